What follows belongs to an exercise in optimizing a design on an open flow for small area; a production flow would make more cautious choices.
Where RTL was checked, it was by simulation tests only, not by an equivalence proof against the original.
Order is by start time. A run may have started before the one above it ended, and the first run may already hold edits.
The series may have gaps, and a smaller design here may also do less where the tests do not look.
For runs 3 to 6 and 11, only the layout was checked, not whether the RTL still works.
No driver is modelled on the clock port, so clocking that relies on it looks cheaper here than on a real chip.
Power and IR drop assume default switching activity.

==> design.v <==
`timescale 1ns / 1ps 
module   STS_generator(  
    input                   clk         ,   
    input                   rst_n       ,   
    input                   Tx_Clr      ,   
    input                   Start_En    ,
    output reg [7:0]        STS_Im      ,
    output reg [7:0]        STS_Re      ,
    output reg              STS_Vld     ,
    output reg [7:0]        STS_Index   ,
    output reg              STS_Done             
);                 
    reg  [15:0] Short_Mem [15:0];
    reg  [3:0]  i,j;
    wire        STS_Req;
    assign STS_Req = Start_En || (STS_Index>0);
    always @(posedge clk or negedge rst_n) begin
        if(~rst_n) begin   
            Short_Mem[0]  <= {8'b00001100,8'b00001100};
            Short_Mem[1]  <= {8'b11011110,8'b00000001};
            Short_Mem[2]  <= {8'b11111101,8'b11101100};
            Short_Mem[3]  <= {8'b00100100,8'b11111101};
            Short_Mem[4]  <= {8'b00011000,8'b00000000};
            Short_Mem[5]  <= {8'b00100100,8'b11111101};
            Short_Mem[6]  <= {8'b11111101,8'b11101100};
            Short_Mem[7]  <= {8'b11011110,8'b00000001};
            Short_Mem[8]  <= {8'b00001100,8'b00001100};
            Short_Mem[9]  <= {8'b00000001,8'b11011110};
            Short_Mem[10] <= {8'b11101100,8'b11111101};
            Short_Mem[11] <= {8'b11111101,8'b00100100};
            Short_Mem[12] <= {8'b00000000,8'b00011000};
            Short_Mem[13] <= {8'b11111101,8'b00100100};
            Short_Mem[14] <= {8'b11101100,8'b11111101};
            Short_Mem[15] <= {8'b00000001,8'b11011110};
            STS_Vld <= 0;
            STS_Index <=  0;
            STS_Done <= 0;
            STS_Re <= 0;
            STS_Im <= 0;
            i <= 0;
            j <= 0;
           end  
        else if( Tx_Clr  ) begin 
            i <= 0;
            j <= 0;
            STS_Vld <= 0;
            STS_Index <= 0;
            STS_Done <= 0;
        end
        else if( STS_Req && (STS_Index<161) ) begin
            STS_Index <= STS_Index + 1;
            STS_Vld <=  1'b1; 
            if(i<10)    begin
                if(j==15) begin 
                    j <= 0;
                    i <= i+ 1; 
                    STS_Re <= Short_Mem[j][15:8];  
                    STS_Im <= Short_Mem[j][7:0];
                end
                else  begin
                    if(i==0 && j==0) begin
                        STS_Re <= Short_Mem[j][15:8]>>1;  
                        STS_Im <= Short_Mem[j][7:0]>>1; 
                    end
                    else begin
                        STS_Re <= Short_Mem[j][15:8];  
                        STS_Im <= Short_Mem[j][7:0];
                    end
                    j <= j + 1;
                end
            end
            else begin   
                STS_Re <= Short_Mem[0][15:8]>>1;  
                STS_Im <= Short_Mem[0][7:0]>>1; 
                STS_Done <= 1'b1;
            end
        end 
        else begin 
            STS_Vld <= 1'b0;
        end
    end
endmodule          
`timescale 1ns / 1ps 
module   LTS_generator(  
    input                   clk         ,   
    input                   rst_n       ,   
    input                   Tx_Clr      ,   
    input                   Start_En    ,
    output reg [7:0]        LTS_Im      ,
    output reg [7:0]        LTS_Re      ,
    output reg              LTS_Vld     ,
    output reg [7:0]        LTS_Index   ,
    output reg              LTS_Done             
);                 
    reg  [15:0] Long_Mem [63:0];
    reg  [6:0]  i,j;
    wire        LTS_Req;
    assign LTS_Req = Start_En || (LTS_Index>0);
    always @(posedge clk or negedge rst_n) begin
        if(~rst_n) begin   
            Long_Mem[0]  <= {8'b00101000 , 8'b00000000};
	        Long_Mem[1]  <= {8'b11111111 , 8'b11100001};
	        Long_Mem[2]  <= {8'b00001010 , 8'b11100100};
	        Long_Mem[3]  <= {8'b00011001 , 8'b00010101};
	        Long_Mem[4]  <= {8'b00000101 , 8'b00000111};
	        Long_Mem[5]  <= {8'b00001111 , 8'b11101010};
	        Long_Mem[6]  <= {8'b11100011 , 8'b11110010};
	        Long_Mem[7]  <= {8'b11110110 , 8'b11100101};
	        Long_Mem[8]  <= {8'b00011001 , 8'b11111001};
	        Long_Mem[9]  <= {8'b00001110 , 8'b00000001};
	        Long_Mem[10] <= {8'b00000000 , 8'b11100011};
	        Long_Mem[11] <= {8'b11011101 , 8'b11110100};
	        Long_Mem[12] <= {8'b00000110 , 8'b11110001};
	        Long_Mem[13] <= {8'b00001111 , 8'b11111100};
	        Long_Mem[14] <= {8'b11111010 , 8'b00101001};
	        Long_Mem[15] <= {8'b00011111 , 8'b11111111};
	        Long_Mem[16] <= {8'b00010000 , 8'b11110000};
	        Long_Mem[17] <= {8'b00001001 , 8'b00011001};
	        Long_Mem[18] <= {8'b11110001 , 8'b00001010};
	        Long_Mem[19] <= {8'b11011110 , 8'b00010001};
	        Long_Mem[20] <= {8'b00010101 , 8'b00011000};
	        Long_Mem[21] <= {8'b00010010 , 8'b00000100};
	        Long_Mem[22] <= {8'b11110001 , 8'b00010101};
	        Long_Mem[23] <= {8'b11110010 , 8'b11111010};
	        Long_Mem[24] <= {8'b11110111 , 8'b11011001};
	        Long_Mem[25] <= {8'b11100001 , 8'b11111100};
	        Long_Mem[26] <= {8'b11011111 , 8'b11111011};
	        Long_Mem[27] <= {8'b00010011 , 8'b11101101};
	        Long_Mem[28] <= {8'b11111111 , 8'b00001110};
	        Long_Mem[29] <= {8'b11101000 , 8'b00011101};
	        Long_Mem[30] <= {8'b00010111 , 8'b00011011};
	        Long_Mem[31] <= {8'b00000011 , 8'b00011001};
	        Long_Mem[32] <= {8'b11011000 , 8'b00000000};
	        Long_Mem[33] <= {8'b00000011 , 8'b11100111};
	        Long_Mem[34] <= {8'b00010111 , 8'b11100101};
	        Long_Mem[35] <= {8'b11101000 , 8'b11100011};
	        Long_Mem[36] <= {8'b11111111 , 8'b11110010};
	        Long_Mem[37] <= {8'b00010011 , 8'b00010011};
	        Long_Mem[38] <= {8'b11011111 , 8'b00000101};
	        Long_Mem[39] <= {8'b11100001 , 8'b00000100};
	        Long_Mem[40] <= {8'b11110111 , 8'b00100111};
	        Long_Mem[41] <= {8'b11110010 , 8'b00000110};
	        Long_Mem[42] <= {8'b11110001 , 8'b11101011};
	        Long_Mem[43] <= {8'b00010010 , 8'b11111100};
	        Long_Mem[44] <= {8'b00010101 , 8'b11101000};
	        Long_Mem[45] <= {8'b11011110 , 8'b11101111};
	        Long_Mem[46] <= {8'b11110001 , 8'b11110110};
	        Long_Mem[47] <= {8'b00001001 , 8'b11100111};
	        Long_Mem[48] <= {8'b00010000 , 8'b00010000};
	        Long_Mem[49] <= {8'b00011111 , 8'b00000001};
	        Long_Mem[50] <= {8'b11111010 , 8'b11010111};
	        Long_Mem[51] <= {8'b00001111 , 8'b00000100};
	        Long_Mem[52] <= {8'b00000110 , 8'b00001111};
	        Long_Mem[53] <= {8'b11011101 , 8'b00001100};
	        Long_Mem[54] <= {8'b00000000 , 8'b00011101};
	        Long_Mem[55] <= {8'b00001110 , 8'b11111111};
	        Long_Mem[56] <= {8'b00011001 , 8'b00000111};
	        Long_Mem[57] <= {8'b11110110 , 8'b00011011};
	        Long_Mem[58] <= {8'b11100011 , 8'b00001110};
	        Long_Mem[59] <= {8'b00001111 , 8'b00010110};
	        Long_Mem[60] <= {8'b00000101 , 8'b11111001};
	        Long_Mem[61] <= {8'b00011001 , 8'b11101011};
	        Long_Mem[62] <= {8'b00001010 , 8'b00011100};
	        Long_Mem[63] <= {8'b11111111 , 8'b00011111};
            LTS_Vld <= 0;
            LTS_Index <=  0;
            LTS_Done <= 0;
            LTS_Re <= 0;
            LTS_Im <= 0;
            i <= 0;
            j <= 0;
           end  
        else if( Tx_Clr  ) begin 
            i <= 0;
            j <= 0;
            LTS_Vld <= 0;
            LTS_Index <= 0;
            LTS_Done <= 0;
        end
        else if( LTS_Req && (LTS_Index<161) ) begin
            LTS_Index <= LTS_Index + 1;
            LTS_Vld <=  1'b1; 
            if(i==0)    begin
                if(j==31) begin 
                    j <= 0;
                    i <= i+ 1; 
                    LTS_Re <= Long_Mem[j+32][15:8];  
                    LTS_Im <= Long_Mem[j+32][7:0];
                end
                else  begin
                    if(i==0 && j==0) begin
                        LTS_Re <= 8'b11101100;  
                        LTS_Im <= Long_Mem[j+32][7:0];
                    end
                    else begin
                        LTS_Re <= Long_Mem[j+32][15:8];  
                        LTS_Im <= Long_Mem[j+32][7:0];
                    end
                    j <= j + 1;
                end
            end
            else if( i==1 || i==2 )    begin
                if(j==63) begin 
                    j <= 0;
                    i <= i+ 1; 
                    LTS_Re <= Long_Mem[j][15:8];  
                    LTS_Im <= Long_Mem[j][7:0];
                end
                else  begin 
                    LTS_Re <= Long_Mem[j][15:8];  
                    LTS_Im <= Long_Mem[j][7:0]; 
                    j <= j + 1;
                end
            end
            else begin   
                LTS_Re <= Long_Mem[0][15:8]>>1;  
                LTS_Im <= Long_Mem[0][7:0]>>1; 
                LTS_Done <= 1'b1;
            end
        end 
        else begin 
            LTS_Vld <= 1'b0;
        end
    end
endmodule          
`timescale 1ns / 1ps 
module   symbol_train(  
    input               clk         ,   
    input               rst_n       ,   
    input               Tx_Clr      ,   
    input               Start_En    ,
    output  [7:0]       Train_Im    ,
    output  [7:0]       Train_Re    ,
    output              Train_Vld   ,
    output  [8:0]       Train_Index ,
    output              Train_Done           
);              
    wire                STS_Start_En;
                             wire    [7:0]       STS_Im      ;
                             wire    [7:0]       STS_Re      ;
                             wire                STS_Vld     ;
    wire    [7:0]       STS_Index   ;
    wire                STS_Done    ;
    wire                LTS_Start_En;
                             wire    [7:0]       LTS_Im      ;
                             wire    [7:0]       LTS_Re      ;
                             wire                LTS_Vld     ;      
    wire    [7:0]       LTS_Index   ;
    wire                LTS_Done    ;
    STS_generator  u_STS
    (
        .clk                (clk            ),
        .rst_n              (rst_n          ),
        .Tx_Clr             (Tx_Clr         ),
        .Start_En           (STS_Start_En   ),
        .STS_Im             (STS_Im         ),
        .STS_Re             (STS_Re         ),
        .STS_Vld            (STS_Vld        ),
        .STS_Index          (STS_Index      ),
        .STS_Done           (STS_Done       )
    );
    LTS_generator  u_LTS
    (
        .clk                (clk            ),
        .rst_n              (rst_n          ),
        .Tx_Clr             (Tx_Clr         ),
        .Start_En           (LTS_Start_En   ),
        .LTS_Im             (LTS_Im         ),
        .LTS_Re             (LTS_Re         ),
        .LTS_Vld            (LTS_Vld        ),
        .LTS_Index          (LTS_Index      ),
        .LTS_Done           (LTS_Done       )
    );
    assign Train_Im = STS_Vld ? STS_Im : LTS_Vld ? LTS_Im : 8'b0 ; 
    assign Train_Re = STS_Vld ? STS_Re : LTS_Vld ? LTS_Re : 8'b0 ; 
    assign Train_Vld = STS_Vld ? 1'b1 : LTS_Vld ? 1'b1 : 1'b0;
    assign Train_Index = STS_Index + LTS_Index;
    assign Train_Done = LTS_Done;
    assign STS_Start_En = Start_En;
    assign LTS_Start_En = STS_Done;
endmodule          
`timescale 1ns / 1ps 
module spram_64
(
    input           rst_n,
	input			clka,  
	input			wea,
	input [5:0]		addra,
	input [7:0] 	dina,
	output[7:0] 	douta,
	input			clkb,
	input			web,
	input [5:0]		addrb,
	input [7:0]  	dinb,
	output[7:0] 	doutb
);
    integer i;
	reg [7:0]	int_mem [63:0]; 
	reg  [7:0]	out_mema;
	reg  [7:0]	out_memb;
	always @ (posedge clka  )
		begin
            if (wea)
				begin
					int_mem[addra] <= dina;
				end
			else
				begin
					out_mema <= int_mem[addra];
				end
		end
	always @ (posedge clkb)
		begin
			if (web)
				begin
					int_mem[addrb] <= dinb;
				end
			else
				begin
					out_memb <= int_mem[addrb];
				end
		end
	assign douta = (wea)? 8'b0 : out_mema;
	assign doutb = (web)? 8'b0 : out_memb;
endmodule
module cp_add(
        input                   clk         ,
        input                   rst_n       ,
        input       [7:0]       Din_Re      ,
        input       [7:0]       Din_Im      ,
        input                   Din_En      ,
        input       [5:0]       Din_Index   ,
        output reg  [7:0]       Dout_Re     ,
        output reg  [7:0]       Dout_Im     ,
        output reg              Dout_Vld        	
    );		 
    wire        wen1;                 
	wire        wen2;                 
    reg         Flag_Spam;
    reg         rd_ram_en;
    reg  [5:0]  rd_ram_addr;
    reg  [5:0]  rd_data_cnt;
    reg  [7:0]  First_Re1; 
    reg  [7:0]  First_Im1; 
    reg  [7:0]  First_Re2; 
    reg  [7:0]  First_Im2; 
    wire [7:0]  dout_Re1;        
	wire [7:0]  dout_Im1;
	wire [7:0]  dout_Re2;
	wire [7:0]  dout_Im2;
	assign wen1 = Din_En&&(~Flag_Spam);
	assign wen2 = Din_En&&Flag_Spam; 
    spram_64  spram_Re1(
        .rst_n          (rst_n          )  ,
	    .clka           (clk            )  , 
	    .wea            (wen1           )  ,
	    .addra          (Din_Index      )  ,
	    .dina           (Din_Re         )  ,
	    .douta          (               )  , 
	    .clkb           (clk            )  ,
	    .web            (1'b0       )  ,
	    .addrb          (rd_ram_addr    )  ,
	    .dinb           (               )  ,
	    .doutb          (dout_Re1       )  
    );
    spram_64  spram_Im1(
        .rst_n          (rst_n          )  ,
	    .clka           (clk            )  , 
	    .wea            (wen1           )  ,
	    .addra          (Din_Index      )  ,
	    .dina           (Din_Im         )  ,
	    .douta          (               )  , 
	    .clkb           (clk            )  ,
	    .web            (1'b0       )  ,
	    .addrb          (rd_ram_addr    )  ,
	    .dinb           (               )  ,
	    .doutb          (dout_Im1       )  
    );
    spram_64  spram_Re2(
        .rst_n          (rst_n          )  ,
	    .clka           (clk            )  , 
	    .wea            (wen2           )  ,
	    .addra          (Din_Index      )  ,
	    .dina           (Din_Re         )  ,
	    .douta          (               )  , 
	    .clkb           (clk            )  ,
	    .web            (1'b0       )  ,
	    .addrb          (rd_ram_addr    )  ,
	    .dinb           (               )  ,
	    .doutb          (dout_Re2       )  
    );
    spram_64  spram_Im2(
        .rst_n          (rst_n          )  ,
	    .clka           (clk            )  , 
	    .wea            (wen2           )  ,
	    .addra          (Din_Index      )  ,
	    .dina           (Din_Im         )  ,
	    .douta          (               )  , 
	    .clkb           (clk            )  ,
	    .web            (1'b0     )  ,
	    .addrb          (rd_ram_addr    )  ,
	    .dinb           (               )  ,
	    .doutb          (dout_Im2       )  
    );
    always@(posedge clk or negedge rst_n ) begin
        if(!rst_n) begin
            Flag_Spam  <= 0;  
        end    
        else  if( Din_Index ==63 ) begin    
            Flag_Spam  <= ~Flag_Spam;  
        end 
    end
    always@(posedge clk or negedge rst_n ) begin
        if(!rst_n) begin
            rd_ram_en  <= 0;  
        end    
        else  if( Din_Index==62 ) begin    
            rd_ram_en  <= 1'b1;  
        end   
        else  if( rd_data_cnt>=63  ) begin    
            rd_ram_en  <= 1'b0;  
        end 
    end
    always@(posedge clk or negedge rst_n ) begin
        if(!rst_n) begin
            rd_ram_addr  <= 0;  
        end     
        else  if( rd_ram_en || (Din_Index==63)  ) begin    
            rd_ram_addr  <= rd_ram_addr + 1'b1;  
        end 
        else begin 
            rd_ram_addr <= 0;
        end
    end
    always@(posedge clk or negedge rst_n ) begin
        if(!rst_n) begin
            rd_data_cnt  <= 0;  
        end      
        else  if( rd_ram_en  ) begin    
            rd_data_cnt  <= rd_ram_addr;  
        end 
        else begin 
            rd_data_cnt  <= 0;
        end
    end
    always@(posedge clk or negedge rst_n ) begin
        if(!rst_n) begin
            First_Re1 <= 0;
            First_Im1 <= 0;
            First_Re2 <= 0;
            First_Im2 <= 0;
        end      
        else  if( Din_Index==0  ) begin    
            case(Flag_Spam)
            0:begin 
                First_Re1 <= Din_Re;
                First_Im1 <= Din_Im;
            end
            1:begin 
                First_Re2 <= Din_Re;
                First_Im2 <= Din_Im;
            end
            endcase
        end
    end
    always@(posedge clk or negedge rst_n ) begin
        if(!rst_n) begin
            Dout_Re  <= 0;
            Dout_Im  <= 0;
            Dout_Vld <= 0; 
        end      
        else  if( Din_Index == 48 ) begin    
            Dout_Vld <= 1;
            case(Flag_Spam) 
            0:begin 
                Dout_Re <= (First_Re2 + Din_Re)>>1; 
                Dout_Im <= (First_Im2 + Din_Im)>>1; 
            end
            1:begin 
                Dout_Re <= (First_Re1 + Din_Re)>>1;
                Dout_Im <= (First_Im1 + Din_Im)>>1;
            end
            endcase
        end
        else  if( Din_Index>48  ) begin    
            Dout_Re  <= Din_Re;
            Dout_Im  <= Din_Im;
            Dout_Vld <= 1; 
        end 
        else  if( rd_ram_en ) begin    
            Dout_Vld <= 1; 
            case(Flag_Spam) 
            0:begin 
                Dout_Re <= dout_Re2;  
                Dout_Im <= dout_Im2;  
            end
            1:begin 
                Dout_Re <= dout_Re1;
                Dout_Im <= dout_Im1;
            end
            endcase  
        end 
        else begin 
            Dout_Vld <= 1'b0;
        end
    end
endmodule
`timescale 1ns / 1ps
module ofdm_tx_backend(
    input               clk             ,
    input               rst_n           ,
    input               Tx_Clr          ,
    input               Train_Start_En  ,
    input       [7:0]   Din_Re          ,
    input       [7:0]   Din_Im          ,
    input               Din_En          ,
    input       [5:0]   Din_Index       ,
    output      [7:0]   Dout_Re         ,
    output      [7:0]   Dout_Im         ,
    output              Dout_Vld
);
    wire [7:0]       Train_Im   ;
    wire [7:0]       Train_Re   ;
    wire             Train_Vld  ;
    wire [8:0]       Train_Index;
    wire             Train_Done ;
    wire [7:0]       Cp_Out_Re  ;
    wire [7:0]       Cp_Out_Im  ;
    wire             Cp_Out_Vld ;
    symbol_train  u_train (
        .clk                (clk            ),
        .rst_n              (rst_n          ),
        .Tx_Clr             (Tx_Clr         ),
        .Start_En           (Train_Start_En ),
        .Train_Im           (Train_Im       ),
        .Train_Re           (Train_Re       ),
        .Train_Vld          (Train_Vld      ),
        .Train_Index        (Train_Index    ),
        .Train_Done         (Train_Done     )
    );
    cp_add  u_cp_add(
        .clk                (clk            ),
        .rst_n              (rst_n          ),
        .Din_Re             (Din_Re         ),
        .Din_Im             (Din_Im         ),
        .Din_En             (Din_En         ),
        .Din_Index          (Din_Index      ),
        .Dout_Re            (Cp_Out_Re      ),
        .Dout_Im            (Cp_Out_Im      ),
        .Dout_Vld           (Cp_Out_Vld     )
    );
    assign Dout_Im  =  Train_Vld ? Train_Re  : Cp_Out_Re  ;
    assign Dout_Re  =  Train_Vld ? Train_Im  : Cp_Out_Im  ;
    assign Dout_Vld =  Train_Vld ? Train_Vld : Cp_Out_Vld ;
endmodule
==> run.sh <==
#!/bin/bash
# synth_recipe.tcl (not shown) runs the flow's synth.tcl, then flattens the netlist and writes it again
# the make line also repeats each setting of config.mk as NAME=value (left out here)
make -C /OpenROAD-flow-scripts/flow DESIGN_CONFIG=/design/flow/config.mk WORK_HOME=/design/flow/orfs CLKGATE_MAP_FILE= SYNTH_SCRIPT=/design/flow/synth_recipe.tcl finish
==> config.mk <==
export PLATFORM = sky130hd
export DESIGN_NAME = ofdm_tx_backend
export DESIGN_NICKNAME = ofdm_tx_backend
export VERILOG_FILES = /design/flow/design.v
export SDC_FILE = /design/flow/constraint.sdc
export NUM_CORES = 4
export LEC_CHECK = 0
export CAP_MARGIN = 20
export CORE_MARGIN = 2
export CORE_UTILIZATION = 40
export SLEW_MARGIN = 20
==> constraint.sdc <==
create_clock -name core_clock -period 5.0 [get_ports {clk}]
set_input_delay 1.0000 -clock core_clock [delete_from_list [all_inputs] [get_ports {clk}]]
set_output_delay 1.0000 -clock core_clock [all_outputs]
set_load 0.01 [all_outputs]
==> impl_metrics.xml, run 1 <==
<?xml version="1.0" encoding="UTF-8"?>
<metrics>
  <group name="cells_and_area">
    <metric name="post-route-cell-area" unit="sq mm">0.103</metric>
    <metric name="leading_cell_types_in_the_layout_fill_and_taps_excluded" unit="">edfxtp_1 (2048), mux2i_1 (410), a21oi_1 (312), mux4_2 (297), buf_4 (274)</metric>
    <metric name="fin_util" unit="%">45.8</metric>
    <metric name="syn2layout_area_growth" unit="%">14.0</metric>
    <metric name="most_common_cell_after_layout_fill_and_taps_aside" unit="">edfxtp_1</metric>
    <metric name="nNetsFinal" unit="">5568</metric>
    <metric name="post_route_cells_drive_above_1_share" unit="%">20.4</metric>
  </group>
  <group name="clocking">
    <metric name="clock_h_tree_levels" unit="">4</metric>
    <metric name="cts.reportedPaths.clkPinSlew" unit="ns">0.06</metric>
    <metric name="cts-resized-gates" unit="">0</metric>
    <metric name="tritoncts" unit="">done</metric>
    <metric name="cts_hold_repair.buffers" unit="">0</metric>
    <metric name="post-cts-setup-buffers" unit="">0</metric>
    <metric name="cts.root.buffer_cell" unit="">clkbuf_16</metric>
    <metric name="clk-insertion-delay-late" unit="ns">0.88</metric>
    <metric name="cts.sink_count" unit="">2214</metric>
    <metric name="clock_tree.buffer_depth" unit="">3</metric>
    <metric name="numCtsBuffers" unit="">221</metric>
  </group>
  <group name="grt">
    <metric name="pin_count_of_the_biggest_net_entering_global_routing" unit="">132</metric>
    <metric name="global_route.overflow_total" unit="">0</metric>
    <metric name="grt_antenna_before_repair" unit="">13</metric>
    <metric name="gr-usage-all-layers" unit="%">21.8</metric>
    <metric name="first_pass_grt_wire_length" unit="um">363000</metric>
    <metric name="grt_pass1_vias" unit="">48700</metric>
  </group>
  <group name="worst_setup_path">
    <metric name="worst_r2r_startpoint" unit="">u_train.u_LTS.j[3]</metric>
    <metric name="timing.critical_path.required" unit="ns">4.00</metric>
    <metric name="path_class" unit="">reg -&gt; out</metric>
    <metric name="rrSetupSlack" unit="ns">1.40</metric>
    <metric name="critical_path.startpoint" unit="">u_train.u_LTS.LTS_Vld</metric>
    <metric name="timing.critical_path.to" unit="">Dout_Im[0]</metric>
    <metric name="cp_cell_sequence" unit="">mux2i_1, o21ai_0, clkdlybuf4s50_1</metric>
    <metric name="reg2reg_depth" unit="">8</metric>
    <metric name="worst_path_largest_cell_delay" unit="ns">0.88</metric>
    <metric name="worst_path_max_delay_cell" unit="">dfrtp_1</metric>
    <metric name="worst_path_arrival" unit="ns">2.96</metric>
    <metric name="worst_r2r_endpoint" unit="">u_train.u_LTS.LTS_Re[6]</metric>
    <metric name="setup.worst_path.start_class" unit="">flip-flop</metric>
    <metric name="crit_fanout" unit="">17</metric>
    <metric name="critical_path.endpoint_type" unit="">output pin</metric>
  </group>
  <group name="routing">
    <metric name="via_count" unit="">50900</metric>
    <metric name="drt-vias-per-instance" unit="">5.86</metric>
    <metric name="antenna_violating_nets_post_route" unit="">0</metric>
    <metric name="drtPass1Iterations" unit="">8</metric>
    <metric name="routed_wire_per_std_cell" unit="um">29.3</metric>
    <metric name="drc" unit="">0</metric>
    <metric name="initialDrtViolationCount" unit="">6520</metric>
    <metric name="route.final.wire_length" unit="um">255000</metric>
  </group>
  <group name="place">
    <metric name="globalplace.congestion" unit="">0.939</metric>
    <metric name="dp_hpwl" unit="um">160000</metric>
    <metric name="dp_worst_setup_slack" unit="ns">0.683</metric>
    <metric name="place_area" unit="sq mm">0.0955</metric>
    <metric name="port_buffers" unit="">43</metric>
  </group>
  <group name="run">
    <metric name="maxCapViolations" unit="">0</metric>
  </group>
  <group name="floorplanning">
    <metric name="placeableCoreArea" unit="sq mm">0.224</metric>
    <metric name="initial_util" unit="%">40.2</metric>
    <metric name="rows" unit="">174</metric>
    <metric name="boundaryPins" unit="">44</metric>
    <metric name="die_height" unit="um">479</metric>
    <metric name="floorplan.die_area" unit="sq mm">0.229</metric>
    <metric name="dieWidth" unit="um">479</metric>
  </group>
  <group name="logic_synthesis">
    <metric name="syn_nets" unit="">5342</metric>
    <metric name="yosysUniqueCellTypes" unit="">87</metric>
    <metric name="yosys_most_used_dff" unit="">edfxtp_1</metric>
    <metric name="average_cell_area_after_synthesis" unit="sq um">17.1</metric>
    <metric name="synthesis.area" unit="sq mm">0.0902</metric>
    <metric name="yosysWarningCount" unit="">6</metric>
    <metric name="synth_sequential_area_ratio" unit="%">72.6</metric>
    <metric name="netlist_instances" unit="">5281</metric>
    <metric name="count_of_flip_flops_with_a_built_in_enable_after_synthesis" unit="">2048</metric>
    <metric name="synth.ff_latch_count" unit="">2214</metric>
    <metric name="async_flop_share" unit="%">6.05</metric>
  </group>
  <group name="sta">
    <metric name="fin_crit" unit="ns">3.96</metric>
    <metric name="fin_tns_setup" unit="ns">0</metric>
    <metric name="whs" unit="ns">0.248</metric>
    <metric name="timing.final.setup_violations" unit="">0</metric>
    <metric name="report.final.hold_viol_count" unit="">0</metric>
    <metric name="finalWorstSetupSlack" unit="ns">1.04</metric>
    <metric name="worst-slew-pin-transition" unit="ns">1.13</metric>
    <metric name="setup_repair_after_global_routing_missed_its_margin" unit="">false</metric>
    <metric name="achievable_freq" unit="MHz">253</metric>
    <metric name="clock_skew" unit="ns">0.0683</metric>
    <metric name="fin_crit_sh" unit="%">79.1</metric>
    <metric name="max_slew_violation_total_from_the_final_report" unit="">0</metric>
    <metric name="max-slew-margin-rel" unit="%">24.8</metric>
  </group>
  <group name="power">
    <metric name="power_density" unit="mW/mm^2">534</metric>
    <metric name="power.sequential.fraction" unit="%">39.5</metric>
    <metric name="power.switching" unit="W">0.0184</metric>
    <metric name="clock_power_share" unit="%">30.1</metric>
    <metric name="cellLeakagePower" unit="nW">34.6</metric>
    <metric name="comb_power_share" unit="%">30.4</metric>
    <metric name="power_switching_share" unit="%">33.5</metric>
    <metric name="internal_power" unit="W">0.0365</metric>
    <metric name="vdd_ir_drop_max" unit="mV">0.379</metric>
  </group>
  <group name="worst_hold_path">
    <metric name="hold_crit_path_type" unit="">in -&gt; async</metric>
  </group>
  <group name="status">
    <metric name="status" unit="">complete, no violations</metric>
  </group>
</metrics>
metal layers:
layer | global-route usage, % | wire, um
met1 | 32.1 | 110000
met3 | 3.30 | 18500
met4 | 5.96 | 7280
met2 | 33.9 | 119000
met5 | 0 | 26
power groups by stage:
stage          logic [W]  clock network [W]  registers (W)
6_report          0.0167             0.0165         0.0217
3_5_place_dp      0.0166                  0         0.0221
4_1_cts           0.0167             0.0168         0.0217
3_3_place_gp      0.0166                  0         0.0220
5_1_grt           0.0176             0.0175         0.0217
2_1_floorplan     0.0104                  0         0.0213
synth_stat cells (all sizes together) (12+ instances only):
master  count  area share (%)
nor3       23            0.13
xnor2      16            0.16
clkbuf    169            0.70
mux4      297             7.4
nor2      276             1.1
o31ai      18            0.15
edfxtp   2048              68
o221ai    125             1.2
o21ai     218             1.2
nand2b     27            0.20
or2        14           0.097
dfrtp     134             3.7
ha         32            0.44
nand3      42            0.23
mux2      172             2.1
a22oi      13            0.11
and3       13           0.090
nand2     268             1.1
a31oi      12           0.083
dfxtp      32            0.71
buf       158            0.85
nor2b      25            0.17
and2       19            0.13
a21oi     315             1.8
o22ai     141            0.98
or3        12           0.083
xor2       21            0.20
mux2i     410             4.6
nand4      16            0.11
inv        36            0.15
a211oi     21            0.18
sequential cells by signal (all words and copies together), names as in the netlist, 512 cells and up:
| name | flops |
|---|---|
| u_cp_add.spram_Im1.int_mem | 512 |
| u_cp_add.spram_Im2.int_mem | 512 |
| u_cp_add.spram_Re1.int_mem | 512 |
| u_cp_add.spram_Re2.int_mem | 512 |
cells by family (layout without fill, tap and decap cells):
logic type | after synthesis | in the layout | synth area share, %
compound gates | 981 | 981 | 6.83
simple gates | 773 | 773 | 3.87
xor+xnor | 37 | 37 | 0.368
flops | 2214 | 2214 | 72.6
mux | 879 | 879 | 14.1
other cells | 0 | 5 | 0
buf+inv | 363 | 774 | 1.71
fa+ha+maj | 34 | 34 | 0.488
worst max-delay path: cells and delay by family, from the launching register on:
family                 cells  cell delay, ns
AOI/OAI and AO/OA          1            0.38
DFF                        1            0.88
buffers and inverters      1            0.61
muxes                      1            0.27
how the worst min path moves through the flow:
stage	to	slack, ns	cells after the start
3_3_place_gp	u_train.u_STS.STS_Re[1]	0.46	2
2_1_floorplan	u_train.u_STS.STS_Re[1]	0.44	2
6_report	u_train.u_STS.STS_Re[4]	0.25	1
4_1_cts	u_train.u_STS.STS_Re[4]	0.25	1
3_5_place_dp	u_train.u_STS.STS_Re[1]	0.46	2
5_1_grt	u_train.u_STS.STS_Re[4]	0.29	1
final cells by class:
type                    instances  area (sq um)
fillers                     19000        122000
flip-flops and latches       2214         65500
multi-input cells            2704         23200
clock buffers                 275          5830
well taps                    2992          3740
repair buffers                330          2910
clock inverters               133          1410
inverters                      36           135
diodes                          5          12.5
stage by stage:
step | instances | total power (W)
final | 8689 | 0.0549
after global routing | 8685 | 0.0568
after CTS | 8684 | 0.0551
after detailed placement | 8276 | 0.0387
after global placement | 8276 | 0.0386
after floorplan | 5281 | 0.0317
==> inputs of run 2 (changes only) <==
==> design.v (replaced) <==
module STS_generator(
    input       [3:0]   addr,
    output reg  [15:0]  rom
);
    always @(*) begin
        case (addr)
            4'd0: rom = {8'h0c, 8'h0c};
            4'd1: rom = {8'hde, 8'h01};
            4'd2: rom = {8'hfd, 8'hec};
            4'd3: rom = {8'h24, 8'hfd};
            4'd4: rom = {8'h18, 8'h00};
            4'd5: rom = {8'h24, 8'hfd};
            4'd6: rom = {8'hfd, 8'hec};
            4'd7: rom = {8'hde, 8'h01};
            4'd8: rom = {8'h0c, 8'h0c};
            4'd9: rom = {8'h01, 8'hde};
            4'd10: rom = {8'hec, 8'hfd};
            4'd11: rom = {8'hfd, 8'h24};
            4'd12: rom = {8'h00, 8'h18};
            4'd13: rom = {8'hfd, 8'h24};
            4'd14: rom = {8'hec, 8'hfd};
            4'd15: rom = {8'h01, 8'hde};
        endcase
    end
endmodule
module LTS_generator(
    input       [5:0]   addr,
    output reg  [15:0]  rom
);
    always @(*) begin
        case (addr)
            6'd0: rom = {8'h28, 8'h00};
            6'd1: rom = {8'hff, 8'he1};
            6'd2: rom = {8'h0a, 8'he4};
            6'd3: rom = {8'h19, 8'h15};
            6'd4: rom = {8'h05, 8'h07};
            6'd5: rom = {8'h0f, 8'hea};
            6'd6: rom = {8'he3, 8'hf2};
            6'd7: rom = {8'hf6, 8'he5};
            6'd8: rom = {8'h19, 8'hf9};
            6'd9: rom = {8'h0e, 8'h01};
            6'd10: rom = {8'h00, 8'he3};
            6'd11: rom = {8'hdd, 8'hf4};
            6'd12: rom = {8'h06, 8'hf1};
            6'd13: rom = {8'h0f, 8'hfc};
            6'd14: rom = {8'hfa, 8'h29};
            6'd15: rom = {8'h1f, 8'hff};
            6'd16: rom = {8'h10, 8'hf0};
            6'd17: rom = {8'h09, 8'h19};
            6'd18: rom = {8'hf1, 8'h0a};
            6'd19: rom = {8'hde, 8'h11};
            6'd20: rom = {8'h15, 8'h18};
            6'd21: rom = {8'h12, 8'h04};
            6'd22: rom = {8'hf1, 8'h15};
            6'd23: rom = {8'hf2, 8'hfa};
            6'd24: rom = {8'hf7, 8'hd9};
            6'd25: rom = {8'he1, 8'hfc};
            6'd26: rom = {8'hdf, 8'hfb};
            6'd27: rom = {8'h13, 8'hed};
            6'd28: rom = {8'hff, 8'h0e};
            6'd29: rom = {8'he8, 8'h1d};
            6'd30: rom = {8'h17, 8'h1b};
            6'd31: rom = {8'h03, 8'h19};
            6'd32: rom = {8'hd8, 8'h00};
            6'd33: rom = {8'h03, 8'he7};
            6'd34: rom = {8'h17, 8'he5};
            6'd35: rom = {8'he8, 8'he3};
            6'd36: rom = {8'hff, 8'hf2};
            6'd37: rom = {8'h13, 8'h13};
            6'd38: rom = {8'hdf, 8'h05};
            6'd39: rom = {8'he1, 8'h04};
            6'd40: rom = {8'hf7, 8'h27};
            6'd41: rom = {8'hf2, 8'h06};
            6'd42: rom = {8'hf1, 8'heb};
            6'd43: rom = {8'h12, 8'hfc};
            6'd44: rom = {8'h15, 8'he8};
            6'd45: rom = {8'hde, 8'hef};
            6'd46: rom = {8'hf1, 8'hf6};
            6'd47: rom = {8'h09, 8'he7};
            6'd48: rom = {8'h10, 8'h10};
            6'd49: rom = {8'h1f, 8'h01};
            6'd50: rom = {8'hfa, 8'hd7};
            6'd51: rom = {8'h0f, 8'h04};
            6'd52: rom = {8'h06, 8'h0f};
            6'd53: rom = {8'hdd, 8'h0c};
            6'd54: rom = {8'h00, 8'h1d};
            6'd55: rom = {8'h0e, 8'hff};
            6'd56: rom = {8'h19, 8'h07};
            6'd57: rom = {8'hf6, 8'h1b};
            6'd58: rom = {8'he3, 8'h0e};
            6'd59: rom = {8'h0f, 8'h16};
            6'd60: rom = {8'h05, 8'hf9};
            6'd61: rom = {8'h19, 8'heb};
            6'd62: rom = {8'h0a, 8'h1c};
            6'd63: rom = {8'hff, 8'h1f};
        endcase
    end
endmodule
module symbol_train(
    input               clk         ,
    input               rst_n       ,
    input               Tx_Clr      ,
    input               Start_En    ,
    output      [7:0]   Train_Im    ,
    output      [7:0]   Train_Re    ,
    output              Train_Vld
);
    reg  [8:0]  T;
    wire        done = (T == 9'd323);
    always @(posedge clk or negedge rst_n) begin
        if (!rst_n)
            T <= 9'd0;
        else if (Tx_Clr)
            T <= 9'd0;
        else if ((Start_En || T != 9'd0) && !done)
            T <= T + 9'd1;
    end
    assign Train_Vld = (T != 9'd0) && !done;
    wire [8:0]  k      = T - 9'd1;
    wire        is_sts = (T <= 9'd161);
    wire [15:0] sts_w;
    STS_generator u_STS (.addr(k[3:0]), .rom(sts_w));
    wire [15:0] sts = (k == 9'd0 || k == 9'd160) ? 16'h0606 : sts_w;
    wire [8:0]  la = T + 9'd62;
    wire [15:0] lts_w;
    LTS_generator u_LTS (.addr(la[5:0]), .rom(lts_w));
    wire [15:0] lts = (T == 9'd162) ? {8'hEC, lts_w[7:0]} :
                      (T == 9'd322) ? 16'h1400 : lts_w;
    wire [15:0] s = is_sts ? sts : lts;
    assign Train_Re = s[15:8];
    assign Train_Im = s[7:0];
endmodule
module spram_64(
    input               clk ,
    input       [15:0]  din ,
    output      [15:0]  dout,
    output      [15:0]  tap
);
    reg [15:0] r [0:63];
    integer i;
    always @(posedge clk) begin
        r[0] <= din;
        for (i = 1; i < 64; i = i + 1)
            r[i] <= r[i-1];
    end
    assign dout = r[63];
    assign tap  = r[62];
endmodule
module cp_add(
    input               clk         ,
    input               rst_n       ,
    input       [7:0]   Din_Re      ,
    input       [7:0]   Din_Im      ,
    input               Din_En      ,
    input       [5:0]   Din_Index   ,
    output reg  [7:0]   Dout_Re     ,
    output reg  [7:0]   Dout_Im     ,
    output reg          Dout_Vld
);
    wire [15:0] dly, first;
    spram_64 u_buf (.clk(clk), .din({Din_Re, Din_Im}), .dout(dly), .tap(first));
    reg  [7:0]  Prev_Re, Prev_Im;
    always @(posedge clk or negedge rst_n) begin
        if (!rst_n) begin
            Prev_Re <= 8'd0;
            Prev_Im <= 8'd0;
        end else if (Din_Index == 6'd63) begin
            Prev_Re <= first[15:8];
            Prev_Im <= first[7:0];
        end
    end
    reg  [6:0]  rd_cnt;
    wire        rd_en = (rd_cnt != 7'd0);
    always @(posedge clk or negedge rst_n) begin
        if (!rst_n)
            rd_cnt <= 7'd0;
        else if (Din_Index == 6'd62)
            rd_cnt <= 7'd65;
        else if (rd_en)
            rd_cnt <= rd_cnt - 7'd1;
    end
    wire [7:0]  win_re = Prev_Re + Din_Re;
    wire [7:0]  win_im = Prev_Im + Din_Im;
    wire        cp     = (Din_Index[5:4] == 2'b11);
    wire        w48    = cp && (Din_Index[3:0] == 4'd0);
    always @(posedge clk or negedge rst_n) begin
        if (!rst_n)
            Dout_Vld <= 1'b0;
        else
            Dout_Vld <= cp || rd_en;
    end
    always @(posedge clk) begin
        if (w48) begin
            Dout_Re <= {1'b0, win_re[7:1]};
            Dout_Im <= {1'b0, win_im[7:1]};
        end else if (cp) begin
            Dout_Re <= Din_Re;
            Dout_Im <= Din_Im;
        end else begin
            Dout_Re <= dly[15:8];
            Dout_Im <= dly[7:0];
        end
    end
endmodule
`timescale 1ns / 1ps
module ofdm_tx_backend(
    input               clk             ,
    input               rst_n           ,
    input               Tx_Clr          ,
    input               Train_Start_En  ,
    input       [7:0]   Din_Re          ,
    input       [7:0]   Din_Im          ,
    input               Din_En          ,
    input       [5:0]   Din_Index       ,
    output      [7:0]   Dout_Re         ,
    output      [7:0]   Dout_Im         ,
    output              Dout_Vld
);
    wire [7:0]       Train_Im   ;
    wire [7:0]       Train_Re   ;
    wire             Train_Vld  ;
    wire [7:0]       Cp_Out_Re  ;
    wire [7:0]       Cp_Out_Im  ;
    wire             Cp_Out_Vld ;
    symbol_train  u_train (
        .clk                (clk            ),
        .rst_n              (rst_n          ),
        .Tx_Clr             (Tx_Clr         ),
        .Start_En           (Train_Start_En ),
        .Train_Im           (Train_Im       ),
        .Train_Re           (Train_Re       ),
        .Train_Vld          (Train_Vld      )
    );
    cp_add  u_cp_add(
        .clk                (clk            ),
        .rst_n              (rst_n          ),
        .Din_Re             (Din_Re         ),
        .Din_Im             (Din_Im         ),
        .Din_En             (Din_En         ),
        .Din_Index          (Din_Index      ),
        .Dout_Re            (Cp_Out_Re      ),
        .Dout_Im            (Cp_Out_Im      ),
        .Dout_Vld           (Cp_Out_Vld     )
    );
    assign Dout_Im  =  Train_Vld ? Train_Re  : Cp_Out_Re  ;
    assign Dout_Re  =  Train_Vld ? Train_Im  : Cp_Out_Im  ;
    assign Dout_Vld =  Train_Vld | Cp_Out_Vld ;
endmodule
==> run 2 against run 1 <==
Compared with the run above:
- wire length fell by 83%
- register-to-register slack improved by 1.2 ns
- sequential share of layout area rose by 7.3 points
- non-clock buffer count fell by 237
- area after synthesis fell by 72%
- critical path depth rose by 6
- flip-flop and latch count fell by 1141
- global-route usage fell by 8.7 points
- critical endpoint unchanged
- highest routed layer is now met4
- die area fell by 71%
- clock skew fell by 0.046 ns
- setup slack got worse by 0.91 ns
- critical path type unchanged
- synthesized cell count fell by 68%
==> impl_metrics.xml, run 2 <==
<?xml version="1.0" encoding="UTF-8"?>
<metrics>
  <group name="status">
    <metric name="status" unit="">complete, no violations</metric>
  </group>
  <group name="sta">
    <metric name="finalWorstSetupSlack" unit="ns">0.129</metric>
    <metric name="max-slew-margin-rel" unit="%">37.1</metric>
    <metric name="fin_crit" unit="ns">4.87</metric>
    <metric name="timing.final.setup_violations" unit="">0</metric>
    <metric name="clock_skew" unit="ns">0.0222</metric>
    <metric name="whs" unit="ns">0.308</metric>
    <metric name="max_slew_violation_total_from_the_final_report" unit="">0</metric>
    <metric name="report.final.hold_viol_count" unit="">0</metric>
    <metric name="fin_crit_sh" unit="%">97.4</metric>
    <metric name="worst-slew-pin-transition" unit="ns">0.942</metric>
    <metric name="achievable_freq" unit="MHz">205</metric>
    <metric name="setup_repair_after_global_routing_missed_its_margin" unit="">true</metric>
  </group>
  <group name="routing">
    <metric name="via_count" unit="">11900</metric>
    <metric name="drt-vias-per-instance" unit="">4.33</metric>
    <metric name="drc" unit="">0</metric>
    <metric name="initialDrtViolationCount" unit="">685</metric>
    <metric name="antenna_violating_nets_post_route" unit="">0</metric>
    <metric name="drtPass1Iterations" unit="">5</metric>
    <metric name="routed_wire_per_std_cell" unit="um">15.4</metric>
    <metric name="route.final.wire_length" unit="um">42400</metric>
  </group>
  <group name="worst_setup_path">
    <metric name="rrSetupSlack" unit="ns">2.58</metric>
    <metric name="worst_path_arrival" unit="ns">3.87</metric>
    <metric name="critical_path.top_delay_family" unit="">compound AO/OA/AOI/OAI gates</metric>
    <metric name="worst_r2r_endpoint" unit="">u_train.T[3]</metric>
    <metric name="worst_r2r_startpoint" unit="">u_train.T[1]</metric>
    <metric name="setup.worst_path.start_class" unit="">flip-flop</metric>
    <metric name="cp_cell_sequence" unit="">buf_4, ha_1, clkinv_1, nor2_1, o21ai_0, a31oi_1, o21ai_0, a221o_1, clkdlybuf4s50_1</metric>
    <metric name="critical_path.endpoint_type" unit="">output pin</metric>
    <metric name="crit_buf_inv" unit="">3</metric>
    <metric name="worst_path_largest_cell_delay" unit="ns">0.48</metric>
    <metric name="crit_fanout" unit="">24</metric>
    <metric name="worst_path_max_delay_cell" unit="">clkdlybuf4s50_1</metric>
    <metric name="cell_occurring_most_often_along_the_worst_timing_path" unit="">o21ai_0</metric>
    <metric name="timing.critical_path.required" unit="ns">4.00</metric>
    <metric name="path_class" unit="">reg -&gt; out</metric>
    <metric name="reg2reg_depth" unit="">9</metric>
  </group>
  <group name="clocking">
    <metric name="cts.reportedPaths.clkPinSlew" unit="ns">0.06</metric>
    <metric name="cts.root.buffer_cell" unit="">clkbuf_16</metric>
    <metric name="clock_h_tree_levels" unit="">3</metric>
    <metric name="tritoncts" unit="">done</metric>
    <metric name="cts.sink_count" unit="">1073</metric>
    <metric name="numCtsBuffers" unit="">93</metric>
    <metric name="clk-insertion-delay-late" unit="ns">0.63</metric>
    <metric name="clock_tree.buffer_depth" unit="">3</metric>
  </group>
  <group name="logic_synthesis">
    <metric name="synth.ff_latch_count" unit="">1073</metric>
    <metric name="syn_nets" unit="">1745</metric>
    <metric name="area_contributors_post_synth" unit="">dfxtp_1 (82%), dfrtp_1 (3.2%), ha_1 (1.3%)</metric>
    <metric name="async_flop_share" unit="%">3.08</metric>
    <metric name="netlist_instances" unit="">1690</metric>
    <metric name="count_of_flip_flops_with_a_built_in_enable_after_synthesis" unit="">0</metric>
    <metric name="yosysUniqueCellTypes" unit="">70</metric>
    <metric name="yosysWarningCount" unit="">6</metric>
    <metric name="synthesis.area" unit="sq mm">0.0255</metric>
    <metric name="average_cell_area_after_synthesis" unit="sq um">15.1</metric>
    <metric name="netlist_top_cells_count" unit="">dfxtp_1 (1040), nand2_1 (71), nor2_1 (70)</metric>
    <metric name="synth_top_area_cell" unit="">dfxtp_1</metric>
    <metric name="yosys_most_used_dff" unit="">dfxtp_1</metric>
    <metric name="synthDominantCellAreaShare" unit="%">81.7</metric>
    <metric name="yosysMostFrequentCell" unit="">dfxtp_1</metric>
    <metric name="synth_sequential_area_ratio" unit="%">84.9</metric>
  </group>
  <group name="power">
    <metric name="power_density" unit="mW/mm^2">656</metric>
    <metric name="cellLeakagePower" unit="nW">12.6</metric>
    <metric name="vdd_ir_drop_max" unit="mV">0.434</metric>
    <metric name="power" unit="W">0.0200</metric>
  </group>
  <group name="place">
    <metric name="dp_hpwl" unit="um">25900</metric>
    <metric name="place_area" unit="sq mm">0.0271</metric>
    <metric name="port_buffers" unit="">42</metric>
    <metric name="globalplace.congestion" unit="">0.828</metric>
    <metric name="dp_worst_setup_slack" unit="ns">0.395</metric>
  </group>
  <group name="cells_and_area">
    <metric name="syn2layout_area_growth" unit="%">19.6</metric>
    <metric name="largest_register_ffs" unit="">1024</metric>
    <metric name="most_common_cell_after_layout_fill_and_taps_aside" unit="">dfxtp_1</metric>
    <metric name="post-route-cell-area" unit="sq mm">0.0305</metric>
    <metric name="leading_cell_types_in_the_layout_fill_and_taps_excluded" unit="">dfxtp_1 (1040), clkbuf_16 (96), nand2_1 (71), nor2_1 (67), o21ai_0 (58)</metric>
    <metric name="nNetsFinal" unit="">1881</metric>
    <metric name="fin_util" unit="%">48.3</metric>
    <metric name="post_route_cells_drive_above_1_share" unit="%">13.7</metric>
    <metric name="max_flop_register" unit="">u_cp_add.u_buf.r</metric>
    <metric name="largest_registers" unit="">u_cp_add.u_buf.r: 1024 flops, u_train.T: 9 flops</metric>
  </group>
  <group name="run">
    <metric name="maxCapViolations" unit="">0</metric>
  </group>
  <group name="grt">
    <metric name="pin_count_of_the_biggest_net_entering_global_routing" unit="">34</metric>
    <metric name="global_route.overflow_total" unit="">0</metric>
    <metric name="first_pass_grt_wire_length" unit="um">67800</metric>
    <metric name="grt_antenna_before_repair" unit="">0</metric>
    <metric name="gr-usage-all-layers" unit="%">13.1</metric>
    <metric name="grt_pass1_vias" unit="">12300</metric>
  </group>
  <group name="floorplanning">
    <metric name="initial_util" unit="%">40.4</metric>
    <metric name="rows" unit="">92</metric>
    <metric name="dieWidth" unit="um">256</metric>
    <metric name="floorplan.die_area" unit="sq mm">0.0657</metric>
    <metric name="boundaryPins" unit="">44</metric>
    <metric name="die_height" unit="um">256</metric>
    <metric name="placeableCoreArea" unit="sq mm">0.0631</metric>
  </group>
  <group name="worst_hold_path">
    <metric name="hold_crit_path_type" unit="">reg -&gt; reg</metric>
    <metric name="holdPathStages" unit="">0</metric>
    <metric name="timing.hold.worst.start" unit="">u_cp_add.u_buf.r[18][8]</metric>
    <metric name="timing.hold.worst_endpoint" unit="">u_cp_add.u_buf.r[19][8]</metric>
  </group>
</metrics>
[run 2: cell count changes after synthesis, sizes merged, moves of 197 or more]
cell / before / now
edfxtp: 2048 / 0
nand2: 268 / 71
dfxtp: 32 / 1040
nor2: 276 / 70
mux2i: 410 / 14
a21oi: 315 / 49
mux4: 297 / 1
[run 2: worst reg2reg max path: cells and delay by family, from the launching register on]
kind / cells / cell delay (ns)
and+or+nand+nor: 4 / 0.93
DFF: 1 / 0.38
buffers and inverters: 2 / 0.35
adders and majority gates: 1 / 0.30
AOI/OAI and AO/OA: 1 / 0.18
xor gates and xnor gates: 1 / 0.16
[run 2: report_power, final]
| group | switching [W] | internal (W) |
|---|---|---|
| Sequential | 0.000111 | 0.00894 |
| Combinational | 0.00227 | 0.00145 |
| Clock | 0.00301 | 0.00420 |
[run 2: what timing repair did]
item | 4_1_cts | 5_1_grt
hold buffers | 0 | 0
hold endpoints to repair | 0 | 0
buffers inserted | 3 | 0
endpoints found under the setup margin | 15 | 16
resized for setup | 6 | 14
[run 2: cell type report]
cell class | count | area, sq um
Antenna cell | 1 | 2.50
Clock buffer | 135 | 2770
Tap cell | 846 | 1060
Clock inverter | 38 | 448
Sequential cell | 1073 | 21600
Fill cell | 5424 | 32600
Multi-Input combinational cell | 543 | 3670
Timing Repair Buffer | 93 | 798
Inverter | 22 | 86.3
[run 2: metal layers]
layer,track usage [%],wire [um],vias up
li1,-,-,5873
met1,18.1,21000,5706
met2,19.8,18200,246
met3,2.87,1910,89
met4,6.15,1260,0
met5,0,0,-
[run 2: per-stage QoR]
step | setup TNS [ns] | std cells
after floorplan | 0 | 1690
after global placement | 0 | 2574
after detailed placement | 0 | 2574
after CTS | 0 | 2750
after global routing | -0.00475 | 2750
final | 0 | 2751
[run 2: kinds of logic (layout without fill, tap and decap cells)]
group	after synthesis	count (layout)	synth area share [%]
adders and majority gates	28	28	1.43
muxes	38	38	1.65
other	0	1	0
buffers and inverters	74	288	1.12
AOI/OAI and AO/OA	222	222	5.67
DFF	1073	1073	84.9
and+or+nand+nor	225	225	4.11
xor gates and xnor gates	30	30	1.06
[run 2: how the worst max path moves through the flow]
| stage | start | end | cells after the start |
|---|---|---|---|
| after global placement | u_train.T[1] | Dout_Im[0] | 11 |
| final | u_train.T[0] | Dout_Im[0] | 9 |
| after global routing | u_train.T[1] | Dout_Im[6] | 12 |
| after detailed placement | u_train.T[1] | Dout_Re[1] | 11 |
| after floorplan | u_train.T[1] | Dout_Im[2] | 11 |
| after CTS | u_train.T[3] | Dout_Re[0] | 9 |
==> inputs of run 3 (changes only) <==
==> design.v (replaced) <==
module STS_generator(
    input       [3:0]   addr,
    output reg  [15:0]  rom
);
    always @(*) begin
        case (addr)
            4'd0: rom = {8'h0c, 8'h0c};
            4'd1: rom = {8'hde, 8'h01};
            4'd2: rom = {8'hfd, 8'hec};
            4'd3: rom = {8'h24, 8'hfd};
            4'd4: rom = {8'h18, 8'h00};
            4'd5: rom = {8'h24, 8'hfd};
            4'd6: rom = {8'hfd, 8'hec};
            4'd7: rom = {8'hde, 8'h01};
            4'd8: rom = {8'h0c, 8'h0c};
            4'd9: rom = {8'h01, 8'hde};
            4'd10: rom = {8'hec, 8'hfd};
            4'd11: rom = {8'hfd, 8'h24};
            4'd12: rom = {8'h00, 8'h18};
            4'd13: rom = {8'hfd, 8'h24};
            4'd14: rom = {8'hec, 8'hfd};
            4'd15: rom = {8'h01, 8'hde};
        endcase
    end
endmodule
module LTS_generator(
    input       [5:0]   addr,
    output reg  [15:0]  rom
);
    always @(*) begin
        case (addr)
            6'd0: rom = {8'hff, 8'h1f};
            6'd1: rom = {8'h28, 8'h00};
            6'd2: rom = {8'hff, 8'he1};
            6'd3: rom = {8'h0a, 8'he4};
            6'd4: rom = {8'h19, 8'h15};
            6'd5: rom = {8'h05, 8'h07};
            6'd6: rom = {8'h0f, 8'hea};
            6'd7: rom = {8'he3, 8'hf2};
            6'd8: rom = {8'hf6, 8'he5};
            6'd9: rom = {8'h19, 8'hf9};
            6'd10: rom = {8'h0e, 8'h01};
            6'd11: rom = {8'h00, 8'he3};
            6'd12: rom = {8'hdd, 8'hf4};
            6'd13: rom = {8'h06, 8'hf1};
            6'd14: rom = {8'h0f, 8'hfc};
            6'd15: rom = {8'hfa, 8'h29};
            6'd16: rom = {8'h1f, 8'hff};
            6'd17: rom = {8'h10, 8'hf0};
            6'd18: rom = {8'h09, 8'h19};
            6'd19: rom = {8'hf1, 8'h0a};
            6'd20: rom = {8'hde, 8'h11};
            6'd21: rom = {8'h15, 8'h18};
            6'd22: rom = {8'h12, 8'h04};
            6'd23: rom = {8'hf1, 8'h15};
            6'd24: rom = {8'hf2, 8'hfa};
            6'd25: rom = {8'hf7, 8'hd9};
            6'd26: rom = {8'he1, 8'hfc};
            6'd27: rom = {8'hdf, 8'hfb};
            6'd28: rom = {8'h13, 8'hed};
            6'd29: rom = {8'hff, 8'h0e};
            6'd30: rom = {8'he8, 8'h1d};
            6'd31: rom = {8'h17, 8'h1b};
            6'd32: rom = {8'h03, 8'h19};
            6'd33: rom = {8'hd8, 8'h00};
            6'd34: rom = {8'h03, 8'he7};
            6'd35: rom = {8'h17, 8'he5};
            6'd36: rom = {8'he8, 8'he3};
            6'd37: rom = {8'hff, 8'hf2};
            6'd38: rom = {8'h13, 8'h13};
            6'd39: rom = {8'hdf, 8'h05};
            6'd40: rom = {8'he1, 8'h04};
            6'd41: rom = {8'hf7, 8'h27};
            6'd42: rom = {8'hf2, 8'h06};
            6'd43: rom = {8'hf1, 8'heb};
            6'd44: rom = {8'h12, 8'hfc};
            6'd45: rom = {8'h15, 8'he8};
            6'd46: rom = {8'hde, 8'hef};
            6'd47: rom = {8'hf1, 8'hf6};
            6'd48: rom = {8'h09, 8'he7};
            6'd49: rom = {8'h10, 8'h10};
            6'd50: rom = {8'h1f, 8'h01};
            6'd51: rom = {8'hfa, 8'hd7};
            6'd52: rom = {8'h0f, 8'h04};
            6'd53: rom = {8'h06, 8'h0f};
            6'd54: rom = {8'hdd, 8'h0c};
            6'd55: rom = {8'h00, 8'h1d};
            6'd56: rom = {8'h0e, 8'hff};
            6'd57: rom = {8'h19, 8'h07};
            6'd58: rom = {8'hf6, 8'h1b};
            6'd59: rom = {8'he3, 8'h0e};
            6'd60: rom = {8'h0f, 8'h16};
            6'd61: rom = {8'h05, 8'hf9};
            6'd62: rom = {8'h19, 8'heb};
            6'd63: rom = {8'h0a, 8'h1c};
        endcase
    end
endmodule
module symbol_train(
    input               clk         ,
    input               rst_n       ,
    input               Tx_Clr      ,
    input               Start_En    ,
    output      [7:0]   Train_Im    ,
    output      [7:0]   Train_Re    ,
    output              Train_Adv
);
    reg  [8:0]  T;
    assign Train_Adv = !Tx_Clr && (Start_En || T != 9'd0) && T != 9'd322;
    always @(posedge clk or negedge rst_n) begin
        if (!rst_n)
            T <= 9'd0;
        else if (Tx_Clr)
            T <= 9'd0;
        else if (Train_Adv)
            T <= T + 9'd1;
    end
    wire [15:0] sts_w;
    STS_generator u_STS (.addr(T[3:0]), .rom(sts_w));
    wire [15:0] sts = (T == 9'd0 || T == 9'd160) ? 16'h0606 : sts_w;
    wire [15:0] lts_w;
    LTS_generator u_LTS (.addr(T[5:0]), .rom(lts_w));
    wire [15:0] lts = (T == 9'd161) ? {8'hEC, lts_w[7:0]} :
                      (T == 9'd321) ? 16'h1400 : lts_w;
    wire [15:0] s = (T <= 9'd160) ? sts : lts;
    assign Train_Re = s[15:8];
    assign Train_Im = s[7:0];
endmodule
module spram_64(
    input               clk ,
    input       [15:0]  din ,
    output      [15:0]  dout,
    output      [15:0]  tap
);
    reg [15:0] r [0:63];
    integer i;
    always @(posedge clk) begin
        r[0] <= din;
        for (i = 1; i < 64; i = i + 1)
            r[i] <= r[i-1];
    end
    assign dout = r[63];
    assign tap  = r[62];
endmodule
module cp_add(
    input               clk         ,
    input               rst_n       ,
    input       [7:0]   Din_Re      ,
    input       [7:0]   Din_Im      ,
    input               Din_En      ,
    input       [5:0]   Din_Index   ,
    output      [7:0]   Cp_Re       ,
    output      [7:0]   Cp_Im       ,
    output              Cp_Vld
);
    wire [15:0] dly, first;
    spram_64 u_buf (.clk(clk), .din({Din_Re, Din_Im}), .dout(dly), .tap(first));
    reg  [7:0]  Prev_Re, Prev_Im;
    always @(posedge clk or negedge rst_n) begin
        if (!rst_n) begin
            Prev_Re <= 8'd0;
            Prev_Im <= 8'd0;
        end else if (Din_Index == 6'd63) begin
            Prev_Re <= first[15:8];
            Prev_Im <= first[7:0];
        end
    end
    reg  [6:0]  rd_cnt;
    wire        rd_en = (rd_cnt != 7'd0);
    always @(posedge clk or negedge rst_n) begin
        if (!rst_n)
            rd_cnt <= 7'd0;
        else if (Din_Index == 6'd62)
            rd_cnt <= 7'd65;
        else if (rd_en)
            rd_cnt <= rd_cnt - 7'd1;
    end
    wire [7:0]  win_re = Prev_Re + Din_Re;
    wire [7:0]  win_im = Prev_Im + Din_Im;
    wire        cp     = (Din_Index[5:4] == 2'b11);
    wire        w48    = cp && (Din_Index[3:0] == 4'd0);
    assign Cp_Vld = cp || rd_en;
    assign Cp_Re  = w48 ? {1'b0, win_re[7:1]} : cp ? Din_Re : dly[15:8];
    assign Cp_Im  = w48 ? {1'b0, win_im[7:1]} : cp ? Din_Im : dly[7:0];
endmodule
`timescale 1ns / 1ps
module ofdm_tx_backend(
    input               clk             ,
    input               rst_n           ,
    input               Tx_Clr          ,
    input               Train_Start_En  ,
    input       [7:0]   Din_Re          ,
    input       [7:0]   Din_Im          ,
    input               Din_En          ,
    input       [5:0]   Din_Index       ,
    output reg  [7:0]   Dout_Re         ,
    output reg  [7:0]   Dout_Im         ,
    output reg          Dout_Vld
);
    wire [7:0]       Train_Im   ;
    wire [7:0]       Train_Re   ;
    wire             Train_Adv  ;
    wire [7:0]       Cp_Re      ;
    wire [7:0]       Cp_Im      ;
    wire             Cp_Vld     ;
    symbol_train  u_train (
        .clk                (clk            ),
        .rst_n              (rst_n          ),
        .Tx_Clr             (Tx_Clr         ),
        .Start_En           (Train_Start_En ),
        .Train_Im           (Train_Im       ),
        .Train_Re           (Train_Re       ),
        .Train_Adv          (Train_Adv      )
    );
    cp_add  u_cp_add(
        .clk                (clk            ),
        .rst_n              (rst_n          ),
        .Din_Re             (Din_Re         ),
        .Din_Im             (Din_Im         ),
        .Din_En             (Din_En         ),
        .Din_Index          (Din_Index      ),
        .Cp_Re              (Cp_Re          ),
        .Cp_Im              (Cp_Im          ),
        .Cp_Vld             (Cp_Vld         )
    );
    always @(posedge clk or negedge rst_n) begin
        if (!rst_n)
            Dout_Vld <= 1'b0;
        else
            Dout_Vld <= Train_Adv | Cp_Vld;
    end
    always @(posedge clk) begin
        Dout_Im <= Train_Adv ? Train_Re : Cp_Re;
        Dout_Re <= Train_Adv ? Train_Im : Cp_Im;
    end
endmodule
--- a/config.mk
+++ b/config.mk
@@ -10,2 +10,4 @@
 export CORE_UTILIZATION = 40
+export CTS_BUF_LIST = sky130_fd_sc_hd__clkbuf_4
+export CTS_CLUSTER_SIZE = 30
 export SLEW_MARGIN = 20
==> run 3 against run 2 <==
Compared with the run above:
- first-iteration DRC count down 30%
- critical path depth down 2
- register-to-register slack worse by 1.0 ns
- non-clock buffer count down 41
- clock skew up 0.029 ns
- sequential power up 0.7%
- wire length down 5.1%
- total power down 16%
- utilization down 0.89 points
- cell count up 4.1%
- hold slack worse by 0.065 ns
- global-route usage down 0.25 points
==> impl_metrics.xml, run 3 <==
<?xml version="1.0" encoding="UTF-8"?>
<metrics>
  <group name="logic_synthesis">
    <metric name="synth_sequential_area_ratio" unit="%">86.0</metric>
    <metric name="netlist_top_cells_count" unit="">dfxtp_1 (1040), nand2_1 (66), a21oi_1 (58)</metric>
    <metric name="async_flop_share" unit="%">3.08</metric>
    <metric name="yosysUniqueCellTypes" unit="">67</metric>
    <metric name="synthDominantCellAreaShare" unit="%">82.7</metric>
    <metric name="count_of_flip_flops_with_a_built_in_enable_after_synthesis" unit="">0</metric>
    <metric name="yosysMostFrequentCell" unit="">dfxtp_1</metric>
    <metric name="syn_nets" unit="">1691</metric>
    <metric name="synth_top_area_cell" unit="">dfxtp_1</metric>
    <metric name="synthesis.area" unit="sq mm">0.0252</metric>
    <metric name="yosys_most_used_dff" unit="">dfxtp_1</metric>
    <metric name="netlist_instances" unit="">1631</metric>
    <metric name="average_cell_area_after_synthesis" unit="sq um">15.4</metric>
    <metric name="yosysWarningCount" unit="">7</metric>
    <metric name="area_contributors_post_synth" unit="">dfxtp_1 (83%), dfrtp_1 (3.3%), ha_1 (1.5%)</metric>
    <metric name="synth.ff_latch_count" unit="">1073</metric>
  </group>
  <group name="routing">
    <metric name="antenna_violating_nets_post_route" unit="">0</metric>
    <metric name="via_count" unit="">12100</metric>
    <metric name="drt-vias-per-instance" unit="">4.23</metric>
    <metric name="drtPass1Iterations" unit="">4</metric>
    <metric name="routed_wire_per_std_cell" unit="um">14.1</metric>
    <metric name="drc" unit="">0</metric>
    <metric name="route.final.wire_length" unit="um">40200</metric>
    <metric name="initialDrtViolationCount" unit="">481</metric>
  </group>
  <group name="floorplanning">
    <metric name="placeableCoreArea" unit="sq mm">0.0619</metric>
    <metric name="dieWidth" unit="um">255</metric>
    <metric name="initial_util" unit="%">40.6</metric>
    <metric name="die_height" unit="um">255</metric>
    <metric name="rows" unit="">91</metric>
    <metric name="floorplan.die_area" unit="sq mm">0.0650</metric>
    <metric name="boundaryPins" unit="">44</metric>
  </group>
  <group name="clocking">
    <metric name="numCtsBuffers" unit="">219</metric>
    <metric name="cts.root.buffer_cell" unit="">clkbuf_4</metric>
    <metric name="clk-insertion-delay-late" unit="ns">0.89</metric>
    <metric name="clock_tree.buffer_depth" unit="">3</metric>
    <metric name="cts.sink_count" unit="">1073</metric>
    <metric name="clock_h_tree_levels" unit="">4</metric>
    <metric name="cts.reportedPaths.clkPinSlew" unit="ns">0.08</metric>
    <metric name="cts-resized-gates" unit="">0</metric>
    <metric name="post-cts-setup-buffers" unit="">0</metric>
    <metric name="tritoncts" unit="">done</metric>
    <metric name="cts_hold_repair.buffers" unit="">0</metric>
  </group>
  <group name="cells_and_area">
    <metric name="post_route_cells_drive_above_1_share" unit="%">19.2</metric>
    <metric name="nNetsFinal" unit="">1922</metric>
    <metric name="largest_register_ffs" unit="">1024</metric>
    <metric name="most_common_cell_after_layout_fill_and_taps_aside" unit="">dfxtp_1</metric>
    <metric name="largest_registers" unit="">u_cp_add.u_buf.r: 1024 flops, u_train.T: 9 flops</metric>
    <metric name="syn2layout_area_growth" unit="%">16.7</metric>
    <metric name="max_flop_register" unit="">u_cp_add.u_buf.r</metric>
    <metric name="fin_util" unit="%">47.4</metric>
    <metric name="leading_cell_types_in_the_layout_fill_and_taps_excluded" unit="">dfxtp_1 (1040), clkbuf_4 (324), nand2_1 (66), a21oi_1 (58), o21ai_0 (54)</metric>
  </group>
  <group name="power">
    <metric name="vdd_ir_drop_max" unit="mV">0.338</metric>
    <metric name="power_density" unit="mW/mm^2">568</metric>
    <metric name="cellLeakagePower" unit="nW">12.3</metric>
  </group>
  <group name="worst_setup_path">
    <metric name="path_class" unit="">reg -&gt; reg</metric>
    <metric name="worst_path_largest_cell_delay" unit="ns">0.91</metric>
    <metric name="cell_occurring_most_often_along_the_worst_timing_path" unit="">o21ai_0</metric>
    <metric name="timing.critical_path.required" unit="ns">5.75</metric>
    <metric name="worst_path_arrival" unit="ns">4.17</metric>
    <metric name="crit_fanout" unit="">40</metric>
    <metric name="rrSetupSlack" unit="ns">1.58</metric>
    <metric name="critical_path.endpoint_type" unit="">flip-flop</metric>
    <metric name="cp_cell_sequence" unit="">buf_4, nor2_1, and2_1, a41oi_1, o31a_1, o21ai_0, o21ai_0</metric>
    <metric name="setup.worst_path.start_class" unit="">flip-flop</metric>
    <metric name="worst_path_max_delay_cell" unit="">dfrtp_1</metric>
  </group>
  <group name="sta">
    <metric name="worst-slew-pin-transition" unit="ns">0.985</metric>
    <metric name="fin_crit_sh" unit="%">68.3</metric>
    <metric name="report.final.hold_viol_count" unit="">0</metric>
    <metric name="fin_tns_setup" unit="ns">0</metric>
    <metric name="max_slew_violation_total_from_the_final_report" unit="">0</metric>
    <metric name="timing.final.setup_violations" unit="">0</metric>
    <metric name="achievable_freq" unit="MHz">293</metric>
    <metric name="fin_crit" unit="ns">3.42</metric>
    <metric name="max-slew-margin-rel" unit="%">33.5</metric>
    <metric name="clock_skew" unit="ns">0.0512</metric>
    <metric name="setup_repair_after_global_routing_missed_its_margin" unit="">false</metric>
  </group>
  <group name="grt">
    <metric name="pin_count_of_the_biggest_net_entering_global_routing" unit="">52</metric>
    <metric name="grt_antenna_before_repair" unit="">1</metric>
    <metric name="gr-usage-all-layers" unit="%">12.9</metric>
    <metric name="grt_pass1_vias" unit="">12500</metric>
    <metric name="first_pass_grt_wire_length" unit="um">65100</metric>
    <metric name="global_route.overflow_total" unit="">0</metric>
  </group>
  <group name="worst_hold_path">
    <metric name="hold_crit_path_type" unit="">in -&gt; async</metric>
  </group>
  <group name="place">
    <metric name="port_buffers" unit="">42</metric>
    <metric name="globalplace.congestion" unit="">0.784</metric>
    <metric name="dp_hpwl" unit="um">23300</metric>
  </group>
  <group name="run">
    <metric name="maxCapViolations" unit="">0</metric>
  </group>
  <group name="status">
    <metric name="status" unit="">complete, no violations</metric>
  </group>
</metrics>
==> run 3: layer usage <==
metal | track usage (%) | vias to the layer above | part of all wire [%]
li1 | - | 5998 | -
met1 | 17.6 | 5765 | 50
met2 | 18.4 | 277 | 43
met3 | 4.58 | 79 | 5.4
met4 | 5.75 | 0 | 2.2
met5 | 0 | - | 0
==> run 3: path summary, 6_finish.rpt <==
| path | from | to | cells after the start |
|---|---|---|---|
| min in group core_clock | u_cp_add.u_buf.r[37][15] | u_cp_add.u_buf.r[38][15] | 0 |
| max in group asynchronous | rst_n | u_train.T[3] | 1 |
| worst min-delay path | rst_n | u_train.T[2] | 1 |
| worst max-delay path | u_train.T[2] | Dout_Re[7] | 7 |
| worst max register to register | u_train.T[2] | Dout_Re[7] | 7 |
| worst min register to register | u_cp_add.u_buf.r[37][15] | u_cp_add.u_buf.r[38][15] | 0 |
==> run 3: worst max-delay path, delay by kind of cell, from the launching register on <==
| kind | cells | cell delay [ns] |
|---|---|---|
| buf+inv | 1 | 0.52 |
| simple gates | 2 | 0.36 |
| flops | 1 | 0.91 |
| compound gates | 4 | 1.47 |
==> run 3: where the power goes <==
| group | internal, W | total [W] | switching, W |
|---|---|---|---|
| registers | 0.00898 | 0.00911 | 0.000139 |
| logic | 0.000519 | 0.00139 | 0.000868 |
| clock network | 0.00324 | 0.00619 | 0.00296 |
| total | 0.0127 | 0.0167 | 0.00396 |
==> run 3: layout make-up <==
type | instances | area (sq um)
Clock inverter | 59 | 412
Antenna cell | 2 | 5.00
Sequential cell | 1073 | 21600
Tap cell | 837 | 1050
Multi-Input combinational cell | 496 | 3270
Fill cell | 5464 | 32600
Inverter | 20 | 75.1
Timing Repair Buffer | 52 | 490
Clock buffer | 324 | 2430
==> run 3: logic make-up after synthesis <==
kind of cell | synth area share, %
AO/OA/AOI/OAI | 5.23
XOR/XNOR | 0.591
adder cells (fa/ha/maj) | 1.70
buffers and inverters | 1.04
flip-flops | 86.0
multiplexers | 1.35
AND/OR/NAND/NOR | 4.10
==> run 3: stage by stage <==
stage / power, W / worst slack [ns] / std cells / cell area (sq um) / hold slack, ns
after detailed placement: 0.0107 / 1.44 / 2478 / 26500 / 0.312
final: 0.0167 / 1.58 / 2863 / 29400 / 0.243
after global placement: 0.0107 / 1.46 / 2478 / 26500 / 0.310
after CTS: 0.0170 / 1.53 / 2861 / 29400 / 0.172
after global routing: 0.0176 / 1.33 / 2862 / 29400 / 0.206
after floorplan: 0.0101 / 2.23 / 1631 / 25200 / 0.310
==> inputs of run 4 (changes only) <==
--- a/config.mk
+++ b/config.mk
@@ -10,4 +10,2 @@
 export CORE_UTILIZATION = 40
-export CTS_BUF_LIST = sky130_fd_sc_hd__clkbuf_4
-export CTS_CLUSTER_SIZE = 30
 export SLEW_MARGIN = 20
==> run 4 against run 3 <==
Compared with the run above:
- still clean on timing, DRC and antenna
- flip-flop and latch count unchanged
- maximum frequency grew 0.93%
- cell count down 7.6%
- critical path depth is the same
- non-clock buffer count stayed put
- die area stayed put
- hold slack better by 0.073 ns
- clock-buffer cell count shrank 198
- area after synthesis is the same
- utilization rose by 0.44 points
- clock skew down 0.040 ns
- critical path type unchanged
- critical endpoint unchanged
- largest power group unchanged
- highest routed layer unchanged
==> impl_metrics.xml, run 4 <==
<?xml version="1.0" encoding="UTF-8"?>
<metrics>
  <group name="status">
    <metric name="status" unit="">complete, no violations</metric>
  </group>
  <group name="place">
    <metric name="globalplace.congestion" unit="">0.784</metric>
    <metric name="dp_hpwl" unit="um">23300</metric>
    <metric name="port_buffers" unit="">42</metric>
    <metric name="dpl.cell_count" unit="">2478</metric>
  </group>
  <group name="grt">
    <metric name="grt_util_met2" unit="%">18.0</metric>
    <metric name="global_route.overflow_total" unit="">0</metric>
    <metric name="grt_antenna_before_repair" unit="">0</metric>
    <metric name="grt_pass1_vias" unit="">11200</metric>
    <metric name="gr-usage-all-layers" unit="%">12.3</metric>
    <metric name="first_pass_grt_wire_length" unit="um">62000</metric>
    <metric name="grt.met1_usage" unit="%">17.6</metric>
    <metric name="grt_busiest_layer" unit="">met2</metric>
    <metric name="pin_count_of_the_biggest_net_entering_global_routing" unit="">52</metric>
    <metric name="use_met3" unit="%">3.19</metric>
  </group>
  <group name="logic_synthesis">
    <metric name="async_flop_share" unit="%">3.08</metric>
    <metric name="yosysUniqueCellTypes" unit="">67</metric>
    <metric name="yosysMostFrequentCell" unit="">dfxtp_1</metric>
    <metric name="count_of_flip_flops_with_a_built_in_enable_after_synthesis" unit="">0</metric>
    <metric name="yosys_most_used_dff" unit="">dfxtp_1</metric>
    <metric name="netlist_instances" unit="">1631</metric>
    <metric name="average_cell_area_after_synthesis" unit="sq um">15.4</metric>
    <metric name="area_contributors_post_synth" unit="">dfxtp_1 (83%), dfrtp_1 (3.3%), ha_1 (1.5%)</metric>
    <metric name="synth_sequential_area_ratio" unit="%">86.0</metric>
    <metric name="synthesis.area" unit="sq mm">0.0252</metric>
    <metric name="yosysWarningCount" unit="">7</metric>
    <metric name="synthDominantCellAreaShare" unit="%">82.7</metric>
    <metric name="synth.ff_latch_count" unit="">1073</metric>
    <metric name="syn_nets" unit="">1691</metric>
    <metric name="synth_top_area_cell" unit="">dfxtp_1</metric>
    <metric name="netlist_top_cells_count" unit="">dfxtp_1 (1040), nand2_1 (66), a21oi_1 (58)</metric>
  </group>
  <group name="sta">
    <metric name="achievable_freq" unit="MHz">296</metric>
    <metric name="max_slew_violation_total_from_the_final_report" unit="">0</metric>
    <metric name="fin_crit_sh" unit="%">67.7</metric>
    <metric name="report.final.hold_viol_count" unit="">0</metric>
    <metric name="fin_crit" unit="ns">3.38</metric>
    <metric name="clock_skew" unit="ns">0.0108</metric>
    <metric name="max-slew-margin-rel" unit="%">32.6</metric>
    <metric name="setup_repair_after_global_routing_missed_its_margin" unit="">false</metric>
    <metric name="whs" unit="ns">0.316</metric>
    <metric name="fin_tns_setup" unit="ns">0</metric>
    <metric name="timing.final.setup_violations" unit="">0</metric>
    <metric name="worst-slew-pin-transition" unit="ns">1.01</metric>
  </group>
  <group name="floorplanning">
    <metric name="dieWidth" unit="um">255</metric>
    <metric name="floorplan.die_area" unit="sq mm">0.0650</metric>
    <metric name="die_height" unit="um">255</metric>
    <metric name="rows" unit="">91</metric>
    <metric name="initial_util" unit="%">40.6</metric>
    <metric name="placeableCoreArea" unit="sq mm">0.0619</metric>
    <metric name="boundaryPins" unit="">44</metric>
  </group>
  <group name="clocking">
    <metric name="clk-insertion-delay-late" unit="ns">0.61</metric>
    <metric name="cts-resized-gates" unit="">0</metric>
    <metric name="cts.root.buffer_cell" unit="">clkbuf_16</metric>
    <metric name="cts_hold_repair.buffers" unit="">0</metric>
    <metric name="numCtsBuffers" unit="">89</metric>
    <metric name="post-cts-setup-buffers" unit="">0</metric>
    <metric name="clock_tree.buffer_depth" unit="">3</metric>
    <metric name="clock_h_tree_levels" unit="">3</metric>
    <metric name="tritoncts" unit="">done</metric>
    <metric name="cts.sink_count" unit="">1073</metric>
    <metric name="cts.reportedPaths.clkPinSlew" unit="ns">0.06</metric>
  </group>
  <group name="routing">
    <metric name="drc" unit="">0</metric>
    <metric name="antenna_violating_nets_post_route" unit="">0</metric>
    <metric name="routed_wire_per_std_cell" unit="um">14.7</metric>
    <metric name="initialDrtViolationCount" unit="">572</metric>
    <metric name="via_count" unit="">11300</metric>
    <metric name="route.final.wire_length" unit="um">38900</metric>
    <metric name="drt-vias-per-instance" unit="">4.27</metric>
    <metric name="drtPass1Iterations" unit="">4</metric>
  </group>
  <group name="run">
    <metric name="maxCapViolations" unit="">0</metric>
  </group>
  <group name="cells_and_area">
    <metric name="layoutNonFillerInstCount" unit="">2645</metric>
    <metric name="largest_register_ffs" unit="">1024</metric>
    <metric name="antennaDiodeCount" unit="">0</metric>
    <metric name="count_of_filler_cells_inserted_in_the_layout" unit="">5276</metric>
    <metric name="syn2layout_area_growth" unit="%">17.8</metric>
    <metric name="post_route_cells_drive_above_1_share" unit="%">11.1</metric>
    <metric name="nNetsFinal" unit="">1792</metric>
    <metric name="leading_cell_types_in_the_layout_fill_and_taps_excluded" unit="">dfxtp_1 (1040), clkbuf_16 (92), nand2_1 (66), a21oi_1 (58), o21ai_0 (54)</metric>
    <metric name="most_common_cell_after_layout_fill_and_taps_aside" unit="">dfxtp_1</metric>
    <metric name="max_flop_register" unit="">u_cp_add.u_buf.r</metric>
    <metric name="largest_registers" unit="">u_cp_add.u_buf.r: 1024 flops, u_train.T: 9 flops</metric>
  </group>
  <group name="worst_setup_path">
    <metric name="crit_buf_inv" unit="">1</metric>
    <metric name="timing.critical_path.required" unit="ns">5.51</metric>
    <metric name="crit_fanout" unit="">40</metric>
    <metric name="worstSetupPathDepth" unit="">7</metric>
    <metric name="worst_path_largest_cell_delay" unit="ns">0.91</metric>
    <metric name="worst_r2r_startpoint" unit="">u_train.T[2]</metric>
    <metric name="worst_path_arrival" unit="ns">3.89</metric>
    <metric name="worst_path_max_delay_cell" unit="">dfrtp_1</metric>
    <metric name="cell_occurring_most_often_along_the_worst_timing_path" unit="">o21ai_0</metric>
    <metric name="critical_path.endpoint_type" unit="">flip-flop</metric>
    <metric name="reg2reg_depth" unit="">7</metric>
    <metric name="setup.worst_path.start_class" unit="">flip-flop</metric>
    <metric name="cp_cell_sequence" unit="">buf_4, nor2_1, and2_1, a41oi_1, o31a_1, o21ai_0, o21ai_0</metric>
    <metric name="path_class" unit="">reg -&gt; reg</metric>
    <metric name="critical_path.top_delay_family" unit="">compound AO/OA/AOI/OAI gates</metric>
    <metric name="critical_path.startpoint" unit="">u_train.T[2]</metric>
  </group>
  <group name="power">
    <metric name="power_density" unit="mW/mm^2">592</metric>
    <metric name="cellLeakagePower" unit="nW">12.2</metric>
    <metric name="vdd_ir_drop_max" unit="mV">0.382</metric>
    <metric name="power" unit="W">0.0176</metric>
  </group>
  <group name="worst_hold_path">
    <metric name="hold_crit_path_type" unit="">reg -&gt; reg</metric>
    <metric name="holdPathStages" unit="">0</metric>
    <metric name="timing.hold.worst.start" unit="">u_cp_add.u_buf.r[47][7]</metric>
  </group>
</metrics>
run 4: path summary, 6_finish.rpt:
check / to / slack, ns
min: u_cp_add.u_buf.r[48][7] / 0.32
min in group asynchronous: u_train.T[2] / 0.53
min reg2reg: u_cp_add.u_buf.r[48][7] / 0.32
max: Dout_Re[7] / 1.62
max reg2reg: Dout_Re[7] / 1.62
max in group asynchronous: u_train.T[3] / 3.80
run 4: final cells by class:
| cell class | instances | area, sq um | share of cell area, % |
|---|---|---|---|
| sequential | 1073 | 21600 | 73.0 |
| multi-input combinational | 496 | 3270 | 11.0 |
| clock buffer | 126 | 2640 | 8.90 |
| tap | 837 | 1050 | 3.53 |
| timing repair buffer | 52 | 490 | 1.65 |
| clock inverter | 41 | 484 | 1.63 |
| inverter | 20 | 75.1 | 0.253 |
run 4: kinds of logic after synthesis:
family,Yosys count,share of synthesized area (%)
xor+xnor,17,0.591
mux,28,1.35
buf+inv,62,1.04
flops,1073,86.0
simple gates,210,4.10
fa+ha+maj,33,1.70
compound gates,208,5.23
run 4: through the flow:
stage          setup slack (ns)  cell area, sq um  util, %
2_1_floorplan              2.23             25200        -
3_3_place_gp               1.46             26500     42.8
3_5_place_dp               1.44             26500     42.8
4_1_cts                    1.58             29700     47.9
5_1_grt                    1.37             29700     47.9
6_report                   1.62             29700     47.9
run 4: metal layers:
layer | wire length [um] | vias up | share of wire [%]
li1 | - | 5614 | -
met1 | 19700 | 5400 | 51
met2 | 16500 | 216 | 42
met3 | 1850 | 73 | 4.7
met4 | 929 | 0 | 2.4
met5 | 0 | - | 0
run 4: worst reg2reg max path: stages (launching register included):
cell and delay (ns):
dfrtp_1 0.91, buf_4 0.53, nor2_1 0.15, and2_1 0.22
a41oi_1 0.79, o31a_1 0.29, o21ai_0 0.22, o21ai_0 0.18
run 4: where the power goes:
| part | internal (W) | switching (W) | total [W] |
|---|---|---|---|
| combinational | 0.000520 | 0.000873 | 0.00139 |
| clock | 0.00414 | 0.00291 | 0.00705 |
| sequential | 0.00898 | 0.000138 | 0.00912 |
==> inputs of run 5 (changes only) <==
--- a/config.mk
+++ b/config.mk
@@ -10,2 +10,4 @@
 export CORE_UTILIZATION = 40
+export CTS_CLUSTER_DIAMETER = 60
+export CTS_CLUSTER_SIZE = 30
 export SLEW_MARGIN = 20
==> run 5 against run 4 <==
Compared with the run above:
- combinational power hardly changed
- clock power is 41% lower
- setup slack better by 0.026 ns
- sequential power hardly changed
==> impl_metrics.xml, run 5 <==
<?xml version="1.0" encoding="UTF-8"?>
<metrics>
  <group name="floorplanning">
    <metric name="initial_util" unit="%">40.6</metric>
    <metric name="dieWidth" unit="um">255</metric>
    <metric name="die_height" unit="um">255</metric>
    <metric name="placeableCoreArea" unit="sq mm">0.0619</metric>
    <metric name="floorplan.die_area" unit="sq mm">0.0650</metric>
    <metric name="rows" unit="">91</metric>
    <metric name="boundaryPins" unit="">44</metric>
  </group>
  <group name="worst_setup_path">
    <metric name="crit_fanout" unit="">40</metric>
    <metric name="timing.critical_path.required" unit="ns">5.51</metric>
    <metric name="setup.worst_path.start_class" unit="">flip-flop</metric>
    <metric name="cp_cell_sequence" unit="">buf_4, nor2_1, and2_1, a41oi_1, o31a_1, o21ai_0, o21ai_0</metric>
    <metric name="worst_path_largest_cell_delay" unit="ns">0.94</metric>
    <metric name="worst_path_max_delay_cell" unit="">dfrtp_1</metric>
    <metric name="critical_path.endpoint_type" unit="">flip-flop</metric>
    <metric name="reg2reg_depth" unit="">7</metric>
    <metric name="rrSetupSlack" unit="ns">1.64</metric>
    <metric name="worst_r2r_startpoint" unit="">u_train.T[2]</metric>
    <metric name="path_class" unit="">reg -&gt; reg</metric>
    <metric name="worst_r2r_endpoint" unit="">Dout_Re[7]</metric>
    <metric name="worst_path_arrival" unit="ns">3.87</metric>
    <metric name="cell_occurring_most_often_along_the_worst_timing_path" unit="">o21ai_0</metric>
  </group>
  <group name="sta">
    <metric name="max-slew-margin-rel" unit="%">33.3</metric>
    <metric name="setup_repair_after_global_routing_missed_its_margin" unit="">false</metric>
    <metric name="clock_skew" unit="ns">0.0197</metric>
    <metric name="timing.final.setup_violations" unit="">0</metric>
    <metric name="achievable_freq" unit="MHz">298</metric>
    <metric name="report.final.hold_viol_count" unit="">0</metric>
    <metric name="worst-slew-pin-transition" unit="ns">0.987</metric>
    <metric name="max_slew_violation_total_from_the_final_report" unit="">0</metric>
    <metric name="whs" unit="ns">0.320</metric>
    <metric name="fin_tns_setup" unit="ns">0</metric>
    <metric name="fin_crit" unit="ns">3.36</metric>
    <metric name="fin_crit_sh" unit="%">67.1</metric>
  </group>
  <group name="logic_synthesis">
    <metric name="async_flop_share" unit="%">3.08</metric>
    <metric name="synth_top_area_cell" unit="">dfxtp_1</metric>
    <metric name="syn_nets" unit="">1691</metric>
    <metric name="synthDominantCellAreaShare" unit="%">82.7</metric>
    <metric name="netlist_top_cells_count" unit="">dfxtp_1 (1040), nand2_1 (66), a21oi_1 (58)</metric>
    <metric name="synthesis.area" unit="sq mm">0.0252</metric>
    <metric name="yosysUniqueCellTypes" unit="">67</metric>
    <metric name="netlist_instances" unit="">1631</metric>
    <metric name="synth_sequential_area_ratio" unit="%">86.0</metric>
    <metric name="yosysWarningCount" unit="">7</metric>
    <metric name="yosys_most_used_dff" unit="">dfxtp_1</metric>
    <metric name="yosysMostFrequentCell" unit="">dfxtp_1</metric>
    <metric name="area_contributors_post_synth" unit="">dfxtp_1 (83%), dfrtp_1 (3.3%), ha_1 (1.5%)</metric>
    <metric name="synth.ff_latch_count" unit="">1073</metric>
    <metric name="average_cell_area_after_synthesis" unit="sq um">15.4</metric>
    <metric name="count_of_flip_flops_with_a_built_in_enable_after_synthesis" unit="">0</metric>
  </group>
  <group name="worst_hold_path">
    <metric name="hold_crit_path_type" unit="">reg -&gt; reg</metric>
    <metric name="timing.hold.worst.start" unit="">u_cp_add.u_buf.r[12][1]</metric>
    <metric name="timing.hold.worst_endpoint" unit="">u_cp_add.u_buf.r[13][1]</metric>
    <metric name="holdPathStages" unit="">0</metric>
  </group>
  <group name="routing">
    <metric name="route.final.wire_length" unit="um">37900</metric>
    <metric name="drtPass1Iterations" unit="">4</metric>
    <metric name="via_count" unit="">10900</metric>
    <metric name="drt-vias-per-instance" unit="">4.29</metric>
    <metric name="drc" unit="">0</metric>
    <metric name="routed_wire_per_std_cell" unit="um">14.9</metric>
    <metric name="antenna_violating_nets_post_route" unit="">0</metric>
    <metric name="initialDrtViolationCount" unit="">517</metric>
  </group>
  <group name="clocking">
    <metric name="cts_hold_repair.buffers" unit="">0</metric>
    <metric name="cts-resized-gates" unit="">0</metric>
    <metric name="post-cts-setup-buffers" unit="">0</metric>
    <metric name="tritoncts" unit="">done</metric>
    <metric name="clock_h_tree_levels" unit="">2</metric>
    <metric name="clock_tree.buffer_depth" unit="">3</metric>
    <metric name="clk-insertion-delay-late" unit="ns">0.60</metric>
    <metric name="cts.root.buffer_cell" unit="">clkbuf_16</metric>
    <metric name="cts.sink_count" unit="">1073</metric>
    <metric name="cts.reportedPaths.clkPinSlew" unit="ns">0.10</metric>
    <metric name="numCtsBuffers" unit="">44</metric>
  </group>
  <group name="place">
    <metric name="globalplace.congestion" unit="">0.784</metric>
    <metric name="port_buffers" unit="">42</metric>
    <metric name="dp_hpwl" unit="um">23300</metric>
  </group>
  <group name="cells_and_area">
    <metric name="max_flop_register" unit="">u_cp_add.u_buf.r</metric>
    <metric name="syn2layout_area_growth" unit="%">10.5</metric>
    <metric name="area_of_the_multi_input_gates" unit="sq mm">0.00327</metric>
    <metric name="most_common_cell_after_layout_fill_and_taps_aside" unit="">dfxtp_1</metric>
    <metric name="count_of_filler_cells_inserted_in_the_layout" unit="">5465</metric>
    <metric name="nNetsFinal" unit="">1747</metric>
    <metric name="post_route_cells_drive_above_1_share" unit="%">5.82</metric>
    <metric name="largest_register_ffs" unit="">1024</metric>
    <metric name="seq_area" unit="sq mm">0.0216</metric>
    <metric name="largest_registers" unit="">u_cp_add.u_buf.r: 1024 flops, u_train.T: 9 flops</metric>
    <metric name="leading_cell_types_in_the_layout_fill_and_taps_excluded" unit="">dfxtp_1 (1040), nand2_1 (66), a21oi_1 (58), o21ai_0 (54), clkbuf_16 (45)</metric>
  </group>
  <group name="grt">
    <metric name="grt_busiest_layer" unit="">met1</metric>
    <metric name="gr-usage-all-layers" unit="%">11.8</metric>
    <metric name="global_route.overflow_total" unit="">0</metric>
    <metric name="grt_util_met2" unit="%">17.2</metric>
    <metric name="pin_count_of_the_biggest_net_entering_global_routing" unit="">52</metric>
    <metric name="grt_antenna_before_repair" unit="">0</metric>
    <metric name="first_pass_grt_wire_length" unit="um">59800</metric>
    <metric name="use_met3" unit="%">2.34</metric>
    <metric name="grt.met1_usage" unit="%">17.6</metric>
    <metric name="grt_pass1_vias" unit="">10600</metric>
  </group>
  <group name="power">
    <metric name="power" unit="W">0.0147</metric>
    <metric name="clock_power_share" unit="%">28.4</metric>
    <metric name="power_density" unit="mW/mm^2">527</metric>
    <metric name="cellLeakagePower" unit="nW">11.2</metric>
    <metric name="comb_power_share" unit="%">9.4</metric>
    <metric name="power.sequential.fraction" unit="%">62.2</metric>
    <metric name="vdd_ir_drop_max" unit="mV">0.313</metric>
    <metric name="power.switching" unit="W">0.00344</metric>
    <metric name="power_switching_share" unit="%">23.5</metric>
    <metric name="internal_power" unit="W">0.0112</metric>
  </group>
  <group name="run">
    <metric name="maxCapViolations" unit="">0</metric>
  </group>
  <group name="status">
    <metric name="status" unit="">complete, no violations</metric>
  </group>
</metrics>
## run 5: cell counts after synthesis
Identical to the previous run, type by type.
## run 5: final cells by class
class / count / area share (%)
Clock inverter: 7 / 0.486
Clock buffer: 52 / 4.18
Tap cell: 837 / 3.76
Antenna cell: 1 / 0.00899
Multi-Input combinational cell: 496 / 11.7
Sequential cell: 1073 / 77.8
Inverter: 20 / 0.270
Timing Repair Buffer: 52 / 1.76
## run 5: power by group through the flow
| stage | clock network, W | logic [W] | registers [W] |
|---|---|---|---|
| final | 0.00416 | 0.00138 | 0.00911 |
| after global routing | 0.00461 | 0.00152 | 0.00916 |
| after CTS | 0.00430 | 0.00139 | 0.00912 |
| after detailed placement | 0 | 0.00138 | 0.00931 |
| after global placement | 0 | 0.00140 | 0.00930 |
| after floorplan | 0 | 0.000815 | 0.00928 |
## run 5: kinds of logic (layout without fill, tap and decap cells)
kind of cell | count (synthesis) | count (layout) | synth area share, %
buffers and inverters | 62 | 131 | 1.04
other | 0 | 1 | 0
AOI/OAI and AO/OA | 208 | 208 | 5.23
muxes | 28 | 28 | 1.35
DFF | 1073 | 1073 | 86.0
xor gates and xnor gates | 17 | 17 | 0.591
adders and majority gates | 33 | 33 | 1.70
and+or+nand+nor | 210 | 210 | 4.10
## run 5: stage by stage
| stage | instances | setup slack [ns] | instance area (sq um) | util [%] |
|---|---|---|---|---|
| 6_report | 2538 | 1.64 | 27800 | 44.9 |
| 5_1_grt | 2537 | 1.37 | 27800 | 44.9 |
| 4_1_cts | 2537 | 1.57 | 27800 | 44.9 |
| 3_5_place_dp | 2478 | 1.44 | 26500 | 42.8 |
| 3_3_place_gp | 2478 | 1.46 | 26500 | 42.8 |
| 2_1_floorplan | 1631 | 2.23 | 25200 | - |
## run 5: metal layers
layer,routed length [um],vias up
li1,-,5445
met1,19900,5198
met2,15500,161
met3,1570,73
met4,966,0
met5,0,-
## run 5: how the worst max path moves through the flow
stage | start | end | slack (ns)
2_1_floorplan | u_train.T[0] | Dout_Re[0] | 2.23
3_3_place_gp | Din_Index[4] | Dout_Re[6] | 1.46
3_5_place_dp | Din_Index[4] | Dout_Re[6] | 1.44
4_1_cts | u_train.T[2] | Dout_Re[7] | 1.57
5_1_grt | u_train.T[2] | Dout_Re[7] | 1.37
6_report | u_train.T[2] | Dout_Re[7] | 1.64
## run 5: critical path, delay by kind of cell (launching register included)
kind	cells	cell delay, ns
AO/OA/AOI/OAI	4	1.46
AND/OR/NAND/NOR	2	0.36
flip-flops	1	0.94
buffers and inverters	1	0.51
==> inputs of run 6 (changes only) <==
--- a/config.mk
+++ b/config.mk
@@ -9,5 +9,5 @@
 export CORE_MARGIN = 2
-export CORE_UTILIZATION = 40
-export CTS_CLUSTER_DIAMETER = 60
-export CTS_CLUSTER_SIZE = 30
+export CORE_UTILIZATION = 50
+export CTS_CLUSTER_DIAMETER = 50
+export CTS_CLUSTER_SIZE = 25
 export SLEW_MARGIN = 20
==> run 6 against run 5 <==
Compared with the run above:
- via count rose by 1.1%
- clock power rose by 19%
- critical endpoint is now Dout_Im[7]
- hold slack got worse by 0.0029 ns
- utilization rose by 11 points
- largest cell class unchanged
- critical path depth rose by 1
- sequential share of layout area fell by 0.91 points
- wire length barely moved
- setup slack improved by 0.083 ns
- clock skew rose by 0.0089 ns
- combinational power barely moved
- die area fell by 20%
==> impl_metrics.xml, run 6 <==
<?xml version="1.0" encoding="UTF-8"?>
<metrics>
  <group name="status">
    <metric name="status" unit="">complete, no violations</metric>
  </group>
  <group name="clocking">
    <metric name="numCtsBuffers" unit="">57</metric>
    <metric name="cts.sink_count" unit="">1073</metric>
    <metric name="clock_tree.buffer_depth" unit="">3</metric>
    <metric name="tritoncts" unit="">done</metric>
    <metric name="clk-insertion-delay-late" unit="ns">0.63</metric>
    <metric name="post-cts-setup-buffers" unit="">0</metric>
    <metric name="clock_h_tree_levels" unit="">2</metric>
    <metric name="cts.reportedPaths.clkPinSlew" unit="ns">0.09</metric>
    <metric name="cts.root.buffer_cell" unit="">clkbuf_16</metric>
    <metric name="cts_hold_repair.buffers" unit="">0</metric>
    <metric name="cts-resized-gates" unit="">0</metric>
  </group>
  <group name="cells_and_area">
    <metric name="count_of_filler_cells_inserted_in_the_layout" unit="">4017</metric>
    <metric name="nNetsFinal" unit="">1761</metric>
    <metric name="leading_cell_types_in_the_layout_fill_and_taps_excluded" unit="">dfxtp_1 (1040), nand2_1 (66), a21oi_1 (58), clkbuf_16 (57), o21ai_0 (54)</metric>
    <metric name="largest_registers" unit="">u_cp_add.u_buf.r: 1024 flops, u_train.T: 9 flops</metric>
    <metric name="syn2layout_area_growth" unit="%">11.9</metric>
    <metric name="most_common_cell_after_layout_fill_and_taps_aside" unit="">dfxtp_1</metric>
    <metric name="max_flop_register" unit="">u_cp_add.u_buf.r</metric>
    <metric name="antennaDiodeCount" unit="">0</metric>
    <metric name="largest_register_ffs" unit="">1024</metric>
    <metric name="post_route_cells_drive_above_1_share" unit="%">7.63</metric>
  </group>
  <group name="worst_hold_path">
    <metric name="hold_crit_path_type" unit="">reg -&gt; reg</metric>
    <metric name="timing.hold.worst_endpoint" unit="">u_cp_add.u_buf.r[8][11]</metric>
    <metric name="holdPathStages" unit="">0</metric>
    <metric name="timing.hold.worst.start" unit="">u_cp_add.u_buf.r[7][11]</metric>
  </group>
  <group name="logic_synthesis">
    <metric name="synth_top_area_cell" unit="">dfxtp_1</metric>
    <metric name="async_flop_share" unit="%">3.08</metric>
    <metric name="area_contributors_post_synth" unit="">dfxtp_1 (83%), dfrtp_1 (3.3%), ha_1 (1.5%)</metric>
    <metric name="yosysMostFrequentCell" unit="">dfxtp_1</metric>
    <metric name="count_of_flip_flops_with_a_built_in_enable_after_synthesis" unit="">0</metric>
    <metric name="netlist_instances" unit="">1631</metric>
    <metric name="synth.ff_latch_count" unit="">1073</metric>
    <metric name="average_cell_area_after_synthesis" unit="sq um">15.4</metric>
    <metric name="yosysUniqueCellTypes" unit="">67</metric>
    <metric name="netlist_top_cells_count" unit="">dfxtp_1 (1040), nand2_1 (66), a21oi_1 (58)</metric>
    <metric name="yosysWarningCount" unit="">7</metric>
    <metric name="synthesis.area" unit="sq mm">0.0252</metric>
    <metric name="yosys_most_used_dff" unit="">dfxtp_1</metric>
    <metric name="syn_nets" unit="">1691</metric>
    <metric name="synth_sequential_area_ratio" unit="%">86.0</metric>
    <metric name="synthDominantCellAreaShare" unit="%">82.7</metric>
  </group>
  <group name="place">
    <metric name="dp_hpwl" unit="um">22500</metric>
    <metric name="globalplace.congestion" unit="">0.848</metric>
    <metric name="port_buffers" unit="">42</metric>
  </group>
  <group name="power">
    <metric name="power_density" unit="mW/mm^2">549</metric>
    <metric name="cellLeakagePower" unit="nW">11.5</metric>
    <metric name="vdd_ir_drop_max" unit="mV">0.327</metric>
  </group>
  <group name="grt">
    <metric name="gr-usage-all-layers" unit="%">14.8</metric>
    <metric name="first_pass_grt_wire_length" unit="um">60600</metric>
    <metric name="pin_count_of_the_biggest_net_entering_global_routing" unit="">54</metric>
    <metric name="grt_antenna_before_repair" unit="">0</metric>
    <metric name="grt_pass1_vias" unit="">11100</metric>
    <metric name="global_route.overflow_total" unit="">0</metric>
  </group>
  <group name="worst_setup_path">
    <metric name="rrSetupSlack" unit="ns">1.73</metric>
    <metric name="crit_fanout" unit="">12</metric>
    <metric name="critical_path.endpoint_type" unit="">flip-flop</metric>
    <metric name="worst_path_largest_cell_delay" unit="ns">0.67</metric>
    <metric name="worst_path_max_delay_cell" unit="">o41ai_1</metric>
    <metric name="setup.worst_path.start_class" unit="">flip-flop</metric>
    <metric name="cell_occurring_most_often_along_the_worst_timing_path" unit="">a211oi_1</metric>
    <metric name="worst_r2r_startpoint" unit="">u_train.T[1]</metric>
    <metric name="reg2reg_depth" unit="">8</metric>
    <metric name="worst_path_arrival" unit="ns">3.83</metric>
    <metric name="timing.critical_path.required" unit="ns">5.56</metric>
    <metric name="cp_cell_sequence" unit="">inv_1, ha_1, nor2b_1, nor2_1, a211oi_1, a211oi_1, o41ai_1, o21bai_1</metric>
    <metric name="path_class" unit="">reg -&gt; reg</metric>
    <metric name="worst_r2r_endpoint" unit="">Dout_Im[7]</metric>
  </group>
  <group name="routing">
    <metric name="via_count" unit="">11000</metric>
    <metric name="drc" unit="">0</metric>
    <metric name="routed_wire_per_std_cell" unit="um">15.8</metric>
    <metric name="route.final.wire_length" unit="um">37900</metric>
    <metric name="drt-vias-per-instance" unit="">4.58</metric>
    <metric name="drtPass1Iterations" unit="">5</metric>
    <metric name="initialDrtViolationCount" unit="">596</metric>
    <metric name="antenna_violating_nets_post_route" unit="">0</metric>
  </group>
  <group name="floorplanning">
    <metric name="boundaryPins" unit="">44</metric>
    <metric name="initial_util" unit="%">50.4</metric>
    <metric name="dieWidth" unit="um">228</metric>
    <metric name="floorplan.die_area" unit="sq mm">0.0522</metric>
    <metric name="die_height" unit="um">228</metric>
    <metric name="placeableCoreArea" unit="sq mm">0.0500</metric>
    <metric name="rows" unit="">82</metric>
  </group>
  <group name="sta">
    <metric name="fin_crit_sh" unit="%">65.5</metric>
    <metric name="report.final.hold_viol_count" unit="">0</metric>
    <metric name="fin_crit" unit="ns">3.27</metric>
    <metric name="max_slew_violation_total_from_the_final_report" unit="">0</metric>
    <metric name="fin_tns_setup" unit="ns">0</metric>
    <metric name="achievable_freq" unit="MHz">305</metric>
    <metric name="worst-slew-pin-transition" unit="ns">0.990</metric>
    <metric name="whs" unit="ns">0.317</metric>
    <metric name="max-slew-margin-rel" unit="%">33.7</metric>
    <metric name="timing.final.setup_violations" unit="">0</metric>
    <metric name="clock_skew" unit="ns">0.0285</metric>
    <metric name="setup_repair_after_global_routing_missed_its_margin" unit="">false</metric>
  </group>
  <group name="run">
    <metric name="maxCapViolations" unit="">0</metric>
  </group>
</metrics>
[run 6: changes by cell type in the layout (fill, tap and decap cells not counted), moves of 3 or more]
cell / change
clkbuf_16: +12
clkinv_4: +3
clkinvlp_4: +3
inv_6: +4
[run 6: worst max-delay path by stage]
stage                  from             endpoint  slack (ns)  depth (start not counted)
2_1_floorplan  u_train.T[0]           Dout_Re[0]        2.23                         11
3_3_place_gp   Din_Index[4]  u_cp_add.Prev_Im[1]        1.42                          6
3_5_place_dp   Din_Index[5]           Dout_Re[6]        1.47                          6
4_1_cts        u_train.T[1]           Dout_Im[7]        1.67                          8
5_1_grt        u_train.T[1]           Dout_Im[4]        1.48                          8
6_report       u_train.T[1]           Dout_Im[7]        1.73                          8
[run 6: metrics by stage]
stage                     util (%)  total power, W  area [sq um]  std cells  setup WS [ns]
after floorplan                  -          0.0101         25200       1631           2.23
after global placement        52.7          0.0107         26300       2314           1.42
after detailed placement      52.7          0.0107         26300       2314           1.47
after CTS                     56.4          0.0156         28200       2403           1.67
after global routing          56.4          0.0161         28200       2403           1.48
final                         56.4          0.0155         28200       2403           1.73
[run 6: critical path, delay by kind of cell, from the launching register on]
| family | cells | cell delay, ns |
|---|---|---|
| buffers and inverters | 1 | 0.40 |
| AND/OR/NAND/NOR | 2 | 0.54 |
| adder cells (fa/ha/maj) | 1 | 0.50 |
| flip-flops | 1 | 0.39 |
| AO/OA/AOI/OAI | 4 | 1.38 |
[run 6: logic make-up after synthesis]
logic type	share of synthesized area, %
AND/OR/NAND/NOR	4.10
buffers and inverters	1.04
multiplexers	1.35
XOR/XNOR	0.591
flip-flops	86.0
adder cells (fa/ha/maj)	1.70
AO/OA/AOI/OAI	5.23
[run 6: where the power goes]
group,leakage (nW),internal [W],switching (W)
clock,0.876,0.00228,0.00266
sequential,9.13,0.00897,0.000145
combinational,1.49,0.000517,0.000886
total,11.5,0.0118,0.00369
[run 6: layout make-up]
class | count | area [sq um] | area share, %
Multi-Input combinational cell | 496 | 3270 | 11.6
Sequential cell | 1073 | 21600 | 76.9
Inverter | 20 | 75.1 | 0.267
Tap cell | 672 | 841 | 2.99
Clock buffer | 64 | 1480 | 5.27
Timing Repair Buffer | 53 | 510 | 1.81
Clock inverter | 25 | 334 | 1.19
[run 6: metal layers]
layer  GRT usage, %  vias to the layer above  share of wire, %
met4           5.88                        0               2.9
met2           20.9                      181                40
li1               -                     5497                 -
met3           2.81                       68               4.2
met1           22.3                     5254                52
met5              0                        -                 0
==> inputs of run 7 (changes only) <==
--- a/design.v
+++ b/design.v
@@ -6,18 +6,18 @@
         case (addr)
-            4'd0: rom = {8'h0c, 8'h0c};
-            4'd1: rom = {8'hde, 8'h01};
-            4'd2: rom = {8'hfd, 8'hec};
-            4'd3: rom = {8'h24, 8'hfd};
-            4'd4: rom = {8'h18, 8'h00};
-            4'd5: rom = {8'h24, 8'hfd};
-            4'd6: rom = {8'hfd, 8'hec};
-            4'd7: rom = {8'hde, 8'h01};
-            4'd8: rom = {8'h0c, 8'h0c};
-            4'd9: rom = {8'h01, 8'hde};
-            4'd10: rom = {8'hec, 8'hfd};
-            4'd11: rom = {8'hfd, 8'h24};
-            4'd12: rom = {8'h00, 8'h18};
-            4'd13: rom = {8'hfd, 8'h24};
-            4'd14: rom = {8'hec, 8'hfd};
-            4'd15: rom = {8'h01, 8'hde};
+            4'd0: rom = {8'hde, 8'h01};
+            4'd1: rom = {8'hfd, 8'hec};
+            4'd2: rom = {8'h24, 8'hfd};
+            4'd3: rom = {8'h18, 8'h00};
+            4'd4: rom = {8'h24, 8'hfd};
+            4'd5: rom = {8'hfd, 8'hec};
+            4'd6: rom = {8'hde, 8'h01};
+            4'd7: rom = {8'h0c, 8'h0c};
+            4'd8: rom = {8'h01, 8'hde};
+            4'd9: rom = {8'hec, 8'hfd};
+            4'd10: rom = {8'hfd, 8'h24};
+            4'd11: rom = {8'h00, 8'h18};
+            4'd12: rom = {8'hfd, 8'h24};
+            4'd13: rom = {8'hec, 8'hfd};
+            4'd14: rom = {8'h01, 8'hde};
+            4'd15: rom = {8'h0c, 8'h0c};
         endcase
@@ -27,72 +27,46 @@
     input       [5:0]   addr,
-    output reg  [15:0]  rom
-);
+    output      [15:0]  rom
+);
+    wire        neg = addr[5] && (addr[4:0] != 5'd0);
+    wire [5:0]  k   = neg ? (~addr + 6'd1) : addr;
+    reg  [7:0]  re, im;
     always @(*) begin
-        case (addr)
-            6'd0: rom = {8'hff, 8'h1f};
-            6'd1: rom = {8'h28, 8'h00};
-            6'd2: rom = {8'hff, 8'he1};
-            6'd3: rom = {8'h0a, 8'he4};
-            6'd4: rom = {8'h19, 8'h15};
-            6'd5: rom = {8'h05, 8'h07};
-            6'd6: rom = {8'h0f, 8'hea};
-            6'd7: rom = {8'he3, 8'hf2};
-            6'd8: rom = {8'hf6, 8'he5};
-            6'd9: rom = {8'h19, 8'hf9};
-            6'd10: rom = {8'h0e, 8'h01};
-            6'd11: rom = {8'h00, 8'he3};
-            6'd12: rom = {8'hdd, 8'hf4};
-            6'd13: rom = {8'h06, 8'hf1};
-            6'd14: rom = {8'h0f, 8'hfc};
-            6'd15: rom = {8'hfa, 8'h29};
-            6'd16: rom = {8'h1f, 8'hff};
-            6'd17: rom = {8'h10, 8'hf0};
-            6'd18: rom = {8'h09, 8'h19};
-            6'd19: rom = {8'hf1, 8'h0a};
-            6'd20: rom = {8'hde, 8'h11};
-            6'd21: rom = {8'h15, 8'h18};
-            6'd22: rom = {8'h12, 8'h04};
-            6'd23: rom = {8'hf1, 8'h15};
-            6'd24: rom = {8'hf2, 8'hfa};
-            6'd25: rom = {8'hf7, 8'hd9};
-            6'd26: rom = {8'he1, 8'hfc};
-            6'd27: rom = {8'hdf, 8'hfb};
-            6'd28: rom = {8'h13, 8'hed};
-            6'd29: rom = {8'hff, 8'h0e};
-            6'd30: rom = {8'he8, 8'h1d};
-            6'd31: rom = {8'h17, 8'h1b};
-            6'd32: rom = {8'h03, 8'h19};
-            6'd33: rom = {8'hd8, 8'h00};
-            6'd34: rom = {8'h03, 8'he7};
-            6'd35: rom = {8'h17, 8'he5};
-            6'd36: rom = {8'he8, 8'he3};
-            6'd37: rom = {8'hff, 8'hf2};
-            6'd38: rom = {8'h13, 8'h13};
-            6'd39: rom = {8'hdf, 8'h05};
-            6'd40: rom = {8'he1, 8'h04};
-            6'd41: rom = {8'hf7, 8'h27};
-            6'd42: rom = {8'hf2, 8'h06};
-            6'd43: rom = {8'hf1, 8'heb};
-            6'd44: rom = {8'h12, 8'hfc};
-            6'd45: rom = {8'h15, 8'he8};
-            6'd46: rom = {8'hde, 8'hef};
-            6'd47: rom = {8'hf1, 8'hf6};
-            6'd48: rom = {8'h09, 8'he7};
-            6'd49: rom = {8'h10, 8'h10};
-            6'd50: rom = {8'h1f, 8'h01};
-            6'd51: rom = {8'hfa, 8'hd7};
-            6'd52: rom = {8'h0f, 8'h04};
-            6'd53: rom = {8'h06, 8'h0f};
-            6'd54: rom = {8'hdd, 8'h0c};
-            6'd55: rom = {8'h00, 8'h1d};
-            6'd56: rom = {8'h0e, 8'hff};
-            6'd57: rom = {8'h19, 8'h07};
-            6'd58: rom = {8'hf6, 8'h1b};
-            6'd59: rom = {8'he3, 8'h0e};
-            6'd60: rom = {8'h0f, 8'h16};
-            6'd61: rom = {8'h05, 8'hf9};
-            6'd62: rom = {8'h19, 8'heb};
-            6'd63: rom = {8'h0a, 8'h1c};
+        case (k)
+            6'd0: begin re = 8'h28; im = 8'h00; end
+            6'd1: begin re = 8'hff; im = 8'he1; end
+            6'd2: begin re = 8'h0a; im = 8'he4; end
+            6'd3: begin re = 8'h19; im = 8'h15; end
+            6'd4: begin re = 8'h05; im = 8'h07; end
+            6'd5: begin re = 8'h0f; im = 8'hea; end
+            6'd6: begin re = 8'he3; im = 8'hf2; end
+            6'd7: begin re = 8'hf6; im = 8'he5; end
+            6'd8: begin re = 8'h19; im = 8'hf9; end
+            6'd9: begin re = 8'h0e; im = 8'h01; end
+            6'd10: begin re = 8'h00; im = 8'he3; end
+            6'd11: begin re = 8'hdd; im = 8'hf4; end
+            6'd12: begin re = 8'h06; im = 8'hf1; end
+            6'd13: begin re = 8'h0f; im = 8'hfc; end
+            6'd14: begin re = 8'hfa; im = 8'h29; end
+            6'd15: begin re = 8'h1f; im = 8'hff; end
+            6'd16: begin re = 8'h10; im = 8'hf0; end
+            6'd17: begin re = 8'h09; im = 8'h19; end
+            6'd18: begin re = 8'hf1; im = 8'h0a; end
+            6'd19: begin re = 8'hde; im = 8'h11; end
+            6'd20: begin re = 8'h15; im = 8'h18; end
+            6'd21: begin re = 8'h12; im = 8'h04; end
+            6'd22: begin re = 8'hf1; im = 8'h15; end
+            6'd23: begin re = 8'hf2; im = 8'hfa; end
+            6'd24: begin re = 8'hf7; im = 8'hd9; end
+            6'd25: begin re = 8'he1; im = 8'hfc; end
+            6'd26: begin re = 8'hdf; im = 8'hfb; end
+            6'd27: begin re = 8'h13; im = 8'hed; end
+            6'd28: begin re = 8'hff; im = 8'h0e; end
+            6'd29: begin re = 8'he8; im = 8'h1d; end
+            6'd30: begin re = 8'h17; im = 8'h1b; end
+            6'd31: begin re = 8'h03; im = 8'h19; end
+            6'd32: begin re = 8'hd8; im = 8'h00; end
+            default: begin re = 8'hxx; im = 8'hxx; end
         endcase
     end
+    assign rom = {re, neg ? 8'd0 - im : im};
 endmodule
@@ -107,20 +81,22 @@
 );
-    reg  [8:0]  T;
-    assign Train_Adv = !Tx_Clr && (Start_En || T != 9'd0) && T != 9'd322;
+    localparam [8:0] ARMED = 9'd63;
+    localparam [8:0] DONE  = 9'd385;
+    reg  [8:0]  c;
+    assign Train_Adv = !Tx_Clr && (Start_En || c != ARMED) && c != DONE;
     always @(posedge clk or negedge rst_n) begin
         if (!rst_n)
-            T <= 9'd0;
+            c <= ARMED;
         else if (Tx_Clr)
-            T <= 9'd0;
+            c <= ARMED;
         else if (Train_Adv)
-            T <= T + 9'd1;
+            c <= c + 9'd1;
     end
     wire [15:0] sts_w;
-    STS_generator u_STS (.addr(T[3:0]), .rom(sts_w));
-    wire [15:0] sts = (T == 9'd0 || T == 9'd160) ? 16'h0606 : sts_w;
+    STS_generator u_STS (.addr(c[3:0]), .rom(sts_w));
+    wire [15:0] sts = (c == 9'd63 || c == 9'd223) ? 16'h0606 : sts_w;
     wire [15:0] lts_w;
-    LTS_generator u_LTS (.addr(T[5:0]), .rom(lts_w));
-    wire [15:0] lts = (T == 9'd161) ? {8'hEC, lts_w[7:0]} :
-                      (T == 9'd321) ? 16'h1400 : lts_w;
-    wire [15:0] s = (T <= 9'd160) ? sts : lts;
+    LTS_generator u_LTS (.addr(c[5:0]), .rom(lts_w));
+    wire [15:0] lts = (c == 9'd224) ? {8'hEC, lts_w[7:0]} :
+                      (c == 9'd384) ? 16'h1400 : lts_w;
+    wire [15:0] s = (c <= 9'd223) ? sts : lts;
     assign Train_Re = s[15:8];
--- a/config.mk
+++ b/config.mk
@@ -9,5 +9,5 @@
 export CORE_MARGIN = 2
-export CORE_UTILIZATION = 50
-export CTS_CLUSTER_DIAMETER = 50
-export CTS_CLUSTER_SIZE = 25
+export CORE_UTILIZATION = 40
+export CTS_CLUSTER_DIAMETER = 70
+export CTS_CLUSTER_SIZE = 35
 export SLEW_MARGIN = 20
==> run 7 against run 6 <==
Compared with the run above:
- global-route usage shrank 3.9 points
- cell count grew 4.4%
- wire length shrank 8.9%
- final area shrank 1.2%
- flip-flop and latch count is the same
- still clean on timing, DRC and antenna
- setup slack lost 0.89 ns
- critical path type unchanged
- utilization shrank 11 points
- critical path depth grew 7
- total power grew 4.1%
- combinational power grew 100%
- maximum frequency shrank 21%
- clock skew grew 0.0013 ns
==> impl_metrics.xml, run 7 <==
<?xml version="1.0" encoding="UTF-8"?>
<metrics>
  <group name="logic_synthesis">
    <metric name="synth_compound_area_share" unit="%">4.45</metric>
    <metric name="synth_sequential_area_ratio" unit="%">86.3</metric>
    <metric name="yosysMostFrequentCell" unit="">dfxtp_1</metric>
    <metric name="yosysWarningCount" unit="">7</metric>
    <metric name="async_flop_share" unit="%">3.08</metric>
    <metric name="netlist_top_cells_count" unit="">dfxtp_1 (1040), a21oi_1 (57), nand2_1 (51)</metric>
    <metric name="yosys.area_share.xor_xnor" unit="%">0.932</metric>
    <metric name="synthDominantCellAreaShare" unit="%">83.0</metric>
    <metric name="synth.ff_latch_count" unit="">1073</metric>
    <metric name="count_of_flip_flops_with_a_built_in_enable_after_synthesis" unit="">0</metric>
    <metric name="syn_nets" unit="">1640</metric>
    <metric name="synth-adder-area-share" unit="%">1.51</metric>
    <metric name="yosys_most_used_dff" unit="">dfxtp_1</metric>
    <metric name="area_contributors_post_synth" unit="">dfxtp_1 (83%), dfrtp_1 (2.7%), ha_1 (1.3%)</metric>
    <metric name="synthesis.area" unit="sq mm">0.0251</metric>
    <metric name="synth-simple-area-share" unit="%">3.85</metric>
    <metric name="average_cell_area_after_synthesis" unit="sq um">15.8</metric>
    <metric name="synth_top_area_cell" unit="">dfxtp_1</metric>
    <metric name="yosysUniqueCellTypes" unit="">78</metric>
    <metric name="netlist_instances" unit="">1584</metric>
    <metric name="combinational_family_with_the_most_area_after_synthesis" unit="">compound AO/OA/AOI/OAI gates</metric>
    <metric name="synth_mux_area_share" unit="%">1.97</metric>
  </group>
  <group name="floorplanning">
    <metric name="rows" unit="">91</metric>
    <metric name="floorplan.die_area" unit="sq mm">0.0647</metric>
    <metric name="die_height" unit="um">254</metric>
    <metric name="dieWidth" unit="um">254</metric>
    <metric name="placeableCoreArea" unit="sq mm">0.0618</metric>
    <metric name="boundaryPins" unit="">44</metric>
    <metric name="initial_util" unit="%">40.6</metric>
  </group>
  <group name="worst_setup_path">
    <metric name="timing.critical_path.required" unit="ns">5.52</metric>
    <metric name="critical_path.endpoint_type" unit="">flip-flop</metric>
    <metric name="setup.worst_path.start_class" unit="">flip-flop</metric>
    <metric name="worst_path_max_delay_cell" unit="">dfstp_2</metric>
    <metric name="critical_path.top_delay_family" unit="">compound AO/OA/AOI/OAI gates</metric>
    <metric name="crit_fanout" unit="">13</metric>
    <metric name="worst_path_arrival" unit="ns">4.68</metric>
    <metric name="path_class" unit="">reg -&gt; reg</metric>
    <metric name="worstSetupPathDepth" unit="">15</metric>
    <metric name="cp_cell_sequence" unit="">inv_1, ha_1, nand2_1, inv_1, ha_1, nand2b_1, buf_4, o21a_1, nor2_2, buf_4, nor2_1, a211oi_1, o21ai_0, a31oi_1, o21bai_1</metric>
    <metric name="crit_buf_inv" unit="">4</metric>
    <metric name="worst_path_largest_cell_delay" unit="ns">0.72</metric>
    <metric name="reg2reg_depth" unit="">15</metric>
  </group>
  <group name="sta">
    <metric name="fin_crit_sh" unit="%">83.2</metric>
    <metric name="max_slew_violation_total_from_the_final_report" unit="">0</metric>
    <metric name="report.final.hold_viol_count" unit="">0</metric>
    <metric name="fin_crit" unit="ns">4.16</metric>
    <metric name="achievable_freq" unit="MHz">240</metric>
    <metric name="fin_tns_setup" unit="ns">0</metric>
    <metric name="worst-slew-pin-transition" unit="ns">0.900</metric>
    <metric name="clock_skew" unit="ns">0.0298</metric>
    <metric name="max-slew-margin-rel" unit="%">39.7</metric>
    <metric name="finalWorstSetupSlack" unit="ns">0.838</metric>
    <metric name="setup_repair_after_global_routing_missed_its_margin" unit="">false</metric>
    <metric name="timing.final.setup_violations" unit="">0</metric>
    <metric name="whs" unit="ns">0.301</metric>
  </group>
  <group name="clocking">
    <metric name="numCtsBuffers" unit="">39</metric>
    <metric name="clock_tree.buffer_depth" unit="">3</metric>
    <metric name="cts.sink_count" unit="">1073</metric>
    <metric name="cts.reportedPaths.clkPinSlew" unit="ns">0.11</metric>
    <metric name="cts.root.buffer_cell" unit="">clkbuf_16</metric>
    <metric name="cts-resized-gates" unit="">0</metric>
    <metric name="clk-insertion-delay-late" unit="ns">0.59</metric>
    <metric name="tritoncts" unit="">done</metric>
    <metric name="clock_h_tree_levels" unit="">2</metric>
    <metric name="post-cts-setup-buffers" unit="">0</metric>
    <metric name="cts_hold_repair.buffers" unit="">0</metric>
  </group>
  <group name="place">
    <metric name="port_buffers" unit="">42</metric>
    <metric name="dpl.cell_count" unit="">2451</metric>
    <metric name="globalplace.congestion" unit="">0.831</metric>
    <metric name="dp_worst_setup_slack" unit="ns">0.786</metric>
    <metric name="dp_hpwl" unit="um">21700</metric>
  </group>
  <group name="cells_and_area">
    <metric name="count_of_filler_cells_inserted_in_the_layout" unit="">5417</metric>
    <metric name="max_flop_register" unit="">u_cp_add.u_buf.r</metric>
    <metric name="largest_register_ffs" unit="">1024</metric>
    <metric name="post_route_cells_drive_above_1_share" unit="%">7.73</metric>
    <metric name="layoutNonFillerInstCount" unit="">2508</metric>
    <metric name="syn2layout_area_growth" unit="%">10.8</metric>
    <metric name="largest_registers" unit="">u_cp_add.u_buf.r: 1024 flops, u_train.c: 9 flops</metric>
    <metric name="most_common_cell_after_layout_fill_and_taps_aside" unit="">dfxtp_1</metric>
    <metric name="nNetsFinal" unit="">1711</metric>
    <metric name="leading_cell_types_in_the_layout_fill_and_taps_excluded" unit="">dfxtp_1 (1040), a21oi_1 (57), nand2_1 (51), nor2_1 (46), clkdlybuf4s50_1 (41)</metric>
  </group>
  <group name="routing">
    <metric name="route.final.wire_length" unit="um">34500</metric>
    <metric name="drc" unit="">0</metric>
    <metric name="initialDrtViolationCount" unit="">548</metric>
    <metric name="routed_wire_per_std_cell" unit="um">13.8</metric>
    <metric name="drtPass1Iterations" unit="">5</metric>
    <metric name="via_count" unit="">10500</metric>
    <metric name="drt-vias-per-instance" unit="">4.20</metric>
    <metric name="antenna_violating_nets_post_route" unit="">0</metric>
  </group>
  <group name="grt">
    <metric name="pin_count_of_the_biggest_net_entering_global_routing" unit="">37</metric>
    <metric name="grt_antenna_before_repair" unit="">1</metric>
    <metric name="global_route.overflow_total" unit="">0</metric>
    <metric name="first_pass_grt_wire_length" unit="um">55900</metric>
    <metric name="gr-usage-all-layers" unit="%">10.9</metric>
    <metric name="grt_pass1_vias" unit="">10500</metric>
  </group>
  <group name="status">
    <metric name="status" unit="">complete, no violations</metric>
  </group>
  <group name="power">
    <metric name="power_density" unit="mW/mm^2">578</metric>
    <metric name="vdd_ir_drop_max" unit="mV">0.329</metric>
    <metric name="cellLeakagePower" unit="nW">11.3</metric>
    <metric name="power" unit="W">0.0161</metric>
  </group>
  <group name="worst_hold_path">
    <metric name="hold_crit_path_type" unit="">reg -&gt; reg</metric>
    <metric name="holdPathStages" unit="">0</metric>
  </group>
  <group name="run">
    <metric name="maxCapViolations" unit="">0</metric>
  </group>
</metrics>
-- run 7: path summary, 6_finish.rpt --
kind | startpoint | to | slack [ns]
max reg2reg | u_train.c[1] | Dout_Im[7] | 0.84
max in group asynchronous | rst_n | u_cp_add.Prev_Im[4] | 3.95
min in group asynchronous | rst_n | u_train.c[7] | 0.49
max | u_train.c[1] | Dout_Im[7] | 0.84
min | u_cp_add.u_buf.r[61][9] | u_cp_add.u_buf.r[62][9] | 0.30
min reg2reg | u_cp_add.u_buf.r[61][9] | u_cp_add.u_buf.r[62][9] | 0.30
-- run 7: logic make-up after synthesis --
logic type	Yosys count
adders and majority gates	29
AOI/OAI and AO/OA	168
buffers and inverters	56
muxes	43
xor gates and xnor gates	25
DFF	1073
and+or+nand+nor	190
-- run 7: worst register-to-register path, cell delays in order (launching register included) --
cell	delay (ns)
dfstp_2	0.72
inv_1	0.14
ha_1	0.30
nand2_1	0.13
inv_1	0.07
ha_1	0.25
nand2b_1	0.22
buf_4	0.18
o21a_1	0.29
nor2_2	0.43
buf_4	0.21
nor2_1	0.04
a211oi_1	0.39
o21ai_0	0.19
a31oi_1	0.39
o21bai_1	0.17
-- run 7: metal layers --
metal,vias up,routed length [um],global-route usage [%]
met5,-,0,0
met4,0,928,4.03
met3,69,1280,1.85
met2,160,14400,16.3
met1,5014,17900,15.9
li1,5289,-,-
-- run 7: per-stage QoR --
step	utilization, %	area, sq um
floorplan	-	25100
global placement	43.0	26600
detailed placement	43.0	26600
CTS	45.0	27800
global route	45.0	27800
finish	45.0	27800
-- run 7: cell type report --
class / instances / area, sq um / share of cell area [%]
antenna: 2 / 5.00 / 0.0180
clock buffer: 44 / 1020 / 3.65
clock inverter: 11 / 216 / 0.778
inverter: 21 / 78.8 / 0.283
multi-input combinational: 455 / 3200 / 11.5
sequential: 1073 / 21700 / 77.9
tap: 837 / 1050 / 3.77
timing repair buffer: 65 / 588 / 2.11
-- run 7: power by group --
part / leakage [nW] / internal (W) / switching [W] / total (W)
Combinational: 1.61 / 0.00116 / 0.00168 / 0.00284
Sequential: 9.12 / 0.00901 / 0.000179 / 0.00919
Clock: 0.590 / 0.00164 / 0.00241 / 0.00405
Total: 11.3 / 0.0118 / 0.00427 / 0.0161
==> inputs of run 8 (changes only) <==
--- a/config.mk
+++ b/config.mk
@@ -10,4 +10,4 @@
 export CORE_UTILIZATION = 40
-export CTS_CLUSTER_DIAMETER = 70
-export CTS_CLUSTER_SIZE = 35
+export CTS_CLUSTER_DIAMETER = 60
+export CTS_CLUSTER_SIZE = 30
 export SLEW_MARGIN = 20
==> run 8 against run 7 <==
Compared with the run above:
- still clean
- synthesized cell count is the same
- via count grew 0.53%
- final area rose by 0.69%
- sequential power hardly changed
- total power grew 1.7%
- critical path type unchanged
- critical endpoint unchanged
- largest power group unchanged
- highest routed layer unchanged
==> impl_metrics.xml, run 8 <==
<?xml version="1.0" encoding="UTF-8"?>
<metrics>
  <group name="logic_synthesis">
    <metric name="synth.ff_latch_count" unit="">1073</metric>
    <metric name="synth-adder-area-share" unit="%">1.51</metric>
    <metric name="netlist_instances" unit="">1584</metric>
    <metric name="combinational_family_with_the_most_area_after_synthesis" unit="">compound AO/OA/AOI/OAI gates</metric>
    <metric name="yosys.area_share.xor_xnor" unit="%">0.932</metric>
    <metric name="yosys_most_used_dff" unit="">dfxtp_1</metric>
    <metric name="yosysMostFrequentCell" unit="">dfxtp_1</metric>
    <metric name="synthDominantCellAreaShare" unit="%">83.0</metric>
    <metric name="synth-simple-area-share" unit="%">3.85</metric>
    <metric name="synthesis.area" unit="sq mm">0.0251</metric>
    <metric name="netlist_top_cells_count" unit="">dfxtp_1 (1040), a21oi_1 (57), nand2_1 (51)</metric>
    <metric name="average_cell_area_after_synthesis" unit="sq um">15.8</metric>
    <metric name="yosysUniqueCellTypes" unit="">78</metric>
    <metric name="area_contributors_post_synth" unit="">dfxtp_1 (83%), dfrtp_1 (2.7%), ha_1 (1.3%)</metric>
    <metric name="synth_top_area_cell" unit="">dfxtp_1</metric>
    <metric name="yosysWarningCount" unit="">7</metric>
    <metric name="async_flop_share" unit="%">3.08</metric>
    <metric name="syn_nets" unit="">1640</metric>
    <metric name="synth_mux_area_share" unit="%">1.97</metric>
    <metric name="count_of_flip_flops_with_a_built_in_enable_after_synthesis" unit="">0</metric>
    <metric name="synth_compound_area_share" unit="%">4.45</metric>
    <metric name="synth_sequential_area_ratio" unit="%">86.3</metric>
  </group>
  <group name="sta">
    <metric name="fin_crit_sh" unit="%">84.2</metric>
    <metric name="achievable_freq" unit="MHz">237</metric>
    <metric name="max-slew-margin-rel" unit="%">39.9</metric>
    <metric name="fin_crit" unit="ns">4.21</metric>
    <metric name="worst-slew-pin-transition" unit="ns">0.896</metric>
    <metric name="setup_repair_after_global_routing_missed_its_margin" unit="">false</metric>
    <metric name="fin_tns_setup" unit="ns">0</metric>
    <metric name="report.final.hold_viol_count" unit="">0</metric>
    <metric name="max_slew_violation_total_from_the_final_report" unit="">0</metric>
    <metric name="timing.final.setup_violations" unit="">0</metric>
    <metric name="clock_skew" unit="ns">0.0341</metric>
  </group>
  <group name="grt">
    <metric name="pin_count_of_the_biggest_net_entering_global_routing" unit="">34</metric>
    <metric name="gr-usage-all-layers" unit="%">11.0</metric>
    <metric name="grt_antenna_before_repair" unit="">1</metric>
    <metric name="first_pass_grt_wire_length" unit="um">56500</metric>
    <metric name="global_route.overflow_total" unit="">0</metric>
    <metric name="grt_pass1_vias" unit="">10600</metric>
  </group>
  <group name="clocking">
    <metric name="clock_h_tree_levels" unit="">2</metric>
    <metric name="clk-insertion-delay-late" unit="ns">0.61</metric>
    <metric name="clock_tree.buffer_depth" unit="">3</metric>
    <metric name="post-cts-setup-buffers" unit="">0</metric>
    <metric name="numCtsBuffers" unit="">46</metric>
    <metric name="tritoncts" unit="">done</metric>
    <metric name="cts.sink_count" unit="">1073</metric>
    <metric name="cts_hold_repair.buffers" unit="">0</metric>
    <metric name="cts-resized-gates" unit="">0</metric>
    <metric name="cts.reportedPaths.clkPinSlew" unit="ns">0.10</metric>
    <metric name="cts.root.buffer_cell" unit="">clkbuf_16</metric>
  </group>
  <group name="cells_and_area">
    <metric name="most_common_cell_after_layout_fill_and_taps_aside" unit="">dfxtp_1</metric>
    <metric name="syn2layout_area_growth" unit="%">11.6</metric>
    <metric name="fin_util" unit="%">45.3</metric>
    <metric name="leading_cell_types_in_the_layout_fill_and_taps_excluded" unit="">dfxtp_1 (1040), a21oi_1 (57), nand2_1 (51), clkbuf_16 (47), nor2_1 (46)</metric>
    <metric name="largest_register_ffs" unit="">1024</metric>
    <metric name="nNetsFinal" unit="">1718</metric>
    <metric name="count_of_filler_cells_inserted_in_the_layout" unit="">5373</metric>
    <metric name="largest_registers" unit="">u_cp_add.u_buf.r: 1024 flops, u_train.c: 9 flops</metric>
    <metric name="seq_area" unit="sq mm">0.0217</metric>
    <metric name="layoutNonFillerInstCount" unit="">2517</metric>
    <metric name="area_of_the_multi_input_gates" unit="sq mm">0.00320</metric>
    <metric name="post_route_cells_drive_above_1_share" unit="%">8.34</metric>
    <metric name="max_flop_register" unit="">u_cp_add.u_buf.r</metric>
  </group>
  <group name="status">
    <metric name="status" unit="">complete, no violations</metric>
  </group>
  <group name="routing">
    <metric name="via_count" unit="">10600</metric>
    <metric name="drt-vias-per-instance" unit="">4.21</metric>
    <metric name="drc" unit="">0</metric>
    <metric name="initialDrtViolationCount" unit="">521</metric>
    <metric name="routed_wire_per_std_cell" unit="um">13.8</metric>
    <metric name="drtPass1Iterations" unit="">4</metric>
    <metric name="antenna_violating_nets_post_route" unit="">0</metric>
    <metric name="route.final.wire_length" unit="um">34700</metric>
  </group>
  <group name="worst_setup_path">
    <metric name="critical_path.endpoint_type" unit="">flip-flop</metric>
    <metric name="setup.worst_path.start_class" unit="">flip-flop</metric>
    <metric name="worst_path_arrival" unit="ns">4.73</metric>
    <metric name="path_class" unit="">reg -&gt; reg</metric>
    <metric name="rrSetupSlack" unit="ns">0.79</metric>
    <metric name="crit_fanout" unit="">13</metric>
    <metric name="timing.critical_path.required" unit="ns">5.52</metric>
  </group>
  <group name="place">
    <metric name="dpl.cell_count" unit="">2451</metric>
    <metric name="port_buffers" unit="">42</metric>
    <metric name="globalplace.congestion" unit="">0.831</metric>
    <metric name="dp_hpwl" unit="um">21700</metric>
  </group>
  <group name="floorplanning">
    <metric name="floorplan.die_area" unit="sq mm">0.0647</metric>
    <metric name="dieWidth" unit="um">254</metric>
    <metric name="boundaryPins" unit="">44</metric>
    <metric name="placeableCoreArea" unit="sq mm">0.0618</metric>
    <metric name="die_height" unit="um">254</metric>
    <metric name="initial_util" unit="%">40.6</metric>
    <metric name="rows" unit="">91</metric>
  </group>
  <group name="power">
    <metric name="power_density" unit="mW/mm^2">584</metric>
    <metric name="cellLeakagePower" unit="nW">11.4</metric>
    <metric name="vdd_ir_drop_max" unit="mV">0.308</metric>
    <metric name="power" unit="W">0.0164</metric>
  </group>
  <group name="worst_hold_path">
    <metric name="hold_crit_path_type" unit="">reg -&gt; reg</metric>
  </group>
  <group name="run">
    <metric name="maxCapViolations" unit="">0</metric>
  </group>
</metrics>
-- run 8: per-stage QoR --
stage | setup WS [ns] | hold slack (ns) | instance area [sq um]
floorplan | 1.09 | 0.310 | 25100
global placement | 0.718 | 0.311 | 26600
detailed placement | 0.786 | 0.312 | 26600
CTS | 0.713 | 0.304 | 28000
global route | 0.436 | 0.311 | 28000
finish | 0.789 | 0.303 | 28000
-- run 8: cell type report --
type	count	area share, %
Tap cell	837	3.74
Multi-Input combinational cell	455	11.4
Antenna cell	2	0.0179
Sequential cell	1073	77.3
Inverter	21	0.282
Clock inverter	14	0.809
Clock buffer	50	4.28
Timing Repair Buffer	65	2.10
-- run 8: power breakdown --
part | internal, W | leakage (nW) | total [W] | switching [W]
combinational | 0.00116 | 1.61 | 0.00285 | 0.00169
sequential | 0.00901 | 9.12 | 0.00919 | 0.000178
clock | 0.00181 | 0.685 | 0.00432 | 0.00251
-- run 8: cells by family (layout without fill, tap and decap cells) --
kind of cell,after synthesis,in the layout
AOI/OAI and AO/OA,168,168
and+or+nand+nor,190,190
buffers and inverters,56,150
DFF,1073,1073
xor gates and xnor gates,25,25
other,0,2
muxes,43,43
adders and majority gates,29,29
-- run 8: critical path, cell delays in order (launching register included) --
cell and delay [ns]:
dfstp_2 0.72, inv_1 0.14, ha_1 0.30, nand2_1 0.13, inv_1 0.07, ha_1 0.25
nand2b_1 0.22, buf_4 0.18, o21a_1 0.30, nor2_2 0.44, buf_4 0.21, nor2_1 0.04
a211oi_1 0.38, o21ai_0 0.19, a31oi_1 0.39, o21bai_1 0.16
-- run 8: final timing paths --
kind | from | end | depth (start not counted)
max in group asynchronous | rst_n | u_cp_add.Prev_Im[4] | 1
hold reg to reg | u_cp_add.u_buf.r[58][14] | u_cp_add.u_buf.r[59][14] | 0
hold / removal | u_cp_add.u_buf.r[58][14] | u_cp_add.u_buf.r[59][14] | 0
min in group asynchronous | rst_n | u_train.c[7] | 1
setup reg to reg | u_train.c[1] | Dout_Im[7] | 15
setup / recovery | u_train.c[1] | Dout_Im[7] | 15
-- run 8: per-layer routing --
layer  GRT usage [%]  share of wire [%]  vias to the layer above
met2            16.3                 42                      172
li1                -                  -                     5307
met1            16.0                 50                     5035
met4            4.27                3.0                        0
met3            2.09                5.0                       74
met5               0                  0                        -
==> inputs of run 9 (changes only) <==
==> flow/run.sh (new file) <==
#!/bin/bash
# Own layout flow: the standard flow (standard.sh) with
#  - the standard synthesis script, except that ABC maps for area
#    (flow/abc_area.script) instead of delay; registers are untouched,
#  - clock tree synthesis without dummy loads,
#  - the smallest buffer on the input and output ports.
# Each tool's output goes to the ORFS logs under orfs/logs/; make's own
# output goes to flow_make.log here.
set -euo pipefail
W=$(pwd)

# synthesis script: synth_recipe.tcl with the ABC script replaced
{
  echo "proc abc {args} { set i [lsearch \$args -script]; lset args [expr {\$i+1}] $W/flow/abc_area.script; yosys abc {*}\$args }"
  cat "$W/synth_recipe.tcl"
} > "$W/flow_synth.tcl"
sed "s#$W/synth_recipe.tcl#$W/flow_synth.tcl#g" "$W/standard.sh" > "$W/flow_standard.sh"
grep -q flow_synth.tcl "$W/flow_standard.sh"

export CTS_ARGS="-sink_clustering_enable -repair_clock_nets -dont_use_dummy_load -sink_clustering_size 30 -sink_clustering_max_diameter 60"
export BUFFER_PORTS_ARGS="-buffer_cell sky130_fd_sc_hd__buf_1"

bash "$W/flow_standard.sh" > "$W/flow_make.log" 2>&1
==> flow/abc_area.script (new file) <==
strash
&get -n
&deepsyn -T 20
&put
dch -f
map -a
==> standard.sh (new file) <==
#!/bin/bash
# synth_recipe.tcl (not shown) runs the flow's synth.tcl, then flattens the netlist and writes it again
# the make line also repeats each setting of config.mk as NAME=value (left out here)
make -C /OpenROAD-flow-scripts/flow DESIGN_CONFIG=/design/flow/config.mk WORK_HOME=/design/flow/orfs CLKGATE_MAP_FILE= SYNTH_SCRIPT=/design/flow/synth_recipe.tcl "${@:-finish}"
--- a/config.mk
+++ b/config.mk
@@ -10,4 +10,2 @@
 export CORE_UTILIZATION = 40
-export CTS_CLUSTER_DIAMETER = 60
-export CTS_CLUSTER_SIZE = 30
 export SLEW_MARGIN = 20
removed: run.sh
==> run 9 against run 8 <==
Compared with the run above:
- sequential share of layout area is 2.9 points higher
- register-to-register slack lost 0.02 ns
- first-iteration DRC count grew 2.9%
- total power fell by 6.7%
- hold slack got worse by 0.043 ns
- global-route usage is 0.48 points higher
- final area is 3.6% lower
- clock skew is 0.075 ns higher
- area after synthesis fell by 2.9%
- die area decreased by 2.8%
- flip-flop and latch count is the same
- largest power group unchanged
- critical endpoint is now Dout_Re[7]
==> impl_metrics.xml, run 9 <==
<?xml version="1.0" encoding="UTF-8"?>
<metrics>
  <group name="routing">
    <metric name="via_count" unit="">10500</metric>
    <metric name="route.final.wire_length" unit="um">35500</metric>
    <metric name="antenna_violating_nets_post_route" unit="">0</metric>
    <metric name="initialDrtViolationCount" unit="">536</metric>
    <metric name="routed_wire_per_std_cell" unit="um">14.4</metric>
    <metric name="drtPass1Iterations" unit="">5</metric>
    <metric name="drc" unit="">0</metric>
    <metric name="drt-vias-per-instance" unit="">4.26</metric>
  </group>
  <group name="logic_synthesis">
    <metric name="yosysMostFrequentCell" unit="">dfxtp_1</metric>
    <metric name="average_cell_area_after_synthesis" unit="sq um">15.6</metric>
    <metric name="area_contributors_post_synth" unit="">dfxtp_1 (85%), dfrtp_1 (2.8%), nor2_1 (1.4%)</metric>
    <metric name="yosysUniqueCellTypes" unit="">40</metric>
    <metric name="combinational_family_with_the_most_area_after_synthesis" unit="">compound AO/OA/AOI/OAI gates</metric>
    <metric name="synth-simple-area-share" unit="%">3.34</metric>
    <metric name="synth.ff_latch_count" unit="">1073</metric>
    <metric name="synth-adder-area-share" unit="%">1.55</metric>
    <metric name="synth_compound_area_share" unit="%">4.10</metric>
    <metric name="count_of_flip_flops_with_a_built_in_enable_after_synthesis" unit="">0</metric>
    <metric name="yosysWarningCount" unit="">7</metric>
    <metric name="yosys.area_share.xor_xnor" unit="%">0.216</metric>
    <metric name="netlist_instances" unit="">1561</metric>
    <metric name="synthesis.area" unit="sq mm">0.0244</metric>
    <metric name="synth_mux_area_share" unit="%">0.647</metric>
    <metric name="synth_sequential_area_ratio" unit="%">88.9</metric>
    <metric name="netlist_top_cells_count" unit="">dfxtp_1 (1040), nor2_1 (92), clkinv_1 (84)</metric>
    <metric name="synth_top_area_cell" unit="">dfxtp_1</metric>
    <metric name="syn_nets" unit="">1617</metric>
    <metric name="yosys_most_used_dff" unit="">dfxtp_1</metric>
    <metric name="synthDominantCellAreaShare" unit="%">85.4</metric>
    <metric name="async_flop_share" unit="%">3.08</metric>
  </group>
  <group name="worst_hold_path">
    <metric name="holdPathStages" unit="">0</metric>
    <metric name="hold_crit_path_type" unit="">reg -&gt; reg</metric>
  </group>
  <group name="clocking">
    <metric name="tritoncts" unit="">done</metric>
    <metric name="cts_hold_repair.buffers" unit="">0</metric>
    <metric name="clock_h_tree_levels" unit="">2</metric>
    <metric name="cts-resized-gates" unit="">0</metric>
    <metric name="cts.reportedPaths.clkPinSlew" unit="ns">0.10</metric>
    <metric name="cts.sink_count" unit="">1073</metric>
    <metric name="clk-insertion-delay-late" unit="ns">0.62</metric>
    <metric name="numCtsBuffers" unit="">49</metric>
    <metric name="clock_tree.buffer_depth" unit="">3</metric>
    <metric name="post-cts-setup-buffers" unit="">0</metric>
    <metric name="cts.root.buffer_cell" unit="">clkbuf_16</metric>
  </group>
  <group name="worst_setup_path">
    <metric name="cp_cell_sequence" unit="">clkinv_1, ha_1, clkinv_1, nor2_1, ha_1, nor2_1, buf_4, o21ai_1, buf_4, clkinv_1, ha_1, a21oi_1, nand3_1, o2111ai_1, nand2_1, o21ai_0, clkinv_1, nor2_1, nor2_1, o21ai_0, a21oi_1</metric>
    <metric name="crit_fanout" unit="">7</metric>
    <metric name="reg2reg_depth" unit="">21</metric>
    <metric name="worstSetupPathDepth" unit="">21</metric>
    <metric name="rrSetupSlack" unit="ns">0.77</metric>
    <metric name="critical_path.endpoint_type" unit="">flip-flop</metric>
    <metric name="path_class" unit="">reg -&gt; reg</metric>
    <metric name="timing.critical_path.required" unit="ns">5.37</metric>
    <metric name="setup.worst_path.start_class" unit="">flip-flop</metric>
    <metric name="worst_path_max_delay_cell" unit="">dfstp_2</metric>
    <metric name="crit_buf_inv" unit="">6</metric>
    <metric name="worst_path_arrival" unit="ns">4.59</metric>
    <metric name="critical_path.top_delay_family" unit="">compound AO/OA/AOI/OAI gates</metric>
    <metric name="worst_path_largest_cell_delay" unit="ns">0.44</metric>
  </group>
  <group name="floorplanning">
    <metric name="die_height" unit="um">251</metric>
    <metric name="floorplan.die_area" unit="sq mm">0.0629</metric>
    <metric name="rows" unit="">90</metric>
    <metric name="initial_util" unit="%">40.5</metric>
    <metric name="dieWidth" unit="um">251</metric>
    <metric name="boundaryPins" unit="">44</metric>
    <metric name="placeableCoreArea" unit="sq mm">0.0602</metric>
  </group>
  <group name="status">
    <metric name="status" unit="">complete, no violations</metric>
  </group>
  <group name="cells_and_area">
    <metric name="syn2layout_area_growth" unit="%">10.7</metric>
    <metric name="layoutNonFillerInstCount" unit="">2467</metric>
    <metric name="most_common_cell_after_layout_fill_and_taps_aside" unit="">dfxtp_1</metric>
    <metric name="largest_registers" unit="">u_cp_add.u_buf.r: 1024 flops, u_train.c: 9 flops</metric>
    <metric name="post_route_cells_drive_above_1_share" unit="%">6.59</metric>
    <metric name="largest_register_ffs" unit="">1024</metric>
    <metric name="max_flop_register" unit="">u_cp_add.u_buf.r</metric>
    <metric name="leading_cell_types_in_the_layout_fill_and_taps_excluded" unit="">dfxtp_1 (1040), nor2_1 (92), clkinv_1 (84), nand2_1 (56), a21oi_1 (55)</metric>
    <metric name="nNetsFinal" unit="">1742</metric>
  </group>
  <group name="sta">
    <metric name="max-slew-margin-rel" unit="%">39.1</metric>
    <metric name="fin_crit_sh" unit="%">84.5</metric>
    <metric name="worst-slew-pin-transition" unit="ns">0.913</metric>
    <metric name="achievable_freq" unit="MHz">237</metric>
    <metric name="fin_tns_setup" unit="ns">0</metric>
    <metric name="fin_crit" unit="ns">4.23</metric>
    <metric name="clock_skew" unit="ns">0.109</metric>
    <metric name="whs" unit="ns">0.260</metric>
    <metric name="setup_repair_after_global_routing_missed_its_margin" unit="">false</metric>
    <metric name="finalWorstSetupSlack" unit="ns">0.773</metric>
    <metric name="max_slew_violation_total_from_the_final_report" unit="">0</metric>
    <metric name="timing.final.setup_violations" unit="">0</metric>
    <metric name="report.final.hold_viol_count" unit="">0</metric>
  </group>
  <group name="grt">
    <metric name="pin_count_of_the_biggest_net_entering_global_routing" unit="">34</metric>
    <metric name="grt_antenna_before_repair" unit="">2</metric>
    <metric name="global_route.overflow_total" unit="">0</metric>
    <metric name="grt_pass1_vias" unit="">10400</metric>
    <metric name="first_pass_grt_wire_length" unit="um">57200</metric>
    <metric name="gr-usage-all-layers" unit="%">11.5</metric>
  </group>
  <group name="place">
    <metric name="dp_hpwl" unit="um">22700</metric>
    <metric name="dpl.cell_count" unit="">2417</metric>
    <metric name="dp_worst_setup_slack" unit="ns">0.864</metric>
    <metric name="port_buffers" unit="">42</metric>
    <metric name="globalplace.congestion" unit="">0.825</metric>
  </group>
  <group name="power">
    <metric name="vdd_ir_drop_max" unit="mV">0.382</metric>
    <metric name="power" unit="W">0.0153</metric>
    <metric name="cellLeakagePower" unit="nW">11.0</metric>
    <metric name="power_density" unit="mW/mm^2">566</metric>
  </group>
  <group name="run">
    <metric name="maxCapViolations" unit="">0</metric>
  </group>
</metrics>
==> run 9: cell count changes in the layout (fill, tap and decap cells not counted), sizes merged, moves of 6 or more <==
cell / previous run / this run
mux2i: 18 / 0
xnor2: 21 / 4
o22ai: 3 / 9
nand3: 31 / 13
clkinv: 8 / 84
inv: 26 / 0
a211oi: 14 / 7
a21o: 6 / 0
a22oi: 2 / 9
nor2: 47 / 92
buf: 24 / 73
clkdlybuf4s50: 41 / 0
nand2b: 7 / 0
mux2: 23 / 14
==> run 9: metal layers <==
metal  global-route usage (%)  part of all wire [%]  vias up
met5                        0                     0        -
met4                     3.32                   2.0        0
met3                     2.23                   4.6       56
met2                     15.9                    39      186
met1                     18.0                    54     5031
li1                         -                     -     5237
==> run 9: layout make-up <==
class	instances	area, sq um
diodes	1	2.50
clock buffers	49	1230
fillers	5242	33300
inverters	84	315
multi-input cells	404	2410
flip-flops and latches	1073	21700
well taps	782	978
repair buffers	74	399
==> run 9: cell families after synthesis <==
logic type	after synthesis
flops	1073
mux	14
simple gates	194
xor+xnor	6
compound gates	161
fa+ha+maj	29
buf+inv	84
==> run 9: final timing paths <==
kind / startpoint / endpoint
worst min-delay path: u_cp_add.u_buf.r[23][8] / u_cp_add.u_buf.r[24][8]
worst min register to register: u_cp_add.u_buf.r[23][8] / u_cp_add.u_buf.r[24][8]
worst max register to register: u_train.c[1] / Dout_Re[7]
max in group asynchronous: rst_n / u_cp_add.Prev_Re[3]
min in group asynchronous: rst_n / Dout_Vld
worst max-delay path: u_train.c[1] / Dout_Re[7]
==> run 9: metrics by stage <==
step                      utilization (%)  instance area (sq um)
after floorplan                         -                  24400
after global placement               42.7                  25700
after detailed placement             42.7                  25800
after CTS                            44.8                  27000
after global routing                 44.8                  27000
final                                44.8                  27000
==> run 9: report_power, final <==
part	total, W	switching, W	internal, W
registers	0.00921	0.000193	0.00902
logic	0.00200	0.00133	0.000671
clock network	0.00405	0.00230	0.00175
==> inputs of run 10 (changes only) <==
==> flow/abc_area.script (replaced) <==
strash
&get -n
&deepsyn -T 20
&put
dch -f
amap
--- a/config.mk
+++ b/config.mk
@@ -10,2 +10,3 @@
 export CORE_UTILIZATION = 40
+export GPL_TIMING_DRIVEN = 0
 export SLEW_MARGIN = 20
==> run 10 against run 9 <==
Compared with the run above:
- still clean on timing, DRC and antenna
- wire length decreased by 2.1%
- global-route usage is 0.19 points lower
- sequential power increased by 0.4%
- synthesized cell count shrank 1.8%
- final area down 0.67%
- sequential share of layout area up 0.56 points
- first-iteration DRC count up 15%
- clock skew up 0.0012 ns
- register-to-register slack got worse by 0.45 ns
- total power rose by 0.69%
- largest power group unchanged
==> impl_metrics.xml, run 10 <==
<?xml version="1.0" encoding="UTF-8"?>
<metrics>
  <group name="status">
    <metric name="status" unit="">complete, no violations</metric>
  </group>
  <group name="floorplanning">
    <metric name="rows" unit="">90</metric>
    <metric name="dieWidth" unit="um">250</metric>
    <metric name="placeableCoreArea" unit="sq mm">0.0601</metric>
    <metric name="initial_util" unit="%">40.4</metric>
    <metric name="floorplan.die_area" unit="sq mm">0.0627</metric>
    <metric name="die_height" unit="um">250</metric>
    <metric name="boundaryPins" unit="">44</metric>
  </group>
  <group name="clocking">
    <metric name="cts_hold_repair.buffers" unit="">0</metric>
    <metric name="clk-insertion-delay-late" unit="ns">0.62</metric>
    <metric name="numCtsBuffers" unit="">46</metric>
    <metric name="cts.sink_count" unit="">1073</metric>
    <metric name="cts.root.buffer_cell" unit="">clkbuf_16</metric>
    <metric name="clock_tree.buffer_depth" unit="">3</metric>
    <metric name="cts.reportedPaths.clkPinSlew" unit="ns">0.10</metric>
    <metric name="clock_h_tree_levels" unit="">2</metric>
    <metric name="tritoncts" unit="">done</metric>
  </group>
  <group name="sta">
    <metric name="fin_crit" unit="ns">4.67</metric>
    <metric name="max_slew_violation_total_from_the_final_report" unit="">0</metric>
    <metric name="fin_tns_setup" unit="ns">0</metric>
    <metric name="worst-slew-pin-transition" unit="ns">0.944</metric>
    <metric name="fin_crit_sh" unit="%">93.5</metric>
    <metric name="clock_skew" unit="ns">0.110</metric>
    <metric name="max-slew-margin-rel" unit="%">36.4</metric>
    <metric name="finalWorstSetupSlack" unit="ns">0.325</metric>
    <metric name="timing.final.setup_violations" unit="">0</metric>
    <metric name="achievable_freq" unit="MHz">214</metric>
    <metric name="report.final.hold_viol_count" unit="">0</metric>
    <metric name="whs" unit="ns">0.255</metric>
  </group>
  <group name="grt">
    <metric name="global_route.overflow_total" unit="">0</metric>
    <metric name="grt_antenna_before_repair" unit="">1</metric>
    <metric name="pin_count_of_the_biggest_net_entering_global_routing" unit="">31</metric>
    <metric name="first_pass_grt_wire_length" unit="um">56000</metric>
    <metric name="gr-usage-all-layers" unit="%">11.3</metric>
    <metric name="grt_pass1_vias" unit="">10300</metric>
  </group>
  <group name="cells_and_area">
    <metric name="syn2layout_area_growth" unit="%">10.4</metric>
    <metric name="post_route_cells_drive_above_1_share" unit="%">5.20</metric>
    <metric name="nNetsFinal" unit="">1693</metric>
    <metric name="seq_area" unit="sq mm">0.0217</metric>
    <metric name="largest_registers" unit="">u_cp_add.u_buf.r: 1024 flops, u_train.c: 9 flops</metric>
    <metric name="most_common_cell_after_layout_fill_and_taps_aside" unit="">dfxtp_1</metric>
    <metric name="largest_register_ffs" unit="">1024</metric>
    <metric name="max_flop_register" unit="">u_cp_add.u_buf.r</metric>
    <metric name="post-route-cell-area" unit="sq mm">0.0268</metric>
    <metric name="count_of_filler_cells_inserted_in_the_layout" unit="">5349</metric>
    <metric name="area_of_the_multi_input_gates" unit="sq mm">0.00246</metric>
    <metric name="leading_cell_types_in_the_layout_fill_and_taps_excluded" unit="">dfxtp_1 (1040), nor2_1 (96), clkinv_1 (58), clkbuf_16 (46), nand2_1 (45)</metric>
  </group>
  <group name="logic_synthesis">
    <metric name="area_contributors_post_synth" unit="">dfxtp_1 (86%), dfrtp_1 (2.8%), nor2_1 (1.5%)</metric>
    <metric name="synth.ff_latch_count" unit="">1073</metric>
    <metric name="count_of_flip_flops_with_a_built_in_enable_after_synthesis" unit="">0</metric>
    <metric name="synth_compound_area_share" unit="%">4.85</metric>
    <metric name="async_flop_share" unit="%">3.08</metric>
    <metric name="yosysUniqueCellTypes" unit="">49</metric>
    <metric name="average_cell_area_after_synthesis" unit="sq um">15.8</metric>
    <metric name="synth_mux_area_share" unit="%">0</metric>
    <metric name="yosysWarningCount" unit="">7</metric>
    <metric name="synthDominantCellAreaShare" unit="%">85.8</metric>
    <metric name="synth-simple-area-share" unit="%">3.39</metric>
    <metric name="synth_sequential_area_ratio" unit="%">89.2</metric>
    <metric name="synth_top_area_cell" unit="">dfxtp_1</metric>
    <metric name="syn_nets" unit="">1589</metric>
    <metric name="combinational_family_with_the_most_area_after_synthesis" unit="">compound AO/OA/AOI/OAI gates</metric>
    <metric name="synthesis.area" unit="sq mm">0.0243</metric>
    <metric name="synth-adder-area-share" unit="%">1.56</metric>
    <metric name="netlist_top_cells_count" unit="">dfxtp_1 (1040), nor2_1 (98), clkinv_1 (65)</metric>
    <metric name="yosys.area_share.xor_xnor" unit="%">0</metric>
    <metric name="yosys_most_used_dff" unit="">dfxtp_1</metric>
    <metric name="netlist_instances" unit="">1533</metric>
    <metric name="yosysMostFrequentCell" unit="">dfxtp_1</metric>
  </group>
  <group name="place">
    <metric name="place_area" unit="sq mm">0.0255</metric>
    <metric name="port_buffers" unit="">42</metric>
    <metric name="dp_hpwl" unit="um">22100</metric>
    <metric name="dp_worst_setup_slack" unit="ns">-1.27</metric>
    <metric name="globalplace.congestion" unit="">0.821</metric>
  </group>
  <group name="worst_setup_path">
    <metric name="setup.worst_path.start_class" unit="">flip-flop</metric>
    <metric name="cp_cell_sequence" unit="">clkinv_4, ha_1, clkinv_1, nor3_1, ha_1, nor2_4, clkinv_1, o22ai_4, inv_2, ha_1, clkinv_1, a21oi_1, o221a_1, a31oi_1, o21ai_2, buf_4, ha_1, a31oi_1, or2_0, o21ai_0, or3_1, a31o_1</metric>
    <metric name="crit_fanout" unit="">13</metric>
    <metric name="path_class" unit="">reg -&gt; reg</metric>
    <metric name="critical_path.endpoint_type" unit="">flip-flop</metric>
    <metric name="worst_path_arrival" unit="ns">5.13</metric>
    <metric name="critical_path.top_delay_family" unit="">compound AO/OA/AOI/OAI gates</metric>
    <metric name="timing.critical_path.required" unit="ns">5.45</metric>
    <metric name="cell_occurring_most_often_along_the_worst_timing_path" unit="">ha_1</metric>
    <metric name="crit_buf_inv" unit="">6</metric>
    <metric name="worst_path_max_delay_cell" unit="">dfstp_4</metric>
    <metric name="worst_path_largest_cell_delay" unit="ns">0.70</metric>
  </group>
  <group name="power">
    <metric name="power" unit="W">0.0154</metric>
    <metric name="vdd_ir_drop_max" unit="mV">0.372</metric>
    <metric name="power_density" unit="mW/mm^2">573</metric>
    <metric name="cellLeakagePower" unit="nW">10.8</metric>
  </group>
  <group name="routing">
    <metric name="antenna_violating_nets_post_route" unit="">0</metric>
    <metric name="initialDrtViolationCount" unit="">616</metric>
    <metric name="via_count" unit="">10300</metric>
    <metric name="drtPass1Iterations" unit="">5</metric>
    <metric name="drc" unit="">0</metric>
    <metric name="drt-vias-per-instance" unit="">4.25</metric>
    <metric name="routed_wire_per_std_cell" unit="um">14.4</metric>
    <metric name="route.final.wire_length" unit="um">34800</metric>
  </group>
  <group name="run">
    <metric name="maxCapViolations" unit="">0</metric>
  </group>
  <group name="worst_hold_path">
    <metric name="hold_crit_path_type" unit="">in -&gt; async</metric>
  </group>
</metrics>
[run 10: cell count changes after synthesis, sizes merged, moves of 7 or more]
cell,before,now
a21oi,55,32
a31oi,7,14
mux2,14,0
clkinv,84,65
nand2,56,45
o22a,0,17
[run 10: cells by family after synthesis]
group,count (synthesis)
adders and majority gates,29
DFF,1073
and+or+nand+nor,195
AOI/OAI and AO/OA,171
buffers and inverters,65
[run 10: layer usage]
| layer | routed length (um) | GRT usage (%) | part of all wire, % | up-vias |
|---|---|---|---|---|
| met1 | 18000 | 16.7 | 52 | 4863 |
| met5 | 0 | 0 | 0 | - |
| met3 | 1560 | 2.29 | 4.5 | 68 |
| li1 | - | - | - | 5174 |
| met2 | 14200 | 16.3 | 41 | 184 |
| met4 | 996 | 4.33 | 2.9 | 0 |
[run 10: through the flow]
| step | cells | util (%) |
|---|---|---|
| floorplan | 1533 | - |
| detailed placement | 2360 | 42.4 |
| global route | 2417 | 44.6 |
| finish | 2419 | 44.6 |
| CTS | 2406 | 44.3 |
| global placement | 2357 | 42.3 |
[run 10: final cells by class]
cell class              count  area share [%]
well taps                 782            3.65
clock buffers              46            4.30
inverters                  65           0.971
diodes                      2          0.0187
multi-input cells         395            9.18
flip-flops and latches   1073            80.8
repair buffers             56            1.07
[run 10: final timing paths]
| check | slack [ns] | cells after the start | from | endpoint |
|---|---|---|---|---|
| min reg2reg | 0.28 | 0 | u_cp_add.u_buf.r[38][4] | u_cp_add.u_buf.r[39][4] |
| max reg2reg | 0.33 | 22 | u_train.c[0] | Dout_Re[6] |
| min | 0.26 | 1 | rst_n | u_cp_add.rd_cnt[3] |
| max | 0.33 | 22 | u_train.c[0] | Dout_Re[6] |
| max in group asynchronous | 4.21 | 2 | rst_n | u_train.c[5] |
| min in group core_clock | 0.28 | 0 | u_cp_add.u_buf.r[38][4] | u_cp_add.u_buf.r[39][4] |
[run 10: repair_timing]
| item | CTS | global route |
|---|---|---|
| setup buffers | 0 | 11 |
| resized for setup | 13 | 14 |
| cloned | 0 | 0 |
| pin swaps | 0 | 2 |
| endpoints found under the setup margin | 15 | 7 |
[run 10: report_power, final]
group / switching, W / internal, W
Sequential: 0.000194 / 0.00905
Clock: 0.00229 / 0.00165
Combinational: 0.00144 / 0.000742
Total: 0.00392 / 0.0114
==> inputs of run 11 (changes only) <==
--- a/design.v
+++ b/design.v
@@ -90,4 +90,4 @@
             c <= ARMED;
-        else if (Train_Adv)
-            c <= c + 9'd1;
+        else
+            c <= c + {8'd0, Train_Adv};
     end
@@ -143,11 +143,13 @@
     end
-    reg  [6:0]  rd_cnt;
-    wire        rd_en = (rd_cnt != 7'd0);
+    reg  [6:0]  rd_st;
+    wire        rd_en = (rd_st != 7'd0);
     always @(posedge clk or negedge rst_n) begin
         if (!rst_n)
-            rd_cnt <= 7'd0;
+            rd_st <= 7'd0;
         else if (Din_Index == 6'd62)
-            rd_cnt <= 7'd65;
-        else if (rd_en)
-            rd_cnt <= rd_cnt - 7'd1;
+            rd_st <= 7'h40;
+        else if (rd_st == 7'h09)
+            rd_st <= 7'd0;
+        else
+            rd_st <= {rd_st[5:0], rd_st[6] ^ rd_st[5]};
     end
--- a/flow/run.sh
+++ b/flow/run.sh
@@ -19,3 +19,3 @@
 
-export CTS_ARGS="-sink_clustering_enable -repair_clock_nets -dont_use_dummy_load -sink_clustering_size 30 -sink_clustering_max_diameter 60"
+export CTS_ARGS="-sink_clustering_enable -repair_clock_nets -dont_use_dummy_load -sink_clustering_size 20 -sink_clustering_max_diameter 45 -sink_clustering_buffer sky130_fd_sc_hd__clkbuf_8"
 export BUFFER_PORTS_ARGS="-buffer_cell sky130_fd_sc_hd__buf_1"
==> run 11 against run 10 <==
Compared with the run above:
- setup slack better by 0.044 ns
- via count up 0.62%
- sequential share of layout area up 0.053 points
- clock power down 1%
- combinational power down 8%
- critical path depth up 1
- cell count up 0.83%
- sequential power down 0.5%
- largest power group unchanged
==> impl_metrics.xml, run 11 <==
<?xml version="1.0" encoding="UTF-8"?>
<metrics>
  <group name="sta">
    <metric name="worst-slew-pin-transition" unit="ns">0.953</metric>
    <metric name="achievable_freq" unit="MHz">216</metric>
    <metric name="report.final.hold_viol_count" unit="">0</metric>
    <metric name="clock_skew" unit="ns">0.0730</metric>
    <metric name="setup_repair_after_global_routing_missed_its_margin" unit="">false</metric>
    <metric name="fin_crit_sh" unit="%">92.6</metric>
    <metric name="max_slew_violation_total_from_the_final_report" unit="">0</metric>
    <metric name="fin_crit" unit="ns">4.63</metric>
    <metric name="timing.final.setup_violations" unit="">0</metric>
    <metric name="max-slew-margin-rel" unit="%">35.9</metric>
    <metric name="whs" unit="ns">0.267</metric>
  </group>
  <group name="logic_synthesis">
    <metric name="synthesis.area" unit="sq mm">0.0243</metric>
    <metric name="synth_top_area_cell" unit="">dfxtp_1</metric>
    <metric name="yosysWarningCount" unit="">7</metric>
    <metric name="yosysMostFrequentCell" unit="">dfxtp_1</metric>
    <metric name="syn_nets" unit="">1586</metric>
    <metric name="synth_sequential_area_ratio" unit="%">89.2</metric>
    <metric name="synthDominantCellAreaShare" unit="%">85.7</metric>
    <metric name="yosysUniqueCellTypes" unit="">46</metric>
    <metric name="async_flop_share" unit="%">3.08</metric>
    <metric name="yosys_most_used_dff" unit="">dfxtp_1</metric>
    <metric name="synth.ff_latch_count" unit="">1073</metric>
    <metric name="netlist_top_cells_count" unit="">dfxtp_1 (1040), nor2_1 (108), clkinv_1 (75)</metric>
    <metric name="netlist_instances" unit="">1529</metric>
    <metric name="count_of_flip_flops_with_a_built_in_enable_after_synthesis" unit="">0</metric>
    <metric name="average_cell_area_after_synthesis" unit="sq um">15.9</metric>
    <metric name="area_contributors_post_synth" unit="">dfxtp_1 (86%), dfrtp_1 (2.8%), nor2_1 (1.7%)</metric>
  </group>
  <group name="worst_setup_path">
    <metric name="critical_path.endpoint_type" unit="">flip-flop</metric>
    <metric name="setup.worst_path.start_class" unit="">flip-flop</metric>
    <metric name="worst_path_max_delay_cell" unit="">dfstp_4</metric>
    <metric name="critical_path.top_delay_family" unit="">simple AND/OR/NAND/NOR gates</metric>
    <metric name="timing.critical_path.required" unit="ns">5.45</metric>
    <metric name="crit_buf_inv" unit="">5</metric>
    <metric name="worst_path_arrival" unit="ns">5.08</metric>
    <metric name="cell_occurring_most_often_along_the_worst_timing_path" unit="">nor2_1</metric>
    <metric name="crit_fanout" unit="">12</metric>
    <metric name="path_class" unit="">reg -&gt; reg</metric>
    <metric name="rrSetupSlack" unit="ns">0.37</metric>
    <metric name="reg2reg_depth" unit="">23</metric>
    <metric name="cp_cell_sequence" unit="">clkinv_4, ha_2, clkinv_1, nor2_1, ha_1, nor2_2, clkinv_2, o22ai_4, clkinv_2, ha_1, clkinv_1, nor2_1, nor4_4, o21ai_0, ha_1, o21ai_1, nor2_1, nor2_1, or2_0, a21oi_1, nor2_1, a21oi_1, nor4_2</metric>
    <metric name="worst_r2r_endpoint" unit="">Dout_Re[6]</metric>
    <metric name="worst_path_largest_cell_delay" unit="ns">0.66</metric>
    <metric name="worst_r2r_startpoint" unit="">u_train.c[0]</metric>
  </group>
  <group name="routing">
    <metric name="drt-vias-per-instance" unit="">4.24</metric>
    <metric name="routed_wire_per_std_cell" unit="um">14.5</metric>
    <metric name="antenna_violating_nets_post_route" unit="">0</metric>
    <metric name="drc" unit="">0</metric>
    <metric name="via_count" unit="">10400</metric>
    <metric name="drtPass1Iterations" unit="">5</metric>
    <metric name="route.final.wire_length" unit="um">35400</metric>
    <metric name="initialDrtViolationCount" unit="">541</metric>
  </group>
  <group name="grt">
    <metric name="grt_antenna_before_repair" unit="">0</metric>
    <metric name="global_route.overflow_total" unit="">0</metric>
    <metric name="grt_pass1_vias" unit="">10600</metric>
    <metric name="first_pass_grt_wire_length" unit="um">57100</metric>
    <metric name="gr-usage-all-layers" unit="%">11.6</metric>
    <metric name="pin_count_of_the_biggest_net_entering_global_routing" unit="">27</metric>
  </group>
  <group name="floorplanning">
    <metric name="boundaryPins" unit="">44</metric>
    <metric name="placeableCoreArea" unit="sq mm">0.0601</metric>
    <metric name="initial_util" unit="%">40.4</metric>
    <metric name="rows" unit="">90</metric>
    <metric name="floorplan.die_area" unit="sq mm">0.0627</metric>
    <metric name="dieWidth" unit="um">250</metric>
    <metric name="die_height" unit="um">250</metric>
  </group>
  <group name="cells_and_area">
    <metric name="layoutNonFillerInstCount" unit="">2439</metric>
    <metric name="largest_registers" unit="">u_cp_add.u_buf.r: 1024 flops, u_train.c: 9 flops</metric>
    <metric name="post_route_cells_drive_above_1_share" unit="%">6.82</metric>
    <metric name="most_common_cell_after_layout_fill_and_taps_aside" unit="">dfxtp_1</metric>
    <metric name="leading_cell_types_in_the_layout_fill_and_taps_excluded" unit="">dfxtp_1 (1040), nor2_1 (103), clkinv_1 (70), clkbuf_8 (69), buf_1 (41)</metric>
    <metric name="largest_register_ffs" unit="">1024</metric>
    <metric name="max_flop_register" unit="">u_cp_add.u_buf.r</metric>
    <metric name="syn2layout_area_growth" unit="%">10.3</metric>
    <metric name="nNetsFinal" unit="">1715</metric>
  </group>
  <group name="clocking">
    <metric name="clock_tree.buffer_depth" unit="">3</metric>
    <metric name="cts.reportedPaths.clkPinSlew" unit="ns">0.10</metric>
    <metric name="cts.root.buffer_cell" unit="">clkbuf_16</metric>
    <metric name="clock_h_tree_levels" unit="">3</metric>
    <metric name="cts.sink_count" unit="">1073</metric>
    <metric name="numCtsBuffers" unit="">78</metric>
    <metric name="tritoncts" unit="">done</metric>
    <metric name="clk-insertion-delay-late" unit="ns">0.58</metric>
    <metric name="cts_hold_repair.buffers" unit="">0</metric>
  </group>
  <group name="worst_hold_path">
    <metric name="timing.hold.worst.start" unit="">u_cp_add.u_buf.r[13][2]</metric>
    <metric name="timing.hold.worst_endpoint" unit="">u_cp_add.u_buf.r[14][2]</metric>
    <metric name="hold_crit_path_type" unit="">reg -&gt; reg</metric>
    <metric name="holdPathStages" unit="">0</metric>
  </group>
  <group name="power">
    <metric name="vdd_ir_drop_max" unit="mV">0.304</metric>
    <metric name="power_density" unit="mW/mm^2">564</metric>
    <metric name="power.switching" unit="W">0.00384</metric>
    <metric name="cellLeakagePower" unit="nW">10.8</metric>
    <metric name="internal_power" unit="W">0.0113</metric>
    <metric name="power.sequential.fraction" unit="%">60.9</metric>
    <metric name="comb_power_share" unit="%">13.3</metric>
    <metric name="clock_power_share" unit="%">25.8</metric>
    <metric name="power_switching_share" unit="%">25.4</metric>
  </group>
  <group name="place">
    <metric name="dp_hpwl" unit="um">22300</metric>
    <metric name="port_buffers" unit="">42</metric>
    <metric name="globalplace.congestion" unit="">0.846</metric>
    <metric name="dpl.cell_count" unit="">2356</metric>
  </group>
  <group name="status">
    <metric name="status" unit="">complete, no violations</metric>
  </group>
  <group name="run">
    <metric name="maxCapViolations" unit="">0</metric>
  </group>
</metrics>
run 11: cell type report:
type,count,area (sq um)
repair buffers,49,231
well taps,782,978
multi-input cells,381,2440
diodes,1,2.50
inverters,75,294
clock buffers,78,1170
flip-flops and latches,1073,21700
fillers,5330,33300
run 11: how the worst max path moves through the flow:
stage | depth (start not counted) | slack, ns | start | to
CTS | 20 | 0.003 | u_train.c[1] | Dout_Re[6]
global route | 21 | 0.001 | u_train.c[0] | Dout_Re[6]
finish | 23 | 0.37 | u_train.c[0] | Dout_Re[6]
floorplan | 21 | 0.47 | u_train.c[0] | Dout_Re[6]
global placement | 19 | -2.46 | u_train.c[0] | Dout_Re[6]
detailed placement | 23 | -1.53 | u_train.c[0] | Dout_Re[6]
run 11: what timing repair did:
action | in CTS | in global routing
buffers inserted | 2 | 2
setup endpoints to repair | 14 | 11
pin swaps | 3 | 1
gates resized for setup | 20 | 8
run 11: power groups by stage:
| stage | registers (W) | clock network, W | logic, W |
|---|---|---|---|
| 5_1_grt | 0.00926 | 0.00441 | 0.00220 |
| 4_1_cts | 0.00922 | 0.00409 | 0.00197 |
| 2_1_floorplan | 0.00937 | 0 | 0.00118 |
| 3_3_place_gp | 0.00940 | 0 | 0.00192 |
| 6_report | 0.00920 | 0.00390 | 0.00200 |
| 3_5_place_dp | 0.00941 | 0 | 0.00186 |
run 11: stage by stage:
step / worst slack (ns) / area [sq um] / total power, W / util [%] / setup TNS (ns)
after floorplan: 0.474 / 24300 / 0.0105 / - / 0
after global placement: -2.46 / 25400 / 0.0113 / 42.3 / -26.03
after detailed placement: -1.53 / 25500 / 0.0113 / 42.4 / -9.57
after CTS: 0.00334 / 26700 / 0.0153 / 44.5 / 0
after global routing: 0.00117 / 26800 / 0.0159 / 44.5 / 0
final: 0.369 / 26800 / 0.0151 / 44.5 / 0
run 11: metal layers:
layer / global-route usage, % / routed length (um)
met4: 4.72 / 1090
met3: 3.16 / 1690
met2: 16.7 / 14500
met1: 16.6 / 18200
met5: 0 / 0
run 11: cell families after synthesis:
group                    synth area share (%)
adder cells (fa/ha/maj)                  1.61
flip-flops                               89.2
AO/OA/AOI/OAI                            4.55
AND/OR/NAND/NOR                          3.48
buffers and inverters                    1.16
XOR/XNOR                               0.0361
==> inputs of run 12 (changes only) <==
--- a/design.v
+++ b/design.v
@@ -101,4 +101,4 @@
     wire [15:0] s = (c <= 9'd223) ? sts : lts;
-    assign Train_Re = s[15:8];
-    assign Train_Im = s[7:0];
+    assign Train_Re = {s[14], s[14:8]};
+    assign Train_Im = {s[6], s[6:0]};
 endmodule
--- a/flow/run.sh
+++ b/flow/run.sh
@@ -19,3 +19,3 @@
 
-export CTS_ARGS="-sink_clustering_enable -repair_clock_nets -dont_use_dummy_load -sink_clustering_size 20 -sink_clustering_max_diameter 45 -sink_clustering_buffer sky130_fd_sc_hd__clkbuf_8"
+export CTS_ARGS="-sink_clustering_enable -repair_clock_nets -dont_use_dummy_load -sink_clustering_size 40 -sink_clustering_max_diameter 50"
 export BUFFER_PORTS_ARGS="-buffer_cell sky130_fd_sc_hd__buf_1"
==> run 12 against run 11 <==
Compared with the run above:
- hold slack worse by 0.021 ns
- flip-flop and latch count stayed put
- non-clock buffer count rose by 5
- clock-buffer cell count shrank 10
- setup slack worse by 0.12 ns
- sequential power fell by 0.5%
- combinational power fell by 17%
- clock power is 24% higher
- synthesized cell count is 2.0% lower
- maximum frequency is 2.6% lower
==> impl_metrics.xml, run 12 <==
<?xml version="1.0" encoding="UTF-8"?>
<metrics>
  <group name="clocking">
    <metric name="cts.root.buffer_cell" unit="">clkbuf_16</metric>
    <metric name="clock_h_tree_levels" unit="">3</metric>
    <metric name="clk-insertion-delay-late" unit="ns">0.61</metric>
    <metric name="clock_tree.buffer_depth" unit="">3</metric>
    <metric name="numCtsBuffers" unit="">68</metric>
    <metric name="cts.sink_count" unit="">1073</metric>
    <metric name="tritoncts" unit="">done</metric>
    <metric name="cts.reportedPaths.clkPinSlew" unit="ns">0.07</metric>
    <metric name="cts_hold_repair.buffers" unit="">0</metric>
  </group>
  <group name="grt">
    <metric name="first_pass_grt_wire_length" unit="um">57300</metric>
    <metric name="gr-usage-all-layers" unit="%">11.8</metric>
    <metric name="grt_busiest_layer" unit="">met2</metric>
    <metric name="grt.met1_usage" unit="%">16.4</metric>
    <metric name="global_route.overflow_total" unit="">0</metric>
    <metric name="pin_count_of_the_biggest_net_entering_global_routing" unit="">33</metric>
    <metric name="grt_antenna_before_repair" unit="">2</metric>
    <metric name="grt_pass1_vias" unit="">10500</metric>
    <metric name="grt_util_met2" unit="%">17.7</metric>
    <metric name="use_met3" unit="%">2.80</metric>
  </group>
  <group name="logic_synthesis">
    <metric name="synth_sequential_area_ratio" unit="%">89.8</metric>
    <metric name="async_flop_share" unit="%">3.08</metric>
    <metric name="count_of_flip_flops_with_a_built_in_enable_after_synthesis" unit="">0</metric>
    <metric name="yosysWarningCount" unit="">7</metric>
    <metric name="syn_nets" unit="">1554</metric>
    <metric name="synth.ff_latch_count" unit="">1073</metric>
    <metric name="synth_mux_area_share" unit="%">0</metric>
    <metric name="synthDominantCellAreaShare" unit="%">86.3</metric>
    <metric name="yosys_most_used_dff" unit="">dfxtp_1</metric>
    <metric name="area_contributors_post_synth" unit="">dfxtp_1 (86%), dfrtp_1 (2.8%), nor2_1 (1.4%)</metric>
    <metric name="synth-simple-area-share" unit="%">2.93</metric>
    <metric name="synthesis.area" unit="sq mm">0.0241</metric>
    <metric name="netlist_top_cells_count" unit="">dfxtp_1 (1040), nor2_1 (91), clkinv_1 (66)</metric>
    <metric name="yosys.area_share.xor_xnor" unit="%">0</metric>
    <metric name="yosysUniqueCellTypes" unit="">46</metric>
    <metric name="netlist_instances" unit="">1498</metric>
    <metric name="combinational_family_with_the_most_area_after_synthesis" unit="">compound AO/OA/AOI/OAI gates</metric>
    <metric name="average_cell_area_after_synthesis" unit="sq um">16.1</metric>
    <metric name="synth_compound_area_share" unit="%">4.68</metric>
    <metric name="synth_top_area_cell" unit="">dfxtp_1</metric>
    <metric name="yosysMostFrequentCell" unit="">dfxtp_1</metric>
    <metric name="synth-adder-area-share" unit="%">1.57</metric>
  </group>
  <group name="floorplanning">
    <metric name="initial_util" unit="%">40.2</metric>
    <metric name="boundaryPins" unit="">44</metric>
    <metric name="placeableCoreArea" unit="sq mm">0.0600</metric>
    <metric name="rows" unit="">90</metric>
    <metric name="dieWidth" unit="um">250</metric>
    <metric name="floorplan.die_area" unit="sq mm">0.0623</metric>
    <metric name="die_height" unit="um">250</metric>
  </group>
  <group name="cells_and_area">
    <metric name="post_route_cells_drive_above_1_share" unit="%">6.67</metric>
    <metric name="largest_register_ffs" unit="">1024</metric>
    <metric name="largest_registers" unit="">u_cp_add.u_buf.r: 1024 flops, u_train.c: 9 flops</metric>
    <metric name="layoutNonFillerInstCount" unit="">2404</metric>
    <metric name="syn2layout_area_growth" unit="%">12.8</metric>
    <metric name="max_flop_register" unit="">u_cp_add.u_buf.r</metric>
    <metric name="nNetsFinal" unit="">1678</metric>
    <metric name="most_common_cell_after_layout_fill_and_taps_aside" unit="">dfxtp_1</metric>
    <metric name="leading_cell_types_in_the_layout_fill_and_taps_excluded" unit="">dfxtp_1 (1040), nor2_1 (89), clkbuf_16 (68), clkinv_1 (62), buf_1 (41)</metric>
  </group>
  <group name="place">
    <metric name="dp_hpwl" unit="um">22300</metric>
    <metric name="dpl.cell_count" unit="">2327</metric>
    <metric name="port_buffers" unit="">42</metric>
    <metric name="globalplace.congestion" unit="">0.838</metric>
    <metric name="dp_worst_setup_slack" unit="ns">-1.99</metric>
  </group>
  <group name="power">
    <metric name="power_switching_share" unit="%">23.6</metric>
    <metric name="power_density" unit="mW/mm^2">576</metric>
    <metric name="power.sequential.fraction" unit="%">58.4</metric>
    <metric name="comb_power_share" unit="%">10.6</metric>
    <metric name="power.switching" unit="W">0.00370</metric>
    <metric name="cellLeakagePower" unit="nW">11.0</metric>
    <metric name="internal_power" unit="W">0.0120</metric>
    <metric name="vdd_ir_drop_max" unit="mV">0.303</metric>
    <metric name="clock_power_share" unit="%">30.9</metric>
  </group>
  <group name="worst_setup_path">
    <metric name="critical_path.endpoint_type" unit="">flip-flop</metric>
    <metric name="worst_path_arrival" unit="ns">5.22</metric>
    <metric name="crit_fanout" unit="">12</metric>
    <metric name="setup.worst_path.start_class" unit="">flip-flop</metric>
    <metric name="timing.critical_path.required" unit="ns">5.47</metric>
    <metric name="path_class" unit="">reg -&gt; reg</metric>
  </group>
  <group name="sta">
    <metric name="setup_repair_after_global_routing_missed_its_margin" unit="">false</metric>
    <metric name="fin_crit" unit="ns">4.75</metric>
    <metric name="report.final.hold_viol_count" unit="">0</metric>
    <metric name="clock_skew" unit="ns">0.0723</metric>
    <metric name="max-slew-margin-rel" unit="%">30.4</metric>
    <metric name="max_slew_violation_total_from_the_final_report" unit="">0</metric>
    <metric name="whs" unit="ns">0.246</metric>
    <metric name="fin_crit_sh" unit="%">95.0</metric>
    <metric name="achievable_freq" unit="MHz">210</metric>
    <metric name="finalWorstSetupSlack" unit="ns">0.248</metric>
    <metric name="worst-slew-pin-transition" unit="ns">1.04</metric>
    <metric name="timing.final.setup_violations" unit="">0</metric>
  </group>
  <group name="routing">
    <metric name="drtPass1Iterations" unit="">5</metric>
    <metric name="route.final.wire_length" unit="um">35500</metric>
    <metric name="antenna_violating_nets_post_route" unit="">0</metric>
    <metric name="routed_wire_per_std_cell" unit="um">14.8</metric>
    <metric name="via_count" unit="">10200</metric>
    <metric name="drt-vias-per-instance" unit="">4.24</metric>
    <metric name="drc" unit="">0</metric>
    <metric name="initialDrtViolationCount" unit="">519</metric>
  </group>
  <group name="run">
    <metric name="maxCapViolations" unit="">0</metric>
  </group>
  <group name="worst_hold_path">
    <metric name="hold_crit_path_type" unit="">in -&gt; async</metric>
  </group>
  <group name="status">
    <metric name="status" unit="">complete, no violations</metric>
  </group>
</metrics>
## run 12: cell types whose count changed in the layout (fill, tap and decap cells not counted), moves of 8 or more
cell	change
a22o_1	+12
clkbuf_16	+59
clkbuf_8	-69
clkinv_1	-8
nor2_1	-14
o21ai_0	+15
o22a_1	-16
## run 12: timing repair
action                     CTS  global route
setup buffers                5             2
pin swaps                    3             4
resized for setup           21            10
setup endpoints to repair   15             2
## run 12: kinds of logic (layout without fill, tap and decap cells)
kind of cell / count (synthesis) / after routing
buf+inv: 66 / 188
fa+ha+maj: 29 / 29
flops: 1073 / 1073
compound gates: 163 / 163
simple gates: 167 / 167
other cells: 0 / 2
## run 12: layout make-up
class	count	area [sq um]
Antenna cell	2	5.00
Clock buffer	68	1700
Fill cell	5268	32800
Inverter	66	259
Multi-Input combinational cell	359	2330
Sequential cell	1073	21700
Tap cell	782	978
Timing Repair Buffer	54	269
## run 12: final timing paths
path | slack (ns) | cells after the start | endpoint | from
worst max-delay path | 0.25 | 23 | Dout_Re[7] | u_train.c[0]
worst min register to register | 0.25 | 0 | u_cp_add.u_buf.r[54][12] | u_cp_add.u_buf.r[53][12]
max in group asynchronous | 4.23 | 2 | u_train.c[5] | rst_n
min in group core_clock | 0.25 | 0 | u_cp_add.u_buf.r[54][12] | u_cp_add.u_buf.r[53][12]
worst min-delay path | 0.25 | 1 | u_cp_add.rd_st[0] | rst_n
worst max register to register | 0.25 | 23 | Dout_Re[7] | u_train.c[0]
## run 12: per-layer routing
metal	vias up	wire length (um)
met5	-	0
met2	167	15100
li1	5076	-
met4	0	1040
met1	4876	17900
met3	81	1420
## run 12: power by group through the flow
stage | logic, W | clock network [W] | registers, W
final | 0.00167 | 0.00485 | 0.00915
after global routing | 0.00183 | 0.00535 | 0.00920
after CTS | 0.00163 | 0.00504 | 0.00916
after detailed placement | 0.00149 | 0 | 0.00936
after global placement | 0.00152 | 0 | 0.00934
after floorplan | 0.000893 | 0 | 0.00932
## run 12: worst max-delay path, stage by stage, from the launching register on
cell	delay [ns]
dfstp_4	0.65
clkinv_4	0.13
ha_2	0.27
nand2_1	0.15
clkinv_1	0.08
ha_1	0.22
nor2_4	0.16
clkinv_1	0.16
o22ai_4	0.28
buf_4	0.16
clkinv_1	0.08
ha_2	0.22
nor2_2	0.17
o41a_1	0.24
o31ai_4	0.09
ha_1	0.24
o21ai_0	0.26
o21ai_1	0.14
nand2_1	0.10
o21ai_2	0.07
a21oi_2	0.21
o32a_1	0.30
buf_4	0.17
o221ai_2	0.10
## run 12: metrics by stage
stage	utilization, %	area [sq um]	total power [W]	setup TNS (ns)
6_report	45.3	27200	0.0157	0
5_1_grt	45.3	27200	0.0164	0
4_1_cts	45.2	27100	0.0158	0
3_5_place_dp	42.2	25300	0.0108	-11.77
3_3_place_gp	42.1	25200	0.0109	-34.47
2_1_floorplan	-	24100	0.0102	0
==> inputs of run 13 (changes only) <==
--- a/flow/run.sh
+++ b/flow/run.sh
@@ -19,3 +19,3 @@
 
-export CTS_ARGS="-sink_clustering_enable -repair_clock_nets -dont_use_dummy_load -sink_clustering_size 40 -sink_clustering_max_diameter 50"
+export CTS_ARGS="-sink_clustering_enable -repair_clock_nets -dont_use_dummy_load -sink_clustering_size 36 -sink_clustering_max_diameter 60"
 export BUFFER_PORTS_ARGS="-buffer_cell sky130_fd_sc_hd__buf_1"
==> run 13 against run 12 <==
Compared with the run above:
- still clean
- sequential power hardly changed
- critical path depth stayed put
- wire length decreased by 1.2%
- final area fell by 2.2%
- maximum frequency is 1.7% higher
- area after synthesis did not move
- register-to-register slack better by 0.08 ns
- non-clock buffer count fell by 1
- cell count down 1.0%
- critical path type unchanged
- largest cell class unchanged
- highest routed layer unchanged
==> impl_metrics.xml, run 13 <==
<?xml version="1.0" encoding="UTF-8"?>
<metrics>
  <group name="grt">
    <metric name="pin_count_of_the_biggest_net_entering_global_routing" unit="">37</metric>
    <metric name="grt_pass1_vias" unit="">10200</metric>
    <metric name="grt_antenna_before_repair" unit="">3</metric>
    <metric name="gr-usage-all-layers" unit="%">11.4</metric>
    <metric name="global_route.overflow_total" unit="">0</metric>
    <metric name="first_pass_grt_wire_length" unit="um">56100</metric>
  </group>
  <group name="place">
    <metric name="dp_hpwl" unit="um">22300</metric>
    <metric name="dpl.cell_count" unit="">2327</metric>
    <metric name="globalplace.congestion" unit="">0.838</metric>
    <metric name="port_buffers" unit="">42</metric>
  </group>
  <group name="floorplanning">
    <metric name="rows" unit="">90</metric>
    <metric name="die_height" unit="um">250</metric>
    <metric name="initial_util" unit="%">40.2</metric>
    <metric name="floorplan.die_area" unit="sq mm">0.0623</metric>
    <metric name="boundaryPins" unit="">44</metric>
    <metric name="dieWidth" unit="um">250</metric>
    <metric name="placeableCoreArea" unit="sq mm">0.0600</metric>
  </group>
  <group name="logic_synthesis">
    <metric name="synth_top_area_cell" unit="">dfxtp_1</metric>
    <metric name="netlist_top_cells_count" unit="">dfxtp_1 (1040), nor2_1 (91), clkinv_1 (66)</metric>
    <metric name="syn_nets" unit="">1554</metric>
    <metric name="yosysWarningCount" unit="">7</metric>
    <metric name="area_contributors_post_synth" unit="">dfxtp_1 (86%), dfrtp_1 (2.8%), nor2_1 (1.4%)</metric>
    <metric name="yosysUniqueCellTypes" unit="">46</metric>
    <metric name="synthesis.area" unit="sq mm">0.0241</metric>
    <metric name="yosysMostFrequentCell" unit="">dfxtp_1</metric>
    <metric name="synthDominantCellAreaShare" unit="%">86.3</metric>
    <metric name="netlist_instances" unit="">1498</metric>
    <metric name="synth.ff_latch_count" unit="">1073</metric>
    <metric name="average_cell_area_after_synthesis" unit="sq um">16.1</metric>
    <metric name="count_of_flip_flops_with_a_built_in_enable_after_synthesis" unit="">0</metric>
    <metric name="synth_sequential_area_ratio" unit="%">89.8</metric>
    <metric name="async_flop_share" unit="%">3.08</metric>
    <metric name="yosys_most_used_dff" unit="">dfxtp_1</metric>
  </group>
  <group name="power">
    <metric name="comb_power_share" unit="%">11.3</metric>
    <metric name="power_switching_share" unit="%">24.1</metric>
    <metric name="internal_power" unit="W">0.0111</metric>
    <metric name="cellLeakagePower" unit="nW">10.7</metric>
    <metric name="vdd_ir_drop_max" unit="mV">0.303</metric>
    <metric name="power.switching" unit="W">0.00354</metric>
    <metric name="power_density" unit="mW/mm^2">551</metric>
    <metric name="clock_power_share" unit="%">26.3</metric>
    <metric name="power.sequential.fraction" unit="%">62.4</metric>
  </group>
  <group name="worst_setup_path">
    <metric name="critical_path.top_delay_family" unit="">compound AO/OA/AOI/OAI gates</metric>
    <metric name="crit_buf_inv" unit="">5</metric>
    <metric name="critical_path.startpoint" unit="">u_train.c[0]</metric>
    <metric name="path_class" unit="">reg -&gt; reg</metric>
    <metric name="cp_cell_sequence" unit="">clkinv_4, ha_2, nand2_1, clkinv_1, ha_1, nor2_4, o22ai_4, buf_4, clkinv_1, ha_2, nor2_2, o41a_1, o31ai_4, ha_1, o21ai_0, o21ai_1, nand2_1, o21ai_2, nor2_1, a21oi_2, o32a_1, buf_4, o311ai_4</metric>
    <metric name="critical_path.endpoint_type" unit="">flip-flop</metric>
    <metric name="timing.critical_path.required" unit="ns">5.39</metric>
    <metric name="worst_path_largest_cell_delay" unit="ns">0.65</metric>
    <metric name="setup.worst_path.start_class" unit="">flip-flop</metric>
    <metric name="worst_path_arrival" unit="ns">5.06</metric>
    <metric name="worst_path_max_delay_cell" unit="">dfstp_4</metric>
    <metric name="crit_fanout" unit="">12</metric>
    <metric name="worst_r2r_startpoint" unit="">u_train.c[0]</metric>
  </group>
  <group name="clocking">
    <metric name="tritoncts" unit="">done</metric>
    <metric name="cts.root.buffer_cell" unit="">clkbuf_16</metric>
    <metric name="clock_tree.buffer_depth" unit="">3</metric>
    <metric name="cts.sink_count" unit="">1073</metric>
    <metric name="cts.reportedPaths.clkPinSlew" unit="ns">0.12</metric>
    <metric name="clock_h_tree_levels" unit="">2</metric>
    <metric name="clk-insertion-delay-late" unit="ns">0.61</metric>
    <metric name="numCtsBuffers" unit="">44</metric>
    <metric name="cts_hold_repair.buffers" unit="">0</metric>
  </group>
  <group name="cells_and_area">
    <metric name="nNetsFinal" unit="">1653</metric>
    <metric name="leading_cell_types_in_the_layout_fill_and_taps_excluded" unit="">dfxtp_1 (1040), nor2_1 (89), clkinv_1 (62), clkbuf_16 (44), buf_1 (41)</metric>
    <metric name="most_common_cell_after_layout_fill_and_taps_aside" unit="">dfxtp_1</metric>
    <metric name="largest_register_ffs" unit="">1024</metric>
    <metric name="syn2layout_area_growth" unit="%">10.3</metric>
    <metric name="count_of_filler_cells_inserted_in_the_layout" unit="">5312</metric>
    <metric name="max_flop_register" unit="">u_cp_add.u_buf.r</metric>
    <metric name="largest_registers" unit="">u_cp_add.u_buf.r: 1024 flops, u_train.c: 9 flops</metric>
    <metric name="post_route_cells_drive_above_1_share" unit="%">5.14</metric>
    <metric name="layoutNonFillerInstCount" unit="">2379</metric>
  </group>
  <group name="routing">
    <metric name="antenna_violating_nets_post_route" unit="">0</metric>
    <metric name="route.final.wire_length" unit="um">35100</metric>
    <metric name="initialDrtViolationCount" unit="">498</metric>
    <metric name="drc" unit="">0</metric>
    <metric name="drtPass1Iterations" unit="">5</metric>
    <metric name="routed_wire_per_std_cell" unit="um">14.7</metric>
    <metric name="drt-vias-per-instance" unit="">4.21</metric>
    <metric name="via_count" unit="">10000</metric>
  </group>
  <group name="sta">
    <metric name="whs" unit="ns">0.231</metric>
    <metric name="achievable_freq" unit="MHz">214</metric>
    <metric name="timing.final.setup_violations" unit="">0</metric>
    <metric name="fin_crit_sh" unit="%">93.5</metric>
    <metric name="worst-slew-pin-transition" unit="ns">1.03</metric>
    <metric name="report.final.hold_viol_count" unit="">0</metric>
    <metric name="max_slew_violation_total_from_the_final_report" unit="">0</metric>
    <metric name="max-slew-margin-rel" unit="%">31.0</metric>
    <metric name="fin_crit" unit="ns">4.67</metric>
    <metric name="clock_skew" unit="ns">0.0915</metric>
  </group>
  <group name="worst_hold_path">
    <metric name="hold_crit_path_type" unit="">in -&gt; async</metric>
  </group>
  <group name="status">
    <metric name="status" unit="">complete, no violations</metric>
  </group>
  <group name="run">
    <metric name="maxCapViolations" unit="">0</metric>
  </group>
</metrics>
[run 13: cell families after synthesis]
logic type	count (synthesis)	share of synthesized area, %
adder cells (fa/ha/maj)	29	1.57
AO/OA/AOI/OAI	163	4.68
AND/OR/NAND/NOR	167	2.93
flip-flops	1073	89.8
buffers and inverters	66	1.03
[run 13: final cells by class]
type                    count  area [sq um]  area share, %
flip-flops and latches   1073         21700           81.4
multi-input cells         359          2330           8.75
clock buffers              44          1100           4.14
well taps                 782           978           3.68
repair buffers             53           262          0.983
inverters                  66           262          0.983
diodes                      2          5.00         0.0188
[run 13: path summary, 6_finish.rpt]
path / slack (ns) / cells past startpoint / end
max: 0.33 / 23 / Dout_Re[6]
min: 0.23 / 1 / u_cp_add.rd_st[0]
max reg2reg: 0.33 / 23 / Dout_Re[6]
min reg2reg: 0.25 / 0 / u_cp_add.u_buf.r[6][1]
max in group asynchronous: 4.21 / 2 / u_train.c[5]
min in group core_clock: 0.25 / 0 / u_cp_add.u_buf.r[6][1]
[run 13: per-layer routing]
layer	vias to the layer above	global-route usage, %	wire [um]
li1	5015	-	-
met5	-	0	0
met4	0	3.08	744
met1	4796	16.2	17700
met3	59	2.74	1650
met2	145	17.5	15000
[run 13: power groups by stage]
stage / Clock [W] / Combinational, W / Sequential [W]
floorplan: 0 / 0.000893 / 0.00932
global placement: 0 / 0.00152 / 0.00934
detailed placement: 0 / 0.00149 / 0.00936
CTS: 0.00401 / 0.00163 / 0.00916
global route: 0.00431 / 0.00182 / 0.00921
finish: 0.00386 / 0.00165 / 0.00915
[run 13: timing repair]
item                       CTS  global route
setup endpoints to repair   15             5
pin swaps                    3             2
resized for setup           19            11
setup buffers                5             1
[run 13: worst register-to-register path, cell delays in order (launching register included)]
cell      delay [ns]
dfstp_4         0.65
clkinv_4        0.13
ha_2            0.28
nand2_1         0.14
clkinv_1        0.08
ha_1            0.22
nor2_4          0.16
o22ai_4         0.12
buf_4           0.15
clkinv_1        0.05
ha_2            0.23
nor2_2          0.07
o41a_1          0.47
o31ai_4         0.31
ha_1            0.21
o21ai_0         0.13
o21ai_1         0.19
nand2_1         0.09
o21ai_2         0.16
nor2_1          0.07
a21oi_2         0.15
o32a_1          0.16
buf_4           0.15
o311ai_4        0.13
[run 13: per-stage QoR]
stage	TNS [ns]	power [W]	area (sq um)	setup slack (ns)	utilization, %
detailed placement	-11.77	0.0108	25300	-1.99	42.2
floorplan	0	0.0102	24100	0.247	-
CTS	0	0.0148	26500	0.0241	44.2
finish	0	0.0147	26600	0.326	44.3
global route	-0.00169	0.0153	26600	-0.00169	44.3
global placement	-34.47	0.0109	25200	-3.23	42.1
==> inputs of run 14 (changes only) <==
--- a/design.v
+++ b/design.v
@@ -118,3 +118,3 @@
     assign dout = r[63];
-    assign tap  = r[62];
+    assign tap  = r[47];
 endmodule
@@ -133,2 +133,4 @@
     spram_64 u_buf (.clk(clk), .din({Din_Re, Din_Im}), .dout(dly), .tap(first));
+    wire        cp     = (Din_Index[5:4] == 2'b11);
+    wire        w48    = cp && (Din_Index[3:0] == 4'd0);
     reg  [7:0]  Prev_Re, Prev_Im;
@@ -138,3 +140,3 @@
             Prev_Im <= 8'd0;
-        end else if (Din_Index == 6'd63) begin
+        end else if (w48) begin
             Prev_Re <= first[15:8];
@@ -155,6 +157,15 @@
     end
-    wire [7:0]  win_re = Prev_Re + Din_Re;
-    wire [7:0]  win_im = Prev_Im + Din_Im;
-    wire        cp     = (Din_Index[5:4] == 2'b11);
-    wire        w48    = cp && (Din_Index[3:0] == 4'd0);
+    wire [7:0]  win_re, win_im;
+    wire [8:0]  cy_re, cy_im;
+    assign cy_re[0] = 1'b0;
+    assign cy_im[0] = 1'b0;
+    genvar b;
+    generate
+        for (b = 0; b < 8; b = b + 1) begin : g_add
+            assign win_re[b]  = Prev_Re[b] ^ Din_Re[b] ^ cy_re[b];
+            assign cy_re[b+1] = (Prev_Re[b] & Din_Re[b]) | (cy_re[b] & (Prev_Re[b] ^ Din_Re[b]));
+            assign win_im[b]  = Prev_Im[b] ^ Din_Im[b] ^ cy_im[b];
+            assign cy_im[b+1] = (Prev_Im[b] & Din_Im[b]) | (cy_im[b] & (Prev_Im[b] ^ Din_Im[b]));
+        end
+    endgenerate
     assign Cp_Vld = cp || rd_en;
==> run 14 against run 13 <==
Compared with the run above:
- still clean
- critical path depth decreased by 2
- synthesized cell count fell by 3.6%
- global-route usage shrank 0.52 points
- sequential power is 0.5% higher
- combinational power increased by 2%
- first-iteration DRC count is 27% higher
- via count shrank 3.5%
- hold slack better by 0.0067 ns
- utilization increased by 0.22 points
- critical endpoint is now Dout_Re[7]
- highest routed layer is now met5
==> impl_metrics.xml, run 14 <==
<?xml version="1.0" encoding="UTF-8"?>
<metrics>
  <group name="routing">
    <metric name="drc" unit="">0</metric>
    <metric name="via_count" unit="">9662</metric>
    <metric name="drtPass1Iterations" unit="">21</metric>
    <metric name="initialDrtViolationCount" unit="">630</metric>
    <metric name="drt-vias-per-instance" unit="">4.18</metric>
    <metric name="routed_wire_per_std_cell" unit="um">14.3</metric>
    <metric name="route.final.wire_length" unit="um">33100</metric>
    <metric name="antenna_violating_nets_post_route" unit="">0</metric>
  </group>
  <group name="cells_and_area">
    <metric name="fin_util" unit="%">44.5</metric>
    <metric name="leading_cell_types_in_the_layout_fill_and_taps_excluded" unit="">dfxtp_1 (1040), nor2_1 (72), clkinv_1 (53), clkbuf_16 (44), buf_1 (41)</metric>
    <metric name="syn2layout_area_growth" unit="%">10.0</metric>
    <metric name="largest_register_ffs" unit="">1024</metric>
    <metric name="largest_registers" unit="">u_cp_add.u_buf.r: 1024 flops, u_train.c: 9 flops</metric>
    <metric name="max_flop_register" unit="">u_cp_add.u_buf.r</metric>
    <metric name="post_route_cells_drive_above_1_share" unit="%">5.20</metric>
    <metric name="most_common_cell_after_layout_fill_and_taps_aside" unit="">dfxtp_1</metric>
    <metric name="area_of_the_multi_input_gates" unit="sq mm">0.00212</metric>
    <metric name="nNetsFinal" unit="">1594</metric>
    <metric name="count_of_filler_cells_inserted_in_the_layout" unit="">5113</metric>
    <metric name="seq_area" unit="sq mm">0.0217</metric>
    <metric name="layoutNonFillerInstCount" unit="">2313</metric>
  </group>
  <group name="worst_setup_path">
    <metric name="cp_cell_sequence" unit="">clkinv_4, ha_2, clkinv_1, nor2_1, ha_1, nor2_2, clkinv_2, o22ai_4, clkinv_2, ha_1, inv_2, a221oi_1, nand3_1, o211ai_1, buf_4, a31oi_1, or2_0, o21ai_0, o21a_1, o32a_1, o221ai_1</metric>
    <metric name="critical_path.endpoint_type" unit="">flip-flop</metric>
    <metric name="critical_path.startpoint" unit="">u_train.c[0]</metric>
    <metric name="worst_r2r_startpoint" unit="">u_train.c[0]</metric>
    <metric name="timing.critical_path.required" unit="ns">5.37</metric>
    <metric name="setup.worst_path.start_class" unit="">flip-flop</metric>
    <metric name="worst_path_max_delay_cell" unit="">dfstp_4</metric>
    <metric name="worst_path_arrival" unit="ns">5.18</metric>
    <metric name="path_class" unit="">reg -&gt; reg</metric>
    <metric name="crit_fanout" unit="">9</metric>
    <metric name="worst_path_largest_cell_delay" unit="ns">0.65</metric>
  </group>
  <group name="sta">
    <metric name="timing.final.setup_violations" unit="">0</metric>
    <metric name="fin_crit" unit="ns">4.81</metric>
    <metric name="max-slew-margin-rel" unit="%">41.7</metric>
    <metric name="worst-slew-pin-transition" unit="ns">0.853</metric>
    <metric name="setup_repair_after_global_routing_missed_its_margin" unit="">false</metric>
    <metric name="report.final.hold_viol_count" unit="">0</metric>
    <metric name="max_slew_violation_total_from_the_final_report" unit="">0</metric>
    <metric name="clock_skew" unit="ns">0.106</metric>
    <metric name="achievable_freq" unit="MHz">208</metric>
    <metric name="fin_crit_sh" unit="%">96.2</metric>
  </group>
  <group name="grt">
    <metric name="grt.met1_usage" unit="%">16.0</metric>
    <metric name="global_route.overflow_total" unit="">0</metric>
    <metric name="grt_busiest_layer" unit="">met1</metric>
    <metric name="pin_count_of_the_biggest_net_entering_global_routing" unit="">37</metric>
    <metric name="use_met3" unit="%">2.41</metric>
    <metric name="first_pass_grt_wire_length" unit="um">53300</metric>
    <metric name="gr-usage-all-layers" unit="%">10.9</metric>
    <metric name="grt_pass1_vias" unit="">9765</metric>
    <metric name="grt_antenna_before_repair" unit="">2</metric>
    <metric name="grt_util_met2" unit="%">15.7</metric>
  </group>
  <group name="worst_hold_path">
    <metric name="timing.hold.worst.start" unit="">u_cp_add.u_buf.r[21][3]</metric>
    <metric name="hold_crit_path_type" unit="">reg -&gt; reg</metric>
  </group>
  <group name="place">
    <metric name="port_buffers" unit="">42</metric>
    <metric name="globalplace.congestion" unit="">0.798</metric>
    <metric name="dp_hpwl" unit="um">21100</metric>
    <metric name="dpl.cell_count" unit="">2263</metric>
  </group>
  <group name="floorplanning">
    <metric name="placeableCoreArea" unit="sq mm">0.0591</metric>
    <metric name="floorplan.die_area" unit="sq mm">0.0618</metric>
    <metric name="dieWidth" unit="um">249</metric>
    <metric name="initial_util" unit="%">40.5</metric>
    <metric name="rows" unit="">89</metric>
    <metric name="boundaryPins" unit="">44</metric>
    <metric name="die_height" unit="um">249</metric>
  </group>
  <group name="clocking">
    <metric name="clk-insertion-delay-late" unit="ns">0.62</metric>
    <metric name="cts.sink_count" unit="">1073</metric>
    <metric name="numCtsBuffers" unit="">44</metric>
    <metric name="cts.root.buffer_cell" unit="">clkbuf_16</metric>
    <metric name="tritoncts" unit="">done</metric>
    <metric name="clock_tree.buffer_depth" unit="">3</metric>
    <metric name="clock_h_tree_levels" unit="">2</metric>
    <metric name="cts.reportedPaths.clkPinSlew" unit="ns">0.12</metric>
  </group>
  <group name="logic_synthesis">
    <metric name="synthDominantCellAreaShare" unit="%">87.0</metric>
    <metric name="area_contributors_post_synth" unit="">dfxtp_1 (87%), dfrtp_1 (2.8%), nor2_1 (1.2%)</metric>
    <metric name="synth_top_area_cell" unit="">dfxtp_1</metric>
    <metric name="average_cell_area_after_synthesis" unit="sq um">16.6</metric>
    <metric name="async_flop_share" unit="%">3.08</metric>
    <metric name="synth_sequential_area_ratio" unit="%">90.5</metric>
    <metric name="netlist_instances" unit="">1444</metric>
    <metric name="count_of_flip_flops_with_a_built_in_enable_after_synthesis" unit="">0</metric>
    <metric name="synthesis.area" unit="sq mm">0.0239</metric>
    <metric name="yosysWarningCount" unit="">7</metric>
    <metric name="yosys_most_used_dff" unit="">dfxtp_1</metric>
    <metric name="netlist_top_cells_count" unit="">dfxtp_1 (1040), nor2_1 (78), clkinv_1 (61)</metric>
    <metric name="yosysUniqueCellTypes" unit="">43</metric>
    <metric name="yosysMostFrequentCell" unit="">dfxtp_1</metric>
    <metric name="synth.ff_latch_count" unit="">1073</metric>
    <metric name="syn_nets" unit="">1498</metric>
  </group>
  <group name="power">
    <metric name="vdd_ir_drop_max" unit="mV">0.358</metric>
    <metric name="cellLeakagePower" unit="nW">10.6</metric>
    <metric name="power_density" unit="mW/mm^2">560</metric>
    <metric name="power" unit="W">0.0147</metric>
  </group>
  <group name="run">
    <metric name="maxCapViolations" unit="">0</metric>
  </group>
  <group name="status">
    <metric name="status" unit="">complete, no violations</metric>
  </group>
</metrics>
-- run 14: changes by cell type in the layout (fill, tap and decap cells not counted), sizes merged, moves of 5 or more --
cell	previous run	this run
o311ai	6	1
o22a	0	14
nor2	91	78
ha	27	15
o22ai	5	11
a21oi	26	17
o21ai	41	22
clkinv	64	58
a22o	12	0
fa	2	12
nand2	35	26
-- run 14: layout make-up --
class | count | share of cell area, %
flip-flops and latches | 1073 | 82.3
multi-input cells | 310 | 8.06
clock buffers | 44 | 4.18
well taps | 773 | 3.67
inverters | 61 | 0.922
repair buffers | 50 | 0.889
diodes | 2 | 0.0190
-- run 14: kinds of logic after synthesis --
kind of cell | after synthesis | synth area share, %
buffers and inverters | 61 | 0.957
flip-flops | 1073 | 90.5
AND/OR/NAND/NOR | 152 | 2.78
AO/OA/AOI/OAI | 131 | 3.99
adder cells (fa/ha/maj) | 27 | 1.79
-- run 14: critical path, delay by kind of cell (launching register included) --
| kind | cells | cell delay, ns |
|---|---|---|
| AO/OA/AOI/OAI | 8 | 1.67 |
| AND/OR/NAND/NOR | 4 | 0.67 |
| flip-flops | 1 | 0.65 |
| buffers and inverters | 6 | 0.77 |
| adder cells (fa/ha/maj) | 3 | 0.85 |
-- run 14: metal layers --
metal | up-vias | routed length [um] | share of wire [%]
li1 | 4834 | - | -
met1 | 4588 | 17400 | 52
met2 | 166 | 13200 | 40
met3 | 72 | 1610 | 4.8
met4 | 2 | 930 | 2.8
met5 | - | 13 | 0.039
-- run 14: final timing paths --
kind                       slack [ns]  cells past startpoint                 endpoint
max in group asynchronous        4.27                      2             u_train.c[3]
hold / removal                   0.24                      0  u_cp_add.u_buf.r[22][3]
hold reg to reg                  0.24                      0  u_cp_add.u_buf.r[22][3]
setup / recovery                 0.19                     21               Dout_Re[7]
min in group asynchronous        0.26                      1             u_train.c[6]
setup reg to reg                 0.19                     21               Dout_Re[7]
-- run 14: power by group --
group	leakage [nW]	internal, W	switching (W)
clock network	0.542	0.00158	0.00227
registers	9.08	0.00904	0.000165
logic	0.926	0.000552	0.00114
-- run 14: timing repair --
item                       4_1_cts  5_1_grt
setup buffers                    4        0
gates resized for setup         17        9
pin swaps                        1        1
hold buffers                     0        0
setup endpoints to repair       12        3
-- run 14: metrics by stage --
step	setup TNS (ns)	cell area (sq um)	worst slack [ns]	hold slack (ns)
2_1_floorplan	0	23900	0.557	0.310
3_3_place_gp	-21.94	25100	-2.14	0.310
3_5_place_dp	-7.06	25100	-1.24	0.312
4_1_cts	0	26300	0.0760	0.223
5_1_grt	0	26300	0.00475	0.236
6_report	0	26300	0.189	0.238
==> inputs of run 15 (changes only) <==
--- a/flow/run.sh
+++ b/flow/run.sh
@@ -5,3 +5,5 @@
 #  - clock tree synthesis without dummy loads,
-#  - the smallest buffer on the input and output ports.
+#  - the smallest buffer on the input and output ports,
+#  - after clock tree synthesis, clock buffers with light loads swapped for
+#    smaller ones (flow/post_cts.tcl).
 # Each tool's output goes to the ORFS logs under orfs/logs/; make's own
@@ -21,2 +23,3 @@
 export BUFFER_PORTS_ARGS="-buffer_cell sky130_fd_sc_hd__buf_1"
+export POST_CTS_TCL="$W/flow/post_cts.tcl"
 
==> flow/post_cts.tcl (new file) <==
estimate_parasitics -placement
set slew_limit 0.110
set sizes {sky130_fd_sc_hd__clkbuf_16 sky130_fd_sc_hd__clkbuf_8 sky130_fd_sc_hd__clkbuf_4}
proc load_slew { inst } {
  set worst 0.0
  foreach pin [get_pins -of_objects [get_nets -of_objects [get_pins $inst/X]]] {
    if { [get_property $pin direction] != "input" } { continue }
    foreach p {slew_max_rise slew_max_fall} {
      set s [get_property $pin $p]
      if { $s > $worst } { set worst $s }
    }
  }
  return $worst
}
set n_changed 0
foreach inst [get_cells -hierarchical clkbuf_*] {
  set master [get_property [get_property $inst liberty_cell] name]
  if { $master != "sky130_fd_sc_hd__clkbuf_16" } { continue }
  set name [get_property $inst full_name]
  set best $master
  foreach cell [lrange $sizes 1 end] {
    replace_cell $name $cell
    estimate_parasitics -placement
    set s [load_slew $name]
    if { $s <= $slew_limit } {
      set best $cell
    } else {
      break
    }
  }
  replace_cell $name $best
  if { $best != $master } {
    incr n_changed
    puts "post_cts: $name $master -> $best"
  }
}
estimate_parasitics -placement
puts "post_cts: resized $n_changed clock buffers"
==> run 15 against run 14 <==
Compared with the run above:
- hold slack improved by 0.032 ns
- still clean on timing, DRC and antenna
- via count increased by 0.45%
- sequential power about the same
- clock-buffer cell count decreased by 1
- utilization increased by 0.082 points
- critical path depth unchanged
- critical path type unchanged
==> impl_metrics.xml, run 15 <==
<?xml version="1.0" encoding="UTF-8"?>
<metrics>
  <group name="logic_synthesis">
    <metric name="synth_top_area_cell" unit="">dfxtp_1</metric>
    <metric name="netlist_instances" unit="">1437</metric>
    <metric name="synth_sequential_area_ratio" unit="%">90.6</metric>
    <metric name="syn_nets" unit="">1491</metric>
    <metric name="area_contributors_post_synth" unit="">dfxtp_1 (87%), dfrtp_1 (2.8%), nor2_1 (1.1%)</metric>
    <metric name="synthDominantCellAreaShare" unit="%">87.2</metric>
    <metric name="yosysUniqueCellTypes" unit="">40</metric>
    <metric name="synth.ff_latch_count" unit="">1073</metric>
    <metric name="synthesis.area" unit="sq mm">0.0239</metric>
    <metric name="netlist_top_cells_count" unit="">dfxtp_1 (1040), nor2_1 (70), clkinv_1 (62)</metric>
    <metric name="async_flop_share" unit="%">3.08</metric>
    <metric name="yosysMostFrequentCell" unit="">dfxtp_1</metric>
    <metric name="count_of_flip_flops_with_a_built_in_enable_after_synthesis" unit="">0</metric>
    <metric name="yosysWarningCount" unit="">7</metric>
    <metric name="yosys_most_used_dff" unit="">dfxtp_1</metric>
    <metric name="average_cell_area_after_synthesis" unit="sq um">16.6</metric>
  </group>
  <group name="cells_and_area">
    <metric name="most_common_cell_after_layout_fill_and_taps_aside" unit="">dfxtp_1</metric>
    <metric name="area_of_the_multi_input_gates" unit="sq mm">0.00219</metric>
    <metric name="fin_util" unit="%">44.6</metric>
    <metric name="largest_registers" unit="">u_cp_add.u_buf.r: 1024 flops, u_train.c: 9 flops</metric>
    <metric name="post_route_cells_drive_above_1_share" unit="%">6.00</metric>
    <metric name="nNetsFinal" unit="">1590</metric>
    <metric name="largest_register_ffs" unit="">1024</metric>
    <metric name="layoutNonFillerInstCount" unit="">2309</metric>
    <metric name="max_flop_register" unit="">u_cp_add.u_buf.r</metric>
    <metric name="seq_area" unit="sq mm">0.0217</metric>
    <metric name="syn2layout_area_growth" unit="%">10.2</metric>
    <metric name="count_of_filler_cells_inserted_in_the_layout" unit="">5169</metric>
    <metric name="leading_cell_types_in_the_layout_fill_and_taps_excluded" unit="">dfxtp_1 (1040), nor2_1 (62), clkinv_1 (55), buf_1 (41), clkbuf_16 (37)</metric>
  </group>
  <group name="floorplanning">
    <metric name="floorplan.die_area" unit="sq mm">0.0617</metric>
    <metric name="die_height" unit="um">248</metric>
    <metric name="placeableCoreArea" unit="sq mm">0.0590</metric>
    <metric name="boundaryPins" unit="">44</metric>
    <metric name="rows" unit="">89</metric>
    <metric name="initial_util" unit="%">40.5</metric>
    <metric name="dieWidth" unit="um">248</metric>
  </group>
  <group name="routing">
    <metric name="antenna_violating_nets_post_route" unit="">0</metric>
    <metric name="initialDrtViolationCount" unit="">525</metric>
    <metric name="drt-vias-per-instance" unit="">4.20</metric>
    <metric name="drc" unit="">0</metric>
    <metric name="routed_wire_per_std_cell" unit="um">14.5</metric>
    <metric name="via_count" unit="">9705</metric>
    <metric name="drtPass1Iterations" unit="">5</metric>
    <metric name="route.final.wire_length" unit="um">33600</metric>
  </group>
  <group name="sta">
    <metric name="timing.final.setup_violations" unit="">0</metric>
    <metric name="report.final.hold_viol_count" unit="">0</metric>
    <metric name="fin_crit" unit="ns">4.73</metric>
    <metric name="clock_skew" unit="ns">0.0941</metric>
    <metric name="fin_crit_sh" unit="%">94.6</metric>
    <metric name="whs" unit="ns">0.270</metric>
    <metric name="achievable_freq" unit="MHz">211</metric>
    <metric name="worst-slew-pin-transition" unit="ns">1.05</metric>
    <metric name="setup_repair_after_global_routing_missed_its_margin" unit="">false</metric>
    <metric name="max-slew-margin-rel" unit="%">30.0</metric>
    <metric name="max_slew_violation_total_from_the_final_report" unit="">0</metric>
  </group>
  <group name="place">
    <metric name="dpl.cell_count" unit="">2255</metric>
    <metric name="globalplace.congestion" unit="">0.837</metric>
    <metric name="port_buffers" unit="">42</metric>
    <metric name="dp_hpwl" unit="um">21100</metric>
  </group>
  <group name="grt">
    <metric name="gr-usage-all-layers" unit="%">11.1</metric>
    <metric name="grt_antenna_before_repair" unit="">1</metric>
    <metric name="global_route.overflow_total" unit="">0</metric>
    <metric name="pin_count_of_the_biggest_net_entering_global_routing" unit="">37</metric>
    <metric name="first_pass_grt_wire_length" unit="um">52500</metric>
    <metric name="grt_pass1_vias" unit="">9489</metric>
  </group>
  <group name="clocking">
    <metric name="cts.reportedPaths.clkPinSlew" unit="ns">0.12</metric>
    <metric name="tritoncts" unit="">done</metric>
    <metric name="clk-insertion-delay-late" unit="ns">0.60</metric>
    <metric name="cts.sink_count" unit="">1073</metric>
  </group>
  <group name="power">
    <metric name="cellLeakagePower" unit="nW">10.5</metric>
    <metric name="vdd_ir_drop_max" unit="mV">0.395</metric>
    <metric name="power_density" unit="mW/mm^2">557</metric>
  </group>
  <group name="worst_setup_path">
    <metric name="setup.worst_path.start_class" unit="">flip-flop</metric>
    <metric name="timing.critical_path.required" unit="ns">5.43</metric>
    <metric name="crit_fanout" unit="">7</metric>
    <metric name="critical_path.endpoint_type" unit="">flip-flop</metric>
    <metric name="worst_path_arrival" unit="ns">5.16</metric>
    <metric name="path_class" unit="">reg -&gt; reg</metric>
  </group>
  <group name="status">
    <metric name="status" unit="">complete, no violations</metric>
  </group>
  <group name="run">
    <metric name="maxCapViolations" unit="">0</metric>
  </group>
  <group name="worst_hold_path">
    <metric name="hold_crit_path_type" unit="">in -&gt; async</metric>
  </group>
</metrics>
==> run 15: cell types whose count changed in the layout (fill, tap and decap cells not counted), moves of 4 or more <==
cell	previous run	this run
o21ai_0	18	13
clkbuf_16	44	37
nand2_1	26	33
buf_4	6	11
nor2_1	72	62
nand3_1	10	2
nor2b_1	4	0
clkbuf_8	0	4
==> run 15: report_power, final <==
part	leakage, nW	internal, W	switching, W	total, W
Sequential	9.08	0.00904	0.000166	0.00920
Combinational	0.914	0.000611	0.00118	0.00180
Clock	0.494	0.00143	0.00223	0.00366
==> run 15: path summary, 6_finish.rpt <==
path	slack [ns]	startpoint	end	depth (start not counted)
max	0.27	u_train.c[0]	Dout_Re[5]	21
min	0.27	rst_n	u_train.c[7]	1
max reg2reg	0.27	u_train.c[0]	Dout_Re[5]	21
min reg2reg	0.28	u_cp_add.u_buf.r[51][5]	u_cp_add.u_buf.r[52][5]	0
max in group asynchronous	4.28	rst_n	u_cp_add.rd_st[1]	2
min in group core_clock	0.28	u_cp_add.u_buf.r[51][5]	u_cp_add.u_buf.r[52][5]	0
==> run 15: area by class of cell <==
class                           instances  area share, %
Sequential cell                      1073           82.3
Antenna cell                            2         0.0190
Timing Repair Buffer                   54          0.993
Inverter                               62          0.941
Clock buffer                           43           3.78
Multi-Input combinational cell        302           8.32
Tap cell                              773           3.67
==> run 15: kinds of logic after synthesis <==
family	after synthesis	synth area share [%]
AOI/OAI and AO/OA	129	3.92
DFF	1073	90.6
buffers and inverters	62	0.974
and+or+nand+nor	146	2.68
adders and majority gates	27	1.79
==> run 15: stage by stage <==
stage | setup TNS (ns) | worst slack, ns | total power [W] | cell area [sq um]
floorplan | 0 | 0.256 | 0.0103 | 23900
global placement | -45.74 | -2.95 | 0.0110 | 25000
detailed placement | -11.03 | -1.86 | 0.0109 | 25100
global route | 0 | 0.0199 | 0.0153 | 26300
finish | 0 | 0.269 | 0.0147 | 26300
==> run 15: critical path, cell delays in order, from the launching register on <==
cell       delay (ns)
dfstp_4          0.67
clkinv_4         0.11
ha_4             0.21
clkinv_1         0.07
nor2_2           0.06
ha_1             0.33
o21ai_4          0.25
clkinv_1         0.18
nor2_4           0.16
clkinv_1         0.16
nor2_1           0.17
a21oi_1          0.06
o21ai_1          0.10
nor3_1           0.06
or4_1            0.49
a31oi_2          0.25
clkinv_1         0.12
a31oi_1          0.23
nor2_1           0.06
a211oi_1         0.27
nor3_1           0.13
a2111oi_4        0.43
==> run 15: layer usage <==
metal / share of wire [%] / track usage, % / vias up
met1: 53 / 16.9 / 4653
met5: 0 / 0 / -
met2: 39 / 15.2 / 178
met4: 2.9 / 4.32 / 0
li1: - / - / 4804
met3: 4.8 / 2.17 / 70
==> inputs of run 16 (changes only) <==
--- a/flow/run.sh
+++ b/flow/run.sh
@@ -21,3 +21,3 @@
 
-export CTS_ARGS="-sink_clustering_enable -repair_clock_nets -dont_use_dummy_load -sink_clustering_size 36 -sink_clustering_max_diameter 60"
+export CTS_ARGS="-sink_clustering_enable -repair_clock_nets -dont_use_dummy_load -sink_clustering_size 36 -sink_clustering_max_diameter 100"
 export BUFFER_PORTS_ARGS="-buffer_cell sky130_fd_sc_hd__buf_1"
==> run 16 against run 15 <==
Compared with the run above:
- first-iteration DRC count up 2.5%
- critical path type unchanged
- die area did not move
- largest cell class unchanged
- maximum frequency down 2.1%
- hold slack lost 0.014 ns
- global-route usage decreased by 0.067 points
- non-clock buffer count grew 3
- critical path depth shrank 9
==> impl_metrics.xml, run 16 <==
<?xml version="1.0" encoding="UTF-8"?>
<metrics>
  <group name="status">
    <metric name="status" unit="">complete, no violations</metric>
  </group>
  <group name="worst_setup_path">
    <metric name="crit_fanout" unit="">9</metric>
    <metric name="worst_path_arrival" unit="ns">5.25</metric>
    <metric name="worst_path_max_delay_cell" unit="">dfstp_2</metric>
    <metric name="timing.critical_path.required" unit="ns">5.41</metric>
    <metric name="worst_path_largest_cell_delay" unit="ns">0.66</metric>
    <metric name="cp_cell_sequence" unit="">clkinv_1, nor2_2, nand2_1, nor3_1, clkinv_1, o41ai_4, buf_4, clkinv_1, nor3_2, buf_4, clkinv_1, o221ai_1</metric>
    <metric name="setup.worst_path.start_class" unit="">flip-flop</metric>
    <metric name="path_class" unit="">reg -&gt; reg</metric>
    <metric name="crit_buf_inv" unit="">6</metric>
    <metric name="critical_path.endpoint_type" unit="">flip-flop</metric>
    <metric name="critical_path.top_delay_family" unit="">buffers and inverters</metric>
    <metric name="cell_occurring_most_often_along_the_worst_timing_path" unit="">clkinv_1</metric>
  </group>
  <group name="power">
    <metric name="power_switching_share" unit="%">24.6</metric>
    <metric name="comb_power_share" unit="%">12.5</metric>
    <metric name="power.sequential.fraction" unit="%">63.3</metric>
    <metric name="power_density" unit="mW/mm^2">554</metric>
    <metric name="vdd_ir_drop_max" unit="mV">0.417</metric>
    <metric name="power.switching" unit="W">0.00357</metric>
    <metric name="cellLeakagePower" unit="nW">10.5</metric>
    <metric name="power" unit="W">0.0145</metric>
    <metric name="internal_power" unit="W">0.0110</metric>
    <metric name="clock_power_share" unit="%">24.2</metric>
  </group>
  <group name="sta">
    <metric name="whs" unit="ns">0.256</metric>
    <metric name="timing.final.setup_violations" unit="">0</metric>
    <metric name="fin_crit" unit="ns">4.83</metric>
    <metric name="clock_skew" unit="ns">0.0580</metric>
    <metric name="fin_crit_sh" unit="%">96.7</metric>
    <metric name="setup_repair_after_global_routing_missed_its_margin" unit="">true</metric>
    <metric name="max-slew-margin-rel" unit="%">29.8</metric>
    <metric name="achievable_freq" unit="MHz">207</metric>
    <metric name="max_slew_violation_total_from_the_final_report" unit="">0</metric>
    <metric name="worst-slew-pin-transition" unit="ns">1.05</metric>
    <metric name="fin_tns_setup" unit="ns">0</metric>
    <metric name="report.final.hold_viol_count" unit="">0</metric>
    <metric name="finalWorstSetupSlack" unit="ns">0.165</metric>
  </group>
  <group name="floorplanning">
    <metric name="floorplan.die_area" unit="sq mm">0.0617</metric>
    <metric name="placeableCoreArea" unit="sq mm">0.0590</metric>
    <metric name="rows" unit="">89</metric>
    <metric name="boundaryPins" unit="">44</metric>
    <metric name="dieWidth" unit="um">248</metric>
    <metric name="die_height" unit="um">248</metric>
    <metric name="initial_util" unit="%">40.5</metric>
  </group>
  <group name="place">
    <metric name="port_buffers" unit="">42</metric>
    <metric name="dp_worst_setup_slack" unit="ns">-1.86</metric>
    <metric name="globalplace.congestion" unit="">0.837</metric>
    <metric name="dp_hpwl" unit="um">21100</metric>
  </group>
  <group name="grt">
    <metric name="grt_pass1_vias" unit="">9344</metric>
    <metric name="pin_count_of_the_biggest_net_entering_global_routing" unit="">37</metric>
    <metric name="first_pass_grt_wire_length" unit="um">52300</metric>
    <metric name="gr-usage-all-layers" unit="%">11.0</metric>
    <metric name="global_route.overflow_total" unit="">0</metric>
    <metric name="grt_antenna_before_repair" unit="">2</metric>
  </group>
  <group name="routing">
    <metric name="route.final.wire_length" unit="um">33700</metric>
    <metric name="drt-vias-per-instance" unit="">4.20</metric>
    <metric name="initialDrtViolationCount" unit="">538</metric>
    <metric name="antenna_violating_nets_post_route" unit="">0</metric>
    <metric name="via_count" unit="">9672</metric>
    <metric name="drc" unit="">0</metric>
    <metric name="drtPass1Iterations" unit="">6</metric>
    <metric name="routed_wire_per_std_cell" unit="um">14.6</metric>
  </group>
  <group name="logic_synthesis">
    <metric name="synth-simple-area-share" unit="%">2.68</metric>
    <metric name="yosys.area_share.xor_xnor" unit="%">0</metric>
    <metric name="synth_mux_area_share" unit="%">0</metric>
    <metric name="count_of_flip_flops_with_a_built_in_enable_after_synthesis" unit="">0</metric>
    <metric name="synth-adder-area-share" unit="%">1.79</metric>
    <metric name="synth_top_area_cell" unit="">dfxtp_1</metric>
    <metric name="combinational_family_with_the_most_area_after_synthesis" unit="">compound AO/OA/AOI/OAI gates</metric>
    <metric name="yosysMostFrequentCell" unit="">dfxtp_1</metric>
    <metric name="yosysWarningCount" unit="">7</metric>
    <metric name="synth_sequential_area_ratio" unit="%">90.6</metric>
    <metric name="synthesis.area" unit="sq mm">0.0239</metric>
    <metric name="async_flop_share" unit="%">3.08</metric>
    <metric name="synth.ff_latch_count" unit="">1073</metric>
    <metric name="synth_compound_area_share" unit="%">3.92</metric>
    <metric name="area_contributors_post_synth" unit="">dfxtp_1 (87%), dfrtp_1 (2.8%), nor2_1 (1.1%)</metric>
    <metric name="yosys_most_used_dff" unit="">dfxtp_1</metric>
    <metric name="yosysUniqueCellTypes" unit="">40</metric>
    <metric name="average_cell_area_after_synthesis" unit="sq um">16.6</metric>
    <metric name="syn_nets" unit="">1491</metric>
    <metric name="synthDominantCellAreaShare" unit="%">87.2</metric>
    <metric name="netlist_instances" unit="">1437</metric>
    <metric name="netlist_top_cells_count" unit="">dfxtp_1 (1040), nor2_1 (70), clkinv_1 (62)</metric>
  </group>
  <group name="cells_and_area">
    <metric name="max_flop_register" unit="">u_cp_add.u_buf.r</metric>
    <metric name="fin_util" unit="%">44.5</metric>
    <metric name="leading_cell_types_in_the_layout_fill_and_taps_excluded" unit="">dfxtp_1 (1040), nor2_1 (62), clkinv_1 (55), buf_1 (41), clkbuf_16 (35)</metric>
    <metric name="largest_registers" unit="">u_cp_add.u_buf.r: 1024 flops, u_train.c: 9 flops</metric>
    <metric name="count_of_filler_cells_inserted_in_the_layout" unit="">5168</metric>
    <metric name="nNetsFinal" unit="">1586</metric>
    <metric name="post_route_cells_drive_above_1_share" unit="%">5.75</metric>
    <metric name="most_common_cell_after_layout_fill_and_taps_aside" unit="">dfxtp_1</metric>
    <metric name="syn2layout_area_growth" unit="%">9.84</metric>
    <metric name="largest_register_ffs" unit="">1024</metric>
  </group>
  <group name="clocking">
    <metric name="cts.sink_count" unit="">1073</metric>
    <metric name="clk-insertion-delay-late" unit="ns">0.58</metric>
    <metric name="cts.reportedPaths.clkPinSlew" unit="ns">0.12</metric>
    <metric name="tritoncts" unit="">done</metric>
  </group>
  <group name="worst_hold_path">
    <metric name="hold_crit_path_type" unit="">in -&gt; async</metric>
  </group>
  <group name="run">
    <metric name="maxCapViolations" unit="">0</metric>
  </group>
</metrics>
==> run 16: final cells by class <==
type                    count  area (sq um)  share of cell area, %
inverters                  62           245                  0.935
multi-input cells         302          2190                   8.34
flip-flops and latches   1073         21700                   82.6
well taps                 773           967                   3.69
diodes                      1          2.50                0.00954
repair buffers             57           284                   1.08
clock buffers              36           890                   3.39
==> run 16: kinds of logic after synthesis <==
| kind of cell | count (synthesis) |
|---|---|
| and+or+nand+nor | 146 |
| DFF | 1073 |
| adders and majority gates | 27 |
| AOI/OAI and AO/OA | 129 |
| buffers and inverters | 62 |
==> run 16: final timing paths <==
check / start / end / slack (ns) / cells after the start
setup / recovery: u_train.c[2] / Dout_Im[6] / 0.17 / 12
hold / removal: rst_n / u_train.c[6] / 0.26 / 1
setup reg to reg: u_train.c[2] / Dout_Im[6] / 0.17 / 12
hold reg to reg: u_cp_add.u_buf.r[48][0] / u_cp_add.u_buf.r[49][0] / 0.28 / 0
max in group asynchronous: rst_n / u_cp_add.rd_st[1] / 4.26 / 2
min in group core_clock: u_cp_add.u_buf.r[48][0] / u_cp_add.u_buf.r[49][0] / 0.28 / 0
==> run 16: layer usage <==
metal	up-vias	track usage, %	share of wire (%)
li1	4806	-	-
met1	4631	17.1	54
met2	174	15.1	39
met3	61	1.90	4.3
met4	0	4.08	2.7
met5	-	0	0
==> run 16: stage by stage <==
stage | std cells | cell area (sq um)
after detailed placement | 2255 | 25100
after global placement | 2252 | 25000
final | 2304 | 26200
after global routing | 2303 | 26200
after floorplan | 1437 | 23900
==> run 16: power groups by stage <==
stage / Sequential [W] / Combinational [W] / Clock [W]
floorplan: 0.00937 / 0.000937 / 0
global placement: 0.00941 / 0.00156 / 0
detailed placement: 0.00942 / 0.00151 / 0
global route: 0.00926 / 0.00198 / 0.00393
finish: 0.00921 / 0.00182 / 0.00352
==> inputs of run 17 (changes only) <==
--- a/flow/run.sh
+++ b/flow/run.sh
@@ -21,3 +21,3 @@
 
-export CTS_ARGS="-sink_clustering_enable -repair_clock_nets -dont_use_dummy_load -sink_clustering_size 36 -sink_clustering_max_diameter 100"
+export CTS_ARGS="-sink_clustering_enable -repair_clock_nets -dont_use_dummy_load -sink_clustering_size 36 -sink_clustering_max_diameter 80"
 export BUFFER_PORTS_ARGS="-buffer_cell sky130_fd_sc_hd__buf_1"
==> run 17 against run 16 <==
Compared with the run above:
- highest routed layer unchanged
- synthesized cell count is the same
- clock power about the same
- critical path type unchanged
- largest power group unchanged
- largest cell class unchanged
- register-to-register slack gained 0.06 ns
- wire length about the same
- sequential share of layout area about the same
- non-clock buffer count shrank 3
- clock skew grew 0.0049 ns
- die area stayed put
- maximum frequency is 1.2% higher
- area after synthesis unchanged
==> impl_metrics.xml, run 17 <==
<?xml version="1.0" encoding="UTF-8"?>
<metrics>
  <group name="clocking">
    <metric name="cts.sink_count" unit="">1073</metric>
    <metric name="clk-insertion-delay-late" unit="ns">0.58</metric>
    <metric name="tritoncts" unit="">done</metric>
    <metric name="cts.reportedPaths.clkPinSlew" unit="ns">0.11</metric>
  </group>
  <group name="worst_setup_path">
    <metric name="setup.worst_path.start_class" unit="">flip-flop</metric>
    <metric name="cell_occurring_most_often_along_the_worst_timing_path" unit="">clkinv_1</metric>
    <metric name="rrSetupSlack" unit="ns">0.22</metric>
    <metric name="critical_path.endpoint_type" unit="">flip-flop</metric>
    <metric name="cp_cell_sequence" unit="">clkinv_1, nor2_2, nand2_1, nor3_1, clkinv_1, o41ai_4, buf_4, clkinv_1, nor3_2, buf_4, clkinv_1, o221ai_1</metric>
    <metric name="path_class" unit="">reg -&gt; reg</metric>
    <metric name="worst_path_largest_cell_delay" unit="ns">0.65</metric>
    <metric name="worst_path_arrival" unit="ns">5.20</metric>
    <metric name="worst_path_max_delay_cell" unit="">dfstp_2</metric>
    <metric name="timing.critical_path.required" unit="ns">5.42</metric>
    <metric name="crit_fanout" unit="">9</metric>
  </group>
  <group name="logic_synthesis">
    <metric name="yosys.area_share.xor_xnor" unit="%">0</metric>
    <metric name="netlist_top_cells_count" unit="">dfxtp_1 (1040), nor2_1 (70), clkinv_1 (62)</metric>
    <metric name="average_cell_area_after_synthesis" unit="sq um">16.6</metric>
    <metric name="netlist_instances" unit="">1437</metric>
    <metric name="synth-adder-area-share" unit="%">1.79</metric>
    <metric name="synth_top_area_cell" unit="">dfxtp_1</metric>
    <metric name="yosys_most_used_dff" unit="">dfxtp_1</metric>
    <metric name="synth_mux_area_share" unit="%">0</metric>
    <metric name="yosysMostFrequentCell" unit="">dfxtp_1</metric>
    <metric name="area_contributors_post_synth" unit="">dfxtp_1 (87%), dfrtp_1 (2.8%), nor2_1 (1.1%)</metric>
    <metric name="async_flop_share" unit="%">3.08</metric>
    <metric name="synth_compound_area_share" unit="%">3.92</metric>
    <metric name="synth_sequential_area_ratio" unit="%">90.6</metric>
    <metric name="synth-simple-area-share" unit="%">2.68</metric>
    <metric name="synthesis.area" unit="sq mm">0.0239</metric>
    <metric name="yosysUniqueCellTypes" unit="">40</metric>
    <metric name="count_of_flip_flops_with_a_built_in_enable_after_synthesis" unit="">0</metric>
    <metric name="yosysWarningCount" unit="">7</metric>
    <metric name="syn_nets" unit="">1491</metric>
    <metric name="synth.ff_latch_count" unit="">1073</metric>
    <metric name="synthDominantCellAreaShare" unit="%">87.2</metric>
    <metric name="combinational_family_with_the_most_area_after_synthesis" unit="">compound AO/OA/AOI/OAI gates</metric>
  </group>
  <group name="cells_and_area">
    <metric name="layoutNonFillerInstCount" unit="">2304</metric>
    <metric name="post_route_cells_drive_above_1_share" unit="%">5.76</metric>
    <metric name="nNetsFinal" unit="">1585</metric>
    <metric name="leading_cell_types_in_the_layout_fill_and_taps_excluded" unit="">dfxtp_1 (1040), nor2_1 (62), clkinv_1 (54), buf_1 (41), clkbuf_16 (36)</metric>
    <metric name="post-route-cell-area" unit="sq mm">0.0262</metric>
    <metric name="max_flop_register" unit="">u_cp_add.u_buf.r</metric>
    <metric name="count_of_filler_cells_inserted_in_the_layout" unit="">5164</metric>
    <metric name="fin_util" unit="%">44.5</metric>
    <metric name="seq_area" unit="sq mm">0.0217</metric>
    <metric name="most_common_cell_after_layout_fill_and_taps_aside" unit="">dfxtp_1</metric>
    <metric name="largest_register_ffs" unit="">1024</metric>
    <metric name="syn2layout_area_growth" unit="%">9.87</metric>
    <metric name="largest_registers" unit="">u_cp_add.u_buf.r: 1024 flops, u_train.c: 9 flops</metric>
    <metric name="area_of_the_multi_input_gates" unit="sq mm">0.00219</metric>
  </group>
  <group name="routing">
    <metric name="drc" unit="">0</metric>
    <metric name="drtPass1Iterations" unit="">8</metric>
    <metric name="route.final.wire_length" unit="um">33700</metric>
    <metric name="antenna_violating_nets_post_route" unit="">0</metric>
    <metric name="routed_wire_per_std_cell" unit="um">14.6</metric>
    <metric name="via_count" unit="">9658</metric>
    <metric name="drt-vias-per-instance" unit="">4.19</metric>
    <metric name="initialDrtViolationCount" unit="">513</metric>
  </group>
  <group name="power">
    <metric name="cellLeakagePower" unit="nW">10.5</metric>
    <metric name="vdd_ir_drop_max" unit="mV">0.417</metric>
    <metric name="power_density" unit="mW/mm^2">555</metric>
  </group>
  <group name="grt">
    <metric name="grt_pass1_vias" unit="">9362</metric>
    <metric name="grt_antenna_before_repair" unit="">2</metric>
    <metric name="global_route.overflow_total" unit="">0</metric>
    <metric name="gr-usage-all-layers" unit="%">11.0</metric>
    <metric name="first_pass_grt_wire_length" unit="um">52300</metric>
    <metric name="pin_count_of_the_biggest_net_entering_global_routing" unit="">37</metric>
  </group>
  <group name="floorplanning">
    <metric name="die_height" unit="um">248</metric>
    <metric name="placeableCoreArea" unit="sq mm">0.0590</metric>
    <metric name="rows" unit="">89</metric>
    <metric name="dieWidth" unit="um">248</metric>
    <metric name="boundaryPins" unit="">44</metric>
    <metric name="initial_util" unit="%">40.5</metric>
    <metric name="floorplan.die_area" unit="sq mm">0.0617</metric>
  </group>
  <group name="sta">
    <metric name="clock_skew" unit="ns">0.0629</metric>
    <metric name="max_slew_violation_total_from_the_final_report" unit="">0</metric>
    <metric name="timing.final.setup_violations" unit="">0</metric>
    <metric name="worst-slew-pin-transition" unit="ns">1.03</metric>
    <metric name="report.final.hold_viol_count" unit="">0</metric>
    <metric name="achievable_freq" unit="MHz">209</metric>
    <metric name="fin_crit" unit="ns">4.78</metric>
    <metric name="setup_repair_after_global_routing_missed_its_margin" unit="">false</metric>
    <metric name="max-slew-margin-rel" unit="%">31.1</metric>
    <metric name="fin_crit_sh" unit="%">95.5</metric>
  </group>
  <group name="place">
    <metric name="dpl.cell_count" unit="">2255</metric>
    <metric name="port_buffers" unit="">42</metric>
    <metric name="dp_hpwl" unit="um">21100</metric>
    <metric name="place_area" unit="sq mm">0.0251</metric>
    <metric name="globalplace.congestion" unit="">0.837</metric>
  </group>
  <group name="status">
    <metric name="status" unit="">complete, no violations</metric>
  </group>
  <group name="worst_hold_path">
    <metric name="hold_crit_path_type" unit="">in -&gt; async</metric>
  </group>
  <group name="run">
    <metric name="maxCapViolations" unit="">0</metric>
  </group>
</metrics>
run 17: where the power goes:
group | leakage [nW] | switching [W] | internal [W]
Combinational | 0.918 | 0.00119 | 0.000611
Clock | 0.453 | 0.00222 | 0.00133
Sequential | 9.08 | 0.000167 | 0.00904
Total | 10.5 | 0.00358 | 0.0110
run 17: through the flow:
stage	power, W	TNS, ns	hold slack, ns	setup slack (ns)
after floorplan	0.0103	0	0.310	0.256
after global placement	0.0110	-45.74	0.310	-2.95
after detailed placement	0.0109	-11.03	0.312	-1.86
after global routing	0.0152	0	0.226	0.0223
final	0.0146	0	0.268	0.224
run 17: logic make-up (layout without fill, tap and decap cells):
logic type / after synthesis / after routing
buf+inv: 62 / 154
other cells: 0 / 2
fa+ha+maj: 27 / 27
compound gates: 129 / 129
flops: 1073 / 1073
simple gates: 146 / 146
run 17: area by class of cell:
type,count,area share [%]
Timing Repair Buffer,54,0.996
Sequential cell,1073,82.5
Clock buffer,38,3.49
Inverter,62,0.944
Tap cell,773,3.68
Multi-Input combinational cell,302,8.34
Antenna cell,2,0.0191
run 17: layer usage:
| metal | GRT usage, % | share of wire, % | vias up |
|---|---|---|---|
| met1 | 17.1 | 54 | 4627 |
| met2 | 15.1 | 39 | 171 |
| li1 | - | - | 4795 |
| met4 | 3.94 | 2.8 | 0 |
| met5 | 0 | 0 | - |
| met3 | 2.08 | 3.8 | 65 |
run 17: path summary, 6_finish.rpt:
kind,start,to,depth (start not counted)
min reg2reg,u_cp_add.u_buf.r[46][0],u_cp_add.u_buf.r[47][0],0
max reg2reg,u_train.c[2],Dout_Im[6],12
max,u_train.c[2],Dout_Im[6],12
min in group core_clock,u_cp_add.u_buf.r[46][0],u_cp_add.u_buf.r[47][0],0
max in group asynchronous,rst_n,u_cp_add.rd_st[1],2
min,rst_n,u_train.c[7],1
run 17: worst max-delay path, delay by kind of cell, from the launching register on:
family	cells	cell delay (ns)
compound gates	2	1.08
buf+inv	6	1.50
flops	1	0.65
simple gates	4	1.37
==> inputs of run 18 (changes only) <==
--- a/flow/run.sh
+++ b/flow/run.sh
@@ -21,3 +21,3 @@
 
-export CTS_ARGS="-sink_clustering_enable -repair_clock_nets -dont_use_dummy_load -sink_clustering_size 36 -sink_clustering_max_diameter 80"
+export CTS_ARGS="-sink_clustering_enable -repair_clock_nets -dont_use_dummy_load -sink_clustering_size 38 -sink_clustering_max_diameter 80"
 export BUFFER_PORTS_ARGS="-buffer_cell sky130_fd_sc_hd__buf_1"
==> run 18 against run 17 <==
Compared with the run above:
- non-clock buffer count did not move
- critical path depth did not move
- wire length fell by 0.13%
- clock-buffer cell count fell by 1
- flip-flop and latch count did not move
- total power fell by 0.35%
- first-iteration DRC count rose by 8.2%
- final area barely moved
- critical path type unchanged
- highest routed layer unchanged
==> impl_metrics.xml, run 18 <==
<?xml version="1.0" encoding="UTF-8"?>
<metrics>
  <group name="place">
    <metric name="dp_hpwl" unit="um">21100</metric>
    <metric name="port_buffers" unit="">42</metric>
    <metric name="globalplace.congestion" unit="">0.837</metric>
    <metric name="dpl.cell_count" unit="">2255</metric>
    <metric name="place_area" unit="sq mm">0.0251</metric>
  </group>
  <group name="logic_synthesis">
    <metric name="yosysWarningCount" unit="">7</metric>
    <metric name="area_contributors_post_synth" unit="">dfxtp_1 (87%), dfrtp_1 (2.8%), nor2_1 (1.1%)</metric>
    <metric name="average_cell_area_after_synthesis" unit="sq um">16.6</metric>
    <metric name="netlist_top_cells_count" unit="">dfxtp_1 (1040), nor2_1 (70), clkinv_1 (62)</metric>
    <metric name="synth.ff_latch_count" unit="">1073</metric>
    <metric name="async_flop_share" unit="%">3.08</metric>
    <metric name="synthDominantCellAreaShare" unit="%">87.2</metric>
    <metric name="yosys.area_share.xor_xnor" unit="%">0</metric>
    <metric name="combinational_family_with_the_most_area_after_synthesis" unit="">compound AO/OA/AOI/OAI gates</metric>
    <metric name="yosysMostFrequentCell" unit="">dfxtp_1</metric>
    <metric name="yosys_most_used_dff" unit="">dfxtp_1</metric>
    <metric name="syn_nets" unit="">1491</metric>
    <metric name="synth-simple-area-share" unit="%">2.68</metric>
    <metric name="synth_mux_area_share" unit="%">0</metric>
    <metric name="count_of_flip_flops_with_a_built_in_enable_after_synthesis" unit="">0</metric>
    <metric name="synth-adder-area-share" unit="%">1.79</metric>
    <metric name="synth_top_area_cell" unit="">dfxtp_1</metric>
    <metric name="yosysUniqueCellTypes" unit="">40</metric>
    <metric name="synthesis.area" unit="sq mm">0.0239</metric>
    <metric name="synth_compound_area_share" unit="%">3.92</metric>
    <metric name="netlist_instances" unit="">1437</metric>
    <metric name="synth_sequential_area_ratio" unit="%">90.6</metric>
  </group>
  <group name="status">
    <metric name="status" unit="">complete, no violations</metric>
  </group>
  <group name="run">
    <metric name="maxCapViolations" unit="">0</metric>
  </group>
  <group name="cells_and_area">
    <metric name="seq_area" unit="sq mm">0.0217</metric>
    <metric name="largest_register_ffs" unit="">1024</metric>
    <metric name="most_common_cell_after_layout_fill_and_taps_aside" unit="">dfxtp_1</metric>
    <metric name="nNetsFinal" unit="">1584</metric>
    <metric name="syn2layout_area_growth" unit="%">9.77</metric>
    <metric name="post_route_cells_drive_above_1_share" unit="%">5.63</metric>
    <metric name="largest_registers" unit="">u_cp_add.u_buf.r: 1024 flops, u_train.c: 9 flops</metric>
    <metric name="area_of_the_multi_input_gates" unit="sq mm">0.00219</metric>
    <metric name="leading_cell_types_in_the_layout_fill_and_taps_excluded" unit="">dfxtp_1 (1040), nor2_1 (62), clkinv_1 (55), buf_1 (41), clkbuf_16 (35)</metric>
    <metric name="count_of_filler_cells_inserted_in_the_layout" unit="">5172</metric>
    <metric name="layoutNonFillerInstCount" unit="">2303</metric>
    <metric name="max_flop_register" unit="">u_cp_add.u_buf.r</metric>
    <metric name="post-route-cell-area" unit="sq mm">0.0262</metric>
  </group>
  <group name="sta">
    <metric name="max_slew_violation_total_from_the_final_report" unit="">0</metric>
    <metric name="clock_skew" unit="ns">0.0707</metric>
    <metric name="achievable_freq" unit="MHz">210</metric>
    <metric name="worst-slew-pin-transition" unit="ns">1.05</metric>
    <metric name="report.final.hold_viol_count" unit="">0</metric>
    <metric name="setup_repair_after_global_routing_missed_its_margin" unit="">false</metric>
    <metric name="fin_crit_sh" unit="%">95.1</metric>
    <metric name="max-slew-margin-rel" unit="%">29.7</metric>
    <metric name="timing.final.setup_violations" unit="">0</metric>
    <metric name="fin_crit" unit="ns">4.76</metric>
  </group>
  <group name="routing">
    <metric name="via_count" unit="">9647</metric>
    <metric name="drt-vias-per-instance" unit="">4.19</metric>
    <metric name="drtPass1Iterations" unit="">5</metric>
    <metric name="antenna_violating_nets_post_route" unit="">0</metric>
    <metric name="routed_wire_per_std_cell" unit="um">14.6</metric>
    <metric name="initialDrtViolationCount" unit="">555</metric>
    <metric name="drc" unit="">0</metric>
    <metric name="route.final.wire_length" unit="um">33700</metric>
  </group>
  <group name="floorplanning">
    <metric name="rows" unit="">89</metric>
    <metric name="initial_util" unit="%">40.5</metric>
    <metric name="floorplan.die_area" unit="sq mm">0.0617</metric>
    <metric name="die_height" unit="um">248</metric>
    <metric name="dieWidth" unit="um">248</metric>
    <metric name="placeableCoreArea" unit="sq mm">0.0590</metric>
    <metric name="boundaryPins" unit="">44</metric>
  </group>
  <group name="worst_setup_path">
    <metric name="path_class" unit="">reg -&gt; reg</metric>
    <metric name="worst_path_largest_cell_delay" unit="ns">0.65</metric>
    <metric name="setup.worst_path.start_class" unit="">flip-flop</metric>
    <metric name="crit_fanout" unit="">9</metric>
    <metric name="cell_occurring_most_often_along_the_worst_timing_path" unit="">clkinv_1</metric>
    <metric name="cp_cell_sequence" unit="">clkinv_1, nor2_2, nand2_1, nor3_1, clkinv_1, o41ai_4, buf_4, clkinv_1, nor3_2, buf_4, clkinv_1, o221ai_1</metric>
    <metric name="crit_buf_inv" unit="">6</metric>
    <metric name="worst_path_arrival" unit="ns">5.19</metric>
    <metric name="worst_path_max_delay_cell" unit="">dfstp_2</metric>
    <metric name="critical_path.endpoint_type" unit="">flip-flop</metric>
    <metric name="timing.critical_path.required" unit="ns">5.43</metric>
    <metric name="critical_path.top_delay_family" unit="">buffers and inverters</metric>
  </group>
  <group name="clocking">
    <metric name="tritoncts" unit="">done</metric>
    <metric name="clk-insertion-delay-late" unit="ns">0.59</metric>
    <metric name="cts.reportedPaths.clkPinSlew" unit="ns">0.12</metric>
    <metric name="cts.sink_count" unit="">1073</metric>
  </group>
  <group name="grt">
    <metric name="use_met3" unit="%">1.93</metric>
    <metric name="gr-usage-all-layers" unit="%">11.0</metric>
    <metric name="grt_antenna_before_repair" unit="">1</metric>
    <metric name="grt.met1_usage" unit="%">17.1</metric>
    <metric name="grt_busiest_layer" unit="">met1</metric>
    <metric name="grt_util_met2" unit="%">15.1</metric>
    <metric name="first_pass_grt_wire_length" unit="um">52400</metric>
    <metric name="global_route.overflow_total" unit="">0</metric>
    <metric name="pin_count_of_the_biggest_net_entering_global_routing" unit="">39</metric>
    <metric name="grt_pass1_vias" unit="">9405</metric>
  </group>
  <group name="power">
    <metric name="vdd_ir_drop_max" unit="mV">0.418</metric>
    <metric name="cellLeakagePower" unit="nW">10.4</metric>
    <metric name="power_density" unit="mW/mm^2">553</metric>
  </group>
  <group name="worst_hold_path">
    <metric name="hold_crit_path_type" unit="">reg -&gt; reg</metric>
  </group>
</metrics>
-- run 18: final timing paths --
kind	start	endpoint	slack, ns	depth (start not counted)
worst min-delay path	u_cp_add.u_buf.r[58][4]	u_cp_add.u_buf.r[59][4]	0.27	0
worst max-delay path	u_train.c[2]	Dout_Im[6]	0.24	12
worst min register to register	u_cp_add.u_buf.r[58][4]	u_cp_add.u_buf.r[59][4]	0.27	0
min in group asynchronous	rst_n	u_train.c[6]	0.28	1
worst max register to register	u_train.c[2]	Dout_Im[6]	0.24	12
max in group asynchronous	rst_n	u_train.c[0]	4.25	2
-- run 18: worst register-to-register path, cell delays in order, from the launching register on --
cell	delay, ns
dfstp_2	0.65
clkinv_1	0.33
nor2_2	0.43
nand2_1	0.19
nor3_1	0.32
clkinv_1	0.22
o41ai_4	0.53
buf_4	0.24
clkinv_1	0.17
nor3_2	0.41
buf_4	0.28
clkinv_1	0.25
o221ai_1	0.58
-- run 18: kinds of logic (layout without fill, tap and decap cells) --
kind of cell / count (synthesis) / count (layout)
AO/OA/AOI/OAI: 129 / 129
AND/OR/NAND/NOR: 146 / 146
buffers and inverters: 62 / 153
adder cells (fa/ha/maj): 27 / 27
other: 0 / 2
flip-flops: 1073 / 1073
-- run 18: stage by stage --
step	util (%)	TNS (ns)	total power (W)	hold WS (ns)	setup slack, ns
2_1_floorplan	-	0	0.0103	0.310	0.256
3_3_place_gp	42.4	-45.74	0.0110	0.310	-2.95
3_5_place_dp	42.5	-11.03	0.0109	0.312	-1.86
5_1_grt	44.4	0	0.0151	0.244	0.00169
6_report	44.4	0	0.0145	0.270	0.245
-- run 18: power by group --
group          switching (W)  internal, W
logic                0.00118     0.000605
registers           0.000168      0.00904
clock network        0.00221      0.00130
total                0.00357       0.0109
-- run 18: cell type report --
class | instances | share of cell area (%)
Inverter | 62 | 0.945
Tap cell | 773 | 3.69
Multi-Input combinational cell | 302 | 8.35
Sequential cell | 1073 | 82.6
Antenna cell | 2 | 0.0191
Timing Repair Buffer | 54 | 0.997
Clock buffer | 37 | 3.40
-- run 18: routing by layer --
| metal | routed length (um) | vias to the layer above | part of all wire (%) |
|---|---|---|---|
| li1 | - | 4798 | - |
| met4 | 965 | 0 | 2.9 |
| met3 | 1260 | 65 | 3.7 |
| met1 | 18300 | 4630 | 54 |
| met5 | 0 | - | 0 |
| met2 | 13200 | 154 | 39 |
==> inputs of run 19 (changes only) <==
--- a/flow/run.sh
+++ b/flow/run.sh
@@ -21,3 +21,3 @@
 
-export CTS_ARGS="-sink_clustering_enable -repair_clock_nets -dont_use_dummy_load -sink_clustering_size 38 -sink_clustering_max_diameter 80"
+export CTS_ARGS="-sink_clustering_enable -repair_clock_nets -dont_use_dummy_load -sink_clustering_size 36 -sink_clustering_max_diameter 80"
 export BUFFER_PORTS_ARGS="-buffer_cell sky130_fd_sc_hd__buf_1"
--- a/config.mk
+++ b/config.mk
@@ -9,3 +9,3 @@
 export CORE_MARGIN = 2
-export CORE_UTILIZATION = 40
+export CORE_UTILIZATION = 30
 export GPL_TIMING_DRIVEN = 0
==> run 19 against run 18 <==
Compared with the run above:
- still clean
- cell count rose by 12%
- sequential power hardly changed
- wire length up 1.5%
- non-clock buffer count unchanged
- hold slack got worse by 0.017 ns
- die area is 33% higher
- global-route usage down 2.6 points
- area after synthesis did not move
- register-to-register slack worse by 0.09 ns
- total power is 0.22% lower
- first-iteration DRC count grew 21%
- critical endpoint is now Dout_Re[5]
- largest cell class unchanged
- largest power group unchanged
==> impl_metrics.xml, run 19 <==
<?xml version="1.0" encoding="UTF-8"?>
<metrics>
  <group name="worst_setup_path">
    <metric name="critical_path.top_delay_family" unit="">simple AND/OR/NAND/NOR gates</metric>
    <metric name="reg2reg_depth" unit="">21</metric>
    <metric name="worst_path_largest_cell_delay" unit="ns">0.68</metric>
    <metric name="critical_path.endpoint_type" unit="">flip-flop</metric>
    <metric name="setup.worst_path.start_class" unit="">flip-flop</metric>
    <metric name="worst_r2r_endpoint" unit="">Dout_Re[5]</metric>
    <metric name="crit_fanout" unit="">7</metric>
    <metric name="path_class" unit="">reg -&gt; reg</metric>
    <metric name="timing.critical_path.required" unit="ns">5.43</metric>
    <metric name="rrSetupSlack" unit="ns">0.15</metric>
    <metric name="worst_path_arrival" unit="ns">5.28</metric>
    <metric name="worst_path_max_delay_cell" unit="">dfstp_4</metric>
    <metric name="crit_buf_inv" unit="">6</metric>
    <metric name="worst_r2r_startpoint" unit="">u_train.c[0]</metric>
    <metric name="cp_cell_sequence" unit="">inv_4, ha_4, clkinv_1, nor2_1, ha_1, o21ai_4, buf_12, nor2_2, clkinv_1, nor2_1, clkinv_1, nor2_1, nor3_1, or4_1, a31oi_2, clkinv_1, a31oi_2, nor2_1, a211oi_2, nor3_1, a2111oi_4</metric>
  </group>
  <group name="power">
    <metric name="power_density" unit="mW/mm^2">545</metric>
    <metric name="vdd_ir_drop_max" unit="mV">0.325</metric>
    <metric name="power" unit="W">0.0145</metric>
    <metric name="cellLeakagePower" unit="nW">10.4</metric>
  </group>
  <group name="logic_synthesis">
    <metric name="async_flop_share" unit="%">3.08</metric>
    <metric name="synth_top_area_cell" unit="">dfxtp_1</metric>
    <metric name="yosysUniqueCellTypes" unit="">40</metric>
    <metric name="average_cell_area_after_synthesis" unit="sq um">16.6</metric>
    <metric name="yosysWarningCount" unit="">7</metric>
    <metric name="netlist_top_cells_count" unit="">dfxtp_1 (1040), nor2_1 (70), clkinv_1 (62)</metric>
    <metric name="synth.ff_latch_count" unit="">1073</metric>
    <metric name="netlist_instances" unit="">1437</metric>
    <metric name="synth_sequential_area_ratio" unit="%">90.6</metric>
    <metric name="area_contributors_post_synth" unit="">dfxtp_1 (87%), dfrtp_1 (2.8%), nor2_1 (1.1%)</metric>
    <metric name="count_of_flip_flops_with_a_built_in_enable_after_synthesis" unit="">0</metric>
    <metric name="synthesis.area" unit="sq mm">0.0239</metric>
    <metric name="syn_nets" unit="">1491</metric>
    <metric name="yosys_most_used_dff" unit="">dfxtp_1</metric>
    <metric name="yosysMostFrequentCell" unit="">dfxtp_1</metric>
    <metric name="synthDominantCellAreaShare" unit="%">87.2</metric>
  </group>
  <group name="routing">
    <metric name="routed_wire_per_std_cell" unit="um">13.2</metric>
    <metric name="initialDrtViolationCount" unit="">670</metric>
    <metric name="drc" unit="">0</metric>
    <metric name="via_count" unit="">9727</metric>
    <metric name="antenna_violating_nets_post_route" unit="">0</metric>
    <metric name="drtPass1Iterations" unit="">5</metric>
    <metric name="drt-vias-per-instance" unit="">3.77</metric>
    <metric name="route.final.wire_length" unit="um">34200</metric>
  </group>
  <group name="clocking">
    <metric name="tritoncts" unit="">done</metric>
    <metric name="clk-insertion-delay-late" unit="ns">0.58</metric>
    <metric name="cts.reportedPaths.clkPinSlew" unit="ns">0.11</metric>
    <metric name="cts.sink_count" unit="">1073</metric>
  </group>
  <group name="grt">
    <metric name="gr-usage-all-layers" unit="%">8.41</metric>
    <metric name="grt_antenna_before_repair" unit="">5</metric>
    <metric name="global_route.overflow_total" unit="">0</metric>
    <metric name="grt_pass1_vias" unit="">9764</metric>
    <metric name="first_pass_grt_wire_length" unit="um">54600</metric>
    <metric name="pin_count_of_the_biggest_net_entering_global_routing" unit="">37</metric>
  </group>
  <group name="sta">
    <metric name="achievable_freq" unit="MHz">206</metric>
    <metric name="max-slew-margin-rel" unit="%">25.7</metric>
    <metric name="fin_crit" unit="ns">4.85</metric>
    <metric name="worst-slew-pin-transition" unit="ns">1.11</metric>
    <metric name="max_slew_violation_total_from_the_final_report" unit="">0</metric>
    <metric name="fin_tns_setup" unit="ns">0</metric>
    <metric name="timing.final.setup_violations" unit="">0</metric>
    <metric name="report.final.hold_viol_count" unit="">0</metric>
    <metric name="setup_repair_after_global_routing_missed_its_margin" unit="">false</metric>
    <metric name="fin_crit_sh" unit="%">97.0</metric>
    <metric name="clock_skew" unit="ns">0.0781</metric>
    <metric name="finalWorstSetupSlack" unit="ns">0.151</metric>
  </group>
  <group name="place">
    <metric name="globalplace.congestion" unit="">0.818</metric>
    <metric name="dp_worst_setup_slack" unit="ns">-1.65</metric>
    <metric name="dp_hpwl" unit="um">21600</metric>
    <metric name="port_buffers" unit="">42</metric>
  </group>
  <group name="floorplanning">
    <metric name="floorplan.die_area" unit="sq mm">0.0819</metric>
    <metric name="die_height" unit="um">286</metric>
    <metric name="rows" unit="">103</metric>
    <metric name="placeableCoreArea" unit="sq mm">0.0789</metric>
    <metric name="dieWidth" unit="um">286</metric>
    <metric name="initial_util" unit="%">30.3</metric>
    <metric name="boundaryPins" unit="">44</metric>
  </group>
  <group name="cells_and_area">
    <metric name="most_common_cell_after_layout_fill_and_taps_aside" unit="">dfxtp_1</metric>
    <metric name="nNetsFinal" unit="">1584</metric>
    <metric name="post_route_cells_drive_above_1_share" unit="%">5.63</metric>
    <metric name="leading_cell_types_in_the_layout_fill_and_taps_excluded" unit="">dfxtp_1 (1040), nor2_1 (64), clkinv_1 (54), buf_1 (41), clkbuf_16 (34)</metric>
    <metric name="fin_util" unit="%">33.7</metric>
    <metric name="largest_register_ffs" unit="">1024</metric>
    <metric name="largest_registers" unit="">u_cp_add.u_buf.r: 1024 flops, u_train.c: 9 flops</metric>
    <metric name="syn2layout_area_growth" unit="%">11.1</metric>
    <metric name="max_flop_register" unit="">u_cp_add.u_buf.r</metric>
  </group>
  <group name="worst_hold_path">
    <metric name="timing.hold.worst.start" unit="">u_cp_add.u_buf.r[62][4]</metric>
    <metric name="holdPathStages" unit="">0</metric>
    <metric name="timing.hold.worst_endpoint" unit="">u_cp_add.u_buf.r[63][4]</metric>
    <metric name="hold_crit_path_type" unit="">reg -&gt; reg</metric>
  </group>
  <group name="run">
    <metric name="maxCapViolations" unit="">0</metric>
  </group>
  <group name="status">
    <metric name="status" unit="">complete, no violations</metric>
  </group>
</metrics>
-- run 19: cell types whose count changed in the layout (fill, tap and decap cells not counted), moves of 2 or more --
cell      delta
buf_2        +2
buf_4        -3
inv_4        +2
clkbuf_8     +2
clkinv_2     -2
nor2_1       +2
-- run 19: worst register-to-register path: cells and delay by family (launching register included) --
family          cells  cell delay (ns)
buf+inv             6             0.86
flops               1             0.68
compound gates      5             1.20
fa+ha+maj           2             0.51
simple gates        8             1.50
-- run 19: kinds of logic (layout without fill, tap and decap cells) --
logic type               after synthesis  in the layout  synth area share (%)
AO/OA/AOI/OAI                        129            129                  3.92
other                                  0              2                     0
flip-flops                          1073           1073                  90.6
AND/OR/NAND/NOR                      146            146                  2.68
adder cells (fa/ha/maj)               27             27                  1.79
buffers and inverters                 62            153                 0.974
-- run 19: routing by layer --
layer	vias to the layer above	global-route usage [%]	share of wire, %
met1	4673	13.1	55
met2	177	11.3	38
met5	-	0	0.061
met3	71	1.93	4.7
met4	4	2.77	2.8
li1	4802	-	-
-- run 19: final cells by class --
| class | instances | area (sq um) |
|---|---|---|
| multi-input cells | 302 | 2170 |
| flip-flops and latches | 1073 | 21700 |
| repair buffers | 54 | 269 |
| well taps | 1050 | 1310 |
| fillers | 7605 | 52300 |
| diodes | 2 | 5.00 |
| clock buffers | 37 | 886 |
| inverters | 62 | 249 |
-- run 19: metrics by stage --
| step | instance area (sq um) | instances | hold WS (ns) |
|---|---|---|---|
| final | 26500 | 2580 | 0.253 |
| after global routing | 26500 | 2578 | 0.234 |
| after detailed placement | 25400 | 2532 | 0.312 |
| after global placement | 25400 | 2529 | 0.310 |
| after floorplan | 23900 | 1437 | 0.310 |
-- run 19: worst max-delay path by stage --
stage / startpoint / end / cells after the start / slack [ns]
2_1_floorplan: u_train.c[0] / Dout_Re[6] / 20 / 0.26
3_3_place_gp: u_train.c[3] / Dout_Re[6] / 10 / -2.90
3_5_place_dp: u_train.c[0] / Dout_Re[5] / 21 / -1.65
5_1_grt: u_train.c[1] / Dout_Re[5] / 21 / 0.001
6_report: u_train.c[0] / Dout_Re[5] / 21 / 0.15
-- run 19: where the power goes --
group	switching, W	internal [W]	leakage [nW]
Sequential	0.000169	0.00904	9.08
Clock	0.00221	0.00129	0.438
Combinational	0.00118	0.000594	0.919
==> inputs of run 20 (changes only) <==
--- a/config.mk
+++ b/config.mk
@@ -9,3 +9,3 @@
 export CORE_MARGIN = 2
-export CORE_UTILIZATION = 30
+export CORE_UTILIZATION = 55
 export GPL_TIMING_DRIVEN = 0
==> run 20 against run 19 <==
Compared with the run above:
- non-clock buffer count is 1 lower
- setup slack improved by 0.044 ns
- first-iteration DRC count is 6.3% lower
- clock skew increased by 0.026 ns
- sequential share of layout area is 1.9 points higher
- wire length is 5.3% lower
- largest cell class unchanged
- register-to-register slack better by 0.04 ns
- critical path type unchanged
- critical endpoint is now Dout_Re[6]
- highest routed layer is now met4
==> impl_metrics.xml, run 20 <==
<?xml version="1.0" encoding="UTF-8"?>
<metrics>
  <group name="logic_synthesis">
    <metric name="count_of_flip_flops_with_a_built_in_enable_after_synthesis" unit="">0</metric>
    <metric name="combinational_family_with_the_most_area_after_synthesis" unit="">compound AO/OA/AOI/OAI gates</metric>
    <metric name="synth_compound_area_share" unit="%">3.92</metric>
    <metric name="synthDominantCellAreaShare" unit="%">87.2</metric>
    <metric name="netlist_instances" unit="">1437</metric>
    <metric name="yosys.area_share.xor_xnor" unit="%">0</metric>
    <metric name="synth_sequential_area_ratio" unit="%">90.6</metric>
    <metric name="synthesis.area" unit="sq mm">0.0239</metric>
    <metric name="syn_nets" unit="">1491</metric>
    <metric name="async_flop_share" unit="%">3.08</metric>
    <metric name="yosysUniqueCellTypes" unit="">40</metric>
    <metric name="area_contributors_post_synth" unit="">dfxtp_1 (87%), dfrtp_1 (2.8%), nor2_1 (1.1%)</metric>
    <metric name="yosysWarningCount" unit="">7</metric>
    <metric name="yosys_most_used_dff" unit="">dfxtp_1</metric>
    <metric name="synth-adder-area-share" unit="%">1.79</metric>
    <metric name="synth.ff_latch_count" unit="">1073</metric>
    <metric name="synth-simple-area-share" unit="%">2.68</metric>
    <metric name="synth_top_area_cell" unit="">dfxtp_1</metric>
    <metric name="yosysMostFrequentCell" unit="">dfxtp_1</metric>
    <metric name="synth_mux_area_share" unit="%">0</metric>
    <metric name="netlist_top_cells_count" unit="">dfxtp_1 (1040), nor2_1 (70), clkinv_1 (62)</metric>
    <metric name="average_cell_area_after_synthesis" unit="sq um">16.6</metric>
  </group>
  <group name="floorplanning">
    <metric name="initial_util" unit="%">55.6</metric>
    <metric name="dieWidth" unit="um">212</metric>
    <metric name="floorplan.die_area" unit="sq mm">0.0451</metric>
    <metric name="rows" unit="">76</metric>
    <metric name="die_height" unit="um">212</metric>
    <metric name="placeableCoreArea" unit="sq mm">0.0430</metric>
    <metric name="boundaryPins" unit="">44</metric>
  </group>
  <group name="power">
    <metric name="cellLeakagePower" unit="nW">10.4</metric>
    <metric name="vdd_ir_drop_max" unit="mV">0.394</metric>
    <metric name="power_density" unit="mW/mm^2">558</metric>
  </group>
  <group name="worst_setup_path">
    <metric name="worst_path_max_delay_cell" unit="">dfstp_2</metric>
    <metric name="path_class" unit="">reg -&gt; reg</metric>
    <metric name="worst_path_largest_cell_delay" unit="ns">0.57</metric>
    <metric name="critical_path.endpoint_type" unit="">flip-flop</metric>
    <metric name="crit_fanout" unit="">6</metric>
    <metric name="cp_cell_sequence" unit="">clkinv_1, ha_4, clkinv_1, nor2_1, ha_1, nor2_4, clkinv_2, o22ai_4, clkinv_4, ha_1, clkinv_1, nor2_1, a2111oi_2, o21ai_1, or2_1, ha_1, o21ai_1, o21ai_1, nand2_1, o21ai_0, or2_0, a31oi_2, o2111ai_2</metric>
    <metric name="worst_path_arrival" unit="ns">5.22</metric>
    <metric name="critical_path.top_delay_family" unit="">compound AO/OA/AOI/OAI gates</metric>
    <metric name="timing.critical_path.required" unit="ns">5.41</metric>
    <metric name="crit_buf_inv" unit="">5</metric>
    <metric name="setup.worst_path.start_class" unit="">flip-flop</metric>
  </group>
  <group name="cells_and_area">
    <metric name="syn2layout_area_growth" unit="%">8.65</metric>
    <metric name="post_route_cells_drive_above_1_share" unit="%">5.50</metric>
    <metric name="fin_util" unit="%">60.4</metric>
    <metric name="antennaDiodeCount" unit="">0</metric>
    <metric name="largest_register_ffs" unit="">1024</metric>
    <metric name="post-route-cell-area" unit="sq mm">0.0260</metric>
    <metric name="most_common_cell_after_layout_fill_and_taps_aside" unit="">dfxtp_1</metric>
    <metric name="max_flop_register" unit="">u_cp_add.u_buf.r</metric>
    <metric name="leading_cell_types_in_the_layout_fill_and_taps_excluded" unit="">dfxtp_1 (1040), nor2_1 (63), clkinv_1 (56), buf_1 (41), clkbuf_16 (36)</metric>
    <metric name="nNetsFinal" unit="">1582</metric>
    <metric name="largest_registers" unit="">u_cp_add.u_buf.r: 1024 flops, u_train.c: 9 flops</metric>
    <metric name="layoutNonFillerInstCount" unit="">2111</metric>
  </group>
  <group name="grt">
    <metric name="first_pass_grt_wire_length" unit="um">51300</metric>
    <metric name="grt_antenna_before_repair" unit="">0</metric>
    <metric name="grt_pass1_vias" unit="">9539</metric>
    <metric name="gr-usage-all-layers" unit="%">14.7</metric>
    <metric name="global_route.overflow_total" unit="">0</metric>
    <metric name="pin_count_of_the_biggest_net_entering_global_routing" unit="">37</metric>
  </group>
  <group name="routing">
    <metric name="route.final.wire_length" unit="um">32400</metric>
    <metric name="drt-vias-per-instance" unit="">4.57</metric>
    <metric name="antenna_violating_nets_post_route" unit="">0</metric>
    <metric name="drc" unit="">0</metric>
    <metric name="routed_wire_per_std_cell" unit="um">15.3</metric>
    <metric name="via_count" unit="">9648</metric>
    <metric name="drtPass1Iterations" unit="">5</metric>
    <metric name="initialDrtViolationCount" unit="">628</metric>
  </group>
  <group name="sta">
    <metric name="report.final.hold_viol_count" unit="">0</metric>
    <metric name="whs" unit="ns">0.291</metric>
    <metric name="clock_skew" unit="ns">0.104</metric>
    <metric name="max_slew_violation_total_from_the_final_report" unit="">0</metric>
    <metric name="worst-slew-pin-transition" unit="ns">0.912</metric>
    <metric name="max-slew-margin-rel" unit="%">39.1</metric>
    <metric name="timing.final.setup_violations" unit="">0</metric>
    <metric name="fin_crit" unit="ns">4.81</metric>
    <metric name="achievable_freq" unit="MHz">208</metric>
    <metric name="finalWorstSetupSlack" unit="ns">0.194</metric>
    <metric name="fin_crit_sh" unit="%">96.1</metric>
  </group>
  <group name="clocking">
    <metric name="cts.reportedPaths.clkPinSlew" unit="ns">0.12</metric>
    <metric name="cts.sink_count" unit="">1073</metric>
    <metric name="tritoncts" unit="">done</metric>
    <metric name="clk-insertion-delay-late" unit="ns">0.61</metric>
  </group>
  <group name="status">
    <metric name="status" unit="">complete, no violations</metric>
  </group>
  <group name="place">
    <metric name="dpl.cell_count" unit="">2068</metric>
    <metric name="globalplace.congestion" unit="">0.814</metric>
    <metric name="port_buffers" unit="">42</metric>
    <metric name="dp_worst_setup_slack" unit="ns">-1.26</metric>
    <metric name="dp_hpwl" unit="um">19900</metric>
    <metric name="place_area" unit="sq mm">0.0248</metric>
  </group>
  <group name="worst_hold_path">
    <metric name="hold_crit_path_type" unit="">in -&gt; async</metric>
  </group>
  <group name="run">
    <metric name="maxCapViolations" unit="">0</metric>
  </group>
</metrics>
==> run 20: cell counts after synthesis <==
Identical to the previous run, type by type.
==> run 20: cells by family (layout without fill, tap and decap cells) <==
group                    Yosys count  after routing
AND/OR/NAND/NOR                  146            146
adder cells (fa/ha/maj)           27             27
flip-flops                      1073           1073
AO/OA/AOI/OAI                    129            129
buffers and inverters             62            151
==> run 20: cell type report <==
class                      instances  area, sq um
timing repair buffer              53          255
tap                              585          732
fill                            3333        17000
sequential                      1073        21700
multi-input combinational        302         2160
clock buffer                      36          901
inverter                          62          245
==> run 20: per-stage QoR <==
step	TNS, ns	total power (W)
floorplan	0	0.0103
global placement	-34.85	0.0109
detailed placement	-6.01	0.0109
global route	-0.0118	0.0151
finish	0	0.0145
==> run 20: worst paths after layout <==
path                                         start                      end  slack [ns]  cells past startpoint
min in group core_clock    u_cp_add.u_buf.r[55][4]  u_cp_add.u_buf.r[56][4]        0.29                      0
max in group asynchronous                    rst_n             u_train.c[4]        4.23                      2
hold reg to reg            u_cp_add.u_buf.r[55][4]  u_cp_add.u_buf.r[56][4]        0.29                      0
setup reg to reg                      u_train.c[1]               Dout_Re[6]        0.19                     23
hold / removal                               rst_n      u_cp_add.Prev_Re[0]        0.29                      1
setup / recovery                      u_train.c[1]               Dout_Re[6]        0.19                     23
==> run 20: per-layer routing <==
metal  vias up  track usage (%)  part of all wire, %
met3        56             2.78                  4.1
met1      4620             21.8                   52
met4         0             4.99                  2.7
li1       4795                -                    -
met5         -                0                    0
met2       177             21.9                   41
==> run 20: report_power, final <==
part / total [W] / internal, W / switching (W)
combinational: 0.00176 / 0.000610 / 0.00115
clock: 0.00352 / 0.00132 / 0.00220
sequential: 0.00920 / 0.00904 / 0.000162
total: 0.0145 / 0.0110 / 0.00351
==> inputs of run 21 (changes only) <==
--- a/design.v
+++ b/design.v
@@ -29,5 +29,16 @@
 );
+    reg  [7:0]  re, im;
     wire        neg = addr[5] && (addr[4:0] != 5'd0);
-    wire [5:0]  k   = neg ? (~addr + 6'd1) : addr;
-    reg  [7:0]  re, im;
+    wire [5:0]  ka;
+    wire [7:0]  imn;
+    genvar i;
+    generate
+        for (i = 0; i < 6; i = i + 1) begin : g_k
+            assign ka[i] = addr[i] ^ (neg & (|(addr & ((6'd1 << i) - 6'd1))));
+        end
+        for (i = 0; i < 8; i = i + 1) begin : g_im
+            assign imn[i] = im[i] ^ (neg & (|(im & ((8'd1 << i) - 8'd1))));
+        end
+    endgenerate
+    wire [5:0]  k   = ka;
     always @(*) begin
@@ -70,3 +81,3 @@
     end
-    assign rom = {re, neg ? 8'd0 - im : im};
+    assign rom = {re, imn};
 endmodule
--- a/config.mk
+++ b/config.mk
@@ -9,3 +9,3 @@
 export CORE_MARGIN = 2
-export CORE_UTILIZATION = 55
+export CORE_UTILIZATION = 40
 export GPL_TIMING_DRIVEN = 0
==> run 21 against run 20 <==
Compared with the run above:
- non-clock buffer count increased by 2
- total power shrank 1.5%
- clock skew is 0.032 ns lower
- clock-buffer cell count grew 1
- maximum frequency rose by 1.7%
- global-route usage fell by 4.0 points
- largest cell class unchanged
- highest routed layer unchanged
==> impl_metrics.xml, run 21 <==
<?xml version="1.0" encoding="UTF-8"?>
<metrics>
  <group name="place">
    <metric name="dpl.cell_count" unit="">2248</metric>
    <metric name="globalplace.congestion" unit="">0.799</metric>
    <metric name="port_buffers" unit="">42</metric>
    <metric name="dp_hpwl" unit="um">20500</metric>
  </group>
  <group name="grt">
    <metric name="use_met3" unit="%">2.06</metric>
    <metric name="grt_pass1_vias" unit="">9381</metric>
    <metric name="grt_busiest_layer" unit="">met1</metric>
    <metric name="global_route.overflow_total" unit="">0</metric>
    <metric name="first_pass_grt_wire_length" unit="um">51300</metric>
    <metric name="grt_util_met2" unit="%">15.3</metric>
    <metric name="grt.met1_usage" unit="%">16.0</metric>
    <metric name="grt_antenna_before_repair" unit="">4</metric>
    <metric name="pin_count_of_the_biggest_net_entering_global_routing" unit="">37</metric>
    <metric name="gr-usage-all-layers" unit="%">10.7</metric>
  </group>
  <group name="worst_setup_path">
    <metric name="cell_occurring_most_often_along_the_worst_timing_path" unit="">nor2_2</metric>
    <metric name="crit_buf_inv" unit="">3</metric>
    <metric name="path_class" unit="">reg -&gt; reg</metric>
    <metric name="timing.critical_path.required" unit="ns">5.45</metric>
    <metric name="cp_cell_sequence" unit="">clkinvlp_4, ha_2, clkinv_1, nor2_2, nand2_2, o21ai_2, nor2_2, nor2_1, a21oi_2, clkinv_2, ha_1, o21ai_0, o32a_1, nor2_2, nor2_1, nor2_2, o21ai_0, nand2_1, nand2_1, a21o_1, nor2b_1, o221ai_1, nand2_1, a2111o_1</metric>
    <metric name="worst_path_arrival" unit="ns">5.17</metric>
    <metric name="worst_path_max_delay_cell" unit="">dfstp_2</metric>
    <metric name="crit_fanout" unit="">5</metric>
    <metric name="worstSetupPathDepth" unit="">24</metric>
    <metric name="critical_path.endpoint_type" unit="">flip-flop</metric>
    <metric name="setup.worst_path.start_class" unit="">flip-flop</metric>
    <metric name="worst_path_largest_cell_delay" unit="ns">0.62</metric>
    <metric name="critical_path.top_delay_family" unit="">compound AO/OA/AOI/OAI gates</metric>
    <metric name="reg2reg_depth" unit="">24</metric>
  </group>
  <group name="sta">
    <metric name="clock_skew" unit="ns">0.0723</metric>
    <metric name="worst-slew-pin-transition" unit="ns">0.780</metric>
    <metric name="whs" unit="ns">0.270</metric>
    <metric name="fin_crit_sh" unit="%">94.5</metric>
    <metric name="setup_repair_after_global_routing_missed_its_margin" unit="">false</metric>
    <metric name="timing.final.setup_violations" unit="">0</metric>
    <metric name="max-slew-margin-rel" unit="%">47.9</metric>
    <metric name="report.final.hold_viol_count" unit="">0</metric>
    <metric name="achievable_freq" unit="MHz">212</metric>
    <metric name="fin_crit" unit="ns">4.73</metric>
    <metric name="max_slew_violation_total_from_the_final_report" unit="">0</metric>
  </group>
  <group name="routing">
    <metric name="initialDrtViolationCount" unit="">581</metric>
    <metric name="drc" unit="">0</metric>
    <metric name="via_count" unit="">9520</metric>
    <metric name="drtPass1Iterations" unit="">5</metric>
    <metric name="antenna_violating_nets_post_route" unit="">0</metric>
    <metric name="routed_wire_per_std_cell" unit="um">14.1</metric>
    <metric name="drt-vias-per-instance" unit="">4.14</metric>
    <metric name="route.final.wire_length" unit="um">32400</metric>
  </group>
  <group name="logic_synthesis">
    <metric name="synth.ff_latch_count" unit="">1073</metric>
    <metric name="area_contributors_post_synth" unit="">dfxtp_1 (87%), dfrtp_1 (2.8%), nor2_1 (1.2%)</metric>
    <metric name="yosys_most_used_dff" unit="">dfxtp_1</metric>
    <metric name="synth_top_area_cell" unit="">dfxtp_1</metric>
    <metric name="yosysMostFrequentCell" unit="">dfxtp_1</metric>
    <metric name="count_of_flip_flops_with_a_built_in_enable_after_synthesis" unit="">0</metric>
    <metric name="synthDominantCellAreaShare" unit="%">87.3</metric>
    <metric name="async_flop_share" unit="%">3.08</metric>
    <metric name="yosysUniqueCellTypes" unit="">46</metric>
    <metric name="synthesis.area" unit="sq mm">0.0238</metric>
    <metric name="synth_sequential_area_ratio" unit="%">90.8</metric>
    <metric name="syn_nets" unit="">1483</metric>
    <metric name="average_cell_area_after_synthesis" unit="sq um">16.7</metric>
    <metric name="yosysWarningCount" unit="">7</metric>
    <metric name="netlist_instances" unit="">1431</metric>
    <metric name="netlist_top_cells_count" unit="">dfxtp_1 (1040), nor2_1 (74), clkinv_1 (59)</metric>
  </group>
  <group name="floorplanning">
    <metric name="initial_util" unit="%">40.4</metric>
    <metric name="boundaryPins" unit="">44</metric>
    <metric name="placeableCoreArea" unit="sq mm">0.0590</metric>
    <metric name="floorplan.die_area" unit="sq mm">0.0616</metric>
    <metric name="rows" unit="">89</metric>
    <metric name="die_height" unit="um">248</metric>
    <metric name="dieWidth" unit="um">248</metric>
  </group>
  <group name="cells_and_area">
    <metric name="leading_cell_types_in_the_layout_fill_and_taps_excluded" unit="">dfxtp_1 (1040), nor2_1 (65), clkinv_1 (50), buf_1 (41), clkbuf_16 (34)</metric>
    <metric name="largest_registers" unit="">u_cp_add.u_buf.r: 1024 flops, u_train.c: 9 flops</metric>
    <metric name="count_of_filler_cells_inserted_in_the_layout" unit="">5184</metric>
    <metric name="syn2layout_area_growth" unit="%">9.42</metric>
    <metric name="nNetsFinal" unit="">1577</metric>
    <metric name="most_common_cell_after_layout_fill_and_taps_aside" unit="">dfxtp_1</metric>
    <metric name="max_flop_register" unit="">u_cp_add.u_buf.r</metric>
    <metric name="layoutNonFillerInstCount" unit="">2298</metric>
    <metric name="largest_register_ffs" unit="">1024</metric>
    <metric name="post_route_cells_drive_above_1_share" unit="%">5.58</metric>
  </group>
  <group name="power">
    <metric name="vdd_ir_drop_max" unit="mV">0.354</metric>
    <metric name="power" unit="W">0.0143</metric>
    <metric name="cellLeakagePower" unit="nW">10.4</metric>
    <metric name="power_density" unit="mW/mm^2">547</metric>
  </group>
  <group name="status">
    <metric name="status" unit="">complete, no violations</metric>
  </group>
  <group name="run">
    <metric name="maxCapViolations" unit="">0</metric>
  </group>
  <group name="clocking">
    <metric name="cts.sink_count" unit="">1073</metric>
    <metric name="cts.reportedPaths.clkPinSlew" unit="ns">0.12</metric>
    <metric name="tritoncts" unit="">done</metric>
    <metric name="clk-insertion-delay-late" unit="ns">0.59</metric>
  </group>
  <group name="worst_hold_path">
    <metric name="hold_crit_path_type" unit="">in -&gt; async</metric>
  </group>
</metrics>
## run 21: cells by family after synthesis
family | share of synthesized area (%)
compound gates | 3.95
xor+xnor | 0.0368
fa+ha+maj | 1.69
buf+inv | 0.929
flops | 90.8
simple gates | 2.55
## run 21: cell type report
cell class	count	area, sq um	area share [%]
diodes	2	5.00	0.0192
multi-input cells	299	2060	7.91
clock buffers	37	886	3.40
flip-flops and latches	1073	21700	83.0
inverters	59	233	0.892
repair buffers	55	269	1.03
well taps	773	967	3.71
## run 21: stage by stage
step / setup slack, ns / instance area [sq um] / util (%) / setup TNS, ns
final: 0.275 / 26100 / 44.2 / 0
after global routing: 0.00865 / 26100 / 44.2 / 0
after detailed placement: -0.895 / 25000 / 42.3 / -3.33
after global placement: -1.09 / 25000 / 42.3 / -6.92
after floorplan: 0.651 / 23800 / - / 0
## run 21: worst paths after layout
path	start	to	slack, ns
setup / recovery	u_train.c[1]	Dout_Re[6]	0.27
hold / removal	rst_n	u_train.c[8]	0.27
setup reg to reg	u_train.c[1]	Dout_Re[6]	0.27
hold reg to reg	u_cp_add.u_buf.r[54][1]	u_cp_add.u_buf.r[55][1]	0.29
max in group asynchronous	rst_n	u_train.c[2]	4.25
min in group core_clock	u_cp_add.u_buf.r[54][1]	u_cp_add.u_buf.r[55][1]	0.29
## run 21: worst register-to-register path: stages, from the launching register on
cell	delay, ns
dfstp_2	0.62
clkinvlp_4	0.16
ha_2	0.21
clkinv_1	0.07
nor2_2	0.05
nand2_2	0.13
o21ai_2	0.09
nor2_2	0.16
nor2_1	0.06
a21oi_2	0.22
clkinv_2	0.12
ha_1	0.34
o21ai_0	0.15
o32a_1	0.24
nor2_2	0.16
nor2_1	0.09
nor2_2	0.17
o21ai_0	0.12
nand2_1	0.10
nand2_1	0.09
a21o_1	0.22
nor2b_1	0.15
o221ai_1	0.24
nand2_1	0.15
a2111o_1	0.48
## run 21: power by group
group / leakage (nW) / internal [W] / switching (W) / total [W]
sequential: 9.08 / 0.00903 / 0.000168 / 0.00920
clock: 0.438 / 0.00129 / 0.00223 / 0.00352
combinational: 0.904 / 0.000542 / 0.00101 / 0.00155
total: 10.4 / 0.0109 / 0.00340 / 0.0143
## run 21: routing by layer
metal  part of all wire (%)  vias up
met5                      0        -
met4                    3.2        0
met3                    4.3       68
met2                     40      164
met1                     52     4523
li1                       -     4765
==> inputs of run 22 (changes only) <==
--- a/flow/run.sh
+++ b/flow/run.sh
@@ -21,3 +21,3 @@
 
-export CTS_ARGS="-sink_clustering_enable -repair_clock_nets -dont_use_dummy_load -sink_clustering_size 36 -sink_clustering_max_diameter 80"
+export CTS_ARGS="-sink_clustering_enable -repair_clock_nets -dont_use_dummy_load -sink_clustering_size 36 -sink_clustering_max_diameter 90"
 export BUFFER_PORTS_ARGS="-buffer_cell sky130_fd_sc_hd__buf_1"
==> run 22 against run 21 <==
Compared with the run above:
- still clean
- global-route usage about the same
- synthesized cell count unchanged
- hold slack got worse by 0.011 ns
- sequential power about the same
- area after synthesis unchanged
- cell count unchanged
- setup slack got worse by 0.052 ns
- clock skew about the same
- final area about the same
- sequential share of layout area about the same
- critical path depth unchanged
- register-to-register slack got worse by 0.05 ns
- critical endpoint unchanged
==> impl_metrics.xml, run 22 <==
<?xml version="1.0" encoding="UTF-8"?>
<metrics>
  <group name="routing">
    <metric name="route.final.wire_length" unit="um">32500</metric>
    <metric name="antenna_violating_nets_post_route" unit="">0</metric>
    <metric name="wl_met1" unit="um">17100</metric>
    <metric name="drtPass1Iterations" unit="">5</metric>
    <metric name="dr_wl_met3" unit="um">1490</metric>
    <metric name="initialDrtViolationCount" unit="">579</metric>
    <metric name="dr.max_layer_used" unit="">met4</metric>
    <metric name="via_count" unit="">9540</metric>
    <metric name="met2RoutedLength" unit="um">12800</metric>
    <metric name="drt-vias-per-instance" unit="">4.15</metric>
    <metric name="routed_wire_per_std_cell" unit="um">14.1</metric>
    <metric name="drc" unit="">0</metric>
  </group>
  <group name="floorplanning">
    <metric name="initial_util" unit="%">40.4</metric>
    <metric name="boundaryPins" unit="">44</metric>
    <metric name="dieWidth" unit="um">248</metric>
    <metric name="die_height" unit="um">248</metric>
    <metric name="rows" unit="">89</metric>
    <metric name="floorplan.die_area" unit="sq mm">0.0616</metric>
    <metric name="placeableCoreArea" unit="sq mm">0.0590</metric>
  </group>
  <group name="worst_setup_path">
    <metric name="critical_path.endpoint_type" unit="">flip-flop</metric>
    <metric name="worst_path_largest_cell_delay" unit="ns">0.62</metric>
    <metric name="reg2reg_depth" unit="">24</metric>
    <metric name="crit_fanout" unit="">5</metric>
    <metric name="timing.critical_path.required" unit="ns">5.45</metric>
    <metric name="worst_path_arrival" unit="ns">5.23</metric>
    <metric name="worst_path_max_delay_cell" unit="">dfstp_2</metric>
    <metric name="setup.worst_path.start_class" unit="">flip-flop</metric>
    <metric name="path_class" unit="">reg -&gt; reg</metric>
    <metric name="critical_path.top_delay_family" unit="">compound AO/OA/AOI/OAI gates</metric>
    <metric name="crit_buf_inv" unit="">3</metric>
    <metric name="worstSetupPathDepth" unit="">24</metric>
    <metric name="cp_cell_sequence" unit="">clkinvlp_4, ha_2, clkinv_1, nor2_2, nand2_2, o21ai_2, nor2_1, nor2_1, a21oi_2, clkinv_2, ha_1, o21ai_0, o32a_1, nor2_2, nor2_1, nor2_2, o21ai_0, nand2_1, nand2_1, a21o_1, nor2b_1, o221ai_1, nand2_1, a2111o_1</metric>
  </group>
  <group name="cells_and_area">
    <metric name="syn2layout_area_growth" unit="%">9.43</metric>
    <metric name="nNetsFinal" unit="">1577</metric>
    <metric name="max_flop_register" unit="">u_cp_add.u_buf.r</metric>
    <metric name="largest_register_ffs" unit="">1024</metric>
    <metric name="count_of_filler_cells_inserted_in_the_layout" unit="">5175</metric>
    <metric name="fin_util" unit="%">44.2</metric>
    <metric name="post-route-cell-area" unit="sq mm">0.0261</metric>
    <metric name="largest_registers" unit="">u_cp_add.u_buf.r: 1024 flops, u_train.c: 9 flops</metric>
    <metric name="most_common_cell_after_layout_fill_and_taps_aside" unit="">dfxtp_1</metric>
    <metric name="post_route_cells_drive_above_1_share" unit="%">5.52</metric>
    <metric name="leading_cell_types_in_the_layout_fill_and_taps_excluded" unit="">dfxtp_1 (1040), nor2_1 (66), clkinv_1 (50), buf_1 (41), clkbuf_16 (34)</metric>
  </group>
  <group name="clocking">
    <metric name="cts.sink_count" unit="">1073</metric>
    <metric name="cts.reportedPaths.clkPinSlew" unit="ns">0.12</metric>
    <metric name="tritoncts" unit="">done</metric>
    <metric name="clk-insertion-delay-late" unit="ns">0.59</metric>
  </group>
  <group name="sta">
    <metric name="whs" unit="ns">0.259</metric>
    <metric name="fin_tns_setup" unit="ns">0</metric>
    <metric name="fin_crit" unit="ns">4.78</metric>
    <metric name="worst-slew-pin-transition" unit="ns">0.791</metric>
    <metric name="fin_crit_sh" unit="%">95.5</metric>
    <metric name="setup_repair_after_global_routing_missed_its_margin" unit="">false</metric>
    <metric name="timing.final.setup_violations" unit="">0</metric>
    <metric name="max-slew-margin-rel" unit="%">47.1</metric>
    <metric name="clock_skew" unit="ns">0.0726</metric>
    <metric name="achievable_freq" unit="MHz">209</metric>
    <metric name="finalWorstSetupSlack" unit="ns">0.223</metric>
    <metric name="report.final.hold_viol_count" unit="">0</metric>
    <metric name="max_slew_violation_total_from_the_final_report" unit="">0</metric>
  </group>
  <group name="grt">
    <metric name="grt_antenna_before_repair" unit="">4</metric>
    <metric name="grt_pass1_vias" unit="">9373</metric>
    <metric name="global_route.overflow_total" unit="">0</metric>
    <metric name="pin_count_of_the_biggest_net_entering_global_routing" unit="">37</metric>
    <metric name="gr-usage-all-layers" unit="%">10.7</metric>
    <metric name="first_pass_grt_wire_length" unit="um">51300</metric>
  </group>
  <group name="logic_synthesis">
    <metric name="yosysWarningCount" unit="">7</metric>
    <metric name="synthDominantCellAreaShare" unit="%">87.3</metric>
    <metric name="count_of_flip_flops_with_a_built_in_enable_after_synthesis" unit="">0</metric>
    <metric name="netlist_top_cells_count" unit="">dfxtp_1 (1040), nor2_1 (74), clkinv_1 (59)</metric>
    <metric name="synth_top_area_cell" unit="">dfxtp_1</metric>
    <metric name="yosys_most_used_dff" unit="">dfxtp_1</metric>
    <metric name="netlist_instances" unit="">1431</metric>
    <metric name="yosysUniqueCellTypes" unit="">46</metric>
    <metric name="async_flop_share" unit="%">3.08</metric>
    <metric name="synth.ff_latch_count" unit="">1073</metric>
    <metric name="yosysMostFrequentCell" unit="">dfxtp_1</metric>
    <metric name="syn_nets" unit="">1483</metric>
    <metric name="synthesis.area" unit="sq mm">0.0238</metric>
    <metric name="average_cell_area_after_synthesis" unit="sq um">16.7</metric>
    <metric name="area_contributors_post_synth" unit="">dfxtp_1 (87%), dfrtp_1 (2.8%), nor2_1 (1.2%)</metric>
    <metric name="synth_sequential_area_ratio" unit="%">90.8</metric>
  </group>
  <group name="place">
    <metric name="globalplace.congestion" unit="">0.799</metric>
    <metric name="port_buffers" unit="">42</metric>
    <metric name="place_area" unit="sq mm">0.0250</metric>
    <metric name="dp_hpwl" unit="um">20500</metric>
    <metric name="dp_worst_setup_slack" unit="ns">-0.895</metric>
  </group>
  <group name="power">
    <metric name="vdd_ir_drop_max" unit="mV">0.348</metric>
    <metric name="cellLeakagePower" unit="nW">10.4</metric>
    <metric name="power_density" unit="mW/mm^2">548</metric>
  </group>
  <group name="run">
    <metric name="maxCapViolations" unit="">0</metric>
  </group>
  <group name="worst_hold_path">
    <metric name="hold_crit_path_type" unit="">in -&gt; async</metric>
  </group>
  <group name="status">
    <metric name="status" unit="">complete, no violations</metric>
  </group>
</metrics>
## run 22: cell counts after synthesis
No cell type changed its count.
## run 22: layout make-up
cell class              instances  area [sq um]  area share (%)
repair buffers                 55           269            1.03
clock buffers                  37           892            3.42
diodes                          2          5.00          0.0192
flip-flops and latches       1073         21700            83.0
well taps                     773           967            3.71
multi-input cells             299          2060            7.90
inverters                      59           233           0.892
## run 22: logic make-up after synthesis
group	synth area share (%)
adders and majority gates	1.69
buffers and inverters	0.929
AOI/OAI and AO/OA	3.95
and+or+nand+nor	2.55
xor gates and xnor gates	0.0368
DFF	90.8
## run 22: routing by layer
| layer | up-vias | global-route usage (%) |
|---|---|---|
| met4 | 0 | 4.36 |
| met5 | - | 0 |
| li1 | 4762 | - |
| met3 | 70 | 2.01 |
| met1 | 4524 | 15.9 |
| met2 | 184 | 15.2 |
## run 22: worst paths after layout
| kind | to | start | slack, ns |
|---|---|---|---|
| worst min register to register | u_cp_add.u_buf.r[55][4] | u_cp_add.u_buf.r[54][4] | 0.28 |
| min in group core_clock | u_cp_add.u_buf.r[55][4] | u_cp_add.u_buf.r[54][4] | 0.28 |
| max in group asynchronous | u_train.c[2] | rst_n | 4.26 |
| worst max-delay path | Dout_Re[6] | u_train.c[1] | 0.22 |
| worst max register to register | Dout_Re[6] | u_train.c[1] | 0.22 |
| worst min-delay path | u_train.c[7] | rst_n | 0.26 |
## run 22: worst reg2reg max path, cell delays in order, from the launching register on
cell,delay [ns]
dfstp_2,0.62
clkinvlp_4,0.16
ha_2,0.21
clkinv_1,0.07
nor2_2,0.05
nand2_2,0.13
o21ai_2,0.09
nor2_1,0.19
nor2_1,0.07
a21oi_2,0.23
clkinv_2,0.12
ha_1,0.33
o21ai_0,0.15
o32a_1,0.24
nor2_2,0.17
nor2_1,0.09
nor2_2,0.16
o21ai_0,0.13
nand2_1,0.11
nand2_1,0.09
a21o_1,0.22
nor2b_1,0.15
o221ai_1,0.24
nand2_1,0.15
a2111o_1,0.48
## run 22: power by group
part / switching [W] / leakage [nW] / internal [W]
clock network: 0.00224 / 0.441 / 0.00130
logic: 0.00101 / 0.903 / 0.000542
registers: 0.000168 / 9.08 / 0.00903
total: 0.00342 / 10.4 / 0.0109
## run 22: through the flow
| step | total power, W | instances |
|---|---|---|
| floorplan | 0.0102 | 1431 |
| global placement | 0.0108 | 2246 |
| detailed placement | 0.0107 | 2248 |
| global route | 0.0149 | 2296 |
| finish | 0.0143 | 2298 |
==> inputs of run 23 (changes only) <==
--- a/flow/run.sh
+++ b/flow/run.sh
@@ -21,3 +21,3 @@
 
-export CTS_ARGS="-sink_clustering_enable -repair_clock_nets -dont_use_dummy_load -sink_clustering_size 36 -sink_clustering_max_diameter 90"
+export CTS_ARGS="-sink_clustering_enable -repair_clock_nets -dont_use_dummy_load -sink_clustering_size 36 -sink_clustering_max_diameter 80"
 export BUFFER_PORTS_ARGS="-buffer_cell sky130_fd_sc_hd__buf_1"
--- a/flow/post_cts.tcl
+++ b/flow/post_cts.tcl
@@ -1,3 +1,3 @@
 estimate_parasitics -placement
-set slew_limit 0.110
+set slew_limit 0.115
 set sizes {sky130_fd_sc_hd__clkbuf_16 sky130_fd_sc_hd__clkbuf_8 sky130_fd_sc_hd__clkbuf_4}
==> run 23 against run 22 <==
Compared with the run above:
- critical path depth unchanged
- area after synthesis unchanged
- first-iteration DRC count up 0.35%
- sequential power about the same
- clock skew about the same
- cell count unchanged
- hold slack better by 0.011 ns
- final area about the same
- setup slack better by 0.052 ns
- via count down 0.21%
- largest power group unchanged
==> impl_metrics.xml, run 23 <==
<?xml version="1.0" encoding="UTF-8"?>
<metrics>
  <group name="worst_setup_path">
    <metric name="critical_path.endpoint_type" unit="">flip-flop</metric>
    <metric name="worst_path_largest_cell_delay" unit="ns">0.62</metric>
    <metric name="worst_path_arrival" unit="ns">5.17</metric>
    <metric name="timing.critical_path.required" unit="ns">5.45</metric>
    <metric name="crit_buf_inv" unit="">3</metric>
    <metric name="worst_path_max_delay_cell" unit="">dfstp_2</metric>
    <metric name="critical_path.top_delay_family" unit="">compound AO/OA/AOI/OAI gates</metric>
    <metric name="cell_occurring_most_often_along_the_worst_timing_path" unit="">nor2_2</metric>
    <metric name="cp_cell_sequence" unit="">clkinvlp_4, ha_2, clkinv_1, nor2_2, nand2_2, o21ai_2, nor2_2, nor2_1, a21oi_2, clkinv_2, ha_1, o21ai_0, o32a_1, nor2_2, nor2_1, nor2_2, o21ai_0, nand2_1, nand2_1, a21o_1, nor2b_1, o221ai_1, nand2_1, a2111o_1</metric>
    <metric name="setup.worst_path.start_class" unit="">flip-flop</metric>
    <metric name="crit_fanout" unit="">5</metric>
    <metric name="path_class" unit="">reg -&gt; reg</metric>
  </group>
  <group name="floorplanning">
    <metric name="placeableCoreArea" unit="sq mm">0.0590</metric>
    <metric name="rows" unit="">89</metric>
    <metric name="initial_util" unit="%">40.4</metric>
    <metric name="boundaryPins" unit="">44</metric>
    <metric name="floorplan.die_area" unit="sq mm">0.0616</metric>
    <metric name="die_height" unit="um">248</metric>
    <metric name="dieWidth" unit="um">248</metric>
  </group>
  <group name="grt">
    <metric name="grt_busiest_layer" unit="">met1</metric>
    <metric name="global_route.overflow_total" unit="">0</metric>
    <metric name="grt_pass1_vias" unit="">9381</metric>
    <metric name="pin_count_of_the_biggest_net_entering_global_routing" unit="">37</metric>
    <metric name="use_met3" unit="%">2.06</metric>
    <metric name="grt_util_met2" unit="%">15.3</metric>
    <metric name="grt_antenna_before_repair" unit="">4</metric>
    <metric name="first_pass_grt_wire_length" unit="um">51300</metric>
    <metric name="grt.met1_usage" unit="%">16.0</metric>
    <metric name="gr-usage-all-layers" unit="%">10.7</metric>
  </group>
  <group name="logic_synthesis">
    <metric name="async_flop_share" unit="%">3.08</metric>
    <metric name="average_cell_area_after_synthesis" unit="sq um">16.7</metric>
    <metric name="count_of_flip_flops_with_a_built_in_enable_after_synthesis" unit="">0</metric>
    <metric name="yosys_most_used_dff" unit="">dfxtp_1</metric>
    <metric name="yosysMostFrequentCell" unit="">dfxtp_1</metric>
    <metric name="syn_nets" unit="">1483</metric>
    <metric name="netlist_instances" unit="">1431</metric>
    <metric name="area_contributors_post_synth" unit="">dfxtp_1 (87%), dfrtp_1 (2.8%), nor2_1 (1.2%)</metric>
    <metric name="yosysWarningCount" unit="">7</metric>
    <metric name="synthesis.area" unit="sq mm">0.0238</metric>
    <metric name="synthDominantCellAreaShare" unit="%">87.3</metric>
    <metric name="synth_top_area_cell" unit="">dfxtp_1</metric>
    <metric name="yosysUniqueCellTypes" unit="">46</metric>
    <metric name="synth.ff_latch_count" unit="">1073</metric>
    <metric name="netlist_top_cells_count" unit="">dfxtp_1 (1040), nor2_1 (74), clkinv_1 (59)</metric>
    <metric name="synth_sequential_area_ratio" unit="%">90.8</metric>
  </group>
  <group name="clocking">
    <metric name="clk-insertion-delay-late" unit="ns">0.59</metric>
    <metric name="cts.reportedPaths.clkPinSlew" unit="ns">0.12</metric>
    <metric name="cts.sink_count" unit="">1073</metric>
    <metric name="tritoncts" unit="">done</metric>
  </group>
  <group name="cells_and_area">
    <metric name="largest_registers" unit="">u_cp_add.u_buf.r: 1024 flops, u_train.c: 9 flops</metric>
    <metric name="max_flop_register" unit="">u_cp_add.u_buf.r</metric>
    <metric name="syn2layout_area_growth" unit="%">9.42</metric>
    <metric name="most_common_cell_after_layout_fill_and_taps_aside" unit="">dfxtp_1</metric>
    <metric name="fin_util" unit="%">44.2</metric>
    <metric name="layoutNonFillerInstCount" unit="">2298</metric>
    <metric name="leading_cell_types_in_the_layout_fill_and_taps_excluded" unit="">dfxtp_1 (1040), nor2_1 (65), clkinv_1 (50), buf_1 (41), clkbuf_16 (34)</metric>
    <metric name="count_of_filler_cells_inserted_in_the_layout" unit="">5184</metric>
    <metric name="largest_register_ffs" unit="">1024</metric>
    <metric name="post_route_cells_drive_above_1_share" unit="%">5.58</metric>
    <metric name="nNetsFinal" unit="">1577</metric>
  </group>
  <group name="power">
    <metric name="vdd_ir_drop_max" unit="mV">0.354</metric>
    <metric name="power" unit="W">0.0143</metric>
    <metric name="power_density" unit="mW/mm^2">547</metric>
    <metric name="cellLeakagePower" unit="nW">10.4</metric>
  </group>
  <group name="routing">
    <metric name="via_count" unit="">9520</metric>
    <metric name="drc" unit="">0</metric>
    <metric name="antenna_violating_nets_post_route" unit="">0</metric>
    <metric name="initialDrtViolationCount" unit="">581</metric>
    <metric name="drt-vias-per-instance" unit="">4.14</metric>
    <metric name="drtPass1Iterations" unit="">5</metric>
    <metric name="route.final.wire_length" unit="um">32400</metric>
    <metric name="routed_wire_per_std_cell" unit="um">14.1</metric>
  </group>
  <group name="sta">
    <metric name="worst-slew-pin-transition" unit="ns">0.780</metric>
    <metric name="report.final.hold_viol_count" unit="">0</metric>
    <metric name="timing.final.setup_violations" unit="">0</metric>
    <metric name="finalWorstSetupSlack" unit="ns">0.275</metric>
    <metric name="max-slew-margin-rel" unit="%">47.9</metric>
    <metric name="fin_crit" unit="ns">4.73</metric>
    <metric name="setup_repair_after_global_routing_missed_its_margin" unit="">false</metric>
    <metric name="max_slew_violation_total_from_the_final_report" unit="">0</metric>
    <metric name="clock_skew" unit="ns">0.0723</metric>
    <metric name="achievable_freq" unit="MHz">212</metric>
    <metric name="fin_crit_sh" unit="%">94.5</metric>
  </group>
  <group name="worst_hold_path">
    <metric name="hold_crit_path_type" unit="">in -&gt; async</metric>
  </group>
  <group name="place">
    <metric name="dpl.cell_count" unit="">2248</metric>
    <metric name="globalplace.congestion" unit="">0.799</metric>
    <metric name="dp_hpwl" unit="um">20500</metric>
    <metric name="port_buffers" unit="">42</metric>
    <metric name="dp_worst_setup_slack" unit="ns">-0.895</metric>
  </group>
  <group name="status">
    <metric name="status" unit="">complete, no violations</metric>
  </group>
  <group name="run">
    <metric name="maxCapViolations" unit="">0</metric>
  </group>
</metrics>
-- run 23: final cells by class --
cell class / instances / area [sq um] / share of cell area [%]
Tap cell: 773 / 967 / 3.71
Sequential cell: 1073 / 21700 / 83.0
Clock buffer: 37 / 886 / 3.40
Antenna cell: 2 / 5.00 / 0.0192
Multi-Input combinational cell: 299 / 2060 / 7.91
Timing Repair Buffer: 55 / 269 / 1.03
Inverter: 59 / 233 / 0.892
-- run 23: cells by family after synthesis --
group | after synthesis | synth area share (%)
fa+ha+maj | 25 | 1.69
simple gates | 138 | 2.55
xor+xnor | 1 | 0.0368
flops | 1073 | 90.8
buf+inv | 59 | 0.929
compound gates | 135 | 3.95
-- run 23: worst paths after layout --
kind                       depth (start not counted)                       to                     from  slack, ns
setup / recovery                                  24               Dout_Re[6]             u_train.c[1]       0.27
hold / removal                                     1             u_train.c[8]                    rst_n       0.27
setup reg to reg                                  24               Dout_Re[6]             u_train.c[1]       0.27
hold reg to reg                                    0  u_cp_add.u_buf.r[55][1]  u_cp_add.u_buf.r[54][1]       0.29
max in group asynchronous                          2             u_train.c[2]                    rst_n       4.25
min in group core_clock                            0  u_cp_add.u_buf.r[55][1]  u_cp_add.u_buf.r[54][1]       0.29
-- run 23: routing by layer --
layer  part of all wire [%]  vias to the layer above
li1                       -                     4765
met1                     52                     4523
met2                     40                      164
met3                    4.3                       68
met4                    3.2                        0
met5                      0                        -
-- run 23: where the power goes --
group          switching, W  internal, W
Combinational       0.00101     0.000542
Clock               0.00223      0.00129
Sequential         0.000168      0.00903
Total               0.00340       0.0109
-- run 23: worst reg2reg max path, stage by stage, from the launching register on --
cell and delay (ns):
dfstp_2 0.62, clkinvlp_4 0.16, ha_2 0.21, clkinv_1 0.07
nor2_2 0.05, nand2_2 0.13, o21ai_2 0.09, nor2_2 0.16
nor2_1 0.06, a21oi_2 0.22, clkinv_2 0.12, ha_1 0.34
o21ai_0 0.15, o32a_1 0.24, nor2_2 0.16, nor2_1 0.09
nor2_2 0.17, o21ai_0 0.12, nand2_1 0.10, nand2_1 0.09
a21o_1 0.22, nor2b_1 0.15, o221ai_1 0.24, nand2_1 0.15
a2111o_1 0.48
-- run 23: metrics by stage --
stage | setup TNS, ns | cell area (sq um) | hold slack (ns)
floorplan | 0 | 23800 | 0.310
global placement | -6.92 | 25000 | 0.310
detailed placement | -3.33 | 25000 | 0.312
global route | 0 | 26100 | 0.229
finish | 0 | 26100 | 0.270
==> inputs of run 24 (changes only) <==
==> flow/abc_area.script (replaced) <==
strash
&get -n
&deepsyn -T 20
&put
dch -f
map -a
amap
--- a/flow/post_cts.tcl
+++ b/flow/post_cts.tcl
@@ -1,3 +1,3 @@
 estimate_parasitics -placement
-set slew_limit 0.115
+set slew_limit 0.110
 set sizes {sky130_fd_sc_hd__clkbuf_16 sky130_fd_sc_hd__clkbuf_8 sky130_fd_sc_hd__clkbuf_4}
==> run 24 against run 23 <==
Compared with the run above:
- sequential share of layout area grew 0.070 points
- combinational power shrank 6%
- clock skew shrank 0.030 ns
- final area is essentially flat
- wire length shrank 0.35%
- critical path depth shrank 4
- sequential power is essentially flat
- utilization is essentially flat
- hold slack lost 0.0074 ns
- cell count shrank 0.65%
- global-route usage is essentially flat
==> impl_metrics.xml, run 24 <==
<?xml version="1.0" encoding="UTF-8"?>
<metrics>
  <group name="status">
    <metric name="status" unit="">complete, no violations</metric>
  </group>
  <group name="logic_synthesis">
    <metric name="count_of_flip_flops_with_a_built_in_enable_after_synthesis" unit="">0</metric>
    <metric name="async_flop_share" unit="%">3.08</metric>
    <metric name="syn_nets" unit="">1471</metric>
    <metric name="synth_top_area_cell" unit="">dfxtp_1</metric>
    <metric name="yosys_most_used_dff" unit="">dfxtp_1</metric>
    <metric name="area_contributors_post_synth" unit="">dfxtp_1 (87%), dfrtp_1 (2.8%), fa_1 (1.0%)</metric>
    <metric name="yosysUniqueCellTypes" unit="">47</metric>
    <metric name="synthDominantCellAreaShare" unit="%">87.3</metric>
    <metric name="synth_sequential_area_ratio" unit="%">90.8</metric>
    <metric name="synth.ff_latch_count" unit="">1073</metric>
    <metric name="netlist_top_cells_count" unit="">dfxtp_1 (1040), clkinv_1 (62), nor2_1 (50)</metric>
    <metric name="synth_compound_area_share" unit="%">4.15</metric>
    <metric name="synthesis.area" unit="sq mm">0.0238</metric>
    <metric name="yosys.area_share.xor_xnor" unit="%">0.0735</metric>
    <metric name="synth_mux_area_share" unit="%">0</metric>
    <metric name="average_cell_area_after_synthesis" unit="sq um">16.8</metric>
    <metric name="netlist_instances" unit="">1419</metric>
    <metric name="synth-adder-area-share" unit="%">1.69</metric>
    <metric name="yosysWarningCount" unit="">7</metric>
    <metric name="yosysMostFrequentCell" unit="">dfxtp_1</metric>
    <metric name="synth-simple-area-share" unit="%">2.27</metric>
    <metric name="combinational_family_with_the_most_area_after_synthesis" unit="">compound AO/OA/AOI/OAI gates</metric>
  </group>
  <group name="power">
    <metric name="internal_power" unit="W">0.0108</metric>
    <metric name="power.switching" unit="W">0.00335</metric>
    <metric name="clock_power_share" unit="%">24.9</metric>
    <metric name="power.sequential.fraction" unit="%">64.8</metric>
    <metric name="cellLeakagePower" unit="nW">10.4</metric>
    <metric name="vdd_ir_drop_max" unit="mV">0.453</metric>
    <metric name="power_density" unit="mW/mm^2">543</metric>
    <metric name="comb_power_share" unit="%">10.3</metric>
    <metric name="power_switching_share" unit="%">23.7</metric>
  </group>
  <group name="worst_hold_path">
    <metric name="hold_crit_path_type" unit="">in -&gt; async</metric>
  </group>
  <group name="cells_and_area">
    <metric name="max_flop_register" unit="">u_cp_add.u_buf.r</metric>
    <metric name="largest_registers" unit="">u_cp_add.u_buf.r: 1024 flops, u_train.c: 9 flops</metric>
    <metric name="count_of_filler_cells_inserted_in_the_layout" unit="">5208</metric>
    <metric name="most_common_cell_after_layout_fill_and_taps_aside" unit="">dfxtp_1</metric>
    <metric name="largest_register_ffs" unit="">1024</metric>
    <metric name="leading_cell_types_in_the_layout_fill_and_taps_excluded" unit="">dfxtp_1 (1040), clkinv_1 (58), nor2_1 (44), buf_1 (41), clkbuf_16 (36)</metric>
    <metric name="post_route_cells_drive_above_1_share" unit="%">4.78</metric>
    <metric name="layoutNonFillerInstCount" unit="">2283</metric>
    <metric name="syn2layout_area_growth" unit="%">9.34</metric>
    <metric name="nNetsFinal" unit="">1560</metric>
    <metric name="post-route-cell-area" unit="sq mm">0.0261</metric>
  </group>
  <group name="floorplanning">
    <metric name="die_height" unit="um">248</metric>
    <metric name="floorplan.die_area" unit="sq mm">0.0616</metric>
    <metric name="placeableCoreArea" unit="sq mm">0.0590</metric>
    <metric name="initial_util" unit="%">40.4</metric>
    <metric name="rows" unit="">89</metric>
    <metric name="dieWidth" unit="um">248</metric>
    <metric name="boundaryPins" unit="">44</metric>
  </group>
  <group name="worst_setup_path">
    <metric name="worst_path_max_delay_cell" unit="">dfstp_4</metric>
    <metric name="cp_cell_sequence" unit="">clkinv_1, ha_1, clkinv_1, o21ai_2, o22ai_2, clkinv_2, nor2_4, clkinv_1, o21ai_0, o32ai_1, and2_4, nor3_1, o21ai_1, nand2_1, a21o_1, nand2_1, nand2_1, nand2_1, o221ai_1, o2111ai_1</metric>
    <metric name="cell_occurring_most_often_along_the_worst_timing_path" unit="">nand2_1</metric>
    <metric name="critical_path.endpoint_type" unit="">flip-flop</metric>
    <metric name="crit_fanout" unit="">11</metric>
    <metric name="path_class" unit="">reg -&gt; reg</metric>
    <metric name="setup.worst_path.start_class" unit="">flip-flop</metric>
    <metric name="worst_path_largest_cell_delay" unit="ns">0.73</metric>
    <metric name="crit_buf_inv" unit="">4</metric>
    <metric name="critical_path.top_delay_family" unit="">compound AO/OA/AOI/OAI gates</metric>
    <metric name="worst_path_arrival" unit="ns">5.05</metric>
    <metric name="timing.critical_path.required" unit="ns">5.36</metric>
  </group>
  <group name="clocking">
    <metric name="cts.sink_count" unit="">1073</metric>
    <metric name="clk-insertion-delay-late" unit="ns">0.59</metric>
    <metric name="tritoncts" unit="">done</metric>
    <metric name="cts.reportedPaths.clkPinSlew" unit="ns">0.12</metric>
  </group>
  <group name="sta">
    <metric name="finalWorstSetupSlack" unit="ns">0.309</metric>
    <metric name="fin_crit_sh" unit="%">93.8</metric>
    <metric name="report.final.hold_viol_count" unit="">0</metric>
    <metric name="worst-slew-pin-transition" unit="ns">0.762</metric>
    <metric name="max_slew_violation_total_from_the_final_report" unit="">0</metric>
    <metric name="fin_crit" unit="ns">4.69</metric>
    <metric name="clock_skew" unit="ns">0.0426</metric>
    <metric name="achievable_freq" unit="MHz">213</metric>
    <metric name="max-slew-margin-rel" unit="%">49.2</metric>
    <metric name="timing.final.setup_violations" unit="">0</metric>
  </group>
  <group name="place">
    <metric name="dp_worst_setup_slack" unit="ns">-1.25</metric>
    <metric name="globalplace.congestion" unit="">0.818</metric>
    <metric name="dp_hpwl" unit="um">20400</metric>
    <metric name="dpl.cell_count" unit="">2237</metric>
    <metric name="place_area" unit="sq mm">0.0250</metric>
    <metric name="port_buffers" unit="">42</metric>
  </group>
  <group name="grt">
    <metric name="global_route.overflow_total" unit="">0</metric>
    <metric name="grt_pass1_vias" unit="">9320</metric>
    <metric name="first_pass_grt_wire_length" unit="um">51400</metric>
    <metric name="pin_count_of_the_biggest_net_entering_global_routing" unit="">37</metric>
    <metric name="grt_antenna_before_repair" unit="">1</metric>
    <metric name="gr-usage-all-layers" unit="%">10.7</metric>
  </group>
  <group name="routing">
    <metric name="drtPass1Iterations" unit="">5</metric>
    <metric name="initialDrtViolationCount" unit="">584</metric>
    <metric name="via_count" unit="">9512</metric>
    <metric name="routed_wire_per_std_cell" unit="um">14.1</metric>
    <metric name="antenna_violating_nets_post_route" unit="">0</metric>
    <metric name="route.final.wire_length" unit="um">32300</metric>
    <metric name="drt-vias-per-instance" unit="">4.17</metric>
    <metric name="drc" unit="">0</metric>
  </group>
  <group name="run">
    <metric name="maxCapViolations" unit="">0</metric>
  </group>
</metrics>
-- run 24: changes by cell type in the layout (fill, tap and decap cells not counted), sizes merged, moves of 5 or more --
cell and delta:
nor2 -23, clkinv +7, o21ai -9, nand2 +13
buf -5, o22a -8, o2111ai +5, a22o +11
-- run 24: through the flow --
| stage | total power [W] | util [%] | hold WS, ns | setup TNS [ns] |
|---|---|---|---|---|
| 2_1_floorplan | 0.0102 | - | 0.310 | 0 |
| 3_3_place_gp | 0.0107 | 42.3 | 0.310 | -56.15 |
| 3_5_place_dp | 0.0107 | 42.4 | 0.312 | -7.08 |
| 5_1_grt | 0.0148 | 44.1 | 0.229 | -0.00136 |
| 6_report | 0.0142 | 44.2 | 0.263 | 0 |
-- run 24: power by group through the flow --
stage | clock (W) | sequential, W | combinational (W)
floorplan | 0 | 0.00933 | 0.000836
global placement | 0 | 0.00936 | 0.00137
detailed placement | 0 | 0.00937 | 0.00132
global route | 0.00397 | 0.00923 | 0.00160
finish | 0.00353 | 0.00917 | 0.00145
-- run 24: path summary, 6_finish.rpt --
kind,from,end,slack (ns),cells past startpoint
hold reg to reg,u_cp_add.u_buf.r[14][11],u_cp_add.u_buf.r[15][11],0.30,0
min in group core_clock,u_cp_add.u_buf.r[14][11],u_cp_add.u_buf.r[15][11],0.30,0
hold / removal,rst_n,u_cp_add.Prev_Im[3],0.26,1
setup reg to reg,u_train.c[1],Dout_Re[5],0.31,20
setup / recovery,u_train.c[1],Dout_Re[5],0.31,20
max in group asynchronous,rst_n,u_train.c[3],4.21,2
-- run 24: worst register-to-register path: stages, from the launching register on --
cell	delay (ns)
dfstp_4	0.73
clkinv_1	0.16
ha_1	0.28
clkinv_1	0.12
o21ai_2	0.10
o22ai_2	0.26
clkinv_2	0.22
nor2_4	0.26
clkinv_1	0.23
o21ai_0	0.33
o32ai_1	0.17
and2_4	0.18
nor3_1	0.29
o21ai_1	0.13
nand2_1	0.13
a21o_1	0.14
nand2_1	0.07
nand2_1	0.09
nand2_1	0.07
o221ai_1	0.23
o2111ai_1	0.30
-- run 24: routing by layer --
layer / vias to the layer above / share of wire (%) / track usage (%) / wire, um
met3: 50 / 3.8 / 1.95 / 1210
li1: 4738 / - / - / -
met1: 4585 / 54 / 16.1 / 17400
met4: 0 / 2.5 / 3.38 / 796
met5: - / 0 / 0 / 0
met2: 139 / 40 / 15.5 / 12900
-- run 24: kinds of logic (layout without fill, tap and decap cells) --
family,after synthesis,count (layout)
XOR/XNOR,2,2
adder cells (fa/ha/maj),25,25
flip-flops,1073,1073
AND/OR/NAND/NOR,122,123
AO/OA/AOI/OAI,135,135
buffers and inverters,62,148
other,0,4
-- run 24: area by class of cell --
type	instances	area, sq um	area share (%)
Sequential cell	1073	21700	83.1
Clock buffer	36	901	3.46
Timing Repair Buffer	50	229	0.879
Inverter	62	236	0.907
Tap cell	773	967	3.71
Multi-Input combinational cell	285	2060	7.90
Antenna cell	4	10.0	0.0384

[separate check: timing with driven ports]
The flow's constraints put no driver on any port. The routed layouts listed below were extracted and timed again, unchanged, in two steps.
Step 1 sets driving cells, clkbuf_16 on the clock port and buf_2 on the other inputs (assumed; they add their load-dependent delay and slew).
Step 2 also shifts input and output timing later by t, the mid clock arrival at the registers, as if the neighbouring blocks saw the same clock.
Three values: ideal ports, drivers, drivers and shift; two values: the first two.
run | t (ns) | setup WS [ns] | worst setup path at the end | slew at the worst register clock pin (ns) | cell pins on the clock port's net
run 1 | 0.944 | 1.043 / 0.948 / 0.685 | input to register | 0.07 / 0.07 | 1
run 2 | 0.676 | 0.129 / 0.073 / 0.749 | register to output | 0.07 / 0.07 | 1
run 3 | 0.909 | 1.585 / 1.585 / 1.438 | input to register | 0.08 / 0.08 | 1
run 4 | 0.654 | 1.616 / 1.616 / 1.444 | input to register | 0.07 / 0.07 | 1
run 5 | 0.643 | 1.643 / 1.643 / 1.439 | input to register | 0.10 / 0.10 | 1
run 6 | 0.668 | 1.726 / 1.726 / 1.438 | input to register | 0.09 / 0.09 | 1
run 7 | 0.637 | 0.838 / 0.838 / 0.838 | register to register | 0.12 / 0.12 | 1
run 8 | 0.640 | 0.789 / 0.789 / 0.789 | register to register | 0.11 / 0.11 | 1
run 9 | 0.617 | 0.773 / 0.773 / 0.773 | register to register | 0.10 / 0.10 | 1
run 10 | 0.621 | 0.325 / 0.325 / 0.325 | register to register | 0.10 / 0.10 | 1
run 11 | 0.609 | 0.369 / 0.369 / 0.369 | register to register | 0.11 / 0.11 | 1
run 12 | 0.625 | 0.248 / 0.248 / 0.248 | register to register | 0.11 / 0.11 | 1
run 13 | 0.627 | 0.326 / 0.326 / 0.326 | register to register | 0.12 / 0.12 | 1
run 14 | 0.619 | 0.189 / 0.189 / 0.128 | input to register | 0.12 / 0.12 | 1
run 15 | 0.604 | 0.269 / 0.269 / 0.138 | input to register | 0.12 / 0.12 | 1
run 16 | 0.609 | 0.165 / 0.165 / 0.165 | register to register | 0.12 / 0.12 | 1
run 17 | 0.605 | 0.224 / 0.224 / 0.210 | input to register | 0.12 / 0.12 | 1
run 18 | 0.611 | 0.245 / 0.245 / 0.205 | input to register | 0.12 / 0.12 | 1
run 19 | 0.596 | 0.151 / 0.151 / 0.052 | input to register | 0.12 / 0.12 | 1
run 20 | 0.610 | 0.194 / 0.194 / 0.194 | register to register | 0.12 / 0.12 | 1
run 21 | 0.608 | 0.275 / 0.275 / 0.182 | input to register | 0.12 / 0.12 | 1
run 22 | 0.609 | 0.223 / 0.223 / 0.198 | input to register | 0.12 / 0.12 | 1
run 23 | 0.608 | 0.275 / 0.275 / 0.182 | input to register | 0.12 / 0.12 | 1
run 24 | 0.611 | 0.309 / 0.309 / 0.160 | input to register | 0.12 / 0.12 | 1
After both steps every run listed still meets setup and hold. For run 1, which loses most, drivers alone change the setup slack by -0.095 ns; drivers and shift together by -0.358 ns.
